From an optimization exercise on the open Yosys and OpenROAD flow, aimed at small area and a short achievable clock period; shortcuts taken in it are not production practice.
Where RTL was checked, it was by simulation tests only, not by an equivalence proof against the original.
Runs are listed by start time; runs that overlapped did not see each other's results, and the first one shown may already differ from the original design.
The series may have gaps, and a smaller design here may also do less where the tests do not look.
No functional check of the RTL was part of runs 6 and 14.
Power is estimated from default activity; no workload was simulated.

### flow/constraint.sdc
create_clock -name core_clock -period 85.0 [get_ports {clk}]
set_input_delay 17.0000 -clock core_clock [delete_from_list [all_inputs] [get_ports {clk}]]
set_output_delay 17.0000 -clock core_clock [all_outputs]
set_load 0.01 [all_outputs]
### flow/config.mk
export PLATFORM = sky130hd
export DESIGN_NAME = int_fu
export DESIGN_NICKNAME = int_fu
export VERILOG_FILES = /design/flow/design.v
export SDC_FILE = /design/flow/constraint.sdc
export NUM_CORES = 4
export LEC_CHECK = 0
export CAP_MARGIN = 20
export CORE_MARGIN = 2
export CORE_UTILIZATION = 40
export SLEW_MARGIN = 20
### flow/run.sh
#!/bin/bash
# synth_recipe.tcl (not shown) runs the flow's synth.tcl, then flattens the netlist and writes it again
# the make line also repeats each setting of config.mk as NAME=value (left out here)
make -C /OpenROAD-flow-scripts/flow DESIGN_CONFIG=/design/flow/config.mk WORK_HOME=/design/flow/orfs CLKGATE_MAP_FILE= SYNTH_SCRIPT=/design/flow/synth_recipe.tcl finish
### flow/design.v
package general_defines;
    parameter INT_DATA_W = 32;
    parameter POSIT_DATA_W = 8;
    parameter ROB_LENGTH = 16;
    parameter IQ_LENGTH = 8;
    parameter BYPASS_LENGTH = 3;
    parameter PHYS_REG_LENGTH = 64;
    parameter ARCH_REG_LENGTH = 32;
    parameter INSTR_MEM_LENGTH = 256;
    parameter DATA_MEM_LENGTH = 256;
    parameter FETCH_BUFFER_LENGTH = 8;
    parameter PHT_LENGTH = 256; 
    parameter BTB_LENGTH = 64;
    localparam ROB_IDX_W = (ROB_LENGTH > 1) ? $clog2(ROB_LENGTH) : 1;
    localparam IQ_IDX_W = (IQ_LENGTH > 1) ? $clog2(IQ_LENGTH) : 1;
    localparam BYPASS_IDX_W = (BYPASS_LENGTH > 1) ? $clog2(BYPASS_LENGTH) : 1;
    localparam PHYS_REG_IDX_W = (PHYS_REG_LENGTH > 1) ? $clog2(PHYS_REG_LENGTH) : 1;
    localparam ARCH_REG_IDX_W = (ARCH_REG_LENGTH > 1) ? $clog2(ARCH_REG_LENGTH) : 1;
    localparam INSTR_MEM_IDX_W = (INSTR_MEM_LENGTH > 1) ? $clog2(INSTR_MEM_LENGTH) : 1;
    localparam DATA_MEM_IDX_W = (DATA_MEM_LENGTH > 1) ? $clog2(DATA_MEM_LENGTH) : 1;
    localparam FETCH_BUFFER_IDX_W = (FETCH_BUFFER_LENGTH > 1) ? $clog2(FETCH_BUFFER_LENGTH) : 1;
    localparam PHT_IDX_W = (PHT_LENGTH> 1) ? $clog2(PHT_LENGTH) : 1;
    localparam BTB_IDX_W = (BTB_LENGTH > 1) ? $clog2(BTB_LENGTH) : 1;
    typedef struct packed{
        logic valid;
        logic [INSTR_MEM_IDX_W-1:0] pc;
        logic [ARCH_REG_IDX_W-1:0] logical_rd;
        logic [PHYS_REG_IDX_W-1:0] phys_rd;
        logic [PHYS_REG_IDX_W-1:0] old_phys_rd;   
        logic [INT_DATA_W-1:0] result;
        logic done;
        logic is_store;
        logic is_load;
        logic [6:0] opcode;
        logic [2:0] funct3;
        logic [6:0] funct7;
        logic is_branch;
        logic pred_taken;
        logic [INSTR_MEM_IDX_W-1:0] pred_target;
        logic branch_taken;                      
        logic [INSTR_MEM_IDX_W-1:0] branch_target;   
    } rob_entry_t;
    typedef struct packed {
        logic [6:0] opcode;
        logic [INSTR_MEM_IDX_W-1:0] pc;
        logic [PHYS_REG_IDX_W-1:0] phys_rd;
        logic [PHYS_REG_IDX_W-1:0] phys_rs1;
        logic [PHYS_REG_IDX_W-1:0] phys_rs2;
        logic [INT_DATA_W-1:0] imm;
        logic [2:0] fu_type;  
        logic rs1_ready;
        logic rs2_ready;
        logic [INT_DATA_W-1:0] rs1_value;  
        logic [INT_DATA_W-1:0] rs2_value;
        logic valid;
        logic [2:0] funct3;
        logic [6:0] funct7;
        logic [ROB_IDX_W-1:0] rob_idx;
    } iq_entry_t;
    typedef struct packed {
        logic valid;
        logic [PHYS_REG_IDX_W-1:0] phys_rd;
        logic [INT_DATA_W-1:0] result;
    } bypass_entry_t;
endpackage
/*verilator lint_off MULTITOP*/
import general_defines::*;
module adder(
    input clk,
    input rst,
    input logic [INT_DATA_W-1:0] a,
    input logic [INT_DATA_W-1:0] b,
    input logic valid_i,
    output logic [INT_DATA_W-1:0] result,
    output logic valid_o
);
always_ff @(posedge clk) begin
    if(rst) begin
        result <= 'b0;
        valid_o <= 1'b0;
    end
    else begin
        valid_o <= valid_i;
        if(valid_i) begin
            result <= a+b;
        end
    end
end
endmodule
module subtractor(
    input clk,
    input rst,
    input logic [INT_DATA_W-1:0] a,
    input logic [INT_DATA_W-1:0] b,
    input logic valid_i,
    output logic [INT_DATA_W-1:0] result,
    output logic valid_o
);
always_ff @(posedge clk) begin
    if(rst) begin
        result <= 'b0;
        valid_o <= 1'b0;
    end
    else begin
        valid_o <= valid_i;
        if(valid_i) begin
            result <= a-b;
        end
    end
end
endmodule
module multiplier(
    input clk,
    input rst,
    input logic [INT_DATA_W-1:0] a,
    input logic [INT_DATA_W-1:0] b,
    input logic valid_i,
    output logic [INT_DATA_W-1:0] result,
    output logic busy
);
logic [1:0] count_mul;
logic [INT_DATA_W-1:0] a_store,b_store ;  
always_ff @(posedge clk) begin
    if(rst) begin
        result <= 'b0;
        count_mul <= 'b0;
        busy <= 'b0;
    end
    else if (valid_i && !busy ) begin
        a_store <= a;  
        b_store <= b;
        busy <= 1'b1;
        count_mul <= 'b0;
    end
    else if(busy) begin
        if(count_mul == 2'b11) begin
            result <= a_store*b_store;
            busy <= 'b0;
            count_mul <= 'b0;
        end
        else begin
            count_mul <= count_mul+1;
        end
    end
end
endmodule
module divider(
    input clk,
    input rst,
    input logic [INT_DATA_W-1:0] a,
    input logic [INT_DATA_W-1:0] b,
    input logic valid_i,
    output logic [INT_DATA_W-1:0] result,
    output logic busy
);
logic [2:0] count_div;
logic [INT_DATA_W-1:0] a_store,b_store ;  
always_ff @(posedge clk) begin
    if(rst) begin
        result <= 'b0;
        count_div <= 'b0;
        busy <= 'b0;
    end
    else if (valid_i && !busy ) begin
        a_store <= a;  
        b_store <= b;
        busy <= 1'b1;
        count_div <= 'b0;
    end
    else if(busy) begin
        if(count_div == 3'b111) begin
            if(b_store == '0) begin
                result <= 'b0;  
                busy <= 'b0;
                count_div <= 'b0;
            end
            else begin
                result <= a_store/b_store;
                busy <= 'b0;
                count_div <= 'b0;
            end
        end
        else begin
            count_div <= count_div+1;
        end
    end
end
endmodule
/*verilator lint_on MULTITOP*/
import general_defines::*;
module int_fu (
    input  logic                  clk,
    input  logic                  rst,
    input  logic [INT_DATA_W-1:0] add_a,
    input  logic [INT_DATA_W-1:0] add_b,
    input  logic                  add_valid_i,
    output logic [INT_DATA_W-1:0] add_result,
    output logic                  add_valid_o,
    input  logic [INT_DATA_W-1:0] sub_a,
    input  logic [INT_DATA_W-1:0] sub_b,
    input  logic                  sub_valid_i,
    output logic [INT_DATA_W-1:0] sub_result,
    output logic                  sub_valid_o,
    input  logic [INT_DATA_W-1:0] mul_a,
    input  logic [INT_DATA_W-1:0] mul_b,
    input  logic                  mul_valid_i,
    output logic [INT_DATA_W-1:0] mul_result,
    output logic                  mul_busy,
    input  logic [INT_DATA_W-1:0] div_a,
    input  logic [INT_DATA_W-1:0] div_b,
    input  logic                  div_valid_i,
    output logic [INT_DATA_W-1:0] div_result,
    output logic                  div_busy
);
    adder int_adder (
        .clk(clk), .rst(rst), .a(add_a), .b(add_b), .valid_i(add_valid_i),
        .result(add_result), .valid_o(add_valid_o)
    );
    subtractor int_subtractor (
        .clk(clk), .rst(rst), .a(sub_a), .b(sub_b), .valid_i(sub_valid_i),
        .result(sub_result), .valid_o(sub_valid_o)
    );
    multiplier int_multiplier (
        .clk(clk), .rst(rst), .a(mul_a), .b(mul_b), .valid_i(mul_valid_i),
        .result(mul_result), .busy(mul_busy)
    );
    divider int_divider (
        .clk(clk), .rst(rst), .a(div_a), .b(div_b), .valid_i(div_valid_i),
        .result(div_result), .busy(div_busy)
    );
endmodule
==> results of run 1 <==
cell usage in the layout (no fill, tap or decap), types with 161 or more instances in the layout:
master and count:
sky130_fd_sc_hd__nor3_1 161, sky130_fd_sc_hd__a21oi_1 464, sky130_fd_sc_hd__fa_1 410, sky130_fd_sc_hd__nor2_1 582, sky130_fd_sc_hd__ha_1 717, sky130_fd_sc_hd__clkdlybuf4s50_1 390
sky130_fd_sc_hd__a21o_1 185, sky130_fd_sc_hd__o21ai_0 261, sky130_fd_sc_hd__nand2_1 914, sky130_fd_sc_hd__inv_1 710, sky130_fd_sc_hd__xnor2_1 298
logic make-up after synthesis:
logic type / synth area share
xor gates and xnor gates: 0.0701
muxes: 0.0289
AOI/OAI and AO/OA: 0.206
buffers and inverters: 0.0691
DFF: 0.118
adders and majority gates: 0.309
and+or+nand+nor: 0.198
layout make-up:
cell class	count	area [um^2]	area share
sequential	265	6590	0.105
timing repair buffer	493	4680	0.0743
clock inverter	20	267	0.00424
tap	1794	2240	0.0357
clock buffer	51	1050	0.0167
inverter	715	2680	0.0427
multi-input combinational	5826	45400	0.722
what timing repair did:
action | CTS | global route
buffers inserted | 0 | 0
endpoints found under the setup margin | 0 | 2
resized for setup | 0 | 29
worst max-delay path by stage:
stage / slack (ps) / cells after the start / end / start
after global placement: 3650 / 295 / int_divider.result[0] / int_divider.b_store[10]
after detailed placement: 2500 / 293 / int_divider.result[0] / int_divider.b_store[10]
after global routing: 30 / 296 / int_divider.result[0] / int_divider.b_store[10]
after CTS: 2240 / 293 / int_divider.result[0] / int_divider.b_store[27]
final: 4970 / 293 / int_divider.result[0] / int_divider.b_store[10]
after floorplan: 16600 / 320 / int_divider.result[0] / int_divider.b_store[0]
power groups by stage:
stage                     clock network, mW  logic, mW  registers (mW)
after floorplan                           0      0.879           0.149
after global placement                    0       1.23           0.150
after detailed placement                  0       1.24           0.150
after CTS                             0.181       1.25           0.148
after global routing                  0.184       1.38           0.148
final                                 0.174       1.23           0.148
stage by stage:
| stage | utilization | area [um^2] | setup WS, ps | total power [mW] | hold slack (ps) |
|---|---|---|---|---|---|
| detailed placement | 0.446 | 61500 | 2500 | 1.39 | 444 |
| floorplan | - | 55600 | 16600 | 1.03 | 476 |
| CTS | 0.456 | 62800 | 2240 | 1.58 | 452 |
| global route | 0.456 | 62900 | 34.2 | 1.71 | 465 |
| finish | 0.456 | 62900 | 4970 | 1.56 | 452 |
| global placement | 0.446 | 61500 | 3650 | 1.38 | 442 |
worst min-delay path, cell delays in order, from the launching register on:
cell and delay, ps:
sky130_fd_sc_hd__dfxtp_1 310, sky130_fd_sc_hd__nand2_1 50, sky130_fd_sc_hd__a21oi_1 50
sequential cells by signal (all words and copies together) (netlist names), 32 cells and up:
name,flops
int_multiplier.a_store,32
int_adder.result,32
int_divider.a_store,32
int_divider.result,32
int_multiplier.b_store,32
int_multiplier.result,32
int_subtractor.result,32
int_divider.b_store,32
per-layer routing:
layer  vias to the layer above  global-route usage  part of all wire
met1                     25800               0.382              0.44
met3                       394              0.0467             0.073
met5                         -                   0          0.000063
met2                      2050               0.458              0.44
met4                         2               0.118             0.046
li1                      25100                   -                 -
==> impl_table.tex, run 1 <==
\begin{tabular}{lr}
\hline
Metric & Value \\
\hline
\multicolumn{2}{l}{\textbf{Status}} \\
\quad Status & no timing/DRC/antenna violations \\
\multicolumn{2}{l}{\textbf{Die}} \\
\quad Area enclosed by the die boundary & roughly 140000 um\^{}2 \\
\quad Number of placement rows & 136 \\
\quad \# IOs & 394 \\
\quad Die Width & 377 um \\
\quad Height of the chip & 377 um \\
\quad Placeable core area & 138000 um\^{}2 \\
\quad Starting Density & 0.404 \\
\multicolumn{2}{l}{\textbf{STA}} \\
\quad Total setup violations reported at the end of the flow & 0 \\
\quad Crit path time final & about 80000 ps \\
\quad Maximum clock frequency & $\sim$12 MHz \\
\quad Tightest slew margin relative to the limit & 0.252 \\
\quad Accumulated negative setup slack & 0 ps \\
\quad Final worst clock skew & 44.8 ps \\
\quad Setup repair after global routing missed its margin & false \\
\quad Slew at the pin with the worst max-slew slack & 1120 ps \\
\quad Final hold violations & 0 \\
\quad Number of pins with negative max-slew slack in the final report & 0 \\
\quad Share of the clock period used by the worst path & 0.942 \\
\multicolumn{2}{l}{\textbf{Synthesis}} \\
\quad Post-synthesis net count & 8463 \\
\quad Cell taking the most area after synthesis & sky130\_fd\_sc\_hd\_\_ha\_1 \\
\quad Cells taking the most area after synthesis & sky130\_fd\_sc\_hd\_\_ha\_1 16\%, sky130\_fd\_sc\_hd\_\_fa\_1 15\%, sky130\_fd\_sc\_hd\_\_edfxtp\_1 6.9\% \\
\quad List of most frequent post-synthesis cells & 915 x sky130\_fd\_sc\_hd\_\_nand2\_1, 717 x sky130\_fd\_sc\_hd\_\_ha\_1, 715 x sky130\_fd\_sc\_hd\_\_inv\_1 \\
\quad Distinct cell type count of the synthesized netlist & about 100 \\
\quad Syn avg cell area & roughly 7.9 um\^{}2 \\
\quad Most used flip-flop cell after synthesis & sky130\_fd\_sc\_hd\_\_dfxtp\_1 \\
\quad Syn Std Cell Area & 55600 um\^{}2 \\
\quad Syn. warnings & 4 \\
\quad Synthesized instance count & 7074 \\
\quad Share of the synthesized area in the top cell type & 0.161 \\
\quad Ys async rst share & 0 \\
\quad Synthesis-stage register bit count & 265 \\
\quad Sequential element share of the synthesized area & 0.118 \\
\quad Post-synth EDFFs & roughly 130 \\
\quad Most common cell in the synthesized netlist & sky130\_fd\_sc\_hd\_\_nand2\_1 \\
\multicolumn{2}{l}{\textbf{Routing}} \\
\quad Number of antenna-violating nets in the routed design & 0 \\
\quad First-pass DRT Iterations & 8 \\
\quad WL per Instance & 22.6 um \\
\quad Vias & 53400 \\
\quad Vias/cell & between 5 and 6 \\
\quad DRC violations left & 0 \\
\quad WL final & a little over 200000 um \\
\quad Number of DRC markers in iteration 0 & 4761 \\
\multicolumn{2}{l}{\textbf{Clock network}} \\
\quad Level count of the clock H-tree & 2 \\
\quad Number of hold-repair buffers added at the cts stage & 0 \\
\quad Clock tree root buffer cell & sky130\_fd\_sc\_hd\_\_clkbuf\_16 \\
\quad Worst-path clk slew & 60 ps \\
\quad Maximum buffer depth of the clock tree & 3 \\
\quad Clock tree from TritonCTS & yes \\
\quad Clock latency at the later pin of the worst-skew pair & 640 ps \\
\quad CTS buffer count & 39 \\
\quad Total number of clock tree sinks & 265 \\
\multicolumn{2}{l}{\textbf{Hold path}} \\
\quad Number of cells on the worst hold path & 2 \\
\quad Type of the worst min-delay path & flip-flop to flip-flop \\
\quad Hold path endpoint & int\_multiplier.result[0] \\
\quad Hold Crit Start & int\_multiplier.result[0] \\
\multicolumn{2}{l}{\textbf{Pwr}} \\
\quad Switching power of the nets & 0.795 mW \\
\quad Fraction of power consumed by combinational cells & 0.793 \\
\quad Leak Pwr & 28.8 nW \\
\quad Power share of the clock group & 0.112 \\
\quad Cell-internal power & 0.761 mW \\
\quad Flop pwr share & 0.095 \\
\quad Total power per unit cell area & 24.7 nW/um\^{}2 \\
\quad Switching part of the total power & 0.511 \\
\quad Maximum ir drop on the vdd rail & 93.8 uV \\
\multicolumn{2}{l}{\textbf{Placement}} \\
\quad Final estimated routing congestion in global placement & slightly above 1 \\
\quad Port Buf Inserts & roughly 390 \\
\quad Detailed Place HPWL & 165000 um \\
\quad Number of cells after detailed placement & 9093 \\
\multicolumn{2}{l}{\textbf{GRT}} \\
\quad Total global-route track usage & 0.286 \\
\quad Global-route wire length before repair & about 320000 um \\
\quad Vias in the first global route & 52600 \\
\quad Pin count of the biggest net entering global routing & 60 \\
\quad Initial antenna violation count & 4 \\
\quad Global-route congestion overflow total & 0 \\
\multicolumn{2}{l}{\textbf{Worst setup path}} \\
\quad Data arrival time of the worst path & 80500 ps \\
\quad Critical path endpoint category & flip-flop \\
\quad Peak fanout along the critical path & 40 \\
\quad Most frequent cell on the critical path & sky130\_fd\_sc\_hd\_\_ha\_1 \\
\quad Reg-to-reg setup timing slack & about 5000 ps \\
\quad Worst path max stage delay & between 700 and 800 ps \\
\quad Depth of the most critical reg-to-reg path & 293 \\
\quad CP max stage cell & sky130\_fd\_sc\_hd\_\_or4b\_2 \\
\quad Worst Path Buf+Inv & 15 \\
\quad Startpoint Class & flip-flop \\
\quad Family with the most delay on the worst path & compound AO/OA/AOI/OAI gates \\
\quad Startpoint of the worst-slack reg-to-reg timing path & int\_divider.b\_store[10] \\
\quad Crit Path Class & flip-flop to flip-flop \\
\quad WP data required & 85470 ps \\
\quad Worst r2r dst & int\_divider.result[0] \\
\multicolumn{2}{l}{\textbf{Finish}} \\
\quad Antenna Diode Count & 0 \\
\quad Post-layout nets & 8729 \\
\quad Fill cell count & 13800 \\
\quad Area growth from synthesis to final layout & 13.1\% \\
\quad Final standard cell count with taps included and fillers excluded & 9164 \\
\quad Proportion of layout cells with a drive suffix above 1 & 0.0520 \\
\multicolumn{2}{l}{\textbf{Flow run}} \\
\quad Max-cap violation count & 0 \\
\hline
\end{tabular}
==> inputs of run 2 (changes only) <==
--- a/flow/design.v
+++ b/flow/design.v
@@ -118,29 +118,30 @@
     output logic [INT_DATA_W-1:0] result,
     output logic busy
 );
-logic [1:0] count_mul;
-logic [INT_DATA_W-1:0] a_store,b_store ;  
-always_ff @(posedge clk) begin
-    if(rst) begin
-        result <= 'b0;
-        count_mul <= 'b0;
+logic [1:0]  count_mul;
+logic [31:0] a_store;
+logic [23:0] hi;
+logic [31:0] t;
+assign t = {8'b0, hi} + a_store * result[7:0];
+always_ff @(posedge clk) begin
+    if (!busy) a_store <= a;
+    hi <= busy ? t[31:8] : 24'b0;
+    count_mul <= busy ? count_mul + 2'd1 : 2'd0;
+end
+always_ff @(posedge clk) begin
+    if(rst) begin
+        result <= 'b0;
         busy <= 'b0;
     end
-    else if (valid_i && !busy ) begin
-        a_store <= a;  
-        b_store <= b;
-        busy <= 1'b1;
-        count_mul <= 'b0;
-    end
-    else if(busy) begin
-        if(count_mul == 2'b11) begin
-            result <= a_store*b_store;
-            busy <= 'b0;
-            count_mul <= 'b0;
-        end
-        else begin
-            count_mul <= count_mul+1;
-        end
+    else if (!busy) begin
+        if (valid_i) begin
+            result <= b;
+            busy <= 1'b1;
+        end
+    end
+    else begin
+        result <= {t[7:0], result[31:8]};
+        if (count_mul == 2'b11) busy <= 1'b0;
     end
 end
 endmodule
@@ -153,36 +154,46 @@
     output logic [INT_DATA_W-1:0] result,
     output logic busy
 );
-logic [2:0] count_div;
-logic [INT_DATA_W-1:0] a_store,b_store ;  
-always_ff @(posedge clk) begin
-    if(rst) begin
-        result <= 'b0;
-        count_div <= 'b0;
+logic [2:0]  count_div;
+logic [31:0] d;
+logic [31:0] rem;
+logic        dnz;
+logic [31:0] r [0:4];
+logic [31:0] q [0:4];
+assign dnz = |d;
+always_comb begin
+    r[0] = rem;
+    q[0] = result;
+    for (int j = 0; j < 4; j++) begin
+        logic [32:0] s;
+        logic [33:0] diff;
+        logic ge;
+        s = {r[j], q[j][31]};
+        diff = {1'b0, s} - {2'b0, d};
+        ge = !diff[33] && dnz;
+        r[j+1] = ge ? diff[31:0] : s[31:0];
+        q[j+1] = {q[j][30:0], ge};
+    end
+end
+always_ff @(posedge clk) begin
+    if (!busy) d <= b;
+    rem <= busy ? r[4] : 32'b0;
+    count_div <= busy ? count_div + 3'd1 : 3'd0;
+end
+always_ff @(posedge clk) begin
+    if(rst) begin
+        result <= 'b0;
         busy <= 'b0;
     end
-    else if (valid_i && !busy ) begin
-        a_store <= a;  
-        b_store <= b;
-        busy <= 1'b1;
-        count_div <= 'b0;
-    end
-    else if(busy) begin
-        if(count_div == 3'b111) begin
-            if(b_store == '0) begin
-                result <= 'b0;  
-                busy <= 'b0;
-                count_div <= 'b0;
-            end
-            else begin
-                result <= a_store/b_store;
-                busy <= 'b0;
-                count_div <= 'b0;
-            end
-        end
-        else begin
-            count_div <= count_div+1;
-        end
+    else if (!busy) begin
+        if (valid_i) begin
+            result <= a;
+            busy <= 1'b1;
+        end
+    end
+    else begin
+        result <= q[4];
+        if (count_div == 3'b111) busy <= 1'b0;
     end
 end
 endmodule
==> impl_table.tex, run 2 <==
\begin{tabular}{lr}
\hline
Metric & Value \\
\hline
\multicolumn{2}{l}{\textbf{Worst setup path}} \\
\quad Crit Path Class & input pin to flip-flop \\
\quad Startpoint Class & input pin \\
\quad Peak fanout along the critical path & 5 \\
\quad Critical path endpoint category & flip-flop \\
\quad WP data required & 85460 ps \\
\quad Data arrival time of the worst path & approximately 20000 ps \\
\multicolumn{2}{l}{\textbf{Clock network}} \\
\quad Total number of clock tree sinks & 257 \\
\quad Number of gates resized after CTS & 0 \\
\quad Level count of the clock H-tree & 2 \\
\quad Clock latency at the later pin of the worst-skew pair & approximately 580 ps \\
\quad Worst-path clk slew & 50 ps \\
\quad Clock tree root buffer cell & sky130\_fd\_sc\_hd\_\_clkbuf\_16 \\
\quad \# Post-CTS Setup Buffers & 0 \\
\quad Maximum buffer depth of the clock tree & 3 \\
\quad Clock tree from TritonCTS & yes \\
\quad Number of hold-repair buffers added at the cts stage & 0 \\
\quad CTS buffer count & 38 \\
\multicolumn{2}{l}{\textbf{Synthesis}} \\
\quad Most used flip-flop cell after synthesis & sky130\_fd\_sc\_hd\_\_dfxtp\_1 \\
\quad Most common cell in the synthesized netlist & sky130\_fd\_sc\_hd\_\_inv\_1 \\
\quad Post-synthesis net count & 3810 \\
\quad Ys async rst share & 0 \\
\quad Distinct cell type count of the synthesized netlist & 96 \\
\quad Sequential element share of the synthesized area & 0.216 \\
\quad Cells taking the most area after synthesis & sky130\_fd\_sc\_hd\_\_dfxtp\_1 14\%, sky130\_fd\_sc\_hd\_\_fa\_1 14\%, sky130\_fd\_sc\_hd\_\_ha\_1 11\% \\
\quad Syn avg cell area & 8.59 um\^{}2 \\
\quad Synthesized instance count & 3122 \\
\quad Post-synth EDFFs & 64 \\
\quad Syn. warnings & 6 \\
\quad List of most frequent post-synthesis cells & 342 x sky130\_fd\_sc\_hd\_\_inv\_1, 302 x sky130\_fd\_sc\_hd\_\_nor2\_1, 257 x sky130\_fd\_sc\_hd\_\_a21oi\_1 \\
\quad Cell taking the most area after synthesis & sky130\_fd\_sc\_hd\_\_dfxtp\_1 \\
\quad Syn Std Cell Area & 26800 um\^{}2 \\
\quad Share of the synthesized area in the top cell type & 0.144 \\
\quad Synthesis-stage register bit count & 257 \\
\multicolumn{2}{l}{\textbf{Pwr}} \\
\quad Maximum ir drop on the vdd rail & 47.1 uV \\
\quad Power share of the clock group & 0.119 \\
\quad Leak Pwr & between 10 and 15 nW \\
\quad Switching power of the nets & around 0.73 mW \\
\quad Fraction of power consumed by combinational cells & 0.771 \\
\quad Switching part of the total power & 0.500 \\
\quad Flop pwr share & 0.110 \\
\quad Cell-internal power & 0.730 mW \\
\quad Total power per unit cell area & approximately 44 nW/um\^{}2 \\
\multicolumn{2}{l}{\textbf{Placement}} \\
\quad Port Buf Inserts & about 400 \\
\quad Detailed Place HPWL & 69500 um \\
\quad Final estimated routing congestion in global placement & 0.968 \\
\multicolumn{2}{l}{\textbf{Finish}} \\
\quad Post-layout nets & 4163 \\
\quad Proportion of layout cells with a drive suffix above 1 & 0.0628 \\
\quad Area growth from synthesis to final layout & 22.8\% \\
\quad Most frequent cells in the layout & 389 x sky130\_fd\_sc\_hd\_\_clkdlybuf4s50\_1, 340 x sky130\_fd\_sc\_hd\_\_inv\_1, 302 x sky130\_fd\_sc\_hd\_\_nor2\_1 \\
\quad Leading cell type in the layout, fill and taps excluded & sky130\_fd\_sc\_hd\_\_clkdlybuf4s50\_1 \\
\quad Fill cell count & approximately 6400 \\
\multicolumn{2}{l}{\textbf{Routing}} \\
\quad First-pass DRT Iterations & 5 \\
\quad DRC violations left & 0 \\
\quad Vias/cell & around 5.4 \\
\quad WL final & 87600 um \\
\quad Vias & 23400 \\
\quad Number of DRC markers in iteration 0 & around 1200 \\
\quad Number of antenna-violating nets in the routed design & 0 \\
\quad WL per Instance & 20.0 um \\
\multicolumn{2}{l}{\textbf{STA}} \\
\quad Slew at the pin with the worst max-slew slack & about 1100 ps \\
\quad Number of pins with negative max-slew slack in the final report & 0 \\
\quad Total setup violations reported at the end of the flow & 0 \\
\quad Final worst clock skew & 32.7 ps \\
\quad Tightest slew margin relative to the limit & 0.248 \\
\quad Setup repair after global routing missed its margin & false \\
\quad Maximum clock frequency & 49.8 MHz \\
\quad Share of the clock period used by the worst path & 0.236 \\
\quad Post-Route Hold Slack & approximately 430 ps \\
\quad Crit path time final & 20090 ps \\
\quad Final hold violations & 0 \\
\quad Accumulated negative setup slack & 0 ps \\
\multicolumn{2}{l}{\textbf{Die}} \\
\quad Area enclosed by the die boundary & 69200 um\^{}2 \\
\quad Starting Density & 0.406 \\
\quad \# IOs & just under 400 \\
\quad Die Width & 263 um \\
\quad Height of the chip & 263 um \\
\quad Placeable core area & 66100 um\^{}2 \\
\quad Number of placement rows & 94 \\
\multicolumn{2}{l}{\textbf{Hold path}} \\
\quad Type of the worst min-delay path & flip-flop to flip-flop \\
\multicolumn{2}{l}{\textbf{Status}} \\
\quad Status & no timing/DRC/antenna violations \\
\multicolumn{2}{l}{\textbf{GRT}} \\
\quad Global-route wire length before repair & roughly 140000 um \\
\quad Global-route congestion overflow total & 0 \\
\quad Initial antenna violation count & 15 \\
\quad Vias in the first global route & between 20000 and 25000 \\
\quad Pin count of the biggest net entering global routing & 88 \\
\quad Total global-route track usage & 0.252 \\
\multicolumn{2}{l}{\textbf{Flow run}} \\
\quad Max-cap violation count & 0 \\
\hline
\end{tabular}
[run 2: routing by layer]
| metal | track usage | routed length [um] | share of wire |
|---|---|---|---|
| met5 | 0 | 129 | 0.0015 |
| met2 | 0.425 | 41400 | 0.47 |
| met1 | 0.317 | 37600 | 0.43 |
| met3 | 0.0604 | 5910 | 0.067 |
| met4 | 0.0764 | 2540 | 0.029 |
[run 2: power by group through the flow]
stage	logic, mW	clock network [mW]	registers (mW)
after floorplan	0.874	0	0.160
after global placement	1.11	0	0.163
after detailed placement	1.11	0	0.163
after CTS	1.12	0.179	0.161
after global routing	1.25	0.184	0.163
final	1.13	0.174	0.161
[run 2: final cells by class]
type	instances	area (um^2)	share of cell area
multi-input cells	2421	19300	0.587
flip-flops and latches	257	5790	0.176
repair buffers	415	4080	0.124
inverters	342	1280	0.0390
clock buffers	50	1090	0.0330
well taps	864	1080	0.0328
clock inverters	19	287	0.00869
diodes	4	10.0	0.000304
[run 2: cell families (layout without fill, tap and decap cells)]
logic type      Yosys count  count (layout)  synth area share
other cells               0               4                 0
compound gates          737             737             0.184
xor+xnor                184             184            0.0601
flops                   257             257             0.216
mux                     173             173            0.0676
buf+inv                 444             826            0.0643
simple gates            901             901             0.158
fa+ha+maj               426             426             0.250
[run 2: worst max-delay path, stage by stage]
cell and delay [ps]:
sky130_fd_sc_hd__clkdlybuf4s50_1 510, sky130_fd_sc_hd__inv_1 60, sky130_fd_sc_hd__ha_1 220, sky130_fd_sc_hd__or3_1 410
sky130_fd_sc_hd__o32a_1 330, sky130_fd_sc_hd__a211o_1 340, sky130_fd_sc_hd__a21oi_1 240, sky130_fd_sc_hd__o31ai_1 180
sky130_fd_sc_hd__a41oi_1 370, sky130_fd_sc_hd__a21oi_1 170, sky130_fd_sc_hd__a41oi_1 300, sky130_fd_sc_hd__a21oi_1 120
sky130_fd_sc_hd__o311ai_0 290
[run 2: final timing paths]
kind                            startpoint                         to  slack [ps]  cells after the start
setup / recovery                  sub_b[6]  int_subtractor.result[31]       64910                     13
hold / removal    int_divider.count_div[0]   int_divider.count_div[0]         430                      1
hold reg to reg   int_divider.count_div[0]   int_divider.count_div[0]         430                      1
setup reg to reg          int_divider.d[1]         int_divider.rem[0]       69260                     47
[run 2: per-stage QoR]
| step | power, mW | instances | worst slack [ps] | util | cell area, um^2 |
|---|---|---|---|---|---|
| global placement | 1.27 | 4299 | 64380 | 0.478 | 31600 |
| finish | 1.46 | 4372 | 64910 | 0.499 | 33000 |
| global route | 1.59 | 4372 | 64670 | 0.499 | 33000 |
| detailed placement | 1.27 | 4299 | 64370 | 0.478 | 31600 |
| CTS | 1.46 | 4368 | 64990 | 0.498 | 32900 |
| floorplan | 1.03 | 3122 | 65170 | - | 26800 |
==> inputs of run 3 (changes only) <==
--- a/flow/design.v
+++ b/flow/design.v
@@ -122,10 +122,12 @@
 logic [31:0] a_store;
 logic [23:0] hi;
 logic [31:0] t;
-assign t = {8'b0, hi} + a_store * result[7:0];
+logic        cprev;
+mul_step step (.a(a_store), .c(result[7:0]), .cprev(cprev), .hi(hi), .t(t));
 always_ff @(posedge clk) begin
     if (!busy) a_store <= a;
     hi <= busy ? t[31:8] : 24'b0;
+    cprev <= busy & result[7];
     count_mul <= busy ? count_mul + 2'd1 : 2'd0;
 end
 always_ff @(posedge clk) begin
@@ -155,28 +157,49 @@
     output logic busy
 );
 logic [2:0]  count_div;
-logic [31:0] d;
+logic [31:0] nd;         
 logic [31:0] rem;
 logic        dnz;
 logic [31:0] r [0:4];
 logic [31:0] q [0:4];
-assign dnz = |d;
+assign dnz = ~&nd;
+function automatic logic [32:0] div_step(input logic [32:0] s, input logic [31:0] nd);
+    logic [31:0] g, p, pp, diff;
+    logic ge;
+    p = s[31:0] ^ nd;
+    g = s[31:0] & nd;
+    g[0] = s[0] | nd[0];       
+    pp = p;
+    for (int l = 1; l <= 5; l++) begin
+        for (int i = (1 << l) - 1; i < 32; i += (1 << l)) begin
+            g[i] = g[i] | (pp[i] & g[i - (1 << (l - 1))]);
+            pp[i] = pp[i] & pp[i - (1 << (l - 1))];
+        end
+    end
+    for (int l = 4; l >= 1; l--) begin
+        for (int i = (1 << l) + (1 << (l - 1)) - 1; i < 32; i += (1 << l)) begin
+            g[i] = g[i] | (pp[i] & g[i - (1 << (l - 1))]);
+            pp[i] = pp[i] & pp[i - (1 << (l - 1))];
+        end
+    end
+    diff = p ^ {g[30:0], 1'b1};
+    ge = s[32] | g[31];
+    div_step = {ge, ge ? diff : s[31:0]};
+endfunction
 always_comb begin
     r[0] = rem;
     q[0] = result;
     for (int j = 0; j < 4; j++) begin
-        logic [32:0] s;
-        logic [33:0] diff;
+        logic [32:0] st;
         logic ge;
-        s = {r[j], q[j][31]};
-        diff = {1'b0, s} - {2'b0, d};
-        ge = !diff[33] && dnz;
-        r[j+1] = ge ? diff[31:0] : s[31:0];
+        st = div_step({r[j], q[j][31]}, nd);
+        ge = st[32] & dnz;
+        r[j+1] = ge ? st[31:0] : {r[j][30:0], q[j][31]};
         q[j+1] = {q[j][30:0], ge};
     end
 end
 always_ff @(posedge clk) begin
-    if (!busy) d <= b;
+    if (!busy) nd <= ~b;
     rem <= busy ? r[4] : 32'b0;
     count_div <= busy ? count_div + 3'd1 : 3'd0;
 end
@@ -197,6 +220,748 @@
     end
 end
 endmodule
+module mul_step (
+    input  logic [31:0] a,
+    input  logic [7:0]  c,
+    input  logic        cprev,
+    input  logic [23:0] hi,
+    output logic [31:0] t
+);
+logic pp1, pp2, pp3, pp4, pp5, pp6, pp7, pp8, pp9, pp10, pp11, pp12;
+logic pp13, pp14, pp15, pp16, pp17, pp18, pp19, pp20, pp21, pp22, pp23, pp24;
+logic pp25, pp26, pp27, pp28, pp29, pp30, pp31, pp32, pp33, pp34, pp35, pp36;
+logic pp37, pp38, pp39, pp40, pp41, pp42, pp43, pp44, pp45, pp46, pp47, pp48;
+logic pp49, pp50, pp51, pp52, pp53, pp54, pp55, pp56, pp57, pp58, pp59, pp60;
+logic pp61, pp62, pp63, pp64, pp65, pp66, pp67, pp68, pp69, pp70, pp71, pp72;
+logic pp73, pp74, pp75, pp76, pp77, pp78, pp79, pp80, pp81, pp82, pp83, pp84;
+logic pp85, pp86, pp87, pp88, pp89, pp90, pp91, pp92, pp93, pp94, pp95, pp96;
+logic pp97, pp98, pp99, pp100, pp101, pp102, pp103, pp104, pp105, pp106, pp107, pp108;
+logic pp109, pp110, pp111, pp112, pp113, pp114, pp115, pp116, pp117, pp118, pp119, pp120;
+logic pp121, pp122, pp123, pp124, pp125, pp126, pp127, pp128, pp129, pp130, pp131, pp132;
+logic pp133, pp134, pp135, pp136, pp137, pp138, pp139, pp140, pp141, pp142, pp143, pp144;
+logic pp145, pp146, pp147, pp148, pp149, pp150, pp151, pp152, pp153, pp154, pp155, pp156;
+logic pp157, pp158, pp159, pp160, pp161, pp162, pp163, pp164, pp165, pp166, pp167, pp168;
+logic pp169, pp170, pp171, pp172, pp173, pp174, pp175, pp176, pp177, pp178, pp179, pp180;
+logic pp181, pp182, pp183, pp184, pp185, pp186, pp187, pp188, pp189, pp190, pp191, pp192;
+logic pp193, pp194, pp195, pp196, pp197, pp198, pp199, pp200, pp201, pp202, pp203, pp204;
+logic pp205, pp206, pp207, pp208, pp209, pp210, pp211, pp212, pp213, pp214, pp215, pp216;
+logic pp217, pp218, pp219, pp220, pp221, pp222, pp223, pp224, pp225, pp226, pp227, pp228;
+logic s229, c230, s231, c232, s233, c234, s235, c236, s237, c238, s239, c240;
+logic s241, c242, s243, c244, s245, c246, s247, c248, s249, c250, s251, c252;
+logic s253, c254, s255, c256, s257, c258, s259, c260, s261, c262, s263, c264;
+logic s265, c266, s267, c268, s269, c270, s271, c272, s273, c274, s275, c276;
+logic s277, c278, s279, c280, s281, c282, s283, c284, s285, c286, s287, c288;
+logic s289, c290, s291, c292, s293, c294, s295, c296, s297, c298, s299, c300;
+logic s301, c302, s303, c304, s305, c306, s307, c308, s309, c310, s311, c312;
+logic s313, c314, s315, c316, s317, c318, s319, c320, s321, c322, s323, c324;
+logic s325, c326, s327, c328, s329, c330, s331, c332, s333, c334, s335, c336;
+logic s337, c338, s339, c340, s341, c342, s343, c344, s345, c346, s347, c348;
+logic s349, c350, s351, c352, s353, c354, s355, c356, s357, c358, s359, c360;
+logic s361, c362, s363, c364, s365, c366, s367, c368, s369, c370, s371, c372;
+logic s373, c374, s375, c376, s377, c378, s379, s380, s381, s382, c383, s384;
+logic c385, s386, c387, s388, c389, s390, c391, s392, c393, s394, c395, s396;
+logic c397, s398, c399, s400, c401, s402, c403, s404, c405, s406, c407, s408;
+logic c409, s410, c411, s412, c413, s414, c415, s416, c417, s418, c419, s420;
+logic c421, s422, c423, s424, c425, s426, c427, s428, c429, s430, c431, s432;
+logic c433, s434, c435, s436, c437, s438, c439, s440, c441, s442, c443, s444;
+logic c445, s446, c447, s448, c449, s450, c451, s452, c453, s454, c455, s456;
+logic c457, s458, c459, s460, c461, s462, c463, s464, c465, s466, c467, s468;
+logic c469, s470, c471, s472, c473, s474, c475, s476, c477, s478, c479, s480;
+logic c481, s482, c483, s484, c485, s486, c487, s488, c489, s490, c491, s492;
+logic s493, s494, c495, s496, c497, s498, c499, s500, c501, s502, c503, s504;
+logic c505, s506, c507, s508, c509, s510, c511, s512, c513, s514, c515, s516;
+logic c517, s518, c519, s520, c521, s522, c523, s524, c525, s526, c527, s528;
+logic c529, s530, c531, s532, c533, s534, c535, s536, c537, s538, c539, s540;
+logic c541, s542, c543, s544, c545, s546, c547, s548, c549, s550, c551, s552;
+logic s553, c554, s555, c556, s557, c558, s559, c560, s561, c562, s563, c564;
+logic s565, c566, s567, c568, s569, c570, s571, c572, s573, c574, s575, c576;
+logic s577, c578, s579, c580, s581, c582, s583, c584, s585, c586, s587, c588;
+logic s589, c590, s591, c592, s593, c594, s595, c596, s597, c598, s599, c600;
+logic s601, c602, s603, c604, s605, c606, s607, c608, s609, c610, s611, c612;
+logic s613, s614, c615, s616, c617, s618, c619, s620, c621, s622, c623, s624;
+logic c625, s626, c627, s628, c629, s630, c631, s632, c633, s634, c635, s636;
+logic c637, s638, c639, s640, c641, s642, c643, s644, c645, s646, c647, s648;
+logic c649, s650, c651, s652, c653, s654, c655, s656, c657, s658, c659, s660;
+logic c661, s662, c663, s664, c665, s666, c667, s668, c669, s670, c671, s672;
+logic c673, s674, c675, s676;
+assign pp1 = a[0] & c[0];
+assign pp2 = a[1] & c[0];
+assign pp3 = a[2] & c[0];
+assign pp4 = a[3] & c[0];
+assign pp5 = a[4] & c[0];
+assign pp6 = a[5] & c[0];
+assign pp7 = a[6] & c[0];
+assign pp8 = a[7] & c[0];
+assign pp9 = a[8] & c[0];
+assign pp10 = a[9] & c[0];
+assign pp11 = a[10] & c[0];
+assign pp12 = a[11] & c[0];
+assign pp13 = a[12] & c[0];
+assign pp14 = a[13] & c[0];
+assign pp15 = a[14] & c[0];
+assign pp16 = a[15] & c[0];
+assign pp17 = a[16] & c[0];
+assign pp18 = a[17] & c[0];
+assign pp19 = a[18] & c[0];
+assign pp20 = a[19] & c[0];
+assign pp21 = a[20] & c[0];
+assign pp22 = a[21] & c[0];
+assign pp23 = a[22] & c[0];
+assign pp24 = a[23] & c[0];
+assign pp25 = a[24] & c[0];
+assign pp26 = a[25] & c[0];
+assign pp27 = a[26] & c[0];
+assign pp28 = a[27] & c[0];
+assign pp29 = a[28] & c[0];
+assign pp30 = a[29] & c[0];
+assign pp31 = a[30] & c[0];
+assign pp32 = a[31] & c[0];
+assign pp33 = a[0] & c[1];
+assign pp34 = a[1] & c[1];
+assign pp35 = a[2] & c[1];
+assign pp36 = a[3] & c[1];
+assign pp37 = a[4] & c[1];
+assign pp38 = a[5] & c[1];
+assign pp39 = a[6] & c[1];
+assign pp40 = a[7] & c[1];
+assign pp41 = a[8] & c[1];
+assign pp42 = a[9] & c[1];
+assign pp43 = a[10] & c[1];
+assign pp44 = a[11] & c[1];
+assign pp45 = a[12] & c[1];
+assign pp46 = a[13] & c[1];
+assign pp47 = a[14] & c[1];
+assign pp48 = a[15] & c[1];
+assign pp49 = a[16] & c[1];
+assign pp50 = a[17] & c[1];
+assign pp51 = a[18] & c[1];
+assign pp52 = a[19] & c[1];
+assign pp53 = a[20] & c[1];
+assign pp54 = a[21] & c[1];
+assign pp55 = a[22] & c[1];
+assign pp56 = a[23] & c[1];
+assign pp57 = a[24] & c[1];
+assign pp58 = a[25] & c[1];
+assign pp59 = a[26] & c[1];
+assign pp60 = a[27] & c[1];
+assign pp61 = a[28] & c[1];
+assign pp62 = a[29] & c[1];
+assign pp63 = a[30] & c[1];
+assign pp64 = a[0] & c[2];
+assign pp65 = a[1] & c[2];
+assign pp66 = a[2] & c[2];
+assign pp67 = a[3] & c[2];
+assign pp68 = a[4] & c[2];
+assign pp69 = a[5] & c[2];
+assign pp70 = a[6] & c[2];
+assign pp71 = a[7] & c[2];
+assign pp72 = a[8] & c[2];
+assign pp73 = a[9] & c[2];
+assign pp74 = a[10] & c[2];
+assign pp75 = a[11] & c[2];
+assign pp76 = a[12] & c[2];
+assign pp77 = a[13] & c[2];
+assign pp78 = a[14] & c[2];
+assign pp79 = a[15] & c[2];
+assign pp80 = a[16] & c[2];
+assign pp81 = a[17] & c[2];
+assign pp82 = a[18] & c[2];
+assign pp83 = a[19] & c[2];
+assign pp84 = a[20] & c[2];
+assign pp85 = a[21] & c[2];
+assign pp86 = a[22] & c[2];
+assign pp87 = a[23] & c[2];
+assign pp88 = a[24] & c[2];
+assign pp89 = a[25] & c[2];
+assign pp90 = a[26] & c[2];
+assign pp91 = a[27] & c[2];
+assign pp92 = a[28] & c[2];
+assign pp93 = a[29] & c[2];
+assign pp94 = a[0] & c[3];
+assign pp95 = a[1] & c[3];
+assign pp96 = a[2] & c[3];
+assign pp97 = a[3] & c[3];
+assign pp98 = a[4] & c[3];
+assign pp99 = a[5] & c[3];
+assign pp100 = a[6] & c[3];
+assign pp101 = a[7] & c[3];
+assign pp102 = a[8] & c[3];
+assign pp103 = a[9] & c[3];
+assign pp104 = a[10] & c[3];
+assign pp105 = a[11] & c[3];
+assign pp106 = a[12] & c[3];
+assign pp107 = a[13] & c[3];
+assign pp108 = a[14] & c[3];
+assign pp109 = a[15] & c[3];
+assign pp110 = a[16] & c[3];
+assign pp111 = a[17] & c[3];
+assign pp112 = a[18] & c[3];
+assign pp113 = a[19] & c[3];
+assign pp114 = a[20] & c[3];
+assign pp115 = a[21] & c[3];
+assign pp116 = a[22] & c[3];
+assign pp117 = a[23] & c[3];
+assign pp118 = a[24] & c[3];
+assign pp119 = a[25] & c[3];
+assign pp120 = a[26] & c[3];
+assign pp121 = a[27] & c[3];
+assign pp122 = a[28] & c[3];
+assign pp123 = a[0] & c[4];
+assign pp124 = a[1] & c[4];
+assign pp125 = a[2] & c[4];
+assign pp126 = a[3] & c[4];
+assign pp127 = a[4] & c[4];
+assign pp128 = a[5] & c[4];
+assign pp129 = a[6] & c[4];
+assign pp130 = a[7] & c[4];
+assign pp131 = a[8] & c[4];
+assign pp132 = a[9] & c[4];
+assign pp133 = a[10] & c[4];
+assign pp134 = a[11] & c[4];
+assign pp135 = a[12] & c[4];
+assign pp136 = a[13] & c[4];
+assign pp137 = a[14] & c[4];
+assign pp138 = a[15] & c[4];
+assign pp139 = a[16] & c[4];
+assign pp140 = a[17] & c[4];
+assign pp141 = a[18] & c[4];
+assign pp142 = a[19] & c[4];
+assign pp143 = a[20] & c[4];
+assign pp144 = a[21] & c[4];
+assign pp145 = a[22] & c[4];
+assign pp146 = a[23] & c[4];
+assign pp147 = a[24] & c[4];
+assign pp148 = a[25] & c[4];
+assign pp149 = a[26] & c[4];
+assign pp150 = a[27] & c[4];
+assign pp151 = a[0] & c[5];
+assign pp152 = a[1] & c[5];
+assign pp153 = a[2] & c[5];
+assign pp154 = a[3] & c[5];
+assign pp155 = a[4] & c[5];
+assign pp156 = a[5] & c[5];
+assign pp157 = a[6] & c[5];
+assign pp158 = a[7] & c[5];
+assign pp159 = a[8] & c[5];
+assign pp160 = a[9] & c[5];
+assign pp161 = a[10] & c[5];
+assign pp162 = a[11] & c[5];
+assign pp163 = a[12] & c[5];
+assign pp164 = a[13] & c[5];
+assign pp165 = a[14] & c[5];
+assign pp166 = a[15] & c[5];
+assign pp167 = a[16] & c[5];
+assign pp168 = a[17] & c[5];
+assign pp169 = a[18] & c[5];
+assign pp170 = a[19] & c[5];
+assign pp171 = a[20] & c[5];
+assign pp172 = a[21] & c[5];
+assign pp173 = a[22] & c[5];
+assign pp174 = a[23] & c[5];
+assign pp175 = a[24] & c[5];
+assign pp176 = a[25] & c[5];
+assign pp177 = a[26] & c[5];
+assign pp178 = a[0] & c[6];
+assign pp179 = a[1] & c[6];
+assign pp180 = a[2] & c[6];
+assign pp181 = a[3] & c[6];
+assign pp182 = a[4] & c[6];
+assign pp183 = a[5] & c[6];
+assign pp184 = a[6] & c[6];
+assign pp185 = a[7] & c[6];
+assign pp186 = a[8] & c[6];
+assign pp187 = a[9] & c[6];
+assign pp188 = a[10] & c[6];
+assign pp189 = a[11] & c[6];
+assign pp190 = a[12] & c[6];
+assign pp191 = a[13] & c[6];
+assign pp192 = a[14] & c[6];
+assign pp193 = a[15] & c[6];
+assign pp194 = a[16] & c[6];
+assign pp195 = a[17] & c[6];
+assign pp196 = a[18] & c[6];
+assign pp197 = a[19] & c[6];
+assign pp198 = a[20] & c[6];
+assign pp199 = a[21] & c[6];
+assign pp200 = a[22] & c[6];
+assign pp201 = a[23] & c[6];
+assign pp202 = a[24] & c[6];
+assign pp203 = a[25] & c[6];
+assign pp204 = a[0] & c[7];
+assign pp205 = a[1] & c[7];
+assign pp206 = a[2] & c[7];
+assign pp207 = a[3] & c[7];
+assign pp208 = a[4] & c[7];
+assign pp209 = a[5] & c[7];
+assign pp210 = a[6] & c[7];
+assign pp211 = a[7] & c[7];
+assign pp212 = a[8] & c[7];
+assign pp213 = a[9] & c[7];
+assign pp214 = a[10] & c[7];
+assign pp215 = a[11] & c[7];
+assign pp216 = a[12] & c[7];
+assign pp217 = a[13] & c[7];
+assign pp218 = a[14] & c[7];
+assign pp219 = a[15] & c[7];
+assign pp220 = a[16] & c[7];
+assign pp221 = a[17] & c[7];
+assign pp222 = a[18] & c[7];
+assign pp223 = a[19] & c[7];
+assign pp224 = a[20] & c[7];
+assign pp225 = a[21] & c[7];
+assign pp226 = a[22] & c[7];
+assign pp227 = a[23] & c[7];
+assign pp228 = a[24] & c[7];
+assign s229 = pp6 ^ pp37;
+assign c230 = pp6 & pp37;
+assign s231 = pp7 ^ pp38 ^ pp68;
+assign c232 = (pp7 & pp38) | (pp7 & pp68) | (pp38 & pp68);
+assign s233 = pp97 ^ pp125;
+assign c234 = pp97 & pp125;
+assign s235 = pp8 ^ pp39 ^ pp69;
+assign c236 = (pp8 & pp39) | (pp8 & pp69) | (pp39 & pp69);
+assign s237 = pp98 ^ pp126 ^ pp153;
+assign c238 = (pp98 & pp126) | (pp98 & pp153) | (pp126 & pp153);
+assign s239 = pp179 ^ pp204;
+assign c240 = pp179 & pp204;
+assign s241 = pp9 ^ pp40 ^ pp70;
+assign c242 = (pp9 & pp40) | (pp9 & pp70) | (pp40 & pp70);
+assign s243 = pp99 ^ pp127 ^ pp154;
+assign c244 = (pp99 & pp127) | (pp99 & pp154) | (pp127 & pp154);
+assign s245 = pp180 ^ pp205 ^ hi[8];
+assign c246 = (pp180 & pp205) | (pp180 & hi[8]) | (pp205 & hi[8]);
+assign s247 = pp10 ^ pp41 ^ pp71;
+assign c248 = (pp10 & pp41) | (pp10 & pp71) | (pp41 & pp71);
+assign s249 = pp100 ^ pp128 ^ pp155;
+assign c250 = (pp100 & pp128) | (pp100 & pp155) | (pp128 & pp155);
+assign s251 = pp181 ^ pp206 ^ hi[9];
+assign c252 = (pp181 & pp206) | (pp181 & hi[9]) | (pp206 & hi[9]);
+assign s253 = pp11 ^ pp42 ^ pp72;
+assign c254 = (pp11 & pp42) | (pp11 & pp72) | (pp42 & pp72);
+assign s255 = pp101 ^ pp129 ^ pp156;
+assign c256 = (pp101 & pp129) | (pp101 & pp156) | (pp129 & pp156);
+assign s257 = pp182 ^ pp207 ^ hi[10];
+assign c258 = (pp182 & pp207) | (pp182 & hi[10]) | (pp207 & hi[10]);
+assign s259 = pp12 ^ pp43 ^ pp73;
+assign c260 = (pp12 & pp43) | (pp12 & pp73) | (pp43 & pp73);
+assign s261 = pp102 ^ pp130 ^ pp157;
+assign c262 = (pp102 & pp130) | (pp102 & pp157) | (pp130 & pp157);
+assign s263 = pp183 ^ pp208 ^ hi[11];
+assign c264 = (pp183 & pp208) | (pp183 & hi[11]) | (pp208 & hi[11]);
+assign s265 = pp13 ^ pp44 ^ pp74;
+assign c266 = (pp13 & pp44) | (pp13 & pp74) | (pp44 & pp74);
+assign s267 = pp103 ^ pp131 ^ pp158;
+assign c268 = (pp103 & pp131) | (pp103 & pp158) | (pp131 & pp158);
+assign s269 = pp184 ^ pp209 ^ hi[12];
+assign c270 = (pp184 & pp209) | (pp184 & hi[12]) | (pp209 & hi[12]);
+assign s271 = pp14 ^ pp45 ^ pp75;
+assign c272 = (pp14 & pp45) | (pp14 & pp75) | (pp45 & pp75);
+assign s273 = pp104 ^ pp132 ^ pp159;
+assign c274 = (pp104 & pp132) | (pp104 & pp159) | (pp132 & pp159);
+assign s275 = pp185 ^ pp210 ^ hi[13];
+assign c276 = (pp185 & pp210) | (pp185 & hi[13]) | (pp210 & hi[13]);
+assign s277 = pp15 ^ pp46 ^ pp76;
+assign c278 = (pp15 & pp46) | (pp15 & pp76) | (pp46 & pp76);
+assign s279 = pp105 ^ pp133 ^ pp160;
+assign c280 = (pp105 & pp133) | (pp105 & pp160) | (pp133 & pp160);
+assign s281 = pp186 ^ pp211 ^ hi[14];
+assign c282 = (pp186 & pp211) | (pp186 & hi[14]) | (pp211 & hi[14]);
+assign s283 = pp16 ^ pp47 ^ pp77;
+assign c284 = (pp16 & pp47) | (pp16 & pp77) | (pp47 & pp77);
+assign s285 = pp106 ^ pp134 ^ pp161;
+assign c286 = (pp106 & pp134) | (pp106 & pp161) | (pp134 & pp161);
+assign s287 = pp187 ^ pp212 ^ hi[15];
+assign c288 = (pp187 & pp212) | (pp187 & hi[15]) | (pp212 & hi[15]);
+assign s289 = pp17 ^ pp48 ^ pp78;
+assign c290 = (pp17 & pp48) | (pp17 & pp78) | (pp48 & pp78);
+assign s291 = pp107 ^ pp135 ^ pp162;
+assign c292 = (pp107 & pp135) | (pp107 & pp162) | (pp135 & pp162);
+assign s293 = pp188 ^ pp213 ^ hi[16];
+assign c294 = (pp188 & pp213) | (pp188 & hi[16]) | (pp213 & hi[16]);
+assign s295 = pp18 ^ pp49 ^ pp79;
+assign c296 = (pp18 & pp49) | (pp18 & pp79) | (pp49 & pp79);
+assign s297 = pp108 ^ pp136 ^ pp163;
+assign c298 = (pp108 & pp136) | (pp108 & pp163) | (pp136 & pp163);
+assign s299 = pp189 ^ pp214 ^ hi[17];
+assign c300 = (pp189 & pp214) | (pp189 & hi[17]) | (pp214 & hi[17]);
+assign s301 = pp19 ^ pp50 ^ pp80;
+assign c302 = (pp19 & pp50) | (pp19 & pp80) | (pp50 & pp80);
+assign s303 = pp109 ^ pp137 ^ pp164;
+assign c304 = (pp109 & pp137) | (pp109 & pp164) | (pp137 & pp164);
+assign s305 = pp190 ^ pp215 ^ hi[18];
+assign c306 = (pp190 & pp215) | (pp190 & hi[18]) | (pp215 & hi[18]);
+assign s307 = pp20 ^ pp51 ^ pp81;
+assign c308 = (pp20 & pp51) | (pp20 & pp81) | (pp51 & pp81);
+assign s309 = pp110 ^ pp138 ^ pp165;
+assign c310 = (pp110 & pp138) | (pp110 & pp165) | (pp138 & pp165);
+assign s311 = pp191 ^ pp216 ^ hi[19];
+assign c312 = (pp191 & pp216) | (pp191 & hi[19]) | (pp216 & hi[19]);
+assign s313 = pp21 ^ pp52 ^ pp82;
+assign c314 = (pp21 & pp52) | (pp21 & pp82) | (pp52 & pp82);
+assign s315 = pp111 ^ pp139 ^ pp166;
+assign c316 = (pp111 & pp139) | (pp111 & pp166) | (pp139 & pp166);
+assign s317 = pp192 ^ pp217 ^ hi[20];
+assign c318 = (pp192 & pp217) | (pp192 & hi[20]) | (pp217 & hi[20]);
+assign s319 = pp22 ^ pp53 ^ pp83;
+assign c320 = (pp22 & pp53) | (pp22 & pp83) | (pp53 & pp83);
+assign s321 = pp112 ^ pp140 ^ pp167;
+assign c322 = (pp112 & pp140) | (pp112 & pp167) | (pp140 & pp167);
+assign s323 = pp193 ^ pp218 ^ hi[21];
+assign c324 = (pp193 & pp218) | (pp193 & hi[21]) | (pp218 & hi[21]);
+assign s325 = pp23 ^ pp54 ^ pp84;
+assign c326 = (pp23 & pp54) | (pp23 & pp84) | (pp54 & pp84);
+assign s327 = pp113 ^ pp141 ^ pp168;
+assign c328 = (pp113 & pp141) | (pp113 & pp168) | (pp141 & pp168);
+assign s329 = pp194 ^ pp219 ^ hi[22];
+assign c330 = (pp194 & pp219) | (pp194 & hi[22]) | (pp219 & hi[22]);
+assign s331 = pp24 ^ pp55 ^ pp85;
+assign c332 = (pp24 & pp55) | (pp24 & pp85) | (pp55 & pp85);
+assign s333 = pp114 ^ pp142 ^ pp169;
+assign c334 = (pp114 & pp142) | (pp114 & pp169) | (pp142 & pp169);
+assign s335 = pp195 ^ pp220 ^ hi[23];
+assign c336 = (pp195 & pp220) | (pp195 & hi[23]) | (pp220 & hi[23]);
+assign s337 = pp25 ^ pp56 ^ pp86;
+assign c338 = (pp25 & pp56) | (pp25 & pp86) | (pp56 & pp86);
+assign s339 = pp115 ^ pp143 ^ pp170;
+assign c340 = (pp115 & pp143) | (pp115 & pp170) | (pp143 & pp170);
+assign s341 = pp196 ^ pp221;
+assign c342 = pp196 & pp221;
+assign s343 = pp26 ^ pp57 ^ pp87;
+assign c344 = (pp26 & pp57) | (pp26 & pp87) | (pp57 & pp87);
+assign s345 = pp116 ^ pp144 ^ pp171;
+assign c346 = (pp116 & pp144) | (pp116 & pp171) | (pp144 & pp171);
+assign s347 = pp197 ^ pp222;
+assign c348 = pp197 & pp222;
+assign s349 = pp27 ^ pp58 ^ pp88;
+assign c350 = (pp27 & pp58) | (pp27 & pp88) | (pp58 & pp88);
+assign s351 = pp117 ^ pp145 ^ pp172;
+assign c352 = (pp117 & pp145) | (pp117 & pp172) | (pp145 & pp172);
+assign s353 = pp198 ^ pp223;
+assign c354 = pp198 & pp223;
+assign s355 = pp28 ^ pp59 ^ pp89;
+assign c356 = (pp28 & pp59) | (pp28 & pp89) | (pp59 & pp89);
+assign s357 = pp118 ^ pp146 ^ pp173;
+assign c358 = (pp118 & pp146) | (pp118 & pp173) | (pp146 & pp173);
+assign s359 = pp199 ^ pp224;
+assign c360 = pp199 & pp224;
+assign s361 = pp29 ^ pp60 ^ pp90;
+assign c362 = (pp29 & pp60) | (pp29 & pp90) | (pp60 & pp90);
+assign s363 = pp119 ^ pp147 ^ pp174;
+assign c364 = (pp119 & pp147) | (pp119 & pp174) | (pp147 & pp174);
+assign s365 = pp200 ^ pp225;
+assign c366 = pp200 & pp225;
+assign s367 = pp30 ^ pp61 ^ pp91;
+assign c368 = (pp30 & pp61) | (pp30 & pp91) | (pp61 & pp91);
+assign s369 = pp120 ^ pp148 ^ pp175;
+assign c370 = (pp120 & pp148) | (pp120 & pp175) | (pp148 & pp175);
+assign s371 = pp201 ^ pp226;
+assign c372 = pp201 & pp226;
+assign s373 = pp31 ^ pp62 ^ pp92;
+assign c374 = (pp31 & pp62) | (pp31 & pp92) | (pp62 & pp92);
+assign s375 = pp121 ^ pp149 ^ pp176;
+assign c376 = (pp121 & pp149) | (pp121 & pp176) | (pp149 & pp176);
+assign s377 = pp202 ^ pp227;
+assign c378 = pp202 & pp227;
+assign s379 = pp32 ^ pp63 ^ pp93;
+assign s380 = pp122 ^ pp150 ^ pp177;
+assign s381 = pp203 ^ pp228;
+assign s382 = pp4 ^ pp35;
+assign c383 = pp4 & pp35;
+assign s384 = pp5 ^ pp36 ^ pp66;
+assign c385 = (pp5 & pp36) | (pp5 & pp66) | (pp36 & pp66);
+assign s386 = pp95 ^ pp123;
+assign c387 = pp95 & pp123;
+assign s388 = pp67 ^ pp96 ^ pp124;
+assign c389 = (pp67 & pp96) | (pp67 & pp124) | (pp96 & pp124);
+assign s390 = pp151 ^ hi[5] ^ s229;
+assign c391 = (pp151 & hi[5]) | (pp151 & s229) | (hi[5] & s229);
+assign s392 = pp152 ^ pp178 ^ hi[6];
+assign c393 = (pp152 & pp178) | (pp152 & hi[6]) | (pp178 & hi[6]);
+assign s394 = s231 ^ s233 ^ c230;
+assign c395 = (s231 & s233) | (s231 & c230) | (s233 & c230);
+assign s396 = hi[7] ^ s235 ^ s237;
+assign c397 = (hi[7] & s235) | (hi[7] & s237) | (s235 & s237);
+assign s398 = s239 ^ c232 ^ c234;
+assign c399 = (s239 & c232) | (s239 & c234) | (c232 & c234);
+assign s400 = s241 ^ s243 ^ s245;
+assign c401 = (s241 & s243) | (s241 & s245) | (s243 & s245);
+assign s402 = c236 ^ c238 ^ c240;
+assign c403 = (c236 & c238) | (c236 & c240) | (c238 & c240);
+assign s404 = s247 ^ s249 ^ s251;
+assign c405 = (s247 & s249) | (s247 & s251) | (s249 & s251);
+assign s406 = c242 ^ c244 ^ c246;
+assign c407 = (c242 & c244) | (c242 & c246) | (c244 & c246);
+assign s408 = s253 ^ s255 ^ s257;
+assign c409 = (s253 & s255) | (s253 & s257) | (s255 & s257);
+assign s410 = c248 ^ c250 ^ c252;
+assign c411 = (c248 & c250) | (c248 & c252) | (c250 & c252);
+assign s412 = s259 ^ s261 ^ s263;
+assign c413 = (s259 & s261) | (s259 & s263) | (s261 & s263);
+assign s414 = c254 ^ c256 ^ c258;
+assign c415 = (c254 & c256) | (c254 & c258) | (c256 & c258);
+assign s416 = s265 ^ s267 ^ s269;
+assign c417 = (s265 & s267) | (s265 & s269) | (s267 & s269);
+assign s418 = c260 ^ c262 ^ c264;
+assign c419 = (c260 & c262) | (c260 & c264) | (c262 & c264);
+assign s420 = s271 ^ s273 ^ s275;
+assign c421 = (s271 & s273) | (s271 & s275) | (s273 & s275);
+assign s422 = c266 ^ c268 ^ c270;
+assign c423 = (c266 & c268) | (c266 & c270) | (c268 & c270);
+assign s424 = s277 ^ s279 ^ s281;
+assign c425 = (s277 & s279) | (s277 & s281) | (s279 & s281);
+assign s426 = c272 ^ c274 ^ c276;
+assign c427 = (c272 & c274) | (c272 & c276) | (c274 & c276);
+assign s428 = s283 ^ s285 ^ s287;
+assign c429 = (s283 & s285) | (s283 & s287) | (s285 & s287);
+assign s430 = c278 ^ c280 ^ c282;
+assign c431 = (c278 & c280) | (c278 & c282) | (c280 & c282);
+assign s432 = s289 ^ s291 ^ s293;
+assign c433 = (s289 & s291) | (s289 & s293) | (s291 & s293);
+assign s434 = c284 ^ c286 ^ c288;
+assign c435 = (c284 & c286) | (c284 & c288) | (c286 & c288);
+assign s436 = s295 ^ s297 ^ s299;
+assign c437 = (s295 & s297) | (s295 & s299) | (s297 & s299);
+assign s438 = c290 ^ c292 ^ c294;
+assign c439 = (c290 & c292) | (c290 & c294) | (c292 & c294);
+assign s440 = s301 ^ s303 ^ s305;
+assign c441 = (s301 & s303) | (s301 & s305) | (s303 & s305);
+assign s442 = c296 ^ c298 ^ c300;
+assign c443 = (c296 & c298) | (c296 & c300) | (c298 & c300);
+assign s444 = s307 ^ s309 ^ s311;
+assign c445 = (s307 & s309) | (s307 & s311) | (s309 & s311);
+assign s446 = c302 ^ c304 ^ c306;
+assign c447 = (c302 & c304) | (c302 & c306) | (c304 & c306);
+assign s448 = s313 ^ s315 ^ s317;
+assign c449 = (s313 & s315) | (s313 & s317) | (s315 & s317);
+assign s450 = c308 ^ c310 ^ c312;
+assign c451 = (c308 & c310) | (c308 & c312) | (c310 & c312);
+assign s452 = s319 ^ s321 ^ s323;
+assign c453 = (s319 & s321) | (s319 & s323) | (s321 & s323);
+assign s454 = c314 ^ c316 ^ c318;
+assign c455 = (c314 & c316) | (c314 & c318) | (c316 & c318);
+assign s456 = s325 ^ s327 ^ s329;
+assign c457 = (s325 & s327) | (s325 & s329) | (s327 & s329);
+assign s458 = c320 ^ c322 ^ c324;
+assign c459 = (c320 & c322) | (c320 & c324) | (c322 & c324);
+assign s460 = s331 ^ s333 ^ s335;
+assign c461 = (s331 & s333) | (s331 & s335) | (s333 & s335);
+assign s462 = c326 ^ c328 ^ c330;
+assign c463 = (c326 & c328) | (c326 & c330) | (c328 & c330);
+assign s464 = s337 ^ s339 ^ s341;
+assign c465 = (s337 & s339) | (s337 & s341) | (s339 & s341);
+assign s466 = c332 ^ c334 ^ c336;
+assign c467 = (c332 & c334) | (c332 & c336) | (c334 & c336);
+assign s468 = s343 ^ s345 ^ s347;
+assign c469 = (s343 & s345) | (s343 & s347) | (s345 & s347);
+assign s470 = c338 ^ c340 ^ c342;
+assign c471 = (c338 & c340) | (c338 & c342) | (c340 & c342);
+assign s472 = s349 ^ s351 ^ s353;
+assign c473 = (s349 & s351) | (s349 & s353) | (s351 & s353);
+assign s474 = c344 ^ c346 ^ c348;
+assign c475 = (c344 & c346) | (c344 & c348) | (c346 & c348);
+assign s476 = s355 ^ s357 ^ s359;
+assign c477 = (s355 & s357) | (s355 & s359) | (s357 & s359);
+assign s478 = c350 ^ c352 ^ c354;
+assign c479 = (c350 & c352) | (c350 & c354) | (c352 & c354);
+assign s480 = s361 ^ s363 ^ s365;
+assign c481 = (s361 & s363) | (s361 & s365) | (s363 & s365);
+assign s482 = c356 ^ c358 ^ c360;
+assign c483 = (c356 & c358) | (c356 & c360) | (c358 & c360);
+assign s484 = s367 ^ s369 ^ s371;
+assign c485 = (s367 & s369) | (s367 & s371) | (s369 & s371);
+assign s486 = c362 ^ c364 ^ c366;
+assign c487 = (c362 & c364) | (c362 & c366) | (c364 & c366);
+assign s488 = s373 ^ s375 ^ s377;
+assign c489 = (s373 & s375) | (s373 & s377) | (s375 & s377);
+assign s490 = c368 ^ c370 ^ c372;
+assign c491 = (c368 & c370) | (c368 & c372) | (c370 & c372);
+assign s492 = s379 ^ s380 ^ s381;
+assign s493 = c374 ^ c376 ^ c378;
+assign s494 = pp3 ^ pp34;
+assign c495 = pp3 & pp34;
+assign s496 = pp65 ^ pp94 ^ hi[3];
+assign c497 = (pp65 & pp94) | (pp65 & hi[3]) | (pp94 & hi[3]);
+assign s498 = hi[4] ^ s384 ^ s386;
+assign c499 = (hi[4] & s384) | (hi[4] & s386) | (s384 & s386);
+assign s500 = s388 ^ s390 ^ c385;
+assign c501 = (s388 & s390) | (s388 & c385) | (s390 & c385);
+assign s502 = s392 ^ s394 ^ c389;
+assign c503 = (s392 & s394) | (s392 & c389) | (s394 & c389);
+assign s504 = s396 ^ s398 ^ c393;
+assign c505 = (s396 & s398) | (s396 & c393) | (s398 & c393);
+assign s506 = s400 ^ s402 ^ c397;
+assign c507 = (s400 & s402) | (s400 & c397) | (s402 & c397);
+assign s508 = s404 ^ s406 ^ c401;
+assign c509 = (s404 & s406) | (s404 & c401) | (s406 & c401);
+assign s510 = s408 ^ s410 ^ c405;
+assign c511 = (s408 & s410) | (s408 & c405) | (s410 & c405);
+assign s512 = s412 ^ s414 ^ c409;
+assign c513 = (s412 & s414) | (s412 & c409) | (s414 & c409);
+assign s514 = s416 ^ s418 ^ c413;
+assign c515 = (s416 & s418) | (s416 & c413) | (s418 & c413);
+assign s516 = s420 ^ s422 ^ c417;
+assign c517 = (s420 & s422) | (s420 & c417) | (s422 & c417);
+assign s518 = s424 ^ s426 ^ c421;
+assign c519 = (s424 & s426) | (s424 & c421) | (s426 & c421);
+assign s520 = s428 ^ s430 ^ c425;
+assign c521 = (s428 & s430) | (s428 & c425) | (s430 & c425);
+assign s522 = s432 ^ s434 ^ c429;
+assign c523 = (s432 & s434) | (s432 & c429) | (s434 & c429);
+assign s524 = s436 ^ s438 ^ c433;
+assign c525 = (s436 & s438) | (s436 & c433) | (s438 & c433);
+assign s526 = s440 ^ s442 ^ c437;
+assign c527 = (s440 & s442) | (s440 & c437) | (s442 & c437);
+assign s528 = s444 ^ s446 ^ c441;
+assign c529 = (s444 & s446) | (s444 & c441) | (s446 & c441);
+assign s530 = s448 ^ s450 ^ c445;
+assign c531 = (s448 & s450) | (s448 & c445) | (s450 & c445);
+assign s532 = s452 ^ s454 ^ c449;
+assign c533 = (s452 & s454) | (s452 & c449) | (s454 & c449);
+assign s534 = s456 ^ s458 ^ c453;
+assign c535 = (s456 & s458) | (s456 & c453) | (s458 & c453);
+assign s536 = s460 ^ s462 ^ c457;
+assign c537 = (s460 & s462) | (s460 & c457) | (s462 & c457);
+assign s538 = s464 ^ s466 ^ c461;
+assign c539 = (s464 & s466) | (s464 & c461) | (s466 & c461);
+assign s540 = s468 ^ s470 ^ c465;
+assign c541 = (s468 & s470) | (s468 & c465) | (s470 & c465);
+assign s542 = s472 ^ s474 ^ c469;
+assign c543 = (s472 & s474) | (s472 & c469) | (s474 & c469);
+assign s544 = s476 ^ s478 ^ c473;
+assign c545 = (s476 & s478) | (s476 & c473) | (s478 & c473);
+assign s546 = s480 ^ s482 ^ c477;
+assign c547 = (s480 & s482) | (s480 & c477) | (s482 & c477);
+assign s548 = s484 ^ s486 ^ c481;
+assign c549 = (s484 & s486) | (s484 & c481) | (s486 & c481);
+assign s550 = s488 ^ s490 ^ c485;
+assign c551 = (s488 & s490) | (s488 & c485) | (s490 & c485);
+assign s552 = s492 ^ s493 ^ c489;
+assign s553 = pp2 ^ pp33;
+assign c554 = pp2 & pp33;
+assign s555 = pp64 ^ hi[2] ^ s494;
+assign c556 = (pp64 & hi[2]) | (pp64 & s494) | (hi[2] & s494);
+assign s557 = s382 ^ s496 ^ c495;
+assign c558 = (s382 & s496) | (s382 & c495) | (s496 & c495);
+assign s559 = c383 ^ s498 ^ c497;
+assign c560 = (c383 & s498) | (c383 & c497) | (s498 & c497);
+assign s561 = c387 ^ s500 ^ c499;
+assign c562 = (c387 & s500) | (c387 & c499) | (s500 & c499);
+assign s563 = c391 ^ s502 ^ c501;
+assign c564 = (c391 & s502) | (c391 & c501) | (s502 & c501);
+assign s565 = c395 ^ s504 ^ c503;
+assign c566 = (c395 & s504) | (c395 & c503) | (s504 & c503);
+assign s567 = c399 ^ s506 ^ c505;
+assign c568 = (c399 & s506) | (c399 & c505) | (s506 & c505);
+assign s569 = c403 ^ s508 ^ c507;
+assign c570 = (c403 & s508) | (c403 & c507) | (s508 & c507);
+assign s571 = c407 ^ s510 ^ c509;
+assign c572 = (c407 & s510) | (c407 & c509) | (s510 & c509);
+assign s573 = c411 ^ s512 ^ c511;
+assign c574 = (c411 & s512) | (c411 & c511) | (s512 & c511);
+assign s575 = c415 ^ s514 ^ c513;
+assign c576 = (c415 & s514) | (c415 & c513) | (s514 & c513);
+assign s577 = c419 ^ s516 ^ c515;
+assign c578 = (c419 & s516) | (c419 & c515) | (s516 & c515);
+assign s579 = c423 ^ s518 ^ c517;
+assign c580 = (c423 & s518) | (c423 & c517) | (s518 & c517);
+assign s581 = c427 ^ s520 ^ c519;
+assign c582 = (c427 & s520) | (c427 & c519) | (s520 & c519);
+assign s583 = c431 ^ s522 ^ c521;
+assign c584 = (c431 & s522) | (c431 & c521) | (s522 & c521);
+assign s585 = c435 ^ s524 ^ c523;
+assign c586 = (c435 & s524) | (c435 & c523) | (s524 & c523);
+assign s587 = c439 ^ s526 ^ c525;
+assign c588 = (c439 & s526) | (c439 & c525) | (s526 & c525);
+assign s589 = c443 ^ s528 ^ c527;
+assign c590 = (c443 & s528) | (c443 & c527) | (s528 & c527);
+assign s591 = c447 ^ s530 ^ c529;
+assign c592 = (c447 & s530) | (c447 & c529) | (s530 & c529);
+assign s593 = c451 ^ s532 ^ c531;
+assign c594 = (c451 & s532) | (c451 & c531) | (s532 & c531);
+assign s595 = c455 ^ s534 ^ c533;
+assign c596 = (c455 & s534) | (c455 & c533) | (s534 & c533);
+assign s597 = c459 ^ s536 ^ c535;
+assign c598 = (c459 & s536) | (c459 & c535) | (s536 & c535);
+assign s599 = c463 ^ s538 ^ c537;
+assign c600 = (c463 & s538) | (c463 & c537) | (s538 & c537);
+assign s601 = c467 ^ s540 ^ c539;
+assign c602 = (c467 & s540) | (c467 & c539) | (s540 & c539);
+assign s603 = c471 ^ s542 ^ c541;
+assign c604 = (c471 & s542) | (c471 & c541) | (s542 & c541);
+assign s605 = c475 ^ s544 ^ c543;
+assign c606 = (c475 & s544) | (c475 & c543) | (s544 & c543);
+assign s607 = c479 ^ s546 ^ c545;
+assign c608 = (c479 & s546) | (c479 & c545) | (s546 & c545);
+assign s609 = c483 ^ s548 ^ c547;
+assign c610 = (c483 & s548) | (c483 & c547) | (s548 & c547);
+assign s611 = c487 ^ s550 ^ c549;
+assign c612 = (c487 & s550) | (c487 & c549) | (s550 & c549);
+assign s613 = c491 ^ s552 ^ c551;
+assign s614 = pp1 ^ hi[0];
+assign c615 = pp1 & hi[0];
+assign s616 = hi[1] ^ s553 ^ c615;
+assign c617 = (hi[1] & s553) | (hi[1] & c615) | (s553 & c615);
+assign s618 = s555 ^ c554 ^ c617;
+assign c619 = (s555 & c554) | (s555 & c617) | (c554 & c617);
+assign s620 = s557 ^ c556 ^ c619;
+assign c621 = (s557 & c556) | (s557 & c619) | (c556 & c619);
+assign s622 = s559 ^ c558 ^ c621;
+assign c623 = (s559 & c558) | (s559 & c621) | (c558 & c621);
+assign s624 = s561 ^ c560 ^ c623;
+assign c625 = (s561 & c560) | (s561 & c623) | (c560 & c623);
+assign s626 = s563 ^ c562 ^ c625;
+assign c627 = (s563 & c562) | (s563 & c625) | (c562 & c625);
+assign s628 = s565 ^ c564 ^ c627;
+assign c629 = (s565 & c564) | (s565 & c627) | (c564 & c627);
+assign s630 = s567 ^ c566 ^ c629;
+assign c631 = (s567 & c566) | (s567 & c629) | (c566 & c629);
+assign s632 = s569 ^ c568 ^ c631;
+assign c633 = (s569 & c568) | (s569 & c631) | (c568 & c631);
+assign s634 = s571 ^ c570 ^ c633;
+assign c635 = (s571 & c570) | (s571 & c633) | (c570 & c633);
+assign s636 = s573 ^ c572 ^ c635;
+assign c637 = (s573 & c572) | (s573 & c635) | (c572 & c635);
+assign s638 = s575 ^ c574 ^ c637;
+assign c639 = (s575 & c574) | (s575 & c637) | (c574 & c637);
+assign s640 = s577 ^ c576 ^ c639;
+assign c641 = (s577 & c576) | (s577 & c639) | (c576 & c639);
+assign s642 = s579 ^ c578 ^ c641;
+assign c643 = (s579 & c578) | (s579 & c641) | (c578 & c641);
+assign s644 = s581 ^ c580 ^ c643;
+assign c645 = (s581 & c580) | (s581 & c643) | (c580 & c643);
+assign s646 = s583 ^ c582 ^ c645;
+assign c647 = (s583 & c582) | (s583 & c645) | (c582 & c645);
+assign s648 = s585 ^ c584 ^ c647;
+assign c649 = (s585 & c584) | (s585 & c647) | (c584 & c647);
+assign s650 = s587 ^ c586 ^ c649;
+assign c651 = (s587 & c586) | (s587 & c649) | (c586 & c649);
+assign s652 = s589 ^ c588 ^ c651;
+assign c653 = (s589 & c588) | (s589 & c651) | (c588 & c651);
+assign s654 = s591 ^ c590 ^ c653;
+assign c655 = (s591 & c590) | (s591 & c653) | (c590 & c653);
+assign s656 = s593 ^ c592 ^ c655;
+assign c657 = (s593 & c592) | (s593 & c655) | (c592 & c655);
+assign s658 = s595 ^ c594 ^ c657;
+assign c659 = (s595 & c594) | (s595 & c657) | (c594 & c657);
+assign s660 = s597 ^ c596 ^ c659;
+assign c661 = (s597 & c596) | (s597 & c659) | (c596 & c659);
+assign s662 = s599 ^ c598 ^ c661;
+assign c663 = (s599 & c598) | (s599 & c661) | (c598 & c661);
+assign s664 = s601 ^ c600 ^ c663;
+assign c665 = (s601 & c600) | (s601 & c663) | (c600 & c663);
+assign s666 = s603 ^ c602 ^ c665;
+assign c667 = (s603 & c602) | (s603 & c665) | (c602 & c665);
+assign s668 = s605 ^ c604 ^ c667;
+assign c669 = (s605 & c604) | (s605 & c667) | (c604 & c667);
+assign s670 = s607 ^ c606 ^ c669;
+assign c671 = (s607 & c606) | (s607 & c669) | (c606 & c669);
+assign s672 = s609 ^ c608 ^ c671;
+assign c673 = (s609 & c608) | (s609 & c671) | (c608 & c671);
+assign s674 = s611 ^ c610 ^ c673;
+assign c675 = (s611 & c610) | (s611 & c673) | (c610 & c673);
+assign s676 = s613 ^ c612 ^ c675;
+assign t = {s676, s674, s672, s670, s668, s666, s664, s662, s660, s658, s656, s654, s652, s650, s648, s646, s644, s642, s640, s638, s636, s634, s632, s630, s628, s626, s624, s622, s620, s618, s616, s614};
+endmodule
 /*verilator lint_on MULTITOP*/
 import general_defines::*;
 module int_fu (
==> flow/flow/run.sh (new file) <==
#!/bin/bash
# The standard layout, with the smallest buffer cell on the ports in place of
# the one buffer_ports picks by default.
set -euo pipefail
export BUFFER_PORTS_ARGS="-buffer_cell sky130_fd_sc_hd__buf_1"
bash standard.sh > standard.log 2>&1
==> flow/standard.sh (new file) <==
#!/bin/bash
# synth_recipe.tcl (not shown) runs the flow's synth.tcl, then flattens the netlist and writes it again
# the make line also repeats each setting of config.mk as NAME=value (left out here)
make -C /OpenROAD-flow-scripts/flow DESIGN_CONFIG=/design/flow/config.mk WORK_HOME=/design/flow/orfs CLKGATE_MAP_FILE= SYNTH_SCRIPT=/design/flow/synth_recipe.tcl "${@:-finish}"
--- a/flow/config.mk
+++ b/flow/config.mk
@@ -7,5 +7,6 @@
 export LEC_CHECK = 0
 export CAP_MARGIN = 20
 export CORE_MARGIN = 2
-export CORE_UTILIZATION = 40
+export CORE_UTILIZATION = 60
+export CTS_BUF_LIST = sky130_fd_sc_hd__clkbuf_4
 export SLEW_MARGIN = 20
removed: flow/run.sh
==> impl_table.tex, run 3 <==
\begin{tabular}{lr}
\hline
Metric & Value \\
\hline
\multicolumn{2}{l}{\textbf{STA}} \\
\quad Accumulated negative setup slack & 0 ps \\
\quad Crit path time final & 20110 ps \\
\quad Final hold violations & 0 \\
\quad Share of the clock period used by the worst path & 0.237 \\
\quad Maximum clock frequency & 49.7 MHz \\
\quad Number of pins with negative max-slew slack in the final report & 0 \\
\quad Total setup violations reported at the end of the flow & 0 \\
\quad Final worst clock skew & just under 60 ps \\
\quad Final setup slack of the worst path & 64890 ps \\
\quad Tightest slew margin relative to the limit & 0.261 \\
\quad Setup repair after global routing missed its margin & false \\
\quad Slew at the pin with the worst max-slew slack & 1110 ps \\
\multicolumn{2}{l}{\textbf{Pwr}} \\
\quad Fraction of power consumed by combinational cells & 0.791 \\
\quad Total power & between 1 and 1.5 mW \\
\quad Switching power of the nets & 0.694 mW \\
\quad Cell-internal power & between 0.6 and 0.7 mW \\
\quad Total power per unit cell area & 48.9 nW/um\^{}2 \\
\quad Flop pwr share & 0.121 \\
\quad Switching part of the total power & 0.505 \\
\quad Maximum ir drop on the vdd rail & 77.7 uV \\
\quad Power share of the clock group & 0.088 \\
\quad Leak Pwr & 12.8 nW \\
\multicolumn{2}{l}{\textbf{GRT}} \\
\quad Global-route congestion overflow total & 0 \\
\quad Pin count of the biggest net entering global routing & 93 \\
\quad Vias in the first global route & $\sim$22000 \\
\quad Global-route wire length before repair & 114000 um \\
\quad Total global-route track usage & 0.332 \\
\quad Initial antenna violation count & 5 \\
\multicolumn{2}{l}{\textbf{Die}} \\
\quad Area enclosed by the die boundary & between 40000 and 50000 um\^{}2 \\
\quad Height of the chip & 209 um \\
\quad Starting Density & 0.605 \\
\quad Die Width & $\sim$210 um \\
\quad \# IOs & 394 \\
\quad Placeable core area & 41700 um\^{}2 \\
\quad Number of placement rows & 75 \\
\multicolumn{2}{l}{\textbf{Synthesis}} \\
\quad Synthesized instance count & between 2000 and 3000 \\
\quad Post-synth EDFFs & 64 \\
\quad Cells taking the most area after synthesis & sky130\_fd\_sc\_hd\_\_fa\_1 22\%, sky130\_fd\_sc\_hd\_\_dfxtp\_1 15\%, sky130\_fd\_sc\_hd\_\_ha\_1 10\% \\
\quad Syn avg cell area & 9.14 um\^{}2 \\
\quad Ys async rst share & 0 \\
\quad Most used flip-flop cell after synthesis & sky130\_fd\_sc\_hd\_\_dfxtp\_1 \\
\quad Sequential element share of the synthesized area & 0.230 \\
\quad Most common cell in the synthesized netlist & sky130\_fd\_sc\_hd\_\_inv\_1 \\
\quad Distinct cell type count of the synthesized netlist & 72 \\
\quad Post-synthesis net count & 3492 \\
\quad Syn Std Cell Area & 25200 um\^{}2 \\
\quad Share of the synthesized area in the top cell type & 0.215 \\
\quad List of most frequent post-synthesis cells & 339 x sky130\_fd\_sc\_hd\_\_inv\_1, 271 x sky130\_fd\_sc\_hd\_\_fa\_1, 236 x sky130\_fd\_sc\_hd\_\_nor2\_1 \\
\quad Synthesis-stage register bit count & 257 \\
\quad Cell taking the most area after synthesis & sky130\_fd\_sc\_hd\_\_fa\_1 \\
\quad Syn. warnings & 6 \\
\multicolumn{2}{l}{\textbf{Finish}} \\
\quad Non-Filler Cell Area, Final & 28100 um\^{}2 \\
\quad Leading cell type in the layout, fill and taps excluded & sky130\_fd\_sc\_hd\_\_buf\_1 \\
\quad Proportion of layout cells with a drive suffix above 1 & 0.0572 \\
\quad Most frequent cells in the layout & 389 x sky130\_fd\_sc\_hd\_\_buf\_1, 338 x sky130\_fd\_sc\_hd\_\_inv\_1, 271 x sky130\_fd\_sc\_hd\_\_fa\_1 \\
\quad Finished Core Util & 0.674 \\
\quad Fill cell count & 3599 \\
\quad Area growth from synthesis to final layout & 11.5\% \\
\quad Post-layout nets & 3881 \\
\multicolumn{2}{l}{\textbf{Clock network}} \\
\quad Worst-path clk slew & 60 ps \\
\quad Number of gates resized after CTS & 0 \\
\quad Maximum buffer depth of the clock tree & 3 \\
\quad Level count of the clock H-tree & 3 \\
\quad Total number of clock tree sinks & 257 \\
\quad Clock latency at the later pin of the worst-skew pair & 810 ps \\
\quad CTS buffer count & 75 \\
\quad \# Post-CTS Setup Buffers & 0 \\
\quad Number of hold-repair buffers added at the cts stage & 0 \\
\quad Clock tree from TritonCTS & yes \\
\quad Clock tree root buffer cell & sky130\_fd\_sc\_hd\_\_clkbuf\_4 \\
\multicolumn{2}{l}{\textbf{Worst setup path}} \\
\quad Startpoint of the most critical setup path & sub\_b[1] \\
\quad Startpoint of the worst-slack reg-to-reg timing path & int\_multiplier.result[0] \\
\quad Cell-by-cell listing of the critical path & buf\_1 > inv\_1 > ha\_1 > nor2b\_1 > o31ai\_1 > a21oi\_1 > o211a\_1 > a31oi\_1 > o21ai\_0 > a2111oi\_1 > o31ai\_1 > a21oi\_1 > nor4b\_1 > a211o\_1 \\
\quad Critical path endpoint category & flip-flop \\
\quad WP data required & 85660 ps \\
\quad Startpoint Class & input pin \\
\quad Crit Path Class & input pin to flip-flop \\
\quad Worst path max stage delay & 970 ps \\
\quad Peak fanout along the critical path & 5 \\
\quad CP max stage cell & sky130\_fd\_sc\_hd\_\_a2111oi\_1 \\
\quad Data arrival time of the worst path & around 21000 ps \\
\multicolumn{2}{l}{\textbf{Placement}} \\
\quad Setup Slack @ Placement & 64240 ps \\
\quad Dpl cell area & 27100 um\^{}2 \\
\quad Port Buf Inserts & roughly 400 \\
\quad Detailed Place HPWL & 53800 um \\
\quad Final estimated routing congestion in global placement & 0.948 \\
\multicolumn{2}{l}{\textbf{Routing}} \\
\quad DRC violations left & 0 \\
\quad Number of antenna-violating nets in the routed design & 0 \\
\quad First-pass DRT Iterations & 7 \\
\quad Number of DRC markers in iteration 0 & 1391 \\
\quad WL final & between 70000 and 80000 um \\
\quad WL per Instance & 19.1 um \\
\quad Vias & 21200 \\
\quad Vias/cell & between 5 and 6 \\
\multicolumn{2}{l}{\textbf{Status}} \\
\quad Status & no timing/DRC/antenna violations \\
\multicolumn{2}{l}{\textbf{Flow run}} \\
\quad Max-cap violation count & 0 \\
\multicolumn{2}{l}{\textbf{Hold path}} \\
\quad Type of the worst min-delay path & flip-flop to flip-flop \\
\quad Hold Crit Start & int\_divider.count\_div[0] \\
\hline
\end{tabular}
==> run 3: changes by cell type in the layout (fill, tap and decap cells not counted), moves of 33 or more <==
cell                              change
sky130_fd_sc_hd__clkdlybuf4s50_1    -389
sky130_fd_sc_hd__mux2_2              -43
sky130_fd_sc_hd__a21oi_1             -79
sky130_fd_sc_hd__mux2i_1             +33
sky130_fd_sc_hd__fa_1                +86
sky130_fd_sc_hd__nor2_1              -67
sky130_fd_sc_hd__xnor2_1             -39
sky130_fd_sc_hd__ha_1                -37
sky130_fd_sc_hd__clkbuf_16           -39
sky130_fd_sc_hd__clkbuf_4           +110
sky130_fd_sc_hd__buf_1              +389
==> run 3: kinds of logic after synthesis <==
kind of cell | after synthesis | synth area share
simple gates | 781 | 0.147
buf+inv | 442 | 0.0671
mux | 165 | 0.0675
xor+xnor | 121 | 0.0421
flops | 257 | 0.230
compound gates | 514 | 0.130
fa+ha+maj | 475 | 0.317
==> run 3: worst paths after layout <==
path	end	slack, ps	depth (start not counted)
setup reg to reg	int_multiplier.hi[23]	70810	40
setup / recovery	int_subtractor.result[25]	64890	14
hold reg to reg	int_divider.count_div[0]	420	1
hold / removal	int_divider.count_div[0]	420	1
==> run 3: final cells by class <==
type                            instances  area (um^2)  share of cell area
Inverter                              339         1270              0.0453
Timing Repair Buffer                  415         1650              0.0587
Sequential cell                       257         5790               0.206
Antenna cell                           10         25.0            0.000891
Clock buffer                          109          818              0.0291
Clock inverter                         26          129             0.00459
Multi-Input combinational cell       2056        17700               0.631
Tap cell                              539          674              0.0240
==> run 3: metal layers <==
layer	global-route usage	wire (um)	vias up
met5	0	0	-
met4	0.126	2520	0
met3	0.0634	4490	152
met2	0.556	34400	693
met1	0.427	30100	10300
li1	-	-	9997
==> run 3: metrics by stage <==
stage / cells / hold WS, ps
floorplan: 2755 / 399
global placement: 3606 / 409
detailed placement: 3606 / 412
CTS: 3741 / 422
global route: 3749 / 457
finish: 3751 / 417
==> run 3: power groups by stage <==
stage | clock network [mW] | registers, mW | logic, mW
after floorplan | 0 | 0.165 | 0.851
after global placement | 0 | 0.169 | 1.04
after detailed placement | 0 | 0.169 | 1.08
after CTS | 0.123 | 0.166 | 1.08
after global routing | 0.130 | 0.169 | 1.22
final | 0.121 | 0.167 | 1.09
==> run 3: worst max-delay path, delay by kind of cell <==
family	cells	cell delay (ps)
compound gates	9	3090
fa+ha+maj	1	260
buf+inv	2	190
simple gates	2	230
==> inputs of run 4 (changes only) <==
==> flow/flow/run.sh (replaced) <==
#!/bin/bash
# The standard layout, with the smallest buffer cell on the ports in place of
# the one buffer_ports picks by default, a clock tree of smaller buffers
# without dummy loads, and timing repair asked to reach a setup slack of
# SETUP_SLACK_MARGIN ns.
set -euo pipefail
export BUFFER_PORTS_ARGS="-buffer_cell sky130_fd_sc_hd__buf_1"
export CTS_ARGS="-sink_clustering_enable -repair_clock_nets -dont_use_dummy_load -buf_list sky130_fd_sc_hd__clkbuf_8 -sink_clustering_size 20 -sink_clustering_max_diameter 60"
bash standard.sh SETUP_SLACK_MARGIN=67.5 > standard.log 2>&1
==> impl_table.tex, run 4 <==
\begin{tabular}{lr}
\hline
Metric & Value \\
\hline
\multicolumn{2}{l}{\textbf{Worst setup path}} \\
\quad Startpoint Class & input pin \\
\quad Critical path endpoint category & flip-flop \\
\quad Worst path max stage delay & about 500 ps \\
\quad Crit Path Class & input pin to flip-flop \\
\quad Cell-by-cell listing of the critical path & buf\_8 > ha\_4 > inv\_2 > fa\_2 > nor2b\_2 > o21a\_1 > o21ai\_2 > a21oi\_2 > o41ai\_4 > o21ai\_2 > a21boi\_2 > o21bai\_1 > a21o\_1 > a2111oi\_2 > or4\_1 \\
\quad Data arrival time of the worst path & 19650 ps \\
\quad WP data required & 85500 ps \\
\quad Most frequent cell on the critical path & sky130\_fd\_sc\_hd\_\_o21ai\_2 \\
\quad CP max stage cell & sky130\_fd\_sc\_hd\_\_or4\_1 \\
\quad Peak fanout along the critical path & 2 \\
\multicolumn{2}{l}{\textbf{Routing}} \\
\quad Vias/cell & 5.86 \\
\quad DRC violations left & 0 \\
\quad Number of DRC markers in iteration 0 & 1500 \\
\quad Vias & 22300 \\
\quad Number of antenna-violating nets in the routed design & 0 \\
\quad WL final & 79500 um \\
\quad First-pass DRT Iterations & 8 \\
\quad WL per Instance & 20.9 um \\
\multicolumn{2}{l}{\textbf{Synthesis}} \\
\quad Syn Std Cell Area & 25200 um\^{}2 \\
\quad Cell taking the most area after synthesis & sky130\_fd\_sc\_hd\_\_fa\_1 \\
\quad Distinct cell type count of the synthesized netlist & 72 \\
\quad Syn. warnings & 6 \\
\quad Ys async rst share & 0 \\
\quad Sequential element share of the synthesized area & 0.230 \\
\quad Post-synth EDFFs & 64 \\
\quad List of most frequent post-synthesis cells & 339 x sky130\_fd\_sc\_hd\_\_inv\_1, 271 x sky130\_fd\_sc\_hd\_\_fa\_1, 236 x sky130\_fd\_sc\_hd\_\_nor2\_1 \\
\quad Synthesis-stage register bit count & 257 \\
\quad Synthesized instance count & around 2800 \\
\quad Post-synthesis net count & 3492 \\
\quad Syn avg cell area & 9.14 um\^{}2 \\
\quad Share of the synthesized area in the top cell type & 0.215 \\
\quad Most used flip-flop cell after synthesis & sky130\_fd\_sc\_hd\_\_dfxtp\_1 \\
\quad Cells taking the most area after synthesis & sky130\_fd\_sc\_hd\_\_fa\_1 22\%, sky130\_fd\_sc\_hd\_\_dfxtp\_1 15\%, sky130\_fd\_sc\_hd\_\_ha\_1 10\% \\
\quad Most common cell in the synthesized netlist & sky130\_fd\_sc\_hd\_\_inv\_1 \\
\multicolumn{2}{l}{\textbf{STA}} \\
\quad Setup repair after global routing missed its margin & true \\
\quad Share of the clock period used by the worst path & 0.225 \\
\quad Total setup violations reported at the end of the flow & 0 \\
\quad Number of pins with negative max-slew slack in the final report & 0 \\
\quad Slew at the pin with the worst max-slew slack & just over 900 ps \\
\quad Final setup slack of the worst path & 65850 ps \\
\quad Crit path time final & 19150 ps \\
\quad Accumulated negative setup slack & 0 ps \\
\quad Maximum clock frequency & 52.2 MHz \\
\quad Final worst clock skew & roughly 71 ps \\
\quad Final hold violations & 0 \\
\quad Tightest slew margin relative to the limit & 0.372 \\
\multicolumn{2}{l}{\textbf{GRT}} \\
\quad Initial antenna violation count & 8 \\
\quad Global-route wire length before repair & 122000 um \\
\quad Global-route congestion overflow total & 0 \\
\quad Total global-route track usage & 0.356 \\
\quad Pin count of the biggest net entering global routing & 74 \\
\quad Vias in the first global route & 23000 \\
\multicolumn{2}{l}{\textbf{Clock network}} \\
\quad CTS buffer count & 36 \\
\quad Worst-path clk slew & 110 ps \\
\quad Total number of clock tree sinks & 257 \\
\quad Clock latency at the later pin of the worst-skew pair & 620 ps \\
\quad Maximum buffer depth of the clock tree & 3 \\
\quad Clock tree from TritonCTS & yes \\
\quad Clock tree root buffer cell & sky130\_fd\_sc\_hd\_\_clkbuf\_8 \\
\quad Level count of the clock H-tree & 2 \\
\multicolumn{2}{l}{\textbf{Finish}} \\
\quad Area growth from synthesis to final layout & 24.0\% \\
\quad Fill cell count & 3012 \\
\quad Proportion of layout cells with a drive suffix above 1 & 0.199 \\
\quad Finished Core Util & 0.750 \\
\quad Post-layout nets & between 3000 and 4000 \\
\quad Most frequent cells in the layout & 331 x sky130\_fd\_sc\_hd\_\_inv\_1, 269 x sky130\_fd\_sc\_hd\_\_fa\_1, 244 x sky130\_fd\_sc\_hd\_\_buf\_1 \\
\quad Leading cell type in the layout, fill and taps excluded & sky130\_fd\_sc\_hd\_\_inv\_1 \\
\quad Non-Filler Cell Area, Final & 31200 um\^{}2 \\
\multicolumn{2}{l}{\textbf{Flow run}} \\
\quad Max-cap violation count & 0 \\
\multicolumn{2}{l}{\textbf{Pwr}} \\
\quad Leak Pwr & 14.3 nW \\
\quad Maximum ir drop on the vdd rail & 66.0 uV \\
\quad Total power per unit cell area & 44.2 nW/um\^{}2 \\
\quad Total power & between 1 and 1.5 mW \\
\multicolumn{2}{l}{\textbf{Die}} \\
\quad Area enclosed by the die boundary & $\sim$44000 um\^{}2 \\
\quad Height of the chip & 209 um \\
\quad \# IOs & 394 \\
\quad Die Width & around 210 um \\
\quad Placeable core area & 41700 um\^{}2 \\
\quad Starting Density & 0.605 \\
\quad Number of placement rows & 75 \\
\multicolumn{2}{l}{\textbf{Placement}} \\
\quad Detailed Place HPWL & 54800 um \\
\quad Final estimated routing congestion in global placement & 0.958 \\
\quad Port Buf Inserts & 393 \\
\quad Setup Slack @ Placement & 64970 ps \\
\quad Dpl cell area & 27500 um\^{}2 \\
\multicolumn{2}{l}{\textbf{Status}} \\
\quad Status & no timing/DRC/antenna violations \\
\multicolumn{2}{l}{\textbf{Hold path}} \\
\quad Type of the worst min-delay path & flip-flop to flip-flop \\
\hline
\end{tabular}
-- run 4: cell counts after synthesis --
Identical to the previous run, type by type.
-- run 4: worst paths after layout --
check                           start                  endpoint  slack, ps  cells after the start
max                          add_b[0]      int_adder.result[26]      65850                     15
min          int_divider.count_div[0]  int_divider.count_div[0]        430                      1
max reg2reg    int_divider.result[31]       int_divider.rem[22]      70710                     51
min reg2reg  int_divider.count_div[0]  int_divider.count_div[0]        430                      1
-- run 4: kinds of logic (layout without fill, tap and decap cells) --
group           after synthesis  count (layout)  synth area share
compound gates              514             514             0.130
mux                         165             165            0.0675
simple gates                781             781             0.147
xor+xnor                    121             121            0.0421
flops                       257             257             0.230
buf+inv                     442             941            0.0671
other cells                   0              11                 0
fa+ha+maj                   475             475             0.317
-- run 4: per-layer routing --
layer	track usage	vias to the layer above	share of wire
met4	0.187	2	0.059
met3	0.0675	290	0.080
met5	0	-	0.00015
met2	0.600	1008	0.48
met1	0.436	10800	0.38
li1	-	10200	-
-- run 4: metrics by stage --
stage | hold WS, ps | instances
floorplan | 399 | 2755
global placement | 410 | 3607
detailed placement | 418 | 3607
CTS | 428 | 3757
global route | 454 | 3799
finish | 432 | 3804
-- run 4: report_power, final --
part           total, mW  internal, mW  switching (mW)
combinational       1.13         0.495           0.632
sequential         0.168         0.151          0.0177
clock             0.0865        0.0376          0.0490
-- run 4: layout make-up --
class                      count  area, um^2  share of cell area
tap                          539         674              0.0216
inverter                     339        1300              0.0416
sequential                   257        6010               0.192
timing repair buffer         565        4200               0.134
antenna                       11        27.5            0.000881
clock buffer                  36         495              0.0159
multi-input combinational   2056       18500               0.593
timing repair inverter         1        7.51            0.000240
-- run 4: critical path, delay by kind of cell --
family          cells  cell delay, ps
buf+inv             2             120
compound gates      9            1400
fa+ha+maj           2             460
simple gates        2             670
-- run 4: repair_timing --
action / 4_1_cts / 5_1_grt
buffers inserted: 108 / 36
hold endpoints to repair: 0 / 0
hold buffers: 0 / 0
cloned: 6 / 0
resized for setup: 549 / 67
pin swaps: 80 / 78
endpoints found under the setup margin: 262 / 198
==> inputs of run 5 (changes only) <==
--- a/flow/flow/run.sh
+++ b/flow/flow/run.sh
@@ -6,4 +6,4 @@
 set -euo pipefail
 export BUFFER_PORTS_ARGS="-buffer_cell sky130_fd_sc_hd__buf_1"
 export CTS_ARGS="-sink_clustering_enable -repair_clock_nets -dont_use_dummy_load -buf_list sky130_fd_sc_hd__clkbuf_8 -sink_clustering_size 20 -sink_clustering_max_diameter 60"
-bash standard.sh SETUP_SLACK_MARGIN=67.5 > standard.log 2>&1
+bash standard.sh SETUP_SLACK_MARGIN=66 > standard.log 2>&1
==> impl_table.tex, run 5 <==
\begin{tabular}{lr}
\hline
Metric & Value \\
\hline
\multicolumn{2}{l}{\textbf{Synthesis}} \\
\quad Synthesis-stage register bit count & around 260 \\
\quad Cell taking the most area after synthesis & sky130\_fd\_sc\_hd\_\_fa\_1 \\
\quad Distinct cell type count of the synthesized netlist & 72 \\
\quad Syn avg cell area & 9.14 um\^{}2 \\
\quad Post-synth EDFFs & 64 \\
\quad List of most frequent post-synthesis cells & 339 x sky130\_fd\_sc\_hd\_\_inv\_1, 271 x sky130\_fd\_sc\_hd\_\_fa\_1, 236 x sky130\_fd\_sc\_hd\_\_nor2\_1 \\
\quad Syn Std Cell Area & 25200 um\^{}2 \\
\quad Post-synthesis net count & 3492 \\
\quad Ys async rst share & 0 \\
\quad Syn. warnings & 6 \\
\quad Synthesized instance count & 2755 \\
\quad Most used flip-flop cell after synthesis & sky130\_fd\_sc\_hd\_\_dfxtp\_1 \\
\quad Sequential element share of the synthesized area & 0.230 \\
\quad Cells taking the most area after synthesis & sky130\_fd\_sc\_hd\_\_fa\_1 22\%, sky130\_fd\_sc\_hd\_\_dfxtp\_1 15\%, sky130\_fd\_sc\_hd\_\_ha\_1 10\% \\
\quad Share of the synthesized area in the top cell type & 0.215 \\
\quad Most common cell in the synthesized netlist & sky130\_fd\_sc\_hd\_\_inv\_1 \\
\multicolumn{2}{l}{\textbf{Routing}} \\
\quad DRC violations left & 0 \\
\quad Number of DRC markers in iteration 0 & $\sim$1200 \\
\quad First-pass DRT Iterations & 5 \\
\quad Vias/cell & 5.74 \\
\quad Number of antenna-violating nets in the routed design & 0 \\
\quad Vias & 21100 \\
\quad WL final & 70900 um \\
\quad WL per Instance & 19.3 um \\
\multicolumn{2}{l}{\textbf{Clock network}} \\
\quad Clock latency at the later pin of the worst-skew pair & between 600 and 700 ps \\
\quad Worst-path clk slew & 110 ps \\
\quad Clock tree from TritonCTS & yes \\
\quad CTS buffer count & 34 \\
\quad Clock tree root buffer cell & sky130\_fd\_sc\_hd\_\_clkbuf\_8 \\
\quad Total number of clock tree sinks & 257 \\
\quad Maximum buffer depth of the clock tree & 3 \\
\quad Level count of the clock H-tree & 2 \\
\multicolumn{2}{l}{\textbf{STA}} \\
\quad Maximum clock frequency & 52.4 MHz \\
\quad Setup repair after global routing missed its margin & true \\
\quad Accumulated negative setup slack & 0 ps \\
\quad Share of the clock period used by the worst path & 0.225 \\
\quad Number of pins with negative max-slew slack in the final report & 0 \\
\quad Final hold violations & 0 \\
\quad Crit path time final & 19100 ps \\
\quad Slew at the pin with the worst max-slew slack & $\sim$1100 ps \\
\quad Final worst clock skew & 64.1 ps \\
\quad Tightest slew margin relative to the limit & 0.270 \\
\quad Total setup violations reported at the end of the flow & 0 \\
\multicolumn{2}{l}{\textbf{Worst setup path}} \\
\quad Worst path max stage delay & 520 ps \\
\quad Crit Path Class & input pin to flip-flop \\
\quad Startpoint Class & input pin \\
\quad Most frequent cell on the critical path & sky130\_fd\_sc\_hd\_\_o21ai\_2 \\
\quad Family with the most delay on the worst path & compound AO/OA/AOI/OAI gates \\
\quad Peak fanout along the critical path & 3 \\
\quad CP max stage cell & sky130\_fd\_sc\_hd\_\_or4\_1 \\
\quad Critical path endpoint category & flip-flop \\
\quad Cell-by-cell listing of the critical path & buf\_8 > ha\_4 > inv\_2 > fa\_2 > nor2b\_4 > o21a\_1 > o21ai\_2 > a21oi\_2 > o41ai\_4 > o21ai\_2 > a21boi\_2 > o21bai\_1 > a21o\_1 > a2111oi\_2 > or4\_1 \\
\quad Data arrival time of the worst path & 19570 ps \\
\quad Worst Path Buf+Inv & 2 \\
\quad WP data required & 85470 ps \\
\multicolumn{2}{l}{\textbf{Flow run}} \\
\quad Max-cap violation count & 0 \\
\multicolumn{2}{l}{\textbf{Placement}} \\
\quad Final estimated routing congestion in global placement & 0.956 \\
\quad Dpl cell area & 27400 um\^{}2 \\
\quad Port Buf Inserts & between 300 and 400 \\
\quad Detailed Place HPWL & 53700 um \\
\multicolumn{2}{l}{\textbf{GRT}} \\
\quad Pin count of the biggest net entering global routing & 88 \\
\quad Global-route wire length before repair & 113000 um \\
\quad Total global-route track usage & 0.327 \\
\quad Global-route congestion overflow total & 0 \\
\quad Initial antenna violation count & 3 \\
\quad Vias in the first global route & 21900 \\
\multicolumn{2}{l}{\textbf{Finish}} \\
\quad Proportion of layout cells with a drive suffix above 1 & 0.0605 \\
\quad Area growth from synthesis to final layout & 12.2\% \\
\quad Fill cell count & 3473 \\
\quad Post-layout nets & 3865 \\
\quad Non-Filler Cell Area, Final & 28300 um\^{}2 \\
\quad Most frequent cells in the layout & 380 x sky130\_fd\_sc\_hd\_\_buf\_1, 334 x sky130\_fd\_sc\_hd\_\_inv\_1, 269 x sky130\_fd\_sc\_hd\_\_fa\_1 \\
\quad Leading cell type in the layout, fill and taps excluded & sky130\_fd\_sc\_hd\_\_buf\_1 \\
\quad Finished Core Util & 0.678 \\
\multicolumn{2}{l}{\textbf{Pwr}} \\
\quad Total power per unit cell area & between 40 and 50 nW/um\^{}2 \\
\quad Total power & 1.34 mW \\
\quad Maximum ir drop on the vdd rail & approximately 110 uV \\
\quad Leak Pwr & about 13 nW \\
\multicolumn{2}{l}{\textbf{Die}} \\
\quad Die Width & 209 um \\
\quad Number of placement rows & 75 \\
\quad Area enclosed by the die boundary & roughly 44000 um\^{}2 \\
\quad \# IOs & 394 \\
\quad Placeable core area & 41700 um\^{}2 \\
\quad Starting Density & 0.605 \\
\quad Height of the chip & 209 um \\
\multicolumn{2}{l}{\textbf{Hold path}} \\
\quad Type of the worst min-delay path & flip-flop to flip-flop \\
\multicolumn{2}{l}{\textbf{Status}} \\
\quad Status & no timing/DRC/antenna violations \\
\hline
\end{tabular}
==> run 5: cell counts after synthesis <==
No cell type changed its count.
==> run 5: cell families (layout without fill, tap and decap cells) <==
| family | count (synthesis) | after routing | share of synthesized area |
|---|---|---|---|
| AND/OR/NAND/NOR | 781 | 781 | 0.147 |
| AO/OA/AOI/OAI | 514 | 514 | 0.130 |
| adder cells (fa/ha/maj) | 475 | 475 | 0.317 |
| buffers and inverters | 442 | 813 | 0.0671 |
| flip-flops | 257 | 257 | 0.230 |
| multiplexers | 165 | 165 | 0.0675 |
| XOR/XNOR | 121 | 121 | 0.0421 |
| other | 0 | 5 | 0 |
==> run 5: final timing paths <==
check                              start                          end  slack [ps]  depth (start not counted)
max                             add_b[0]         int_adder.result[26]       65900                         15
min          int_multiplier.count_mul[0]  int_multiplier.count_mul[0]         430                          1
max reg2reg     int_multiplier.result[0]        int_multiplier.hi[23]       70960                         39
min reg2reg  int_multiplier.count_mul[0]  int_multiplier.count_mul[0]         430                          1
==> run 5: timing repair <==
action / 4_1_cts / 5_1_grt
setup buffers: 18 / 8
setup endpoints to repair: 14 / 15
pin swaps: 34 / 25
gates resized for setup: 27 / 23
hold buffers: 0 / 0
==> run 5: area by class of cell <==
class | count | area [um^2] | share of cell area
Timing Repair Buffer | 440 | 1900 | 0.0674
Tap cell | 539 | 674 | 0.0239
Antenna cell | 5 | 12.5 | 0.000443
Multi-Input combinational cell | 2056 | 18100 | 0.641
Inverter | 339 | 1300 | 0.0459
Clock buffer | 34 | 468 | 0.0166
Sequential cell | 257 | 5790 | 0.205
==> run 5: power breakdown <==
part | switching, mW | internal [mW] | leakage (nW)
registers | 0.0171 | 0.150 | 2.24
logic | 0.618 | 0.471 | 10.3
clock network | 0.0466 | 0.0356 | 0.244
==> run 5: per-stage QoR <==
step                setup WS [ps]  cells  hold WS [ps]
floorplan                   65510   2755           399
global placement            65000   3604           408
detailed placement          64970   3604           423
CTS                         65950   3656           439
global route                65780   3668           459
finish                      65900   3670           434
==> run 5: routing by layer <==
metal  track usage  share of wire
met1         0.412           0.41
met2         0.554           0.49
met3        0.0511          0.056
met4         0.154          0.042
met5             0              0
==> inputs of run 6 (changes only) <==
--- a/flow/design.v
+++ b/flow/design.v
@@ -123,110 +123,6 @@
 logic [23:0] hi;
 logic [31:0] t;
 logic        cprev;
-mul_step step (.a(a_store), .c(result[7:0]), .cprev(cprev), .hi(hi), .t(t));
-always_ff @(posedge clk) begin
-    if (!busy) a_store <= a;
-    hi <= busy ? t[31:8] : 24'b0;
-    cprev <= busy & result[7];
-    count_mul <= busy ? count_mul + 2'd1 : 2'd0;
-end
-always_ff @(posedge clk) begin
-    if(rst) begin
-        result <= 'b0;
-        busy <= 'b0;
-    end
-    else if (!busy) begin
-        if (valid_i) begin
-            result <= b;
-            busy <= 1'b1;
-        end
-    end
-    else begin
-        result <= {t[7:0], result[31:8]};
-        if (count_mul == 2'b11) busy <= 1'b0;
-    end
-end
-endmodule
-module divider(
-    input clk,
-    input rst,
-    input logic [INT_DATA_W-1:0] a,
-    input logic [INT_DATA_W-1:0] b,
-    input logic valid_i,
-    output logic [INT_DATA_W-1:0] result,
-    output logic busy
-);
-logic [2:0]  count_div;
-logic [31:0] nd;         
-logic [31:0] rem;
-logic        dnz;
-logic [31:0] r [0:4];
-logic [31:0] q [0:4];
-assign dnz = ~&nd;
-function automatic logic [32:0] div_step(input logic [32:0] s, input logic [31:0] nd);
-    logic [31:0] g, p, pp, diff;
-    logic ge;
-    p = s[31:0] ^ nd;
-    g = s[31:0] & nd;
-    g[0] = s[0] | nd[0];       
-    pp = p;
-    for (int l = 1; l <= 5; l++) begin
-        for (int i = (1 << l) - 1; i < 32; i += (1 << l)) begin
-            g[i] = g[i] | (pp[i] & g[i - (1 << (l - 1))]);
-            pp[i] = pp[i] & pp[i - (1 << (l - 1))];
-        end
-    end
-    for (int l = 4; l >= 1; l--) begin
-        for (int i = (1 << l) + (1 << (l - 1)) - 1; i < 32; i += (1 << l)) begin
-            g[i] = g[i] | (pp[i] & g[i - (1 << (l - 1))]);
-            pp[i] = pp[i] & pp[i - (1 << (l - 1))];
-        end
-    end
-    diff = p ^ {g[30:0], 1'b1};
-    ge = s[32] | g[31];
-    div_step = {ge, ge ? diff : s[31:0]};
-endfunction
-always_comb begin
-    r[0] = rem;
-    q[0] = result;
-    for (int j = 0; j < 4; j++) begin
-        logic [32:0] st;
-        logic ge;
-        st = div_step({r[j], q[j][31]}, nd);
-        ge = st[32] & dnz;
-        r[j+1] = ge ? st[31:0] : {r[j][30:0], q[j][31]};
-        q[j+1] = {q[j][30:0], ge};
-    end
-end
-always_ff @(posedge clk) begin
-    if (!busy) nd <= ~b;
-    rem <= busy ? r[4] : 32'b0;
-    count_div <= busy ? count_div + 3'd1 : 3'd0;
-end
-always_ff @(posedge clk) begin
-    if(rst) begin
-        result <= 'b0;
-        busy <= 'b0;
-    end
-    else if (!busy) begin
-        if (valid_i) begin
-            result <= a;
-            busy <= 1'b1;
-        end
-    end
-    else begin
-        result <= q[4];
-        if (count_div == 3'b111) busy <= 1'b0;
-    end
-end
-endmodule
-module mul_step (
-    input  logic [31:0] a,
-    input  logic [7:0]  c,
-    input  logic        cprev,
-    input  logic [23:0] hi,
-    output logic [31:0] t
-);
 logic pp1, pp2, pp3, pp4, pp5, pp6, pp7, pp8, pp9, pp10, pp11, pp12;
 logic pp13, pp14, pp15, pp16, pp17, pp18, pp19, pp20, pp21, pp22, pp23, pp24;
 logic pp25, pp26, pp27, pp28, pp29, pp30, pp31, pp32, pp33, pp34, pp35, pp36;
@@ -284,234 +180,234 @@
 logic c649, s650, c651, s652, c653, s654, c655, s656, c657, s658, c659, s660;
 logic c661, s662, c663, s664, c665, s666, c667, s668, c669, s670, c671, s672;
 logic c673, s674, c675, s676;
-assign pp1 = a[0] & c[0];
-assign pp2 = a[1] & c[0];
-assign pp3 = a[2] & c[0];
-assign pp4 = a[3] & c[0];
-assign pp5 = a[4] & c[0];
-assign pp6 = a[5] & c[0];
-assign pp7 = a[6] & c[0];
-assign pp8 = a[7] & c[0];
-assign pp9 = a[8] & c[0];
-assign pp10 = a[9] & c[0];
-assign pp11 = a[10] & c[0];
-assign pp12 = a[11] & c[0];
-assign pp13 = a[12] & c[0];
-assign pp14 = a[13] & c[0];
-assign pp15 = a[14] & c[0];
-assign pp16 = a[15] & c[0];
-assign pp17 = a[16] & c[0];
-assign pp18 = a[17] & c[0];
-assign pp19 = a[18] & c[0];
-assign pp20 = a[19] & c[0];
-assign pp21 = a[20] & c[0];
-assign pp22 = a[21] & c[0];
-assign pp23 = a[22] & c[0];
-assign pp24 = a[23] & c[0];
-assign pp25 = a[24] & c[0];
-assign pp26 = a[25] & c[0];
-assign pp27 = a[26] & c[0];
-assign pp28 = a[27] & c[0];
-assign pp29 = a[28] & c[0];
-assign pp30 = a[29] & c[0];
-assign pp31 = a[30] & c[0];
-assign pp32 = a[31] & c[0];
-assign pp33 = a[0] & c[1];
-assign pp34 = a[1] & c[1];
-assign pp35 = a[2] & c[1];
-assign pp36 = a[3] & c[1];
-assign pp37 = a[4] & c[1];
-assign pp38 = a[5] & c[1];
-assign pp39 = a[6] & c[1];
-assign pp40 = a[7] & c[1];
-assign pp41 = a[8] & c[1];
-assign pp42 = a[9] & c[1];
-assign pp43 = a[10] & c[1];
-assign pp44 = a[11] & c[1];
-assign pp45 = a[12] & c[1];
-assign pp46 = a[13] & c[1];
-assign pp47 = a[14] & c[1];
-assign pp48 = a[15] & c[1];
-assign pp49 = a[16] & c[1];
-assign pp50 = a[17] & c[1];
-assign pp51 = a[18] & c[1];
-assign pp52 = a[19] & c[1];
-assign pp53 = a[20] & c[1];
-assign pp54 = a[21] & c[1];
-assign pp55 = a[22] & c[1];
-assign pp56 = a[23] & c[1];
-assign pp57 = a[24] & c[1];
-assign pp58 = a[25] & c[1];
-assign pp59 = a[26] & c[1];
-assign pp60 = a[27] & c[1];
-assign pp61 = a[28] & c[1];
-assign pp62 = a[29] & c[1];
-assign pp63 = a[30] & c[1];
-assign pp64 = a[0] & c[2];
-assign pp65 = a[1] & c[2];
-assign pp66 = a[2] & c[2];
-assign pp67 = a[3] & c[2];
-assign pp68 = a[4] & c[2];
-assign pp69 = a[5] & c[2];
-assign pp70 = a[6] & c[2];
-assign pp71 = a[7] & c[2];
-assign pp72 = a[8] & c[2];
-assign pp73 = a[9] & c[2];
-assign pp74 = a[10] & c[2];
-assign pp75 = a[11] & c[2];
-assign pp76 = a[12] & c[2];
-assign pp77 = a[13] & c[2];
-assign pp78 = a[14] & c[2];
-assign pp79 = a[15] & c[2];
-assign pp80 = a[16] & c[2];
-assign pp81 = a[17] & c[2];
-assign pp82 = a[18] & c[2];
-assign pp83 = a[19] & c[2];
-assign pp84 = a[20] & c[2];
-assign pp85 = a[21] & c[2];
-assign pp86 = a[22] & c[2];
-assign pp87 = a[23] & c[2];
-assign pp88 = a[24] & c[2];
-assign pp89 = a[25] & c[2];
-assign pp90 = a[26] & c[2];
-assign pp91 = a[27] & c[2];
-assign pp92 = a[28] & c[2];
-assign pp93 = a[29] & c[2];
-assign pp94 = a[0] & c[3];
-assign pp95 = a[1] & c[3];
-assign pp96 = a[2] & c[3];
-assign pp97 = a[3] & c[3];
-assign pp98 = a[4] & c[3];
-assign pp99 = a[5] & c[3];
-assign pp100 = a[6] & c[3];
-assign pp101 = a[7] & c[3];
-assign pp102 = a[8] & c[3];
-assign pp103 = a[9] & c[3];
-assign pp104 = a[10] & c[3];
-assign pp105 = a[11] & c[3];
-assign pp106 = a[12] & c[3];
-assign pp107 = a[13] & c[3];
-assign pp108 = a[14] & c[3];
-assign pp109 = a[15] & c[3];
-assign pp110 = a[16] & c[3];
-assign pp111 = a[17] & c[3];
-assign pp112 = a[18] & c[3];
-assign pp113 = a[19] & c[3];
-assign pp114 = a[20] & c[3];
-assign pp115 = a[21] & c[3];
-assign pp116 = a[22] & c[3];
-assign pp117 = a[23] & c[3];
-assign pp118 = a[24] & c[3];
-assign pp119 = a[25] & c[3];
-assign pp120 = a[26] & c[3];
-assign pp121 = a[27] & c[3];
-assign pp122 = a[28] & c[3];
-assign pp123 = a[0] & c[4];
-assign pp124 = a[1] & c[4];
-assign pp125 = a[2] & c[4];
-assign pp126 = a[3] & c[4];
-assign pp127 = a[4] & c[4];
-assign pp128 = a[5] & c[4];
-assign pp129 = a[6] & c[4];
-assign pp130 = a[7] & c[4];
-assign pp131 = a[8] & c[4];
-assign pp132 = a[9] & c[4];
-assign pp133 = a[10] & c[4];
-assign pp134 = a[11] & c[4];
-assign pp135 = a[12] & c[4];
-assign pp136 = a[13] & c[4];
-assign pp137 = a[14] & c[4];
-assign pp138 = a[15] & c[4];
-assign pp139 = a[16] & c[4];
-assign pp140 = a[17] & c[4];
-assign pp141 = a[18] & c[4];
-assign pp142 = a[19] & c[4];
-assign pp143 = a[20] & c[4];
-assign pp144 = a[21] & c[4];
-assign pp145 = a[22] & c[4];
-assign pp146 = a[23] & c[4];
-assign pp147 = a[24] & c[4];
-assign pp148 = a[25] & c[4];
-assign pp149 = a[26] & c[4];
-assign pp150 = a[27] & c[4];
-assign pp151 = a[0] & c[5];
-assign pp152 = a[1] & c[5];
-assign pp153 = a[2] & c[5];
-assign pp154 = a[3] & c[5];
-assign pp155 = a[4] & c[5];
-assign pp156 = a[5] & c[5];
-assign pp157 = a[6] & c[5];
-assign pp158 = a[7] & c[5];
-assign pp159 = a[8] & c[5];
-assign pp160 = a[9] & c[5];
-assign pp161 = a[10] & c[5];
-assign pp162 = a[11] & c[5];
-assign pp163 = a[12] & c[5];
-assign pp164 = a[13] & c[5];
-assign pp165 = a[14] & c[5];
-assign pp166 = a[15] & c[5];
-assign pp167 = a[16] & c[5];
-assign pp168 = a[17] & c[5];
-assign pp169 = a[18] & c[5];
-assign pp170 = a[19] & c[5];
-assign pp171 = a[20] & c[5];
-assign pp172 = a[21] & c[5];
-assign pp173 = a[22] & c[5];
-assign pp174 = a[23] & c[5];
-assign pp175 = a[24] & c[5];
-assign pp176 = a[25] & c[5];
-assign pp177 = a[26] & c[5];
-assign pp178 = a[0] & c[6];
-assign pp179 = a[1] & c[6];
-assign pp180 = a[2] & c[6];
-assign pp181 = a[3] & c[6];
-assign pp182 = a[4] & c[6];
-assign pp183 = a[5] & c[6];
-assign pp184 = a[6] & c[6];
-assign pp185 = a[7] & c[6];
-assign pp186 = a[8] & c[6];
-assign pp187 = a[9] & c[6];
-assign pp188 = a[10] & c[6];
-assign pp189 = a[11] & c[6];
-assign pp190 = a[12] & c[6];
-assign pp191 = a[13] & c[6];
-assign pp192 = a[14] & c[6];
-assign pp193 = a[15] & c[6];
-assign pp194 = a[16] & c[6];
-assign pp195 = a[17] & c[6];
-assign pp196 = a[18] & c[6];
-assign pp197 = a[19] & c[6];
-assign pp198 = a[20] & c[6];
-assign pp199 = a[21] & c[6];
-assign pp200 = a[22] & c[6];
-assign pp201 = a[23] & c[6];
-assign pp202 = a[24] & c[6];
-assign pp203 = a[25] & c[6];
-assign pp204 = a[0] & c[7];
-assign pp205 = a[1] & c[7];
-assign pp206 = a[2] & c[7];
-assign pp207 = a[3] & c[7];
-assign pp208 = a[4] & c[7];
-assign pp209 = a[5] & c[7];
-assign pp210 = a[6] & c[7];
-assign pp211 = a[7] & c[7];
-assign pp212 = a[8] & c[7];
-assign pp213 = a[9] & c[7];
-assign pp214 = a[10] & c[7];
-assign pp215 = a[11] & c[7];
-assign pp216 = a[12] & c[7];
-assign pp217 = a[13] & c[7];
-assign pp218 = a[14] & c[7];
-assign pp219 = a[15] & c[7];
-assign pp220 = a[16] & c[7];
-assign pp221 = a[17] & c[7];
-assign pp222 = a[18] & c[7];
-assign pp223 = a[19] & c[7];
-assign pp224 = a[20] & c[7];
-assign pp225 = a[21] & c[7];
-assign pp226 = a[22] & c[7];
-assign pp227 = a[23] & c[7];
-assign pp228 = a[24] & c[7];
+assign pp1 = a_store[0] & result[0];
+assign pp2 = a_store[1] & result[0];
+assign pp3 = a_store[2] & result[0];
+assign pp4 = a_store[3] & result[0];
+assign pp5 = a_store[4] & result[0];
+assign pp6 = a_store[5] & result[0];
+assign pp7 = a_store[6] & result[0];
+assign pp8 = a_store[7] & result[0];
+assign pp9 = a_store[8] & result[0];
+assign pp10 = a_store[9] & result[0];
+assign pp11 = a_store[10] & result[0];
+assign pp12 = a_store[11] & result[0];
+assign pp13 = a_store[12] & result[0];
+assign pp14 = a_store[13] & result[0];
+assign pp15 = a_store[14] & result[0];
+assign pp16 = a_store[15] & result[0];
+assign pp17 = a_store[16] & result[0];
+assign pp18 = a_store[17] & result[0];
+assign pp19 = a_store[18] & result[0];
+assign pp20 = a_store[19] & result[0];
+assign pp21 = a_store[20] & result[0];
+assign pp22 = a_store[21] & result[0];
+assign pp23 = a_store[22] & result[0];
+assign pp24 = a_store[23] & result[0];
+assign pp25 = a_store[24] & result[0];
+assign pp26 = a_store[25] & result[0];
+assign pp27 = a_store[26] & result[0];
+assign pp28 = a_store[27] & result[0];
+assign pp29 = a_store[28] & result[0];
+assign pp30 = a_store[29] & result[0];
+assign pp31 = a_store[30] & result[0];
+assign pp32 = a_store[31] & result[0];
+assign pp33 = a_store[0] & result[1];
+assign pp34 = a_store[1] & result[1];
+assign pp35 = a_store[2] & result[1];
+assign pp36 = a_store[3] & result[1];
+assign pp37 = a_store[4] & result[1];
+assign pp38 = a_store[5] & result[1];
+assign pp39 = a_store[6] & result[1];
+assign pp40 = a_store[7] & result[1];
+assign pp41 = a_store[8] & result[1];
+assign pp42 = a_store[9] & result[1];
+assign pp43 = a_store[10] & result[1];
+assign pp44 = a_store[11] & result[1];
+assign pp45 = a_store[12] & result[1];
+assign pp46 = a_store[13] & result[1];
+assign pp47 = a_store[14] & result[1];
+assign pp48 = a_store[15] & result[1];
+assign pp49 = a_store[16] & result[1];
+assign pp50 = a_store[17] & result[1];
+assign pp51 = a_store[18] & result[1];
+assign pp52 = a_store[19] & result[1];
+assign pp53 = a_store[20] & result[1];
+assign pp54 = a_store[21] & result[1];
+assign pp55 = a_store[22] & result[1];
+assign pp56 = a_store[23] & result[1];
+assign pp57 = a_store[24] & result[1];
+assign pp58 = a_store[25] & result[1];
+assign pp59 = a_store[26] & result[1];
+assign pp60 = a_store[27] & result[1];
+assign pp61 = a_store[28] & result[1];
+assign pp62 = a_store[29] & result[1];
+assign pp63 = a_store[30] & result[1];
+assign pp64 = a_store[0] & result[2];
+assign pp65 = a_store[1] & result[2];
+assign pp66 = a_store[2] & result[2];
+assign pp67 = a_store[3] & result[2];
+assign pp68 = a_store[4] & result[2];
+assign pp69 = a_store[5] & result[2];
+assign pp70 = a_store[6] & result[2];
+assign pp71 = a_store[7] & result[2];
+assign pp72 = a_store[8] & result[2];
+assign pp73 = a_store[9] & result[2];
+assign pp74 = a_store[10] & result[2];
+assign pp75 = a_store[11] & result[2];
+assign pp76 = a_store[12] & result[2];
+assign pp77 = a_store[13] & result[2];
+assign pp78 = a_store[14] & result[2];
+assign pp79 = a_store[15] & result[2];
+assign pp80 = a_store[16] & result[2];
+assign pp81 = a_store[17] & result[2];
+assign pp82 = a_store[18] & result[2];
+assign pp83 = a_store[19] & result[2];
+assign pp84 = a_store[20] & result[2];
+assign pp85 = a_store[21] & result[2];
+assign pp86 = a_store[22] & result[2];
+assign pp87 = a_store[23] & result[2];
+assign pp88 = a_store[24] & result[2];
+assign pp89 = a_store[25] & result[2];
+assign pp90 = a_store[26] & result[2];
+assign pp91 = a_store[27] & result[2];
+assign pp92 = a_store[28] & result[2];
+assign pp93 = a_store[29] & result[2];
+assign pp94 = a_store[0] & result[3];
+assign pp95 = a_store[1] & result[3];
+assign pp96 = a_store[2] & result[3];
+assign pp97 = a_store[3] & result[3];
+assign pp98 = a_store[4] & result[3];
+assign pp99 = a_store[5] & result[3];
+assign pp100 = a_store[6] & result[3];
+assign pp101 = a_store[7] & result[3];
+assign pp102 = a_store[8] & result[3];
+assign pp103 = a_store[9] & result[3];
+assign pp104 = a_store[10] & result[3];
+assign pp105 = a_store[11] & result[3];
+assign pp106 = a_store[12] & result[3];
+assign pp107 = a_store[13] & result[3];
+assign pp108 = a_store[14] & result[3];
+assign pp109 = a_store[15] & result[3];
+assign pp110 = a_store[16] & result[3];
+assign pp111 = a_store[17] & result[3];
+assign pp112 = a_store[18] & result[3];
+assign pp113 = a_store[19] & result[3];
+assign pp114 = a_store[20] & result[3];
+assign pp115 = a_store[21] & result[3];
+assign pp116 = a_store[22] & result[3];
+assign pp117 = a_store[23] & result[3];
+assign pp118 = a_store[24] & result[3];
+assign pp119 = a_store[25] & result[3];
+assign pp120 = a_store[26] & result[3];
+assign pp121 = a_store[27] & result[3];
+assign pp122 = a_store[28] & result[3];
+assign pp123 = a_store[0] & result[4];
+assign pp124 = a_store[1] & result[4];
+assign pp125 = a_store[2] & result[4];
+assign pp126 = a_store[3] & result[4];
+assign pp127 = a_store[4] & result[4];
+assign pp128 = a_store[5] & result[4];
+assign pp129 = a_store[6] & result[4];
+assign pp130 = a_store[7] & result[4];
+assign pp131 = a_store[8] & result[4];
+assign pp132 = a_store[9] & result[4];
+assign pp133 = a_store[10] & result[4];
+assign pp134 = a_store[11] & result[4];
+assign pp135 = a_store[12] & result[4];
+assign pp136 = a_store[13] & result[4];
+assign pp137 = a_store[14] & result[4];
+assign pp138 = a_store[15] & result[4];
+assign pp139 = a_store[16] & result[4];
+assign pp140 = a_store[17] & result[4];
+assign pp141 = a_store[18] & result[4];
+assign pp142 = a_store[19] & result[4];
+assign pp143 = a_store[20] & result[4];
+assign pp144 = a_store[21] & result[4];
+assign pp145 = a_store[22] & result[4];
+assign pp146 = a_store[23] & result[4];
+assign pp147 = a_store[24] & result[4];
+assign pp148 = a_store[25] & result[4];
+assign pp149 = a_store[26] & result[4];
+assign pp150 = a_store[27] & result[4];
+assign pp151 = a_store[0] & result[5];
+assign pp152 = a_store[1] & result[5];
+assign pp153 = a_store[2] & result[5];
+assign pp154 = a_store[3] & result[5];
+assign pp155 = a_store[4] & result[5];
+assign pp156 = a_store[5] & result[5];
+assign pp157 = a_store[6] & result[5];
+assign pp158 = a_store[7] & result[5];
+assign pp159 = a_store[8] & result[5];
+assign pp160 = a_store[9] & result[5];
+assign pp161 = a_store[10] & result[5];
+assign pp162 = a_store[11] & result[5];
+assign pp163 = a_store[12] & result[5];
+assign pp164 = a_store[13] & result[5];
+assign pp165 = a_store[14] & result[5];
+assign pp166 = a_store[15] & result[5];
+assign pp167 = a_store[16] & result[5];
+assign pp168 = a_store[17] & result[5];
+assign pp169 = a_store[18] & result[5];
+assign pp170 = a_store[19] & result[5];
+assign pp171 = a_store[20] & result[5];
+assign pp172 = a_store[21] & result[5];
+assign pp173 = a_store[22] & result[5];
+assign pp174 = a_store[23] & result[5];
+assign pp175 = a_store[24] & result[5];
+assign pp176 = a_store[25] & result[5];
+assign pp177 = a_store[26] & result[5];
+assign pp178 = a_store[0] & result[6];
+assign pp179 = a_store[1] & result[6];
+assign pp180 = a_store[2] & result[6];
+assign pp181 = a_store[3] & result[6];
+assign pp182 = a_store[4] & result[6];
+assign pp183 = a_store[5] & result[6];
+assign pp184 = a_store[6] & result[6];
+assign pp185 = a_store[7] & result[6];
+assign pp186 = a_store[8] & result[6];
+assign pp187 = a_store[9] & result[6];
+assign pp188 = a_store[10] & result[6];
+assign pp189 = a_store[11] & result[6];
+assign pp190 = a_store[12] & result[6];
+assign pp191 = a_store[13] & result[6];
+assign pp192 = a_store[14] & result[6];
+assign pp193 = a_store[15] & result[6];
+assign pp194 = a_store[16] & result[6];
+assign pp195 = a_store[17] & result[6];
+assign pp196 = a_store[18] & result[6];
+assign pp197 = a_store[19] & result[6];
+assign pp198 = a_store[20] & result[6];
+assign pp199 = a_store[21] & result[6];
+assign pp200 = a_store[22] & result[6];
+assign pp201 = a_store[23] & result[6];
+assign pp202 = a_store[24] & result[6];
+assign pp203 = a_store[25] & result[6];
+assign pp204 = a_store[0] & result[7];
+assign pp205 = a_store[1] & result[7];
+assign pp206 = a_store[2] & result[7];
+assign pp207 = a_store[3] & result[7];
+assign pp208 = a_store[4] & result[7];
+assign pp209 = a_store[5] & result[7];
+assign pp210 = a_store[6] & result[7];
+assign pp211 = a_store[7] & result[7];
+assign pp212 = a_store[8] & result[7];
+assign pp213 = a_store[9] & result[7];
+assign pp214 = a_store[10] & result[7];
+assign pp215 = a_store[11] & result[7];
+assign pp216 = a_store[12] & result[7];
+assign pp217 = a_store[13] & result[7];
+assign pp218 = a_store[14] & result[7];
+assign pp219 = a_store[15] & result[7];
+assign pp220 = a_store[16] & result[7];
+assign pp221 = a_store[17] & result[7];
+assign pp222 = a_store[18] & result[7];
+assign pp223 = a_store[19] & result[7];
+assign pp224 = a_store[20] & result[7];
+assign pp225 = a_store[21] & result[7];
+assign pp226 = a_store[22] & result[7];
+assign pp227 = a_store[23] & result[7];
+assign pp228 = a_store[24] & result[7];
 assign s229 = pp6 ^ pp37;
 assign c230 = pp6 & pp37;
 assign s231 = pp7 ^ pp38 ^ pp68;
@@ -961,6 +857,95 @@
 assign c675 = (s611 & c610) | (s611 & c673) | (c610 & c673);
 assign s676 = s613 ^ c612 ^ c675;
 assign t = {s676, s674, s672, s670, s668, s666, s664, s662, s660, s658, s656, s654, s652, s650, s648, s646, s644, s642, s640, s638, s636, s634, s632, s630, s628, s626, s624, s622, s620, s618, s616, s614};
+always_ff @(posedge clk) begin
+    if (!busy) a_store <= a;
+    hi <= busy ? t[31:8] : 24'b0;
+    cprev <= busy & result[7];
+    count_mul <= busy ? count_mul + 2'd1 : 2'd0;
+end
+always_ff @(posedge clk) begin
+    if(rst) begin
+        result <= 'b0;
+        busy <= 'b0;
+    end
+    else if (!busy) begin
+        if (valid_i) begin
+            result <= b;
+            busy <= 1'b1;
+        end
+    end
+    else begin
+        result <= {t[7:0], result[31:8]};
+        if (count_mul == 2'b11) busy <= 1'b0;
+    end
+end
+endmodule
+module divider(
+    input clk,
+    input rst,
+    input logic [INT_DATA_W-1:0] a,
+    input logic [INT_DATA_W-1:0] b,
+    input logic valid_i,
+    output logic [INT_DATA_W-1:0] result,
+    output logic busy
+);
+logic [2:0]  count_div;
+logic [31:0] nd;         
+logic [31:0] rem;
+logic        dnz;
+logic [31:0] r [0:4];
+logic [31:0] q [0:4];
+assign dnz = ~&nd;
+function automatic logic [32:0] div_step(input logic [32:0] s, input logic [31:0] nd);
+    logic [31:0] g, p, pp, diff;
+    logic ge;
+    p = s[31:0] ^ nd;
+    g = s[31:0] & nd;
+    g[0] = s[0] | nd[0];       
+    pp = p;
+    for (int l = 0; l < 5; l++)
+        for (int i = 0; i < 32; i++)
+            if (i & (1 << l)) begin
+                g[i] = g[i] | (pp[i] & g[((i >> l) << l) - 1]);
+                pp[i] = pp[i] & pp[((i >> l) << l) - 1];
+            end
+    diff = p ^ {g[30:0], 1'b1};
+    ge = s[32] | g[31];
+    div_step = {ge, ge ? diff : s[31:0]};
+endfunction
+always_comb begin
+    r[0] = rem;
+    q[0] = result;
+    for (int j = 0; j < 4; j++) begin
+        logic [32:0] st;
+        logic ge;
+        st = div_step({r[j], q[j][31]}, nd);
+        ge = st[32] & dnz;
+        r[j+1] = ge ? st[31:0] : {r[j][30:0], q[j][31]};
+        q[j+1] = {q[j][30:0], ge};
+    end
+end
+always_ff @(posedge clk) begin
+    if (!busy) nd <= ~b;
+    rem <= busy ? r[4] : 32'b0;
+    count_div <= busy ? count_div + 3'd1 : 3'd0;
+end
+always_ff @(posedge clk) begin
+    if(rst) begin
+        result <= 'b0;
+        busy <= 'b0;
+    end
+    else if (!busy) begin
+        if (valid_i) begin
+            result <= a;
+            busy <= 1'b1;
+        end
+    end
+    else begin
+        result <= q[4];
+        if (count_div == 3'b111) busy <= 1'b0;
+    end
+end
 endmodule
 /*verilator lint_on MULTITOP*/
 import general_defines::*;
==> flow/flow/run.sh (replaced) <==
#!/bin/bash
# The standard layout, with the smallest buffer cell on the ports in place of
# the one buffer_ports picks by default, a clock tree of smaller buffers
# without dummy loads, and timing repair asked to reach a setup slack of
# SETUP_SLACK_MARGIN ns.
set -euo pipefail
export BUFFER_PORTS_ARGS="-buffer_cell sky130_fd_sc_hd__buf_1"
export CTS_ARGS="-sink_clustering_enable -repair_clock_nets -dont_use_dummy_load -buf_list sky130_fd_sc_hd__clkbuf_8 -sink_clustering_size 16 -sink_clustering_max_diameter 80"
bash standard.sh SETUP_SLACK_MARGIN=66 > standard.log 2>&1
--- a/flow/config.mk
+++ b/flow/config.mk
@@ -8,5 +8,5 @@
 export CAP_MARGIN = 20
 export CORE_MARGIN = 2
 export CORE_UTILIZATION = 60
-export CTS_BUF_LIST = sky130_fd_sc_hd__clkbuf_4
 export SLEW_MARGIN = 20
+export SYNTH_HIERARCHICAL = 1
==> impl_table.tex, run 6 <==
\begin{tabular}{lr}
\hline
Metric & Value \\
\hline
\multicolumn{2}{l}{\textbf{Clock network}} \\
\quad CTS buffer count & 25 \\
\quad Worst-path clk slew & $\sim$80 ps \\
\quad Maximum buffer depth of the clock tree & 3 \\
\quad Level count of the clock H-tree & 1 \\
\quad \# Post-CTS Setup Buffers & 0 \\
\quad Number of gates resized after CTS & 0 \\
\quad Total number of clock tree sinks & 257 \\
\quad Number of hold-repair buffers added at the cts stage & 0 \\
\quad Clock latency at the later pin of the worst-skew pair & 640 ps \\
\quad Clock tree root buffer cell & sky130\_fd\_sc\_hd\_\_clkbuf\_8 \\
\quad Clock tree from TritonCTS & yes \\
\multicolumn{2}{l}{\textbf{GRT}} \\
\quad Global Route met2 Usage & 0.530 \\
\quad Vias in the first global route & 21600 \\
\quad GR Layer Usage met3 & 0.0503 \\
\quad Global-route congestion overflow total & 0 \\
\quad Most heavily used metal layer in global routing & met2 \\
\quad Pin count of the biggest net entering global routing & 92 \\
\quad Fraction of met1 tracks used by global routing & 0.425 \\
\quad Global-route wire length before repair & 112000 um \\
\quad Initial antenna violation count & 2 \\
\quad Total global-route track usage & 0.316 \\
\multicolumn{2}{l}{\textbf{Synthesis}} \\
\quad Distinct cell type count of the synthesized netlist & 88 \\
\quad List of most frequent post-synthesis cells & 300 x sky130\_fd\_sc\_hd\_\_nor2\_1, 297 x sky130\_fd\_sc\_hd\_\_inv\_1, 247 x sky130\_fd\_sc\_hd\_\_nand2\_1 \\
\quad Cell taking the most area after synthesis & sky130\_fd\_sc\_hd\_\_fa\_1 \\
\quad Post-synthesis share of cell area spent on full adders, half adders and majority gates & 0.282 \\
\quad Share of the synthesized area in the top cell type & 0.181 \\
\quad Most common cell in the synthesized netlist & sky130\_fd\_sc\_hd\_\_nor2\_1 \\
\quad Post-synthesis share of cell area spent on xor and xnor gates & 0.0510 \\
\quad Syn. warnings & 12 \\
\quad Area fraction in compound gates after synthesis & 0.145 \\
\quad Mux share of post-synthesis cell area & 0.0698 \\
\quad Most used flip-flop cell after synthesis & sky130\_fd\_sc\_hd\_\_dfxtp\_1 \\
\quad Combinational family with the most area after synthesis & adder cells \\
\quad Syn Std Cell Area & $\sim$25000 um\^{}2 \\
\quad Ys async rst share & 0 \\
\quad Cells taking the most area after synthesis & sky130\_fd\_sc\_hd\_\_fa\_1 18\%, sky130\_fd\_sc\_hd\_\_dfxtp\_1 15\%, sky130\_fd\_sc\_hd\_\_ha\_1 10\% \\
\quad Post-synth EDFFs & between 60 and 70 \\
\quad Syn avg cell area & 8.87 um\^{}2 \\
\quad Post-synthesis simple-gate area fraction & 0.161 \\
\quad Synthesized instance count & 2836 \\
\quad Synthesis-stage register bit count & 257 \\
\quad Sequential element share of the synthesized area & 0.230 \\
\quad Post-synthesis net count & 3529 \\
\multicolumn{2}{l}{\textbf{Placement}} \\
\quad Final estimated routing congestion in global placement & between 0.9 and 1 \\
\quad Detailed Place HPWL & 54400 um \\
\quad Port Buf Inserts & 393 \\
\quad Number of cells after detailed placement & 3689 \\
\quad Dpl cell area & 27100 um\^{}2 \\
\multicolumn{2}{l}{\textbf{Hold path}} \\
\quad Type of the worst min-delay path & flip-flop to flip-flop \\
\multicolumn{2}{l}{\textbf{STA}} \\
\quad Number of pins with negative max-slew slack in the final report & 0 \\
\quad Slew at the pin with the worst max-slew slack & 1100 ps \\
\quad Final hold violations & 0 \\
\quad Accumulated negative setup slack & 0 ps \\
\quad Share of the clock period used by the worst path & 0.221 \\
\quad Crit path time final & approximately 19000 ps \\
\quad Final worst clock skew & 93.6 ps \\
\quad Maximum clock frequency & 53.1 MHz \\
\quad Setup repair after global routing missed its margin & false \\
\quad Tightest slew margin relative to the limit & 0.269 \\
\quad Total setup violations reported at the end of the flow & 0 \\
\multicolumn{2}{l}{\textbf{Flow run}} \\
\quad Max-cap violation count & 0 \\
\multicolumn{2}{l}{\textbf{Finish}} \\
\quad Non-Filler Cell Area, Final & 27500 um\^{}2 \\
\quad Fill cell count & $\sim$3600 \\
\quad Most frequent cells in the layout & 389 x sky130\_fd\_sc\_hd\_\_buf\_1, 300 x sky130\_fd\_sc\_hd\_\_nor2\_1, 296 x sky130\_fd\_sc\_hd\_\_inv\_1 \\
\quad Finished Core Util & 0.659 \\
\quad Area growth from synthesis to final layout & 9.07\% \\
\quad Leading cell type in the layout, fill and taps excluded & sky130\_fd\_sc\_hd\_\_buf\_1 \\
\quad Antenna Diode Count & 0 \\
\quad Total area of multi-input combinational cells & approximately 18000 um\^{}2 \\
\quad Register cell area after layout & 5790 um\^{}2 \\
\quad Final standard cell count with taps included and fillers excluded & between 3000 and 4000 \\
\quad Proportion of layout cells with a drive suffix above 1 & 0.0482 \\
\quad Post-layout nets & 3870 \\
\multicolumn{2}{l}{\textbf{Worst setup path}} \\
\quad Peak fanout along the critical path & 4 \\
\quad Critical path endpoint category & flip-flop \\
\quad Crit Path Class & input pin to flip-flop \\
\quad Data arrival time of the worst path & 19270 ps \\
\quad Startpoint Class & input pin \\
\quad WP data required & 85450 ps \\
\multicolumn{2}{l}{\textbf{Die}} \\
\quad Starting Density & 0.604 \\
\quad Height of the chip & 209 um \\
\quad Placeable core area & about 42000 um\^{}2 \\
\quad Die Width & about 210 um \\
\quad Number of placement rows & 75 \\
\quad Area enclosed by the die boundary & 43600 um\^{}2 \\
\quad \# IOs & 394 \\
\multicolumn{2}{l}{\textbf{Routing}} \\
\quad DRC violations left & 0 \\
\quad Vias/cell & around 5.8 \\
\quad Number of DRC markers in iteration 0 & 1546 \\
\quad First-pass DRT Iterations & 8 \\
\quad Vias & 21500 \\
\quad WL per Instance & between 15 and 20 um \\
\quad Number of antenna-violating nets in the routed design & 0 \\
\quad WL final & between 60000 and 70000 um \\
\multicolumn{2}{l}{\textbf{Pwr}} \\
\quad Total power & 1.13 mW \\
\quad Total power per unit cell area & just over 40 nW/um\^{}2 \\
\quad Maximum ir drop on the vdd rail & 40.1 uV \\
\quad Leak Pwr & roughly 12 nW \\
\multicolumn{2}{l}{\textbf{Status}} \\
\quad Status & no timing/DRC/antenna violations \\
\hline
\end{tabular}
[run 6: cell count changes after synthesis, moves of 35 or more]
cell,before,now
sky130_fd_sc_hd__a21oi_1,178,230
sky130_fd_sc_hd__inv_1,339,297
sky130_fd_sc_hd__mux2_2,18,53
sky130_fd_sc_hd__fa_1,271,227
sky130_fd_sc_hd__nor2_1,236,300
sky130_fd_sc_hd__nand2_1,211,247
[run 6: critical path, stage by stage]
cell	delay, ps
sky130_fd_sc_hd__buf_1	120
sky130_fd_sc_hd__ha_1	320
sky130_fd_sc_hd__a211oi_1	340
sky130_fd_sc_hd__o21ai_0	190
sky130_fd_sc_hd__a21oi_2	220
sky130_fd_sc_hd__nand2b_1	110
sky130_fd_sc_hd__a221o_1	470
sky130_fd_sc_hd__a31oi_1	250
sky130_fd_sc_hd__xor2_1	170
sky130_fd_sc_hd__o21ai_1	70
[run 6: layout make-up]
| cell class | count | area share |
|---|---|---|
| multi-input combinational | 2181 | 0.652 |
| timing repair buffer | 413 | 0.0595 |
| inverter | 299 | 0.0409 |
| sequential | 257 | 0.211 |
| clock buffer | 25 | 0.0125 |
| tap | 539 | 0.0246 |
[run 6: final timing paths]
| check | startpoint | endpoint | slack (ps) | cells after the start |
|---|---|---|---|---|
| hold / removal | int_divider.count_div[0] | int_divider.count_div[0] | 410 | 1 |
| setup reg to reg | int_multiplier.result[1] | int_multiplier.hi[23] | 68560 | 39 |
| hold reg to reg | int_divider.count_div[0] | int_divider.count_div[0] | 410 | 1 |
| setup / recovery | add_a[1] | int_adder.result[23] | 66180 | 10 |
[run 6: cells by family after synthesis]
logic type	after synthesis
flip-flops	257
buffers and inverters	398
AO/OA/AOI/OAI	570
XOR/XNOR	145
adder cells (fa/ha/maj)	431
AND/OR/NAND/NOR	868
multiplexers	167
[run 6: routing by layer]
metal | up-vias | share of wire
met5 | - | 0.00043
met4 | 4 | 0.026
met3 | 117 | 0.074
met2 | 821 | 0.47
met1 | 10300 | 0.43
li1 | 10200 | -
[run 6: per-module statistics from Yosys (local to each module, per instance), excerpt]
module / times used / flip-flops and latches / cells inside / cell area (um^2)
adder: 1 / 33 / 365 / 2920
divider: 1 / 100 / 1173 / 9990
multiplier: 1 / 91 / 915 / 9380
subtractor: 1 / 33 / 383 / 2880
[run 6: power by group]
part           internal, mW  switching (mW)  total (mW)
combinational         0.398           0.503       0.900
clock                0.0261          0.0445      0.0706
sequential            0.146          0.0164       0.163
total                 0.570           0.563        1.13
[run 6: metrics by stage]
step,hold WS [ps],worst slack [ps]
finish,412,66180
detailed placement,404,65610
CTS,415,66260
floorplan,390,65990
global placement,400,65570
global route,426,66010
==> inputs of run 7 (changes only) <==
==> flow/design.v (replaced) <==
package general_defines;
    parameter INT_DATA_W = 32;
    parameter POSIT_DATA_W = 8;
    parameter ROB_LENGTH = 16;
    parameter IQ_LENGTH = 8;
    parameter BYPASS_LENGTH = 3;
    parameter PHYS_REG_LENGTH = 64;
    parameter ARCH_REG_LENGTH = 32;
    parameter INSTR_MEM_LENGTH = 256;
    parameter DATA_MEM_LENGTH = 256;
    parameter FETCH_BUFFER_LENGTH = 8;
    parameter PHT_LENGTH = 256; 
    parameter BTB_LENGTH = 64;
    localparam ROB_IDX_W = (ROB_LENGTH > 1) ? $clog2(ROB_LENGTH) : 1;
    localparam IQ_IDX_W = (IQ_LENGTH > 1) ? $clog2(IQ_LENGTH) : 1;
    localparam BYPASS_IDX_W = (BYPASS_LENGTH > 1) ? $clog2(BYPASS_LENGTH) : 1;
    localparam PHYS_REG_IDX_W = (PHYS_REG_LENGTH > 1) ? $clog2(PHYS_REG_LENGTH) : 1;
    localparam ARCH_REG_IDX_W = (ARCH_REG_LENGTH > 1) ? $clog2(ARCH_REG_LENGTH) : 1;
    localparam INSTR_MEM_IDX_W = (INSTR_MEM_LENGTH > 1) ? $clog2(INSTR_MEM_LENGTH) : 1;
    localparam DATA_MEM_IDX_W = (DATA_MEM_LENGTH > 1) ? $clog2(DATA_MEM_LENGTH) : 1;
    localparam FETCH_BUFFER_IDX_W = (FETCH_BUFFER_LENGTH > 1) ? $clog2(FETCH_BUFFER_LENGTH) : 1;
    localparam PHT_IDX_W = (PHT_LENGTH> 1) ? $clog2(PHT_LENGTH) : 1;
    localparam BTB_IDX_W = (BTB_LENGTH > 1) ? $clog2(BTB_LENGTH) : 1;
    typedef struct packed{
        logic valid;
        logic [INSTR_MEM_IDX_W-1:0] pc;
        logic [ARCH_REG_IDX_W-1:0] logical_rd;
        logic [PHYS_REG_IDX_W-1:0] phys_rd;
        logic [PHYS_REG_IDX_W-1:0] old_phys_rd;   
        logic [INT_DATA_W-1:0] result;
        logic done;
        logic is_store;
        logic is_load;
        logic [6:0] opcode;
        logic [2:0] funct3;
        logic [6:0] funct7;
        logic is_branch;
        logic pred_taken;
        logic [INSTR_MEM_IDX_W-1:0] pred_target;
        logic branch_taken;                      
        logic [INSTR_MEM_IDX_W-1:0] branch_target;   
    } rob_entry_t;
    typedef struct packed {
        logic [6:0] opcode;
        logic [INSTR_MEM_IDX_W-1:0] pc;
        logic [PHYS_REG_IDX_W-1:0] phys_rd;
        logic [PHYS_REG_IDX_W-1:0] phys_rs1;
        logic [PHYS_REG_IDX_W-1:0] phys_rs2;
        logic [INT_DATA_W-1:0] imm;
        logic [2:0] fu_type;  
        logic rs1_ready;
        logic rs2_ready;
        logic [INT_DATA_W-1:0] rs1_value;  
        logic [INT_DATA_W-1:0] rs2_value;
        logic valid;
        logic [2:0] funct3;
        logic [6:0] funct7;
        logic [ROB_IDX_W-1:0] rob_idx;
    } iq_entry_t;
    typedef struct packed {
        logic valid;
        logic [PHYS_REG_IDX_W-1:0] phys_rd;
        logic [INT_DATA_W-1:0] result;
    } bypass_entry_t;
endpackage
/*verilator lint_off MULTITOP*/
import general_defines::*;
module adder(
    input clk,
    input rst,
    input logic [INT_DATA_W-1:0] a,
    input logic [INT_DATA_W-1:0] b,
    input logic valid_i,
    output logic [INT_DATA_W-1:0] result,
    output logic valid_o
);
always_ff @(posedge clk) begin
    if(rst) begin
        result <= 'b0;
        valid_o <= 1'b0;
    end
    else begin
        valid_o <= valid_i;
        if(valid_i) begin
            result <= a+b;
        end
    end
end
endmodule
module subtractor(
    input clk,
    input rst,
    input logic [INT_DATA_W-1:0] a,
    input logic [INT_DATA_W-1:0] b,
    input logic valid_i,
    output logic [INT_DATA_W-1:0] result,
    output logic valid_o
);
always_ff @(posedge clk) begin
    if(rst) begin
        result <= 'b0;
        valid_o <= 1'b0;
    end
    else begin
        valid_o <= valid_i;
        if(valid_i) begin
            result <= a-b;
        end
    end
end
endmodule
module multiplier(
    input clk,
    input rst,
    input logic [INT_DATA_W-1:0] a,
    input logic [INT_DATA_W-1:0] b,
    input logic valid_i,
    output logic [INT_DATA_W-1:0] result,
    output logic busy
);
localparam int K = 1;
localparam int PW = 4;
logic [1:0]  count_mul;
logic [31:0] a_store;
logic [31-K:0] hi;
logic [31:0] t;
logic [31:0] step;
logic pp1, pp2, pp3, pp4, pp5, pp6, pp7, pp8, pp9, pp10, pp11, pp12;
logic pp13, pp14, pp15, pp16, pp17, pp18, pp19, pp20, pp21, pp22, pp23, pp24;
logic pp25, pp26, pp27, pp28, pp29, pp30, pp31, pp32, pp33, pp34, pp35, pp36;
logic pp37, pp38, pp39, pp40, pp41, pp42, pp43, pp44, pp45, pp46, pp47, pp48;
logic pp49, pp50, pp51, pp52, pp53, pp54, pp55, pp56, pp57, pp58, pp59, pp60;
logic pp61, pp62, pp63, pp64, pp65, pp66, pp67, pp68, pp69, pp70, pp71, pp72;
logic pp73, pp74, pp75, pp76, pp77, pp78, pp79, pp80, pp81, pp82, pp83, pp84;
logic pp85, pp86, pp87, pp88, pp89, pp90, pp91, pp92, pp93, pp94, pp95, pp96;
logic pp97, pp98, pp99, pp100, pp101, pp102, pp103, pp104, pp105, pp106, pp107, pp108;
logic pp109, pp110, pp111, pp112, pp113, pp114, pp115, pp116, pp117, pp118, pp119, pp120;
logic pp121, pp122, pp123, pp124, pp125, pp126, pp127, pp128, pp129, pp130, pp131, pp132;
logic pp133, pp134, pp135, pp136, pp137, pp138, pp139, pp140, pp141, pp142, pp143, pp144;
logic s145, c146, s147, c148, s149, c150, s151, c152, s153, c154, s155, c156;
logic s157, c158, s159, c160, s161, c162, s163, c164, s165, c166, s167, c168;
logic s169, c170, s171, c172, s173, c174, s175, c176, s177, c178, s179, c180;
logic s181, c182, s183, c184, s185, c186, s187, s188, s189, s190, c191, s192;
logic c193, s194, c195, s196, c197, s198, c199, s200, c201, s202, c203, s204;
logic c205, s206, c207, s208, c209, s210, c211, s212, c213, s214, c215, s216;
logic c217, s218, c219, s220, c221, s222, c223, s224, c225, s226, c227, s228;
logic c229, s230, c231, s232, c233, s234, c235, s236, c237, s238, c239, s240;
logic c241, s242, c243, s244, c245, s246, c247, s248, c249, s250, c251, s252;
logic c253, s254, c255, s256, c257, s258, s259, s260, c261, s262, c263, s264;
logic c265, s266, c267, s268, c269, s270, c271, s272, c273, s274, c275, s276;
logic c277, s278, c279, s280, c281, s282, c283, s284, c285, s286, c287, s288;
logic c289, s290, c291, s292, c293, s294, c295, s296, c297, s298, c299, s300;
logic c301, s302, c303, s304, c305, s306, s307, c308, s309, c310, s311, c312;
logic s313, c314, s315, c316, s317, c318, s319, c320, s321, c322, s323, c324;
logic s325, c326, s327, c328, s329, c330, s331, c332, s333, c334, s335, c336;
logic s337, c338, s339, c340, s341, c342, s343, c344, s345, c346, s347, c348;
logic s349, c350, s351, c352, s353, c354, s355, c356, s357, c358, s359, c360;
logic s361, s362, c363, s364, c365, s366, c367, s368, c369, s370, c371, s372;
logic c373, s374, c375, s376, c377, s378, c379, s380, c381, s382, c383, s384;
logic c385, s386, c387, s388, c389, s390, c391, s392, c393, s394, c395, s396;
logic c397, s398, c399, s400, c401, s402, c403, s404, c405, s406, c407, s408;
logic c409, s410, c411, s412, c413, s414, c415, s416, c417, s418, c419, s420;
logic c421, s422, c423, s424;
assign pp1 = a_store[0] & result[0];
assign pp2 = a_store[1] & result[0];
assign pp3 = a_store[2] & result[0];
assign pp4 = a_store[3] & result[0];
assign pp5 = a_store[4] & result[0];
assign pp6 = a_store[5] & result[0];
assign pp7 = a_store[6] & result[0];
assign pp8 = a_store[7] & result[0];
assign pp9 = a_store[8] & result[0];
assign pp10 = a_store[9] & result[0];
assign pp11 = a_store[10] & result[0];
assign pp12 = a_store[11] & result[0];
assign pp13 = a_store[12] & result[0];
assign pp14 = a_store[13] & result[0];
assign pp15 = a_store[14] & result[0];
assign pp16 = a_store[15] & result[0];
assign pp17 = a_store[16] & result[0];
assign pp18 = a_store[17] & result[0];
assign pp19 = a_store[18] & result[0];
assign pp20 = a_store[19] & result[0];
assign pp21 = a_store[20] & result[0];
assign pp22 = a_store[21] & result[0];
assign pp23 = a_store[22] & result[0];
assign pp24 = a_store[23] & result[0];
assign pp25 = a_store[24] & result[0];
assign pp26 = a_store[25] & result[0];
assign pp27 = a_store[26] & result[0];
assign pp28 = a_store[27] & result[0];
assign pp29 = a_store[28] & result[0];
assign pp30 = a_store[29] & result[0];
assign pp31 = a_store[30] & result[0];
assign pp32 = a_store[31] & result[0];
assign pp33 = a_store[0] & result[4];
assign pp34 = a_store[1] & result[4];
assign pp35 = a_store[2] & result[4];
assign pp36 = a_store[3] & result[4];
assign pp37 = a_store[4] & result[4];
assign pp38 = a_store[5] & result[4];
assign pp39 = a_store[6] & result[4];
assign pp40 = a_store[7] & result[4];
assign pp41 = a_store[8] & result[4];
assign pp42 = a_store[9] & result[4];
assign pp43 = a_store[10] & result[4];
assign pp44 = a_store[11] & result[4];
assign pp45 = a_store[12] & result[4];
assign pp46 = a_store[13] & result[4];
assign pp47 = a_store[14] & result[4];
assign pp48 = a_store[15] & result[4];
assign pp49 = a_store[16] & result[4];
assign pp50 = a_store[17] & result[4];
assign pp51 = a_store[18] & result[4];
assign pp52 = a_store[19] & result[4];
assign pp53 = a_store[20] & result[4];
assign pp54 = a_store[21] & result[4];
assign pp55 = a_store[22] & result[4];
assign pp56 = a_store[23] & result[4];
assign pp57 = a_store[24] & result[4];
assign pp58 = a_store[25] & result[4];
assign pp59 = a_store[26] & result[4];
assign pp60 = a_store[27] & result[4];
assign pp61 = a_store[0] & result[8];
assign pp62 = a_store[1] & result[8];
assign pp63 = a_store[2] & result[8];
assign pp64 = a_store[3] & result[8];
assign pp65 = a_store[4] & result[8];
assign pp66 = a_store[5] & result[8];
assign pp67 = a_store[6] & result[8];
assign pp68 = a_store[7] & result[8];
assign pp69 = a_store[8] & result[8];
assign pp70 = a_store[9] & result[8];
assign pp71 = a_store[10] & result[8];
assign pp72 = a_store[11] & result[8];
assign pp73 = a_store[12] & result[8];
assign pp74 = a_store[13] & result[8];
assign pp75 = a_store[14] & result[8];
assign pp76 = a_store[15] & result[8];
assign pp77 = a_store[16] & result[8];
assign pp78 = a_store[17] & result[8];
assign pp79 = a_store[18] & result[8];
assign pp80 = a_store[19] & result[8];
assign pp81 = a_store[20] & result[8];
assign pp82 = a_store[21] & result[8];
assign pp83 = a_store[22] & result[8];
assign pp84 = a_store[23] & result[8];
assign pp85 = a_store[0] & result[12];
assign pp86 = a_store[1] & result[12];
assign pp87 = a_store[2] & result[12];
assign pp88 = a_store[3] & result[12];
assign pp89 = a_store[4] & result[12];
assign pp90 = a_store[5] & result[12];
assign pp91 = a_store[6] & result[12];
assign pp92 = a_store[7] & result[12];
assign pp93 = a_store[8] & result[12];
assign pp94 = a_store[9] & result[12];
assign pp95 = a_store[10] & result[12];
assign pp96 = a_store[11] & result[12];
assign pp97 = a_store[12] & result[12];
assign pp98 = a_store[13] & result[12];
assign pp99 = a_store[14] & result[12];
assign pp100 = a_store[15] & result[12];
assign pp101 = a_store[16] & result[12];
assign pp102 = a_store[17] & result[12];
assign pp103 = a_store[18] & result[12];
assign pp104 = a_store[19] & result[12];
assign pp105 = a_store[0] & result[16];
assign pp106 = a_store[1] & result[16];
assign pp107 = a_store[2] & result[16];
assign pp108 = a_store[3] & result[16];
assign pp109 = a_store[4] & result[16];
assign pp110 = a_store[5] & result[16];
assign pp111 = a_store[6] & result[16];
assign pp112 = a_store[7] & result[16];
assign pp113 = a_store[8] & result[16];
assign pp114 = a_store[9] & result[16];
assign pp115 = a_store[10] & result[16];
assign pp116 = a_store[11] & result[16];
assign pp117 = a_store[12] & result[16];
assign pp118 = a_store[13] & result[16];
assign pp119 = a_store[14] & result[16];
assign pp120 = a_store[15] & result[16];
assign pp121 = a_store[0] & result[20];
assign pp122 = a_store[1] & result[20];
assign pp123 = a_store[2] & result[20];
assign pp124 = a_store[3] & result[20];
assign pp125 = a_store[4] & result[20];
assign pp126 = a_store[5] & result[20];
assign pp127 = a_store[6] & result[20];
assign pp128 = a_store[7] & result[20];
assign pp129 = a_store[8] & result[20];
assign pp130 = a_store[9] & result[20];
assign pp131 = a_store[10] & result[20];
assign pp132 = a_store[11] & result[20];
assign pp133 = a_store[0] & result[24];
assign pp134 = a_store[1] & result[24];
assign pp135 = a_store[2] & result[24];
assign pp136 = a_store[3] & result[24];
assign pp137 = a_store[4] & result[24];
assign pp138 = a_store[5] & result[24];
assign pp139 = a_store[6] & result[24];
assign pp140 = a_store[7] & result[24];
assign pp141 = a_store[0] & result[28];
assign pp142 = a_store[1] & result[28];
assign pp143 = a_store[2] & result[28];
assign pp144 = a_store[3] & result[28];
assign s145 = pp21 ^ pp49;
assign c146 = pp21 & pp49;
assign s147 = pp22 ^ pp50 ^ pp74;
assign c148 = (pp22 & pp50) | (pp22 & pp74) | (pp50 & pp74);
assign s149 = pp23 ^ pp51 ^ pp75;
assign c150 = (pp23 & pp51) | (pp23 & pp75) | (pp51 & pp75);
assign s151 = pp24 ^ pp52 ^ pp76;
assign c152 = (pp24 & pp52) | (pp24 & pp76) | (pp52 & pp76);
assign s153 = pp25 ^ pp53 ^ pp77;
assign c154 = (pp25 & pp53) | (pp25 & pp77) | (pp53 & pp77);
assign s155 = pp97 ^ pp113;
assign c156 = pp97 & pp113;
assign s157 = pp26 ^ pp54 ^ pp78;
assign c158 = (pp26 & pp54) | (pp26 & pp78) | (pp54 & pp78);
assign s159 = pp98 ^ pp114 ^ pp126;
assign c160 = (pp98 & pp114) | (pp98 & pp126) | (pp114 & pp126);
assign s161 = pp27 ^ pp55 ^ pp79;
assign c162 = (pp27 & pp55) | (pp27 & pp79) | (pp55 & pp79);
assign s163 = pp99 ^ pp115 ^ pp127;
assign c164 = (pp99 & pp115) | (pp99 & pp127) | (pp115 & pp127);
assign s165 = pp28 ^ pp56 ^ pp80;
assign c166 = (pp28 & pp56) | (pp28 & pp80) | (pp56 & pp80);
assign s167 = pp100 ^ pp116 ^ pp128;
assign c168 = (pp100 & pp116) | (pp100 & pp128) | (pp116 & pp128);
assign s169 = pp29 ^ pp57 ^ pp81;
assign c170 = (pp29 & pp57) | (pp29 & pp81) | (pp57 & pp81);
assign s171 = pp101 ^ pp117 ^ pp129;
assign c172 = (pp101 & pp117) | (pp101 & pp129) | (pp117 & pp129);
assign s173 = pp137 ^ pp141;
assign c174 = pp137 & pp141;
assign s175 = pp30 ^ pp58 ^ pp82;
assign c176 = (pp30 & pp58) | (pp30 & pp82) | (pp58 & pp82);
assign s177 = pp102 ^ pp118 ^ pp130;
assign c178 = (pp102 & pp118) | (pp102 & pp130) | (pp118 & pp130);
assign s179 = pp138 ^ pp142 ^ hi[29];
assign c180 = (pp138 & pp142) | (pp138 & hi[29]) | (pp142 & hi[29]);
assign s181 = pp31 ^ pp59 ^ pp83;
assign c182 = (pp31 & pp59) | (pp31 & pp83) | (pp59 & pp83);
assign s183 = pp103 ^ pp119 ^ pp131;
assign c184 = (pp103 & pp119) | (pp103 & pp131) | (pp119 & pp131);
assign s185 = pp139 ^ pp143 ^ hi[30];
assign c186 = (pp139 & pp143) | (pp139 & hi[30]) | (pp143 & hi[30]);
assign s187 = pp32 ^ pp60 ^ pp84;
assign s188 = pp104 ^ pp120 ^ pp132;
assign s189 = pp140 ^ pp144;
assign s190 = pp13 ^ pp41;
assign c191 = pp13 & pp41;
assign s192 = pp14 ^ pp42 ^ pp66;
assign c193 = (pp14 & pp42) | (pp14 & pp66) | (pp42 & pp66);
assign s194 = pp15 ^ pp43 ^ pp67;
assign c195 = (pp15 & pp43) | (pp15 & pp67) | (pp43 & pp67);
assign s196 = pp16 ^ pp44 ^ pp68;
assign c197 = (pp16 & pp44) | (pp16 & pp68) | (pp44 & pp68);
assign s198 = pp17 ^ pp45 ^ pp69;
assign c199 = (pp17 & pp45) | (pp17 & pp69) | (pp45 & pp69);
assign s200 = pp89 ^ pp105;
assign c201 = pp89 & pp105;
assign s202 = pp18 ^ pp46 ^ pp70;
assign c203 = (pp18 & pp46) | (pp18 & pp70) | (pp46 & pp70);
assign s204 = pp90 ^ pp106 ^ hi[17];
assign c205 = (pp90 & pp106) | (pp90 & hi[17]) | (pp106 & hi[17]);
assign s206 = pp19 ^ pp47 ^ pp71;
assign c207 = (pp19 & pp47) | (pp19 & pp71) | (pp47 & pp71);
assign s208 = pp91 ^ pp107 ^ hi[18];
assign c209 = (pp91 & pp107) | (pp91 & hi[18]) | (pp107 & hi[18]);
assign s210 = pp20 ^ pp48 ^ pp72;
assign c211 = (pp20 & pp48) | (pp20 & pp72) | (pp48 & pp72);
assign s212 = pp92 ^ pp108 ^ hi[19];
assign c213 = (pp92 & pp108) | (pp92 & hi[19]) | (pp108 & hi[19]);
assign s214 = pp73 ^ pp93 ^ pp109;
assign c215 = (pp73 & pp93) | (pp73 & pp109) | (pp93 & pp109);
assign s216 = pp121 ^ hi[20] ^ s145;
assign c217 = (pp121 & hi[20]) | (pp121 & s145) | (hi[20] & s145);
assign s218 = pp94 ^ pp110 ^ pp122;
assign c219 = (pp94 & pp110) | (pp94 & pp122) | (pp110 & pp122);
assign s220 = hi[21] ^ s147 ^ c146;
assign c221 = (hi[21] & s147) | (hi[21] & c146) | (s147 & c146);
assign s222 = pp95 ^ pp111 ^ pp123;
assign c223 = (pp95 & pp111) | (pp95 & pp123) | (pp111 & pp123);
assign s224 = hi[22] ^ s149 ^ c148;
assign c225 = (hi[22] & s149) | (hi[22] & c148) | (s149 & c148);
assign s226 = pp96 ^ pp112 ^ pp124;
assign c227 = (pp96 & pp112) | (pp96 & pp124) | (pp112 & pp124);
assign s228 = hi[23] ^ s151 ^ c150;
assign c229 = (hi[23] & s151) | (hi[23] & c150) | (s151 & c150);
assign s230 = pp125 ^ pp133 ^ hi[24];
assign c231 = (pp125 & pp133) | (pp125 & hi[24]) | (pp133 & hi[24]);
assign s232 = s153 ^ s155 ^ c152;
assign c233 = (s153 & s155) | (s153 & c152) | (s155 & c152);
assign s234 = pp134 ^ hi[25] ^ s157;
assign c235 = (pp134 & hi[25]) | (pp134 & s157) | (hi[25] & s157);
assign s236 = s159 ^ c154 ^ c156;
assign c237 = (s159 & c154) | (s159 & c156) | (c154 & c156);
assign s238 = pp135 ^ hi[26] ^ s161;
assign c239 = (pp135 & hi[26]) | (pp135 & s161) | (hi[26] & s161);
assign s240 = s163 ^ c158 ^ c160;
assign c241 = (s163 & c158) | (s163 & c160) | (c158 & c160);
assign s242 = pp136 ^ hi[27] ^ s165;
assign c243 = (pp136 & hi[27]) | (pp136 & s165) | (hi[27] & s165);
assign s244 = s167 ^ c162 ^ c164;
assign c245 = (s167 & c162) | (s167 & c164) | (c162 & c164);
assign s246 = hi[28] ^ s169 ^ s171;
assign c247 = (hi[28] & s169) | (hi[28] & s171) | (s169 & s171);
assign s248 = s173 ^ c166 ^ c168;
assign c249 = (s173 & c166) | (s173 & c168) | (c166 & c168);
assign s250 = s175 ^ s177 ^ s179;
assign c251 = (s175 & s177) | (s175 & s179) | (s177 & s179);
assign s252 = c170 ^ c172 ^ c174;
assign c253 = (c170 & c172) | (c170 & c174) | (c172 & c174);
assign s254 = s181 ^ s183 ^ s185;
assign c255 = (s181 & s183) | (s181 & s185) | (s183 & s185);
assign s256 = c176 ^ c178 ^ c180;
assign c257 = (c176 & c178) | (c176 & c180) | (c178 & c180);
assign s258 = s187 ^ s188 ^ s189;
assign s259 = c182 ^ c184 ^ c186;
assign s260 = pp9 ^ pp37;
assign c261 = pp9 & pp37;
assign s262 = pp10 ^ pp38 ^ pp62;
assign c263 = (pp10 & pp38) | (pp10 & pp62) | (pp38 & pp62);
assign s264 = pp11 ^ pp39 ^ pp63;
assign c265 = (pp11 & pp39) | (pp11 & pp63) | (pp39 & pp63);
assign s266 = pp12 ^ pp40 ^ pp64;
assign c267 = (pp12 & pp40) | (pp12 & pp64) | (pp40 & pp64);
assign s268 = pp65 ^ pp85 ^ hi[12];
assign c269 = (pp65 & pp85) | (pp65 & hi[12]) | (pp85 & hi[12]);
assign s270 = pp86 ^ hi[13] ^ s192;
assign c271 = (pp86 & hi[13]) | (pp86 & s192) | (hi[13] & s192);
assign s272 = pp87 ^ hi[14] ^ s194;
assign c273 = (pp87 & hi[14]) | (pp87 & s194) | (hi[14] & s194);
assign s274 = pp88 ^ hi[15] ^ s196;
assign c275 = (pp88 & hi[15]) | (pp88 & s196) | (hi[15] & s196);
assign s276 = hi[16] ^ s198 ^ s200;
assign c277 = (hi[16] & s198) | (hi[16] & s200) | (s198 & s200);
assign s278 = s202 ^ s204 ^ c199;
assign c279 = (s202 & s204) | (s202 & c199) | (s204 & c199);
assign s280 = s206 ^ s208 ^ c203;
assign c281 = (s206 & s208) | (s206 & c203) | (s208 & c203);
assign s282 = s210 ^ s212 ^ c207;
assign c283 = (s210 & s212) | (s210 & c207) | (s212 & c207);
assign s284 = s214 ^ s216 ^ c211;
assign c285 = (s214 & s216) | (s214 & c211) | (s216 & c211);
assign s286 = s218 ^ s220 ^ c215;
assign c287 = (s218 & s220) | (s218 & c215) | (s220 & c215);
assign s288 = s222 ^ s224 ^ c219;
assign c289 = (s222 & s224) | (s222 & c219) | (s224 & c219);
assign s290 = s226 ^ s228 ^ c223;
assign c291 = (s226 & s228) | (s226 & c223) | (s228 & c223);
assign s292 = s230 ^ s232 ^ c227;
assign c293 = (s230 & s232) | (s230 & c227) | (s232 & c227);
assign s294 = s234 ^ s236 ^ c231;
assign c295 = (s234 & s236) | (s234 & c231) | (s236 & c231);
assign s296 = s238 ^ s240 ^ c235;
assign c297 = (s238 & s240) | (s238 & c235) | (s240 & c235);
assign s298 = s242 ^ s244 ^ c239;
assign c299 = (s242 & s244) | (s242 & c239) | (s244 & c239);
assign s300 = s246 ^ s248 ^ c243;
assign c301 = (s246 & s248) | (s246 & c243) | (s248 & c243);
assign s302 = s250 ^ s252 ^ c247;
assign c303 = (s250 & s252) | (s250 & c247) | (s252 & c247);
assign s304 = s254 ^ s256 ^ c251;
assign c305 = (s254 & s256) | (s254 & c251) | (s256 & c251);
assign s306 = s258 ^ s259 ^ c255;
assign s307 = pp5 ^ pp33;
assign c308 = pp5 & pp33;
assign s309 = pp6 ^ pp34 ^ hi[5];
assign c310 = (pp6 & pp34) | (pp6 & hi[5]) | (pp34 & hi[5]);
assign s311 = pp7 ^ pp35 ^ hi[6];
assign c312 = (pp7 & pp35) | (pp7 & hi[6]) | (pp35 & hi[6]);
assign s313 = pp8 ^ pp36 ^ hi[7];
assign c314 = (pp8 & pp36) | (pp8 & hi[7]) | (pp36 & hi[7]);
assign s315 = pp61 ^ hi[8] ^ s260;
assign c316 = (pp61 & hi[8]) | (pp61 & s260) | (hi[8] & s260);
assign s317 = hi[9] ^ s262 ^ c261;
assign c318 = (hi[9] & s262) | (hi[9] & c261) | (s262 & c261);
assign s319 = hi[10] ^ s264 ^ c263;
assign c320 = (hi[10] & s264) | (hi[10] & c263) | (s264 & c263);
assign s321 = hi[11] ^ s266 ^ c265;
assign c322 = (hi[11] & s266) | (hi[11] & c265) | (s266 & c265);
assign s323 = s190 ^ s268 ^ c267;
assign c324 = (s190 & s268) | (s190 & c267) | (s268 & c267);
assign s325 = c191 ^ s270 ^ c269;
assign c326 = (c191 & s270) | (c191 & c269) | (s270 & c269);
assign s327 = c193 ^ s272 ^ c271;
assign c328 = (c193 & s272) | (c193 & c271) | (s272 & c271);
assign s329 = c195 ^ s274 ^ c273;
assign c330 = (c195 & s274) | (c195 & c273) | (s274 & c273);
assign s331 = c197 ^ s276 ^ c275;
assign c332 = (c197 & s276) | (c197 & c275) | (s276 & c275);
assign s333 = c201 ^ s278 ^ c277;
assign c334 = (c201 & s278) | (c201 & c277) | (s278 & c277);
assign s335 = c205 ^ s280 ^ c279;
assign c336 = (c205 & s280) | (c205 & c279) | (s280 & c279);
assign s337 = c209 ^ s282 ^ c281;
assign c338 = (c209 & s282) | (c209 & c281) | (s282 & c281);
assign s339 = c213 ^ s284 ^ c283;
assign c340 = (c213 & s284) | (c213 & c283) | (s284 & c283);
assign s341 = c217 ^ s286 ^ c285;
assign c342 = (c217 & s286) | (c217 & c285) | (s286 & c285);
assign s343 = c221 ^ s288 ^ c287;
assign c344 = (c221 & s288) | (c221 & c287) | (s288 & c287);
assign s345 = c225 ^ s290 ^ c289;
assign c346 = (c225 & s290) | (c225 & c289) | (s290 & c289);
assign s347 = c229 ^ s292 ^ c291;
assign c348 = (c229 & s292) | (c229 & c291) | (s292 & c291);
assign s349 = c233 ^ s294 ^ c293;
assign c350 = (c233 & s294) | (c233 & c293) | (s294 & c293);
assign s351 = c237 ^ s296 ^ c295;
assign c352 = (c237 & s296) | (c237 & c295) | (s296 & c295);
assign s353 = c241 ^ s298 ^ c297;
assign c354 = (c241 & s298) | (c241 & c297) | (s298 & c297);
assign s355 = c245 ^ s300 ^ c299;
assign c356 = (c245 & s300) | (c245 & c299) | (s300 & c299);
assign s357 = c249 ^ s302 ^ c301;
assign c358 = (c249 & s302) | (c249 & c301) | (s302 & c301);
assign s359 = c253 ^ s304 ^ c303;
assign c360 = (c253 & s304) | (c253 & c303) | (s304 & c303);
assign s361 = c257 ^ s306 ^ c305;
assign s362 = pp1 ^ hi[0];
assign c363 = pp1 & hi[0];
assign s364 = pp2 ^ hi[1] ^ c363;
assign c365 = (pp2 & hi[1]) | (pp2 & c363) | (hi[1] & c363);
assign s366 = pp3 ^ hi[2] ^ c365;
assign c367 = (pp3 & hi[2]) | (pp3 & c365) | (hi[2] & c365);
assign s368 = pp4 ^ hi[3] ^ c367;
assign c369 = (pp4 & hi[3]) | (pp4 & c367) | (hi[3] & c367);
assign s370 = hi[4] ^ s307 ^ c369;
assign c371 = (hi[4] & s307) | (hi[4] & c369) | (s307 & c369);
assign s372 = s309 ^ c308 ^ c371;
assign c373 = (s309 & c308) | (s309 & c371) | (c308 & c371);
assign s374 = s311 ^ c310 ^ c373;
assign c375 = (s311 & c310) | (s311 & c373) | (c310 & c373);
assign s376 = s313 ^ c312 ^ c375;
assign c377 = (s313 & c312) | (s313 & c375) | (c312 & c375);
assign s378 = s315 ^ c314 ^ c377;
assign c379 = (s315 & c314) | (s315 & c377) | (c314 & c377);
assign s380 = s317 ^ c316 ^ c379;
assign c381 = (s317 & c316) | (s317 & c379) | (c316 & c379);
assign s382 = s319 ^ c318 ^ c381;
assign c383 = (s319 & c318) | (s319 & c381) | (c318 & c381);
assign s384 = s321 ^ c320 ^ c383;
assign c385 = (s321 & c320) | (s321 & c383) | (c320 & c383);
assign s386 = s323 ^ c322 ^ c385;
assign c387 = (s323 & c322) | (s323 & c385) | (c322 & c385);
assign s388 = s325 ^ c324 ^ c387;
assign c389 = (s325 & c324) | (s325 & c387) | (c324 & c387);
assign s390 = s327 ^ c326 ^ c389;
assign c391 = (s327 & c326) | (s327 & c389) | (c326 & c389);
assign s392 = s329 ^ c328 ^ c391;
assign c393 = (s329 & c328) | (s329 & c391) | (c328 & c391);
assign s394 = s331 ^ c330 ^ c393;
assign c395 = (s331 & c330) | (s331 & c393) | (c330 & c393);
assign s396 = s333 ^ c332 ^ c395;
assign c397 = (s333 & c332) | (s333 & c395) | (c332 & c395);
assign s398 = s335 ^ c334 ^ c397;
assign c399 = (s335 & c334) | (s335 & c397) | (c334 & c397);
assign s400 = s337 ^ c336 ^ c399;
assign c401 = (s337 & c336) | (s337 & c399) | (c336 & c399);
assign s402 = s339 ^ c338 ^ c401;
assign c403 = (s339 & c338) | (s339 & c401) | (c338 & c401);
assign s404 = s341 ^ c340 ^ c403;
assign c405 = (s341 & c340) | (s341 & c403) | (c340 & c403);
assign s406 = s343 ^ c342 ^ c405;
assign c407 = (s343 & c342) | (s343 & c405) | (c342 & c405);
assign s408 = s345 ^ c344 ^ c407;
assign c409 = (s345 & c344) | (s345 & c407) | (c344 & c407);
assign s410 = s347 ^ c346 ^ c409;
assign c411 = (s347 & c346) | (s347 & c409) | (c346 & c409);
assign s412 = s349 ^ c348 ^ c411;
assign c413 = (s349 & c348) | (s349 & c411) | (c348 & c411);
assign s414 = s351 ^ c350 ^ c413;
assign c415 = (s351 & c350) | (s351 & c413) | (c350 & c413);
assign s416 = s353 ^ c352 ^ c415;
assign c417 = (s353 & c352) | (s353 & c415) | (c352 & c415);
assign s418 = s355 ^ c354 ^ c417;
assign c419 = (s355 & c354) | (s355 & c417) | (c354 & c417);
assign s420 = s357 ^ c356 ^ c419;
assign c421 = (s357 & c356) | (s357 & c419) | (c356 & c419);
assign s422 = s359 ^ c358 ^ c421;
assign c423 = (s359 & c358) | (s359 & c421) | (c358 & c421);
assign s424 = s361 ^ c360 ^ c423;
assign t = {s424, s422, s420, s418, s416, s414, s412, s410, s408, s406, s404, s402, s400, s398, s396, s394, s392, s390, s388, s386, s384, s382, s380, s378, s376, s374, s372, s370, s368, s366, s364, s362};
always_comb begin
    step[PW-1:0] = {t[K-1:0], result[PW-1:K]};
    for (int i = PW; i < 32; i++)
        step[i] = (count_mul == 2'b11 || i % PW >= PW - K) ? t[K + i - PW] : result[i + K];
end
always_ff @(posedge clk) begin
    if (!busy) a_store <= a;
    hi <= busy ? t[31:K] : '0;
    count_mul <= busy ? count_mul + 2'd1 : 2'd0;
end
always_ff @(posedge clk) begin
    if(rst) begin
        result <= 'b0;
        busy <= 'b0;
    end
    else if (!busy) begin
        if (valid_i) begin
            result <= b;
            busy <= 1'b1;
        end
    end
    else begin
        result <= step;
        if (count_mul == 2'b11) busy <= 1'b0;
    end
end
endmodule
module divider(
    input clk,
    input rst,
    input logic [INT_DATA_W-1:0] a,
    input logic [INT_DATA_W-1:0] b,
    input logic valid_i,
    output logic [INT_DATA_W-1:0] result,
    output logic busy
);
logic [2:0]  count_div;
logic [31:0] nd;         
logic [31:0] rem;
logic        dnz;
logic [31:0] r [0:4];
logic [31:0] q [0:4];
assign dnz = ~&nd;
function automatic logic [32:0] div_step(input logic [32:0] s, input logic [31:0] nd);
    logic [31:0] g, p, pp, diff;
    logic ge;
    p = s[31:0] ^ nd;
    g = s[31:0] & nd;
    g[0] = s[0] | nd[0];       
    pp = p;
    for (int l = 0; l < 5; l++)
        for (int i = 0; i < 32; i++)
            if (i & (1 << l)) begin
                g[i] = g[i] | (pp[i] & g[((i >> l) << l) - 1]);
                pp[i] = pp[i] & pp[((i >> l) << l) - 1];
            end
    diff = p ^ {g[30:0], 1'b1};
    ge = s[32] | g[31];
    div_step = {ge, ge ? diff : s[31:0]};
endfunction
always_comb begin
    r[0] = rem;
    q[0] = result;
    for (int j = 0; j < 4; j++) begin
        logic [32:0] st;
        logic ge;
        st = div_step({r[j], q[j][31]}, nd);
        ge = st[32] & dnz;
        r[j+1] = ge ? st[31:0] : {r[j][30:0], q[j][31]};
        q[j+1] = {q[j][30:0], ge};
    end
end
always_ff @(posedge clk) begin
    if (!busy) nd <= ~b;
    rem <= busy ? r[4] : 32'b0;
    count_div <= busy ? count_div + 3'd1 : 3'd0;
end
always_ff @(posedge clk) begin
    if(rst) begin
        result <= 'b0;
        busy <= 'b0;
    end
    else if (!busy) begin
        if (valid_i) begin
            result <= a;
            busy <= 1'b1;
        end
    end
    else begin
        result <= q[4];
        if (count_div == 3'b111) busy <= 1'b0;
    end
end
endmodule
/*verilator lint_on MULTITOP*/
import general_defines::*;
module int_fu (
    input  logic                  clk,
    input  logic                  rst,
    input  logic [INT_DATA_W-1:0] add_a,
    input  logic [INT_DATA_W-1:0] add_b,
    input  logic                  add_valid_i,
    output logic [INT_DATA_W-1:0] add_result,
    output logic                  add_valid_o,
    input  logic [INT_DATA_W-1:0] sub_a,
    input  logic [INT_DATA_W-1:0] sub_b,
    input  logic                  sub_valid_i,
    output logic [INT_DATA_W-1:0] sub_result,
    output logic                  sub_valid_o,
    input  logic [INT_DATA_W-1:0] mul_a,
    input  logic [INT_DATA_W-1:0] mul_b,
    input  logic                  mul_valid_i,
    output logic [INT_DATA_W-1:0] mul_result,
    output logic                  mul_busy,
    input  logic [INT_DATA_W-1:0] div_a,
    input  logic [INT_DATA_W-1:0] div_b,
    input  logic                  div_valid_i,
    output logic [INT_DATA_W-1:0] div_result,
    output logic                  div_busy
);
    adder int_adder (
        .clk(clk), .rst(rst), .a(add_a), .b(add_b), .valid_i(add_valid_i),
        .result(add_result), .valid_o(add_valid_o)
    );
    subtractor int_subtractor (
        .clk(clk), .rst(rst), .a(sub_a), .b(sub_b), .valid_i(sub_valid_i),
        .result(sub_result), .valid_o(sub_valid_o)
    );
    multiplier int_multiplier (
        .clk(clk), .rst(rst), .a(mul_a), .b(mul_b), .valid_i(mul_valid_i),
        .result(mul_result), .busy(mul_busy)
    );
    divider int_divider (
        .clk(clk), .rst(rst), .a(div_a), .b(div_b), .valid_i(div_valid_i),
        .result(div_result), .busy(div_busy)
    );
endmodule
--- a/flow/config.mk
+++ b/flow/config.mk
@@ -9,4 +9,3 @@
 export CORE_MARGIN = 2
 export CORE_UTILIZATION = 60
 export SLEW_MARGIN = 20
-export SYNTH_HIERARCHICAL = 1
==> impl_table.tex, run 7 <==
\begin{tabular}{lr}
\hline
Metric & Value \\
\hline
\multicolumn{2}{l}{\textbf{GRT}} \\
\quad Pin count of the biggest net entering global routing & 87 \\
\quad Global Route met2 Usage & 0.580 \\
\quad Total global-route track usage & 0.337 \\
\quad Global-route wire length before repair & 104000 um \\
\quad Most heavily used metal layer in global routing & met2 \\
\quad GR Layer Usage met3 & 0.0685 \\
\quad Fraction of met1 tracks used by global routing & 0.424 \\
\quad Initial antenna violation count & 4 \\
\quad Vias in the first global route & 19700 \\
\quad Global-route congestion overflow total & 0 \\
\multicolumn{2}{l}{\textbf{Hold path}} \\
\quad Hold Crit Start & int\_multiplier.count\_mul[0] \\
\quad Number of cells on the worst hold path & 1 \\
\quad Hold path endpoint & int\_multiplier.count\_mul[0] \\
\quad Type of the worst min-delay path & flip-flop to flip-flop \\
\multicolumn{2}{l}{\textbf{STA}} \\
\quad Final hold violations & 0 \\
\quad Final setup slack of the worst path & 65750 ps \\
\quad Slew at the pin with the worst max-slew slack & around 970 ps \\
\quad Maximum clock frequency & between 50 and 60 MHz \\
\quad Number of pins with negative max-slew slack in the final report & 0 \\
\quad Accumulated negative setup slack & 0 ps \\
\quad Crit path time final & 19250 ps \\
\quad Share of the clock period used by the worst path & 0.226 \\
\quad Final worst clock skew & 57.1 ps \\
\quad Tightest slew margin relative to the limit & 0.352 \\
\quad Setup repair after global routing missed its margin & true \\
\quad Total setup violations reported at the end of the flow & 0 \\
\multicolumn{2}{l}{\textbf{Worst setup path}} \\
\quad Critical path endpoint category & flip-flop \\
\quad Depth of the most critical reg-to-reg path & 49 \\
\quad Family with the most delay on the worst path & compound AO/OA/AOI/OAI gates \\
\quad Startpoint Class & input pin \\
\quad Data arrival time of the worst path & approximately 20000 ps \\
\quad Crit Path Class & input pin to flip-flop \\
\quad Most frequent cell on the critical path & sky130\_fd\_sc\_hd\_\_buf\_4 \\
\quad Reg-to-reg setup timing slack & around 70000 ps \\
\quad Startpoint of the worst-slack reg-to-reg timing path & int\_divider.nd[26] \\
\quad CP max stage cell & sky130\_fd\_sc\_hd\_\_fa\_2 \\
\quad Worst r2r dst & int\_divider.rem[4] \\
\quad Cell-by-cell listing of the critical path & buf\_6 > ha\_4 > inv\_2 > fa\_2 > nor2b\_2 > o21ai\_2 > a21boi\_2 > o2111ai\_2 > a32oi\_2 > a221oi\_2 > o21a\_1 > o31ai\_4 > o41ai\_2 > buf\_4 > buf\_4 > xor2\_2 > a211oi\_2 \\
\quad Worst path max stage delay & 360 ps \\
\quad Peak fanout along the critical path & 3 \\
\quad Worst Path Buf+Inv & 4 \\
\quad WP data required & 85540 ps \\
\multicolumn{2}{l}{\textbf{Clock network}} \\
\quad Level count of the clock H-tree & 1 \\
\quad Worst-path clk slew & about 110 ps \\
\quad Maximum buffer depth of the clock tree & 3 \\
\quad CTS buffer count & 25 \\
\quad Clock tree from TritonCTS & yes \\
\quad Clock tree root buffer cell & sky130\_fd\_sc\_hd\_\_clkbuf\_8 \\
\quad Total number of clock tree sinks & between 200 and 300 \\
\quad Clock latency at the later pin of the worst-skew pair & 620 ps \\
\multicolumn{2}{l}{\textbf{Routing}} \\
\quad Vias/cell & 5.73 \\
\quad WL per Instance & 19.6 um \\
\quad Number of antenna-violating nets in the routed design & 0 \\
\quad DRC violations left & 0 \\
\quad WL final & 65800 um \\
\quad First-pass DRT Iterations & 5 \\
\quad Number of DRC markers in iteration 0 & between 1000 and 1500 \\
\quad Vias & 19200 \\
\multicolumn{2}{l}{\textbf{Synthesis}} \\
\quad Synthesis-stage register bit count & 264 \\
\quad Share of the synthesized area in the top cell type & 0.178 \\
\quad Syn. warnings & 7 \\
\quad Syn avg cell area & 9.04 um\^{}2 \\
\quad Cells taking the most area after synthesis & sky130\_fd\_sc\_hd\_\_dfxtp\_1 18\%, sky130\_fd\_sc\_hd\_\_fa\_1 13\%, sky130\_fd\_sc\_hd\_\_ha\_1 11\% \\
\quad List of most frequent post-synthesis cells & 249 x sky130\_fd\_sc\_hd\_\_nor2\_1, 247 x sky130\_fd\_sc\_hd\_\_inv\_1, 200 x sky130\_fd\_sc\_hd\_\_dfxtp\_1 \\
\quad Syn Std Cell Area & 22500 um\^{}2 \\
\quad Post-synthesis net count & 3099 \\
\quad Ys async rst share & 0 \\
\quad Most common cell in the synthesized netlist & sky130\_fd\_sc\_hd\_\_nor2\_1 \\
\quad Most used flip-flop cell after synthesis & sky130\_fd\_sc\_hd\_\_dfxtp\_1 \\
\quad Cell taking the most area after synthesis & sky130\_fd\_sc\_hd\_\_dfxtp\_1 \\
\quad Post-synth EDFFs & 64 \\
\quad Synthesized instance count & around 2500 \\
\quad Sequential element share of the synthesized area & 0.263 \\
\quad Distinct cell type count of the synthesized netlist & 66 \\
\multicolumn{2}{l}{\textbf{Die}} \\
\quad Number of placement rows & 70 \\
\quad Area enclosed by the die boundary & 39100 um\^{}2 \\
\quad Height of the chip & 198 um \\
\quad Placeable core area & 36800 um\^{}2 \\
\quad Die Width & 198 um \\
\quad Starting Density & 0.612 \\
\quad \# IOs & 394 \\
\multicolumn{2}{l}{\textbf{Finish}} \\
\quad Area growth from synthesis to final layout & 13.9\% \\
\quad Leading cell type in the layout, fill and taps excluded & sky130\_fd\_sc\_hd\_\_buf\_1 \\
\quad Post-layout nets & 3494 \\
\quad Proportion of layout cells with a drive suffix above 1 & 0.0839 \\
\quad Most frequent cells in the layout & 379 x sky130\_fd\_sc\_hd\_\_buf\_1, 246 x sky130\_fd\_sc\_hd\_\_nor2\_1, 241 x sky130\_fd\_sc\_hd\_\_inv\_1 \\
\quad Non-Filler Cell Area, Final & 25600 um\^{}2 \\
\multicolumn{2}{l}{\textbf{Status}} \\
\quad Status & no timing/DRC/antenna violations \\
\multicolumn{2}{l}{\textbf{Pwr}} \\
\quad Leak Pwr & 11.4 nW \\
\quad Maximum ir drop on the vdd rail & roughly 78 uV \\
\quad Total power per unit cell area & approximately 48 nW/um\^{}2 \\
\quad Total power & 1.22 mW \\
\multicolumn{2}{l}{\textbf{Flow run}} \\
\quad Max-cap violation count & 0 \\
\multicolumn{2}{l}{\textbf{Placement}} \\
\quad Detailed Place HPWL & 50500 um \\
\quad Final estimated routing congestion in global placement & 0.989 \\
\quad Dpl cell area & between 20000 and 25000 um\^{}2 \\
\quad Port Buf Inserts & 393 \\
\quad Setup Slack @ Placement & 64920 ps \\
\hline
\end{tabular}
## run 7: cell count changes in the layout (fill, tap and decap cells not counted), sizes merged, moves of 15 or more
cell	previous run	this run
nand2	248	133
fa	227	150
a21oi	233	169
inv	297	246
nor2	300	249
a211oi	36	80
buf	409	451
nor2b	16	46
a21o	44	64
o21ai	101	86
## run 7: through the flow
step | std cells | hold WS, ps | utilization
after floorplan | 2490 | 399 | -
after global placement | 3281 | 414 | 0.671
after detailed placement | 3281 | 419 | 0.671
after CTS | 3339 | 433 | 0.690
after global routing | 3354 | 450 | 0.697
final | 3354 | 436 | 0.697
## run 7: layout make-up
type,instances,area [um^2]
diodes,3,7.51
clock buffers,25,344
fillers,3048,11200
inverters,248,956
multi-input cells,1889,15800
flip-flops and latches,264,5930
well taps,468,586
repair buffers,457,2050
## run 7: worst max path at each step
stage	startpoint	to	slack [ps]	cells past startpoint
4_1_cts	add_a[0]	int_adder.result[28]	65810	17
6_report	add_a[0]	int_adder.result[26]	65750	17
3_3_place_gp	sub_b[1]	int_subtractor.result[29]	64980	16
5_1_grt	add_b[0]	int_adder.result[30]	65610	17
2_1_floorplan	add_a[0]	int_adder.result[30]	65460	16
3_5_place_dp	sub_b[1]	int_subtractor.result[29]	64920	16
## run 7: logic make-up (layout without fill, tap and decap cells)
kind of cell	after synthesis	in the layout	share of synthesized area
compound gates	529	529	0.153
xor+xnor	145	145	0.0564
fa+ha+maj	347	347	0.243
buf+inv	337	730	0.0570
flops	264	264	0.263
mux	160	160	0.0738
other cells	0	3	0
simple gates	708	708	0.153
## run 7: worst register-to-register path, delay by kind of cell (launching register included)
family                   cells  cell delay (ps)
AO/OA/AOI/OAI               29             8620
buffers and inverters        5             1520
AND/OR/NAND/NOR              8             1270
multiplexers                 3             1430
adder cells (fa/ha/maj)      4             1430
flip-flops                   1              500
## run 7: metal layers
metal  vias up  wire, um
met2       656     31400
met3       136      5010
met1      9153     26900
met5         -        13
li1       9275         -
met4         2      2420
## run 7: report_power, final
group          internal [mW]  switching [mW]  leakage [nW]  total (mW)
logic                  0.437           0.545          8.95       0.982
clock network         0.0261          0.0441         0.180      0.0702
registers              0.151          0.0162          2.30       0.167
## run 7: repair_timing
action	in CTS	in global routing
hold buffers	0	0
resized for setup	33	37
setup buffers	33	12
cloned	0	0
pin swaps	34	35
setup endpoints to repair	18	20
==> inputs of run 8 (changes only) <==
--- a/flow/config.mk
+++ b/flow/config.mk
@@ -9,3 +9,4 @@
 export CORE_MARGIN = 2
 export CORE_UTILIZATION = 60
 export SLEW_MARGIN = 20
+export SYNTH_HIERARCHICAL = 1
==> impl_table.tex, run 8 <==
\begin{tabular}{lr}
\hline
Metric & Value \\
\hline
\multicolumn{2}{l}{\textbf{Synthesis}} \\
\quad Synthesis-stage register bit count & 264 \\
\quad Area fraction in compound gates after synthesis & 0.180 \\
\quad Syn avg cell area & 8.96 um\^{}2 \\
\quad Sequential element share of the synthesized area & 0.249 \\
\quad Most common cell in the synthesized netlist & sky130\_fd\_sc\_hd\_\_inv\_1 \\
\quad Ys async rst share & 0 \\
\quad Combinational family with the most area after synthesis & adder cells \\
\quad Share of the synthesized area in the top cell type & 0.169 \\
\quad Distinct cell type count of the synthesized netlist & 98 \\
\quad Post-synthesis share of cell area spent on xor and xnor gates & 0.0559 \\
\quad Syn. warnings & 13 \\
\quad Synthesized instance count & 2653 \\
\quad List of most frequent post-synthesis cells & 254 x sky130\_fd\_sc\_hd\_\_inv\_1, 201 x sky130\_fd\_sc\_hd\_\_a21oi\_1, 200 x sky130\_fd\_sc\_hd\_\_dfxtp\_1 \\
\quad Post-synthesis simple-gate area fraction & 0.159 \\
\quad Cells taking the most area after synthesis & sky130\_fd\_sc\_hd\_\_dfxtp\_1 17\%, sky130\_fd\_sc\_hd\_\_fa\_1 13\%, sky130\_fd\_sc\_hd\_\_ha\_1 10\% \\
\quad Syn Std Cell Area & roughly 24000 um\^{}2 \\
\quad Post-synthesis share of cell area spent on full adders, half adders and majority gates & 0.230 \\
\quad Cell taking the most area after synthesis & sky130\_fd\_sc\_hd\_\_dfxtp\_1 \\
\quad Most used flip-flop cell after synthesis & sky130\_fd\_sc\_hd\_\_dfxtp\_1 \\
\quad Post-synthesis net count & 3262 \\
\quad Post-synth EDFFs & 64 \\
\quad Mux share of post-synthesis cell area & 0.0656 \\
\multicolumn{2}{l}{\textbf{Hold path}} \\
\quad Type of the worst min-delay path & flip-flop to flip-flop \\
\multicolumn{2}{l}{\textbf{Finish}} \\
\quad Most frequent cells in the layout & 389 x sky130\_fd\_sc\_hd\_\_buf\_1, 254 x sky130\_fd\_sc\_hd\_\_inv\_1, 201 x sky130\_fd\_sc\_hd\_\_a21oi\_1 \\
\quad Area growth from synthesis to final layout & 9.26\% \\
\quad Fill cell count & 3358 \\
\quad Register cell area after layout & approximately 5900 um\^{}2 \\
\quad Finished Core Util & 0.669 \\
\quad Proportion of layout cells with a drive suffix above 1 & 0.0552 \\
\quad Post-layout nets & 3599 \\
\quad Total area of multi-input combinational cells & 16500 um\^{}2 \\
\quad Leading cell type in the layout, fill and taps excluded & sky130\_fd\_sc\_hd\_\_buf\_1 \\
\multicolumn{2}{l}{\textbf{STA}} \\
\quad Final worst clock skew & around 46 ps \\
\quad Total setup violations reported at the end of the flow & 0 \\
\quad Crit path time final & 18780 ps \\
\quad Accumulated negative setup slack & 0 ps \\
\quad Slew at the pin with the worst max-slew slack & 1060 ps \\
\quad Maximum clock frequency & $\sim$53 MHz \\
\quad Setup repair after global routing missed its margin & false \\
\quad Number of pins with negative max-slew slack in the final report & 0 \\
\quad Share of the clock period used by the worst path & 0.221 \\
\quad Final hold violations & 0 \\
\quad Tightest slew margin relative to the limit & 0.291 \\
\multicolumn{2}{l}{\textbf{Worst setup path}} \\
\quad Capture point of the worst path & int\_adder.result[26] \\
\quad WP data required & 85490 ps \\
\quad Worst r2r dst & int\_multiplier.hi[30] \\
\quad Depth of the most critical reg-to-reg path & 39 \\
\quad Data arrival time of the worst path & around 19000 ps \\
\quad Startpoint Class & input pin \\
\quad Reg-to-reg setup timing slack & 69380 ps \\
\quad Startpoint of the worst-slack reg-to-reg timing path & int\_multiplier.a\_store[0] \\
\quad Peak fanout along the critical path & 4 \\
\quad Startpoint of the most critical setup path & add\_b[0] \\
\quad Crit Path Class & input pin to flip-flop \\
\quad Critical path endpoint category & flip-flop \\
\multicolumn{2}{l}{\textbf{Placement}} \\
\quad Detailed Place HPWL & 53900 um \\
\quad Final estimated routing congestion in global placement & 0.937 \\
\quad Port Buf Inserts & 393 \\
\multicolumn{2}{l}{\textbf{Routing}} \\
\quad Number of antenna-violating nets in the routed design & 0 \\
\quad WL per Instance & 19.8 um \\
\quad DRC violations left & 0 \\
\quad WL final & 69300 um \\
\quad Number of DRC markers in iteration 0 & 1570 \\
\quad Vias & 20700 \\
\quad Vias/cell & 5.91 \\
\quad First-pass DRT Iterations & 6 \\
\multicolumn{2}{l}{\textbf{Clock network}} \\
\quad Maximum buffer depth of the clock tree & 3 \\
\quad Worst-path clk slew & 100 ps \\
\quad Clock tree from TritonCTS & yes \\
\quad \# Post-CTS Setup Buffers & 0 \\
\quad Clock latency at the later pin of the worst-skew pair & 610 ps \\
\quad Number of gates resized after CTS & 0 \\
\quad CTS buffer count & 24 \\
\quad Total number of clock tree sinks & 264 \\
\quad Clock tree root buffer cell & sky130\_fd\_sc\_hd\_\_clkbuf\_8 \\
\quad Level count of the clock H-tree & 1 \\
\quad Number of hold-repair buffers added at the cts stage & 0 \\
\multicolumn{2}{l}{\textbf{Pwr}} \\
\quad Switching part of the total power & 0.510 \\
\quad Power share of the clock group & 0.059 \\
\quad Maximum ir drop on the vdd rail & 48.0 uV \\
\quad Switching power of the nets & approximately 0.6 mW \\
\quad Total power per unit cell area & roughly 45 nW/um\^{}2 \\
\quad Flop pwr share & 0.141 \\
\quad Fraction of power consumed by combinational cells & 0.800 \\
\quad Cell-internal power & 0.576 mW \\
\quad Leak Pwr & 11.2 nW \\
\quad Total power & 1.18 mW \\
\multicolumn{2}{l}{\textbf{Die}} \\
\quad Area enclosed by the die boundary & 41200 um\^{}2 \\
\quad Placeable core area & $\sim$39000 um\^{}2 \\
\quad Die Width & 203 um \\
\quad Starting Density & 0.612 \\
\quad \# IOs & $\sim$400 \\
\quad Height of the chip & 203 um \\
\quad Number of placement rows & 72 \\
\multicolumn{2}{l}{\textbf{GRT}} \\
\quad Total global-route track usage & 0.332 \\
\quad Global-route congestion overflow total & 0 \\
\quad Initial antenna violation count & 2 \\
\quad Global-route wire length before repair & 109000 um \\
\quad Vias in the first global route & 20700 \\
\quad Pin count of the biggest net entering global routing & 84 \\
\multicolumn{2}{l}{\textbf{Status}} \\
\quad Status & no timing/DRC/antenna violations \\
\multicolumn{2}{l}{\textbf{Flow run}} \\
\quad Max-cap violation count & 0 \\
\hline
\end{tabular}
==> run 8: changes by cell type after synthesis, moves of 18 or more <==
cell and delta:
sky130_fd_sc_hd__nand2_1 +41, sky130_fd_sc_hd__a21oi_1 +32, sky130_fd_sc_hd__nand3_1 +21, sky130_fd_sc_hd__buf_2 +18, sky130_fd_sc_hd__mux2i_1 -24, sky130_fd_sc_hd__nor2_1 -50
==> run 8: layout make-up <==
type                    count  share of cell area
clock buffers              24              0.0127
diodes                      1           0.0000964
repair buffers            410              0.0620
multi-input cells        2033               0.635
well taps                 518              0.0250
inverters                 257              0.0372
flip-flops and latches    264               0.228
==> run 8: how the worst min path moves through the flow <==
stage / cells after the start / startpoint / slack [ps] / to
after floorplan: 1 / int_divider.count_div[0] / 390 / int_divider.count_div[0]
final: 1 / int_divider.count_div[0] / 430 / int_divider.count_div[0]
after global routing: 1 / int_divider.count_div[0] / 430 / int_divider.count_div[0]
after detailed placement: 1 / int_divider.count_div[0] / 410 / int_divider.count_div[0]
after CTS: 1 / int_divider.count_div[0] / 430 / int_divider.count_div[0]
after global placement: 1 / int_multiplier.count_mul[0] / 400 / int_multiplier.count_mul[0]
==> run 8: logic make-up after synthesis <==
kind of cell,after synthesis
multiplexers,144
adder cells (fa/ha/maj),347
AO/OA/AOI/OAI,640
AND/OR/NAND/NOR,752
flip-flops,264
buffers and inverters,356
XOR/XNOR,150
==> run 8: power by group through the flow <==
| stage | combinational, mW | clock, mW | sequential [mW] |
|---|---|---|---|
| 2_1_floorplan | 0.731 | 0 | 0.164 |
| 3_3_place_gp | 0.900 | 0 | 0.168 |
| 3_5_place_dp | 0.925 | 0 | 0.168 |
| 4_1_cts | 0.930 | 0.0715 | 0.166 |
| 5_1_grt | 1.04 | 0.0751 | 0.168 |
| 6_report | 0.942 | 0.0694 | 0.166 |
==> run 8: critical path, stage by stage <==
cell                       delay, ps
sky130_fd_sc_hd__buf_1           100
sky130_fd_sc_hd__ha_4            180
sky130_fd_sc_hd__fa_2            390
sky130_fd_sc_hd__a211oi_2        230
sky130_fd_sc_hd__o21ai_1         130
sky130_fd_sc_hd__a211oi_2        400
sky130_fd_sc_hd__o21ai_2         150
sky130_fd_sc_hd__a31oi_4         190
sky130_fd_sc_hd__o21ai_2          70
sky130_fd_sc_hd__nor4bb_1        120
sky130_fd_sc_hd__or3_1           310
==> run 8: Yosys stat by module (local to each module, per instance), excerpt <==
module      cell area, um^2  times used
multiplier             7580           1
subtractor             2880           1
adder                  2920           1
divider               10400           1
==> run 8: layer usage <==
layer | vias to the layer above | wire length (um) | GRT usage
met5 | - | 13 | 0
met4 | 2 | 2120 | 0.105
met3 | 126 | 5590 | 0.0437
met2 | 857 | 32200 | 0.564
met1 | 9819 | 29500 | 0.442
li1 | 9908 | - | -
==> run 8: through the flow <==
step                std cells  instance area [um^2]  hold slack (ps)  worst slack, ps
global route             3506                 26000              432            66030
finish                   3507                 26000              426            66220
global placement         3482                 25600              400            65670
CTS                      3506                 26000              426            66260
floorplan                2653                 23800              390            65990
detailed placement       3482                 25600              411            65610
==> inputs of run 9 (changes only) <==
--- a/flow/design.v
+++ b/flow/design.v
@@ -65,6 +65,20 @@
 endpackage
 /*verilator lint_off MULTITOP*/
 import general_defines::*;
+function automatic logic [31:0] add32(input logic [31:0] a, input logic [31:0] b, input logic cin);
+    logic [31:0] g, p, pp;
+    p = a ^ b;
+    g = a & b;
+    g[0] = g[0] | (p[0] & cin);
+    pp = p;
+    for (int l = 0; l < 5; l++)
+        for (int i = 0; i < 32; i++)
+            if (i & (1 << l)) begin
+                g[i] = g[i] | (pp[i] & g[((i >> l) << l) - 1]);
+                pp[i] = pp[i] & pp[((i >> l) << l) - 1];
+            end
+    add32 = p ^ {g[30:0], cin};
+endfunction
 module adder(
     input clk,
     input rst,
@@ -82,7 +96,7 @@
     else begin
         valid_o <= valid_i;
         if(valid_i) begin
-            result <= a+b;
+            result <= add32(a, b, 1'b0);
         end
     end
 end
@@ -104,7 +118,7 @@
     else begin
         valid_o <= valid_i;
         if(valid_i) begin
-            result <= a-b;
+            result <= add32(a, ~b, 1'b1);
         end
     end
 end
@@ -644,7 +658,7 @@
             end
     diff = p ^ {g[30:0], 1'b1};
     ge = s[32] | g[31];
-    div_step = {ge, ge ? diff : s[31:0]};
+    div_step = {ge, diff};
 endfunction
 always_comb begin
     r[0] = rem;
==> impl_table.tex, run 9 <==
\begin{tabular}{lr}
\hline
Metric & Value \\
\hline
\multicolumn{2}{l}{\textbf{STA}} \\
\quad Setup repair after global routing missed its margin & false \\
\quad Accumulated negative setup slack & 0 ps \\
\quad Maximum clock frequency & 52.8 MHz \\
\quad Final worst clock skew & 93.6 ps \\
\quad Final hold violations & 0 \\
\quad Slew at the pin with the worst max-slew slack & about 1100 ps \\
\quad Tightest slew margin relative to the limit & 0.258 \\
\quad Share of the clock period used by the worst path & 0.223 \\
\quad Final setup slack of the worst path & 66070 ps \\
\quad Number of pins with negative max-slew slack in the final report & 0 \\
\quad Crit path time final & 18930 ps \\
\quad Total setup violations reported at the end of the flow & 0 \\
\multicolumn{2}{l}{\textbf{Clock network}} \\
\quad Total number of clock tree sinks & 264 \\
\quad Worst-path clk slew & 100 ps \\
\quad Level count of the clock H-tree & 1 \\
\quad Clock tree root buffer cell & sky130\_fd\_sc\_hd\_\_clkbuf\_8 \\
\quad Clock tree from TritonCTS & yes \\
\quad CTS buffer count & 25 \\
\quad Maximum buffer depth of the clock tree & 3 \\
\quad Clock latency at the later pin of the worst-skew pair & 640 ps \\
\quad Number of hold-repair buffers added at the cts stage & 0 \\
\multicolumn{2}{l}{\textbf{Finish}} \\
\quad Leading cell type in the layout, fill and taps excluded & sky130\_fd\_sc\_hd\_\_buf\_1 \\
\quad Proportion of layout cells with a drive suffix above 1 & 0.0580 \\
\quad Most frequent cells in the layout & 388 x sky130\_fd\_sc\_hd\_\_buf\_1, 262 x sky130\_fd\_sc\_hd\_\_inv\_1, 198 x sky130\_fd\_sc\_hd\_\_nor2\_1, 198 x sky130\_fd\_sc\_hd\_\_dfxtp\_1, 193 x sky130\_fd\_sc\_hd\_\_ha\_1 \\
\quad Post-layout nets & 3447 \\
\quad Area growth from synthesis to final layout & 10.3\% \\
\multicolumn{2}{l}{\textbf{Worst setup path}} \\
\quad Startpoint of the most critical setup path & sub\_a[0] \\
\quad Data arrival time of the worst path & 19500 ps \\
\quad Startpoint of the worst-slack reg-to-reg timing path & int\_divider.nd[2] \\
\quad Depth of the most critical reg-to-reg path & 41 \\
\quad Startpoint Class & input pin \\
\quad WP data required & 85570 ps \\
\quad Capture point of the worst path & int\_subtractor.result[27] \\
\quad Crit Path Class & input pin to flip-flop \\
\quad Worst r2r dst & int\_divider.rem[31] \\
\quad Reg-to-reg setup timing slack & 70900 ps \\
\quad Peak fanout along the critical path & 4 \\
\quad Critical path endpoint category & flip-flop \\
\multicolumn{2}{l}{\textbf{Synthesis}} \\
\quad Share of the synthesized area in the top cell type & 0.175 \\
\quad Ys async rst share & 0 \\
\quad Syn Std Cell Area & 22900 um\^{}2 \\
\quad List of most frequent post-synthesis cells & 265 x sky130\_fd\_sc\_hd\_\_inv\_1, 200 x sky130\_fd\_sc\_hd\_\_dfxtp\_1, 199 x sky130\_fd\_sc\_hd\_\_nor2\_1 \\
\quad Most common cell in the synthesized netlist & sky130\_fd\_sc\_hd\_\_inv\_1 \\
\quad Post-synth EDFFs & 64 \\
\quad Post-synthesis net count & 3092 \\
\quad Sequential element share of the synthesized area & 0.258 \\
\quad Synthesis-stage register bit count & 264 \\
\quad Cells taking the most area after synthesis & sky130\_fd\_sc\_hd\_\_dfxtp\_1 17\%, sky130\_fd\_sc\_hd\_\_fa\_1 14\%, sky130\_fd\_sc\_hd\_\_ha\_1 11\% \\
\quad Most used flip-flop cell after synthesis & sky130\_fd\_sc\_hd\_\_dfxtp\_1 \\
\quad Distinct cell type count of the synthesized netlist & 105 \\
\quad Cell taking the most area after synthesis & sky130\_fd\_sc\_hd\_\_dfxtp\_1 \\
\quad Synthesized instance count & 2477 \\
\quad Syn avg cell area & around 9 um\^{}2 \\
\quad Syn. warnings & 13 \\
\multicolumn{2}{l}{\textbf{Routing}} \\
\quad Number of DRC markers in iteration 0 & between 1000 and 1500 \\
\quad Vias/cell & 5.78 \\
\quad Number of antenna-violating nets in the routed design & 0 \\
\quad WL per Instance & 19.3 um \\
\quad Vias & 19300 \\
\quad First-pass DRT Iterations & 5 \\
\quad WL final & around 65000 um \\
\quad DRC violations left & 0 \\
\multicolumn{2}{l}{\textbf{Placement}} \\
\quad Port Buf Inserts & about 390 \\
\quad Detailed Place HPWL & 50400 um \\
\quad Final estimated routing congestion in global placement & approximately 0.94 \\
\quad Setup Slack @ Placement & 65310 ps \\
\multicolumn{2}{l}{\textbf{Pwr}} \\
\quad Cell-internal power & 0.486 mW \\
\quad Leak Pwr & 11.0 nW \\
\quad Total power & 0.973 mW \\
\quad Flop pwr share & 0.169 \\
\quad Power share of the clock group & 0.074 \\
\quad Maximum ir drop on the vdd rail & 27.5 uV \\
\quad Switching part of the total power & 0.500 \\
\quad Total power per unit cell area & 38.4 nW/um\^{}2 \\
\quad Switching power of the nets & 0.486 mW \\
\quad Fraction of power consumed by combinational cells & 0.757 \\
\multicolumn{2}{l}{\textbf{GRT}} \\
\quad Pin count of the biggest net entering global routing & 83 \\
\quad Vias in the first global route & roughly 19000 \\
\quad Global-route wire length before repair & approximately 100000 um \\
\quad Initial antenna violation count & 5 \\
\quad Total global-route track usage & 0.324 \\
\quad Global-route congestion overflow total & 0 \\
\multicolumn{2}{l}{\textbf{Die}} \\
\quad \# IOs & 394 \\
\quad Number of placement rows & 71 \\
\quad Starting Density & 0.609 \\
\quad Height of the chip & 200 um \\
\quad Area enclosed by the die boundary & 39800 um\^{}2 \\
\quad Placeable core area & $\sim$38000 um\^{}2 \\
\quad Die Width & 200 um \\
\multicolumn{2}{l}{\textbf{Flow run}} \\
\quad Max-cap violation count & 0 \\
\multicolumn{2}{l}{\textbf{Hold path}} \\
\quad Type of the worst min-delay path & flip-flop to flip-flop \\
\multicolumn{2}{l}{\textbf{Status}} \\
\quad Status & no timing/DRC/antenna violations \\
\hline
\end{tabular}
==> run 9: cell count changes after synthesis, moves of 16 or more <==
cell                        delta
sky130_fd_sc_hd__a21oi_1      -44
sky130_fd_sc_hd__nand2_1      -23
sky130_fd_sc_hd__clkbuf_1     -20
sky130_fd_sc_hd__o21ai_0      -19
sky130_fd_sc_hd__o2bb2ai_2    +17
sky130_fd_sc_hd__nor4_1       -16
==> run 9: final cells by class <==
class	instances	area, um^2
antenna	4	10.0
clock buffer	25	344
fill	3251	12400
inverter	266	1010
multi-input combinational	1861	15700
sequential	264	5930
tap	511	639
timing repair buffer	414	1640
==> run 9: power groups by stage <==
stage	clock network [mW]	registers, mW	logic, mW
floorplan	0	0.163	0.571
global placement	0	0.166	0.700
detailed placement	0	0.166	0.727
CTS	0.0740	0.164	0.732
global route	0.0775	0.166	0.821
finish	0.0725	0.164	0.736
==> run 9: worst max-delay path, cell delays in order <==
cell	delay, ps
sky130_fd_sc_hd__clkbuf_2	140
sky130_fd_sc_hd__inv_8	30
sky130_fd_sc_hd__ha_4	150
sky130_fd_sc_hd__fa_2	350
sky130_fd_sc_hd__nand2b_4	160
sky130_fd_sc_hd__a21oi_4	180
sky130_fd_sc_hd__o211ai_4	120
sky130_fd_sc_hd__o311ai_4	360
sky130_fd_sc_hd__a41oi_4	210
sky130_fd_sc_hd__nor2b_2	180
sky130_fd_sc_hd__a311oi_1	110
sky130_fd_sc_hd__or3b_1	380
sky130_fd_sc_hd__a21oi_2	120
==> run 9: Yosys stat by module, one instance, submodules excluded, excerpt <==
module,cells,times used,flops+latches,cell area [um^2]
multiplier,706,1,98,7580
adder,284,1,33,2440
subtractor,297,1,33,2580
divider,1190,1,100,10300
==> run 9: per-stage QoR <==
stage	instances	utilization	cell area, um^2	hold WS (ps)
3_3_place_gp	3310	0.661	24900	399
6_report	3345	0.672	25300	422
3_5_place_dp	3310	0.661	24900	409
4_1_cts	3335	0.670	25200	424
2_1_floorplan	2477	-	23000	390
5_1_grt	3344	0.672	25300	457
==> run 9: worst min path at each step <==
stage | from | to | slack [ps] | cells past startpoint
2_1_floorplan | int_divider.count_div[0] | int_divider.count_div[0] | 390 | 1
3_3_place_gp | int_multiplier.count_mul[0] | int_multiplier.count_mul[0] | 400 | 1
3_5_place_dp | int_divider.count_div[0] | int_divider.count_div[0] | 410 | 1
4_1_cts | int_multiplier.count_mul[0] | int_multiplier.count_mul[0] | 420 | 1
5_1_grt | int_divider.count_div[0] | int_divider.count_div[0] | 460 | 1
6_report | int_multiplier.count_mul[0] | int_multiplier.count_mul[0] | 420 | 1
==> run 9: kinds of logic after synthesis <==
family,Yosys count,share of synthesized area
buffers and inverters,352,0.0603
multiplexers,135,0.0611
AND/OR/NAND/NOR,681,0.149
flip-flops,264,0.258
XOR/XNOR,132,0.0513
AO/OA/AOI/OAI,560,0.176
adder cells (fa/ha/maj),353,0.244
==> run 9: routing by layer <==
layer,part of all wire,vias up,track usage
met5,0.00017,-,0
li1,-,9275,-
met4,0.026,2,0.0807
met3,0.061,88,0.0555
met2,0.47,584,0.545
met1,0.44,9386,0.435
==> run 9: what timing repair did <==
item | CTS | global route
endpoints found under the setup margin | 1 | 8
gates resized for setup | 0 | 4
cloned | 0 | 0
buffers inserted | 0 | 6
pin swaps | 1 | 4
==> inputs of run 10 (changes only) <==
==> flow/flow/run.sh (replaced) <==
#!/bin/bash
# The standard layout, with the smallest buffer cell on the ports in place of
# the one buffer_ports picks by default, a clock tree of smaller buffers
# without dummy loads, and timing repair asked to reach a setup slack of
# SETUP_SLACK_MARGIN ns.
set -euo pipefail
export BUFFER_PORTS_ARGS="-buffer_cell sky130_fd_sc_hd__buf_1"
export CTS_ARGS="-sink_clustering_enable -repair_clock_nets -dont_use_dummy_load -buf_list sky130_fd_sc_hd__clkbuf_8 -sink_clustering_size 12 -sink_clustering_max_diameter 60"
bash standard.sh SETUP_SLACK_MARGIN=66.3 > standard.log 2>&1
--- a/flow/config.mk
+++ b/flow/config.mk
@@ -7,6 +7,6 @@
 export LEC_CHECK = 0
 export CAP_MARGIN = 20
 export CORE_MARGIN = 2
-export CORE_UTILIZATION = 60
+export CORE_UTILIZATION = 70
 export SLEW_MARGIN = 20
 export SYNTH_HIERARCHICAL = 1
==> impl_table.tex, run 10 <==
\begin{tabular}{lr}
\hline
Metric & Value \\
\hline
\multicolumn{2}{l}{\textbf{STA}} \\
\quad Post-Route Hold Slack & 418 ps \\
\quad Accumulated negative setup slack & 0 ps \\
\quad Final setup slack of the worst path & 66170 ps \\
\quad Final hold violations & 0 \\
\quad Tightest slew margin relative to the limit & 0.263 \\
\quad Final worst clock skew & $\sim$65 ps \\
\quad Total setup violations reported at the end of the flow & 0 \\
\quad Share of the clock period used by the worst path & 0.221 \\
\quad Setup repair after global routing missed its margin & true \\
\quad Slew at the pin with the worst max-slew slack & 1100 ps \\
\quad Crit path time final & 18830 ps \\
\quad Number of pins with negative max-slew slack in the final report & 0 \\
\quad Maximum clock frequency & 53.1 MHz \\
\multicolumn{2}{l}{\textbf{Worst setup path}} \\
\quad Crit Path Class & input pin to flip-flop \\
\quad Peak fanout along the critical path & 4 \\
\quad Family with the most delay on the worst path & compound AO/OA/AOI/OAI gates \\
\quad Data arrival time of the worst path & 19400 ps \\
\quad Startpoint of the worst-slack reg-to-reg timing path & int\_multiplier.a\_store[0] \\
\quad Critical path endpoint category & flip-flop \\
\quad Depth of the most critical reg-to-reg path & 39 \\
\quad Worst path max stage delay & about 370 ps \\
\quad Cell-by-cell listing of the critical path & buf\_8 > inv\_8 > ha\_4 > fa\_2 > nand2b\_4 > a21oi\_4 > o211ai\_4 > o311ai\_4 > a41oi\_4 > nor2b\_2 > a311oi\_1 > or3b\_1 > a21oi\_2 \\
\quad Startpoint Class & input pin \\
\quad Worst Path Buf+Inv & 2 \\
\quad CP max stage cell & sky130\_fd\_sc\_hd\_\_or3b\_1 \\
\quad Reg-to-reg setup timing slack & 71150 ps \\
\quad Worst r2r dst & int\_multiplier.hi[30] \\
\quad WP data required & 85570 ps \\
\multicolumn{2}{l}{\textbf{Finish}} \\
\quad Most frequent cells in the layout & 385 x sky130\_fd\_sc\_hd\_\_buf\_1, 263 x sky130\_fd\_sc\_hd\_\_inv\_1, 197 x sky130\_fd\_sc\_hd\_\_nor2\_1, 197 x sky130\_fd\_sc\_hd\_\_dfxtp\_1, 189 x sky130\_fd\_sc\_hd\_\_ha\_1 \\
\quad Fill cell count & 2276 \\
\quad Proportion of layout cells with a drive suffix above 1 & 0.0764 \\
\quad Area growth from synthesis to final layout & 12.0\% \\
\quad Post-layout nets & 3471 \\
\quad Leading cell type in the layout, fill and taps excluded & sky130\_fd\_sc\_hd\_\_buf\_1 \\
\quad Finished Core Util & 0.794 \\
\multicolumn{2}{l}{\textbf{Clock network}} \\
\quad Clock tree from TritonCTS & yes \\
\quad Worst-path clk slew & approximately 80 ps \\
\quad CTS buffer count & 31 \\
\quad Number of hold-repair buffers added at the cts stage & 0 \\
\quad Clock latency at the later pin of the worst-skew pair & 650 ps \\
\quad Maximum buffer depth of the clock tree & 3 \\
\quad Clock tree root buffer cell & sky130\_fd\_sc\_hd\_\_clkbuf\_8 \\
\quad Level count of the clock H-tree & 1 \\
\quad Total number of clock tree sinks & 264 \\
\multicolumn{2}{l}{\textbf{GRT}} \\
\quad Total global-route track usage & 0.372 \\
\quad Vias in the first global route & a little under 20000 \\
\quad Global-route wire length before repair & 101000 um \\
\quad Initial antenna violation count & 6 \\
\quad Global-route congestion overflow total & 0 \\
\quad Pin count of the biggest net entering global routing & 89 \\
\multicolumn{2}{l}{\textbf{Placement}} \\
\quad Port Buf Inserts & 393 \\
\quad Detailed Place HPWL & 49600 um \\
\quad Setup Slack @ Placement & 65280 ps \\
\quad Final estimated routing congestion in global placement & 0.970 \\
\multicolumn{2}{l}{\textbf{Routing}} \\
\quad DRC violations left & 0 \\
\quad WL final & 64800 um \\
\quad Number of antenna-violating nets in the routed design & 0 \\
\quad Number of DRC markers in iteration 0 & approximately 1300 \\
\quad Vias/cell & 6.06 \\
\quad Vias & 20000 \\
\quad First-pass DRT Iterations & 5 \\
\quad WL per Instance & a little under 20 um \\
\multicolumn{2}{l}{\textbf{Synthesis}} \\
\quad Post-synthesis net count & 3092 \\
\quad Most common cell in the synthesized netlist & sky130\_fd\_sc\_hd\_\_inv\_1 \\
\quad Synthesized instance count & between 2000 and 2500 \\
\quad Syn avg cell area & 9.26 um\^{}2 \\
\quad Sequential element share of the synthesized area & 0.258 \\
\quad Post-synth EDFFs & 64 \\
\quad List of most frequent post-synthesis cells & 265 x sky130\_fd\_sc\_hd\_\_inv\_1, 200 x sky130\_fd\_sc\_hd\_\_dfxtp\_1, 199 x sky130\_fd\_sc\_hd\_\_nor2\_1 \\
\quad Synthesis-stage register bit count & 264 \\
\quad Cells taking the most area after synthesis & sky130\_fd\_sc\_hd\_\_dfxtp\_1 17\%, sky130\_fd\_sc\_hd\_\_fa\_1 14\%, sky130\_fd\_sc\_hd\_\_ha\_1 11\% \\
\quad Share of the synthesized area in the top cell type & 0.175 \\
\quad Ys async rst share & 0 \\
\quad Syn Std Cell Area & 22900 um\^{}2 \\
\quad Cell taking the most area after synthesis & sky130\_fd\_sc\_hd\_\_dfxtp\_1 \\
\quad Most used flip-flop cell after synthesis & sky130\_fd\_sc\_hd\_\_dfxtp\_1 \\
\quad Distinct cell type count of the synthesized netlist & approximately 110 \\
\quad Syn. warnings & 13 \\
\multicolumn{2}{l}{\textbf{Hold path}} \\
\quad Number of cells on the worst hold path & 1 \\
\quad Hold Crit Start & int\_multiplier.count\_mul[0] \\
\quad Type of the worst min-delay path & flip-flop to flip-flop \\
\quad Hold path endpoint & int\_multiplier.count\_mul[0] \\
\multicolumn{2}{l}{\textbf{Pwr}} \\
\quad Switching power of the nets & 0.494 mW \\
\quad Total power per unit cell area & 38.5 nW/um\^{}2 \\
\quad Flop pwr share & 0.166 \\
\quad Total power & 0.989 mW \\
\quad Maximum ir drop on the vdd rail & 52.1 uV \\
\quad Cell-internal power & 0.495 mW \\
\quad Switching part of the total power & 0.499 \\
\quad Power share of the clock group & 0.079 \\
\quad Leak Pwr & 11.2 nW \\
\quad Fraction of power consumed by combinational cells & 0.756 \\
\multicolumn{2}{l}{\textbf{Die}} \\
\quad Starting Density & 0.709 \\
\quad Number of placement rows & 66 \\
\quad Die Width & 185 um \\
\quad \# IOs & 394 \\
\quad Area enclosed by the die boundary & 34200 um\^{}2 \\
\quad Height of the chip & roughly 190 um \\
\quad Placeable core area & 32400 um\^{}2 \\
\multicolumn{2}{l}{\textbf{Flow run}} \\
\quad Max-cap violation count & 0 \\
\multicolumn{2}{l}{\textbf{Status}} \\
\quad Status & no timing/DRC/antenna violations \\
\hline
\end{tabular}
[run 10: cell counts after synthesis]
Identical to the previous run, type by type.
[run 10: repair_timing]
item | in CTS | in global routing
setup endpoints to repair | 21 | 25
hold endpoints to repair | 0 | 0
pin swaps | 17 | 20
setup buffers | 12 | 11
resized for setup | 25 | 28
[run 10: worst max-delay path by stage]
stage | to | start | depth (start not counted)
floorplan | int_subtractor.result[27] | sub_a[0] | 12
global placement | int_subtractor.result[27] | sub_a[0] | 13
detailed placement | int_subtractor.result[27] | sub_a[0] | 13
CTS | int_subtractor.result[31] | sub_a[0] | 13
global route | int_subtractor.result[31] | sub_a[0] | 13
finish | int_subtractor.result[27] | sub_a[0] | 13
[run 10: routing by layer]
metal	global-route usage	vias up	wire length, um
met5	0	-	0
met4	0.165	0	3050
met3	0.0694	196	5150
met2	0.625	844	30900
met1	0.468	9653	25700
li1	-	9319	-
[run 10: stage by stage]
step,instances,area [um^2]
floorplan,2477,23000
global placement,3242,24800
detailed placement,3242,24800
CTS,3285,25400
global route,3302,25700
finish,3303,25700
[run 10: final cells by class]
class                      count  area [um^2]  area share
timing repair buffer         432         1820      0.0710
antenna                        7         17.5    0.000682
multi-input combinational   1861        15900       0.620
tap                          442          553      0.0215
clock buffer                  31          427      0.0166
sequential                   264         5930       0.231
inverter                     266         1010      0.0392
[run 10: kinds of logic (layout without fill, tap and decap cells)]
logic type / after synthesis / after routing / synth area share
flops: 264 / 264 / 0.258
compound gates: 560 / 560 / 0.176
xor+xnor: 132 / 132 / 0.0513
other cells: 0 / 7 / 0
simple gates: 681 / 681 / 0.149
mux: 135 / 135 / 0.0611
buf+inv: 352 / 729 / 0.0603
fa+ha+maj: 353 / 353 / 0.244
[run 10: modules after synthesis, one instance, submodules excluded, a selection]
module | copies in the design | flip-flops and latches
adder | 1 | 33
divider | 1 | 100
multiplier | 1 | 98
subtractor | 1 | 33
[run 10: power groups by stage]
stage | sequential, mW | combinational (mW) | clock, mW
after floorplan | 0.163 | 0.572 | 0
after global placement | 0.165 | 0.695 | 0
after detailed placement | 0.166 | 0.728 | 0
after CTS | 0.163 | 0.735 | 0.0786
after global routing | 0.165 | 0.822 | 0.0830
final | 0.164 | 0.748 | 0.0779
==> inputs of run 11 (changes only) <==
--- a/flow/flow/run.sh
+++ b/flow/flow/run.sh
@@ -6,4 +6,4 @@
 set -euo pipefail
 export BUFFER_PORTS_ARGS="-buffer_cell sky130_fd_sc_hd__buf_1"
 export CTS_ARGS="-sink_clustering_enable -repair_clock_nets -dont_use_dummy_load -buf_list sky130_fd_sc_hd__clkbuf_8 -sink_clustering_size 12 -sink_clustering_max_diameter 60"
-bash standard.sh SETUP_SLACK_MARGIN=66.3 > standard.log 2>&1
+bash standard.sh SETUP_SLACK_MARGIN=66.6 > standard.log 2>&1
==> impl_table.tex, run 11 <==
\begin{tabular}{lr}
\hline
Metric & Value \\
\hline
\multicolumn{2}{l}{\textbf{Synthesis}} \\
\quad Sequential element share of the synthesized area & 0.258 \\
\quad Ys async rst share & 0 \\
\quad Post-synth EDFFs & 64 \\
\quad Post-synthesis net count & 3092 \\
\quad List of most frequent post-synthesis cells & 265 x sky130\_fd\_sc\_hd\_\_inv\_1, 200 x sky130\_fd\_sc\_hd\_\_dfxtp\_1, 199 x sky130\_fd\_sc\_hd\_\_nor2\_1 \\
\quad Most used flip-flop cell after synthesis & sky130\_fd\_sc\_hd\_\_dfxtp\_1 \\
\quad Syn. warnings & 13 \\
\quad Synthesized instance count & between 2000 and 2500 \\
\quad Cells taking the most area after synthesis & sky130\_fd\_sc\_hd\_\_dfxtp\_1 17\%, sky130\_fd\_sc\_hd\_\_fa\_1 14\%, sky130\_fd\_sc\_hd\_\_ha\_1 11\% \\
\quad Syn avg cell area & 9.26 um\^{}2 \\
\quad Most common cell in the synthesized netlist & sky130\_fd\_sc\_hd\_\_inv\_1 \\
\quad Share of the synthesized area in the top cell type & 0.175 \\
\quad Synthesis-stage register bit count & 264 \\
\quad Cell taking the most area after synthesis & sky130\_fd\_sc\_hd\_\_dfxtp\_1 \\
\quad Syn Std Cell Area & 22900 um\^{}2 \\
\quad Distinct cell type count of the synthesized netlist & 105 \\
\multicolumn{2}{l}{\textbf{Pwr}} \\
\quad Leak Pwr & 11.4 nW \\
\quad Maximum ir drop on the vdd rail & 47.6 uV \\
\quad Cell-internal power & 0.502 mW \\
\quad Switching part of the total power & 0.496 \\
\quad Flop pwr share & 0.164 \\
\quad Switching power of the nets & 0.495 mW \\
\quad Power share of the clock group & 0.084 \\
\quad Total power & between 0.9 and 1 mW \\
\quad Fraction of power consumed by combinational cells & 0.751 \\
\quad Total power per unit cell area & between 30 and 40 nW/um\^{}2 \\
\multicolumn{2}{l}{\textbf{Die}} \\
\quad \# IOs & 394 \\
\quad Die Width & 185 um \\
\quad Placeable core area & $\sim$32000 um\^{}2 \\
\quad Starting Density & 0.709 \\
\quad Height of the chip & approximately 190 um \\
\quad Area enclosed by the die boundary & approximately 34000 um\^{}2 \\
\quad Number of placement rows & 66 \\
\multicolumn{2}{l}{\textbf{STA}} \\
\quad Final worst clock skew & 64.1 ps \\
\quad Accumulated negative setup slack & 0 ps \\
\quad Setup repair after global routing missed its margin & true \\
\quad Post-Route Hold Slack & 417 ps \\
\quad Crit path time final & 18830 ps \\
\quad Tightest slew margin relative to the limit & 0.217 \\
\quad Maximum clock frequency & approximately 53 MHz \\
\quad Share of the clock period used by the worst path & 0.221 \\
\quad Slew at the pin with the worst max-slew slack & 1170 ps \\
\quad Total setup violations reported at the end of the flow & 0 \\
\quad Final hold violations & 0 \\
\quad Number of pins with negative max-slew slack in the final report & 0 \\
\multicolumn{2}{l}{\textbf{GRT}} \\
\quad Vias in the first global route & between 15000 and 20000 \\
\quad Pin count of the biggest net entering global routing & 84 \\
\quad Global-route wire length before repair & around 100000 um \\
\quad Total global-route track usage & 0.376 \\
\quad Initial antenna violation count & 4 \\
\quad Global-route congestion overflow total & 0 \\
\multicolumn{2}{l}{\textbf{Routing}} \\
\quad WL final & 66000 um \\
\quad Number of antenna-violating nets in the routed design & 0 \\
\quad WL per Instance & 19.9 um \\
\quad Vias/cell & 6.07 \\
\quad DRC violations left & 0 \\
\quad First-pass DRT Iterations & 6 \\
\quad Vias & 20100 \\
\quad Number of DRC markers in iteration 0 & 1585 \\
\multicolumn{2}{l}{\textbf{Flow run}} \\
\quad Max-cap violation count & 0 \\
\multicolumn{2}{l}{\textbf{Worst setup path}} \\
\quad WP data required & 85530 ps \\
\quad Startpoint of the worst-slack reg-to-reg timing path & int\_divider.result[31] \\
\quad Critical path endpoint category & flip-flop \\
\quad Data arrival time of the worst path & 19350 ps \\
\quad Worst path max stage delay & 370 ps \\
\quad Startpoint of the most critical setup path & sub\_b[0] \\
\quad Peak fanout along the critical path & 4 \\
\quad Crit Path Class & input pin to flip-flop \\
\quad CP max stage cell & sky130\_fd\_sc\_hd\_\_or3b\_1 \\
\quad Cell-by-cell listing of the critical path & buf\_8 > ha\_4 > fa\_2 > nand2b\_4 > a21oi\_4 > o211ai\_4 > o311ai\_4 > a41oi\_4 > nor2b\_4 > a311oi\_2 > or3b\_1 > a21oi\_1 \\
\quad Startpoint Class & input pin \\
\multicolumn{2}{l}{\textbf{Finish}} \\
\quad Fill cell count & 2167 \\
\quad Area growth from synthesis to final layout & 13.8\% \\
\quad Total area of multi-input combinational cells & approximately 16000 um\^{}2 \\
\quad Finished Core Util & 0.806 \\
\quad Most frequent cells in the layout & 382 x sky130\_fd\_sc\_hd\_\_buf\_1, 263 x sky130\_fd\_sc\_hd\_\_inv\_1, 195 x sky130\_fd\_sc\_hd\_\_nor2\_1, 195 x sky130\_fd\_sc\_hd\_\_dfxtp\_1, 181 x sky130\_fd\_sc\_hd\_\_ha\_1 \\
\quad Leading cell type in the layout, fill and taps excluded & sky130\_fd\_sc\_hd\_\_buf\_1 \\
\quad Non-Filler Cell Area, Final & 26100 um\^{}2 \\
\quad Register cell area after layout & 5930 um\^{}2 \\
\quad Post-layout nets & 3484 \\
\quad Proportion of layout cells with a drive suffix above 1 & 0.0956 \\
\multicolumn{2}{l}{\textbf{Clock network}} \\
\quad Total number of clock tree sinks & 264 \\
\quad Clock tree from TritonCTS & yes \\
\quad Worst-path clk slew & 80 ps \\
\quad Clock tree root buffer cell & sky130\_fd\_sc\_hd\_\_clkbuf\_8 \\
\quad Level count of the clock H-tree & 2 \\
\quad Maximum buffer depth of the clock tree & 3 \\
\quad Clock latency at the later pin of the worst-skew pair & 600 ps \\
\quad CTS buffer count & 35 \\
\multicolumn{2}{l}{\textbf{Placement}} \\
\quad Final estimated routing congestion in global placement & 0.971 \\
\quad Port Buf Inserts & a little under 400 \\
\quad Dpl cell area & 24800 um\^{}2 \\
\quad Detailed Place HPWL & 48900 um \\
\multicolumn{2}{l}{\textbf{Status}} \\
\quad Status & no timing/DRC/antenna violations \\
\multicolumn{2}{l}{\textbf{Hold path}} \\
\quad Type of the worst min-delay path & flip-flop to flip-flop \\
\quad Hold Crit Start & int\_multiplier.count\_mul[0] \\
\hline
\end{tabular}
[run 11: cell types whose count changed in the layout (fill, tap and decap cells not counted), sizes merged]
cell and delta:
clkbuf +4, diode -3, buf +9
[run 11: stage by stage]
stage	setup slack (ps)	cells
finish	66170	3313
global route	66090	3313
CTS	66230	3300
detailed placement	65310	3242
global placement	65400	3242
floorplan	65770	2477
[run 11: routing by layer]
layer | up-vias | track usage | part of all wire
met5 | - | 0 | 0
met4 | 0 | 0.166 | 0.048
met3 | 228 | 0.0745 | 0.079
met2 | 914 | 0.629 | 0.48
met1 | 9612 | 0.472 | 0.40
li1 | 9358 | - | -
[run 11: power by group through the flow]
stage,sequential (mW),clock (mW),combinational [mW]
2_1_floorplan,0.163,0,0.572
3_3_place_gp,0.165,0,0.694
3_5_place_dp,0.165,0,0.726
4_1_cts,0.163,0.0846,0.736
5_1_grt,0.165,0.0896,0.827
6_report,0.164,0.0841,0.749
[run 11: final timing paths]
check | endpoint | slack [ps] | cells after the start
min reg2reg | int_multiplier.count_mul[0] | 420 | 1
min | int_multiplier.count_mul[0] | 420 | 1
max reg2reg | int_divider.rem[28] | 71400 | 44
max | int_subtractor.result[27] | 66170 | 12
[run 11: timing repair]
| item | 4_1_cts | 5_1_grt |
|---|---|---|
| gates resized for setup | 58 | 51 |
| setup buffers | 23 | 9 |
| pin swaps | 37 | 37 |
| endpoints found under the setup margin | 49 | 46 |
| hold buffers | 0 | 0 |
[run 11: critical path: cells and delay by family]
| kind | cells | cell delay [ps] |
|---|---|---|
| buf+inv | 1 | 110 |
| simple gates | 3 | 710 |
| fa+ha+maj | 2 | 510 |
| compound gates | 6 | 1030 |
[run 11: logic make-up (layout without fill, tap and decap cells)]
logic type | after synthesis | in the layout | share of synthesized area
AOI/OAI and AO/OA | 560 | 560 | 0.176
xor gates and xnor gates | 132 | 132 | 0.0513
adders and majority gates | 353 | 353 | 0.244
buffers and inverters | 352 | 742 | 0.0603
DFF | 264 | 264 | 0.258
muxes | 135 | 135 | 0.0611
other | 0 | 4 | 0
and+or+nand+nor | 681 | 681 | 0.149
[run 11: layout make-up]
| class | count | area share |
|---|---|---|
| diodes | 4 | 0.000384 |
| clock buffers | 35 | 0.0185 |
| inverters | 266 | 0.0385 |
| multi-input cells | 1861 | 0.619 |
| flip-flops and latches | 264 | 0.227 |
| well taps | 442 | 0.0212 |
| repair buffers | 441 | 0.0749 |
[run 11: modules after synthesis, one instance, submodules excluded, excerpt]
module,flip-flops and latches,times used,cell area [um^2]
multiplier,98,1,7580
subtractor,33,1,2580
adder,33,1,2440
divider,100,1,10300
==> inputs of run 12 (changes only) <==
==> flow/flow/run.sh (replaced) <==
#!/bin/bash
# The standard layout, with the smallest buffer cell on the ports in place of
# the one buffer_ports picks by default, a clock tree of smaller buffers
# without dummy loads, and timing repair asked to reach a setup slack of
# SETUP_SLACK_MARGIN ns.
set -euo pipefail
export BUFFER_PORTS_ARGS="-buffer_cell sky130_fd_sc_hd__buf_1"
export CTS_ARGS="-sink_clustering_enable -repair_clock_nets -dont_use_dummy_load -buf_list sky130_fd_sc_hd__clkbuf_16 -sink_clustering_size 30 -sink_clustering_max_diameter 100"
bash standard.sh SETUP_SLACK_MARGIN=66 > standard.log 2>&1
==> impl_table.tex, run 12 <==
\begin{tabular}{lr}
\hline
Metric & Value \\
\hline
\multicolumn{2}{l}{\textbf{Worst setup path}} \\
\quad Crit Path Class & input pin to flip-flop \\
\quad Startpoint Class & input pin \\
\quad Critical path endpoint category & flip-flop \\
\quad Peak fanout along the critical path & 4 \\
\quad WP data required & 85470 ps \\
\quad Data arrival time of the worst path & 19470 ps \\
\multicolumn{2}{l}{\textbf{Clock network}} \\
\quad Clock tree root buffer cell & sky130\_fd\_sc\_hd\_\_clkbuf\_16 \\
\quad Number of hold-repair buffers added at the cts stage & 0 \\
\quad CTS buffer count & 14 \\
\quad Clock tree from TritonCTS & yes \\
\quad Level count of the clock H-tree & 1 \\
\quad Total number of clock tree sinks & 264 \\
\quad Maximum buffer depth of the clock tree & 3 \\
\quad Worst-path clk slew & $\sim$110 ps \\
\quad Clock latency at the later pin of the worst-skew pair & 520 ps \\
\multicolumn{2}{l}{\textbf{Synthesis}} \\
\quad Post-synth EDFFs & 64 \\
\quad Post-synthesis net count & 3092 \\
\quad Cells taking the most area after synthesis & sky130\_fd\_sc\_hd\_\_dfxtp\_1 17\%, sky130\_fd\_sc\_hd\_\_fa\_1 14\%, sky130\_fd\_sc\_hd\_\_ha\_1 11\% \\
\quad List of most frequent post-synthesis cells & 265 x sky130\_fd\_sc\_hd\_\_inv\_1, 200 x sky130\_fd\_sc\_hd\_\_dfxtp\_1, 199 x sky130\_fd\_sc\_hd\_\_nor2\_1 \\
\quad Most common cell in the synthesized netlist & sky130\_fd\_sc\_hd\_\_inv\_1 \\
\quad Distinct cell type count of the synthesized netlist & 105 \\
\quad Synthesis-stage register bit count & 264 \\
\quad Syn avg cell area & 9.26 um\^{}2 \\
\quad Share of the synthesized area in the top cell type & 0.175 \\
\quad Post-synthesis share of cell area spent on full adders, half adders and majority gates & 0.244 \\
\quad Ys async rst share & 0 \\
\quad Sequential element share of the synthesized area & 0.258 \\
\quad Post-synthesis share of cell area spent on xor and xnor gates & 0.0513 \\
\quad Cell taking the most area after synthesis & sky130\_fd\_sc\_hd\_\_dfxtp\_1 \\
\quad Combinational family with the most area after synthesis & adder cells \\
\quad Synthesized instance count & around 2500 \\
\quad Most used flip-flop cell after synthesis & sky130\_fd\_sc\_hd\_\_dfxtp\_1 \\
\quad Mux share of post-synthesis cell area & 0.0611 \\
\quad Syn. warnings & 13 \\
\quad Post-synthesis simple-gate area fraction & 0.149 \\
\quad Area fraction in compound gates after synthesis & 0.176 \\
\quad Syn Std Cell Area & 22900 um\^{}2 \\
\multicolumn{2}{l}{\textbf{Finish}} \\
\quad Most frequent cells in the layout & 386 x sky130\_fd\_sc\_hd\_\_buf\_1, 263 x sky130\_fd\_sc\_hd\_\_inv\_1, 199 x sky130\_fd\_sc\_hd\_\_nor2\_1 \\
\quad Post-layout nets & 3439 \\
\quad Final standard cell count with taps included and fillers excluded & about 3300 \\
\quad Proportion of layout cells with a drive suffix above 1 & 0.0578 \\
\quad Leading cell type in the layout, fill and taps excluded & sky130\_fd\_sc\_hd\_\_buf\_1 \\
\quad Fill cell count & 2370 \\
\quad Area growth from synthesis to final layout & 10.4\% \\
\multicolumn{2}{l}{\textbf{Die}} \\
\quad Starting Density & 0.709 \\
\quad Area enclosed by the die boundary & 34200 um\^{}2 \\
\quad Number of placement rows & 66 \\
\quad Die Width & 185 um \\
\quad Height of the chip & 185 um \\
\quad \# IOs & 394 \\
\quad Placeable core area & 32400 um\^{}2 \\
\multicolumn{2}{l}{\textbf{GRT}} \\
\quad Pin count of the biggest net entering global routing & 84 \\
\quad Total global-route track usage & 0.365 \\
\quad Initial antenna violation count & 4 \\
\quad Global-route wire length before repair & 99200 um \\
\quad Global-route congestion overflow total & 0 \\
\quad Vias in the first global route & 19600 \\
\multicolumn{2}{l}{\textbf{STA}} \\
\quad Tightest slew margin relative to the limit & 0.254 \\
\quad Slew at the pin with the worst max-slew slack & 1120 ps \\
\quad Final hold violations & 0 \\
\quad Total setup violations reported at the end of the flow & 0 \\
\quad Accumulated negative setup slack & 0 ps \\
\quad Maximum clock frequency & between 50 and 60 MHz \\
\quad Setup repair after global routing missed its margin & true \\
\quad Share of the clock period used by the worst path & 0.224 \\
\quad Crit path time final & 19010 ps \\
\quad Final worst clock skew & about 63 ps \\
\quad Number of pins with negative max-slew slack in the final report & 0 \\
\multicolumn{2}{l}{\textbf{Status}} \\
\quad Status & no timing/DRC/antenna violations \\
\multicolumn{2}{l}{\textbf{Routing}} \\
\quad WL per Instance & 19.3 um \\
\quad Number of antenna-violating nets in the routed design & 0 \\
\quad First-pass DRT Iterations & 5 \\
\quad Number of DRC markers in iteration 0 & approximately 1400 \\
\quad DRC violations left & 0 \\
\quad Vias/cell & 6.06 \\
\quad WL final & 63200 um \\
\quad Vias & 19800 \\
\multicolumn{2}{l}{\textbf{Flow run}} \\
\quad Max-cap violation count & 0 \\
\multicolumn{2}{l}{\textbf{Pwr}} \\
\quad Maximum ir drop on the vdd rail & 33.3 uV \\
\quad Leak Pwr & 11.1 nW \\
\quad Total power per unit cell area & 38.7 nW/um\^{}2 \\
\multicolumn{2}{l}{\textbf{Placement}} \\
\quad Final estimated routing congestion in global placement & 0.981 \\
\quad Detailed Place HPWL & 49100 um \\
\quad Port Buf Inserts & 393 \\
\quad Number of cells after detailed placement & 3241 \\
\multicolumn{2}{l}{\textbf{Hold path}} \\
\quad Type of the worst min-delay path & flip-flop to flip-flop \\
\hline
\end{tabular}
==> run 12: cell families after synthesis <==
group / Yosys count
multiplexers: 135
buffers and inverters: 352
AND/OR/NAND/NOR: 681
AO/OA/AOI/OAI: 560
XOR/XNOR: 132
adder cells (fa/ha/maj): 353
flip-flops: 264
==> run 12: modules after synthesis, one instance, submodules excluded, a selection <==
module / flops+latches / cells
subtractor: 33 / 297
adder: 33 / 284
multiplier: 98 / 706
divider: 100 / 1190
==> run 12: cell type report <==
| type | instances | area (um^2) | share of cell area |
|---|---|---|---|
| multi-input combinational | 1861 | 15800 | 0.623 |
| sequential | 264 | 5930 | 0.234 |
| timing repair buffer | 417 | 1690 | 0.0669 |
| inverter | 266 | 1010 | 0.0397 |
| tap | 442 | 553 | 0.0218 |
| clock buffer | 14 | 350 | 0.0138 |
| antenna | 4 | 10.0 | 0.000395 |
==> run 12: metal layers <==
metal  part of all wire  GRT usage
met1               0.41      0.474
met2               0.47      0.605
met3              0.071     0.0627
met4              0.047      0.150
met5                  0          0
==> run 12: worst paths after layout <==
path / start / endpoint / slack, ps / cells after the start
max: add_b[0] / int_adder.result[29] / 65990 / 11
min: int_multiplier.count_mul[0] / int_multiplier.count_mul[0] / 430 / 1
max reg2reg: int_multiplier.a_store[0] / int_multiplier.hi[30] / 71220 / 39
min reg2reg: int_multiplier.count_mul[0] / int_multiplier.count_mul[0] / 430 / 1
==> run 12: repair_timing <==
action                                  4_1_cts  5_1_grt
endpoints found under the hold margin         0        0
pin swaps                                     2       14
endpoints found under the setup margin        9       14
buffers inserted                              3        6
gates resized for setup                       5       20
==> run 12: power breakdown <==
group	switching (mW)	leakage (nW)	internal, mW
clock	0.0420	0.173	0.0298
combinational	0.431	8.58	0.313
sequential	0.0159	2.30	0.148
==> run 12: critical path, cell delays in order <==
cell and delay [ps]:
sky130_fd_sc_hd__buf_8 110, sky130_fd_sc_hd__ha_4 150, sky130_fd_sc_hd__fa_2 400, sky130_fd_sc_hd__a211oi_4 270, sky130_fd_sc_hd__o211ai_2 170, sky130_fd_sc_hd__a211oi_4 360, sky130_fd_sc_hd__buf_4 180, sky130_fd_sc_hd__nand4b_1 190
sky130_fd_sc_hd__a211oi_2 120, sky130_fd_sc_hd__or4_1 410, sky130_fd_sc_hd__nand3_1 90
==> run 12: metrics by stage <==
step / total power [mW] / util / setup slack, ps / instance area, um^2 / hold WS [ps]
5_1_grt: 1.06 / 0.782 / 65900 / 25300 / 446
4_1_cts: 0.967 / 0.778 / 66010 / 25200 / 427
3_5_place_dp: 0.890 / 0.766 / 65280 / 24800 / 410
6_report: 0.980 / 0.782 / 65990 / 25300 / 426
2_1_floorplan: 0.735 / - / 65770 / 23000 / 390
3_3_place_gp: 0.858 / 0.766 / 65380 / 24800 / 400
==> inputs of run 13 (changes only) <==
==> flow/flow/run.sh (replaced) <==
#!/bin/bash
# The standard layout, with the smallest buffer cell on the ports in place of
# the one buffer_ports picks by default, a clock tree of smaller buffers
# without dummy loads, and timing repair asked to reach a setup slack of
# SETUP_SLACK_MARGIN ns.
set -euo pipefail
export BUFFER_PORTS_ARGS="-buffer_cell sky130_fd_sc_hd__buf_1"
export CTS_ARGS="-sink_clustering_enable -repair_clock_nets -dont_use_dummy_load -buf_list sky130_fd_sc_hd__clkbuf_8 -sink_clustering_size 14 -sink_clustering_max_diameter 70"
bash standard.sh SETUP_SLACK_MARGIN=65.7 > standard.log 2>&1
--- a/flow/config.mk
+++ b/flow/config.mk
@@ -7,6 +7,6 @@
 export LEC_CHECK = 0
 export CAP_MARGIN = 20
 export CORE_MARGIN = 2
-export CORE_UTILIZATION = 70
+export CORE_UTILIZATION = 60
 export SLEW_MARGIN = 20
 export SYNTH_HIERARCHICAL = 1
==> impl_table.tex, run 13 <==
\begin{tabular}{lr}
\hline
Metric & Value \\
\hline
\multicolumn{2}{l}{\textbf{Status}} \\
\quad Status & no timing/DRC/antenna violations \\
\multicolumn{2}{l}{\textbf{Worst setup path}} \\
\quad Capture point of the worst path & int\_subtractor.result[27] \\
\quad Worst path max stage delay & 390 ps \\
\quad Worst Path Buf+Inv & 2 \\
\quad Depth of the most critical reg-to-reg path & 42 \\
\quad Count of cell instances traversed by the critical path & 13 \\
\quad Startpoint of the most critical setup path & sub\_a[0] \\
\quad Worst r2r dst & int\_divider.result[0] \\
\quad Startpoint of the worst-slack reg-to-reg timing path & int\_divider.nd[16] \\
\quad Family with the most delay on the worst path & compound AO/OA/AOI/OAI gates \\
\quad Reg-to-reg setup timing slack & 71070 ps \\
\quad Peak fanout along the critical path & 4 \\
\quad CP max stage cell & sky130\_fd\_sc\_hd\_\_o311ai\_4 \\
\quad Crit Path Class & input pin to flip-flop \\
\quad Data arrival time of the worst path & 19580 ps \\
\quad Critical path endpoint category & flip-flop \\
\quad Startpoint Class & input pin \\
\quad WP data required & 85590 ps \\
\quad Cell-by-cell listing of the critical path & buf\_1 > inv\_1 > ha\_2 > fa\_2 > nand2b\_4 > a21oi\_4 > o211ai\_2 > o311ai\_4 > a41oi\_4 > nor2b\_2 > a311oi\_1 > or3b\_1 > a21oi\_1 \\
\multicolumn{2}{l}{\textbf{GRT}} \\
\quad Initial antenna violation count & 5 \\
\quad Total global-route track usage & 0.315 \\
\quad Global-route wire length before repair & roughly 99000 um \\
\quad Pin count of the biggest net entering global routing & between 80 and 90 \\
\quad Vias in the first global route & 18800 \\
\quad Global-route congestion overflow total & 0 \\
\multicolumn{2}{l}{\textbf{Finish}} \\
\quad Post-layout nets & 3446 \\
\quad Leading cell type in the layout, fill and taps excluded & sky130\_fd\_sc\_hd\_\_buf\_1 \\
\quad Proportion of layout cells with a drive suffix above 1 & 0.0537 \\
\quad Area growth from synthesis to final layout & 10.1\% \\
\quad Finished Core Util & 0.670 \\
\quad Most frequent cells in the layout & 389 x sky130\_fd\_sc\_hd\_\_buf\_1, 263 x sky130\_fd\_sc\_hd\_\_inv\_1, 199 x sky130\_fd\_sc\_hd\_\_nor2\_1 \\
\multicolumn{2}{l}{\textbf{STA}} \\
\quad Total setup violations reported at the end of the flow & 0 \\
\quad Accumulated negative setup slack & 0 ps \\
\quad Final hold violations & 0 \\
\quad Slew at the pin with the worst max-slew slack & approximately 1100 ps \\
\quad Tightest slew margin relative to the limit & 0.274 \\
\quad Maximum clock frequency & 52.7 MHz \\
\quad Final worst clock skew & approximately 70 ps \\
\quad Number of pins with negative max-slew slack in the final report & 0 \\
\quad Crit path time final & 18990 ps \\
\quad Setup repair after global routing missed its margin & false \\
\quad Share of the clock period used by the worst path & 0.223 \\
\multicolumn{2}{l}{\textbf{Clock network}} \\
\quad Number of gates resized after CTS & 0 \\
\quad CTS buffer count & 30 \\
\quad Worst-path clk slew & 100 ps \\
\quad Number of hold-repair buffers added at the cts stage & 0 \\
\quad \# Post-CTS Setup Buffers & 0 \\
\quad Total number of clock tree sinks & 264 \\
\quad Level count of the clock H-tree & 1 \\
\quad Clock tree from TritonCTS & yes \\
\quad Clock latency at the later pin of the worst-skew pair & 650 ps \\
\quad Maximum buffer depth of the clock tree & 3 \\
\quad Clock tree root buffer cell & sky130\_fd\_sc\_hd\_\_clkbuf\_8 \\
\multicolumn{2}{l}{\textbf{Synthesis}} \\
\quad Post-synth EDFFs & 64 \\
\quad Cell taking the most area after synthesis & sky130\_fd\_sc\_hd\_\_dfxtp\_1 \\
\quad Sequential element share of the synthesized area & 0.258 \\
\quad Ys async rst share & 0 \\
\quad Synthesis-stage register bit count & 264 \\
\quad Distinct cell type count of the synthesized netlist & 105 \\
\quad Most used flip-flop cell after synthesis & sky130\_fd\_sc\_hd\_\_dfxtp\_1 \\
\quad Syn Std Cell Area & between 20000 and 25000 um\^{}2 \\
\quad Cells taking the most area after synthesis & sky130\_fd\_sc\_hd\_\_dfxtp\_1 17\%, sky130\_fd\_sc\_hd\_\_fa\_1 14\%, sky130\_fd\_sc\_hd\_\_ha\_1 11\% \\
\quad Post-synthesis net count & 3092 \\
\quad Most common cell in the synthesized netlist & sky130\_fd\_sc\_hd\_\_inv\_1 \\
\quad List of most frequent post-synthesis cells & 265 x sky130\_fd\_sc\_hd\_\_inv\_1, 200 x sky130\_fd\_sc\_hd\_\_dfxtp\_1, 199 x sky130\_fd\_sc\_hd\_\_nor2\_1 \\
\quad Share of the synthesized area in the top cell type & 0.175 \\
\quad Syn. warnings & 13 \\
\quad Synthesized instance count & 2477 \\
\quad Syn avg cell area & 9.26 um\^{}2 \\
\multicolumn{2}{l}{\textbf{Hold path}} \\
\quad Type of the worst min-delay path & flip-flop to flip-flop \\
\multicolumn{2}{l}{\textbf{Pwr}} \\
\quad Power share of the clock group & 0.079 \\
\quad Total power per unit cell area & 38.7 nW/um\^{}2 \\
\quad Maximum ir drop on the vdd rail & 28.7 uV \\
\quad Fraction of power consumed by combinational cells & 0.753 \\
\quad Switching power of the nets & 0.486 mW \\
\quad Cell-internal power & a little under 0.5 mW \\
\quad Flop pwr share & 0.168 \\
\quad Leak Pwr & 11.0 nW \\
\quad Switching part of the total power & 0.498 \\
\multicolumn{2}{l}{\textbf{Die}} \\
\quad Area enclosed by the die boundary & approximately 40000 um\^{}2 \\
\quad Number of placement rows & 71 \\
\quad Height of the chip & approximately 200 um \\
\quad Die Width & 200 um \\
\quad Placeable core area & 37700 um\^{}2 \\
\quad Starting Density & 0.609 \\
\quad \# IOs & 394 \\
\multicolumn{2}{l}{\textbf{Routing}} \\
\quad Number of DRC markers in iteration 0 & 997 \\
\quad Vias & 19300 \\
\quad Number of antenna-violating nets in the routed design & 0 \\
\quad WL per Instance & 19.0 um \\
\quad WL final & 63400 um \\
\quad Vias/cell & 5.78 \\
\quad DRC violations left & 0 \\
\quad First-pass DRT Iterations & 6 \\
\multicolumn{2}{l}{\textbf{Flow run}} \\
\quad Max-cap violation count & 0 \\
\multicolumn{2}{l}{\textbf{Placement}} \\
\quad Port Buf Inserts & 393 \\
\quad Final estimated routing congestion in global placement & 0.960 \\
\quad Detailed Place HPWL & 49300 um \\
\hline
\end{tabular}
-- run 13: worst register-to-register path, delay by kind of cell (launching register included) --
| kind | cells | cell delay [ps] |
|---|---|---|
| AOI/OAI and AO/OA | 22 | 6590 |
| muxes | 2 | 860 |
| and+or+nand+nor | 10 | 2710 |
| buffers and inverters | 5 | 1840 |
| adders and majority gates | 3 | 1090 |
| DFF | 1 | 680 |
-- run 13: final cells by class --
cell class	count	area, um^2
Antenna cell	4	10.0
Clock buffer	30	413
Fill cell	3232	12400
Inverter	266	998
Multi-Input combinational cell	1861	15700
Sequential cell	264	5930
Tap cell	511	639
Timing Repair Buffer	408	1600
-- run 13: power by group through the flow --
| stage | Clock, mW | Combinational, mW | Sequential, mW |
|---|---|---|---|
| 3_5_place_dp | 0 | 0.727 | 0.166 |
| 3_3_place_gp | 0 | 0.702 | 0.166 |
| 2_1_floorplan | 0 | 0.571 | 0.163 |
| 6_report | 0.0773 | 0.735 | 0.164 |
| 4_1_cts | 0.0790 | 0.732 | 0.164 |
| 5_1_grt | 0.0825 | 0.816 | 0.166 |
-- run 13: logic make-up after synthesis --
| logic type | count (synthesis) | synth area share |
|---|---|---|
| buf+inv | 352 | 0.0603 |
| fa+ha+maj | 353 | 0.244 |
| mux | 135 | 0.0611 |
| compound gates | 560 | 0.176 |
| xor+xnor | 132 | 0.0513 |
| flops | 264 | 0.258 |
| simple gates | 681 | 0.149 |
-- run 13: modules after synthesis, one instance, submodules excluded, excerpt --
module / copies in the design / cells / area (um^2)
adder: 1 / 284 / 2440
multiplier: 1 / 706 / 7580
subtractor: 1 / 297 / 2580
divider: 1 / 1190 / 10300
-- run 13: metrics by stage --
| step | instances | hold WS [ps] | total power [mW] | cell area [um^2] | setup slack, ps |
|---|---|---|---|---|---|
| after detailed placement | 3310 | 408 | 0.893 | 24800 | 65340 |
| final | 3344 | 423 | 0.977 | 25200 | 66010 |
| after global routing | 3343 | 443 | 1.06 | 25200 | 65860 |
| after global placement | 3310 | 401 | 0.868 | 24800 | 65430 |
| after CTS | 3340 | 425 | 0.975 | 25200 | 66040 |
| after floorplan | 2477 | 390 | 0.734 | 23000 | 65690 |
-- run 13: worst min path at each step --
stage	startpoint	to	slack, ps	depth (start not counted)
floorplan	int_divider.count_div[0]	int_divider.count_div[0]	390	1
global placement	int_multiplier.count_mul[0]	int_multiplier.count_mul[0]	400	1
detailed placement	int_multiplier.count_mul[0]	int_multiplier.count_mul[0]	410	1
CTS	int_multiplier.count_mul[0]	int_multiplier.count_mul[0]	420	1
global route	int_multiplier.count_mul[0]	int_multiplier.count_mul[0]	440	1
finish	int_multiplier.count_mul[0]	int_multiplier.count_mul[0]	420	1
-- run 13: per-layer routing --
layer / routed length, um / vias up / share of wire / global-route usage
li1: - / 9276 / - / -
met1: 27600 / 9277 / 0.44 / 0.422
met2: 28800 / 637 / 0.45 / 0.509
met3: 4640 / 127 / 0.073 / 0.0621
met4: 2360 / 4 / 0.037 / 0.113
met5: 27 / - / 0.00043 / 0
==> inputs of run 14 (changes only) <==
--- a/flow/design.v
+++ b/flow/design.v
@@ -66,17 +66,23 @@
 /*verilator lint_off MULTITOP*/
 import general_defines::*;
 function automatic logic [31:0] add32(input logic [31:0] a, input logic [31:0] b, input logic cin);
-    logic [31:0] g, p, pp;
+    logic [31:0] g, p, pp, g2, pp2;
     p = a ^ b;
     g = a & b;
     g[0] = g[0] | (p[0] & cin);
     pp = p;
-    for (int l = 0; l < 5; l++)
-        for (int i = 0; i < 32; i++)
+    for (int i = 1; i < 32; i += 2) begin
+        g[i] = g[i] | (pp[i] & g[i - 1]);
+        pp[i] = pp[i] & pp[i - 1];
+    end
+    for (int l = 1; l < 5; l++)
+        for (int i = 1; i < 32; i += 2)
             if (i & (1 << l)) begin
                 g[i] = g[i] | (pp[i] & g[((i >> l) << l) - 1]);
                 pp[i] = pp[i] & pp[((i >> l) << l) - 1];
             end
+    for (int i = 2; i < 32; i += 2)
+        g[i] = g[i] | (pp[i] & g[i - 1]);
     add32 = p ^ {g[30:0], cin};
 endfunction
 module adder(
==> impl_table.tex, run 14 <==
\begin{tabular}{lr}
\hline
Metric & Value \\
\hline
\multicolumn{2}{l}{\textbf{Status}} \\
\quad Status & no timing/DRC/antenna violations \\
\multicolumn{2}{l}{\textbf{Clock network}} \\
\quad Number of gates resized after CTS & 0 \\
\quad Clock tree from TritonCTS & yes \\
\quad \# Post-CTS Setup Buffers & 0 \\
\quad Clock tree root buffer cell & sky130\_fd\_sc\_hd\_\_clkbuf\_8 \\
\quad Total number of clock tree sinks & 264 \\
\quad Number of hold-repair buffers added at the cts stage & 0 \\
\quad CTS buffer count & 27 \\
\quad Maximum buffer depth of the clock tree & 3 \\
\quad Level count of the clock H-tree & 1 \\
\quad Worst-path clk slew & roughly 90 ps \\
\quad Clock latency at the later pin of the worst-skew pair & 620 ps \\
\multicolumn{2}{l}{\textbf{Synthesis}} \\
\quad Post-synthesis net count & 3032 \\
\quad Syn Std Cell Area & 22600 um\^{}2 \\
\quad Distinct cell type count of the synthesized netlist & 87 \\
\quad Syn. warnings & 13 \\
\quad Most common cell in the synthesized netlist & sky130\_fd\_sc\_hd\_\_inv\_1 \\
\quad Post-synth EDFFs & 64 \\
\quad Syn avg cell area & 9.44 um\^{}2 \\
\quad Ys async rst share & 0 \\
\quad Share of the synthesized area in the top cell type & 0.177 \\
\quad Cells taking the most area after synthesis & sky130\_fd\_sc\_hd\_\_dfxtp\_1 18\%, sky130\_fd\_sc\_hd\_\_fa\_1 16\%, sky130\_fd\_sc\_hd\_\_ha\_1 11\% \\
\quad List of most frequent post-synthesis cells & 261 x sky130\_fd\_sc\_hd\_\_inv\_1, 204 x sky130\_fd\_sc\_hd\_\_nor2\_1, 200 x sky130\_fd\_sc\_hd\_\_dfxtp\_1 \\
\quad Synthesized instance count & 2397 \\
\quad Cell taking the most area after synthesis & sky130\_fd\_sc\_hd\_\_dfxtp\_1 \\
\quad Synthesis-stage register bit count & 264 \\
\quad Sequential element share of the synthesized area & 0.262 \\
\quad Most used flip-flop cell after synthesis & sky130\_fd\_sc\_hd\_\_dfxtp\_1 \\
\multicolumn{2}{l}{\textbf{STA}} \\
\quad Slew at the pin with the worst max-slew slack & around 1100 ps \\
\quad Final worst clock skew & 63.6 ps \\
\quad Accumulated negative setup slack & 0 ps \\
\quad Final hold violations & 0 \\
\quad Final setup slack of the worst path & 65840 ps \\
\quad Post-Route Hold Slack & around 420 ps \\
\quad Maximum clock frequency & 52.2 MHz \\
\quad Number of pins with negative max-slew slack in the final report & 0 \\
\quad Total setup violations reported at the end of the flow & 0 \\
\quad Crit path time final & between 15000 and 20000 ps \\
\quad Share of the clock period used by the worst path & 0.225 \\
\quad Tightest slew margin relative to the limit & 0.264 \\
\quad Setup repair after global routing missed its margin & false \\
\multicolumn{2}{l}{\textbf{Routing}} \\
\quad DRC violations left & 0 \\
\quad Uppermost layer routed & met4 \\
\quad Vias & 18500 \\
\quad Met1 wire length & roughly 28000 um \\
\quad WL final & 63200 um \\
\quad Number of antenna-violating nets in the routed design & 0 \\
\quad Routed met3 length & 4660 um \\
\quad WL per Instance & 19.4 um \\
\quad Number of DRC markers in iteration 0 & 1009 \\
\quad First-pass DRT Iterations & 5 \\
\quad Met2 WL & 29200 um \\
\quad Vias/cell & between 5 and 6 \\
\multicolumn{2}{l}{\textbf{Worst setup path}} \\
\quad Critical path endpoint category & flip-flop \\
\quad Data arrival time of the worst path & 19620 ps \\
\quad Peak fanout along the critical path & 4 \\
\quad Worst path max stage delay & 340 ps \\
\quad WP data required & $\sim$85000 ps \\
\quad Cell-by-cell listing of the critical path & buf\_1 > inv\_1 > ha\_1 > fa\_2 > nand2b\_4 > a21oi\_4 > o211ai\_1 > a21oi\_2 > o211ai\_2 > o211a\_1 > fa\_2 > xnor2\_1 > xnor2\_1 > mux2i\_1 > nor2\_1 \\
\quad Startpoint Class & input pin \\
\quad CP max stage cell & sky130\_fd\_sc\_hd\_\_fa\_2 \\
\quad Crit Path Class & input pin to flip-flop \\
\multicolumn{2}{l}{\textbf{GRT}} \\
\quad Global-route congestion overflow total & 0 \\
\quad Vias in the first global route & about 19000 \\
\quad Pin count of the biggest net entering global routing & 95 \\
\quad Initial antenna violation count & 1 \\
\quad Global-route wire length before repair & 99400 um \\
\quad Total global-route track usage & 0.324 \\
\multicolumn{2}{l}{\textbf{Die}} \\
\quad \# IOs & 394 \\
\quad Starting Density & 0.605 \\
\quad Height of the chip & between 150 and 200 um \\
\quad Area enclosed by the die boundary & about 39000 um\^{}2 \\
\quad Die Width & 198 um \\
\quad Number of placement rows & 71 \\
\quad Placeable core area & around 37000 um\^{}2 \\
\multicolumn{2}{l}{\textbf{Finish}} \\
\quad Leading cell type in the layout, fill and taps excluded & sky130\_fd\_sc\_hd\_\_buf\_1 \\
\quad Post-layout nets & 3372 \\
\quad Most frequent cells in the layout & 388 x sky130\_fd\_sc\_hd\_\_buf\_1, 259 x sky130\_fd\_sc\_hd\_\_inv\_1, 203 x sky130\_fd\_sc\_hd\_\_nor2\_1 \\
\quad Non-Filler Cell Area, Final & 24900 um\^{}2 \\
\quad Final standard cell count with taps included and fillers excluded & 3251 \\
\quad Proportion of layout cells with a drive suffix above 1 & 0.0611 \\
\quad Finished Core Util & 0.665 \\
\quad Area growth from synthesis to final layout & 9.99\% \\
\multicolumn{2}{l}{\textbf{Placement}} \\
\quad Final estimated routing congestion in global placement & 0.968 \\
\quad Number of cells after detailed placement & between 3000 and 4000 \\
\quad Dpl cell area & 24500 um\^{}2 \\
\quad Port Buf Inserts & 393 \\
\quad Detailed Place HPWL & approximately 49000 um \\
\quad Setup Slack @ Placement & 65240 ps \\
\multicolumn{2}{l}{\textbf{Pwr}} \\
\quad Leak Pwr & 10.9 nW \\
\quad Maximum ir drop on the vdd rail & 55.4 uV \\
\quad Total power per unit cell area & $\sim$42 nW/um\^{}2 \\
\quad Total power & 1.05 mW \\
\multicolumn{2}{l}{\textbf{Hold path}} \\
\quad Type of the worst min-delay path & flip-flop to flip-flop \\
\multicolumn{2}{l}{\textbf{Flow run}} \\
\quad Max-cap violation count & 0 \\
\hline
\end{tabular}
run 14: cell types whose count changed in the layout (fill, tap and decap cells not counted), sizes merged, moves of 10 or more:
cell     previous run  this run
a211oi             72        90
a21oi             158       178
fa                158       180
mux2               41        66
nand2             152       110
nand2b             20        10
nor3b              12         2
o21ai              87        66
o2bb2ai            24         1
xor2               51        36
run 14: cells by family after synthesis:
kind of cell / count (synthesis) / synth area share
XOR/XNOR: 122 / 0.0482
buffers and inverters: 359 / 0.0618
AND/OR/NAND/NOR: 615 / 0.135
multiplexers: 163 / 0.0781
adder cells (fa/ha/maj): 373 / 0.266
AO/OA/AOI/OAI: 501 / 0.149
flip-flops: 264 / 0.262
run 14: path summary, 6_finish.rpt:
path / from / end / slack, ps / depth (start not counted)
max reg2reg: int_multiplier.a_store[0] / int_multiplier.hi[30] / 69850 / 39
min: int_multiplier.count_mul[0] / int_multiplier.count_mul[0] / 420 / 1
max: sub_a[0] / int_subtractor.result[31] / 65840 / 15
min reg2reg: int_multiplier.count_mul[0] / int_multiplier.count_mul[0] / 420 / 1
run 14: modules after synthesis, one instance, submodules excluded, excerpt:
module | cells | flip-flops and latches | times used
adder | 242 | 33 | 1
divider | 1167 | 100 | 1
multiplier | 709 | 98 | 1
subtractor | 279 | 33 | 1
run 14: area by class of cell:
type | count | area, um^2
inverters | 262 | 985
multi-input cells | 1774 | 15300
clock buffers | 27 | 372
repair buffers | 408 | 1600
fillers | 3187 | 12500
diodes | 5 | 12.5
flip-flops and latches | 264 | 5930
well taps | 511 | 639
run 14: layer usage:
metal  up-vias  track usage
li1       8890            -
met1      8928        0.442
met2       609        0.525
met3       111       0.0629
met4         0       0.0894
met5         -            0
run 14: worst max-delay path: cells and delay by family:
family,cells,cell delay [ps]
xor+xnor,2,270
simple gates,2,220
fa+ha+maj,3,870
compound gates,5,1000
mux,1,140
buf+inv,2,110
run 14: where the power goes:
part / switching [mW] / internal [mW]
clock network: 0.0443 / 0.0281
logic: 0.453 / 0.360
registers: 0.0164 / 0.149
total: 0.513 / 0.537
==> inputs of run 15 (changes only) <==
--- a/flow/design.v
+++ b/flow/design.v
@@ -71,18 +71,16 @@
     g = a & b;
     g[0] = g[0] | (p[0] & cin);
     pp = p;
-    for (int i = 1; i < 32; i += 2) begin
-        g[i] = g[i] | (pp[i] & g[i - 1]);
-        pp[i] = pp[i] & pp[i - 1];
-    end
-    for (int l = 1; l < 5; l++)
-        for (int i = 1; i < 32; i += 2)
-            if (i & (1 << l)) begin
-                g[i] = g[i] | (pp[i] & g[((i >> l) << l) - 1]);
-                pp[i] = pp[i] & pp[((i >> l) << l) - 1];
-            end
-    for (int i = 2; i < 32; i += 2)
-        g[i] = g[i] | (pp[i] & g[i - 1]);
+    for (int l = 1; l <= 5; l++)
+        for (int i = (1 << l) - 1; i < 32; i += (1 << l)) begin
+            g[i] = g[i] | (pp[i] & g[i - (1 << (l - 1))]);
+            pp[i] = pp[i] & pp[i - (1 << (l - 1))];
+        end
+    for (int l = 4; l >= 1; l--)
+        for (int i = (1 << l) + (1 << (l - 1)) - 1; i < 32; i += (1 << l)) begin
+            g[i] = g[i] | (pp[i] & g[i - (1 << (l - 1))]);
+            pp[i] = pp[i] & pp[i - (1 << (l - 1))];
+        end
     add32 = p ^ {g[30:0], cin};
 endfunction
 module adder(
==> impl_table.tex, run 15 <==
\begin{tabular}{lr}
\hline
Metric & Value \\
\hline
\multicolumn{2}{l}{\textbf{Placement}} \\
\quad Final estimated routing congestion in global placement & 0.936 \\
\quad Detailed Place HPWL & 48800 um \\
\quad Number of cells after detailed placement & 3185 \\
\quad Port Buf Inserts & 393 \\
\multicolumn{2}{l}{\textbf{Synthesis}} \\
\quad Synthesis-stage register bit count & 264 \\
\quad Ys async rst share & 0 \\
\quad Share of the synthesized area in the top cell type & 0.177 \\
\quad Cell taking the most area after synthesis & sky130\_fd\_sc\_hd\_\_dfxtp\_1 \\
\quad Post-synthesis net count & 3031 \\
\quad Distinct cell type count of the synthesized netlist & 84 \\
\quad Sequential element share of the synthesized area & 0.263 \\
\quad Post-synth EDFFs & 64 \\
\quad List of most frequent post-synthesis cells & 259 x sky130\_fd\_sc\_hd\_\_inv\_1, 200 x sky130\_fd\_sc\_hd\_\_dfxtp\_1, 193 x sky130\_fd\_sc\_hd\_\_ha\_1 \\
\quad Most common cell in the synthesized netlist & sky130\_fd\_sc\_hd\_\_inv\_1 \\
\quad Syn. warnings & 13 \\
\quad Syn Std Cell Area & 22600 um\^{}2 \\
\quad Syn avg cell area & 9.42 um\^{}2 \\
\quad Cells taking the most area after synthesis & sky130\_fd\_sc\_hd\_\_dfxtp\_1 18\%, sky130\_fd\_sc\_hd\_\_fa\_1 16\%, sky130\_fd\_sc\_hd\_\_ha\_1 11\% \\
\quad Synthesized instance count & 2396 \\
\quad Most used flip-flop cell after synthesis & sky130\_fd\_sc\_hd\_\_dfxtp\_1 \\
\multicolumn{2}{l}{\textbf{Routing}} \\
\quad WL per Instance & 19.7 um \\
\quad Vias/cell & 5.84 \\
\quad First-pass DRT Iterations & 5 \\
\quad Vias & 18800 \\
\quad WL final & 63300 um \\
\quad DRC violations left & 0 \\
\quad Number of antenna-violating nets in the routed design & 0 \\
\quad Number of DRC markers in iteration 0 & 1070 \\
\multicolumn{2}{l}{\textbf{STA}} \\
\quad Final worst clock skew & 61.9 ps \\
\quad Crit path time final & 19160 ps \\
\quad Share of the clock period used by the worst path & 0.225 \\
\quad Final hold violations & 0 \\
\quad Setup repair after global routing missed its margin & false \\
\quad Tightest slew margin relative to the limit & 0.277 \\
\quad Maximum clock frequency & 52.2 MHz \\
\quad Slew at the pin with the worst max-slew slack & 1080 ps \\
\quad Accumulated negative setup slack & 0 ps \\
\quad Total setup violations reported at the end of the flow & 0 \\
\quad Number of pins with negative max-slew slack in the final report & 0 \\
\quad Post-Route Hold Slack & 433 ps \\
\multicolumn{2}{l}{\textbf{Finish}} \\
\quad Leading cell type in the layout, fill and taps excluded & sky130\_fd\_sc\_hd\_\_buf\_1 \\
\quad Post-layout nets & $\sim$3400 \\
\quad Most frequent cells in the layout & 388 x sky130\_fd\_sc\_hd\_\_buf\_1, 257 x sky130\_fd\_sc\_hd\_\_inv\_1, 198 x sky130\_fd\_sc\_hd\_\_dfxtp\_1 \\
\quad Register cell area after layout & about 6000 um\^{}2 \\
\quad Fill cell count & 3181 \\
\quad Area growth from synthesis to final layout & 9.88\% \\
\quad Proportion of layout cells with a drive suffix above 1 & 0.0541 \\
\quad Total area of multi-input combinational cells & 15300 um\^{}2 \\
\quad Final standard cell count with taps included and fillers excluded & around 3200 \\
\multicolumn{2}{l}{\textbf{Hold path}} \\
\quad Number of cells on the worst hold path & 1 \\
\quad Type of the worst min-delay path & flip-flop to flip-flop \\
\multicolumn{2}{l}{\textbf{Clock network}} \\
\quad Maximum buffer depth of the clock tree & 3 \\
\quad CTS buffer count & 27 \\
\quad Level count of the clock H-tree & 1 \\
\quad Clock tree root buffer cell & sky130\_fd\_sc\_hd\_\_clkbuf\_8 \\
\quad Worst-path clk slew & 90 ps \\
\quad Number of hold-repair buffers added at the cts stage & 0 \\
\quad Total number of clock tree sinks & approximately 260 \\
\quad Number of gates resized after CTS & 0 \\
\quad \# Post-CTS Setup Buffers & 0 \\
\quad Clock latency at the later pin of the worst-skew pair & roughly 640 ps \\
\quad Clock tree from TritonCTS & yes \\
\multicolumn{2}{l}{\textbf{Worst setup path}} \\
\quad Crit Path Class & input pin to flip-flop \\
\quad Depth of the most critical reg-to-reg path & 39 \\
\quad Startpoint Class & input pin \\
\quad Data arrival time of the worst path & 19640 ps \\
\quad Critical path endpoint category & flip-flop \\
\quad WP data required & 85480 ps \\
\quad Peak fanout along the critical path & 4 \\
\multicolumn{2}{l}{\textbf{Die}} \\
\quad Die Width & 198 um \\
\quad Starting Density & 0.605 \\
\quad Placeable core area & 37300 um\^{}2 \\
\quad \# IOs & 394 \\
\quad Height of the chip & 198 um \\
\quad Number of placement rows & 71 \\
\quad Area enclosed by the die boundary & 39200 um\^{}2 \\
\multicolumn{2}{l}{\textbf{GRT}} \\
\quad Total global-route track usage & 0.323 \\
\quad Pin count of the biggest net entering global routing & slightly above 90 \\
\quad Initial antenna violation count & 3 \\
\quad Vias in the first global route & 18800 \\
\quad Global-route congestion overflow total & 0 \\
\quad Global-route wire length before repair & 99200 um \\
\multicolumn{2}{l}{\textbf{Pwr}} \\
\quad Maximum ir drop on the vdd rail & 54.8 uV \\
\quad Total power per unit cell area & just over 40 nW/um\^{}2 \\
\quad Leak Pwr & 10.9 nW \\
\multicolumn{2}{l}{\textbf{Status}} \\
\quad Status & no timing/DRC/antenna violations \\
\multicolumn{2}{l}{\textbf{Flow run}} \\
\quad Max-cap violation count & 0 \\
\hline
\end{tabular}
-- run 15: cell count changes after synthesis, moves of 10 or more --
cell,before,now
sky130_fd_sc_hd__a21oi_1,173,145
sky130_fd_sc_hd__a21o_1,38,48
sky130_fd_sc_hd__mux2_4,14,0
sky130_fd_sc_hd__nand2_1,108,127
sky130_fd_sc_hd__o21ai_0,45,69
sky130_fd_sc_hd__nor2_1,204,187
-- run 15: critical path, stage by stage --
cell	delay (ps)
sky130_fd_sc_hd__buf_1	100
sky130_fd_sc_hd__ha_4	160
sky130_fd_sc_hd__fa_2	370
sky130_fd_sc_hd__a211o_1	350
sky130_fd_sc_hd__a211oi_4	290
sky130_fd_sc_hd__o22ai_2	140
sky130_fd_sc_hd__o21ai_1	320
sky130_fd_sc_hd__o31ai_1	170
sky130_fd_sc_hd__fa_1	400
sky130_fd_sc_hd__xnor2_1	130
sky130_fd_sc_hd__mux2i_1	130
sky130_fd_sc_hd__nor2_1	60
-- run 15: kinds of logic after synthesis --
group	count (synthesis)	synth area share
AOI/OAI and AO/OA	506	0.153
adders and majority gates	373	0.267
DFF	264	0.263
and+or+nand+nor	618	0.136
buffers and inverters	356	0.0611
muxes	149	0.0690
xor gates and xnor gates	130	0.0514
-- run 15: layout make-up --
cell class | count | share of cell area
repair buffers | 412 | 0.0656
diodes | 3 | 0.000303
multi-input cells | 1776 | 0.617
flip-flops and latches | 264 | 0.239
inverters | 259 | 0.0392
well taps | 474 | 0.0239
clock buffers | 27 | 0.0150
-- run 15: path summary, 6_finish.rpt --
| check | startpoint | end | slack (ps) |
|---|---|---|---|
| worst max-delay path | add_a[0] | int_adder.result[31] | 65840 |
| worst min-delay path | int_divider.count_div[0] | int_divider.count_div[0] | 430 |
| worst max register to register | int_multiplier.a_store[0] | int_multiplier.hi[30] | 69490 |
| worst min register to register | int_divider.count_div[0] | int_divider.count_div[0] | 430 |
-- run 15: routing by layer --
metal	global-route usage	share of wire	up-vias
li1	-	-	8880
met1	0.435	0.43	9113
met2	0.528	0.47	650
met3	0.0637	0.072	119
met4	0.0983	0.029	0
met5	0	0	-
-- run 15: power by group --
group          internal, mW  switching (mW)  leakage [nW]
logic                 0.330           0.433          8.42
registers             0.148          0.0142          2.30
clock network        0.0281          0.0458         0.194
total                 0.507           0.493          10.9
-- run 15: through the flow --
| step | util | setup slack [ps] | power [mW] | cell area, um^2 |
|---|---|---|---|---|
| 2_1_floorplan | - | 65570 | 0.748 | 22600 |
| 3_3_place_gp | 0.654 | 65250 | 0.889 | 24400 |
| 3_5_place_dp | 0.654 | 65180 | 0.914 | 24400 |
| 4_1_cts | 0.664 | 65870 | 0.992 | 24800 |
| 5_1_grt | 0.664 | 65740 | 1.09 | 24800 |
| 6_report | 0.664 | 65840 | 1.00 | 24800 |
-- run 15: per-module statistics from Yosys (local to each module, per instance), a selection --
module      copies in the design  cells  cell area, um^2
multiplier                     1    706             7580
adder                          1    253             2430
subtractor                     1    273             2500
divider                        1   1164            10100
==> inputs of run 16 (changes only) <==
==> flow/flow/run.sh (replaced) <==
#!/bin/bash
# The standard layout, with the smallest buffer cell on the ports in place of
# the one buffer_ports picks by default, a clock tree of smaller buffers
# without dummy loads, and timing repair asked to reach a setup slack of
# SETUP_SLACK_MARGIN ns.
set -euo pipefail
export BUFFER_PORTS_ARGS="-buffer_cell sky130_fd_sc_hd__buf_1"
export CTS_ARGS="-sink_clustering_enable -repair_clock_nets -dont_use_dummy_load -buf_list sky130_fd_sc_hd__clkbuf_8 -sink_clustering_size 18 -sink_clustering_max_diameter 70"
bash standard.sh SETUP_SLACK_MARGIN=65.85 > standard.log 2>&1
==> impl_table.tex, run 16 <==
\begin{tabular}{lr}
\hline
Metric & Value \\
\hline
\multicolumn{2}{l}{\textbf{STA}} \\
\quad Slew at the pin with the worst max-slew slack & roughly 1100 ps \\
\quad Final hold violations & 0 \\
\quad Maximum clock frequency & 52.4 MHz \\
\quad Share of the clock period used by the worst path & 0.224 \\
\quad Accumulated negative setup slack & 0 ps \\
\quad Final setup slack of the worst path & 65930 ps \\
\quad Crit path time final & $\sim$19000 ps \\
\quad Final worst clock skew & 58.2 ps \\
\quad Post-Route Hold Slack & a little over 400 ps \\
\quad Total setup violations reported at the end of the flow & 0 \\
\quad Number of pins with negative max-slew slack in the final report & 0 \\
\quad Tightest slew margin relative to the limit & 0.264 \\
\quad Setup repair after global routing missed its margin & false \\
\multicolumn{2}{l}{\textbf{Pwr}} \\
\quad Maximum ir drop on the vdd rail & between 30 and 40 uV \\
\quad Leak Pwr & 11.0 nW \\
\quad Switching power of the nets & 0.486 mW \\
\quad Switching part of the total power & 0.488 \\
\quad Cell-internal power & roughly 0.5 mW \\
\quad Total power per unit cell area & 39.8 nW/um\^{}2 \\
\quad Power share of the clock group & 0.076 \\
\quad Fraction of power consumed by combinational cells & 0.759 \\
\quad Flop pwr share & 0.164 \\
\multicolumn{2}{l}{\textbf{Synthesis}} \\
\quad Cells taking the most area after synthesis & sky130\_fd\_sc\_hd\_\_dfxtp\_1 18\%, sky130\_fd\_sc\_hd\_\_fa\_1 16\%, sky130\_fd\_sc\_hd\_\_ha\_1 11\% \\
\quad Syn. warnings & 13 \\
\quad Mux share of post-synthesis cell area & 0.0690 \\
\quad List of most frequent post-synthesis cells & 259 x sky130\_fd\_sc\_hd\_\_inv\_1, 200 x sky130\_fd\_sc\_hd\_\_dfxtp\_1, 193 x sky130\_fd\_sc\_hd\_\_ha\_1 \\
\quad Syn avg cell area & between 9 and 10 um\^{}2 \\
\quad Post-synthesis net count & $\sim$3000 \\
\quad Combinational family with the most area after synthesis & adder cells \\
\quad Synthesis-stage register bit count & 264 \\
\quad Synthesized instance count & 2396 \\
\quad Most common cell in the synthesized netlist & sky130\_fd\_sc\_hd\_\_inv\_1 \\
\quad Sequential element share of the synthesized area & 0.263 \\
\quad Cell taking the most area after synthesis & sky130\_fd\_sc\_hd\_\_dfxtp\_1 \\
\quad Share of the synthesized area in the top cell type & 0.177 \\
\quad Most used flip-flop cell after synthesis & sky130\_fd\_sc\_hd\_\_dfxtp\_1 \\
\quad Post-synth EDFFs & 64 \\
\quad Area fraction in compound gates after synthesis & 0.153 \\
\quad Post-synthesis share of cell area spent on xor and xnor gates & 0.0514 \\
\quad Ys async rst share & 0 \\
\quad Post-synthesis share of cell area spent on full adders, half adders and majority gates & 0.267 \\
\quad Post-synthesis simple-gate area fraction & 0.136 \\
\quad Syn Std Cell Area & 22600 um\^{}2 \\
\quad Distinct cell type count of the synthesized netlist & 84 \\
\multicolumn{2}{l}{\textbf{Routing}} \\
\quad WL final & 63800 um \\
\quad Number of DRC markers in iteration 0 & 945 \\
\quad Vias & 18700 \\
\quad WL per Instance & approximately 20 um \\
\quad Vias/cell & 5.80 \\
\quad Number of antenna-violating nets in the routed design & 0 \\
\quad First-pass DRT Iterations & 7 \\
\quad DRC violations left & 0 \\
\multicolumn{2}{l}{\textbf{Worst setup path}} \\
\quad Worst r2r dst & int\_multiplier.hi[30] \\
\quad Reg-to-reg setup timing slack & between 60000 and 70000 ps \\
\quad Critical path endpoint category & flip-flop \\
\quad Capture point of the worst path & int\_adder.result[20] \\
\quad WP data required & 85560 ps \\
\quad Startpoint of the worst-slack reg-to-reg timing path & int\_multiplier.a\_store[0] \\
\quad Startpoint of the most critical setup path & add\_a[0] \\
\quad Startpoint Class & input pin \\
\quad Data arrival time of the worst path & 19640 ps \\
\quad Depth of the most critical reg-to-reg path & 39 \\
\quad Peak fanout along the critical path & 3 \\
\quad Crit Path Class & input pin to flip-flop \\
\multicolumn{2}{l}{\textbf{Finish}} \\
\quad Area growth from synthesis to final layout & 10.9\% \\
\quad Total area of multi-input combinational cells & 15400 um\^{}2 \\
\quad Most frequent cells in the layout & 385 x sky130\_fd\_sc\_hd\_\_buf\_1, 255 x sky130\_fd\_sc\_hd\_\_inv\_1, 198 x sky130\_fd\_sc\_hd\_\_dfxtp\_1 \\
\quad Post-layout nets & 3378 \\
\quad Leading cell type in the layout, fill and taps excluded & sky130\_fd\_sc\_hd\_\_buf\_1 \\
\quad Fill cell count & 3163 \\
\quad Finished Core Util & 0.670 \\
\quad Register cell area after layout & 5930 um\^{}2 \\
\quad Proportion of layout cells with a drive suffix above 1 & 0.0649 \\
\multicolumn{2}{l}{\textbf{GRT}} \\
\quad Total global-route track usage & 0.328 \\
\quad Pin count of the biggest net entering global routing & 86 \\
\quad Initial antenna violation count & 9 \\
\quad Global-route wire length before repair & about 100000 um \\
\quad Vias in the first global route & 18700 \\
\quad Global-route congestion overflow total & 0 \\
\multicolumn{2}{l}{\textbf{Die}} \\
\quad Area enclosed by the die boundary & 39200 um\^{}2 \\
\quad Number of placement rows & between 70 and 80 \\
\quad Starting Density & 0.605 \\
\quad Placeable core area & 37300 um\^{}2 \\
\quad \# IOs & a little under 400 \\
\quad Height of the chip & a little under 200 um \\
\quad Die Width & about 200 um \\
\multicolumn{2}{l}{\textbf{Clock network}} \\
\quad Maximum buffer depth of the clock tree & 3 \\
\quad Worst-path clk slew & 110 ps \\
\quad Clock tree root buffer cell & sky130\_fd\_sc\_hd\_\_clkbuf\_8 \\
\quad CTS buffer count & 29 \\
\quad Clock tree from TritonCTS & yes \\
\quad Clock latency at the later pin of the worst-skew pair & 640 ps \\
\quad Level count of the clock H-tree & 1 \\
\quad Total number of clock tree sinks & 264 \\
\multicolumn{2}{l}{\textbf{Hold path}} \\
\quad Type of the worst min-delay path & flip-flop to flip-flop \\
\multicolumn{2}{l}{\textbf{Status}} \\
\quad Status & no timing/DRC/antenna violations \\
\multicolumn{2}{l}{\textbf{Placement}} \\
\quad Detailed Place HPWL & slightly below 50000 um \\
\quad Port Buf Inserts & 393 \\
\quad Setup Slack @ Placement & 65180 ps \\
\quad Final estimated routing congestion in global placement & between 0.9 and 1 \\
\multicolumn{2}{l}{\textbf{Flow run}} \\
\quad Max-cap violation count & 0 \\
\hline
\end{tabular}
run 16: worst min path at each step:
stage                                           start                          end  slack (ps)  depth (start not counted)
after floorplan              int_divider.count_div[0]     int_divider.count_div[0]         390                          1
after global placement    int_multiplier.count_mul[0]  int_multiplier.count_mul[0]         400                          1
after detailed placement  int_multiplier.count_mul[0]  int_multiplier.count_mul[0]         400                          1
after CTS                 int_multiplier.count_mul[0]  int_multiplier.count_mul[0]         420                          1
after global routing         int_divider.count_div[0]     int_divider.count_div[0]         430                          1
final                     int_multiplier.count_mul[0]  int_multiplier.count_mul[0]         410                          1
run 16: cells by family (layout without fill, tap and decap cells):
family	after synthesis	count (layout)
other	0	3
DFF	264	264
buffers and inverters	356	701
xor gates and xnor gates	130	130
AOI/OAI and AO/OA	506	506
adders and majority gates	373	373
and+or+nand+nor	618	618
muxes	149	149
run 16: worst max-delay path, cell delays in order:
cell,delay [ps]
sky130_fd_sc_hd__buf_6,100
sky130_fd_sc_hd__ha_4,150
sky130_fd_sc_hd__fa_2,350
sky130_fd_sc_hd__a211o_1,320
sky130_fd_sc_hd__a211oi_4,300
sky130_fd_sc_hd__o22ai_2,160
sky130_fd_sc_hd__or2_4,300
sky130_fd_sc_hd__a221oi_4,270
sky130_fd_sc_hd__fa_1,470
sky130_fd_sc_hd__a211oi_2,220
run 16: through the flow:
stage / total power [mW] / std cells / area (um^2)
final: 0.996 / 3218 / 25000
after global routing: 1.09 / 3218 / 25000
after CTS: 0.990 / 3212 / 24900
after detailed placement: 0.910 / 3183 / 24500
after global placement: 0.882 / 3182 / 24500
after floorplan: 0.749 / 2396 / 22700
run 16: per-module statistics from Yosys (local to each module, per instance), excerpt:
module,cells,cell area (um^2),copies in the design
adder,253,2430,1
multiplier,706,7580,1
subtractor,273,2500,1
divider,1164,10100,1
run 16: metal layers:
metal,wire [um],vias to the layer above,track usage
li1,-,8894,-
met1,27300,8983,0.436
met2,29700,642,0.538
met3,4600,125,0.0603
met4,2180,8,0.114
met5,56,-,0
run 16: final cells by class:
type	instances	area share
multi-input combinational	1776	0.618
sequential	264	0.237
timing repair buffer	413	0.0661
inverter	259	0.0393
tap	474	0.0237
clock buffer	29	0.0160
antenna	3	0.000300
run 16: power groups by stage:
stage	clock [mW]	sequential, mW	combinational (mW)
finish	0.0761	0.163	0.756
global route	0.0818	0.165	0.843
CTS	0.0782	0.163	0.749
detailed placement	0	0.166	0.745
global placement	0	0.165	0.716
floorplan	0	0.163	0.586
run 16: what timing repair did:
| action | CTS | global route |
|---|---|---|
| resized for setup | 0 | 14 |
| endpoints found under the setup margin | 0 | 12 |
| hold buffers | 0 | 0 |
| setup buffers | 0 | 3 |
==> inputs of run 17 (changes only) <==
==> flow/flow/run.sh (replaced) <==
#!/bin/bash
# The standard layout, with the smallest buffer cell on the ports in place of
# the one buffer_ports picks by default, a clock tree of smaller buffers
# without dummy loads, and timing repair asked to reach a setup slack of
# SETUP_SLACK_MARGIN ns.
set -euo pipefail
export BUFFER_PORTS_ARGS="-buffer_cell sky130_fd_sc_hd__buf_1"
export CTS_ARGS="-sink_clustering_enable -repair_clock_nets -dont_use_dummy_load -buf_list sky130_fd_sc_hd__clkbuf_8 -sink_clustering_size 14 -sink_clustering_max_diameter 70"
bash standard.sh SETUP_SLACK_MARGIN=65.7 > standard.log 2>&1
--- a/flow/config.mk
+++ b/flow/config.mk
@@ -7,6 +7,6 @@
 export LEC_CHECK = 0
 export CAP_MARGIN = 20
 export CORE_MARGIN = 2
-export CORE_UTILIZATION = 60
+export CORE_UTILIZATION = 75
 export SLEW_MARGIN = 20
 export SYNTH_HIERARCHICAL = 1
==> impl_table.tex, run 17 <==
\begin{tabular}{lr}
\hline
Metric & Value \\
\hline
\multicolumn{2}{l}{\textbf{Die}} \\
\quad Placeable core area & between 20000 and 30000 um\^{}2 \\
\quad \# IOs & 394 \\
\quad Starting Density & 0.761 \\
\quad Number of placement rows & 63 \\
\quad Height of the chip & between 150 and 200 um \\
\quad Area enclosed by the die boundary & 31500 um\^{}2 \\
\quad Die Width & between 150 and 200 um \\
\multicolumn{2}{l}{\textbf{Routing}} \\
\quad Number of DRC markers in iteration 0 & 1743 \\
\quad Number of antenna-violating nets in the routed design & 0 \\
\quad WL final & 67600 um \\
\quad WL per Instance & 21.6 um \\
\quad DRC violations left & 0 \\
\quad Vias/cell & between 6 and 7 \\
\quad First-pass DRT Iterations & 5 \\
\quad Vias & 19900 \\
\multicolumn{2}{l}{\textbf{Synthesis}} \\
\quad Syn. warnings & 13 \\
\quad Cells taking the most area after synthesis & sky130\_fd\_sc\_hd\_\_dfxtp\_1 18\%, sky130\_fd\_sc\_hd\_\_fa\_1 16\%, sky130\_fd\_sc\_hd\_\_ha\_1 11\% \\
\quad Sequential element share of the synthesized area & 0.263 \\
\quad Distinct cell type count of the synthesized netlist & 84 \\
\quad Most used flip-flop cell after synthesis & sky130\_fd\_sc\_hd\_\_dfxtp\_1 \\
\quad Share of the synthesized area in the top cell type & 0.177 \\
\quad Syn avg cell area & 9.42 um\^{}2 \\
\quad Cell taking the most area after synthesis & sky130\_fd\_sc\_hd\_\_dfxtp\_1 \\
\quad Post-synth EDFFs & between 60 and 70 \\
\quad List of most frequent post-synthesis cells & 259 x sky130\_fd\_sc\_hd\_\_inv\_1, 200 x sky130\_fd\_sc\_hd\_\_dfxtp\_1, 193 x sky130\_fd\_sc\_hd\_\_ha\_1 \\
\quad Synthesized instance count & 2396 \\
\quad Ys async rst share & 0 \\
\quad Syn Std Cell Area & approximately 23000 um\^{}2 \\
\quad Synthesis-stage register bit count & 264 \\
\quad Most common cell in the synthesized netlist & sky130\_fd\_sc\_hd\_\_inv\_1 \\
\quad Post-synthesis net count & 3031 \\
\multicolumn{2}{l}{\textbf{Worst setup path}} \\
\quad Worst path max stage delay & 460 ps \\
\quad Worst Path Buf+Inv & 1 \\
\quad Crit Path Class & input pin to flip-flop \\
\quad Cell-by-cell listing of the critical path & buf\_1 > ha\_4 > fa\_2 > a211o\_1 > a211oi\_4 > o22ai\_4 > or2\_4 > a221oi\_2 > fa\_1 > a211oi\_1 \\
\quad Data arrival time of the worst path & just under 20000 ps \\
\quad WP data required & 85510 ps \\
\quad CP max stage cell & sky130\_fd\_sc\_hd\_\_fa\_1 \\
\quad Family with the most delay on the worst path & compound AO/OA/AOI/OAI gates \\
\quad Peak fanout along the critical path & 3 \\
\quad Startpoint of the worst-slack reg-to-reg timing path & int\_multiplier.a\_store[0] \\
\quad Startpoint of the most critical setup path & add\_a[0] \\
\quad Startpoint Class & input pin \\
\quad Critical path endpoint category & flip-flop \\
\multicolumn{2}{l}{\textbf{GRT}} \\
\quad Total global-route track usage & 0.423 \\
\quad Global-route congestion overflow total & 0 \\
\quad Global-route wire length before repair & between 100000 and 150000 um \\
\quad Vias in the first global route & 19900 \\
\quad Initial antenna violation count & 6 \\
\quad Pin count of the biggest net entering global routing & 84 \\
\multicolumn{2}{l}{\textbf{Finish}} \\
\quad Post-layout nets & 3371 \\
\quad Area growth from synthesis to final layout & 9.34\% \\
\quad Non-Filler Cell Area, Final & around 25000 um\^{}2 \\
\quad Fill cell count & 1775 \\
\quad Most frequent cells in the layout & 388 x sky130\_fd\_sc\_hd\_\_buf\_1, 258 x sky130\_fd\_sc\_hd\_\_inv\_1, 198 x sky130\_fd\_sc\_hd\_\_dfxtp\_1 \\
\quad Leading cell type in the layout, fill and taps excluded & sky130\_fd\_sc\_hd\_\_buf\_1 \\
\quad Proportion of layout cells with a drive suffix above 1 & 0.0538 \\
\multicolumn{2}{l}{\textbf{Placement}} \\
\quad Detailed Place HPWL & around 52000 um \\
\quad Final estimated routing congestion in global placement & 0.986 \\
\quad Dpl cell area & 24300 um\^{}2 \\
\quad Port Buf Inserts & 393 \\
\multicolumn{2}{l}{\textbf{Status}} \\
\quad Status & no timing/DRC/antenna violations \\
\multicolumn{2}{l}{\textbf{Clock network}} \\
\quad Number of hold-repair buffers added at the cts stage & 0 \\
\quad Clock latency at the later pin of the worst-skew pair & roughly 600 ps \\
\quad Clock tree from TritonCTS & yes \\
\quad Clock tree root buffer cell & sky130\_fd\_sc\_hd\_\_clkbuf\_8 \\
\quad Total number of clock tree sinks & 264 \\
\quad Worst-path clk slew & 90 ps \\
\quad Level count of the clock H-tree & 1 \\
\quad Maximum buffer depth of the clock tree & 3 \\
\quad CTS buffer count & 25 \\
\multicolumn{2}{l}{\textbf{Pwr}} \\
\quad Maximum ir drop on the vdd rail & approximately 34 uV \\
\quad Leak Pwr & 10.9 nW \\
\quad Total power per unit cell area & 40.8 nW/um\^{}2 \\
\multicolumn{2}{l}{\textbf{STA}} \\
\quad Maximum clock frequency & 52.1 MHz \\
\quad Tightest slew margin relative to the limit & 0.270 \\
\quad Number of pins with negative max-slew slack in the final report & 0 \\
\quad Slew at the pin with the worst max-slew slack & 1100 ps \\
\quad Post-Route Hold Slack & $\sim$430 ps \\
\quad Final hold violations & 0 \\
\quad Setup repair after global routing missed its margin & true \\
\quad Accumulated negative setup slack & 0 ps \\
\quad Final worst clock skew & between 70 and 80 ps \\
\quad Share of the clock period used by the worst path & 0.226 \\
\quad Total setup violations reported at the end of the flow & 0 \\
\quad Crit path time final & around 19000 ps \\
\multicolumn{2}{l}{\textbf{Flow run}} \\
\quad Max-cap violation count & 0 \\
\multicolumn{2}{l}{\textbf{Hold path}} \\
\quad Type of the worst min-delay path & flip-flop to flip-flop \\
\quad Hold Crit Start & int\_divider.count\_div[0] \\
\hline
\end{tabular}
run 17: layout make-up:
type / instances / area [um^2] / share of cell area
Tap cell: 390 / 488 / 0.0198
Clock buffer: 25 / 344 / 0.0139
Sequential cell: 264 / 5930 / 0.240
Timing Repair Buffer: 410 / 1610 / 0.0653
Multi-Input combinational cell: 1776 / 15300 / 0.621
Inverter: 259 / 972 / 0.0394
Antenna cell: 6 / 15.0 / 0.000609
run 17: worst paths after layout:
check	to	slack [ps]	cells past startpoint
max	int_adder.result[20]	65790	10
min	int_divider.count_div[0]	430	1
max reg2reg	int_multiplier.hi[30]	69490	39
min reg2reg	int_divider.count_div[0]	430	1
run 17: report_power, final:
| part | leakage, nW | switching, mW | internal, mW |
|---|---|---|---|
| Combinational | 8.41 | 0.440 | 0.331 |
| Clock | 0.180 | 0.0447 | 0.0262 |
| Sequential | 2.30 | 0.0168 | 0.148 |
run 17: Yosys stat by module (local to each module, per instance), excerpt:
module / area, um^2 / times used / cells inside
subtractor: 2500 / 1 / 273
adder: 2430 / 1 / 253
divider: 10100 / 1 / 1164
multiplier: 7580 / 1 / 706
run 17: metrics by stage:
| step | instances | utilization | power [mW] | worst slack, ps |
|---|---|---|---|---|
| after floorplan | 2396 | - | 0.748 | 65570 |
| after global placement | 3098 | 0.819 | 0.876 | 65280 |
| after detailed placement | 3098 | 0.819 | 0.914 | 65220 |
| after CTS | 3123 | 0.831 | 0.986 | 65830 |
| after global routing | 3129 | 0.832 | 1.09 | 65700 |
| final | 3130 | 0.832 | 1.01 | 65790 |
run 17: cells by family (layout without fill, tap and decap cells):
| family | Yosys count | count (layout) | share of synthesized area |
|---|---|---|---|
| AO/OA/AOI/OAI | 506 | 506 | 0.153 |
| flip-flops | 264 | 264 | 0.263 |
| AND/OR/NAND/NOR | 618 | 618 | 0.136 |
| other | 0 | 6 | 0 |
| XOR/XNOR | 130 | 130 | 0.0514 |
| buffers and inverters | 356 | 694 | 0.0611 |
| multiplexers | 149 | 149 | 0.0690 |
| adder cells (fa/ha/maj) | 373 | 373 | 0.267 |
run 17: worst reg2reg max path: cells and delay by family, from the launching register on:
kind	cells	cell delay, ps
xor gates and xnor gates	4	740
adders and majority gates	31	13520
buffers and inverters	2	150
DFF	1	630
and+or+nand+nor	2	430
run 17: what timing repair did:
item                       in CTS  in global routing
buffers inserted                0                  1
setup endpoints to repair       0                  5
resized for setup               0                  3
run 17: layer usage:
metal  wire [um]  global-route usage  share of wire
met5           0                   0              0
met4        3920               0.211          0.058
met3        7540              0.0947           0.11
met2       31200               0.686           0.46
met1       24900               0.533           0.37

## separate check: timing with driven ports
Ports are ideal in the flow. The routed layouts listed here were re-timed in OpenROAD.
Step 1: set_driving_cell puts a clkbuf_16 on clk and a buf_2 on each other input, an assumption about the parent block.
Step 2, shift: input delay + t, output delay - t, t = (earliest + latest rising clock arrival at the registers) / 2. This alone moves slack from input paths to output paths.
a / b / c = no drivers / after step 1 / after step 2; a / b = the first two.
| run | t, ns | slack for setup (ns) | hold WS [ns] |
|---|---|---|---|
| run 1 | 0.691 | 4.966 / 4.966 / 4.966 | 0.452 / 0.452 / 0.452 |
| run 2 | 0.633 | 64.913 / 64.935 / 64.302 | 0.433 / 0.433 / 0.433 |
| run 3 | 0.830 | 64.887 / 64.907 / 64.077 | 0.417 / 0.417 / 0.417 |
| run 4 | 0.633 | 65.851 / 65.830 / 65.197 | 0.432 / 0.432 / 0.432 |
| run 5 | 0.653 | 65.899 / 65.893 / 65.240 | 0.434 / 0.434 / 0.434 |
| run 6 | 0.647 | 66.182 / 66.219 / 65.572 | 0.412 / 0.412 / 0.412 |
| run 7 | 0.644 | 65.749 / 65.766 / 65.122 | 0.436 / 0.436 / 0.436 |
| run 8 | 0.643 | 66.220 / 66.126 / 65.484 | 0.426 / 0.426 / 0.426 |
| run 9 | 0.652 | 66.068 / 66.092 / 65.440 | 0.422 / 0.422 / 0.422 |
| run 10 | 0.672 | 66.173 / 66.175 / 65.502 | 0.418 / 0.418 / 0.418 |
| run 11 | 0.630 | 66.173 / 66.183 / 65.553 | 0.417 / 0.417 / 0.417 |
| run 12 | 0.548 | 65.995 / 66.012 / 65.464 | 0.426 / 0.426 / 0.426 |
| run 13 | 0.668 | 66.009 / 66.029 / 65.361 | 0.423 / 0.423 / 0.423 |
| run 14 | 0.637 | 65.841 / 65.869 / 65.231 | 0.420 / 0.420 / 0.420 |
| run 15 | 0.666 | 65.835 / 65.855 / 65.189 | 0.433 / 0.433 / 0.433 |
| run 16 | 0.667 | 65.929 / 65.941 / 65.274 | 0.413 / 0.413 / 0.413 |
| run 17 | 0.622 | 65.790 / 65.822 / 65.200 | 0.432 / 0.432 / 0.432 |
After both steps every run listed still meets setup and hold. The setup slack of run 3, which loses most, moves by +0.020 ns with the drivers and by -0.810 ns with both steps.
